From an optimization exercise on the open Yosys and OpenROAD flow, aimed at small area; shortcuts taken in it are not production practice. At most, simulation tests tie the RTL to the original design; equivalence was not proved. Runs are listed by start time; runs that overlapped did not see each other's results, and the first one shown may already differ from the original design. Some runs may be left out. An edit can pass the tests and still lose a function that they never use. Only the layout flow was run in runs 7 and 11; the RTL was not checked for function there. Power and IR drop assume default switching activity.

File: design/flow/config.mk
export PLATFORM = sky130hd
export DESIGN_NAME = MIPS_ALU_top
export DESIGN_NICKNAME = MIPS_ALU_top
export VERILOG_FILES = /design/flow/design.v
export SDC_FILE = /design/flow/constraint.sdc
export NUM_CORES = 4
export LEC_CHECK = 0
export CAP_MARGIN = 20
export CORE_MARGIN = 2
export CORE_UTILIZATION = 40
export SLEW_MARGIN = 20
File: design/flow/constraint.sdc
create_clock -name core_clock -period 11.0 [get_ports {clk}]
set_input_delay 2.2000 -clock core_clock [delete_from_list [all_inputs] [get_ports {clk}]]
set_output_delay 2.2000 -clock core_clock [all_outputs]
set_load 0.01 [all_outputs]
File: design/flow/design.v
module ALU
#(
	parameter WORD_LENGTH =8
)
(
	input [WORD_LENGTH-1:0] dataA,
	input [WORD_LENGTH-1:0] dataB,
	input [3:0] control,
	input [4:0] shmt,
	output carry,
	output zero,
	output negative,
	output [WORD_LENGTH-1:0] dataC  
);
reg [WORD_LENGTH:0]result_reg; 				 
wire [WORD_LENGTH:0]mask= 1<< WORD_LENGTH;  
reg [WORD_LENGTH:0]compl_B;
reg negative_reg;
assign dataC = result_reg[31:0];
assign zero = (result_reg==0) ? 1'd1:1'd0;
assign carry =(result_reg & mask)?1'b1:1'b0; 
always@(*)begin 
	compl_B=(~dataB)+1; 	
	case(control)
		4'b0000:  
		begin
			result_reg	<=dataA * dataB;
			negative_reg <=0;
		end
		4'b0001:  
		begin						
			if(dataA > dataB)
			begin				
				result_reg 	<= dataA-dataB;								
				negative_reg <=0;
			end
			else if(dataA < dataB)
			begin								
				result_reg  <=(~(dataA+compl_B))+1'b1;
				negative_reg <=1;
			end	else if(dataA == dataB)begin
				result_reg 	<=0;								
				negative_reg <=0;				
			end else begin
				result_reg 	<=0;								
				negative_reg <=0;				
			end 
		end
		4'b0010:    
		begin
			result_reg 	<= dataA+dataB; 	
			negative_reg <=0;
		end	
		4'b0011:   
		begin
			result_reg	<=~dataA;
			negative_reg <=0;
		end
		4'b0100: 
		begin
			result_reg	<=(~dataA)+1'b1;
			negative_reg <=0;
		end 	
		4'b0101:  
		begin
			result_reg	<=(dataA & dataB);
			negative_reg <=0;
		end
		4'b0110:  
		begin
			result_reg	<=(dataA | dataB);
			negative_reg <=0;
		end
		4'b0111:  
		begin
			result_reg	<=(dataA ^ dataB);
			negative_reg <=0;
		end		
		4'b1000:  
		begin		
			result_reg	<=  dataB<< shmt;		
			negative_reg <=0;
		end
		4'b1001:  
		begin
			result_reg	<= dataB >> shmt;
			negative_reg <=0;
		end	
		4'b1010:	 
		begin
			result_reg	<=  dataB<< dataA;		
			negative_reg <=0;
		end 
		4'b1011:	 
		begin 
			result_reg	<=  dataB<< 16;		
			negative_reg <=0;
		end 
		4'b1100:	 
		begin
			if(dataA < dataB)
			begin
				result_reg	 <=	1'd1;
				negative_reg <=1'd1;
			end else begin
				result_reg	 <=	1'd0;
				negative_reg <=1'b0;
			end
		end
		default:
		begin 
			result_reg	 <=	1'd0;
			negative_reg <=0;		
		end
	endcase
end
assign negative = negative_reg;
endmodule
module MIPS_ALU_top (
    input             clk,
    input      [31:0] dataA,
    input      [31:0] dataB,
    input      [3:0]  control,
    input      [4:0]  shmt,
    output reg [31:0] dataC,
    output reg        carry,
    output reg        zero,
    output reg        negative
);
reg [31:0] dataA_q;
reg [31:0] dataB_q;
reg [3:0]  control_q;
reg [4:0]  shmt_q;
wire [31:0] dataC_w;
wire        carry_w;
wire        zero_w;
wire        negative_w;
always @(posedge clk) begin
    dataA_q   <= dataA;
    dataB_q   <= dataB;
    control_q <= control;
    shmt_q    <= shmt;
    dataC     <= dataC_w;
    carry     <= carry_w;
    zero      <= zero_w;
    negative  <= negative_w;
end
ALU #(
    .WORD_LENGTH(32)
) alu_unit (
    .dataA(dataA_q),
    .dataB(dataB_q),
    .control(control_q),
    .shmt(shmt_q),
    .carry(carry_w),
    .zero(zero_w),
    .negative(negative_w),
    .dataC(dataC_w)
);
endmodule
File: design/flow/run.sh
#!/bin/bash
# synth_recipe.tcl (not shown) runs the flow's synth.tcl, then flattens the netlist and writes it again
# the make line also repeats each setting of config.mk as NAME=value (left out here)
make -C /OpenROAD-flow-scripts/flow DESIGN_CONFIG=/design/flow/config.mk WORK_HOME=/design/flow/orfs CLKGATE_MAP_FILE= SYNTH_SCRIPT=/design/flow/synth_recipe.tcl finish
==> impl_metrics.json, run 1 <==
{
  "postCtsSetupRepairBufs": 0,
  "start_util_pct": 40.2,
  "cp-startpoint": "dataB_q[5]$_DFF_P_",
  "fp.dieH_um": 277,
  "criticalPathCategory": "flop to flop",
  "dp_hpwl_um": 113000,
  "finalCriticalPeriod_ns": 9.61,
  "cts_buffer_depth": 2,
  "ys_seq_area_share_pct": 7.25,
  "drive_above_1_share_pct": 6.96,
  "grt_use_met1_pct": 50.1,
  "drc_errors": 0,
  "cts_buffers": 9,
  "yosysMostFrequentCell": "inv_1",
  "ctsRootBufferMaster": "clkbuf_16",
  "grt_antenna_before_repair": 8,
  "grt_overflow_total": 0,
  "grt_pass1_wl_um": 213000,
  "holdBufCountCts": 0,
  "worst_path_dominant_cell_family": "adder cells",
  "cp.buffers_inverters": 3,
  "drv_slew": 0,
  "max_cap_viol_count": 0,
  "first_global_vias": 29700,
  "status": "finished clean",
  "worst_pin_slew_ns": 1.35,
  "hp-class": "flop to flop",
  "gp_congestion": 1.05,
  "wl_per_cell_um": 31.6,
  "syn_area_sq_um": 29800,
  "nFillCells": 7572,
  "yosys.area.top_type": "fa_1",
  "r2r_start": "dataB_q[5]$_DFF_P_",
  "gr-usage-all-layers_pct": 38.5,
  "clkSinkCount": 108,
  "synth_nets": 4417,
  "path_max_fanout": 19,
  "dieArea_sq_um": 76800,
  "ys_types": 99,
  "wl_um": 148000,
  "boundaryPins": 109,
  "hold_viol": 0,
  "slew_headroom_pct": 10.1,
  "fin_worst_skew_ns": 0.0229,
  "placed_cells": 4658,
  "die_w_um": 277,
  "areaGrowthSynthToFinish_pct": 9.22,
  "worst_setup_path_start_kind": "flop",
  "drtIter0Drc": 4225,
  "reg.largest.list": "dataA_q x32, dataB_q x32, dataC x32",
  "async_flop_share_pct": 0,
  "fin_cells": 4675,
  "synth-seq-cells": 108,
  "max_freq_mhz": 104,
  "vias": 29700,
  "synth_top_cells_by_count": "488 x inv_1, 463 x nor2_1, 440 x fa_1, 410 x nand2_1, 222 x ha_1",
  "min-delay-start": "control_q[3]$_DFF_P_",
  "critical_path_arrival_ns": 9.97,
  "syn_inst": 3681,
  "ant_nets": 0,
  "insertion_delay_ns": 0.43,
  "post-route-period-util_pct": 87.4,
  "grt_setup_unrepaired": "false",
  "drtPass1Iterations": 6,
  "crit_slowest_cell": "clkinv_1",
  "cts.clk_slew.worst_paths_ns": 0.10,
  "via_per_inst": 6.35,
  "rows": 100,
  "critPathMaxStageDelay_ns": 0.89,
  "grt_use_met3_pct": 12.1,
  "yosys-top-cells-area": "fa_1 30%, ha_1 9.3%, dfxtp_1 7.2%",
  "grt_max_degree": 43,
  "busiest_layer": "met2",
  "core_area_sq_um": 74200,
  "finalSetupViolCount": 0,
  "nets": 4436,
  "synth_edf_count": 0,
  "fin_setup_tns_ns": 0,
  "numPortBuffers": 108,
  "cts-resized-gates": 0,
  "yosysWarnings": 2,
  "grt_use_met2_pct": 56.0,
  "htreeDepth": 3,
  "cp_common_cell": "fa_1",
  "endpoint_kind": "flop",
  "crit_required_ns": 11.36,
  "synth_top_area_share_pct": 29.5,
  "syn_area_per_cell_sq_um": 8.11,
  "cts_tree": "done",
  "synthFlopType": "dfxtp_1"
}
[per-layer routing]
layer / routed length [um] / part of all wire, %
met1: 57900 / 39
met2: 61100 / 41
met3: 18200 / 12
met4: 10700 / 7.2
met5: 87 / 0.059
[final timing paths]
kind / cells past startpoint / slack [ns] / end
hold reg to reg: 3 / 0.94 / dataC[0]$_DFF_P_
setup reg to reg: 25 / 1.39 / zero$_DFF_P_
hold / removal: 3 / 0.94 / dataC[0]$_DFF_P_
setup / recovery: 25 / 1.39 / zero$_DFF_P_
[cells by family (layout without fill, tap and decap cells)]
group	count (synthesis)	count (layout)	share of synthesized area [%]
AO/OA/AOI/OAI	663	663	15.5
XOR/XNOR	171	171	5.07
adder cells (fa/ha/maj)	662	662	38.8
buffers and inverters	748	772	9.61
flip-flops	108	108	7.25
multiplexers	140	140	6.08
other	0	1	0
AND/OR/NAND/NOR	1189	1189	17.6
[final cells by class]
| cell class | instances | area [sq um] | area share [%] |
|---|---|---|---|
| multi-input combinational | 2825 | 24900 | 76.3 |
| sequential | 108 | 2160 | 6.64 |
| inverter | 517 | 1940 | 5.96 |
| clock buffer | 9 | 225 | 0.691 |
| tap | 969 | 1210 | 3.72 |
| timing repair buffer | 239 | 2080 | 6.37 |
| antenna | 1 | 2.50 | 0.00768 |
| clock inverter | 7 | 95.1 | 0.292 |
[worst register-to-register path: cells and delay by family (launching register included)]
| family | cells | cell delay (ns) |
|---|---|---|
| xor+xnor | 1 | 0.27 |
| simple gates | 7 | 2.02 |
| buf+inv | 3 | 0.99 |
| fa+ha+maj | 9 | 4.28 |
| flops | 1 | 0.34 |
| compound gates | 5 | 1.66 |
[layout by cell type, fill, tap and decap left out, types with 22 or more instances in the layout]
master           synthesis  final
a211oi_1                43     43
a21o_1                  27     27
a21oi_1                150    150
a31oi_1                 23     23
buf_4                    2    130
clkdlybuf4s50_1          0    108
dfxtp_1                108    106
fa_1                   440    440
ha_1                   222    222
inv_1                  488    487
mux2i_1                 88     86
mux4_2                  30     30
nand2_1                410    410
nand2b_1                26     26
nand3_1                 43     43
nor2_1                 463    462
nor3_1                  71     68
nor4_1                  33     32
o211ai_1                37     37
o21ai_0                106    106
o221ai_1                27     27
o22ai_1                 22     22
xnor2_1                139    139
xor2_1                  31     31
[metrics by stage]
step	hold WS, ns	util [%]	cell area, sq um	setup slack [ns]
after floorplan	0.758	-	29800	3.05
after global placement	0.898	43.5	32300	1.76
after detailed placement	0.900	43.5	32300	1.74
after CTS	0.910	43.9	32600	1.69
after global routing	0.918	43.9	32600	0.980
final	0.942	43.9	32600	1.39
Power of run 1 is not shown: default switching activity piles up to over one toggle a cycle in this logic, so the estimate is an artifact.
==> run 2, diff against run 1 <==
==> design/flow/design.v (replaced) <==
module ALU (
    input  [31:0] dataA,
    input  [31:0] dataB,
    input  [3:0]  control,
    input  [4:0]  shmt,
    output [32:0] R,
    output        negative
);
    wire op0 = (control == 4'd0);
    wire op1 = (control == 4'd1);
    wire op2 = (control == 4'd2);
    wire op3 = (control == 4'd3);
    wire op4 = (control == 4'd4);
    wire op5 = (control == 4'd5);
    wire op6 = (control == 4'd6);
    wire op7 = (control == 4'd7);
    wire op8 = (control == 4'd8);
    wire op9 = (control == 4'd9);
    wire op10 = (control == 4'd10);
    wire op11 = (control == 4'd11);
    wire op12 = (control == 4'd12);
    wire opL = op5 | op6 | op7;
    wire cg0 = dataB[0] & ~dataA[0];
    wire cp0 = dataB[0] | ~dataA[0];
    wire cg1 = dataB[1] & ~dataA[1];
    wire cp1 = dataB[1] | ~dataA[1];
    wire cg2 = dataB[2] & ~dataA[2];
    wire cp2 = dataB[2] | ~dataA[2];
    wire cg3 = dataB[3] & ~dataA[3];
    wire cp3 = dataB[3] | ~dataA[3];
    wire cg4 = dataB[4] & ~dataA[4];
    wire cp4 = dataB[4] | ~dataA[4];
    wire cg5 = dataB[5] & ~dataA[5];
    wire cp5 = dataB[5] | ~dataA[5];
    wire cg6 = dataB[6] & ~dataA[6];
    wire cp6 = dataB[6] | ~dataA[6];
    wire cg7 = dataB[7] & ~dataA[7];
    wire cp7 = dataB[7] | ~dataA[7];
    wire cg8 = dataB[8] & ~dataA[8];
    wire cp8 = dataB[8] | ~dataA[8];
    wire cg9 = dataB[9] & ~dataA[9];
    wire cp9 = dataB[9] | ~dataA[9];
    wire cg10 = dataB[10] & ~dataA[10];
    wire cp10 = dataB[10] | ~dataA[10];
    wire cg11 = dataB[11] & ~dataA[11];
    wire cp11 = dataB[11] | ~dataA[11];
    wire cg12 = dataB[12] & ~dataA[12];
    wire cp12 = dataB[12] | ~dataA[12];
    wire cg13 = dataB[13] & ~dataA[13];
    wire cp13 = dataB[13] | ~dataA[13];
    wire cg14 = dataB[14] & ~dataA[14];
    wire cp14 = dataB[14] | ~dataA[14];
    wire cg15 = dataB[15] & ~dataA[15];
    wire cp15 = dataB[15] | ~dataA[15];
    wire cg16 = dataB[16] & ~dataA[16];
    wire cp16 = dataB[16] | ~dataA[16];
    wire cg17 = dataB[17] & ~dataA[17];
    wire cp17 = dataB[17] | ~dataA[17];
    wire cg18 = dataB[18] & ~dataA[18];
    wire cp18 = dataB[18] | ~dataA[18];
    wire cg19 = dataB[19] & ~dataA[19];
    wire cp19 = dataB[19] | ~dataA[19];
    wire cg20 = dataB[20] & ~dataA[20];
    wire cp20 = dataB[20] | ~dataA[20];
    wire cg21 = dataB[21] & ~dataA[21];
    wire cp21 = dataB[21] | ~dataA[21];
    wire cg22 = dataB[22] & ~dataA[22];
    wire cp22 = dataB[22] | ~dataA[22];
    wire cg23 = dataB[23] & ~dataA[23];
    wire cp23 = dataB[23] | ~dataA[23];
    wire cg24 = dataB[24] & ~dataA[24];
    wire cp24 = dataB[24] | ~dataA[24];
    wire cg25 = dataB[25] & ~dataA[25];
    wire cp25 = dataB[25] | ~dataA[25];
    wire cg26 = dataB[26] & ~dataA[26];
    wire cp26 = dataB[26] | ~dataA[26];
    wire cg27 = dataB[27] & ~dataA[27];
    wire cp27 = dataB[27] | ~dataA[27];
    wire cg28 = dataB[28] & ~dataA[28];
    wire cp28 = dataB[28] | ~dataA[28];
    wire cg29 = dataB[29] & ~dataA[29];
    wire cp29 = dataB[29] | ~dataA[29];
    wire cg30 = dataB[30] & ~dataA[30];
    wire cp30 = dataB[30] | ~dataA[30];
    wire cg31 = dataB[31] & ~dataA[31];
    wire cp31 = dataB[31] | ~dataA[31];
    wire cG1 = cg1 | (cp1 & cg0);
    wire cP1 = cp1 & cp0;
    wire cG2 = cg3 | (cp3 & cg2);
    wire cP2 = cp3 & cp2;
    wire cG3 = cg5 | (cp5 & cg4);
    wire cP3 = cp5 & cp4;
    wire cG4 = cg7 | (cp7 & cg6);
    wire cP4 = cp7 & cp6;
    wire cG5 = cg9 | (cp9 & cg8);
    wire cP5 = cp9 & cp8;
    wire cG6 = cg11 | (cp11 & cg10);
    wire cP6 = cp11 & cp10;
    wire cG7 = cg13 | (cp13 & cg12);
    wire cP7 = cp13 & cp12;
    wire cG8 = cg15 | (cp15 & cg14);
    wire cP8 = cp15 & cp14;
    wire cG9 = cg17 | (cp17 & cg16);
    wire cP9 = cp17 & cp16;
    wire cG10 = cg19 | (cp19 & cg18);
    wire cP10 = cp19 & cp18;
    wire cG11 = cg21 | (cp21 & cg20);
    wire cP11 = cp21 & cp20;
    wire cG12 = cg23 | (cp23 & cg22);
    wire cP12 = cp23 & cp22;
    wire cG13 = cg25 | (cp25 & cg24);
    wire cP13 = cp25 & cp24;
    wire cG14 = cg27 | (cp27 & cg26);
    wire cP14 = cp27 & cp26;
    wire cG15 = cg29 | (cp29 & cg28);
    wire cP15 = cp29 & cp28;
    wire cG16 = cg31 | (cp31 & cg30);
    wire cP16 = cp31 & cp30;
    wire cG17 = cG2 | (cP2 & cG1);
    wire cP17 = cP2 & cP1;
    wire cG18 = cG4 | (cP4 & cG3);
    wire cP18 = cP4 & cP3;
    wire cG19 = cG6 | (cP6 & cG5);
    wire cP19 = cP6 & cP5;
    wire cG20 = cG8 | (cP8 & cG7);
    wire cP20 = cP8 & cP7;
    wire cG21 = cG10 | (cP10 & cG9);
    wire cP21 = cP10 & cP9;
    wire cG22 = cG12 | (cP12 & cG11);
    wire cP22 = cP12 & cP11;
    wire cG23 = cG14 | (cP14 & cG13);
    wire cP23 = cP14 & cP13;
    wire cG24 = cG16 | (cP16 & cG15);
    wire cP24 = cP16 & cP15;
    wire cG25 = cG18 | (cP18 & cG17);
    wire cP25 = cP18 & cP17;
    wire cG26 = cG20 | (cP20 & cG19);
    wire cP26 = cP20 & cP19;
    wire cG27 = cG22 | (cP22 & cG21);
    wire cP27 = cP22 & cP21;
    wire cG28 = cG24 | (cP24 & cG23);
    wire cP28 = cP24 & cP23;
    wire cG29 = cG26 | (cP26 & cG25);
    wire cP29 = cP26 & cP25;
    wire cG30 = cG28 | (cP28 & cG27);
    wire cP30 = cP28 & cP27;
    wire cG31 = cG30 | (cP30 & cG29);
    wire lt = cG31;
    wire [31:0] Brev;
    genvar gi;
    generate for (gi = 0; gi < 32; gi = gi + 1) begin : g_rev
        assign Brev[gi] = dataB[31-gi];
    end endgenerate
    wire [31:0] X = op9 ? Brev : dataB;
    wire a_hi_zero = ~|dataA[31:5];
    wire [4:0] amt = op10 ? dataA[4:0] : (op8 | op9) ? shmt : op11 ? 5'd16 : 5'd0;
    wire oh_en = op1 | op2 | opL | op8 | op9 | op11 | (op10 & a_hi_zero);
    wire [31:0] oh;
    generate for (gi = 0; gi < 32; gi = gi + 1) begin : g_oh
        assign oh[gi] = oh_en & (amt == gi);
    end endgenerate
    wire [31:0] Y = ({32{op0}} & dataA) | oh;
    wire zinv = op3 | op4 | (op1 & lt);
    wire zen = op1 | op2 | op3 | op4 | opL;
    wire [32:0] Z = {zinv, {32{zen}} & (dataA ^ {32{zinv}})};
    wire c0 = Y[1] | op4 | op1;   
    wire negfix = op1 & ~lt;   
    wire t32 = op10 & ~|dataA[31:6] & dataA[5] & ~|dataA[4:0] & dataB[0];
    wire one0 = Y[0] ^ 1'b0;
    wire two0 = (Y[1] & ~Y[0] & ~1'b0) | (~Y[1] & Y[0] & 1'b0);
    wire neg0 = (Y[1] & ~(Y[0] & 1'b0)) | negfix;
    wire pp0_0 = ((X[0] & one0)) ^ neg0;
    wire pp0_1 = ((X[1] & one0) | (X[0] & two0)) ^ neg0;
    wire pp0_2 = ((X[2] & one0) | (X[1] & two0)) ^ neg0;
    wire pp0_3 = ((X[3] & one0) | (X[2] & two0)) ^ neg0;
    wire pp0_4 = ((X[4] & one0) | (X[3] & two0)) ^ neg0;
    wire pp0_5 = ((X[5] & one0) | (X[4] & two0)) ^ neg0;
    wire pp0_6 = ((X[6] & one0) | (X[5] & two0)) ^ neg0;
    wire pp0_7 = ((X[7] & one0) | (X[6] & two0)) ^ neg0;
    wire pp0_8 = ((X[8] & one0) | (X[7] & two0)) ^ neg0;
    wire pp0_9 = ((X[9] & one0) | (X[8] & two0)) ^ neg0;
    wire pp0_10 = ((X[10] & one0) | (X[9] & two0)) ^ neg0;
    wire pp0_11 = ((X[11] & one0) | (X[10] & two0)) ^ neg0;
    wire pp0_12 = ((X[12] & one0) | (X[11] & two0)) ^ neg0;
    wire pp0_13 = ((X[13] & one0) | (X[12] & two0)) ^ neg0;
    wire pp0_14 = ((X[14] & one0) | (X[13] & two0)) ^ neg0;
    wire pp0_15 = ((X[15] & one0) | (X[14] & two0)) ^ neg0;
    wire pp0_16 = ((X[16] & one0) | (X[15] & two0)) ^ neg0;
    wire pp0_17 = ((X[17] & one0) | (X[16] & two0)) ^ neg0;
    wire pp0_18 = ((X[18] & one0) | (X[17] & two0)) ^ neg0;
    wire pp0_19 = ((X[19] & one0) | (X[18] & two0)) ^ neg0;
    wire pp0_20 = ((X[20] & one0) | (X[19] & two0)) ^ neg0;
    wire pp0_21 = ((X[21] & one0) | (X[20] & two0)) ^ neg0;
    wire pp0_22 = ((X[22] & one0) | (X[21] & two0)) ^ neg0;
    wire pp0_23 = ((X[23] & one0) | (X[22] & two0)) ^ neg0;
    wire pp0_24 = ((X[24] & one0) | (X[23] & two0)) ^ neg0;
    wire pp0_25 = ((X[25] & one0) | (X[24] & two0)) ^ neg0;
    wire pp0_26 = ((X[26] & one0) | (X[25] & two0)) ^ neg0;
    wire pp0_27 = ((X[27] & one0) | (X[26] & two0)) ^ neg0;
    wire pp0_28 = ((X[28] & one0) | (X[27] & two0)) ^ neg0;
    wire pp0_29 = ((X[29] & one0) | (X[28] & two0)) ^ neg0;
    wire pp0_30 = ((X[30] & one0) | (X[29] & two0)) ^ neg0;
    wire pp0_31 = ((X[31] & one0) | (X[30] & two0)) ^ neg0;
    wire pp0_32 = ((X[31] & two0)) ^ neg0;
    wire one1 = Y[2] ^ Y[1];
    wire two1 = (Y[3] & ~Y[2] & ~Y[1]) | (~Y[3] & Y[2] & Y[1]);
    wire neg1 = Y[3] & ~(Y[2] & Y[1]);
    wire pp1_0 = ((X[0] & one1)) ^ neg1;
    wire pp1_1 = ((X[1] & one1) | (X[0] & two1)) ^ neg1;
    wire pp1_2 = ((X[2] & one1) | (X[1] & two1)) ^ neg1;
    wire pp1_3 = ((X[3] & one1) | (X[2] & two1)) ^ neg1;
    wire pp1_4 = ((X[4] & one1) | (X[3] & two1)) ^ neg1;
    wire pp1_5 = ((X[5] & one1) | (X[4] & two1)) ^ neg1;
    wire pp1_6 = ((X[6] & one1) | (X[5] & two1)) ^ neg1;
    wire pp1_7 = ((X[7] & one1) | (X[6] & two1)) ^ neg1;
    wire pp1_8 = ((X[8] & one1) | (X[7] & two1)) ^ neg1;
    wire pp1_9 = ((X[9] & one1) | (X[8] & two1)) ^ neg1;
    wire pp1_10 = ((X[10] & one1) | (X[9] & two1)) ^ neg1;
    wire pp1_11 = ((X[11] & one1) | (X[10] & two1)) ^ neg1;
    wire pp1_12 = ((X[12] & one1) | (X[11] & two1)) ^ neg1;
    wire pp1_13 = ((X[13] & one1) | (X[12] & two1)) ^ neg1;
    wire pp1_14 = ((X[14] & one1) | (X[13] & two1)) ^ neg1;
    wire pp1_15 = ((X[15] & one1) | (X[14] & two1)) ^ neg1;
    wire pp1_16 = ((X[16] & one1) | (X[15] & two1)) ^ neg1;
    wire pp1_17 = ((X[17] & one1) | (X[16] & two1)) ^ neg1;
    wire pp1_18 = ((X[18] & one1) | (X[17] & two1)) ^ neg1;
    wire pp1_19 = ((X[19] & one1) | (X[18] & two1)) ^ neg1;
    wire pp1_20 = ((X[20] & one1) | (X[19] & two1)) ^ neg1;
    wire pp1_21 = ((X[21] & one1) | (X[20] & two1)) ^ neg1;
    wire pp1_22 = ((X[22] & one1) | (X[21] & two1)) ^ neg1;
    wire pp1_23 = ((X[23] & one1) | (X[22] & two1)) ^ neg1;
    wire pp1_24 = ((X[24] & one1) | (X[23] & two1)) ^ neg1;
    wire pp1_25 = ((X[25] & one1) | (X[24] & two1)) ^ neg1;
    wire pp1_26 = ((X[26] & one1) | (X[25] & two1)) ^ neg1;
    wire pp1_27 = ((X[27] & one1) | (X[26] & two1)) ^ neg1;
    wire pp1_28 = ((X[28] & one1) | (X[27] & two1)) ^ neg1;
    wire pp1_29 = ((X[29] & one1) | (X[28] & two1)) ^ neg1;
    wire pp1_30 = ((X[30] & one1) | (X[29] & two1)) ^ neg1;
    wire one2 = Y[4] ^ Y[3];
    wire two2 = (Y[5] & ~Y[4] & ~Y[3]) | (~Y[5] & Y[4] & Y[3]);
    wire neg2 = Y[5] & ~(Y[4] & Y[3]);
    wire pp2_0 = ((X[0] & one2)) ^ neg2;
    wire pp2_1 = ((X[1] & one2) | (X[0] & two2)) ^ neg2;
    wire pp2_2 = ((X[2] & one2) | (X[1] & two2)) ^ neg2;
    wire pp2_3 = ((X[3] & one2) | (X[2] & two2)) ^ neg2;
    wire pp2_4 = ((X[4] & one2) | (X[3] & two2)) ^ neg2;
    wire pp2_5 = ((X[5] & one2) | (X[4] & two2)) ^ neg2;
    wire pp2_6 = ((X[6] & one2) | (X[5] & two2)) ^ neg2;
    wire pp2_7 = ((X[7] & one2) | (X[6] & two2)) ^ neg2;
    wire pp2_8 = ((X[8] & one2) | (X[7] & two2)) ^ neg2;
    wire pp2_9 = ((X[9] & one2) | (X[8] & two2)) ^ neg2;
    wire pp2_10 = ((X[10] & one2) | (X[9] & two2)) ^ neg2;
    wire pp2_11 = ((X[11] & one2) | (X[10] & two2)) ^ neg2;
    wire pp2_12 = ((X[12] & one2) | (X[11] & two2)) ^ neg2;
    wire pp2_13 = ((X[13] & one2) | (X[12] & two2)) ^ neg2;
    wire pp2_14 = ((X[14] & one2) | (X[13] & two2)) ^ neg2;
    wire pp2_15 = ((X[15] & one2) | (X[14] & two2)) ^ neg2;
    wire pp2_16 = ((X[16] & one2) | (X[15] & two2)) ^ neg2;
    wire pp2_17 = ((X[17] & one2) | (X[16] & two2)) ^ neg2;
    wire pp2_18 = ((X[18] & one2) | (X[17] & two2)) ^ neg2;
    wire pp2_19 = ((X[19] & one2) | (X[18] & two2)) ^ neg2;
    wire pp2_20 = ((X[20] & one2) | (X[19] & two2)) ^ neg2;
    wire pp2_21 = ((X[21] & one2) | (X[20] & two2)) ^ neg2;
    wire pp2_22 = ((X[22] & one2) | (X[21] & two2)) ^ neg2;
    wire pp2_23 = ((X[23] & one2) | (X[22] & two2)) ^ neg2;
    wire pp2_24 = ((X[24] & one2) | (X[23] & two2)) ^ neg2;
    wire pp2_25 = ((X[25] & one2) | (X[24] & two2)) ^ neg2;
    wire pp2_26 = ((X[26] & one2) | (X[25] & two2)) ^ neg2;
    wire pp2_27 = ((X[27] & one2) | (X[26] & two2)) ^ neg2;
    wire pp2_28 = ((X[28] & one2) | (X[27] & two2)) ^ neg2;
    wire one3 = Y[6] ^ Y[5];
    wire two3 = (Y[7] & ~Y[6] & ~Y[5]) | (~Y[7] & Y[6] & Y[5]);
    wire neg3 = Y[7] & ~(Y[6] & Y[5]);
    wire pp3_0 = ((X[0] & one3)) ^ neg3;
    wire pp3_1 = ((X[1] & one3) | (X[0] & two3)) ^ neg3;
    wire pp3_2 = ((X[2] & one3) | (X[1] & two3)) ^ neg3;
    wire pp3_3 = ((X[3] & one3) | (X[2] & two3)) ^ neg3;
    wire pp3_4 = ((X[4] & one3) | (X[3] & two3)) ^ neg3;
    wire pp3_5 = ((X[5] & one3) | (X[4] & two3)) ^ neg3;
    wire pp3_6 = ((X[6] & one3) | (X[5] & two3)) ^ neg3;
    wire pp3_7 = ((X[7] & one3) | (X[6] & two3)) ^ neg3;
    wire pp3_8 = ((X[8] & one3) | (X[7] & two3)) ^ neg3;
    wire pp3_9 = ((X[9] & one3) | (X[8] & two3)) ^ neg3;
    wire pp3_10 = ((X[10] & one3) | (X[9] & two3)) ^ neg3;
    wire pp3_11 = ((X[11] & one3) | (X[10] & two3)) ^ neg3;
    wire pp3_12 = ((X[12] & one3) | (X[11] & two3)) ^ neg3;
    wire pp3_13 = ((X[13] & one3) | (X[12] & two3)) ^ neg3;
    wire pp3_14 = ((X[14] & one3) | (X[13] & two3)) ^ neg3;
    wire pp3_15 = ((X[15] & one3) | (X[14] & two3)) ^ neg3;
    wire pp3_16 = ((X[16] & one3) | (X[15] & two3)) ^ neg3;
    wire pp3_17 = ((X[17] & one3) | (X[16] & two3)) ^ neg3;
    wire pp3_18 = ((X[18] & one3) | (X[17] & two3)) ^ neg3;
    wire pp3_19 = ((X[19] & one3) | (X[18] & two3)) ^ neg3;
    wire pp3_20 = ((X[20] & one3) | (X[19] & two3)) ^ neg3;
    wire pp3_21 = ((X[21] & one3) | (X[20] & two3)) ^ neg3;
    wire pp3_22 = ((X[22] & one3) | (X[21] & two3)) ^ neg3;
    wire pp3_23 = ((X[23] & one3) | (X[22] & two3)) ^ neg3;
    wire pp3_24 = ((X[24] & one3) | (X[23] & two3)) ^ neg3;
    wire pp3_25 = ((X[25] & one3) | (X[24] & two3)) ^ neg3;
    wire pp3_26 = ((X[26] & one3) | (X[25] & two3)) ^ neg3;
    wire one4 = Y[8] ^ Y[7];
    wire two4 = (Y[9] & ~Y[8] & ~Y[7]) | (~Y[9] & Y[8] & Y[7]);
    wire neg4 = Y[9] & ~(Y[8] & Y[7]);
    wire pp4_0 = ((X[0] & one4)) ^ neg4;
    wire pp4_1 = ((X[1] & one4) | (X[0] & two4)) ^ neg4;
    wire pp4_2 = ((X[2] & one4) | (X[1] & two4)) ^ neg4;
    wire pp4_3 = ((X[3] & one4) | (X[2] & two4)) ^ neg4;
    wire pp4_4 = ((X[4] & one4) | (X[3] & two4)) ^ neg4;
    wire pp4_5 = ((X[5] & one4) | (X[4] & two4)) ^ neg4;
    wire pp4_6 = ((X[6] & one4) | (X[5] & two4)) ^ neg4;
    wire pp4_7 = ((X[7] & one4) | (X[6] & two4)) ^ neg4;
    wire pp4_8 = ((X[8] & one4) | (X[7] & two4)) ^ neg4;
    wire pp4_9 = ((X[9] & one4) | (X[8] & two4)) ^ neg4;
    wire pp4_10 = ((X[10] & one4) | (X[9] & two4)) ^ neg4;
    wire pp4_11 = ((X[11] & one4) | (X[10] & two4)) ^ neg4;
    wire pp4_12 = ((X[12] & one4) | (X[11] & two4)) ^ neg4;
    wire pp4_13 = ((X[13] & one4) | (X[12] & two4)) ^ neg4;
    wire pp4_14 = ((X[14] & one4) | (X[13] & two4)) ^ neg4;
    wire pp4_15 = ((X[15] & one4) | (X[14] & two4)) ^ neg4;
    wire pp4_16 = ((X[16] & one4) | (X[15] & two4)) ^ neg4;
    wire pp4_17 = ((X[17] & one4) | (X[16] & two4)) ^ neg4;
    wire pp4_18 = ((X[18] & one4) | (X[17] & two4)) ^ neg4;
    wire pp4_19 = ((X[19] & one4) | (X[18] & two4)) ^ neg4;
    wire pp4_20 = ((X[20] & one4) | (X[19] & two4)) ^ neg4;
    wire pp4_21 = ((X[21] & one4) | (X[20] & two4)) ^ neg4;
    wire pp4_22 = ((X[22] & one4) | (X[21] & two4)) ^ neg4;
    wire pp4_23 = ((X[23] & one4) | (X[22] & two4)) ^ neg4;
    wire pp4_24 = ((X[24] & one4) | (X[23] & two4)) ^ neg4;
    wire one5 = Y[10] ^ Y[9];
    wire two5 = (Y[11] & ~Y[10] & ~Y[9]) | (~Y[11] & Y[10] & Y[9]);
    wire neg5 = Y[11] & ~(Y[10] & Y[9]);
    wire pp5_0 = ((X[0] & one5)) ^ neg5;
    wire pp5_1 = ((X[1] & one5) | (X[0] & two5)) ^ neg5;
    wire pp5_2 = ((X[2] & one5) | (X[1] & two5)) ^ neg5;
    wire pp5_3 = ((X[3] & one5) | (X[2] & two5)) ^ neg5;
    wire pp5_4 = ((X[4] & one5) | (X[3] & two5)) ^ neg5;
    wire pp5_5 = ((X[5] & one5) | (X[4] & two5)) ^ neg5;
    wire pp5_6 = ((X[6] & one5) | (X[5] & two5)) ^ neg5;
    wire pp5_7 = ((X[7] & one5) | (X[6] & two5)) ^ neg5;
    wire pp5_8 = ((X[8] & one5) | (X[7] & two5)) ^ neg5;
    wire pp5_9 = ((X[9] & one5) | (X[8] & two5)) ^ neg5;
    wire pp5_10 = ((X[10] & one5) | (X[9] & two5)) ^ neg5;
    wire pp5_11 = ((X[11] & one5) | (X[10] & two5)) ^ neg5;
    wire pp5_12 = ((X[12] & one5) | (X[11] & two5)) ^ neg5;
    wire pp5_13 = ((X[13] & one5) | (X[12] & two5)) ^ neg5;
    wire pp5_14 = ((X[14] & one5) | (X[13] & two5)) ^ neg5;
    wire pp5_15 = ((X[15] & one5) | (X[14] & two5)) ^ neg5;
    wire pp5_16 = ((X[16] & one5) | (X[15] & two5)) ^ neg5;
    wire pp5_17 = ((X[17] & one5) | (X[16] & two5)) ^ neg5;
    wire pp5_18 = ((X[18] & one5) | (X[17] & two5)) ^ neg5;
    wire pp5_19 = ((X[19] & one5) | (X[18] & two5)) ^ neg5;
    wire pp5_20 = ((X[20] & one5) | (X[19] & two5)) ^ neg5;
    wire pp5_21 = ((X[21] & one5) | (X[20] & two5)) ^ neg5;
    wire pp5_22 = ((X[22] & one5) | (X[21] & two5)) ^ neg5;
    wire one6 = Y[12] ^ Y[11];
    wire two6 = (Y[13] & ~Y[12] & ~Y[11]) | (~Y[13] & Y[12] & Y[11]);
    wire neg6 = Y[13] & ~(Y[12] & Y[11]);
    wire pp6_0 = ((X[0] & one6)) ^ neg6;
    wire pp6_1 = ((X[1] & one6) | (X[0] & two6)) ^ neg6;
    wire pp6_2 = ((X[2] & one6) | (X[1] & two6)) ^ neg6;
    wire pp6_3 = ((X[3] & one6) | (X[2] & two6)) ^ neg6;
    wire pp6_4 = ((X[4] & one6) | (X[3] & two6)) ^ neg6;
    wire pp6_5 = ((X[5] & one6) | (X[4] & two6)) ^ neg6;
    wire pp6_6 = ((X[6] & one6) | (X[5] & two6)) ^ neg6;
    wire pp6_7 = ((X[7] & one6) | (X[6] & two6)) ^ neg6;
    wire pp6_8 = ((X[8] & one6) | (X[7] & two6)) ^ neg6;
    wire pp6_9 = ((X[9] & one6) | (X[8] & two6)) ^ neg6;
    wire pp6_10 = ((X[10] & one6) | (X[9] & two6)) ^ neg6;
    wire pp6_11 = ((X[11] & one6) | (X[10] & two6)) ^ neg6;
    wire pp6_12 = ((X[12] & one6) | (X[11] & two6)) ^ neg6;
    wire pp6_13 = ((X[13] & one6) | (X[12] & two6)) ^ neg6;
    wire pp6_14 = ((X[14] & one6) | (X[13] & two6)) ^ neg6;
    wire pp6_15 = ((X[15] & one6) | (X[14] & two6)) ^ neg6;
    wire pp6_16 = ((X[16] & one6) | (X[15] & two6)) ^ neg6;
    wire pp6_17 = ((X[17] & one6) | (X[16] & two6)) ^ neg6;
    wire pp6_18 = ((X[18] & one6) | (X[17] & two6)) ^ neg6;
    wire pp6_19 = ((X[19] & one6) | (X[18] & two6)) ^ neg6;
    wire pp6_20 = ((X[20] & one6) | (X[19] & two6)) ^ neg6;
    wire one7 = Y[14] ^ Y[13];
    wire two7 = (Y[15] & ~Y[14] & ~Y[13]) | (~Y[15] & Y[14] & Y[13]);
    wire neg7 = Y[15] & ~(Y[14] & Y[13]);
    wire pp7_0 = ((X[0] & one7)) ^ neg7;
    wire pp7_1 = ((X[1] & one7) | (X[0] & two7)) ^ neg7;
    wire pp7_2 = ((X[2] & one7) | (X[1] & two7)) ^ neg7;
    wire pp7_3 = ((X[3] & one7) | (X[2] & two7)) ^ neg7;
    wire pp7_4 = ((X[4] & one7) | (X[3] & two7)) ^ neg7;
    wire pp7_5 = ((X[5] & one7) | (X[4] & two7)) ^ neg7;
    wire pp7_6 = ((X[6] & one7) | (X[5] & two7)) ^ neg7;
    wire pp7_7 = ((X[7] & one7) | (X[6] & two7)) ^ neg7;
    wire pp7_8 = ((X[8] & one7) | (X[7] & two7)) ^ neg7;
    wire pp7_9 = ((X[9] & one7) | (X[8] & two7)) ^ neg7;
    wire pp7_10 = ((X[10] & one7) | (X[9] & two7)) ^ neg7;
    wire pp7_11 = ((X[11] & one7) | (X[10] & two7)) ^ neg7;
    wire pp7_12 = ((X[12] & one7) | (X[11] & two7)) ^ neg7;
    wire pp7_13 = ((X[13] & one7) | (X[12] & two7)) ^ neg7;
    wire pp7_14 = ((X[14] & one7) | (X[13] & two7)) ^ neg7;
    wire pp7_15 = ((X[15] & one7) | (X[14] & two7)) ^ neg7;
    wire pp7_16 = ((X[16] & one7) | (X[15] & two7)) ^ neg7;
    wire pp7_17 = ((X[17] & one7) | (X[16] & two7)) ^ neg7;
    wire pp7_18 = ((X[18] & one7) | (X[17] & two7)) ^ neg7;
    wire one8 = Y[16] ^ Y[15];
    wire two8 = (Y[17] & ~Y[16] & ~Y[15]) | (~Y[17] & Y[16] & Y[15]);
    wire neg8 = Y[17] & ~(Y[16] & Y[15]);
    wire pp8_0 = ((X[0] & one8)) ^ neg8;
    wire pp8_1 = ((X[1] & one8) | (X[0] & two8)) ^ neg8;
    wire pp8_2 = ((X[2] & one8) | (X[1] & two8)) ^ neg8;
    wire pp8_3 = ((X[3] & one8) | (X[2] & two8)) ^ neg8;
    wire pp8_4 = ((X[4] & one8) | (X[3] & two8)) ^ neg8;
    wire pp8_5 = ((X[5] & one8) | (X[4] & two8)) ^ neg8;
    wire pp8_6 = ((X[6] & one8) | (X[5] & two8)) ^ neg8;
    wire pp8_7 = ((X[7] & one8) | (X[6] & two8)) ^ neg8;
    wire pp8_8 = ((X[8] & one8) | (X[7] & two8)) ^ neg8;
    wire pp8_9 = ((X[9] & one8) | (X[8] & two8)) ^ neg8;
    wire pp8_10 = ((X[10] & one8) | (X[9] & two8)) ^ neg8;
    wire pp8_11 = ((X[11] & one8) | (X[10] & two8)) ^ neg8;
    wire pp8_12 = ((X[12] & one8) | (X[11] & two8)) ^ neg8;
    wire pp8_13 = ((X[13] & one8) | (X[12] & two8)) ^ neg8;
    wire pp8_14 = ((X[14] & one8) | (X[13] & two8)) ^ neg8;
    wire pp8_15 = ((X[15] & one8) | (X[14] & two8)) ^ neg8;
    wire pp8_16 = ((X[16] & one8) | (X[15] & two8)) ^ neg8;
    wire one9 = Y[18] ^ Y[17];
    wire two9 = (Y[19] & ~Y[18] & ~Y[17]) | (~Y[19] & Y[18] & Y[17]);
    wire neg9 = Y[19] & ~(Y[18] & Y[17]);
    wire pp9_0 = ((X[0] & one9)) ^ neg9;
    wire pp9_1 = ((X[1] & one9) | (X[0] & two9)) ^ neg9;
    wire pp9_2 = ((X[2] & one9) | (X[1] & two9)) ^ neg9;
    wire pp9_3 = ((X[3] & one9) | (X[2] & two9)) ^ neg9;
    wire pp9_4 = ((X[4] & one9) | (X[3] & two9)) ^ neg9;
    wire pp9_5 = ((X[5] & one9) | (X[4] & two9)) ^ neg9;
    wire pp9_6 = ((X[6] & one9) | (X[5] & two9)) ^ neg9;
    wire pp9_7 = ((X[7] & one9) | (X[6] & two9)) ^ neg9;
    wire pp9_8 = ((X[8] & one9) | (X[7] & two9)) ^ neg9;
    wire pp9_9 = ((X[9] & one9) | (X[8] & two9)) ^ neg9;
    wire pp9_10 = ((X[10] & one9) | (X[9] & two9)) ^ neg9;
    wire pp9_11 = ((X[11] & one9) | (X[10] & two9)) ^ neg9;
    wire pp9_12 = ((X[12] & one9) | (X[11] & two9)) ^ neg9;
    wire pp9_13 = ((X[13] & one9) | (X[12] & two9)) ^ neg9;
    wire pp9_14 = ((X[14] & one9) | (X[13] & two9)) ^ neg9;
    wire one10 = Y[20] ^ Y[19];
    wire two10 = (Y[21] & ~Y[20] & ~Y[19]) | (~Y[21] & Y[20] & Y[19]);
    wire neg10 = Y[21] & ~(Y[20] & Y[19]);
    wire pp10_0 = ((X[0] & one10)) ^ neg10;
    wire pp10_1 = ((X[1] & one10) | (X[0] & two10)) ^ neg10;
    wire pp10_2 = ((X[2] & one10) | (X[1] & two10)) ^ neg10;
    wire pp10_3 = ((X[3] & one10) | (X[2] & two10)) ^ neg10;
    wire pp10_4 = ((X[4] & one10) | (X[3] & two10)) ^ neg10;
    wire pp10_5 = ((X[5] & one10) | (X[4] & two10)) ^ neg10;
    wire pp10_6 = ((X[6] & one10) | (X[5] & two10)) ^ neg10;
    wire pp10_7 = ((X[7] & one10) | (X[6] & two10)) ^ neg10;
    wire pp10_8 = ((X[8] & one10) | (X[7] & two10)) ^ neg10;
    wire pp10_9 = ((X[9] & one10) | (X[8] & two10)) ^ neg10;
    wire pp10_10 = ((X[10] & one10) | (X[9] & two10)) ^ neg10;
    wire pp10_11 = ((X[11] & one10) | (X[10] & two10)) ^ neg10;
    wire pp10_12 = ((X[12] & one10) | (X[11] & two10)) ^ neg10;
    wire one11 = Y[22] ^ Y[21];
    wire two11 = (Y[23] & ~Y[22] & ~Y[21]) | (~Y[23] & Y[22] & Y[21]);
    wire neg11 = Y[23] & ~(Y[22] & Y[21]);
    wire pp11_0 = ((X[0] & one11)) ^ neg11;
    wire pp11_1 = ((X[1] & one11) | (X[0] & two11)) ^ neg11;
    wire pp11_2 = ((X[2] & one11) | (X[1] & two11)) ^ neg11;
    wire pp11_3 = ((X[3] & one11) | (X[2] & two11)) ^ neg11;
    wire pp11_4 = ((X[4] & one11) | (X[3] & two11)) ^ neg11;
    wire pp11_5 = ((X[5] & one11) | (X[4] & two11)) ^ neg11;
    wire pp11_6 = ((X[6] & one11) | (X[5] & two11)) ^ neg11;
    wire pp11_7 = ((X[7] & one11) | (X[6] & two11)) ^ neg11;
    wire pp11_8 = ((X[8] & one11) | (X[7] & two11)) ^ neg11;
    wire pp11_9 = ((X[9] & one11) | (X[8] & two11)) ^ neg11;
    wire pp11_10 = ((X[10] & one11) | (X[9] & two11)) ^ neg11;
    wire one12 = Y[24] ^ Y[23];
    wire two12 = (Y[25] & ~Y[24] & ~Y[23]) | (~Y[25] & Y[24] & Y[23]);
    wire neg12 = Y[25] & ~(Y[24] & Y[23]);
    wire pp12_0 = ((X[0] & one12)) ^ neg12;
    wire pp12_1 = ((X[1] & one12) | (X[0] & two12)) ^ neg12;
    wire pp12_2 = ((X[2] & one12) | (X[1] & two12)) ^ neg12;
    wire pp12_3 = ((X[3] & one12) | (X[2] & two12)) ^ neg12;
    wire pp12_4 = ((X[4] & one12) | (X[3] & two12)) ^ neg12;
    wire pp12_5 = ((X[5] & one12) | (X[4] & two12)) ^ neg12;
    wire pp12_6 = ((X[6] & one12) | (X[5] & two12)) ^ neg12;
    wire pp12_7 = ((X[7] & one12) | (X[6] & two12)) ^ neg12;
    wire pp12_8 = ((X[8] & one12) | (X[7] & two12)) ^ neg12;
    wire one13 = Y[26] ^ Y[25];
    wire two13 = (Y[27] & ~Y[26] & ~Y[25]) | (~Y[27] & Y[26] & Y[25]);
    wire neg13 = Y[27] & ~(Y[26] & Y[25]);
    wire pp13_0 = ((X[0] & one13)) ^ neg13;
    wire pp13_1 = ((X[1] & one13) | (X[0] & two13)) ^ neg13;
    wire pp13_2 = ((X[2] & one13) | (X[1] & two13)) ^ neg13;
    wire pp13_3 = ((X[3] & one13) | (X[2] & two13)) ^ neg13;
    wire pp13_4 = ((X[4] & one13) | (X[3] & two13)) ^ neg13;
    wire pp13_5 = ((X[5] & one13) | (X[4] & two13)) ^ neg13;
    wire pp13_6 = ((X[6] & one13) | (X[5] & two13)) ^ neg13;
    wire one14 = Y[28] ^ Y[27];
    wire two14 = (Y[29] & ~Y[28] & ~Y[27]) | (~Y[29] & Y[28] & Y[27]);
    wire neg14 = Y[29] & ~(Y[28] & Y[27]);
    wire pp14_0 = ((X[0] & one14)) ^ neg14;
    wire pp14_1 = ((X[1] & one14) | (X[0] & two14)) ^ neg14;
    wire pp14_2 = ((X[2] & one14) | (X[1] & two14)) ^ neg14;
    wire pp14_3 = ((X[3] & one14) | (X[2] & two14)) ^ neg14;
    wire pp14_4 = ((X[4] & one14) | (X[3] & two14)) ^ neg14;
    wire one15 = Y[30] ^ Y[29];
    wire two15 = (Y[31] & ~Y[30] & ~Y[29]) | (~Y[31] & Y[30] & Y[29]);
    wire neg15 = Y[31] & ~(Y[30] & Y[29]);
    wire pp15_0 = ((X[0] & one15)) ^ neg15;
    wire pp15_1 = ((X[1] & one15) | (X[0] & two15)) ^ neg15;
    wire pp15_2 = ((X[2] & one15) | (X[1] & two15)) ^ neg15;
    wire pp16_0 = X[0] & Y[31];
    wire s0;
    wire c1;
    assign s0 = Z[0] ^ pp0_0 ^ c0;
    assign c1 = (Z[0] & pp0_0) | (Z[0] & c0) | (pp0_0 & c0);
    wire s2;
    wire c3;
    assign s2 = Z[1] ^ pp0_1;
    assign c3 = Z[1] & pp0_1;
    wire s4;
    wire c5;
    assign s4 = Z[2] ^ pp0_2 ^ neg1;
    assign c5 = (Z[2] & pp0_2) | (Z[2] & neg1) | (pp0_2 & neg1);
    wire s6;
    wire c7;
    assign s6 = pp1_0 ^ c3;
    assign c7 = pp1_0 & c3;
    wire s8;
    wire c9;
    assign s8 = Z[3] ^ pp0_3 ^ pp1_1;
    assign c9 = (Z[3] & pp0_3) | (Z[3] & pp1_1) | (pp0_3 & pp1_1);
    wire s10;
    wire c11;
    assign s10 = c5 ^ s8;
    assign c11 = c5 & s8;
    wire s12;
    wire c13;
    assign s12 = Z[4] ^ pp0_4 ^ neg2;
    assign c13 = (Z[4] & pp0_4) | (Z[4] & neg2) | (pp0_4 & neg2);
    wire s14;
    wire c15;
    assign s14 = pp1_2 ^ pp2_0 ^ c9;
    assign c15 = (pp1_2 & pp2_0) | (pp1_2 & c9) | (pp2_0 & c9);
    wire s16;
    wire c17;
    assign s16 = s12 ^ c11;
    assign c17 = s12 & c11;
    wire s18;
    wire c19;
    assign s18 = Z[5] ^ pp0_5 ^ pp1_3;
    assign c19 = (Z[5] & pp0_5) | (Z[5] & pp1_3) | (pp0_5 & pp1_3);
    wire s20;
    wire c21;
    assign s20 = pp2_1 ^ c13 ^ s18;
    assign c21 = (pp2_1 & c13) | (pp2_1 & s18) | (c13 & s18);
    wire s22;
    wire c23;
    assign s22 = c15 ^ s20;
    assign c23 = c15 & s20;
    wire s24;
    wire c25;
    assign s24 = Z[6] ^ pp0_6 ^ neg3;
    assign c25 = (Z[6] & pp0_6) | (Z[6] & neg3) | (pp0_6 & neg3);
    wire s26;
    wire c27;
    assign s26 = pp1_4 ^ pp2_2 ^ pp3_0;
    assign c27 = (pp1_4 & pp2_2) | (pp1_4 & pp3_0) | (pp2_2 & pp3_0);
    wire s28;
    wire c29;
    assign s28 = s26 ^ c19 ^ s24;
    assign c29 = (s26 & c19) | (s26 & s24) | (c19 & s24);
    wire s30;
    wire c31;
    assign s30 = c21 ^ s28;
    assign c31 = c21 & s28;
    wire s32;
    wire c33;
    assign s32 = Z[7] ^ pp0_7 ^ pp1_5;
    assign c33 = (Z[7] & pp0_7) | (Z[7] & pp1_5) | (pp0_7 & pp1_5);
    wire s34;
    wire c35;
    assign s34 = pp2_3 ^ pp3_1 ^ c27;
    assign c35 = (pp2_3 & pp3_1) | (pp2_3 & c27) | (pp3_1 & c27);
    wire s36;
    wire c37;
    assign s36 = c25 ^ s32 ^ s34;
    assign c37 = (c25 & s32) | (c25 & s34) | (s32 & s34);
    wire s38;
    wire c39;
    assign s38 = c29 ^ c31;
    assign c39 = c29 & c31;
    wire s40;
    wire c41;
    assign s40 = Z[8] ^ pp0_8 ^ neg4;
    assign c41 = (Z[8] & pp0_8) | (Z[8] & neg4) | (pp0_8 & neg4);
    wire s42;
    wire c43;
    assign s42 = pp1_6 ^ pp2_4 ^ pp3_2;
    assign c43 = (pp1_6 & pp2_4) | (pp1_6 & pp3_2) | (pp2_4 & pp3_2);
    wire s44;
    wire c45;
    assign s44 = pp4_0 ^ s42 ^ c33;
    assign c45 = (pp4_0 & s42) | (pp4_0 & c33) | (s42 & c33);
    wire s46;
    wire c47;
    assign s46 = s40 ^ c35 ^ s44;
    assign c47 = (s40 & c35) | (s40 & s44) | (c35 & s44);
    wire s48;
    wire c49;
    assign s48 = c37 ^ s46;
    assign c49 = c37 & s46;
    wire s50;
    wire c51;
    assign s50 = Z[9] ^ pp0_9 ^ pp1_7;
    assign c51 = (Z[9] & pp0_9) | (Z[9] & pp1_7) | (pp0_9 & pp1_7);
    wire s52;
    wire c53;
    assign s52 = pp2_5 ^ pp3_3 ^ pp4_1;
    assign c53 = (pp2_5 & pp3_3) | (pp2_5 & pp4_1) | (pp3_3 & pp4_1);
    wire s54;
    wire c55;
    assign s54 = c43 ^ s52 ^ c41;
    assign c55 = (c43 & s52) | (c43 & c41) | (s52 & c41);
    wire s56;
    wire c57;
    assign s56 = s50 ^ c45 ^ s54;
    assign c57 = (s50 & c45) | (s50 & s54) | (c45 & s54);
    wire s58;
    wire c59;
    assign s58 = c47 ^ s56;
    assign c59 = c47 & s56;
    wire s60;
    wire c61;
    assign s60 = Z[10] ^ pp0_10 ^ neg5;
    assign c61 = (Z[10] & pp0_10) | (Z[10] & neg5) | (pp0_10 & neg5);
    wire s62;
    wire c63;
    assign s62 = pp1_8 ^ pp2_6 ^ pp3_4;
    assign c63 = (pp1_8 & pp2_6) | (pp1_8 & pp3_4) | (pp2_6 & pp3_4);
    wire s64;
    wire c65;
    assign s64 = pp4_2 ^ pp5_0 ^ c53;
    assign c65 = (pp4_2 & pp5_0) | (pp4_2 & c53) | (pp5_0 & c53);
    wire s66;
    wire c67;
    assign s66 = s62 ^ c51 ^ s60;
    assign c67 = (s62 & c51) | (s62 & s60) | (c51 & s60);
    wire s68;
    wire c69;
    assign s68 = s64 ^ c55 ^ s66;
    assign c69 = (s64 & c55) | (s64 & s66) | (c55 & s66);
    wire s70;
    wire c71;
    assign s70 = c57 ^ s68;
    assign c71 = c57 & s68;
    wire s72;
    wire c73;
    assign s72 = Z[11] ^ pp0_11 ^ pp1_9;
    assign c73 = (Z[11] & pp0_11) | (Z[11] & pp1_9) | (pp0_11 & pp1_9);
    wire s74;
    wire c75;
    assign s74 = pp2_7 ^ pp3_5 ^ pp4_3;
    assign c75 = (pp2_7 & pp3_5) | (pp2_7 & pp4_3) | (pp3_5 & pp4_3);
    wire s76;
    wire c77;
    assign s76 = pp5_1 ^ c63 ^ s74;
    assign c77 = (pp5_1 & c63) | (pp5_1 & s74) | (c63 & s74);
    wire s78;
    wire c79;
    assign s78 = c61 ^ s72 ^ c65;
    assign c79 = (c61 & s72) | (c61 & c65) | (s72 & c65);
    wire s80;
    wire c81;
    assign s80 = s76 ^ c67 ^ s78;
    assign c81 = (s76 & c67) | (s76 & s78) | (c67 & s78);
    wire s82;
    wire c83;
    assign s82 = c69 ^ c71;
    assign c83 = c69 & c71;
    wire s84;
    wire c85;
    assign s84 = Z[12] ^ pp0_12 ^ neg6;
    assign c85 = (Z[12] & pp0_12) | (Z[12] & neg6) | (pp0_12 & neg6);
    wire s86;
    wire c87;
    assign s86 = pp1_10 ^ pp2_8 ^ pp3_6;
    assign c87 = (pp1_10 & pp2_8) | (pp1_10 & pp3_6) | (pp2_8 & pp3_6);
    wire s88;
    wire c89;
    assign s88 = pp4_4 ^ pp5_2 ^ pp6_0;
    assign c89 = (pp4_4 & pp5_2) | (pp4_4 & pp6_0) | (pp5_2 & pp6_0);
    wire s90;
    wire c91;
    assign s90 = c75 ^ s86 ^ s88;
    assign c91 = (c75 & s86) | (c75 & s88) | (s86 & s88);
    wire s92;
    wire c93;
    assign s92 = c73 ^ s84 ^ c77;
    assign c93 = (c73 & s84) | (c73 & c77) | (s84 & c77);
    wire s94;
    wire c95;
    assign s94 = s90 ^ c79 ^ s92;
    assign c95 = (s90 & c79) | (s90 & s92) | (c79 & s92);
    wire s96;
    wire c97;
    assign s96 = c81 ^ s94;
    assign c97 = c81 & s94;
    wire s98;
    wire c99;
    assign s98 = Z[13] ^ pp0_13 ^ pp1_11;
    assign c99 = (Z[13] & pp0_13) | (Z[13] & pp1_11) | (pp0_13 & pp1_11);
    wire s100;
    wire c101;
    assign s100 = pp2_9 ^ pp3_7 ^ pp4_5;
    assign c101 = (pp2_9 & pp3_7) | (pp2_9 & pp4_5) | (pp3_7 & pp4_5);
    wire s102;
    wire c103;
    assign s102 = pp5_3 ^ pp6_1 ^ c87;
    assign c103 = (pp5_3 & pp6_1) | (pp5_3 & c87) | (pp6_1 & c87);
    wire s104;
    wire c105;
    assign s104 = c89 ^ s100 ^ c85;
    assign c105 = (c89 & s100) | (c89 & c85) | (s100 & c85);
    wire s106;
    wire c107;
    assign s106 = s98 ^ c91 ^ s102;
    assign c107 = (s98 & c91) | (s98 & s102) | (c91 & s102);
    wire s108;
    wire c109;
    assign s108 = s104 ^ c93 ^ s106;
    assign c109 = (s104 & c93) | (s104 & s106) | (c93 & s106);
    wire s110;
    wire c111;
    assign s110 = c95 ^ s108;
    assign c111 = c95 & s108;
    wire s112;
    wire c113;
    assign s112 = Z[14] ^ pp0_14 ^ neg7;
    assign c113 = (Z[14] & pp0_14) | (Z[14] & neg7) | (pp0_14 & neg7);
    wire s114;
    wire c115;
    assign s114 = pp1_12 ^ pp2_10 ^ pp3_8;
    assign c115 = (pp1_12 & pp2_10) | (pp1_12 & pp3_8) | (pp2_10 & pp3_8);
    wire s116;
    wire c117;
    assign s116 = pp4_6 ^ pp5_4 ^ pp6_2;
    assign c117 = (pp4_6 & pp5_4) | (pp4_6 & pp6_2) | (pp5_4 & pp6_2);
    wire s118;
    wire c119;
    assign s118 = pp7_0 ^ c101 ^ s114;
    assign c119 = (pp7_0 & c101) | (pp7_0 & s114) | (c101 & s114);
    wire s120;
    wire c121;
    assign s120 = s116 ^ c99 ^ s112;
    assign c121 = (s116 & c99) | (s116 & s112) | (c99 & s112);
    wire s122;
    wire c123;
    assign s122 = c103 ^ s118 ^ c105;
    assign c123 = (c103 & s118) | (c103 & c105) | (s118 & c105);
    wire s124;
    wire c125;
    assign s124 = s120 ^ c107 ^ s122;
    assign c125 = (s120 & c107) | (s120 & s122) | (c107 & s122);
    wire s126;
    wire c127;
    assign s126 = c109 ^ s124;
    assign c127 = c109 & s124;
    wire s128;
    wire c129;
    assign s128 = Z[15] ^ pp0_15 ^ pp1_13;
    assign c129 = (Z[15] & pp0_15) | (Z[15] & pp1_13) | (pp0_15 & pp1_13);
    wire s130;
    wire c131;
    assign s130 = pp2_11 ^ pp3_9 ^ pp4_7;
    assign c131 = (pp2_11 & pp3_9) | (pp2_11 & pp4_7) | (pp3_9 & pp4_7);
    wire s132;
    wire c133;
    assign s132 = pp5_5 ^ pp6_3 ^ pp7_1;
    assign c133 = (pp5_5 & pp6_3) | (pp5_5 & pp7_1) | (pp6_3 & pp7_1);
    wire s134;
    wire c135;
    assign s134 = c115 ^ c117 ^ s130;
    assign c135 = (c115 & c117) | (c115 & s130) | (c117 & s130);
    wire s136;
    wire c137;
    assign s136 = s132 ^ c113 ^ s128;
    assign c137 = (s132 & c113) | (s132 & s128) | (c113 & s128);
    wire s138;
    wire c139;
    assign s138 = c119 ^ s134 ^ c121;
    assign c139 = (c119 & s134) | (c119 & c121) | (s134 & c121);
    wire s140;
    wire c141;
    assign s140 = s136 ^ c123 ^ s138;
    assign c141 = (s136 & c123) | (s136 & s138) | (c123 & s138);
    wire s142;
    wire c143;
    assign s142 = c125 ^ s140;
    assign c143 = c125 & s140;
    wire s144;
    wire c145;
    assign s144 = Z[16] ^ pp0_16 ^ neg8;
    assign c145 = (Z[16] & pp0_16) | (Z[16] & neg8) | (pp0_16 & neg8);
    wire s146;
    wire c147;
    assign s146 = pp1_14 ^ pp2_12 ^ pp3_10;
    assign c147 = (pp1_14 & pp2_12) | (pp1_14 & pp3_10) | (pp2_12 & pp3_10);
    wire s148;
    wire c149;
    assign s148 = pp4_8 ^ pp5_6 ^ pp6_4;
    assign c149 = (pp4_8 & pp5_6) | (pp4_8 & pp6_4) | (pp5_6 & pp6_4);
    wire s150;
    wire c151;
    assign s150 = pp7_2 ^ pp8_0 ^ c131;
    assign c151 = (pp7_2 & pp8_0) | (pp7_2 & c131) | (pp8_0 & c131);
    wire s152;
    wire c153;
    assign s152 = c133 ^ s146 ^ s148;
    assign c153 = (c133 & s146) | (c133 & s148) | (s146 & s148);
    wire s154;
    wire c155;
    assign s154 = c129 ^ s144 ^ c135;
    assign c155 = (c129 & s144) | (c129 & c135) | (s144 & c135);
    wire s156;
    wire c157;
    assign s156 = s150 ^ s152 ^ c137;
    assign c157 = (s150 & s152) | (s150 & c137) | (s152 & c137);
    wire s158;
    wire c159;
    assign s158 = s154 ^ c139 ^ s156;
    assign c159 = (s154 & c139) | (s154 & s156) | (c139 & s156);
    wire s160;
    wire c161;
    assign s160 = c141 ^ s158;
    assign c161 = c141 & s158;
    wire s162;
    wire c163;
    assign s162 = Z[17] ^ pp0_17 ^ pp1_15;
    assign c163 = (Z[17] & pp0_17) | (Z[17] & pp1_15) | (pp0_17 & pp1_15);
    wire s164;
    wire c165;
    assign s164 = pp2_13 ^ pp3_11 ^ pp4_9;
    assign c165 = (pp2_13 & pp3_11) | (pp2_13 & pp4_9) | (pp3_11 & pp4_9);
    wire s166;
    wire c167;
    assign s166 = pp5_7 ^ pp6_5 ^ pp7_3;
    assign c167 = (pp5_7 & pp6_5) | (pp5_7 & pp7_3) | (pp6_5 & pp7_3);
    wire s168;
    wire c169;
    assign s168 = pp8_1 ^ c147 ^ c149;
    assign c169 = (pp8_1 & c147) | (pp8_1 & c149) | (c147 & c149);
    wire s170;
    wire c171;
    assign s170 = s164 ^ s166 ^ c145;
    assign c171 = (s164 & s166) | (s164 & c145) | (s166 & c145);
    wire s172;
    wire c173;
    assign s172 = s162 ^ c151 ^ c153;
    assign c173 = (s162 & c151) | (s162 & c153) | (c151 & c153);
    wire s174;
    wire c175;
    assign s174 = s168 ^ s170 ^ c155;
    assign c175 = (s168 & s170) | (s168 & c155) | (s170 & c155);
    wire s176;
    wire c177;
    assign s176 = s172 ^ c157 ^ s174;
    assign c177 = (s172 & c157) | (s172 & s174) | (c157 & s174);
    wire s178;
    wire c179;
    assign s178 = c159 ^ c161;
    assign c179 = c159 & c161;
    wire s180;
    wire c181;
    assign s180 = Z[18] ^ pp0_18 ^ neg9;
    assign c181 = (Z[18] & pp0_18) | (Z[18] & neg9) | (pp0_18 & neg9);
    wire s182;
    wire c183;
    assign s182 = pp1_16 ^ pp2_14 ^ pp3_12;
    assign c183 = (pp1_16 & pp2_14) | (pp1_16 & pp3_12) | (pp2_14 & pp3_12);
    wire s184;
    wire c185;
    assign s184 = pp4_10 ^ pp5_8 ^ pp6_6;
    assign c185 = (pp4_10 & pp5_8) | (pp4_10 & pp6_6) | (pp5_8 & pp6_6);
    wire s186;
    wire c187;
    assign s186 = pp7_4 ^ pp8_2 ^ pp9_0;
    assign c187 = (pp7_4 & pp8_2) | (pp7_4 & pp9_0) | (pp8_2 & pp9_0);
    wire s188;
    wire c189;
    assign s188 = c165 ^ c167 ^ s182;
    assign c189 = (c165 & c167) | (c165 & s182) | (c167 & s182);
    wire s190;
    wire c191;
    assign s190 = s184 ^ s186 ^ c163;
    assign c191 = (s184 & s186) | (s184 & c163) | (s186 & c163);
    wire s192;
    wire c193;
    assign s192 = s180 ^ c169 ^ s188;
    assign c193 = (s180 & c169) | (s180 & s188) | (c169 & s188);
    wire s194;
    wire c195;
    assign s194 = c171 ^ s190 ^ c173;
    assign c195 = (c171 & s190) | (c171 & c173) | (s190 & c173);
    wire s196;
    wire c197;
    assign s196 = s192 ^ c175 ^ s194;
    assign c197 = (s192 & c175) | (s192 & s194) | (c175 & s194);
    wire s198;
    wire c199;
    assign s198 = c177 ^ s196;
    assign c199 = c177 & s196;
    wire s200;
    wire c201;
    assign s200 = Z[19] ^ pp0_19 ^ pp1_17;
    assign c201 = (Z[19] & pp0_19) | (Z[19] & pp1_17) | (pp0_19 & pp1_17);
    wire s202;
    wire c203;
    assign s202 = pp2_15 ^ pp3_13 ^ pp4_11;
    assign c203 = (pp2_15 & pp3_13) | (pp2_15 & pp4_11) | (pp3_13 & pp4_11);
    wire s204;
    wire c205;
    assign s204 = pp5_9 ^ pp6_7 ^ pp7_5;
    assign c205 = (pp5_9 & pp6_7) | (pp5_9 & pp7_5) | (pp6_7 & pp7_5);
    wire s206;
    wire c207;
    assign s206 = pp8_3 ^ pp9_1 ^ c183;
    assign c207 = (pp8_3 & pp9_1) | (pp8_3 & c183) | (pp9_1 & c183);
    wire s208;
    wire c209;
    assign s208 = c185 ^ c187 ^ s202;
    assign c209 = (c185 & c187) | (c185 & s202) | (c187 & s202);
    wire s210;
    wire c211;
    assign s210 = s204 ^ c181 ^ s200;
    assign c211 = (s204 & c181) | (s204 & s200) | (c181 & s200);
    wire s212;
    wire c213;
    assign s212 = c189 ^ s206 ^ s208;
    assign c213 = (c189 & s206) | (c189 & s208) | (s206 & s208);
    wire s214;
    wire c215;
    assign s214 = c191 ^ s210 ^ c193;
    assign c215 = (c191 & s210) | (c191 & c193) | (s210 & c193);
    wire s216;
    wire c217;
    assign s216 = s212 ^ c195 ^ s214;
    assign c217 = (s212 & c195) | (s212 & s214) | (c195 & s214);
    wire s218;
    wire c219;
    assign s218 = c197 ^ s216;
    assign c219 = c197 & s216;
    wire s220;
    wire c221;
    assign s220 = Z[20] ^ pp0_20 ^ neg10;
    assign c221 = (Z[20] & pp0_20) | (Z[20] & neg10) | (pp0_20 & neg10);
    wire s222;
    wire c223;
    assign s222 = pp10_0 ^ pp1_18 ^ pp2_16;
    assign c223 = (pp10_0 & pp1_18) | (pp10_0 & pp2_16) | (pp1_18 & pp2_16);
    wire s224;
    wire c225;
    assign s224 = pp3_14 ^ pp4_12 ^ pp5_10;
    assign c225 = (pp3_14 & pp4_12) | (pp3_14 & pp5_10) | (pp4_12 & pp5_10);
    wire s226;
    wire c227;
    assign s226 = pp6_8 ^ pp7_6 ^ pp8_4;
    assign c227 = (pp6_8 & pp7_6) | (pp6_8 & pp8_4) | (pp7_6 & pp8_4);
    wire s228;
    wire c229;
    assign s228 = pp9_2 ^ c203 ^ c205;
    assign c229 = (pp9_2 & c203) | (pp9_2 & c205) | (c203 & c205);
    wire s230;
    wire c231;
    assign s230 = s222 ^ s224 ^ s226;
    assign c231 = (s222 & s224) | (s222 & s226) | (s224 & s226);
    wire s232;
    wire c233;
    assign s232 = c201 ^ s220 ^ c207;
    assign c233 = (c201 & s220) | (c201 & c207) | (s220 & c207);
    wire s234;
    wire c235;
    assign s234 = c209 ^ s228 ^ s230;
    assign c235 = (c209 & s228) | (c209 & s230) | (s228 & s230);
    wire s236;
    wire c237;
    assign s236 = c211 ^ s232 ^ c213;
    assign c237 = (c211 & s232) | (c211 & c213) | (s232 & c213);
    wire s238;
    wire c239;
    assign s238 = s234 ^ c215 ^ s236;
    assign c239 = (s234 & c215) | (s234 & s236) | (c215 & s236);
    wire s240;
    wire c241;
    assign s240 = c217 ^ s238;
    assign c241 = c217 & s238;
    wire s242;
    wire c243;
    assign s242 = Z[21] ^ pp0_21 ^ pp10_1;
    assign c243 = (Z[21] & pp0_21) | (Z[21] & pp10_1) | (pp0_21 & pp10_1);
    wire s244;
    wire c245;
    assign s244 = pp1_19 ^ pp2_17 ^ pp3_15;
    assign c245 = (pp1_19 & pp2_17) | (pp1_19 & pp3_15) | (pp2_17 & pp3_15);
    wire s246;
    wire c247;
    assign s246 = pp4_13 ^ pp5_11 ^ pp6_9;
    assign c247 = (pp4_13 & pp5_11) | (pp4_13 & pp6_9) | (pp5_11 & pp6_9);
    wire s248;
    wire c249;
    assign s248 = pp7_7 ^ pp8_5 ^ pp9_3;
    assign c249 = (pp7_7 & pp8_5) | (pp7_7 & pp9_3) | (pp8_5 & pp9_3);
    wire s250;
    wire c251;
    assign s250 = c223 ^ c225 ^ c227;
    assign c251 = (c223 & c225) | (c223 & c227) | (c225 & c227);
    wire s252;
    wire c253;
    assign s252 = s244 ^ s246 ^ s248;
    assign c253 = (s244 & s246) | (s244 & s248) | (s246 & s248);
    wire s254;
    wire c255;
    assign s254 = c221 ^ s242 ^ c229;
    assign c255 = (c221 & s242) | (c221 & c229) | (s242 & c229);
    wire s256;
    wire c257;
    assign s256 = c231 ^ s250 ^ s252;
    assign c257 = (c231 & s250) | (c231 & s252) | (s250 & s252);
    wire s258;
    wire c259;
    assign s258 = c233 ^ s254 ^ c235;
    assign c259 = (c233 & s254) | (c233 & c235) | (s254 & c235);
    wire s260;
    wire c261;
    assign s260 = s256 ^ c237 ^ s258;
    assign c261 = (s256 & c237) | (s256 & s258) | (c237 & s258);
    wire s262;
    wire c263;
    assign s262 = c239 ^ s260;
    assign c263 = c239 & s260;
    wire s264;
    wire c265;
    assign s264 = Z[22] ^ pp0_22 ^ neg11;
    assign c265 = (Z[22] & pp0_22) | (Z[22] & neg11) | (pp0_22 & neg11);
    wire s266;
    wire c267;
    assign s266 = pp10_2 ^ pp11_0 ^ pp1_20;
    assign c267 = (pp10_2 & pp11_0) | (pp10_2 & pp1_20) | (pp11_0 & pp1_20);
    wire s268;
    wire c269;
    assign s268 = pp2_18 ^ pp3_16 ^ pp4_14;
    assign c269 = (pp2_18 & pp3_16) | (pp2_18 & pp4_14) | (pp3_16 & pp4_14);
    wire s270;
    wire c271;
    assign s270 = pp5_12 ^ pp6_10 ^ pp7_8;
    assign c271 = (pp5_12 & pp6_10) | (pp5_12 & pp7_8) | (pp6_10 & pp7_8);
    wire s272;
    wire c273;
    assign s272 = pp8_6 ^ pp9_4 ^ c245;
    assign c273 = (pp8_6 & pp9_4) | (pp8_6 & c245) | (pp9_4 & c245);
    wire s274;
    wire c275;
    assign s274 = c247 ^ c249 ^ s266;
    assign c275 = (c247 & c249) | (c247 & s266) | (c249 & s266);
    wire s276;
    wire c277;
    assign s276 = s268 ^ s270 ^ c243;
    assign c277 = (s268 & s270) | (s268 & c243) | (s270 & c243);
    wire s278;
    wire c279;
    assign s278 = s264 ^ c251 ^ c253;
    assign c279 = (s264 & c251) | (s264 & c253) | (c251 & c253);
    wire s280;
    wire c281;
    assign s280 = s272 ^ s274 ^ s276;
    assign c281 = (s272 & s274) | (s272 & s276) | (s274 & s276);
    wire s282;
    wire c283;
    assign s282 = c255 ^ c257 ^ s278;
    assign c283 = (c255 & c257) | (c255 & s278) | (c257 & s278);
    wire s284;
    wire c285;
    assign s284 = s280 ^ c259 ^ s282;
    assign c285 = (s280 & c259) | (s280 & s282) | (c259 & s282);
    wire s286;
    wire c287;
    assign s286 = c261 ^ s284;
    assign c287 = c261 & s284;
    wire s288;
    wire c289;
    assign s288 = Z[23] ^ pp0_23 ^ pp10_3;
    assign c289 = (Z[23] & pp0_23) | (Z[23] & pp10_3) | (pp0_23 & pp10_3);
    wire s290;
    wire c291;
    assign s290 = pp11_1 ^ pp1_21 ^ pp2_19;
    assign c291 = (pp11_1 & pp1_21) | (pp11_1 & pp2_19) | (pp1_21 & pp2_19);
    wire s292;
    wire c293;
    assign s292 = pp3_17 ^ pp4_15 ^ pp5_13;
    assign c293 = (pp3_17 & pp4_15) | (pp3_17 & pp5_13) | (pp4_15 & pp5_13);
    wire s294;
    wire c295;
    assign s294 = pp6_11 ^ pp7_9 ^ pp8_7;
    assign c295 = (pp6_11 & pp7_9) | (pp6_11 & pp8_7) | (pp7_9 & pp8_7);
    wire s296;
    wire c297;
    assign s296 = pp9_5 ^ c267 ^ c269;
    assign c297 = (pp9_5 & c267) | (pp9_5 & c269) | (c267 & c269);
    wire s298;
    wire c299;
    assign s298 = c271 ^ s290 ^ s292;
    assign c299 = (c271 & s290) | (c271 & s292) | (s290 & s292);
    wire s300;
    wire c301;
    assign s300 = s294 ^ c265 ^ s288;
    assign c301 = (s294 & c265) | (s294 & s288) | (c265 & s288);
    wire s302;
    wire c303;
    assign s302 = c273 ^ c275 ^ s296;
    assign c303 = (c273 & c275) | (c273 & s296) | (c275 & s296);
    wire s304;
    wire c305;
    assign s304 = s298 ^ c277 ^ s300;
    assign c305 = (s298 & c277) | (s298 & s300) | (c277 & s300);
    wire s306;
    wire c307;
    assign s306 = c279 ^ s302 ^ c281;
    assign c307 = (c279 & s302) | (c279 & c281) | (s302 & c281);
    wire s308;
    wire c309;
    assign s308 = s304 ^ c283 ^ s306;
    assign c309 = (s304 & c283) | (s304 & s306) | (c283 & s306);
    wire s310;
    wire c311;
    assign s310 = c285 ^ s308;
    assign c311 = c285 & s308;
    wire s312;
    wire c313;
    assign s312 = Z[24] ^ pp0_24 ^ neg12;
    assign c313 = (Z[24] & pp0_24) | (Z[24] & neg12) | (pp0_24 & neg12);
    wire s314;
    wire c315;
    assign s314 = pp10_4 ^ pp11_2 ^ pp12_0;
    assign c315 = (pp10_4 & pp11_2) | (pp10_4 & pp12_0) | (pp11_2 & pp12_0);
    wire s316;
    wire c317;
    assign s316 = pp1_22 ^ pp2_20 ^ pp3_18;
    assign c317 = (pp1_22 & pp2_20) | (pp1_22 & pp3_18) | (pp2_20 & pp3_18);
    wire s318;
    wire c319;
    assign s318 = pp4_16 ^ pp5_14 ^ pp6_12;
    assign c319 = (pp4_16 & pp5_14) | (pp4_16 & pp6_12) | (pp5_14 & pp6_12);
    wire s320;
    wire c321;
    assign s320 = pp7_10 ^ pp8_8 ^ pp9_6;
    assign c321 = (pp7_10 & pp8_8) | (pp7_10 & pp9_6) | (pp8_8 & pp9_6);
    wire s322;
    wire c323;
    assign s322 = c291 ^ c293 ^ c295;
    assign c323 = (c291 & c293) | (c291 & c295) | (c293 & c295);
    wire s324;
    wire c325;
    assign s324 = s314 ^ s316 ^ s318;
    assign c325 = (s314 & s316) | (s314 & s318) | (s316 & s318);
    wire s326;
    wire c327;
    assign s326 = s320 ^ c289 ^ s312;
    assign c327 = (s320 & c289) | (s320 & s312) | (c289 & s312);
    wire s328;
    wire c329;
    assign s328 = c297 ^ c299 ^ s322;
    assign c329 = (c297 & c299) | (c297 & s322) | (c299 & s322);
    wire s330;
    wire c331;
    assign s330 = s324 ^ c301 ^ s326;
    assign c331 = (s324 & c301) | (s324 & s326) | (c301 & s326);
    wire s332;
    wire c333;
    assign s332 = c303 ^ s328 ^ c305;
    assign c333 = (c303 & s328) | (c303 & c305) | (s328 & c305);
    wire s334;
    wire c335;
    assign s334 = s330 ^ c307 ^ s332;
    assign c335 = (s330 & c307) | (s330 & s332) | (c307 & s332);
    wire s336;
    wire c337;
    assign s336 = c309 ^ s334;
    assign c337 = c309 & s334;
    wire s338;
    wire c339;
    assign s338 = Z[25] ^ pp0_25 ^ pp10_5;
    assign c339 = (Z[25] & pp0_25) | (Z[25] & pp10_5) | (pp0_25 & pp10_5);
    wire s340;
    wire c341;
    assign s340 = pp11_3 ^ pp12_1 ^ pp1_23;
    assign c341 = (pp11_3 & pp12_1) | (pp11_3 & pp1_23) | (pp12_1 & pp1_23);
    wire s342;
    wire c343;
    assign s342 = pp2_21 ^ pp3_19 ^ pp4_17;
    assign c343 = (pp2_21 & pp3_19) | (pp2_21 & pp4_17) | (pp3_19 & pp4_17);
    wire s344;
    wire c345;
    assign s344 = pp5_15 ^ pp6_13 ^ pp7_11;
    assign c345 = (pp5_15 & pp6_13) | (pp5_15 & pp7_11) | (pp6_13 & pp7_11);
    wire s346;
    wire c347;
    assign s346 = pp8_9 ^ pp9_7 ^ c315;
    assign c347 = (pp8_9 & pp9_7) | (pp8_9 & c315) | (pp9_7 & c315);
    wire s348;
    wire c349;
    assign s348 = c317 ^ c319 ^ c321;
    assign c349 = (c317 & c319) | (c317 & c321) | (c319 & c321);
    wire s350;
    wire c351;
    assign s350 = s340 ^ s342 ^ s344;
    assign c351 = (s340 & s342) | (s340 & s344) | (s342 & s344);
    wire s352;
    wire c353;
    assign s352 = c313 ^ s338 ^ c323;
    assign c353 = (c313 & s338) | (c313 & c323) | (s338 & c323);
    wire s354;
    wire c355;
    assign s354 = c325 ^ s346 ^ s348;
    assign c355 = (c325 & s346) | (c325 & s348) | (s346 & s348);
    wire s356;
    wire c357;
    assign s356 = s350 ^ c327 ^ c329;
    assign c357 = (s350 & c327) | (s350 & c329) | (c327 & c329);
    wire s358;
    wire c359;
    assign s358 = s352 ^ s354 ^ c331;
    assign c359 = (s352 & s354) | (s352 & c331) | (s354 & c331);
    wire s360;
    wire c361;
    assign s360 = s356 ^ c333 ^ s358;
    assign c361 = (s356 & c333) | (s356 & s358) | (c333 & s358);
    wire s362;
    wire c363;
    assign s362 = c335 ^ s360;
    assign c363 = c335 & s360;
    wire s364;
    wire c365;
    assign s364 = Z[26] ^ pp0_26 ^ neg13;
    assign c365 = (Z[26] & pp0_26) | (Z[26] & neg13) | (pp0_26 & neg13);
    wire s366;
    wire c367;
    assign s366 = pp10_6 ^ pp11_4 ^ pp12_2;
    assign c367 = (pp10_6 & pp11_4) | (pp10_6 & pp12_2) | (pp11_4 & pp12_2);
    wire s368;
    wire c369;
    assign s368 = pp13_0 ^ pp1_24 ^ pp2_22;
    assign c369 = (pp13_0 & pp1_24) | (pp13_0 & pp2_22) | (pp1_24 & pp2_22);
    wire s370;
    wire c371;
    assign s370 = pp3_20 ^ pp4_18 ^ pp5_16;
    assign c371 = (pp3_20 & pp4_18) | (pp3_20 & pp5_16) | (pp4_18 & pp5_16);
    wire s372;
    wire c373;
    assign s372 = pp6_14 ^ pp7_12 ^ pp8_10;
    assign c373 = (pp6_14 & pp7_12) | (pp6_14 & pp8_10) | (pp7_12 & pp8_10);
    wire s374;
    wire c375;
    assign s374 = pp9_8 ^ c341 ^ c343;
    assign c375 = (pp9_8 & c341) | (pp9_8 & c343) | (c341 & c343);
    wire s376;
    wire c377;
    assign s376 = c345 ^ s366 ^ s368;
    assign c377 = (c345 & s366) | (c345 & s368) | (s366 & s368);
    wire s378;
    wire c379;
    assign s378 = s370 ^ s372 ^ c339;
    assign c379 = (s370 & s372) | (s370 & c339) | (s372 & c339);
    wire s380;
    wire c381;
    assign s380 = s364 ^ c347 ^ c349;
    assign c381 = (s364 & c347) | (s364 & c349) | (c347 & c349);
    wire s382;
    wire c383;
    assign s382 = c351 ^ s374 ^ s376;
    assign c383 = (c351 & s374) | (c351 & s376) | (s374 & s376);
    wire s384;
    wire c385;
    assign s384 = s378 ^ c353 ^ c355;
    assign c385 = (s378 & c353) | (s378 & c355) | (c353 & c355);
    wire s386;
    wire c387;
    assign s386 = s380 ^ s382 ^ c357;
    assign c387 = (s380 & s382) | (s380 & c357) | (s382 & c357);
    wire s388;
    wire c389;
    assign s388 = s384 ^ c359 ^ s386;
    assign c389 = (s384 & c359) | (s384 & s386) | (c359 & s386);
    wire s390;
    wire c391;
    assign s390 = c361 ^ c363;
    assign c391 = c361 & c363;
    wire s392;
    wire c393;
    assign s392 = Z[27] ^ pp0_27 ^ pp10_7;
    assign c393 = (Z[27] & pp0_27) | (Z[27] & pp10_7) | (pp0_27 & pp10_7);
    wire s394;
    wire c395;
    assign s394 = pp11_5 ^ pp12_3 ^ pp13_1;
    assign c395 = (pp11_5 & pp12_3) | (pp11_5 & pp13_1) | (pp12_3 & pp13_1);
    wire s396;
    wire c397;
    assign s396 = pp1_25 ^ pp2_23 ^ pp3_21;
    assign c397 = (pp1_25 & pp2_23) | (pp1_25 & pp3_21) | (pp2_23 & pp3_21);
    wire s398;
    wire c399;
    assign s398 = pp4_19 ^ pp5_17 ^ pp6_15;
    assign c399 = (pp4_19 & pp5_17) | (pp4_19 & pp6_15) | (pp5_17 & pp6_15);
    wire s400;
    wire c401;
    assign s400 = pp7_13 ^ pp8_11 ^ pp9_9;
    assign c401 = (pp7_13 & pp8_11) | (pp7_13 & pp9_9) | (pp8_11 & pp9_9);
    wire s402;
    wire c403;
    assign s402 = c367 ^ c369 ^ c371;
    assign c403 = (c367 & c369) | (c367 & c371) | (c369 & c371);
    wire s404;
    wire c405;
    assign s404 = c373 ^ s394 ^ s396;
    assign c405 = (c373 & s394) | (c373 & s396) | (s394 & s396);
    wire s406;
    wire c407;
    assign s406 = s398 ^ s400 ^ c365;
    assign c407 = (s398 & s400) | (s398 & c365) | (s400 & c365);
    wire s408;
    wire c409;
    assign s408 = s392 ^ c375 ^ c377;
    assign c409 = (s392 & c375) | (s392 & c377) | (c375 & c377);
    wire s410;
    wire c411;
    assign s410 = s402 ^ s404 ^ c379;
    assign c411 = (s402 & s404) | (s402 & c379) | (s404 & c379);
    wire s412;
    wire c413;
    assign s412 = s406 ^ c381 ^ c383;
    assign c413 = (s406 & c381) | (s406 & c383) | (c381 & c383);
    wire s414;
    wire c415;
    assign s414 = s408 ^ s410 ^ c385;
    assign c415 = (s408 & s410) | (s408 & c385) | (s410 & c385);
    wire s416;
    wire c417;
    assign s416 = s412 ^ c387 ^ s414;
    assign c417 = (s412 & c387) | (s412 & s414) | (c387 & s414);
    wire s418;
    wire c419;
    assign s418 = c389 ^ s416;
    assign c419 = c389 & s416;
    wire s420;
    wire c421;
    assign s420 = Z[28] ^ pp0_28 ^ neg14;
    assign c421 = (Z[28] & pp0_28) | (Z[28] & neg14) | (pp0_28 & neg14);
    wire s422;
    wire c423;
    assign s422 = pp10_8 ^ pp11_6 ^ pp12_4;
    assign c423 = (pp10_8 & pp11_6) | (pp10_8 & pp12_4) | (pp11_6 & pp12_4);
    wire s424;
    wire c425;
    assign s424 = pp13_2 ^ pp14_0 ^ pp1_26;
    assign c425 = (pp13_2 & pp14_0) | (pp13_2 & pp1_26) | (pp14_0 & pp1_26);
    wire s426;
    wire c427;
    assign s426 = pp2_24 ^ pp3_22 ^ pp4_20;
    assign c427 = (pp2_24 & pp3_22) | (pp2_24 & pp4_20) | (pp3_22 & pp4_20);
    wire s428;
    wire c429;
    assign s428 = pp5_18 ^ pp6_16 ^ pp7_14;
    assign c429 = (pp5_18 & pp6_16) | (pp5_18 & pp7_14) | (pp6_16 & pp7_14);
    wire s430;
    wire c431;
    assign s430 = pp8_12 ^ pp9_10 ^ c395;
    assign c431 = (pp8_12 & pp9_10) | (pp8_12 & c395) | (pp9_10 & c395);
    wire s432;
    wire c433;
    assign s432 = c397 ^ c399 ^ c401;
    assign c433 = (c397 & c399) | (c397 & c401) | (c399 & c401);
    wire s434;
    wire c435;
    assign s434 = s422 ^ s424 ^ s426;
    assign c435 = (s422 & s424) | (s422 & s426) | (s424 & s426);
    wire s436;
    wire c437;
    assign s436 = s428 ^ c393 ^ s420;
    assign c437 = (s428 & c393) | (s428 & s420) | (c393 & s420);
    wire s438;
    wire c439;
    assign s438 = c403 ^ c405 ^ s430;
    assign c439 = (c403 & c405) | (c403 & s430) | (c405 & s430);
    wire s440;
    wire c441;
    assign s440 = s432 ^ s434 ^ c407;
    assign c441 = (s432 & s434) | (s432 & c407) | (s434 & c407);
    wire s442;
    wire c443;
    assign s442 = s436 ^ c409 ^ s438;
    assign c443 = (s436 & c409) | (s436 & s438) | (c409 & s438);
    wire s444;
    wire c445;
    assign s444 = c411 ^ s440 ^ c413;
    assign c445 = (c411 & s440) | (c411 & c413) | (s440 & c413);
    wire s446;
    wire c447;
    assign s446 = s442 ^ c415 ^ s444;
    assign c447 = (s442 & c415) | (s442 & s444) | (c415 & s444);
    wire s448;
    wire c449;
    assign s448 = c417 ^ s446;
    assign c449 = c417 & s446;
    wire s450;
    wire c451;
    assign s450 = Z[29] ^ pp0_29 ^ pp10_9;
    assign c451 = (Z[29] & pp0_29) | (Z[29] & pp10_9) | (pp0_29 & pp10_9);
    wire s452;
    wire c453;
    assign s452 = pp11_7 ^ pp12_5 ^ pp13_3;
    assign c453 = (pp11_7 & pp12_5) | (pp11_7 & pp13_3) | (pp12_5 & pp13_3);
    wire s454;
    wire c455;
    assign s454 = pp14_1 ^ pp1_27 ^ pp2_25;
    assign c455 = (pp14_1 & pp1_27) | (pp14_1 & pp2_25) | (pp1_27 & pp2_25);
    wire s456;
    wire c457;
    assign s456 = pp3_23 ^ pp4_21 ^ pp5_19;
    assign c457 = (pp3_23 & pp4_21) | (pp3_23 & pp5_19) | (pp4_21 & pp5_19);
    wire s458;
    wire c459;
    assign s458 = pp6_17 ^ pp7_15 ^ pp8_13;
    assign c459 = (pp6_17 & pp7_15) | (pp6_17 & pp8_13) | (pp7_15 & pp8_13);
    wire s460;
    wire c461;
    assign s460 = pp9_11 ^ c423 ^ c425;
    assign c461 = (pp9_11 & c423) | (pp9_11 & c425) | (c423 & c425);
    wire s462;
    wire c463;
    assign s462 = c427 ^ c429 ^ s452;
    assign c463 = (c427 & c429) | (c427 & s452) | (c429 & s452);
    wire s464;
    wire c465;
    assign s464 = s454 ^ s456 ^ s458;
    assign c465 = (s454 & s456) | (s454 & s458) | (s456 & s458);
    wire s466;
    wire c467;
    assign s466 = c421 ^ s450 ^ c431;
    assign c467 = (c421 & s450) | (c421 & c431) | (s450 & c431);
    wire s468;
    wire c469;
    assign s468 = c433 ^ c435 ^ s460;
    assign c469 = (c433 & c435) | (c433 & s460) | (c435 & s460);
    wire s470;
    wire c471;
    assign s470 = s462 ^ s464 ^ c437;
    assign c471 = (s462 & s464) | (s462 & c437) | (s464 & c437);
    wire s472;
    wire c473;
    assign s472 = c439 ^ s466 ^ s468;
    assign c473 = (c439 & s466) | (c439 & s468) | (s466 & s468);
    wire s474;
    wire c475;
    assign s474 = c441 ^ s470 ^ c443;
    assign c475 = (c441 & s470) | (c441 & c443) | (s470 & c443);
    wire s476;
    wire c477;
    assign s476 = s472 ^ c445 ^ s474;
    assign c477 = (s472 & c445) | (s472 & s474) | (c445 & s474);
    wire s478;
    wire c479;
    assign s478 = c447 ^ s476;
    assign c479 = c447 & s476;
    wire s480;
    wire c481;
    assign s480 = Z[30] ^ pp0_30 ^ neg15;
    assign c481 = (Z[30] & pp0_30) | (Z[30] & neg15) | (pp0_30 & neg15);
    wire s482;
    wire c483;
    assign s482 = pp10_10 ^ pp11_8 ^ pp12_6;
    assign c483 = (pp10_10 & pp11_8) | (pp10_10 & pp12_6) | (pp11_8 & pp12_6);
    wire s484;
    wire c485;
    assign s484 = pp13_4 ^ pp14_2 ^ pp15_0;
    assign c485 = (pp13_4 & pp14_2) | (pp13_4 & pp15_0) | (pp14_2 & pp15_0);
    wire s486;
    wire c487;
    assign s486 = pp1_28 ^ pp2_26 ^ pp3_24;
    assign c487 = (pp1_28 & pp2_26) | (pp1_28 & pp3_24) | (pp2_26 & pp3_24);
    wire s488;
    wire c489;
    assign s488 = pp4_22 ^ pp5_20 ^ pp6_18;
    assign c489 = (pp4_22 & pp5_20) | (pp4_22 & pp6_18) | (pp5_20 & pp6_18);
    wire s490;
    wire c491;
    assign s490 = pp7_16 ^ pp8_14 ^ pp9_12;
    assign c491 = (pp7_16 & pp8_14) | (pp7_16 & pp9_12) | (pp8_14 & pp9_12);
    wire s492;
    wire c493;
    assign s492 = c453 ^ c455 ^ c457;
    assign c493 = (c453 & c455) | (c453 & c457) | (c455 & c457);
    wire s494;
    wire c495;
    assign s494 = c459 ^ s482 ^ s484;
    assign c495 = (c459 & s482) | (c459 & s484) | (s482 & s484);
    wire s496;
    wire c497;
    assign s496 = s486 ^ s488 ^ s490;
    assign c497 = (s486 & s488) | (s486 & s490) | (s488 & s490);
    wire s498;
    wire c499;
    assign s498 = c451 ^ s480 ^ c461;
    assign c499 = (c451 & s480) | (c451 & c461) | (s480 & c461);
    wire s500;
    wire c501;
    assign s500 = c463 ^ c465 ^ s492;
    assign c501 = (c463 & c465) | (c463 & s492) | (c465 & s492);
    wire s502;
    wire c503;
    assign s502 = s494 ^ s496 ^ c467;
    assign c503 = (s494 & s496) | (s494 & c467) | (s496 & c467);
    wire s504;
    wire c505;
    assign s504 = c469 ^ s498 ^ s500;
    assign c505 = (c469 & s498) | (c469 & s500) | (s498 & s500);
    wire s506;
    wire c507;
    assign s506 = c471 ^ s502 ^ c473;
    assign c507 = (c471 & s502) | (c471 & c473) | (s502 & c473);
    wire s508;
    wire c509;
    assign s508 = s504 ^ c475 ^ s506;
    assign c509 = (s504 & c475) | (s504 & s506) | (c475 & s506);
    wire s510;
    wire c511;
    assign s510 = c477 ^ s508;
    assign c511 = c477 & s508;
    wire s512;
    wire c513;
    assign s512 = Z[31] ^ pp0_31 ^ pp10_11;
    assign c513 = (Z[31] & pp0_31) | (Z[31] & pp10_11) | (pp0_31 & pp10_11);
    wire s514;
    wire c515;
    assign s514 = pp11_9 ^ pp12_7 ^ pp13_5;
    assign c515 = (pp11_9 & pp12_7) | (pp11_9 & pp13_5) | (pp12_7 & pp13_5);
    wire s516;
    wire c517;
    assign s516 = pp14_3 ^ pp15_1 ^ pp1_29;
    assign c517 = (pp14_3 & pp15_1) | (pp14_3 & pp1_29) | (pp15_1 & pp1_29);
    wire s518;
    wire c519;
    assign s518 = pp2_27 ^ pp3_25 ^ pp4_23;
    assign c519 = (pp2_27 & pp3_25) | (pp2_27 & pp4_23) | (pp3_25 & pp4_23);
    wire s520;
    wire c521;
    assign s520 = pp5_21 ^ pp6_19 ^ pp7_17;
    assign c521 = (pp5_21 & pp6_19) | (pp5_21 & pp7_17) | (pp6_19 & pp7_17);
    wire s522;
    wire c523;
    assign s522 = pp8_15 ^ pp9_13 ^ c483;
    assign c523 = (pp8_15 & pp9_13) | (pp8_15 & c483) | (pp9_13 & c483);
    wire s524;
    wire c525;
    assign s524 = c485 ^ c487 ^ c489;
    assign c525 = (c485 & c487) | (c485 & c489) | (c487 & c489);
    wire s526;
    wire c527;
    assign s526 = c491 ^ s514 ^ s516;
    assign c527 = (c491 & s514) | (c491 & s516) | (s514 & s516);
    wire s528;
    wire c529;
    assign s528 = s518 ^ s520 ^ c481;
    assign c529 = (s518 & s520) | (s518 & c481) | (s520 & c481);
    wire s530;
    wire c531;
    assign s530 = s512 ^ c493 ^ c495;
    assign c531 = (s512 & c493) | (s512 & c495) | (c493 & c495);
    wire s532;
    wire c533;
    assign s532 = c497 ^ s522 ^ s524;
    assign c533 = (c497 & s522) | (c497 & s524) | (s522 & s524);
    wire s534;
    wire c535;
    assign s534 = s526 ^ s528 ^ c499;
    assign c535 = (s526 & s528) | (s526 & c499) | (s528 & c499);
    wire s536;
    wire c537;
    assign s536 = c501 ^ s530 ^ s532;
    assign c537 = (c501 & s530) | (c501 & s532) | (s530 & s532);
    wire s538;
    wire c539;
    assign s538 = c503 ^ s534 ^ c505;
    assign c539 = (c503 & s534) | (c503 & c505) | (s534 & c505);
    wire s540;
    wire c541;
    assign s540 = s536 ^ c507 ^ s538;
    assign c541 = (s536 & c507) | (s536 & s538) | (c507 & s538);
    wire s542;
    wire c543;
    assign s542 = c509 ^ s540;
    assign c543 = c509 & s540;
    wire x544;
    assign x544 = t32 ^ Z[32];
    wire x545;
    assign x545 = pp10_12 ^ pp11_10;
    wire x546;
    assign x546 = pp12_8 ^ pp13_6;
    wire x547;
    assign x547 = pp14_4 ^ pp15_2;
    wire x548;
    assign x548 = pp16_0 ^ pp1_30;
    wire x549;
    assign x549 = pp2_28 ^ pp3_26;
    wire x550;
    assign x550 = pp4_24 ^ pp5_22;
    wire x551;
    assign x551 = pp6_20 ^ pp7_18;
    wire x552;
    assign x552 = pp8_16 ^ pp9_14;
    wire x553;
    assign x553 = pp0_32 ^ x544;
    wire x554;
    assign x554 = x545 ^ x546;
    wire x555;
    assign x555 = x547 ^ x548;
    wire x556;
    assign x556 = x549 ^ x550;
    wire x557;
    assign x557 = x551 ^ x552;
    wire x558;
    assign x558 = c515 ^ c517;
    wire x559;
    assign x559 = c519 ^ c521;
    wire x560;
    assign x560 = x553 ^ x554;
    wire x561;
    assign x561 = x555 ^ x556;
    wire x562;
    assign x562 = x557 ^ c513;
    wire x563;
    assign x563 = x558 ^ x559;
    wire x564;
    assign x564 = x560 ^ x561;
    wire x565;
    assign x565 = x562 ^ c523;
    wire x566;
    assign x566 = c525 ^ c527;
    wire x567;
    assign x567 = x563 ^ x564;
    wire x568;
    assign x568 = c529 ^ x565;
    wire x569;
    assign x569 = x566 ^ x567;
    wire x570;
    assign x570 = c531 ^ c533;
    wire x571;
    assign x571 = x568 ^ x569;
    wire x572;
    assign x572 = x570 ^ x571;
    wire x573;
    assign x573 = c535 ^ c537;
    wire x574;
    assign x574 = x572 ^ x573;
    wire x575;
    assign x575 = c539 ^ x574;
    wire x576;
    assign x576 = x575 ^ c541;
    wire x577;
    assign x577 = x576 ^ c543;
    wire g0 = 1'b0;
    wire p0 = s0;
    wire g1 = s2 & c1;
    wire p1 = s2 ^ c1;
    wire g2 = s4 & s6;
    wire p2 = s4 ^ s6;
    wire g3 = c7 & s10;
    wire p3 = c7 ^ s10;
    wire g4 = s14 & s16;
    wire p4 = s14 ^ s16;
    wire g5 = c17 & s22;
    wire p5 = c17 ^ s22;
    wire g6 = c23 & s30;
    wire p6 = c23 ^ s30;
    wire g7 = s36 & s38;
    wire p7 = s36 ^ s38;
    wire g8 = c39 & s48;
    wire p8 = c39 ^ s48;
    wire g9 = c49 & s58;
    wire p9 = c49 ^ s58;
    wire g10 = c59 & s70;
    wire p10 = c59 ^ s70;
    wire g11 = s80 & s82;
    wire p11 = s80 ^ s82;
    wire g12 = c83 & s96;
    wire p12 = c83 ^ s96;
    wire g13 = c97 & s110;
    wire p13 = c97 ^ s110;
    wire g14 = c111 & s126;
    wire p14 = c111 ^ s126;
    wire g15 = c127 & s142;
    wire p15 = c127 ^ s142;
    wire g16 = c143 & s160;
    wire p16 = c143 ^ s160;
    wire g17 = s176 & s178;
    wire p17 = s176 ^ s178;
    wire g18 = c179 & s198;
    wire p18 = c179 ^ s198;
    wire g19 = c199 & s218;
    wire p19 = c199 ^ s218;
    wire g20 = c219 & s240;
    wire p20 = c219 ^ s240;
    wire g21 = c241 & s262;
    wire p21 = c241 ^ s262;
    wire g22 = c263 & s286;
    wire p22 = c263 ^ s286;
    wire g23 = c287 & s310;
    wire p23 = c287 ^ s310;
    wire g24 = c311 & s336;
    wire p24 = c311 ^ s336;
    wire g25 = c337 & s362;
    wire p25 = c337 ^ s362;
    wire g26 = s388 & s390;
    wire p26 = s388 ^ s390;
    wire g27 = c391 & s418;
    wire p27 = c391 ^ s418;
    wire g28 = c419 & s448;
    wire p28 = c419 ^ s448;
    wire g29 = c449 & s478;
    wire p29 = c449 ^ s478;
    wire g30 = c479 & s510;
    wire p30 = c479 ^ s510;
    wire g31 = c511 & s542;
    wire p31 = c511 ^ s542;
    wire [32:0] cy;
    assign cy[0] = 1'b0;
    wire G_u1_1 = g1 | (p1 & g0);
    wire P_u1_1 = p1 & p0;
    wire G_u3_1 = g3 | (p3 & g2);
    wire P_u3_1 = p3 & p2;
    wire G_u5_1 = g5 | (p5 & g4);
    wire P_u5_1 = p5 & p4;
    wire G_u7_1 = g7 | (p7 & g6);
    wire P_u7_1 = p7 & p6;
    wire G_u9_1 = g9 | (p9 & g8);
    wire P_u9_1 = p9 & p8;
    wire G_u11_1 = g11 | (p11 & g10);
    wire P_u11_1 = p11 & p10;
    wire G_u13_1 = g13 | (p13 & g12);
    wire P_u13_1 = p13 & p12;
    wire G_u15_1 = g15 | (p15 & g14);
    wire P_u15_1 = p15 & p14;
    wire G_u17_1 = g17 | (p17 & g16);
    wire P_u17_1 = p17 & p16;
    wire G_u19_1 = g19 | (p19 & g18);
    wire P_u19_1 = p19 & p18;
    wire G_u21_1 = g21 | (p21 & g20);
    wire P_u21_1 = p21 & p20;
    wire G_u23_1 = g23 | (p23 & g22);
    wire P_u23_1 = p23 & p22;
    wire G_u25_1 = g25 | (p25 & g24);
    wire P_u25_1 = p25 & p24;
    wire G_u27_1 = g27 | (p27 & g26);
    wire P_u27_1 = p27 & p26;
    wire G_u29_1 = g29 | (p29 & g28);
    wire P_u29_1 = p29 & p28;
    wire G_u31_1 = g31 | (p31 & g30);
    wire P_u31_1 = p31 & p30;
    wire G_u3_2 = G_u3_1 | (P_u3_1 & G_u1_1);
    wire P_u3_2 = P_u3_1 & P_u1_1;
    wire G_u7_2 = G_u7_1 | (P_u7_1 & G_u5_1);
    wire P_u7_2 = P_u7_1 & P_u5_1;
    wire G_u11_2 = G_u11_1 | (P_u11_1 & G_u9_1);
    wire P_u11_2 = P_u11_1 & P_u9_1;
    wire G_u15_2 = G_u15_1 | (P_u15_1 & G_u13_1);
    wire P_u15_2 = P_u15_1 & P_u13_1;
    wire G_u19_2 = G_u19_1 | (P_u19_1 & G_u17_1);
    wire P_u19_2 = P_u19_1 & P_u17_1;
    wire G_u23_2 = G_u23_1 | (P_u23_1 & G_u21_1);
    wire P_u23_2 = P_u23_1 & P_u21_1;
    wire G_u27_2 = G_u27_1 | (P_u27_1 & G_u25_1);
    wire P_u27_2 = P_u27_1 & P_u25_1;
    wire G_u31_2 = G_u31_1 | (P_u31_1 & G_u29_1);
    wire P_u31_2 = P_u31_1 & P_u29_1;
    wire G_u7_4 = G_u7_2 | (P_u7_2 & G_u3_2);
    wire P_u7_4 = P_u7_2 & P_u3_2;
    wire G_u15_4 = G_u15_2 | (P_u15_2 & G_u11_2);
    wire P_u15_4 = P_u15_2 & P_u11_2;
    wire G_u23_4 = G_u23_2 | (P_u23_2 & G_u19_2);
    wire P_u23_4 = P_u23_2 & P_u19_2;
    wire G_u31_4 = G_u31_2 | (P_u31_2 & G_u27_2);
    wire P_u31_4 = P_u31_2 & P_u27_2;
    wire G_u15_8 = G_u15_4 | (P_u15_4 & G_u7_4);
    wire P_u15_8 = P_u15_4 & P_u7_4;
    wire G_u31_8 = G_u31_4 | (P_u31_4 & G_u23_4);
    wire P_u31_8 = P_u31_4 & P_u23_4;
    wire G_u31_16 = G_u31_8 | (P_u31_8 & G_u15_8);
    wire P_u31_16 = P_u31_8 & P_u15_8;
    wire G_d23_8 = G_u23_4 | (P_u23_4 & G_u15_8);
    wire P_d23_8 = P_u23_4 & P_u15_8;
    wire G_d11_4 = G_u11_2 | (P_u11_2 & G_u7_4);
    wire P_d11_4 = P_u11_2 & P_u7_4;
    wire G_d19_4 = G_u19_2 | (P_u19_2 & G_u15_8);
    wire P_d19_4 = P_u19_2 & P_u15_8;
    wire G_d27_4 = G_u27_2 | (P_u27_2 & G_d23_8);
    wire P_d27_4 = P_u27_2 & P_d23_8;
    wire G_d5_2 = G_u5_1 | (P_u5_1 & G_u3_2);
    wire P_d5_2 = P_u5_1 & P_u3_2;
    wire G_d9_2 = G_u9_1 | (P_u9_1 & G_u7_4);
    wire P_d9_2 = P_u9_1 & P_u7_4;
    wire G_d13_2 = G_u13_1 | (P_u13_1 & G_d11_4);
    wire P_d13_2 = P_u13_1 & P_d11_4;
    wire G_d17_2 = G_u17_1 | (P_u17_1 & G_u15_8);
    wire P_d17_2 = P_u17_1 & P_u15_8;
    wire G_d21_2 = G_u21_1 | (P_u21_1 & G_d19_4);
    wire P_d21_2 = P_u21_1 & P_d19_4;
    wire G_d25_2 = G_u25_1 | (P_u25_1 & G_d23_8);
    wire P_d25_2 = P_u25_1 & P_d23_8;
    wire G_d29_2 = G_u29_1 | (P_u29_1 & G_d27_4);
    wire P_d29_2 = P_u29_1 & P_d27_4;
    wire G_d2_1 = g2 | (p2 & G_u1_1);
    wire P_d2_1 = p2 & P_u1_1;
    wire G_d4_1 = g4 | (p4 & G_u3_2);
    wire P_d4_1 = p4 & P_u3_2;
    wire G_d6_1 = g6 | (p6 & G_d5_2);
    wire P_d6_1 = p6 & P_d5_2;
    wire G_d8_1 = g8 | (p8 & G_u7_4);
    wire P_d8_1 = p8 & P_u7_4;
    wire G_d10_1 = g10 | (p10 & G_d9_2);
    wire P_d10_1 = p10 & P_d9_2;
    wire G_d12_1 = g12 | (p12 & G_d11_4);
    wire P_d12_1 = p12 & P_d11_4;
    wire G_d14_1 = g14 | (p14 & G_d13_2);
    wire P_d14_1 = p14 & P_d13_2;
    wire G_d16_1 = g16 | (p16 & G_u15_8);
    wire P_d16_1 = p16 & P_u15_8;
    wire G_d18_1 = g18 | (p18 & G_d17_2);
    wire P_d18_1 = p18 & P_d17_2;
    wire G_d20_1 = g20 | (p20 & G_d19_4);
    wire P_d20_1 = p20 & P_d19_4;
    wire G_d22_1 = g22 | (p22 & G_d21_2);
    wire P_d22_1 = p22 & P_d21_2;
    wire G_d24_1 = g24 | (p24 & G_d23_8);
    wire P_d24_1 = p24 & P_d23_8;
    wire G_d26_1 = g26 | (p26 & G_d25_2);
    wire P_d26_1 = p26 & P_d25_2;
    wire G_d28_1 = g28 | (p28 & G_d27_4);
    wire P_d28_1 = p28 & P_d27_4;
    wire G_d30_1 = g30 | (p30 & G_d29_2);
    wire P_d30_1 = p30 & P_d29_2;
    assign cy[1] = g0;
    assign cy[2] = G_u1_1;
    assign cy[3] = G_d2_1;
    assign cy[4] = G_u3_2;
    assign cy[5] = G_d4_1;
    assign cy[6] = G_d5_2;
    assign cy[7] = G_d6_1;
    assign cy[8] = G_u7_4;
    assign cy[9] = G_d8_1;
    assign cy[10] = G_d9_2;
    assign cy[11] = G_d10_1;
    assign cy[12] = G_d11_4;
    assign cy[13] = G_d12_1;
    assign cy[14] = G_d13_2;
    assign cy[15] = G_d14_1;
    assign cy[16] = G_u15_8;
    assign cy[17] = G_d16_1;
    assign cy[18] = G_d17_2;
    assign cy[19] = G_d18_1;
    assign cy[20] = G_d19_4;
    assign cy[21] = G_d20_1;
    assign cy[22] = G_d21_2;
    assign cy[23] = G_d22_1;
    assign cy[24] = G_d23_8;
    assign cy[25] = G_d24_1;
    assign cy[26] = G_d25_2;
    assign cy[27] = G_d26_1;
    assign cy[28] = G_d27_4;
    assign cy[29] = G_d28_1;
    assign cy[30] = G_d29_2;
    assign cy[31] = G_d30_1;
    assign cy[32] = G_u31_16;
    wire [32:0] P;
    assign P[0] = p0 ^ cy[0];
    assign P[1] = p1 ^ cy[1];
    assign P[2] = p2 ^ cy[2];
    assign P[3] = p3 ^ cy[3];
    assign P[4] = p4 ^ cy[4];
    assign P[5] = p5 ^ cy[5];
    assign P[6] = p6 ^ cy[6];
    assign P[7] = p7 ^ cy[7];
    assign P[8] = p8 ^ cy[8];
    assign P[9] = p9 ^ cy[9];
    assign P[10] = p10 ^ cy[10];
    assign P[11] = p11 ^ cy[11];
    assign P[12] = p12 ^ cy[12];
    assign P[13] = p13 ^ cy[13];
    assign P[14] = p14 ^ cy[14];
    assign P[15] = p15 ^ cy[15];
    assign P[16] = p16 ^ cy[16];
    assign P[17] = p17 ^ cy[17];
    assign P[18] = p18 ^ cy[18];
    assign P[19] = p19 ^ cy[19];
    assign P[20] = p20 ^ cy[20];
    assign P[21] = p21 ^ cy[21];
    assign P[22] = p22 ^ cy[22];
    assign P[23] = p23 ^ cy[23];
    assign P[24] = p24 ^ cy[24];
    assign P[25] = p25 ^ cy[25];
    assign P[26] = p26 ^ cy[26];
    assign P[27] = p27 ^ cy[27];
    assign P[28] = p28 ^ cy[28];
    assign P[29] = p29 ^ cy[29];
    assign P[30] = p30 ^ cy[30];
    assign P[31] = p31 ^ cy[31];
    assign P[32] = x577 ^ cy[32];
    wire kx = op6 | op7;
    wire ka = op5 | op6;
    wire kP = ~op9 & ~opL;
    wire [31:0] Lg;
    assign Lg[0] = (s0 & kx) | (c1 & ka);
    assign Lg[1] = (s2 & kx) | (c3 & ka);
    assign Lg[2] = (s4 & kx) | (c5 & ka);
    assign Lg[3] = (s8 & kx) | (c9 & ka);
    assign Lg[4] = (s12 & kx) | (c13 & ka);
    assign Lg[5] = (s18 & kx) | (c19 & ka);
    assign Lg[6] = (s24 & kx) | (c25 & ka);
    assign Lg[7] = (s32 & kx) | (c33 & ka);
    assign Lg[8] = (s40 & kx) | (c41 & ka);
    assign Lg[9] = (s50 & kx) | (c51 & ka);
    assign Lg[10] = (s60 & kx) | (c61 & ka);
    assign Lg[11] = (s72 & kx) | (c73 & ka);
    assign Lg[12] = (s84 & kx) | (c85 & ka);
    assign Lg[13] = (s98 & kx) | (c99 & ka);
    assign Lg[14] = (s112 & kx) | (c113 & ka);
    assign Lg[15] = (s128 & kx) | (c129 & ka);
    assign Lg[16] = (s144 & kx) | (c145 & ka);
    assign Lg[17] = (s162 & kx) | (c163 & ka);
    assign Lg[18] = (s180 & kx) | (c181 & ka);
    assign Lg[19] = (s200 & kx) | (c201 & ka);
    assign Lg[20] = (s220 & kx) | (c221 & ka);
    assign Lg[21] = (s242 & kx) | (c243 & ka);
    assign Lg[22] = (s264 & kx) | (c265 & ka);
    assign Lg[23] = (s288 & kx) | (c289 & ka);
    assign Lg[24] = (s312 & kx) | (c313 & ka);
    assign Lg[25] = (s338 & kx) | (c339 & ka);
    assign Lg[26] = (s364 & kx) | (c365 & ka);
    assign Lg[27] = (s392 & kx) | (c393 & ka);
    assign Lg[28] = (s420 & kx) | (c421 & ka);
    assign Lg[29] = (s450 & kx) | (c451 & ka);
    assign Lg[30] = (s480 & kx) | (c481 & ka);
    assign Lg[31] = (s512 & kx) | (c513 & ka);
    wire [31:0] Prev;
    generate for (gi = 0; gi < 32; gi = gi + 1) begin : g_prev
        assign Prev[gi] = P[31-gi];
    end endgenerate
    assign R = {P[32] & kP, ({32{kP}} & P[31:0]) | ({32{op9}} & Prev) | Lg | {31'd0, op12 & lt}};
    assign negative = lt & (op1 | op12);
endmodule
module MIPS_ALU_top (
    input             clk,
    input      [31:0] dataA,
    input      [31:0] dataB,
    input      [3:0]  control,
    input      [4:0]  shmt,
    output reg [31:0] dataC,
    output reg        carry,
    output reg        zero,
    output reg        negative
);
wire [32:0] r_w;
wire        negative_w;
reg  [32:0] r_q;
reg         negative_q;
ALU alu_unit (
    .dataA(dataA),
    .dataB(dataB),
    .control(control),
    .shmt(shmt),
    .R(r_w),
    .negative(negative_w)
);
always @(posedge clk) begin
    r_q        <= r_w;
    negative_q <= negative_w;
    dataC      <= r_q[31:0];
    carry      <= r_q[32];
    zero       <= (r_q == 33'd0);
    negative   <= negative_q;
end
endmodule
==> impl_metrics.json, run 2 <==
{
  "critical_path_arrival_ns": 11.02,
  "cts.clk_slew.worst_paths_ns": 0.06,
  "drtPass1Iterations": 7,
  "grt_setup_unrepaired": "false",
  "via_per_inst": 6.00,
  "grt_max_degree": 40,
  "nets": 2896,
  "finalCriticalPeriod_ns": 10.80,
  "wl_per_cell_um": 28.8,
  "async_flop_share_pct": 0,
  "nFillCells": 4489,
  "p_per_area_nw_per_um2": 182,
  "ctsRootBufferMaster": "clkbuf_16",
  "criticalPathCategory": "input pin to flop",
  "drive_above_1_share_pct": 13.8,
  "synth_top_area_share_pct": 27.8,
  "grt_overflow_total": 0,
  "endpoint_kind": "flop",
  "syn_inst": 2239,
  "synth_edf_count": 0,
  "fp.dieH_um": 219,
  "drv_slew": 0,
  "yosysMostFrequentCell": "inv_1",
  "drtIter0Drc": 2393,
  "areaGrowthSynthToFinish_pct": 21.3,
  "cp_common_cell": "fa_1",
  "boundaryPins": 109,
  "ys_seq_area_share_pct": 7.49,
  "path_max_fanout": 16,
  "gr-usage-all-layers_pct": 37.5,
  "core_area_sq_um": 45500,
  "post-route-period-util_pct": 98.2,
  "ir_worst_vdd_uv": 275,
  "ant_nets": 0,
  "worst_pin_slew_ns": 1.15,
  "fin_util_pct": 49.2,
  "synthFlopType": "dfxtp_1",
  "grt_pass1_wl_um": 128000,
  "die_w_um": 219,
  "holdBufCountCts": 0,
  "seq_area_sq_um": 1380,
  "crit_slowest_cell": "o21ai_1",
  "postCtsSetupRepairBufs": 0,
  "syn_area_sq_um": 18400,
  "hp-class": "flop to flop",
  "cts_buffers": 9,
  "synth_nets": 2646,
  "drc_errors": 0,
  "multi_input_area_sq_um": 15300,
  "yosysWarnings": 1,
  "dieArea_sq_um": 47800,
  "most-common-layout-cells": "316 x inv_1, 268 x xnor2_1, 264 x buf_4, 256 x fa_1, 228 x nand2_1",
  "gp_congestion": 1.06,
  "synth_top_cells_by_count": "316 x inv_1, 268 x xnor2_1, 256 x fa_1, 228 x nand2_1, 163 x o21ai_0",
  "rows": 78,
  "hold_viol": 0,
  "yosys-top-cells-area": "fa_1 28%, xnor2_1 13%, dfxtp_1 7.5%",
  "finalSetupViolCount": 0,
  "yosys.area.top_type": "fa_1",
  "largest_reg_flops": 33,
  "max_cap_viol_count": 0,
  "htreeDepth": 3,
  "grt_antenna_before_repair": 3,
  "synth-seq-cells": 69,
  "cts_tree": "done",
  "wl_um": 89100,
  "worst_setup_path_start_kind": "input pin",
  "numPortBuffers": 108,
  "vias": 18600,
  "clkSinkCount": 69,
  "max_freq_mhz": 92.6,
  "critPathMaxStageDelay_ns": 1.02,
  "start_util_pct": 40.5,
  "insertion_delay_ns": 0.35,
  "p_leak_nw": 9.55,
  "slew_headroom_pct": 22.8,
  "regMostFlops": "r_q",
  "cts_buffer_depth": 2,
  "fin_setup_tns_ns": 0,
  "syn_area_per_cell_sq_um": 8.24,
  "reg.largest.list": "r_q x33, dataC x32",
  "fin_worst_skew_ns": 0.0113,
  "ys_types": 80,
  "layout_commonest_cell": "inv_1",
  "cts-resized-gates": 0,
  "first_global_vias": 18700,
  "crit_required_ns": 11.22,
  "dp_hpwl_um": 72000,
  "status": "finished clean"
}
## run 2: cell types whose count changed after synthesis, moves of 129 or more
cell / before / now
ha_1: 222 / 77
nand2_1: 410 / 228
fa_1: 440 / 256
inv_1: 488 / 316
nor2_1: 463 / 85
xnor2_1: 139 / 268
## run 2: layout make-up
type / instances / share of cell area [%]
antenna: 1 / 0.0112
multi-input combinational: 1697 / 68.5
timing repair buffer: 387 / 15.0
tap: 600 / 3.36
sequential: 69 / 6.17
inverter: 325 / 5.47
clock buffer: 9 / 1.01
clock inverter: 7 / 0.470
## run 2: cell families after synthesis
logic type      share of synthesized area, %
compound gates                          20.2
xor+xnor                                16.3
fa+ha+maj                               33.5
buf+inv                                 9.90
flops                                   7.49
mux                                     1.76
simple gates                            10.9
## run 2: final timing paths
kind | start | end | slack, ns | cells after the start
worst max-delay path | control[3] | r_q[4]$_DFF_P_ | 0.20 | 29
worst min register to register | negative_q$_DFF_P_ | negative$_DFF_P_ | 0.33 | 0
worst min-delay path | negative_q$_DFF_P_ | negative$_DFF_P_ | 0.33 | 0
worst max register to register | r_q[29]$_DFF_P_ | zero$_DFF_P_ | 9.68 | 3
## run 2: power by group
part / switching, mW / total (mW) / internal [mW]
clock: 0.125 / 0.327 / 0.203
sequential: 0.0533 / 0.450 / 0.397
combinational: 1.89 / 3.29 / 1.40
## run 2: critical path, delay by kind of cell
kind	cells	cell delay [ns]
AO/OA/AOI/OAI	9	2.71
buffers and inverters	6	1.45
AND/OR/NAND/NOR	4	1.05
XOR/XNOR	2	0.72
adder cells (fa/ha/maj)	8	2.85
## run 2: per-stage QoR
| step | cell area [sq um] | instances | hold WS, ns | setup WS [ns] | power (mW) |
|---|---|---|---|---|---|
| final | 22400 | 3095 | 0.333 | 0.199 | 4.07 |
| after global routing | 22400 | 3094 | 0.342 | 0.00407 | 4.32 |
| after CTS | 22300 | 3094 | 0.338 | 0.151 | 4.05 |
| after detailed placement | 22000 | 3078 | 0.324 | -0.184 | 3.70 |
| after global placement | 22000 | 3078 | 0.311 | -0.159 | 3.67 |
| after floorplan | 18400 | 2239 | 0.310 | 0.528 | 2.20 |
## run 2: routing by layer
layer | wire [um] | global-route usage [%] | vias up
li1 | - | - | 7938
met1 | 34600 | 47.7 | 9137
met2 | 39800 | 59.7 | 1197
met3 | 8370 | 6.26 | 299
met4 | 6260 | 22.0 | 2
met5 | 63 | 0 | -
--- run 3: outline of the changes from run 2 ---
design/flow/design.v: 1982 -> 2512 lines; modules unchanged: 1
  ALU: edited, 1950 -> 2480 lines, shown in part
==> module ALU, changes in run 3, first 37 of 3115 lines <==
@@ -155,20 +155,111 @@
     wire a_hi_zero = ~|dataA[31:5];
     wire [4:0] amt = op10 ? dataA[4:0] : (op8 | op9) ? shmt : op11 ? 5'd16 : 5'd0;
     wire oh_en = op1 | op2 | opL | op8 | op9 | op11 | (op10 & a_hi_zero);
-    wire [31:0] oh;
-    generate for (gi = 0; gi < 32; gi = gi + 1) begin : g_oh
-        assign oh[gi] = oh_en & (amt == gi);
-    end endgenerate
-    wire [31:0] Y = ({32{op0}} & dataA) | oh;
     wire zinv = op3 | op4 | (op1 & lt);
     wire zen = op1 | op2 | op3 | op4 | opL;
     wire [32:0] Z = {zinv, {32{zen}} & (dataA ^ {32{zinv}})};
-    wire c0 = Y[1] | op4 | op1;   
-    wire negfix = op1 & ~lt;   
+    wire negfix = op1 & ~lt;
+    wire cin = 1'b0;
+    wire inv = 1'b0;
     wire t32 = op10 & ~|dataA[31:6] & dataA[5] & ~|dataA[4:0] & dataB[0];
-    wire one0 = Y[0] ^ 1'b0;
-    wire two0 = (Y[1] & ~Y[0] & ~1'b0) | (~Y[1] & Y[0] & 1'b0);
-    wire neg0 = (Y[1] & ~(Y[0] & 1'b0)) | negfix;
+    wire bo0 = dataA[0] ^ 1'b0;
+    wire bt0 = (dataA[1] & ~dataA[0] & ~1'b0) | (~dataA[1] & dataA[0] & 1'b0);
+    wire bn0 = dataA[1] & ~(dataA[0] & 1'b0);
+    wire one0 = (op0 & bo0) | (oh_en & (amt == 5'd0));
+    wire two0 = (op0 & bt0) | (oh_en & (amt == 5'd1));
+    wire neg0 = (op0 & bn0) | negfix;
+    wire bo1 = dataA[2] ^ dataA[1];
+    wire bt1 = (dataA[3] & ~dataA[2] & ~dataA[1]) | (~dataA[3] & dataA[2] & dataA[1]);
+    wire bn1 = dataA[3] & ~(dataA[2] & dataA[1]);
+    wire one1 = (op0 & bo1) | (oh_en & (amt == 5'd2));
+    wire two1 = (op0 & bt1) | (oh_en & (amt == 5'd3));
+    wire neg1 = (op0 & bn1);
+    wire bo2 = dataA[4] ^ dataA[3];
+    wire bt2 = (dataA[5] & ~dataA[4] & ~dataA[3]) | (~dataA[5] & dataA[4] & dataA[3]);
+    wire bn2 = dataA[5] & ~(dataA[4] & dataA[3]);
+    wire one2 = (op0 & bo2) | (oh_en & (amt == 5'd4));
--- a/design/flow/config.mk
+++ b/design/flow/config.mk
@@ -5,7 +5,10 @@
 export SDC_FILE = /design/flow/constraint.sdc
 export NUM_CORES = 4
 export LEC_CHECK = 0
+export ABC_AREA = 1
 export CAP_MARGIN = 20
 export CORE_MARGIN = 2
 export CORE_UTILIZATION = 40
+export GPL_TIMING_DRIVEN = 0
+export SETUP_SLACK_MARGIN = 0.2
 export SLEW_MARGIN = 20
==> impl_metrics.json, run 3 <==
{
  "grt_antenna_before_repair": 1,
  "async_flop_share_pct": 0,
  "most-common-layout-cells": "280 x o22ai_1, 279 x inv_1, 277 x nand2_1, 252 x xor2_1, 252 x fa_1",
  "synth-seq-cells": 69,
  "min-delay-start": "negative_q$_DFF_P_",
  "grt_setup_unrepaired": "false",
  "max_freq_mhz": 94.4,
  "p_per_area_nw_per_um2": 144,
  "path_max_fanout": 10,
  "grt_max_degree": 13,
  "hp-class": "flop to flop",
  "synth_nets": 2621,
  "yosys.area.top_type": "fa_1",
  "regMostFlops": "r_q",
  "post-route-period-util_pct": 96.3,
  "internal_power_mw": 1.42,
  "ys_types": 47,
  "first_global_vias": 17400,
  "cts_tree": "done",
  "dieArea_sq_um": 45300,
  "wl_per_cell_um": 28.9,
  "yosys-top-cells-area": "fa_1 29%, xor2_1 13%, o22ai_1 10%",
  "cp_common_cell": "fa_1",
  "cp-startpoint": "control[1]",
  "areaGrowthSynthToFinish_pct": 13.8,
  "drv_slew": 0,
  "ant_nets": 0,
  "clkSinkCount": 69,
  "p_leak_nw": 7.72,
  "pwr-share-clk_pct": 9.8,
  "htreeDepth": 3,
  "largest_reg_flops": 33,
  "cp.buffers_inverters": 7,
  "finalCriticalPeriod_ns": 10.60,
  "worst_setup_path_start_kind": "input pin",
  "finalSetupViolCount": 0,
  "ys_seq_area_share_pct": 7.92,
  "power_switching_mw": 1.43,
  "vias": 17700,
  "criticalPathCategory": "input pin to flop",
  "ctsRootBufferMaster": "clkbuf_16",
  "drive_above_1_share_pct": 7.10,
  "max_cap_viol_count": 0,
  "power_frac_comb_pct": 75.2,
  "worst_pin_slew_ns": 1.12,
  "wl_um": 84400,
  "grt_pass1_wl_um": 120000,
  "synth_top_area_share_pct": 29.0,
  "p_sw_share_pct": 50.1,
  "critPathMaxStageDelay_ns": 0.61,
  "dp_hpwl_um": 69500,
  "critical_path_arrival_ns": 10.79,
  "drtPass1Iterations": 8,
  "gr-usage-all-layers_pct": 37.5,
  "synth_top_cells_by_count": "291 x inv_1, 280 x o22ai_1, 277 x nand2_1, 253 x fa_1, 253 x xor2_1",
  "core_area_sq_um": 43100,
  "crit_slowest_cell": "clkdlybuf4s50_1",
  "p_seq_share_pct": 15.0,
  "die_w_um": 213,
  "yosysMostFrequentCell": "inv_1",
  "r2r_start": "r_q[1]$_DFF_P_",
  "numPortBuffers": 107,
  "via_per_inst": 6.06,
  "drc_errors": 0,
  "slew_headroom_pct": 25.2,
  "rows": 76,
  "ir_worst_vdd_uv": 149,
  "synthFlopType": "dfxtp_1",
  "start_util_pct": 40.5,
  "worst_path_dominant_cell_family": "adder cells",
  "crit_required_ns": 11.20,
  "grt_overflow_total": 0,
  "synth_edf_count": 0,
  "fin_setup_tns_ns": 0,
  "boundaryPins": 109,
  "fin_worst_skew_ns": 0.00349,
  "layout_commonest_cell": "o22ai_1",
  "syn_area_per_cell_sq_um": 7.92,
  "cts_buffer_depth": 2,
  "fin_cells": 2922,
  "syn_area_sq_um": 17400,
  "fin_util_pct": 46.1,
  "syn_inst": 2204,
  "drtIter0Drc": 2180,
  "endpoint_kind": "flop",
  "reg.largest.list": "r_q x33, dataC x32",
  "status": "finished clean",
  "hold_viol": 0,
  "n_antenna_cell": 0,
  "cts.clk_slew.worst_paths_ns": 0.05,
  "holdBufCountCts": 0,
  "placed_cells": 2896,
  "insertion_delay_ns": 0.32,
  "nets": 2749,
  "gp_congestion": 1.07,
  "fp.dieH_um": 213,
  "cts_buffers": 9,
  "yosysWarnings": 1
}
==> run 3: changes by cell type after synthesis, moves of 27 or more <==
cell / change
nor2_1: -36
o22ai_1: +236
nand2_1: +49
xor2_1: +190
a22oi_1: -113
nand3_1: +61
o21ai_0: -27
mux2i_1: -30
xnor2_1: -216
==> run 3: power groups by stage <==
stage,Sequential (mW),Combinational [mW],Clock [mW]
floorplan,0.461,1.24,0
global placement,0.435,2.03,0
detailed placement,0.436,2.06,0
CTS,0.431,2.08,0.284
global route,0.438,2.34,0.291
finish,0.429,2.15,0.279
==> run 3: per-layer routing <==
| metal | GRT usage [%] | vias to the layer above | routed length, um |
|---|---|---|---|
| li1 | - | 7621 | - |
| met1 | 49.9 | 8640 | 34000 |
| met5 | 0 | - | 13 |
| met4 | 17.7 | 2 | 4730 |
| met3 | 10.4 | 209 | 10400 |
| met2 | 56.1 | 1238 | 35300 |
==> run 3: logic make-up (layout without fill, tap and decap cells) <==
| kind of cell | after synthesis | after routing | synth area share (%) |
|---|---|---|---|
| compound gates | 571 | 571 | 19.4 |
| simple gates | 462 | 462 | 11.9 |
| buf+inv | 454 | 587 | 10.0 |
| fa+ha+maj | 343 | 343 | 35.5 |
| xor+xnor | 305 | 305 | 15.3 |
| flops | 69 | 69 | 7.92 |
==> run 3: final timing paths <==
kind                                    endpoint  slack (ns)  cells past startpoint
worst min-delay path            negative$_DFF_P_        0.32                      0
worst max register to register      zero$_DFF_P_        9.82                      3
worst min register to register  negative$_DFF_P_        0.32                      0
worst max-delay path             r_q[31]$_DFF_P_        0.40                     30
==> run 3: through the flow <==
step / worst slack (ns) / power, mW / instance area, sq um / hold WS, ns
floorplan: 1.98 / 1.70 / 17400 / 0.310
global placement: -0.906 / 2.46 / 19200 / 0.316
detailed placement: -0.901 / 2.49 / 19200 / 0.321
CTS: 0.203 / 2.79 / 19600 / 0.328
global route: 0.209 / 3.07 / 19800 / 0.329
finish: 0.405 / 2.85 / 19800 / 0.324
==> run 3: worst reg2reg max path: stages, from the launching register on <==
cell and delay, ns:
dfxtp_1 0.30, nor4_1 0.46, nand4_1 0.16, nor3_1 0.19
==> run 3: cell type report <==
class / count / area (sq um)
Tap cell: 585 / 732
Clock inverter: 5 / 58.8
Clock buffer: 11 / 243
Buffer: 125 / 559
Timing Repair Buffer: 117 / 1190
Inverter: 329 / 1280
Multi-Input combinational cell: 1681 / 14400
Fill cell: 4358 / 23200
Sequential cell: 69 / 1380
==> run 3: timing repair <==
action	4_1_cts	5_1_grt
resized for setup	35	108
endpoints found under the setup margin	20	20
buffers inserted	2	8
pin swaps	1	1
==> run 4, diff against run 3 <==
--- a/design/flow/config.mk
+++ b/design/flow/config.mk
@@ -9,6 +9,4 @@
 export CAP_MARGIN = 20
 export CORE_MARGIN = 2
 export CORE_UTILIZATION = 40
-export GPL_TIMING_DRIVEN = 0
-export SETUP_SLACK_MARGIN = 0.2
 export SLEW_MARGIN = 20
==> impl_metrics.json, run 4 <==
{
  "finalSetupViolCount": 0,
  "layout_commonest_cell": "inv_1",
  "power_frac_comb_pct": 75.4,
  "worst_pin_slew_ns": 1.17,
  "most-common-layout-cells": "291 x inv_1, 280 x o22ai_1, 274 x nand2_1, 253 x xor2_1, 253 x fa_1",
  "grt_pass1_wl_um": 112000,
  "endpoint_kind": "flop",
  "die_w_um": 213,
  "vias": 17300,
  "seq_area_sq_um": 1380,
  "worst_setup_path_start_kind": "input pin",
  "p_seq_share_pct": 15.0,
  "p_leak_nw": 7.88,
  "rows": 76,
  "path_max_fanout": 34,
  "yosysWarnings": 1,
  "multi_input_area_sq_um": 14300,
  "wl_um": 75100,
  "synthFlopType": "dfxtp_1",
  "synth_nets": 2621,
  "power_switching_mw": 1.46,
  "internal_power_mw": 1.45,
  "clkSinkCount": 69,
  "synth-xor-area-share_pct": 15.3,
  "drtIter0Drc": 1994,
  "synthAdderAreaFrac_pct": 35.5,
  "ctsRootBufferMaster": "clkbuf_16",
  "ant_nets": 0,
  "core_area_sq_um": 43100,
  "cts_buffer_depth": 2,
  "areaGrowthSynthToFinish_pct": 15.8,
  "ys_types": 47,
  "finalCriticalPeriod_ns": 10.61,
  "criticalPathCategory": "input pin to flop",
  "drtPass1Iterations": 6,
  "p_per_area_nw_per_um2": 144,
  "reg.largest.list": "r_q x33, dataC x32",
  "dieArea_sq_um": 45300,
  "grt_use_met2_pct": 52.1,
  "insertion_delay_ns": 0.32,
  "critical_path_arrival_ns": 10.86,
  "ys_seq_area_share_pct": 7.92,
  "synth_top_family_by_area": "adder cells",
  "ir_worst_vdd_uv": 181,
  "drv_slew": 0,
  "slew_headroom_pct": 22.1,
  "gp_congestion": 1.05,
  "busiest_layer": "met2",
  "syn_inst": 2204,
  "hp-class": "flop to flop",
  "synth_edf_count": 0,
  "crit_required_ns": 11.24,
  "gr-usage-all-layers_pct": 33.8,
  "htreeDepth": 3,
  "regMostFlops": "r_q",
  "grt_overflow_total": 0,
  "syn_area_sq_um": 17400,
  "fin_setup_tns_ns": 0,
  "max_freq_mhz": 94.2,
  "total_power_mw": 2.91,
  "crit_slowest_cell": "o21ai_0",
  "boundaryPins": 109,
  "grt_antenna_before_repair": 0,
  "fin_worst_skew_ns": 0.00359,
  "wl_per_cell_um": 25.6,
  "synth_top_cells_by_count": "291 x inv_1, 280 x o22ai_1, 277 x nand2_1, 253 x fa_1, 253 x xor2_1",
  "first_global_vias": 17300,
  "drc_errors": 0,
  "max_cap_viol_count": 0,
  "dp_hpwl_um": 62400,
  "grt_max_degree": 35,
  "yosysMostFrequentCell": "inv_1",
  "drive_above_1_share_pct": 9.36,
  "grt_setup_unrepaired": "false",
  "start_util_pct": 40.5,
  "cts_buffers": 9,
  "pwr-share-clk_pct": 9.6,
  "cp.buffers_inverters": 5,
  "grt_use_met1_pct": 45.1,
  "cts_tree": "done",
  "nets": 2763,
  "cp_cell_sequence": "clkdlybuf4s50_1, inv_2, nor2_2, nand2_2, o21ai_0, clkinv_1, buf_4, o22ai_1, xor2_1, fa_1, fa_1, fa_1, fa_1, fa_1, inv_1, fa_1, ha_1, ha_1, a21o_1, a221oi_1, o21ai_0, a31oi_1, fa_1, o21ai_0",
  "worst_path_dominant_cell_family": "adder cells",
  "p_sw_share_pct": 50.2,
  "synth_top_area_share_pct": 29.0,
  "synth-seq-cells": 69,
  "nFillCells": 4270,
  "synth_compound_area_share_pct": 19.4,
  "yosys.area.top_type": "fa_1",
  "async_flop_share_pct": 0,
  "status": "finished clean",
  "fp.dieH_um": 213,
  "synthMuxAreaShare_pct": 0,
  "largest_reg_flops": 33,
  "hold_viol": 0,
  "grt_use_met3_pct": 6.99,
  "synth-simple-area-share_pct": 11.9,
  "numPortBuffers": 108,
  "syn_area_per_cell_sq_um": 7.92,
  "yosys-top-cells-area": "fa_1 29%, xor2_1 13%, o22ai_1 10%",
  "post-route-period-util_pct": 96.5,
  "holdBufCountCts": 0,
  "cts.clk_slew.worst_paths_ns": 0.05,
  "via_per_inst": 5.88,
  "critPathMaxStageDelay_ns": 0.77,
  "cp_common_cell": "fa_1"
}
[run 4: path summary, 6_finish.rpt]
path	endpoint	depth (start not counted)	startpoint	slack (ns)
setup / recovery	r_q[30]$_DFF_P_	24	control[3]	0.39
hold / removal	negative$_DFF_P_	0	negative_q$_DFF_P_	0.32
setup reg to reg	zero$_DFF_P_	3	r_q[0]$_DFF_P_	9.79
hold reg to reg	negative$_DFF_P_	0	negative_q$_DFF_P_	0.32
[run 4: cells by family after synthesis]
kind of cell / Yosys count
AOI/OAI and AO/OA: 571
xor gates and xnor gates: 305
adders and majority gates: 343
buffers and inverters: 454
DFF: 69
and+or+nand+nor: 462
[run 4: through the flow]
step           cells  instance area (sq um)  hold slack, ns  utilization (%)  worst slack (ns)
6_report        2937                  20200           0.324             46.9             0.387
5_1_grt         2936                  20200           0.343             46.9            0.0936
4_1_cts         2936                  20200           0.324             46.9             0.376
3_5_place_dp    2920                  19900           0.312             46.2            0.0677
3_3_place_gp    2920                  19900           0.315             46.2             0.240
2_1_floorplan   2204                  17400           0.310                -              1.98
[run 4: repair_timing]
item                       CTS  global route
setup endpoints to repair    0             2
resized for setup            0             1
setup buffers                0             0
[run 4: power by group through the flow]
stage / Sequential (mW) / Combinational (mW) / Clock [mW]
after global routing: 0.448 / 2.40 / 0.292
final: 0.436 / 2.19 / 0.280
after detailed placement: 0.442 / 2.15 / 0
after global placement: 0.439 / 2.13 / 0
after CTS: 0.437 / 2.17 / 0.284
after floorplan: 0.461 / 1.24 / 0
[run 4: metal layers]
metal	routed length [um]	up-vias	part of all wire [%]
li1	-	7640	-
met1	30500	8402	41
met2	32600	1025	43
met3	7640	201	10
met4	4400	0	5.9
met5	0	-	0
[run 4: cell type report]
cell class                      count  share of cell area, %
Clock inverter                      4                  0.235
Multi-Input combinational cell   1681                   71.0
Antenna cell                        1                 0.0124
Tap cell                          585                   3.62
Timing Repair Buffer              256                   11.0
Clock buffer                       12                   1.22
Inverter                          329                   6.11
Sequential cell                    69                   6.84
==> run 5, diff against run 4 <==
--- a/design/flow/config.mk
+++ b/design/flow/config.mk
@@ -9,4 +9,7 @@
 export CAP_MARGIN = 20
 export CORE_MARGIN = 2
 export CORE_UTILIZATION = 40
+export CTS_BUF_LIST = sky130_fd_sc_hd__clkbuf_4 sky130_fd_sc_hd__clkbuf_8
+export GPL_TIMING_DRIVEN = 0
+export SETUP_SLACK_MARGIN = 0.2
 export SLEW_MARGIN = 20
==> impl_metrics.json, run 5 <==
{
  "max_cap_viol_count": 0,
  "cp_common_cell": "fa_1",
  "preCtsSetupSlack_ns": -0.901,
  "cts_tree": "done",
  "syn_inst": 2204,
  "n_antenna_cell": 0,
  "gp_congestion": 1.07,
  "grt_max_degree": 13,
  "multi_input_area_sq_um": 14400,
  "rows": 76,
  "core_area_sq_um": 43100,
  "synth_nets": 2621,
  "reg2regPathDepth": 3,
  "p_leak_nw": 7.62,
  "drv_slew": 0,
  "whs_ns": 0.329,
  "drive_above_1_share_pct": 6.85,
  "power_frac_comb_pct": 77.3,
  "hold_viol": 0,
  "start_util_pct": 40.5,
  "areaGrowthSynthToFinish_pct": 13.0,
  "regMostFlops": "r_q",
  "cts_buffer_depth": 2,
  "grt_overflow_total": 0,
  "crit_required_ns": 11.20,
  "yosysWarnings": 1,
  "status": "finished clean",
  "nets": 2748,
  "crit_slowest_cell": "fa_1",
  "reg.largest.list": "r_q x33, dataC x32",
  "r2r_end": "zero$_DFF_P_",
  "worst_pin_slew_ns": 1.14,
  "clkSinkCount": 69,
  "via_per_inst": 6.07,
  "p_seq_share_pct": 15.5,
  "synth_top_area_share_pct": 29.0,
  "die_w_um": 213,
  "seq_area_sq_um": 1380,
  "cp-endpoint": "r_q[31]$_DFF_P_",
  "synth_edf_count": 0,
  "synth-seq-cells": 69,
  "most-common-layout-cells": "280 x inv_1, 280 x o22ai_1, 277 x nand2_1, 252 x xor2_1, 252 x fa_1",
  "ys_seq_area_share_pct": 7.92,
  "critPathMaxStageDelay_ns": 0.59,
  "r2r_slack_ns": 9.74,
  "ys_types": 47,
  "largest_reg_flops": 33,
  "ant_nets": 0,
  "dp_hpwl_um": 69500,
  "gr-usage-all-layers_pct": 37.4,
  "grt_pass1_wl_um": 120000,
  "grt_antenna_before_repair": 1,
  "cp_num_cells": 30,
  "first_global_vias": 17500,
  "htreeDepth": 3,
  "r2r_start": "r_q[0]$_DFF_P_",
  "synth_top_cells_by_count": "291 x inv_1, 280 x o22ai_1, 277 x nand2_1, 253 x fa_1, 253 x xor2_1",
  "wl_per_cell_um": 28.9,
  "wl_um": 84400,
  "yosysMostFrequentCell": "inv_1",
  "dieArea_sq_um": 45300,
  "cts_buffers": 9,
  "finalCriticalPeriod_ns": 10.72,
  "grt_setup_unrepaired": "true",
  "critical_path_arrival_ns": 10.92,
  "finalSetupViolCount": 0,
  "endpoint_kind": "flop",
  "worst_setup_path_start_kind": "input pin",
  "insertion_delay_ns": 0.33,
  "cp.buffers_inverters": 8,
  "yosys.area.top_type": "fa_1",
  "drtPass1Iterations": 9,
  "drtIter0Drc": 2142,
  "power_switching_mw": 1.42,
  "fin_worst_skew_ns": 0.00376,
  "cts.clk_slew.worst_paths_ns": 0.07,
  "pwr-share-clk_pct": 7.2,
  "worst_path_dominant_cell_family": "adder cells",
  "path_max_fanout": 10,
  "criticalPathCategory": "input pin to flop",
  "setup_slack_ns": 0.283,
  "max_freq_mhz": 93.3,
  "drc_errors": 0,
  "async_flop_share_pct": 0,
  "yosys-top-cells-area": "fa_1 29%, xor2_1 13%, o22ai_1 10%",
  "ctsRootBufferMaster": "clkbuf_8",
  "synthFlopType": "dfxtp_1",
  "vias": 17700,
  "nFillCells": 4381,
  "post-route-period-util_pct": 97.4,
  "syn_area_sq_um": 17400,
  "hp-class": "flop to flop",
  "internal_power_mw": 1.36,
  "slew_headroom_pct": 24.1,
  "boundaryPins": 109,
  "numPortBuffers": 107,
  "p_per_area_nw_per_um2": 141,
  "p_sw_share_pct": 51.2,
  "syn_area_per_cell_sq_um": 7.92,
  "fp.dieH_um": 213,
  "ir_worst_vdd_uv": 115,
  "cp-startpoint": "control[1]"
}
==> run 5: cell count changes in the layout (fill, tap and decap cells not counted), moves of 14 or more <==
cell,change
buf_4,-135
clkbuf_1,+67
clkbuf_2,+26
clkdlybuf4s50_1,-17
dlymetal6s2s_1,+15
clkinv_1,-14
==> run 5: kinds of logic after synthesis <==
logic type,share of synthesized area (%)
flops,7.92
fa+ha+maj,35.5
xor+xnor,15.3
compound gates,19.4
buf+inv,10.0
simple gates,11.9
==> run 5: how the worst min path moves through the flow <==
stage	to	cells past startpoint	start	slack, ns
final	negative$_DFF_P_	0	negative_q$_DFF_P_	0.33
after global routing	negative$_DFF_P_	0	negative_q$_DFF_P_	0.33
after floorplan	negative$_DFF_P_	0	negative_q$_DFF_P_	0.31
after global placement	negative$_DFF_P_	0	negative_q$_DFF_P_	0.32
after CTS	negative$_DFF_P_	0	negative_q$_DFF_P_	0.33
after detailed placement	negative$_DFF_P_	0	negative_q$_DFF_P_	0.32
==> run 5: power groups by stage <==
stage | Combinational [mW] | Sequential, mW | Clock (mW)
5_1_grt | 2.34 | 0.438 | 0.213
3_5_place_dp | 2.06 | 0.436 | 0
4_1_cts | 2.08 | 0.431 | 0.205
3_3_place_gp | 2.03 | 0.435 | 0
2_1_floorplan | 1.24 | 0.461 | 0
6_report | 2.15 | 0.429 | 0.201
==> run 5: per-layer routing <==
layer  vias up  share of wire, %  routed length (um)  track usage [%]
met2      1178                42               35300             56.0
li1       7633                 -                   -                -
met4         2               5.8                4900             18.0
met1      8694                40               33700             49.6
met3       219                12               10400             10.6
met5         -             0.015                  13                0
==> run 5: layout make-up <==
type                    count  share of cell area [%]
plain buffers             125                    2.81
clock buffers              11                   0.736
clock inverters             5                   0.298
inverters                 329                    6.47
multi-input cells        1681                    73.0
flip-flops and latches     69                    7.00
well taps                 585                    3.71
repair buffers            116                    5.96
==> run 5: repair_timing <==
item,CTS,global route
endpoints found under the setup margin,20,20
gates resized for setup,33,93
buffers inserted,2,7
pin swaps,1,0
hold buffers,0,0
==> run 5: metrics by stage <==
step	std cells	setup TNS [ns]	power (mW)	instance area, sq um	util [%]
floorplan	2204	0	1.70	17400	-
detailed placement	2896	-11.39	2.49	19200	44.7
CTS	2914	0	2.71	19500	45.3
global route	2921	0	2.99	19700	45.8
finish	2921	0	2.78	19700	45.8
global placement	2896	-11.56	2.46	19200	44.7
==> run 6, diff against run 5 <==
==> design/flow/flow/run.sh (new file) <==
#!/bin/bash
set -uo pipefail
W=$(pwd)
{ cat <<'EOT'
# synth_recipe.tcl with ABC's -script argument pointed at flow/abc.script
proc abc {args} {
  set i [lsearch -exact $args -script]
  if {$i >= 0} { lset args [expr {$i + 1}] @ABC@ }
  yosys abc {*}$args
}
EOT
cat synth_recipe.tcl; } | sed "s#@ABC@#$W/flow/abc.script#" > synth_abc.tcl
bash standard.sh SYNTH_SCRIPT=$W/synth_abc.tcl synth > synth.log 2>&1 || exit 1
bash standard.sh > layout.log 2>&1
==> design/flow/flow/abc.script (new file) <==
strash
&get -n
&st
&dch
&nf -R 1000
&put
topo
stime -c
buffer -c
upsize -c
dnsize -c
==> design/flow/standard.sh (new file) <==
#!/bin/bash
# synth_recipe.tcl (not shown) runs the flow's synth.tcl, then flattens the netlist and writes it again
# the make line also repeats each setting of config.mk as NAME=value (left out here)
make -C /OpenROAD-flow-scripts/flow DESIGN_CONFIG=/design/flow/config.mk WORK_HOME=/design/flow/orfs CLKGATE_MAP_FILE= SYNTH_SCRIPT=/design/flow/synth_recipe.tcl "${@:-finish}"
removed: design/flow/run.sh
==> impl_metrics.json, run 6 <==
{
  "syn_area_sq_um": 16500,
  "preCtsSetupSlack_ns": -3.16,
  "ant_nets": 0,
  "yosys-top-cells-area": "fa_1 31%, xnor2_1 14%, o22ai_1 11%",
  "first_global_vias": 16900,
  "reg2regPathDepth": 3,
  "reg.largest.list": "r_q x33, dataC x32",
  "vias": 16700,
  "async_flop_share_pct": 0,
  "die_w_um": 207,
  "max_freq_mhz": 93.3,
  "worst_pin_slew_ns": 1.17,
  "synth_top_cells_by_count": "295 x o22ai_1, 269 x xnor2_1, 253 x fa_1, 175 x inv_1, 138 x clkbuf_1",
  "cts_buffer_depth": 2,
  "drc_errors": 0,
  "synthMuxAreaShare_pct": 0.243,
  "grt_max_degree": 14,
  "grt_setup_unrepaired": "false",
  "cts_buffers": 9,
  "synth_top_area_share_pct": 30.7,
  "insertion_delay_ns": 0.35,
  "cts_tree": "done",
  "worst_setup_path_start_kind": "input pin",
  "drive_above_1_share_pct": 15.5,
  "slew_headroom_pct": 21.5,
  "cp.buffers_inverters": 8,
  "r2r_slack_ns": 9.71,
  "worstHoldEndpoint": "negative$_DFF_P_",
  "synth-seq-cells": 69,
  "min_path_cells": 0,
  "p_sw_share_pct": 52.5,
  "post-route-period-util_pct": 97.4,
  "critPathMaxStageDelay_ns": 0.61,
  "ctsRootBufferMaster": "clkbuf_8",
  "synth_edf_count": 0,
  "finalCriticalPeriod_ns": 10.72,
  "rows": 74,
  "fp.dieH_um": 207,
  "ys_types": 49,
  "wl_um": 83400,
  "power_switching_mw": 1.72,
  "yosysMostFrequentCell": "o22ai_1",
  "clkSinkCount": 69,
  "setup_slack_ns": 0.282,
  "drtIter0Drc": 1944,
  "fin_util_pct": 49.0,
  "ir_worst_vdd_uv": 249,
  "synth_compound_area_share_pct": 20.8,
  "finalSetupViolCount": 0,
  "hp-class": "flop to flop",
  "synth_top_family_by_area": "adder cells",
  "yosys.area.top_type": "fa_1",
  "status": "finished clean",
  "synth-xor-area-share_pct": 18.3,
  "drtPass1Iterations": 6,
  "syn_area_per_cell_sq_um": 8.63,
  "yosysWarnings": 1,
  "crit_required_ns": 11.23,
  "p_leak_nw": 6.95,
  "crit_slowest_cell": "fa_1",
  "regMostFlops": "r_q",
  "gr-usage-all-layers_pct": 39.2,
  "worst_path_dominant_cell_family": "adder cells",
  "grt_overflow_total": 0,
  "dieArea_sq_um": 42800,
  "r2r_end": "zero$_DFF_P_",
  "p_seq_share_pct": 13.4,
  "synthAdderAreaFrac_pct": 37.7,
  "numPortBuffers": 103,
  "path_max_fanout": 10,
  "core_area_sq_um": 40700,
  "cts.clk_slew.worst_paths_ns": 0.07,
  "min-delay-start": "negative_q$_DFF_P_",
  "r2r_start": "r_q[17]$_DFF_P_",
  "grt_antenna_before_repair": 3,
  "power_frac_comb_pct": 80.4,
  "grt_pass1_wl_um": 118000,
  "total_power_mw": 3.27,
  "drv_slew": 0,
  "areaGrowthSynthToFinish_pct": 21.2,
  "via_per_inst": 6.43,
  "internal_power_mw": 1.56,
  "synth_nets": 2326,
  "synthFlopType": "dfxtp_1",
  "boundaryPins": 109,
  "largest_reg_flops": 33,
  "ys_seq_area_share_pct": 8.38,
  "layout_commonest_cell": "o22ai_1",
  "fin_worst_skew_ns": 0.00313,
  "nFillCells": 3982,
  "max_cap_viol_count": 0,
  "nets": 2482,
  "p_per_area_nw_per_um2": 164,
  "synth-simple-area-share_pct": 6.92,
  "start_util_pct": 40.4,
  "critical_path_arrival_ns": 10.95,
  "syn_inst": 1909,
  "htreeDepth": 3,
  "wl_per_cell_um": 32.0,
  "gp_congestion": 1.07,
  "hold_viol": 0,
  "dp_hpwl_um": 67000,
  "pwr-share-clk_pct": 6.2,
  "most-common-layout-cells": "284 x o22ai_1, 265 x xnor2_1, 235 x fa_1, 166 x inv_1, 86 x nand2_1",
  "endpoint_kind": "flop",
  "criticalPathCategory": "input pin to flop"
}
-- run 6: changes by cell type after synthesis, sizes merged, moves of 16 or more --
| cell | delta |
|---|---|
| nand2 | -195 |
| clkbuf | +45 |
| inv | -129 |
| xnor2 | +217 |
| xor2 | -178 |
| nor2 | +41 |
| clkinv | -23 |
| a22oi | +22 |
| o21ai | -79 |
| nand3 | -64 |
| o22ai | +16 |
-- run 6: area by class of cell --
cell class / instances / area (sq um) / area share, %
multi-input cells: 1506 / 14700 / 73.6
repair buffers: 145 / 1380 / 6.93
flip-flops and latches: 69 / 1380 / 6.92
plain buffers: 157 / 977 / 4.89
well taps: 532 / 666 / 3.33
inverters: 177 / 664 / 3.33
clock buffers: 9 / 124 / 0.620
clock inverters: 7 / 72.6 / 0.363
diodes: 1 / 2.50 / 0.0125
-- run 6: through the flow --
stage                     cells  area [sq um]  hold slack, ns  setup TNS (ns)
after floorplan            1909         16500           0.310               0
after global placement     2544         18200           0.315          -54.46
after detailed placement   2549         18300           0.318          -56.59
after CTS                  2586         19300           0.335               0
after global routing       2602         20000           0.338               0
final                      2603         20000           0.330               0
-- run 6: cell families (layout without fill, tap and decap cells) --
kind of cell               after synthesis  after routing
AOI/OAI and AO/OA                      554            554
adders and majority gates              345            345
xor gates and xnor gates               344            344
buffers and inverters                  334            495
and+or+nand+nor                        259            259
DFF                                     69             69
muxes                                    4              4
other                                    0              1
-- run 6: what timing repair did --
action / in CTS / in global routing
cloned: 1 / 0
pin swaps: 25 / 34
endpoints found under the setup margin: 33 / 11
hold buffers: 0 / 0
buffers inserted: 20 / 16
gates resized for setup: 248 / 187
-- run 6: power groups by stage --
stage / clock (mW) / combinational (mW) / sequential [mW]
floorplan: 0 / 1.24 / 0.462
global placement: 0 / 2.24 / 0.438
detailed placement: 0 / 2.26 / 0.442
CTS: 0.206 / 2.49 / 0.437
global route: 0.215 / 2.83 / 0.453
finish: 0.202 / 2.63 / 0.440
-- run 6: worst max-delay path by stage --
stage | startpoint | slack, ns | endpoint | cells past startpoint
after floorplan | control[1] | 0.88 | r_q[0]$_DFF_P_ | 33
after global placement | dataA[21] | -3.12 | r_q[0]$_DFF_P_ | 39
after detailed placement | control[3] | -3.16 | r_q[0]$_DFF_P_ | 35
after CTS | dataA[21] | 0.20 | r_q[0]$_DFF_P_ | 35
after global routing | dataA[16] | 0.17 | r_q[0]$_DFF_P_ | 41
final | dataA[19] | 0.28 | r_q[0]$_DFF_P_ | 36
-- run 6: worst reg2reg max path, cell delays in order, from the launching register on --
cell and delay, ns:
dfxtp_1 0.32, nor4_1 0.55, nand4_1 0.16, nor3_1 0.18
-- run 6: routing by layer --
metal  share of wire (%)  global-route usage [%]
met1                  38                    51.0
met2                  44                    60.6
met3                  11                    7.96
met4                 7.0                    22.0
met5               0.016                       0
==> run 7: too many edits to list; what changed since run 6 <==
design/flow/design.v: 2512 -> 2516 lines; modules unchanged: 0
  ALU: edited, 2480 -> 2480 lines, shown in part
  MIPS_ALU_top: edited, 32 -> 36 lines
==> module ALU, changes in run 7, first 67 of 2535 lines <==
@@ -551,1570 +551,1570 @@
     wire pp16_0 = X[0] & one16;
     wire s0;
     wire c1;
-    wire t2;
-    assign t2 = Z[0] ^ pp0_0;
-    assign s0 = t2 ^ c0;
-    assign c1 = (Z[0] & pp0_0) | (t2 & c0);
+    wire fx2;
+    assign fx2 = Z[0] ^ pp0_0;
+    assign s0 = fx2 ^ c0;
+    assign c1 = (Z[0] & pp0_0) | (fx2 & c0);
     wire s3;
     wire c4;
     assign s3 = Z[1] ^ pp0_1;
     assign c4 = Z[1] & pp0_1;
     wire s5;
     wire c6;
-    wire t7;
-    assign t7 = Z[2] ^ pp0_2;
-    assign s5 = t7 ^ pp1_0;
-    assign c6 = (Z[2] & pp0_2) | (t7 & pp1_0);
+    wire fx7;
+    assign fx7 = Z[2] ^ pp0_2;
+    assign s5 = fx7 ^ pp1_0;
+    assign c6 = (Z[2] & pp0_2) | (fx7 & pp1_0);
     wire s8;
     wire c9;
     assign s8 = neg1 ^ c4;
     assign c9 = neg1 & c4;
     wire s10;
     wire c11;
-    wire t12;
-    assign t12 = Z[3] ^ pp0_3;
-    assign s10 = t12 ^ pp1_1;
-    assign c11 = (Z[3] & pp0_3) | (t12 & pp1_1);
+    wire fx12;
+    assign fx12 = Z[3] ^ pp0_3;
+    assign s10 = fx12 ^ pp1_1;
+    assign c11 = (Z[3] & pp0_3) | (fx12 & pp1_1);
     wire s13;
     wire c14;
     assign s13 = c6 ^ s10;
     assign c14 = c6 & s10;
     wire s15;
     wire c16;
-    wire t17;
-    assign t17 = neg2 ^ pp1_2;
-    assign s15 = t17 ^ pp2_0;
-    assign c16 = (neg2 & pp1_2) | (t17 & pp2_0);
+    wire fx17;
+    assign fx17 = neg2 ^ pp1_2;
+    assign s15 = fx17 ^ pp2_0;
+    assign c16 = (neg2 & pp1_2) | (fx17 & pp2_0);
     wire s18;
     wire c19;
-    wire t20;
-    assign t20 = Z[4] ^ pp0_4;
-    assign s18 = t20 ^ s15;
-    assign c19 = (Z[4] & pp0_4) | (t20 & s15);
+    wire fx20;
+    assign fx20 = Z[4] ^ pp0_4;
+    assign s18 = fx20 ^ s15;
+    assign c19 = (Z[4] & pp0_4) | (fx20 & s15);
     wire s21;
     wire c22;
     assign s21 = c11 ^ s18;
==> module MIPS_ALU_top as of run 7 <==
module MIPS_ALU_top (
    input             clk,
    input      [31:0] dataA,
    input      [31:0] dataB,
    input      [3:0]  control,
    input      [4:0]  shmt,
    output reg [31:0] dataC,
    output reg        carry,
    output reg        zero,
    output reg        negative
);
reg [31:0] dataA_q;
reg [31:0] dataB_q;
reg [3:0]  control_q;
reg [4:0]  shmt_q;
wire [32:0] r_w;
wire        negative_w;
always @(posedge clk) begin
    dataA_q   <= dataA;
    dataB_q   <= dataB;
    control_q <= control;
    shmt_q    <= shmt;
    dataC     <= r_w[31:0];
    carry     <= r_w[32];
    zero      <= (r_w == 33'd0);
    negative  <= negative_w;
end
ALU alu_unit (
    .dataA(dataA_q),
    .dataB(dataB_q),
    .control(control_q),
    .shmt(shmt_q),
    .R(r_w),
    .negative(negative_w)
);
endmodule
==> design/flow/flow/abc.script (replaced) <==
strash
&get -n
&st
&dch
&nf -R 1000 -p
&st
&dch
&nf -R 1000 -p
&put
==> impl_metrics.json, run 7 <==
{
  "ant_nets": 0,
  "ir_worst_vdd_uv": 129,
  "p_per_area_nw_per_um2": 148,
  "ctsRootBufferMaster": "clkbuf_8",
  "max_cap_viol_count": 0,
  "via_per_inst": 6.69,
  "yosysMostFrequentCell": "o22ai_1",
  "grt_max_degree": 25,
  "insertion_delay_ns": 0.44,
  "finalCriticalPeriod_ns": 10.49,
  "synth_top_area_share_pct": 30.7,
  "hp-class": "flop to flop",
  "layout_commonest_cell": "o22ai_1",
  "synth_edf_count": 0,
  "syn_inst": 1711,
  "first_global_vias": 16800,
  "drive_above_1_share_pct": 10.2,
  "yosys-top-cells-area": "fa_1 31%, xnor2_1 15%, dfxtp_1 13%",
  "total_power_mw": 3.09,
  "synth_top_cells_by_count": "295 x o22ai_1, 283 x xnor2_1, 253 x fa_1, 167 x clkinv_1, 108 x dfxtp_1",
  "grt_pass1_wl_um": 106000,
  "cp_common_cell": "fa_1",
  "rows": 74,
  "htreeDepth": 3,
  "grt_setup_unrepaired": "false",
  "fp.dieH_um": 207,
  "critPathMaxStageDelay_ns": 0.75,
  "async_flop_share_pct": 0,
  "syn_area_sq_um": 16500,
  "preCtsSetupSlack_ns": -0.630,
  "drtPass1Iterations": 6,
  "endpoint_kind": "flop",
  "boundaryPins": 109,
  "wl_um": 70900,
  "holdBufCountCts": 0,
  "areaGrowthSynthToFinish_pct": 25.8,
  "syn_area_per_cell_sq_um": 9.65,
  "worst_pin_slew_ns": 1.23,
  "nets": 2348,
  "hold_viol": 0,
  "slew_headroom_pct": 17.8,
  "synthFlopType": "dfxtp_1",
  "dp_hpwl_um": 54600,
  "synth-seq-cells": 108,
  "reg.largest.list": "dataA_q x32, dataB_q x32, dataC x32",
  "worst_path_dominant_cell_family": "adder cells",
  "drtIter0Drc": 2206,
  "clkSinkCount": 108,
  "setup_slack_ns": 0.512,
  "cp.buffers_inverters": 4,
  "finalSetupViolCount": 0,
  "ys_seq_area_share_pct": 13.1,
  "critical_path_arrival_ns": 10.84,
  "path_max_fanout": 16,
  "nFillCells": 3685,
  "die_w_um": 207,
  "core_area_sq_um": 40800,
  "synth_nets": 2128,
  "crit_required_ns": 11.35,
  "n_antenna_cell": 0,
  "start_util_pct": 40.5,
  "p_leak_nw": 6.46,
  "dieArea_sq_um": 42900,
  "gr-usage-all-layers_pct": 32.6,
  "gp_congestion": 0.924,
  "wl_per_cell_um": 28.7,
  "grt_overflow_total": 0,
  "numPortBuffers": 108,
  "cts.clk_slew.worst_paths_ns": 0.12,
  "most-common-layout-cells": "295 x o22ai_1, 283 x xnor2_1, 253 x fa_1, 167 x clkinv_1, 108 x clkdlybuf4s50_1",
  "drc_errors": 0,
  "yosys.area.top_type": "fa_1",
  "cts_tree": "done",
  "cts_buffer_depth": 2,
  "status": "finished clean",
  "r2r_slack_ns": 0.51,
  "crit_slowest_cell": "nor2_2",
  "criticalPathCategory": "flop to flop",
  "worst_setup_path_start_kind": "flop",
  "fin_worst_skew_ns": 0.0253,
  "drv_slew": 0,
  "yosysWarnings": 1,
  "vias": 16500,
  "cts_buffers": 9,
  "max_freq_mhz": 95.3,
  "post-route-period-util_pct": 95.3,
  "grt_antenna_before_repair": 1,
  "ys_types": 46
}
run 7: changes by cell type after synthesis, sizes merged, moves of 25 or more:
cell    delta
mux2i     +28
clkinv   +167
nand2     -48
inv      -177
a32oi     +25
dfxtp     +39
clkbuf   -138
xor2      -25
run 7: cells by family (layout without fill, tap and decap cells):
family	count (synthesis)	after routing	share of synthesized area [%]
fa+ha+maj	343	343	37.5
compound gates	556	556	21.2
simple gates	171	171	4.82
buf+inv	167	392	3.79
mux	33	33	2.01
flops	108	108	13.1
xor+xnor	333	333	17.7
run 7: through the flow:
step	utilization [%]	cell area [sq um]	TNS, ns	hold WS [ns]	instances
floorplan	-	16500	0	0.549	1711
global placement	44.8	18300	-63.66	0.632	2351
detailed placement	49.7	20300	-0.630	0.674	2425
CTS	50.8	20700	0	0.690	2464
global route	50.9	20800	0	0.744	2468
finish	50.9	20800	0	0.710	2468
run 7: where the power goes:
group | internal [mW] | leakage (nW) | total, mW | switching, mW
combinational | 0.935 | 5.44 | 2.30 | 1.36
sequential | 0.481 | 0.910 | 0.532 | 0.0509
clock | 0.0923 | 0.105 | 0.257 | 0.165
run 7: worst paths after layout:
| kind | startpoint | to | cells past startpoint |
|---|---|---|---|
| max | dataA_q[19]$_DFF_P_ | zero$_DFF_P_ | 35 |
| min | control_q[3]$_DFF_P_ | negative$_DFF_P_ | 2 |
| max reg2reg | dataA_q[19]$_DFF_P_ | zero$_DFF_P_ | 35 |
| min reg2reg | control_q[3]$_DFF_P_ | negative$_DFF_P_ | 2 |
run 7: worst min-delay path: cells and delay by family, from the launching register on:
kind          cells  cell delay, ns
simple gates      2            0.24
flops             1            0.44
run 7: layout make-up:
cell class	count	area, sq um	area share, %
Clock buffer	9	124	0.596
Tap cell	532	666	3.20
Sequential cell	108	2170	10.4
Clock inverter	7	91.3	0.439
Timing Repair Buffer	209	2630	12.6
Inverter	167	627	3.02
Multi-Input combinational cell	1436	14500	69.7
run 7: timing repair:
item,in CTS,in global routing
buffers inserted,23,4
setup endpoints to repair,2,1
gates resized for setup,10,12
pin swaps,6,3
endpoints found under the hold margin,0,0
run 7: layer usage:
metal | vias to the layer above | share of wire [%] | track usage [%]
met3 | 328 | 13 | 8.71
li1 | 6667 | - | -
met2 | 1362 | 45 | 50.6
met5 | - | 0 | 0
met4 | 0 | 5.4 | 16.3
met1 | 8152 | 37 | 42.0
==> run 8, diff against run 7 <==
==> design/flow/design.v: back to that of run 3 <==
==> design/flow/run.sh (new file) <==
#!/bin/bash
# synth_recipe.tcl (not shown) runs the flow's synth.tcl, then flattens the netlist and writes it again
# the make line also repeats each setting of config.mk as NAME=value (left out here)
make -C /OpenROAD-flow-scripts/flow DESIGN_CONFIG=/design/flow/config.mk WORK_HOME=/design/flow/orfs CLKGATE_MAP_FILE= SYNTH_SCRIPT=/design/flow/synth_recipe.tcl finish
--- a/design/flow/config.mk
+++ b/design/flow/config.mk
@@ -8,7 +8,7 @@
 export ABC_AREA = 1
 export CAP_MARGIN = 20
 export CORE_MARGIN = 2
-export CORE_UTILIZATION = 40
+export CORE_UTILIZATION = 50
 export CTS_BUF_LIST = sky130_fd_sc_hd__clkbuf_4 sky130_fd_sc_hd__clkbuf_8
 export GPL_TIMING_DRIVEN = 0
 export SETUP_SLACK_MARGIN = 0.2
removed: design/flow/flow/run.sh
removed: design/flow/flow/abc.script
removed: design/flow/standard.sh
==> impl_metrics.json, run 8 <==
{
  "max_freq_mhz": 92.9,
  "hold_viol": 0,
  "ir_worst_vdd_uv": 165,
  "endpoint_kind": "flop",
  "finalCriticalPeriod_ns": 10.76,
  "htreeDepth": 3,
  "drv_slew": 0,
  "reg.largest.list": "r_q x33, dataC x32",
  "fin_setup_tns_ns": 0,
  "p_leak_nw": 7.57,
  "drt-met1-wl_um": 30900,
  "synth-seq-cells": 69,
  "met2_length_um": 34000,
  "wl_per_cell_um": 29.3,
  "drtPass1Iterations": 10,
  "slew_headroom_pct": 24.5,
  "synth_nets": 2621,
  "ys_types": 47,
  "clkSinkCount": 69,
  "status": "finished clean",
  "core_area_sq_um": 34500,
  "worst_setup_path_start_kind": "input pin",
  "gp_congestion": 1.08,
  "hp-class": "flop to flop",
  "yosysWarnings": 1,
  "drtIter0Drc": 2753,
  "grt_pass1_wl_um": 116000,
  "async_flop_share_pct": 0,
  "cts.clk_slew.worst_paths_ns": 0.06,
  "first_global_vias": 17500,
  "critical_path_arrival_ns": 10.99,
  "p_per_area_nw_per_um2": 141,
  "grt_max_degree": 12,
  "wl_um": 81500,
  "cp-endpoint": "r_q[2]$_DFF_P_",
  "reg2regPathDepth": 3,
  "layout_commonest_cell": "inv_1",
  "max_cap_viol_count": 0,
  "synth_top_area_share_pct": 29.0,
  "cts_buffer_depth": 2,
  "synthFlopType": "dfxtp_1",
  "ant_nets": 0,
  "post-route-period-util_pct": 97.8,
  "p_sw_share_pct": 51.3,
  "via_per_inst": 6.45,
  "boundaryPins": 109,
  "worst_pin_slew_ns": 1.13,
  "yosys.area.top_type": "fa_1",
  "preCtsSetupSlack_ns": -0.804,
  "cts_tree": "done",
  "grt_antenna_before_repair": 3,
  "critPathMaxStageDelay_ns": 0.68,
  "areaGrowthSynthToFinish_pct": 11.5,
  "finalSetupViolCount": 0,
  "min_path_cells": 0,
  "crit_slowest_cell": "clkbuf_1",
  "power_frac_comb_pct": 77.4,
  "largest_reg_flops": 33,
  "rows": 68,
  "grt_setup_unrepaired": "false",
  "start_util_pct": 50.6,
  "vias": 18000,
  "fp.dieH_um": 191,
  "criticalPathCategory": "input pin to flop",
  "grt_overflow_total": 0,
  "cp-startpoint": "control[1]",
  "most-common-layout-cells": "284 x inv_1, 280 x o22ai_1, 277 x nand2_1, 253 x xor2_1, 252 x fa_1",
  "syn_inst": 2204,
  "r2r_end": "zero$_DFF_P_",
  "synth_top_cells_by_count": "291 x inv_1, 280 x o22ai_1, 277 x nand2_1, 253 x fa_1, 253 x xor2_1",
  "internal_power_mw": 1.33,
  "pwr-share-clk_pct": 6.8,
  "crit_required_ns": 11.23,
  "ys_seq_area_share_pct": 7.92,
  "yosysMostFrequentCell": "inv_1",
  "nets": 2744,
  "syn_area_per_cell_sq_um": 7.92,
  "regMostFlops": "r_q",
  "drive_above_1_share_pct": 6.09,
  "insertion_delay_ns": 0.33,
  "power_switching_mw": 1.41,
  "cp_common_cell": "fa_1",
  "numPortBuffers": 107,
  "r2r_start": "r_q[1]$_DFF_P_",
  "r2r_slack_ns": 9.74,
  "wl_met3_um": 11400,
  "path_max_fanout": 10,
  "gr-usage-all-layers_pct": 44.7,
  "ctsRootBufferMaster": "clkbuf_8",
  "top_layer_used": "met5",
  "nFillCells": 3316,
  "synth_edf_count": 0,
  "die_w_um": 191,
  "fin_worst_skew_ns": 0.00355,
  "drc_errors": 0,
  "p_seq_share_pct": 15.8,
  "cts_buffers": 9,
  "setup_slack_ns": 0.241,
  "syn_area_sq_um": 17400,
  "dp_hpwl_um": 66900,
  "yosys-top-cells-area": "fa_1 29%, xor2_1 13%, o22ai_1 10%",
  "dieArea_sq_um": 36400
}
-- run 8: routing by layer --
layer | track usage (%) | vias to the layer above
li1 | - | 7612
met1 | 57.5 | 8687
met2 | 66.9 | 1396
met3 | 15.2 | 284
met4 | 22.0 | 6
met5 | 0 | -
-- run 8: worst max-delay path, delay by kind of cell --
kind                       cells  cell delay (ns)
xor gates and xnor gates       2             0.55
buffers and inverters          9             2.74
and+or+nand+nor                4             0.53
AOI/OAI and AO/OA              6             1.07
adders and majority gates      9             3.89
-- run 8: area by class of cell --
cell class                      instances  area (sq um)  area share (%)
Antenna cell                            1          2.50          0.0129
Buffer                                125           551            2.83
Clock buffer                           10           131           0.675
Clock inverter                          5          52.6           0.270
Inverter                              329          1270            6.54
Multi-Input combinational cell       1681         14400            73.8
Sequential cell                        69          1380            7.10
Tap cell                              455           569            2.93
Timing Repair Buffer                  112          1150            5.89
-- run 8: worst min path at each step --
| stage | from | to | slack [ns] |
|---|---|---|---|
| after CTS | negative_q$_DFF_P_ | negative$_DFF_P_ | 0.33 |
| after global routing | negative_q$_DFF_P_ | negative$_DFF_P_ | 0.34 |
| after floorplan | negative_q$_DFF_P_ | negative$_DFF_P_ | 0.31 |
| after detailed placement | negative_q$_DFF_P_ | negative$_DFF_P_ | 0.32 |
| final | negative_q$_DFF_P_ | negative$_DFF_P_ | 0.33 |
| after global placement | negative_q$_DFF_P_ | negative$_DFF_P_ | 0.31 |
-- run 8: metrics by stage --
stage | cell area (sq um) | hold WS, ns | utilization [%] | std cells | power (mW)
after floorplan | 17400 | 0.310 | - | 2204 | 1.70
after global placement | 19100 | 0.315 | 55.4 | 2766 | 2.42
after detailed placement | 19100 | 0.315 | 55.4 | 2766 | 2.45
after CTS | 19300 | 0.331 | 56.1 | 2783 | 2.66
after global routing | 19500 | 0.343 | 56.5 | 2786 | 2.93
final | 19500 | 0.328 | 56.5 | 2787 | 2.74
-- run 8: logic make-up (layout without fill, tap and decap cells) --
family	Yosys count	in the layout	share of synthesized area [%]
other cells	0	1	0
compound gates	571	571	19.4
buf+inv	454	581	10.0
xor+xnor	305	305	15.3
simple gates	462	462	11.9
fa+ha+maj	343	343	35.5
flops	69	69	7.92
-- run 8: timing repair --
item,CTS,global route
cloned,0,0
endpoints found under the setup margin,17,22
resized for setup,21,83
hold buffers,0,0
pin swaps,1,0
buffers inserted,2,3
-- run 8: power groups by stage --
stage	registers [mW]	clock network, mW	logic [mW]
floorplan	0.461	0	1.24
global placement	0.436	0	1.98
detailed placement	0.440	0	2.01
CTS	0.436	0.192	2.03
global route	0.445	0.200	2.29
finish	0.433	0.187	2.12
--- run 9: outline of the changes from run 8 ---
design/flow/design.v: 2512 -> 2510 lines; modules unchanged: 1
  ALU: edited, 2480 -> 2478 lines, shown in part
==> module ALU as of run 9, first 52 of 2478 lines <==
module ALU (
    input  [31:0] dataA,
    input  [31:0] dataB,
    input  [3:0]  control,
    input  [4:0]  shmt,
    output [32:0] R,
    output        negative
);
    wire op0 = (control == 4'd0);
    wire op1 = (control == 4'd1);
    wire op2 = (control == 4'd2);
    wire op3 = (control == 4'd3);
    wire op4 = (control == 4'd4);
    wire op5 = (control == 4'd5);
    wire op6 = (control == 4'd6);
    wire op7 = (control == 4'd7);
    wire op8 = (control == 4'd8);
    wire op9 = (control == 4'd9);
    wire op10 = (control == 4'd10);
    wire op11 = (control == 4'd11);
    wire op12 = (control == 4'd12);
    wire opL = op5 | op6 | op7;
    wire cg0 = dataB[0] & ~dataA[0];
    wire cp0 = dataB[0] | ~dataA[0];
    wire cg1 = dataB[1] & ~dataA[1];
    wire cp1 = dataB[1] | ~dataA[1];
    wire cg2 = dataB[2] & ~dataA[2];
    wire cp2 = dataB[2] | ~dataA[2];
    wire cg3 = dataB[3] & ~dataA[3];
    wire cp3 = dataB[3] | ~dataA[3];
    wire cg4 = dataB[4] & ~dataA[4];
    wire cp4 = dataB[4] | ~dataA[4];
    wire cg5 = dataB[5] & ~dataA[5];
    wire cp5 = dataB[5] | ~dataA[5];
    wire cg6 = dataB[6] & ~dataA[6];
    wire cp6 = dataB[6] | ~dataA[6];
    wire cg7 = dataB[7] & ~dataA[7];
    wire cp7 = dataB[7] | ~dataA[7];
    wire cg8 = dataB[8] & ~dataA[8];
    wire cp8 = dataB[8] | ~dataA[8];
    wire cg9 = dataB[9] & ~dataA[9];
    wire cp9 = dataB[9] | ~dataA[9];
    wire cg10 = dataB[10] & ~dataA[10];
    wire cp10 = dataB[10] | ~dataA[10];
    wire cg11 = dataB[11] & ~dataA[11];
    wire cp11 = dataB[11] | ~dataA[11];
    wire cg12 = dataB[12] & ~dataA[12];
    wire cp12 = dataB[12] | ~dataA[12];
    wire cg13 = dataB[13] & ~dataA[13];
    wire cp13 = dataB[13] | ~dataA[13];
    wire cg14 = dataB[14] & ~dataA[14];
    wire cp14 = dataB[14] | ~dataA[14];
--- a/design/flow/config.mk
+++ b/design/flow/config.mk
@@ -8,7 +8,7 @@
 export ABC_AREA = 1
 export CAP_MARGIN = 20
 export CORE_MARGIN = 2
-export CORE_UTILIZATION = 50
+export CORE_UTILIZATION = 40
 export CTS_BUF_LIST = sky130_fd_sc_hd__clkbuf_4 sky130_fd_sc_hd__clkbuf_8
 export GPL_TIMING_DRIVEN = 0
 export SETUP_SLACK_MARGIN = 0.2
==> impl_metrics.json, run 9 <==
{
  "fp.dieH_um": 209,
  "htreeDepth": 3,
  "synthFlopType": "dfxtp_1",
  "cts_buffers": 9,
  "critPathMaxStageDelay_ns": 1.00,
  "areaGrowthSynthToFinish_pct": 15.8,
  "criticalPathCategory": "input pin to flop",
  "synth_nets": 2669,
  "largest_reg_flops": 33,
  "gr-usage-all-layers_pct": 45.8,
  "first_global_vias": 19100,
  "p_seq_share_pct": 18.5,
  "placed_cells": 2908,
  "status": "finished clean",
  "async_flop_share_pct": 0,
  "dp_hpwl_um": 83600,
  "synth-seq-cells": 69,
  "post-route-period-util_pct": 98.2,
  "hold_viol": 0,
  "drv_slew": 0,
  "cts_tree": "done",
  "power_switching_mw": 1.14,
  "whs_ns": 0.327,
  "slew_headroom_pct": 13.6,
  "cts_buffer_depth": 2,
  "rows": 75,
  "cp_common_cell": "fa_1",
  "p_sw_share_pct": 51.6,
  "synth_top_cells_by_count": "333 x nand2_1, 286 x a21oi_1, 258 x fa_1, 256 x inv_1, 237 x o22ai_1",
  "numPortBuffers": 105,
  "most-common-layout-cells": "324 x nand2_1, 276 x a21oi_1, 254 x inv_1, 240 x fa_1, 237 x o22ai_1",
  "vias": 19900,
  "ir_worst_vdd_uv": 91.6,
  "syn_inst": 2262,
  "fin_cells": 2943,
  "r2r_slack_ns": 9.83,
  "drtPass1Iterations": 11,
  "grt_pass1_wl_um": 141000,
  "synth_edf_count": 0,
  "grt_antenna_before_repair": 4,
  "nets": 2806,
  "wl_um": 101000,
  "drtIter0Drc": 2961,
  "critical_path_arrival_ns": 11.02,
  "grt_setup_unrepaired": "true",
  "worst_setup_path_start_kind": "input pin",
  "yosysMostFrequentCell": "nand2_1",
  "ant_nets": 0,
  "max_cap_viol_count": 0,
  "start_util_pct": 40.4,
  "holdBufCountCts": 0,
  "ctsRootBufferMaster": "clkbuf_8",
  "via_per_inst": 6.75,
  "drive_above_1_share_pct": 8.83,
  "synth_top_area_share_pct": 30.6,
  "yosys-top-cells-area": "fa_1 31%, o22ai_1 8.8%, a21oi_1 8.5%",
  "yosys.area.top_type": "fa_1",
  "regMostFlops": "r_q",
  "wl_per_cell_um": 34.4,
  "dieArea_sq_um": 43800,
  "grt_max_degree": 11,
  "clkSinkCount": 69,
  "syn_area_per_cell_sq_um": 7.45,
  "worst_path_dominant_cell_family": "adder cells",
  "endpoint_kind": "flop",
  "crit_required_ns": 11.22,
  "pwr-share-clk_pct": 8.7,
  "drc_errors": 0,
  "power_frac_comb_pct": 72.8,
  "reg.largest.list": "r_q x33, dataC x32",
  "worst_pin_slew_ns": 1.29,
  "finalSetupViolCount": 0,
  "core_area_sq_um": 41800,
  "p_per_area_nw_per_um2": 113,
  "hp-class": "flop to flop",
  "boundaryPins": 109,
  "cp.buffers_inverters": 6,
  "layout_commonest_cell": "nand2_1",
  "yosysWarnings": 1,
  "p_leak_nw": 7.22,
  "cts.clk_slew.worst_paths_ns": 0.06,
  "max_freq_mhz": 92.6,
  "path_max_fanout": 10,
  "die_w_um": 209,
  "insertion_delay_ns": 0.33,
  "gp_congestion": 1.14,
  "grt_overflow_total": 0,
  "fin_worst_skew_ns": 0.00333,
  "internal_power_mw": 1.07,
  "syn_area_sq_um": 16900,
  "finalCriticalPeriod_ns": 10.80,
  "crit_slowest_cell": "nor3_1",
  "ys_types": 51,
  "fin_setup_tns_ns": 0,
  "ys_seq_area_share_pct": 8.19
}
[run 9: routing by layer]
metal	vias to the layer above	track usage (%)	part of all wire, %
li1	8126	-	-
met1	9654	56.0	36
met2	1663	67.0	41
met3	424	17.6	15
met4	4	30.4	8.4
met5	-	2.00	0.021
[run 9: cell type report]
class / instances / area, sq um
antenna: 2 / 5.00
buffer: 127 / 548
clock buffer: 12 / 153
clock inverter: 2 / 35.0
fill: 4217 / 22200
inverter: 295 / 1130
multi-input combinational: 1771 / 14400
sequential: 69 / 1380
tap: 539 / 674
timing repair buffer: 126 / 1220
[run 9: cell families (layout without fill, tap and decap cells)]
group | count (synthesis) | after routing | synth area share, %
AO/OA/AOI/OAI | 757 | 757 | 26.5
XOR/XNOR | 70 | 70 | 3.64
adder cells (fa/ha/maj) | 333 | 333 | 36.2
buffers and inverters | 422 | 562 | 9.71
flip-flops | 69 | 69 | 8.19
other | 0 | 2 | 0
AND/OR/NAND/NOR | 611 | 611 | 15.8
[run 9: power by group through the flow]
stage | registers [mW] | logic [mW] | clock network (mW)
after floorplan | 0.435 | 0.796 | 0
after global placement | 0.409 | 1.42 | 0
after detailed placement | 0.414 | 1.45 | 0
after CTS | 0.409 | 1.48 | 0.195
after global routing | 0.417 | 1.69 | 0.202
final | 0.407 | 1.60 | 0.193
[run 9: worst paths after layout]
path	startpoint	to	depth (start not counted)
worst min-delay path	negative_q$_DFF_P_	negative$_DFF_P_	0
worst max-delay path	control[2]	r_q[30]$_DFF_P_	27
worst min register to register	negative_q$_DFF_P_	negative$_DFF_P_	0
worst max register to register	r_q[29]$_DFF_P_	zero$_DFF_P_	3
[run 9: worst reg2reg max path, stage by stage, from the launching register on]
cell,delay [ns]
dfxtp_1,0.31
nor4_1,0.45
nand4_1,0.18
nor3_1,0.15
[run 9: repair_timing]
| item | in CTS | in global routing |
|---|---|---|
| pin swaps | 5 | 24 |
| gates resized for setup | 50 | 86 |
| buffers inserted | 3 | 16 |
| endpoints found under the setup margin | 21 | 26 |
| hold endpoints to repair | 0 | 0 |
[run 9: metrics by stage]
| step | utilization [%] | setup WS [ns] | total power, mW | instance area (sq um) |
|---|---|---|---|---|
| after floorplan | - | 1.15 | 1.23 | 16900 |
| after global placement | 44.5 | -1.47 | 1.83 | 18600 |
| after detailed placement | 44.6 | -1.57 | 1.86 | 18600 |
| after CTS | 45.7 | 0.231 | 2.08 | 19100 |
| after global routing | 46.7 | 0.140 | 2.31 | 19500 |
| final | 46.7 | 0.202 | 2.20 | 19500 |
==> run 10, diff against run 9 <==
--- a/design/flow/design.v
+++ b/design/flow/design.v
@@ -224,144 +224,190 @@
     wire tp30 = dataB[30] ^ dataB[29];
     wire tg31 = dataB[31] & dataB[30];
     wire tp31 = dataB[31] ^ dataB[30];
-    wire Gt_u1_1 = tg2 | (tp2 & tg1);
-    wire Pt_u1_1 = tp2 & tp1;
-    wire Gt_u3_1 = tg4 | (tp4 & tg3);
-    wire Pt_u3_1 = tp4 & tp3;
-    wire Gt_u5_1 = tg6 | (tp6 & tg5);
-    wire Pt_u5_1 = tp6 & tp5;
-    wire Gt_u7_1 = tg8 | (tp8 & tg7);
-    wire Pt_u7_1 = tp8 & tp7;
-    wire Gt_u9_1 = tg10 | (tp10 & tg9);
-    wire Pt_u9_1 = tp10 & tp9;
-    wire Gt_u11_1 = tg12 | (tp12 & tg11);
-    wire Pt_u11_1 = tp12 & tp11;
-    wire Gt_u13_1 = tg14 | (tp14 & tg13);
-    wire Pt_u13_1 = tp14 & tp13;
-    wire Gt_u15_1 = tg16 | (tp16 & tg15);
-    wire Pt_u15_1 = tp16 & tp15;
-    wire Gt_u17_1 = tg18 | (tp18 & tg17);
-    wire Pt_u17_1 = tp18 & tp17;
-    wire Gt_u19_1 = tg20 | (tp20 & tg19);
-    wire Pt_u19_1 = tp20 & tp19;
-    wire Gt_u21_1 = tg22 | (tp22 & tg21);
-    wire Pt_u21_1 = tp22 & tp21;
-    wire Gt_u23_1 = tg24 | (tp24 & tg23);
-    wire Pt_u23_1 = tp24 & tp23;
-    wire Gt_u25_1 = tg26 | (tp26 & tg25);
-    wire Pt_u25_1 = tp26 & tp25;
-    wire Gt_u27_1 = tg28 | (tp28 & tg27);
-    wire Pt_u27_1 = tp28 & tp27;
-    wire Gt_u29_1 = tg30 | (tp30 & tg29);
-    wire Pt_u29_1 = tp30 & tp29;
-    wire Gt_u3_2 = Gt_u3_1 | (Pt_u3_1 & Gt_u1_1);
-    wire Pt_u3_2 = Pt_u3_1 & Pt_u1_1;
-    wire Gt_u7_2 = Gt_u7_1 | (Pt_u7_1 & Gt_u5_1);
-    wire Pt_u7_2 = Pt_u7_1 & Pt_u5_1;
-    wire Gt_u11_2 = Gt_u11_1 | (Pt_u11_1 & Gt_u9_1);
-    wire Pt_u11_2 = Pt_u11_1 & Pt_u9_1;
-    wire Gt_u15_2 = Gt_u15_1 | (Pt_u15_1 & Gt_u13_1);
-    wire Pt_u15_2 = Pt_u15_1 & Pt_u13_1;
-    wire Gt_u19_2 = Gt_u19_1 | (Pt_u19_1 & Gt_u17_1);
-    wire Pt_u19_2 = Pt_u19_1 & Pt_u17_1;
-    wire Gt_u23_2 = Gt_u23_1 | (Pt_u23_1 & Gt_u21_1);
-    wire Pt_u23_2 = Pt_u23_1 & Pt_u21_1;
-    wire Gt_u27_2 = Gt_u27_1 | (Pt_u27_1 & Gt_u25_1);
-    wire Pt_u27_2 = Pt_u27_1 & Pt_u25_1;
-    wire Gt_u7_4 = Gt_u7_2 | (Pt_u7_2 & Gt_u3_2);
-    wire Pt_u7_4 = Pt_u7_2 & Pt_u3_2;
-    wire Gt_u15_4 = Gt_u15_2 | (Pt_u15_2 & Gt_u11_2);
-    wire Pt_u15_4 = Pt_u15_2 & Pt_u11_2;
-    wire Gt_u23_4 = Gt_u23_2 | (Pt_u23_2 & Gt_u19_2);
-    wire Pt_u23_4 = Pt_u23_2 & Pt_u19_2;
-    wire Gt_u15_8 = Gt_u15_4 | (Pt_u15_4 & Gt_u7_4);
-    wire Pt_u15_8 = Pt_u15_4 & Pt_u7_4;
-    wire Gt_d2 = tg3 | (tp3 & Gt_u1_1);
-    wire Pt_d2 = tp3 & Pt_u1_1;
-    wire Gt_d4 = tg5 | (tp5 & Gt_u3_2);
-    wire Pt_d4 = tp5 & Pt_u3_2;
-    wire Gt_d5 = Gt_u5_1 | (Pt_u5_1 & Gt_u3_2);
-    wire Pt_d5 = Pt_u5_1 & Pt_u3_2;
-    wire Gt_d6 = tg7 | (tp7 & Gt_d5);
-    wire Pt_d6 = tp7 & Pt_d5;
-    wire Gt_d8 = tg9 | (tp9 & Gt_u7_4);
-    wire Pt_d8 = tp9 & Pt_u7_4;
-    wire Gt_d9 = Gt_u9_1 | (Pt_u9_1 & Gt_u7_4);
-    wire Pt_d9 = Pt_u9_1 & Pt_u7_4;
-    wire Gt_d10 = tg11 | (tp11 & Gt_d9);
-    wire Pt_d10 = tp11 & Pt_d9;
-    wire Gt_d11 = Gt_u11_2 | (Pt_u11_2 & Gt_u7_4);
-    wire Pt_d11 = Pt_u11_2 & Pt_u7_4;
-    wire Gt_d12 = tg13 | (tp13 & Gt_d11);
-    wire Pt_d12 = tp13 & Pt_d11;
-    wire Gt_d13 = Gt_u13_1 | (Pt_u13_1 & Gt_d11);
-    wire Pt_d13 = Pt_u13_1 & Pt_d11;
-    wire Gt_d14 = tg15 | (tp15 & Gt_d13);
-    wire Pt_d14 = tp15 & Pt_d13;
-    wire Gt_d16 = tg17 | (tp17 & Gt_u15_8);
-    wire Pt_d16 = tp17 & Pt_u15_8;
-    wire Gt_d17 = Gt_u17_1 | (Pt_u17_1 & Gt_u15_8);
-    wire Pt_d17 = Pt_u17_1 & Pt_u15_8;
-    wire Gt_d18 = tg19 | (tp19 & Gt_d17);
-    wire Pt_d18 = tp19 & Pt_d17;
-    wire Gt_d19 = Gt_u19_2 | (Pt_u19_2 & Gt_u15_8);
-    wire Pt_d19 = Pt_u19_2 & Pt_u15_8;
-    wire Gt_d20 = tg21 | (tp21 & Gt_d19);
-    wire Pt_d20 = tp21 & Pt_d19;
-    wire Gt_d21 = Gt_u21_1 | (Pt_u21_1 & Gt_d19);
-    wire Pt_d21 = Pt_u21_1 & Pt_d19;
-    wire Gt_d22 = tg23 | (tp23 & Gt_d21);
-    wire Pt_d22 = tp23 & Pt_d21;
-    wire Gt_d23 = Gt_u23_4 | (Pt_u23_4 & Gt_u15_8);
-    wire Pt_d23 = Pt_u23_4 & Pt_u15_8;
-    wire Gt_d24 = tg25 | (tp25 & Gt_d23);
-    wire Pt_d24 = tp25 & Pt_d23;
-    wire Gt_d25 = Gt_u25_1 | (Pt_u25_1 & Gt_d23);
-    wire Pt_d25 = Pt_u25_1 & Pt_d23;
-    wire Gt_d26 = tg27 | (tp27 & Gt_d25);
-    wire Pt_d26 = tp27 & Pt_d25;
-    wire Gt_d27 = Gt_u27_2 | (Pt_u27_2 & Gt_d23);
-    wire Pt_d27 = Pt_u27_2 & Pt_d23;
-    wire Gt_d28 = tg29 | (tp29 & Gt_d27);
-    wire Pt_d28 = tp29 & Pt_d27;
-    wire Gt_d29 = Gt_u29_1 | (Pt_u29_1 & Gt_d27);
-    wire Pt_d29 = Pt_u29_1 & Pt_d27;
-    wire Gt_d30 = tg31 | (tp31 & Gt_d29);
-    wire Pt_d30 = tp31 & Pt_d29;
+    wire Gt_s1_1 = tg2 | (tp2 & tg1);
+    wire Pt_s1_1 = tp2 & tp1;
+    wire Gt_s3_1 = tg4 | (tp4 & tg3);
+    wire Pt_s3_1 = tp4 & tp3;
+    wire Gt_s5_1 = tg6 | (tp6 & tg5);
+    wire Pt_s5_1 = tp6 & tp5;
+    wire Gt_s7_1 = tg8 | (tp8 & tg7);
+    wire Pt_s7_1 = tp8 & tp7;
+    wire Gt_s9_1 = tg10 | (tp10 & tg9);
+    wire Pt_s9_1 = tp10 & tp9;
+    wire Gt_s11_1 = tg12 | (tp12 & tg11);
+    wire Pt_s11_1 = tp12 & tp11;
+    wire Gt_s13_1 = tg14 | (tp14 & tg13);
+    wire Pt_s13_1 = tp14 & tp13;
+    wire Gt_s15_1 = tg16 | (tp16 & tg15);
+    wire Pt_s15_1 = tp16 & tp15;
+    wire Gt_s17_1 = tg18 | (tp18 & tg17);
+    wire Pt_s17_1 = tp18 & tp17;
+    wire Gt_s19_1 = tg20 | (tp20 & tg19);
+    wire Pt_s19_1 = tp20 & tp19;
+    wire Gt_s21_1 = tg22 | (tp22 & tg21);
+    wire Pt_s21_1 = tp22 & tp21;
+    wire Gt_s23_1 = tg24 | (tp24 & tg23);
+    wire Pt_s23_1 = tp24 & tp23;
+    wire Gt_s25_1 = tg26 | (tp26 & tg25);
+    wire Pt_s25_1 = tp26 & tp25;
+    wire Gt_s27_1 = tg28 | (tp28 & tg27);
+    wire Pt_s27_1 = tp28 & tp27;
+    wire Gt_s29_1 = tg30 | (tp30 & tg29);
+    wire Pt_s29_1 = tp30 & tp29;
+    wire Gt_s2_2 = tg3 | (tp3 & Gt_s1_1);
+    wire Pt_s2_2 = tp3 & Pt_s1_1;
+    wire Gt_s3_2 = Gt_s3_1 | (Pt_s3_1 & Gt_s1_1);
+    wire Pt_s3_2 = Pt_s3_1 & Pt_s1_1;
+    wire Gt_s6_2 = tg7 | (tp7 & Gt_s5_1);
+    wire Pt_s6_2 = tp7 & Pt_s5_1;
+    wire Gt_s7_2 = Gt_s7_1 | (Pt_s7_1 & Gt_s5_1);
+    wire Pt_s7_2 = Pt_s7_1 & Pt_s5_1;
+    wire Gt_s10_2 = tg11 | (tp11 & Gt_s9_1);
+    wire Pt_s10_2 = tp11 & Pt_s9_1;
+    wire Gt_s11_2 = Gt_s11_1 | (Pt_s11_1 & Gt_s9_1);
+    wire Pt_s11_2 = Pt_s11_1 & Pt_s9_1;
+    wire Gt_s14_2 = tg15 | (tp15 & Gt_s13_1);
+    wire Pt_s14_2 = tp15 & Pt_s13_1;
+    wire Gt_s15_2 = Gt_s15_1 | (Pt_s15_1 & Gt_s13_1);
+    wire Pt_s15_2 = Pt_s15_1 & Pt_s13_1;
+    wire Gt_s18_2 = tg19 | (tp19 & Gt_s17_1);
+    wire Pt_s18_2 = tp19 & Pt_s17_1;
+    wire Gt_s19_2 = Gt_s19_1 | (Pt_s19_1 & Gt_s17_1);
+    wire Pt_s19_2 = Pt_s19_1 & Pt_s17_1;
+    wire Gt_s22_2 = tg23 | (tp23 & Gt_s21_1);
+    wire Pt_s22_2 = tp23 & Pt_s21_1;
+    wire Gt_s23_2 = Gt_s23_1 | (Pt_s23_1 & Gt_s21_1);
+    wire Pt_s23_2 = Pt_s23_1 & Pt_s21_1;
+    wire Gt_s26_2 = tg27 | (tp27 & Gt_s25_1);
+    wire Pt_s26_2 = tp27 & Pt_s25_1;
+    wire Gt_s27_2 = Gt_s27_1 | (Pt_s27_1 & Gt_s25_1);
+    wire Pt_s27_2 = Pt_s27_1 & Pt_s25_1;
+    wire Gt_s30_2 = tg31 | (tp31 & Gt_s29_1);
+    wire Pt_s30_2 = tp31 & Pt_s29_1;
+    wire Gt_s4_4 = tg5 | (tp5 & Gt_s3_2);
+    wire Pt_s4_4 = tp5 & Pt_s3_2;
+    wire Gt_s5_4 = Gt_s5_1 | (Pt_s5_1 & Gt_s3_2);
+    wire Pt_s5_4 = Pt_s5_1 & Pt_s3_2;
+    wire Gt_s6_4 = Gt_s6_2 | (Pt_s6_2 & Gt_s3_2);
+    wire Pt_s6_4 = Pt_s6_2 & Pt_s3_2;
+    wire Gt_s7_4 = Gt_s7_2 | (Pt_s7_2 & Gt_s3_2);
+    wire Pt_s7_4 = Pt_s7_2 & Pt_s3_2;
+    wire Gt_s12_4 = tg13 | (tp13 & Gt_s11_2);
+    wire Pt_s12_4 = tp13 & Pt_s11_2;
+    wire Gt_s13_4 = Gt_s13_1 | (Pt_s13_1 & Gt_s11_2);
+    wire Pt_s13_4 = Pt_s13_1 & Pt_s11_2;
+    wire Gt_s14_4 = Gt_s14_2 | (Pt_s14_2 & Gt_s11_2);
+    wire Pt_s14_4 = Pt_s14_2 & Pt_s11_2;
+    wire Gt_s15_4 = Gt_s15_2 | (Pt_s15_2 & Gt_s11_2);
+    wire Pt_s15_4 = Pt_s15_2 & Pt_s11_2;
+    wire Gt_s20_4 = tg21 | (tp21 & Gt_s19_2);
+    wire Pt_s20_4 = tp21 & Pt_s19_2;
+    wire Gt_s21_4 = Gt_s21_1 | (Pt_s21_1 & Gt_s19_2);
+    wire Pt_s21_4 = Pt_s21_1 & Pt_s19_2;
+    wire Gt_s22_4 = Gt_s22_2 | (Pt_s22_2 & Gt_s19_2);
+    wire Pt_s22_4 = Pt_s22_2 & Pt_s19_2;
+    wire Gt_s23_4 = Gt_s23_2 | (Pt_s23_2 & Gt_s19_2);
+    wire Pt_s23_4 = Pt_s23_2 & Pt_s19_2;
+    wire Gt_s28_4 = tg29 | (tp29 & Gt_s27_2);
+    wire Pt_s28_4 = tp29 & Pt_s27_2;
+    wire Gt_s29_4 = Gt_s29_1 | (Pt_s29_1 & Gt_s27_2);
+    wire Pt_s29_4 = Pt_s29_1 & Pt_s27_2;
+    wire Gt_s30_4 = Gt_s30_2 | (Pt_s30_2 & Gt_s27_2);
+    wire Pt_s30_4 = Pt_s30_2 & Pt_s27_2;
+    wire Gt_s8_8 = tg9 | (tp9 & Gt_s7_4);
+    wire Pt_s8_8 = tp9 & Pt_s7_4;
+    wire Gt_s9_8 = Gt_s9_1 | (Pt_s9_1 & Gt_s7_4);
+    wire Pt_s9_8 = Pt_s9_1 & Pt_s7_4;
+    wire Gt_s10_8 = Gt_s10_2 | (Pt_s10_2 & Gt_s7_4);
+    wire Pt_s10_8 = Pt_s10_2 & Pt_s7_4;
+    wire Gt_s11_8 = Gt_s11_2 | (Pt_s11_2 & Gt_s7_4);
+    wire Pt_s11_8 = Pt_s11_2 & Pt_s7_4;
+    wire Gt_s12_8 = Gt_s12_4 | (Pt_s12_4 & Gt_s7_4);
+    wire Pt_s12_8 = Pt_s12_4 & Pt_s7_4;
+    wire Gt_s13_8 = Gt_s13_4 | (Pt_s13_4 & Gt_s7_4);
+    wire Pt_s13_8 = Pt_s13_4 & Pt_s7_4;
+    wire Gt_s14_8 = Gt_s14_4 | (Pt_s14_4 & Gt_s7_4);
+    wire Pt_s14_8 = Pt_s14_4 & Pt_s7_4;
+    wire Gt_s15_8 = Gt_s15_4 | (Pt_s15_4 & Gt_s7_4);
+    wire Pt_s15_8 = Pt_s15_4 & Pt_s7_4;
+    wire Gt_s24_8 = tg25 | (tp25 & Gt_s23_4);
+    wire Pt_s24_8 = tp25 & Pt_s23_4;
+    wire Gt_s25_8 = Gt_s25_1 | (Pt_s25_1 & Gt_s23_4);
+    wire Pt_s25_8 = Pt_s25_1 & Pt_s23_4;
+    wire Gt_s26_8 = Gt_s26_2 | (Pt_s26_2 & Gt_s23_4);
+    wire Pt_s26_8 = Pt_s26_2 & Pt_s23_4;
+    wire Gt_s27_8 = Gt_s27_2 | (Pt_s27_2 & Gt_s23_4);
+    wire Pt_s27_8 = Pt_s27_2 & Pt_s23_4;
+    wire Gt_s28_8 = Gt_s28_4 | (Pt_s28_4 & Gt_s23_4);
+    wire Pt_s28_8 = Pt_s28_4 & Pt_s23_4;
+    wire Gt_s29_8 = Gt_s29_4 | (Pt_s29_4 & Gt_s23_4);
+    wire Pt_s29_8 = Pt_s29_4 & Pt_s23_4;
+    wire Gt_s30_8 = Gt_s30_4 | (Pt_s30_4 & Gt_s23_4);
+    wire Pt_s30_8 = Pt_s30_4 & Pt_s23_4;
+    wire Gt_s16_16 = tg17 | (tp17 & Gt_s15_8);
+    wire Pt_s16_16 = tp17 & Pt_s15_8;
+    wire Gt_s17_16 = Gt_s17_1 | (Pt_s17_1 & Gt_s15_8);
+    wire Pt_s17_16 = Pt_s17_1 & Pt_s15_8;
+    wire Gt_s18_16 = Gt_s18_2 | (Pt_s18_2 & Gt_s15_8);
+    wire Pt_s18_16 = Pt_s18_2 & Pt_s15_8;
+    wire Gt_s19_16 = Gt_s19_2 | (Pt_s19_2 & Gt_s15_8);
+    wire Pt_s19_16 = Pt_s19_2 & Pt_s15_8;
+    wire Gt_s20_16 = Gt_s20_4 | (Pt_s20_4 & Gt_s15_8);
+    wire Pt_s20_16 = Pt_s20_4 & Pt_s15_8;
+    wire Gt_s21_16 = Gt_s21_4 | (Pt_s21_4 & Gt_s15_8);
+    wire Pt_s21_16 = Pt_s21_4 & Pt_s15_8;
+    wire Gt_s22_16 = Gt_s22_4 | (Pt_s22_4 & Gt_s15_8);
+    wire Pt_s22_16 = Pt_s22_4 & Pt_s15_8;
+    wire Gt_s23_16 = Gt_s23_4 | (Pt_s23_4 & Gt_s15_8);
+    wire Pt_s23_16 = Pt_s23_4 & Pt_s15_8;
+    wire Gt_s24_16 = Gt_s24_8 | (Pt_s24_8 & Gt_s15_8);
+    wire Pt_s24_16 = Pt_s24_8 & Pt_s15_8;
+    wire Gt_s25_16 = Gt_s25_8 | (Pt_s25_8 & Gt_s15_8);
+    wire Pt_s25_16 = Pt_s25_8 & Pt_s15_8;
+    wire Gt_s26_16 = Gt_s26_8 | (Pt_s26_8 & Gt_s15_8);
+    wire Pt_s26_16 = Pt_s26_8 & Pt_s15_8;
+    wire Gt_s27_16 = Gt_s27_8 | (Pt_s27_8 & Gt_s15_8);
+    wire Pt_s27_16 = Pt_s27_8 & Pt_s15_8;
+    wire Gt_s28_16 = Gt_s28_8 | (Pt_s28_8 & Gt_s15_8);
+    wire Pt_s28_16 = Pt_s28_8 & Pt_s15_8;
+    wire Gt_s29_16 = Gt_s29_8 | (Pt_s29_8 & Gt_s15_8);
+    wire Pt_s29_16 = Pt_s29_8 & Pt_s15_8;
+    wire Gt_s30_16 = Gt_s30_8 | (Pt_s30_8 & Gt_s15_8);
+    wire Pt_s30_16 = Pt_s30_8 & Pt_s15_8;
     wire [32:0] T;
     assign T[0] = dataB[0];
     assign T[1] = tp1;
     assign T[2] = tp2 ^ tg1;
-    assign T[3] = tp3 ^ Gt_u1_1;
-    assign T[4] = tp4 ^ Gt_d2;
-    assign T[5] = tp5 ^ Gt_u3_2;
-    assign T[6] = tp6 ^ Gt_d4;
-    assign T[7] = tp7 ^ Gt_d5;
-    assign T[8] = tp8 ^ Gt_d6;
-    assign T[9] = tp9 ^ Gt_u7_4;
-    assign T[10] = tp10 ^ Gt_d8;
-    assign T[11] = tp11 ^ Gt_d9;
-    assign T[12] = tp12 ^ Gt_d10;
-    assign T[13] = tp13 ^ Gt_d11;
-    assign T[14] = tp14 ^ Gt_d12;
-    assign T[15] = tp15 ^ Gt_d13;
-    assign T[16] = tp16 ^ Gt_d14;
-    assign T[17] = tp17 ^ Gt_u15_8;
-    assign T[18] = tp18 ^ Gt_d16;
-    assign T[19] = tp19 ^ Gt_d17;
-    assign T[20] = tp20 ^ Gt_d18;
-    assign T[21] = tp21 ^ Gt_d19;
-    assign T[22] = tp22 ^ Gt_d20;
-    assign T[23] = tp23 ^ Gt_d21;
-    assign T[24] = tp24 ^ Gt_d22;
-    assign T[25] = tp25 ^ Gt_d23;
-    assign T[26] = tp26 ^ Gt_d24;
-    assign T[27] = tp27 ^ Gt_d25;
-    assign T[28] = tp28 ^ Gt_d26;
-    assign T[29] = tp29 ^ Gt_d27;
-    assign T[30] = tp30 ^ Gt_d28;
-    assign T[31] = tp31 ^ Gt_d29;
-    assign T[32] = dataB[31] ^ Gt_d30;
+    assign T[3] = tp3 ^ Gt_s1_1;
+    assign T[4] = tp4 ^ Gt_s2_2;
+    assign T[5] = tp5 ^ Gt_s3_2;
+    assign T[6] = tp6 ^ Gt_s4_4;
+    assign T[7] = tp7 ^ Gt_s5_4;
+    assign T[8] = tp8 ^ Gt_s6_4;
+    assign T[9] = tp9 ^ Gt_s7_4;
+    assign T[10] = tp10 ^ Gt_s8_8;
+    assign T[11] = tp11 ^ Gt_s9_8;
+    assign T[12] = tp12 ^ Gt_s10_8;
+    assign T[13] = tp13 ^ Gt_s11_8;
+    assign T[14] = tp14 ^ Gt_s12_8;
+    assign T[15] = tp15 ^ Gt_s13_8;
+    assign T[16] = tp16 ^ Gt_s14_8;
+    assign T[17] = tp17 ^ Gt_s15_8;
+    assign T[18] = tp18 ^ Gt_s16_16;
+    assign T[19] = tp19 ^ Gt_s17_16;
+    assign T[20] = tp20 ^ Gt_s18_16;
+    assign T[21] = tp21 ^ Gt_s19_16;
+    assign T[22] = tp22 ^ Gt_s20_16;
+    assign T[23] = tp23 ^ Gt_s21_16;
+    assign T[24] = tp24 ^ Gt_s22_16;
+    assign T[25] = tp25 ^ Gt_s23_16;
+    assign T[26] = tp26 ^ Gt_s24_16;
+    assign T[27] = tp27 ^ Gt_s25_16;
+    assign T[28] = tp28 ^ Gt_s26_16;
+    assign T[29] = tp29 ^ Gt_s27_16;
+    assign T[30] = tp30 ^ Gt_s28_16;
+    assign T[31] = tp31 ^ Gt_s29_16;
+    assign T[32] = dataB[31] ^ Gt_s30_16;
     wire one0 = (op0 & ~dataA[1] & dataA[0]) | (oh_en & (amt == 5'd0));
     wire two0 = (op0 & dataA[1] & ~dataA[0]) | (oh_en & (amt == 5'd1));
     wire thr0 = op0 & dataA[1] & dataA[0];
==> impl_metrics.json, run 10 <==
{
  "insertion_delay_ns": 0.33,
  "nFillCells": 4401,
  "yosys.area.top_type": "fa_1",
  "endpoint_kind": "flop",
  "crit_slowest_cell": "clkbuf_1",
  "rows": 76,
  "r2r_slack_ns": 9.64,
  "finalSetupViolCount": 0,
  "wl_um": 101000,
  "grt_setup_unrepaired": "false",
  "wl_per_cell_um": 32.2,
  "power_switching_mw": 1.09,
  "whs_ns": 0.330,
  "r2r_start": "r_q[1]$_DFF_P_",
  "finalCriticalPeriod_ns": 10.70,
  "vias": 20300,
  "core_area_sq_um": 42900,
  "first_global_vias": 19700,
  "syn_area_sq_um": 17300,
  "synthFlopType": "dfxtp_1",
  "regMostFlops": "r_q",
  "max_cap_viol_count": 0,
  "synth_top_cells_by_count": "427 x nand2_1, 300 x inv_1, 280 x a21oi_1, 247 x fa_1, 219 x o22ai_1",
  "htreeDepth": 3,
  "preCtsSetupSlack_ns": -0.618,
  "ys_types": 50,
  "most-common-layout-cells": "423 x nand2_1, 299 x inv_1, 277 x a21oi_1, 245 x fa_1, 219 x o22ai_1",
  "cts_buffers": 9,
  "boundaryPins": 109,
  "max_freq_mhz": 93.5,
  "pwr-share-clk_pct": 8.7,
  "slew_headroom_pct": 19.1,
  "synth_edf_count": 0,
  "dp_hpwl_um": 82500,
  "reg2regPathDepth": 3,
  "yosysWarnings": 1,
  "yosysMostFrequentCell": "nand2_1",
  "worst_path_dominant_cell_family": "adder cells",
  "drc_errors": 0,
  "hp-class": "flop to flop",
  "cts_buffer_depth": 2,
  "critPathMaxStageDelay_ns": 0.64,
  "worst_setup_path_start_kind": "input pin",
  "path_max_fanout": 10,
  "drv_slew": 0,
  "gp_congestion": 1.07,
  "drive_above_1_share_pct": 5.87,
  "crit_required_ns": 11.22,
  "nets": 2930,
  "met2_length_um": 41700,
  "worst_pin_slew_ns": 1.20,
  "worstHoldEndpoint": "negative$_DFF_P_",
  "syn_area_per_cell_sq_um": 7.17,
  "internal_power_mw": 1.01,
  "cp.buffers_inverters": 9,
  "cts.clk_slew.worst_paths_ns": 0.06,
  "fin_worst_skew_ns": 0.00452,
  "cts_tree": "done",
  "placed_cell_area_sq_um": 19100,
  "hold_viol": 0,
  "wl_met3_um": 13400,
  "syn_inst": 2413,
  "drt-met1-wl_um": 38300,
  "status": "finished clean",
  "grt_max_degree": 12,
  "ant_nets": 0,
  "post-route-period-util_pct": 97.3,
  "drtPass1Iterations": 8,
  "total_power_mw": 2.09,
  "p_seq_share_pct": 19.4,
  "min_path_cells": 0,
  "synth_nets": 2810,
  "layout_commonest_cell": "nand2_1",
  "die_w_um": 212,
  "top_layer_used": "met4",
  "drtIter0Drc": 3197,
  "clkSinkCount": 69,
  "holdBufCountCts": 0,
  "ys_seq_area_share_pct": 7.99,
  "criticalPathCategory": "input pin to flop",
  "async_flop_share_pct": 0,
  "cp_common_cell": "fa_1",
  "areaGrowthSynthToFinish_pct": 12.6,
  "setup_slack_ns": 0.300,
  "min-delay-start": "negative_q$_DFF_P_",
  "p_leak_nw": 7.44,
  "synth_top_area_share_pct": 28.6,
  "fp.dieH_um": 212,
  "power_frac_comb_pct": 71.9,
  "gr-usage-all-layers_pct": 44.6,
  "ctsRootBufferMaster": "clkbuf_8",
  "placed_cells": 3104,
  "p_sw_share_pct": 51.9,
  "final_cell_area_sq_um": 19500,
  "grt_antenna_before_repair": 1,
  "yosys-top-cells-area": "fa_1 29%, nand2_1 9.3%, a21oi_1 8.1%",
  "reg.largest.list": "r_q x33, dataC x32",
  "p_per_area_nw_per_um2": 107,
  "via_per_inst": 6.48,
  "fin_cells": 3126,
  "dieArea_sq_um": 44900,
  "ir_worst_vdd_uv": 104,
  "synth-seq-cells": 69,
  "r2r_end": "zero$_DFF_P_",
  "largest_reg_flops": 33,
  "start_util_pct": 40.3,
  "numPortBuffers": 106,
  "grt_overflow_total": 0,
  "critical_path_arrival_ns": 10.92,
  "multi_input_area_sq_um": 14300,
  "grt_pass1_wl_um": 140000,
  "seq_area_sq_um": 1380
}
==> run 10: how the worst max path moves through the flow <==
stage	startpoint	endpoint	slack, ns	depth (start not counted)
final	control[1]	r_q[30]$_DFF_P_	0.30	29
after global routing	control[1]	r_q[31]$_DFF_P_	0.20	31
after CTS	control[0]	r_q[31]$_DFF_P_	0.23	36
after detailed placement	dataA[28]	r_q[31]$_DFF_P_	-0.62	37
after global placement	dataB[2]	r_q[31]$_DFF_P_	-0.75	37
after floorplan	dataB[0]	r_q[30]$_DFF_P_	1.77	35
==> run 10: logic make-up (layout without fill, tap and decap cells) <==
family,count (synthesis),in the layout,synth area share (%)
compound gates,741,741,25.4
xor+xnor,70,70,3.54
fa+ha+maj,323,323,34.1
buf+inv,462,587,10.2
flops,69,69,7.99
other cells,0,3,0
simple gates,748,748,18.8
==> run 10: through the flow <==
step	setup TNS, ns	utilization (%)
after global routing	0	45.4
after CTS	0	45.0
after floorplan	0	-
after detailed placement	-6.43	44.6
after global placement	-9.11	44.5
final	0	45.4
==> run 10: power groups by stage <==
stage               registers, mW  logic, mW  clock network [mW]
floorplan                   0.435      0.812                   0
global placement            0.410       1.41                   0
detailed placement          0.414       1.44                   0
CTS                         0.408       1.44               0.186
global route                0.420       1.61               0.196
finish                      0.406       1.50               0.183
==> run 10: metal layers <==
metal  vias up  global-route usage (%)
met5         -                       0
met4         0                    26.4
met3       380                    14.8
met2      1579                    66.0
met1      9856                    56.5
li1       8447                       -
==> run 10: layout make-up <==
cell class	count	share of cell area (%)
well taps	585	3.76
plain buffers	130	2.91
multi-input cells	1882	73.2
clock buffers	13	0.854
diodes	3	0.0385
flip-flops and latches	69	7.09
repair buffers	109	5.58
inverters	332	6.46
clock inverters	3	0.103
==> run 10: timing repair <==
item / 4_1_cts / 5_1_grt
pin swaps: 0 / 0
buffers inserted: 0 / 2
endpoints found under the setup margin: 15 / 20
resized for setup: 12 / 69
cloned: 0 / 0
==> run 11, diff against run 10 <==
--- a/design/flow/design.v
+++ b/design/flow/design.v
@@ -224,190 +224,144 @@
     wire tp30 = dataB[30] ^ dataB[29];
     wire tg31 = dataB[31] & dataB[30];
     wire tp31 = dataB[31] ^ dataB[30];
-    wire Gt_s1_1 = tg2 | (tp2 & tg1);
-    wire Pt_s1_1 = tp2 & tp1;
-    wire Gt_s3_1 = tg4 | (tp4 & tg3);
-    wire Pt_s3_1 = tp4 & tp3;
-    wire Gt_s5_1 = tg6 | (tp6 & tg5);
-    wire Pt_s5_1 = tp6 & tp5;
-    wire Gt_s7_1 = tg8 | (tp8 & tg7);
-    wire Pt_s7_1 = tp8 & tp7;
-    wire Gt_s9_1 = tg10 | (tp10 & tg9);
-    wire Pt_s9_1 = tp10 & tp9;
-    wire Gt_s11_1 = tg12 | (tp12 & tg11);
-    wire Pt_s11_1 = tp12 & tp11;
-    wire Gt_s13_1 = tg14 | (tp14 & tg13);
-    wire Pt_s13_1 = tp14 & tp13;
-    wire Gt_s15_1 = tg16 | (tp16 & tg15);
-    wire Pt_s15_1 = tp16 & tp15;
-    wire Gt_s17_1 = tg18 | (tp18 & tg17);
-    wire Pt_s17_1 = tp18 & tp17;
-    wire Gt_s19_1 = tg20 | (tp20 & tg19);
-    wire Pt_s19_1 = tp20 & tp19;
-    wire Gt_s21_1 = tg22 | (tp22 & tg21);
-    wire Pt_s21_1 = tp22 & tp21;
-    wire Gt_s23_1 = tg24 | (tp24 & tg23);
-    wire Pt_s23_1 = tp24 & tp23;
-    wire Gt_s25_1 = tg26 | (tp26 & tg25);
-    wire Pt_s25_1 = tp26 & tp25;
-    wire Gt_s27_1 = tg28 | (tp28 & tg27);
-    wire Pt_s27_1 = tp28 & tp27;
-    wire Gt_s29_1 = tg30 | (tp30 & tg29);
-    wire Pt_s29_1 = tp30 & tp29;
-    wire Gt_s2_2 = tg3 | (tp3 & Gt_s1_1);
-    wire Pt_s2_2 = tp3 & Pt_s1_1;
-    wire Gt_s3_2 = Gt_s3_1 | (Pt_s3_1 & Gt_s1_1);
-    wire Pt_s3_2 = Pt_s3_1 & Pt_s1_1;
-    wire Gt_s6_2 = tg7 | (tp7 & Gt_s5_1);
-    wire Pt_s6_2 = tp7 & Pt_s5_1;
-    wire Gt_s7_2 = Gt_s7_1 | (Pt_s7_1 & Gt_s5_1);
-    wire Pt_s7_2 = Pt_s7_1 & Pt_s5_1;
-    wire Gt_s10_2 = tg11 | (tp11 & Gt_s9_1);
-    wire Pt_s10_2 = tp11 & Pt_s9_1;
-    wire Gt_s11_2 = Gt_s11_1 | (Pt_s11_1 & Gt_s9_1);
-    wire Pt_s11_2 = Pt_s11_1 & Pt_s9_1;
-    wire Gt_s14_2 = tg15 | (tp15 & Gt_s13_1);
-    wire Pt_s14_2 = tp15 & Pt_s13_1;
-    wire Gt_s15_2 = Gt_s15_1 | (Pt_s15_1 & Gt_s13_1);
-    wire Pt_s15_2 = Pt_s15_1 & Pt_s13_1;
-    wire Gt_s18_2 = tg19 | (tp19 & Gt_s17_1);
-    wire Pt_s18_2 = tp19 & Pt_s17_1;
-    wire Gt_s19_2 = Gt_s19_1 | (Pt_s19_1 & Gt_s17_1);
-    wire Pt_s19_2 = Pt_s19_1 & Pt_s17_1;
-    wire Gt_s22_2 = tg23 | (tp23 & Gt_s21_1);
-    wire Pt_s22_2 = tp23 & Pt_s21_1;
-    wire Gt_s23_2 = Gt_s23_1 | (Pt_s23_1 & Gt_s21_1);
-    wire Pt_s23_2 = Pt_s23_1 & Pt_s21_1;
-    wire Gt_s26_2 = tg27 | (tp27 & Gt_s25_1);
-    wire Pt_s26_2 = tp27 & Pt_s25_1;
-    wire Gt_s27_2 = Gt_s27_1 | (Pt_s27_1 & Gt_s25_1);
-    wire Pt_s27_2 = Pt_s27_1 & Pt_s25_1;
-    wire Gt_s30_2 = tg31 | (tp31 & Gt_s29_1);
-    wire Pt_s30_2 = tp31 & Pt_s29_1;
-    wire Gt_s4_4 = tg5 | (tp5 & Gt_s3_2);
-    wire Pt_s4_4 = tp5 & Pt_s3_2;
-    wire Gt_s5_4 = Gt_s5_1 | (Pt_s5_1 & Gt_s3_2);
-    wire Pt_s5_4 = Pt_s5_1 & Pt_s3_2;
-    wire Gt_s6_4 = Gt_s6_2 | (Pt_s6_2 & Gt_s3_2);
-    wire Pt_s6_4 = Pt_s6_2 & Pt_s3_2;
-    wire Gt_s7_4 = Gt_s7_2 | (Pt_s7_2 & Gt_s3_2);
-    wire Pt_s7_4 = Pt_s7_2 & Pt_s3_2;
-    wire Gt_s12_4 = tg13 | (tp13 & Gt_s11_2);
-    wire Pt_s12_4 = tp13 & Pt_s11_2;
-    wire Gt_s13_4 = Gt_s13_1 | (Pt_s13_1 & Gt_s11_2);
-    wire Pt_s13_4 = Pt_s13_1 & Pt_s11_2;
-    wire Gt_s14_4 = Gt_s14_2 | (Pt_s14_2 & Gt_s11_2);
-    wire Pt_s14_4 = Pt_s14_2 & Pt_s11_2;
-    wire Gt_s15_4 = Gt_s15_2 | (Pt_s15_2 & Gt_s11_2);
-    wire Pt_s15_4 = Pt_s15_2 & Pt_s11_2;
-    wire Gt_s20_4 = tg21 | (tp21 & Gt_s19_2);
-    wire Pt_s20_4 = tp21 & Pt_s19_2;
-    wire Gt_s21_4 = Gt_s21_1 | (Pt_s21_1 & Gt_s19_2);
-    wire Pt_s21_4 = Pt_s21_1 & Pt_s19_2;
-    wire Gt_s22_4 = Gt_s22_2 | (Pt_s22_2 & Gt_s19_2);
-    wire Pt_s22_4 = Pt_s22_2 & Pt_s19_2;
-    wire Gt_s23_4 = Gt_s23_2 | (Pt_s23_2 & Gt_s19_2);
-    wire Pt_s23_4 = Pt_s23_2 & Pt_s19_2;
-    wire Gt_s28_4 = tg29 | (tp29 & Gt_s27_2);
-    wire Pt_s28_4 = tp29 & Pt_s27_2;
-    wire Gt_s29_4 = Gt_s29_1 | (Pt_s29_1 & Gt_s27_2);
-    wire Pt_s29_4 = Pt_s29_1 & Pt_s27_2;
-    wire Gt_s30_4 = Gt_s30_2 | (Pt_s30_2 & Gt_s27_2);
-    wire Pt_s30_4 = Pt_s30_2 & Pt_s27_2;
-    wire Gt_s8_8 = tg9 | (tp9 & Gt_s7_4);
-    wire Pt_s8_8 = tp9 & Pt_s7_4;
-    wire Gt_s9_8 = Gt_s9_1 | (Pt_s9_1 & Gt_s7_4);
-    wire Pt_s9_8 = Pt_s9_1 & Pt_s7_4;
-    wire Gt_s10_8 = Gt_s10_2 | (Pt_s10_2 & Gt_s7_4);
-    wire Pt_s10_8 = Pt_s10_2 & Pt_s7_4;
-    wire Gt_s11_8 = Gt_s11_2 | (Pt_s11_2 & Gt_s7_4);
-    wire Pt_s11_8 = Pt_s11_2 & Pt_s7_4;
-    wire Gt_s12_8 = Gt_s12_4 | (Pt_s12_4 & Gt_s7_4);
-    wire Pt_s12_8 = Pt_s12_4 & Pt_s7_4;
-    wire Gt_s13_8 = Gt_s13_4 | (Pt_s13_4 & Gt_s7_4);
-    wire Pt_s13_8 = Pt_s13_4 & Pt_s7_4;
-    wire Gt_s14_8 = Gt_s14_4 | (Pt_s14_4 & Gt_s7_4);
-    wire Pt_s14_8 = Pt_s14_4 & Pt_s7_4;
-    wire Gt_s15_8 = Gt_s15_4 | (Pt_s15_4 & Gt_s7_4);
-    wire Pt_s15_8 = Pt_s15_4 & Pt_s7_4;
-    wire Gt_s24_8 = tg25 | (tp25 & Gt_s23_4);
-    wire Pt_s24_8 = tp25 & Pt_s23_4;
-    wire Gt_s25_8 = Gt_s25_1 | (Pt_s25_1 & Gt_s23_4);
-    wire Pt_s25_8 = Pt_s25_1 & Pt_s23_4;
-    wire Gt_s26_8 = Gt_s26_2 | (Pt_s26_2 & Gt_s23_4);
-    wire Pt_s26_8 = Pt_s26_2 & Pt_s23_4;
-    wire Gt_s27_8 = Gt_s27_2 | (Pt_s27_2 & Gt_s23_4);
-    wire Pt_s27_8 = Pt_s27_2 & Pt_s23_4;
-    wire Gt_s28_8 = Gt_s28_4 | (Pt_s28_4 & Gt_s23_4);
-    wire Pt_s28_8 = Pt_s28_4 & Pt_s23_4;
-    wire Gt_s29_8 = Gt_s29_4 | (Pt_s29_4 & Gt_s23_4);
-    wire Pt_s29_8 = Pt_s29_4 & Pt_s23_4;
-    wire Gt_s30_8 = Gt_s30_4 | (Pt_s30_4 & Gt_s23_4);
-    wire Pt_s30_8 = Pt_s30_4 & Pt_s23_4;
-    wire Gt_s16_16 = tg17 | (tp17 & Gt_s15_8);
-    wire Pt_s16_16 = tp17 & Pt_s15_8;
-    wire Gt_s17_16 = Gt_s17_1 | (Pt_s17_1 & Gt_s15_8);
-    wire Pt_s17_16 = Pt_s17_1 & Pt_s15_8;
-    wire Gt_s18_16 = Gt_s18_2 | (Pt_s18_2 & Gt_s15_8);
-    wire Pt_s18_16 = Pt_s18_2 & Pt_s15_8;
-    wire Gt_s19_16 = Gt_s19_2 | (Pt_s19_2 & Gt_s15_8);
-    wire Pt_s19_16 = Pt_s19_2 & Pt_s15_8;
-    wire Gt_s20_16 = Gt_s20_4 | (Pt_s20_4 & Gt_s15_8);
-    wire Pt_s20_16 = Pt_s20_4 & Pt_s15_8;
-    wire Gt_s21_16 = Gt_s21_4 | (Pt_s21_4 & Gt_s15_8);
-    wire Pt_s21_16 = Pt_s21_4 & Pt_s15_8;
-    wire Gt_s22_16 = Gt_s22_4 | (Pt_s22_4 & Gt_s15_8);
-    wire Pt_s22_16 = Pt_s22_4 & Pt_s15_8;
-    wire Gt_s23_16 = Gt_s23_4 | (Pt_s23_4 & Gt_s15_8);
-    wire Pt_s23_16 = Pt_s23_4 & Pt_s15_8;
-    wire Gt_s24_16 = Gt_s24_8 | (Pt_s24_8 & Gt_s15_8);
-    wire Pt_s24_16 = Pt_s24_8 & Pt_s15_8;
-    wire Gt_s25_16 = Gt_s25_8 | (Pt_s25_8 & Gt_s15_8);
-    wire Pt_s25_16 = Pt_s25_8 & Pt_s15_8;
-    wire Gt_s26_16 = Gt_s26_8 | (Pt_s26_8 & Gt_s15_8);
-    wire Pt_s26_16 = Pt_s26_8 & Pt_s15_8;
-    wire Gt_s27_16 = Gt_s27_8 | (Pt_s27_8 & Gt_s15_8);
-    wire Pt_s27_16 = Pt_s27_8 & Pt_s15_8;
-    wire Gt_s28_16 = Gt_s28_8 | (Pt_s28_8 & Gt_s15_8);
-    wire Pt_s28_16 = Pt_s28_8 & Pt_s15_8;
-    wire Gt_s29_16 = Gt_s29_8 | (Pt_s29_8 & Gt_s15_8);
-    wire Pt_s29_16 = Pt_s29_8 & Pt_s15_8;
-    wire Gt_s30_16 = Gt_s30_8 | (Pt_s30_8 & Gt_s15_8);
-    wire Pt_s30_16 = Pt_s30_8 & Pt_s15_8;
+    wire Gt_u1_1 = tg2 | (tp2 & tg1);
+    wire Pt_u1_1 = tp2 & tp1;
+    wire Gt_u3_1 = tg4 | (tp4 & tg3);
+    wire Pt_u3_1 = tp4 & tp3;
+    wire Gt_u5_1 = tg6 | (tp6 & tg5);
+    wire Pt_u5_1 = tp6 & tp5;
+    wire Gt_u7_1 = tg8 | (tp8 & tg7);
+    wire Pt_u7_1 = tp8 & tp7;
+    wire Gt_u9_1 = tg10 | (tp10 & tg9);
+    wire Pt_u9_1 = tp10 & tp9;
+    wire Gt_u11_1 = tg12 | (tp12 & tg11);
+    wire Pt_u11_1 = tp12 & tp11;
+    wire Gt_u13_1 = tg14 | (tp14 & tg13);
+    wire Pt_u13_1 = tp14 & tp13;
+    wire Gt_u15_1 = tg16 | (tp16 & tg15);
+    wire Pt_u15_1 = tp16 & tp15;
+    wire Gt_u17_1 = tg18 | (tp18 & tg17);
+    wire Pt_u17_1 = tp18 & tp17;
+    wire Gt_u19_1 = tg20 | (tp20 & tg19);
+    wire Pt_u19_1 = tp20 & tp19;
+    wire Gt_u21_1 = tg22 | (tp22 & tg21);
+    wire Pt_u21_1 = tp22 & tp21;
+    wire Gt_u23_1 = tg24 | (tp24 & tg23);
+    wire Pt_u23_1 = tp24 & tp23;
+    wire Gt_u25_1 = tg26 | (tp26 & tg25);
+    wire Pt_u25_1 = tp26 & tp25;
+    wire Gt_u27_1 = tg28 | (tp28 & tg27);
+    wire Pt_u27_1 = tp28 & tp27;
+    wire Gt_u29_1 = tg30 | (tp30 & tg29);
+    wire Pt_u29_1 = tp30 & tp29;
+    wire Gt_u3_2 = Gt_u3_1 | (Pt_u3_1 & Gt_u1_1);
+    wire Pt_u3_2 = Pt_u3_1 & Pt_u1_1;
+    wire Gt_u7_2 = Gt_u7_1 | (Pt_u7_1 & Gt_u5_1);
+    wire Pt_u7_2 = Pt_u7_1 & Pt_u5_1;
+    wire Gt_u11_2 = Gt_u11_1 | (Pt_u11_1 & Gt_u9_1);
+    wire Pt_u11_2 = Pt_u11_1 & Pt_u9_1;
+    wire Gt_u15_2 = Gt_u15_1 | (Pt_u15_1 & Gt_u13_1);
+    wire Pt_u15_2 = Pt_u15_1 & Pt_u13_1;
+    wire Gt_u19_2 = Gt_u19_1 | (Pt_u19_1 & Gt_u17_1);
+    wire Pt_u19_2 = Pt_u19_1 & Pt_u17_1;
+    wire Gt_u23_2 = Gt_u23_1 | (Pt_u23_1 & Gt_u21_1);
+    wire Pt_u23_2 = Pt_u23_1 & Pt_u21_1;
+    wire Gt_u27_2 = Gt_u27_1 | (Pt_u27_1 & Gt_u25_1);
+    wire Pt_u27_2 = Pt_u27_1 & Pt_u25_1;
+    wire Gt_u7_4 = Gt_u7_2 | (Pt_u7_2 & Gt_u3_2);
+    wire Pt_u7_4 = Pt_u7_2 & Pt_u3_2;
+    wire Gt_u15_4 = Gt_u15_2 | (Pt_u15_2 & Gt_u11_2);
+    wire Pt_u15_4 = Pt_u15_2 & Pt_u11_2;
+    wire Gt_u23_4 = Gt_u23_2 | (Pt_u23_2 & Gt_u19_2);
+    wire Pt_u23_4 = Pt_u23_2 & Pt_u19_2;
+    wire Gt_u15_8 = Gt_u15_4 | (Pt_u15_4 & Gt_u7_4);
+    wire Pt_u15_8 = Pt_u15_4 & Pt_u7_4;
+    wire Gt_d2 = tg3 | (tp3 & Gt_u1_1);
+    wire Pt_d2 = tp3 & Pt_u1_1;
+    wire Gt_d4 = tg5 | (tp5 & Gt_u3_2);
+    wire Pt_d4 = tp5 & Pt_u3_2;
+    wire Gt_d5 = Gt_u5_1 | (Pt_u5_1 & Gt_u3_2);
+    wire Pt_d5 = Pt_u5_1 & Pt_u3_2;
+    wire Gt_d6 = tg7 | (tp7 & Gt_d5);
+    wire Pt_d6 = tp7 & Pt_d5;
+    wire Gt_d8 = tg9 | (tp9 & Gt_u7_4);
+    wire Pt_d8 = tp9 & Pt_u7_4;
+    wire Gt_d9 = Gt_u9_1 | (Pt_u9_1 & Gt_u7_4);
+    wire Pt_d9 = Pt_u9_1 & Pt_u7_4;
+    wire Gt_d10 = tg11 | (tp11 & Gt_d9);
+    wire Pt_d10 = tp11 & Pt_d9;
+    wire Gt_d11 = Gt_u11_2 | (Pt_u11_2 & Gt_u7_4);
+    wire Pt_d11 = Pt_u11_2 & Pt_u7_4;
+    wire Gt_d12 = tg13 | (tp13 & Gt_d11);
+    wire Pt_d12 = tp13 & Pt_d11;
+    wire Gt_d13 = Gt_u13_1 | (Pt_u13_1 & Gt_d11);
+    wire Pt_d13 = Pt_u13_1 & Pt_d11;
+    wire Gt_d14 = tg15 | (tp15 & Gt_d13);
+    wire Pt_d14 = tp15 & Pt_d13;
+    wire Gt_d16 = tg17 | (tp17 & Gt_u15_8);
+    wire Pt_d16 = tp17 & Pt_u15_8;
+    wire Gt_d17 = Gt_u17_1 | (Pt_u17_1 & Gt_u15_8);
+    wire Pt_d17 = Pt_u17_1 & Pt_u15_8;
+    wire Gt_d18 = tg19 | (tp19 & Gt_d17);
+    wire Pt_d18 = tp19 & Pt_d17;
+    wire Gt_d19 = Gt_u19_2 | (Pt_u19_2 & Gt_u15_8);
+    wire Pt_d19 = Pt_u19_2 & Pt_u15_8;
+    wire Gt_d20 = tg21 | (tp21 & Gt_d19);
+    wire Pt_d20 = tp21 & Pt_d19;
+    wire Gt_d21 = Gt_u21_1 | (Pt_u21_1 & Gt_d19);
+    wire Pt_d21 = Pt_u21_1 & Pt_d19;
+    wire Gt_d22 = tg23 | (tp23 & Gt_d21);
+    wire Pt_d22 = tp23 & Pt_d21;
+    wire Gt_d23 = Gt_u23_4 | (Pt_u23_4 & Gt_u15_8);
+    wire Pt_d23 = Pt_u23_4 & Pt_u15_8;
+    wire Gt_d24 = tg25 | (tp25 & Gt_d23);
+    wire Pt_d24 = tp25 & Pt_d23;
+    wire Gt_d25 = Gt_u25_1 | (Pt_u25_1 & Gt_d23);
+    wire Pt_d25 = Pt_u25_1 & Pt_d23;
+    wire Gt_d26 = tg27 | (tp27 & Gt_d25);
+    wire Pt_d26 = tp27 & Pt_d25;
+    wire Gt_d27 = Gt_u27_2 | (Pt_u27_2 & Gt_d23);
+    wire Pt_d27 = Pt_u27_2 & Pt_d23;
+    wire Gt_d28 = tg29 | (tp29 & Gt_d27);
+    wire Pt_d28 = tp29 & Pt_d27;
+    wire Gt_d29 = Gt_u29_1 | (Pt_u29_1 & Gt_d27);
+    wire Pt_d29 = Pt_u29_1 & Pt_d27;
+    wire Gt_d30 = tg31 | (tp31 & Gt_d29);
+    wire Pt_d30 = tp31 & Pt_d29;
     wire [32:0] T;
     assign T[0] = dataB[0];
     assign T[1] = tp1;
     assign T[2] = tp2 ^ tg1;
-    assign T[3] = tp3 ^ Gt_s1_1;
-    assign T[4] = tp4 ^ Gt_s2_2;
-    assign T[5] = tp5 ^ Gt_s3_2;
-    assign T[6] = tp6 ^ Gt_s4_4;
-    assign T[7] = tp7 ^ Gt_s5_4;
-    assign T[8] = tp8 ^ Gt_s6_4;
-    assign T[9] = tp9 ^ Gt_s7_4;
-    assign T[10] = tp10 ^ Gt_s8_8;
-    assign T[11] = tp11 ^ Gt_s9_8;
-    assign T[12] = tp12 ^ Gt_s10_8;
-    assign T[13] = tp13 ^ Gt_s11_8;
-    assign T[14] = tp14 ^ Gt_s12_8;
-    assign T[15] = tp15 ^ Gt_s13_8;
-    assign T[16] = tp16 ^ Gt_s14_8;
-    assign T[17] = tp17 ^ Gt_s15_8;
-    assign T[18] = tp18 ^ Gt_s16_16;
-    assign T[19] = tp19 ^ Gt_s17_16;
-    assign T[20] = tp20 ^ Gt_s18_16;
-    assign T[21] = tp21 ^ Gt_s19_16;
-    assign T[22] = tp22 ^ Gt_s20_16;
-    assign T[23] = tp23 ^ Gt_s21_16;
-    assign T[24] = tp24 ^ Gt_s22_16;
-    assign T[25] = tp25 ^ Gt_s23_16;
-    assign T[26] = tp26 ^ Gt_s24_16;
-    assign T[27] = tp27 ^ Gt_s25_16;
-    assign T[28] = tp28 ^ Gt_s26_16;
-    assign T[29] = tp29 ^ Gt_s27_16;
-    assign T[30] = tp30 ^ Gt_s28_16;
-    assign T[31] = tp31 ^ Gt_s29_16;
-    assign T[32] = dataB[31] ^ Gt_s30_16;
+    assign T[3] = tp3 ^ Gt_u1_1;
+    assign T[4] = tp4 ^ Gt_d2;
+    assign T[5] = tp5 ^ Gt_u3_2;
+    assign T[6] = tp6 ^ Gt_d4;
+    assign T[7] = tp7 ^ Gt_d5;
+    assign T[8] = tp8 ^ Gt_d6;
+    assign T[9] = tp9 ^ Gt_u7_4;
+    assign T[10] = tp10 ^ Gt_d8;
+    assign T[11] = tp11 ^ Gt_d9;
+    assign T[12] = tp12 ^ Gt_d10;
+    assign T[13] = tp13 ^ Gt_d11;
+    assign T[14] = tp14 ^ Gt_d12;
+    assign T[15] = tp15 ^ Gt_d13;
+    assign T[16] = tp16 ^ Gt_d14;
+    assign T[17] = tp17 ^ Gt_u15_8;
+    assign T[18] = tp18 ^ Gt_d16;
+    assign T[19] = tp19 ^ Gt_d17;
+    assign T[20] = tp20 ^ Gt_d18;
+    assign T[21] = tp21 ^ Gt_d19;
+    assign T[22] = tp22 ^ Gt_d20;
+    assign T[23] = tp23 ^ Gt_d21;
+    assign T[24] = tp24 ^ Gt_d22;
+    assign T[25] = tp25 ^ Gt_d23;
+    assign T[26] = tp26 ^ Gt_d24;
+    assign T[27] = tp27 ^ Gt_d25;
+    assign T[28] = tp28 ^ Gt_d26;
+    assign T[29] = tp29 ^ Gt_d27;
+    assign T[30] = tp30 ^ Gt_d28;
+    assign T[31] = tp31 ^ Gt_d29;
+    assign T[32] = dataB[31] ^ Gt_d30;
     wire one0 = (op0 & ~dataA[1] & dataA[0]) | (oh_en & (amt == 5'd0));
     wire two0 = (op0 & dataA[1] & ~dataA[0]) | (oh_en & (amt == 5'd1));
     wire thr0 = op0 & dataA[1] & dataA[0];
@@ -2533,24 +2487,28 @@
     output reg        zero,
     output reg        negative
 );
+reg [31:0] dataA_q;
+reg [31:0] dataB_q;
+reg [3:0]  control_q;
+reg [4:0]  shmt_q;
 wire [32:0] r_w;
 wire        negative_w;
-reg  [32:0] r_q;
-reg         negative_q;
+always @(posedge clk) begin
+    dataA_q   <= dataA;
+    dataB_q   <= dataB;
+    control_q <= control;
+    shmt_q    <= shmt;
+    dataC     <= r_w[31:0];
+    carry     <= r_w[32];
+    zero      <= (r_w == 33'd0);
+    negative  <= negative_w;
+end
 ALU alu_unit (
-    .dataA(dataA),
-    .dataB(dataB),
-    .control(control),
-    .shmt(shmt),
+    .dataA(dataA_q),
+    .dataB(dataB_q),
+    .control(control_q),
+    .shmt(shmt_q),
     .R(r_w),
     .negative(negative_w)
 );
-always @(posedge clk) begin
-    r_q        <= r_w;
-    negative_q <= negative_w;
-    dataC      <= r_q[31:0];
-    carry      <= r_q[32];
-    zero       <= (r_q == 33'd0);
-    negative   <= negative_q;
-end
 endmodule
--- a/design/flow/config.mk
+++ b/design/flow/config.mk
@@ -9,7 +9,6 @@
 export CAP_MARGIN = 20
 export CORE_MARGIN = 2
 export CORE_UTILIZATION = 40
-export CTS_BUF_LIST = sky130_fd_sc_hd__clkbuf_4 sky130_fd_sc_hd__clkbuf_8
 export GPL_TIMING_DRIVEN = 0
 export SETUP_SLACK_MARGIN = 0.2
 export SLEW_MARGIN = 20
==> impl_metrics.json, run 11 <==
{
  "cts.clk_slew.worst_paths_ns": 0.08,
  "hp-class": "flop to flop",
  "ant_nets": 0,
  "fp.dieH_um": 214,
  "finalCriticalPeriod_ns": 10.36,
  "status": "finished clean",
  "cp_num_cells": 41,
  "first_global_vias": 18700,
  "worst_pin_slew_ns": 1.20,
  "wl_per_cell_um": 32.5,
  "via_per_inst": 6.47,
  "start_util_pct": 40.7,
  "drc_errors": 0,
  "criticalPathCategory": "flop to flop",
  "total_power_mw": 2.24,
  "r2r_slack_ns": 0.64,
  "gp_congestion": 1.08,
  "layout_commonest_cell": "nand2_1",
  "drtIter0Drc": 3030,
  "htreeDepth": 3,
  "p_leak_nw": 7.24,
  "ys_seq_area_share_pct": 12.3,
  "ir_worst_vdd_uv": 108,
  "holdBufCountCts": 0,
  "r2r_end": "zero$_DFF_P_",
  "drive_above_1_share_pct": 3.26,
  "fin_worst_skew_ns": 0.00954,
  "postCtsSetupRepairBufs": 0,
  "worst_setup_path_start_kind": "flop",
  "synthFlopType": "dfxtp_1",
  "drtPass1Iterations": 6,
  "r2r_start": "dataB_q[4]$_DFF_P_",
  "wl_um": 98000,
  "cts_buffer_depth": 2,
  "critical_path_arrival_ns": 10.71,
  "gr-usage-all-layers_pct": 43.4,
  "vias": 19500,
  "reg2regPathDepth": 41,
  "finalSetupViolCount": 0,
  "yosys-top-cells-area": "fa_1 29%, dfxtp_1 12%, o22ai_1 8.7%",
  "yosysWarnings": 1,
  "cp.buffers_inverters": 2,
  "critPathMaxStageDelay_ns": 0.61,
  "worst_path_dominant_cell_family": "adder cells",
  "cp-startpoint": "dataB_q[4]$_DFF_P_",
  "grt_pass1_wl_um": 137000,
  "grt_max_degree": 20,
  "yosysMostFrequentCell": "nand2_1",
  "reg.largest.list": "dataA_q x32, dataB_q x32, dataC x32",
  "synth_edf_count": 0,
  "synth_top_area_share_pct": 29.4,
  "synth_nets": 2710,
  "yosys.area.top_type": "fa_1",
  "boundaryPins": 109,
  "syn_inst": 2303,
  "drv_slew": 0,
  "areaGrowthSynthToFinish_pct": 12.4,
  "core_area_sq_um": 43200,
  "grt_setup_unrepaired": "false",
  "numPortBuffers": 108,
  "slew_headroom_pct": 18.9,
  "min-delay-start": "control_q[2]$_DFF_P_",
  "cts_tree": "done",
  "nets": 2829,
  "cp-endpoint": "zero$_DFF_P_",
  "die_w_um": 214,
  "syn_area_per_cell_sq_um": 7.63,
  "synth-seq-cells": 108,
  "most-common-layout-cells": "323 x nand2_1, 291 x a21oi_1, 264 x inv_1, 258 x fa_1, 244 x o22ai_1",
  "max_cap_viol_count": 0,
  "async_flop_share_pct": 0,
  "p_per_area_nw_per_um2": 114,
  "ys_types": 46,
  "crit_slowest_cell": "fa_1",
  "ctsRootBufferMaster": "clkbuf_16",
  "grt_antenna_before_repair": 2,
  "placed_cells": 2996,
  "endpoint_kind": "flop",
  "rows": 76,
  "grt_overflow_total": 0,
  "cts_buffers": 9,
  "crit_required_ns": 11.35,
  "clkSinkCount": 108,
  "dp_hpwl_um": 82000,
  "dieArea_sq_um": 45600,
  "syn_area_sq_um": 17600,
  "hold_viol": 0,
  "insertion_delay_ns": 0.41,
  "fin_cells": 3013,
  "path_max_fanout": 7,
  "post-route-period-util_pct": 94.2,
  "synth_top_cells_by_count": "323 x nand2_1, 294 x a21oi_1, 264 x inv_1, 258 x fa_1, 244 x o22ai_1",
  "max_freq_mhz": 96.5
}
## run 11: changes by cell type after synthesis, sizes merged, moves of 16 or more
cell    delta
a221oi    -27
xor2      +16
nand2    -117
inv       -32
nor2      -54
nand4     +19
o22ai     +25
dfxtp     +39
## run 11: where the power goes
group	switching, mW	internal [mW]
registers	0.0441	0.465
clock network	0.169	0.158
logic	0.882	0.526
total	1.10	1.15
## run 11: worst min-delay path: cells and delay by family (launching register included)
kind	cells	cell delay [ns]
flip-flops	1	0.37
AND/OR/NAND/NOR	3	0.21
buffers and inverters	1	0.10
## run 11: how the worst min path moves through the flow
| stage | end | cells past startpoint |
|---|---|---|
| 3_3_place_gp | negative$_DFF_P_ | 4 |
| 4_1_cts | negative$_DFF_P_ | 4 |
| 2_1_floorplan | negative$_DFF_P_ | 4 |
| 3_5_place_dp | negative$_DFF_P_ | 4 |
| 5_1_grt | negative$_DFF_P_ | 4 |
| 6_report | negative$_DFF_P_ | 4 |
## run 11: cells by family after synthesis
logic type	after synthesis	synth area share [%]
flops	108	12.3
buf+inv	442	9.61
compound gates	762	25.2
xor+xnor	73	3.64
fa+ha+maj	333	34.7
simple gates	585	14.5
## run 11: final cells by class
cell class	instances	area, sq um
Fill cell	4496	23400
Multi-Input combinational cell	1753	13800
Sequential cell	108	2160
Inverter	298	1120
Timing Repair Buffer	108	1080
Tap cell	585	732
Buffer	144	571
Clock buffer	10	229
Clock inverter	6	60.1
Antenna cell	1	2.50
## run 11: metal layers
layer	global-route usage, %	vias up	part of all wire (%)
met2	62.7	1507	41
met4	22.2	4	6.2
met5	0.216	-	0.027
met1	56.0	9483	39
li1	-	8189	-
met3	17.0	307	14
## run 11: metrics by stage
stage	worst slack, ns	hold WS, ns	utilization [%]	TNS, ns	area [sq um]
after global routing	0.209	0.761	45.7	0	19700
after floorplan	2.02	0.630	-	0	17600
after CTS	0.248	0.715	45.6	0	19700
after global placement	-0.0810	0.694	44.9	-0.0810	19400
after detailed placement	-0.220	0.703	44.9	-0.220	19400
final	0.642	0.718	45.7	0	19800
## run 11: what timing repair did
action                     in CTS  in global routing
setup endpoints to repair       1                  1
gates cloned                    0                  0
gates resized for setup         6                 14
==> run 12, diff against run 11 <==
--- a/design/flow/design.v
+++ b/design/flow/design.v
@@ -224,144 +224,190 @@
     wire tp30 = dataB[30] ^ dataB[29];
     wire tg31 = dataB[31] & dataB[30];
     wire tp31 = dataB[31] ^ dataB[30];
-    wire Gt_u1_1 = tg2 | (tp2 & tg1);
-    wire Pt_u1_1 = tp2 & tp1;
-    wire Gt_u3_1 = tg4 | (tp4 & tg3);
-    wire Pt_u3_1 = tp4 & tp3;
-    wire Gt_u5_1 = tg6 | (tp6 & tg5);
-    wire Pt_u5_1 = tp6 & tp5;
-    wire Gt_u7_1 = tg8 | (tp8 & tg7);
-    wire Pt_u7_1 = tp8 & tp7;
-    wire Gt_u9_1 = tg10 | (tp10 & tg9);
-    wire Pt_u9_1 = tp10 & tp9;
-    wire Gt_u11_1 = tg12 | (tp12 & tg11);
-    wire Pt_u11_1 = tp12 & tp11;
-    wire Gt_u13_1 = tg14 | (tp14 & tg13);
-    wire Pt_u13_1 = tp14 & tp13;
-    wire Gt_u15_1 = tg16 | (tp16 & tg15);
-    wire Pt_u15_1 = tp16 & tp15;
-    wire Gt_u17_1 = tg18 | (tp18 & tg17);
-    wire Pt_u17_1 = tp18 & tp17;
-    wire Gt_u19_1 = tg20 | (tp20 & tg19);
-    wire Pt_u19_1 = tp20 & tp19;
-    wire Gt_u21_1 = tg22 | (tp22 & tg21);
-    wire Pt_u21_1 = tp22 & tp21;
-    wire Gt_u23_1 = tg24 | (tp24 & tg23);
-    wire Pt_u23_1 = tp24 & tp23;
-    wire Gt_u25_1 = tg26 | (tp26 & tg25);
-    wire Pt_u25_1 = tp26 & tp25;
-    wire Gt_u27_1 = tg28 | (tp28 & tg27);
-    wire Pt_u27_1 = tp28 & tp27;
-    wire Gt_u29_1 = tg30 | (tp30 & tg29);
-    wire Pt_u29_1 = tp30 & tp29;
-    wire Gt_u3_2 = Gt_u3_1 | (Pt_u3_1 & Gt_u1_1);
-    wire Pt_u3_2 = Pt_u3_1 & Pt_u1_1;
-    wire Gt_u7_2 = Gt_u7_1 | (Pt_u7_1 & Gt_u5_1);
-    wire Pt_u7_2 = Pt_u7_1 & Pt_u5_1;
-    wire Gt_u11_2 = Gt_u11_1 | (Pt_u11_1 & Gt_u9_1);
-    wire Pt_u11_2 = Pt_u11_1 & Pt_u9_1;
-    wire Gt_u15_2 = Gt_u15_1 | (Pt_u15_1 & Gt_u13_1);
-    wire Pt_u15_2 = Pt_u15_1 & Pt_u13_1;
-    wire Gt_u19_2 = Gt_u19_1 | (Pt_u19_1 & Gt_u17_1);
-    wire Pt_u19_2 = Pt_u19_1 & Pt_u17_1;
-    wire Gt_u23_2 = Gt_u23_1 | (Pt_u23_1 & Gt_u21_1);
-    wire Pt_u23_2 = Pt_u23_1 & Pt_u21_1;
-    wire Gt_u27_2 = Gt_u27_1 | (Pt_u27_1 & Gt_u25_1);
-    wire Pt_u27_2 = Pt_u27_1 & Pt_u25_1;
-    wire Gt_u7_4 = Gt_u7_2 | (Pt_u7_2 & Gt_u3_2);
-    wire Pt_u7_4 = Pt_u7_2 & Pt_u3_2;
-    wire Gt_u15_4 = Gt_u15_2 | (Pt_u15_2 & Gt_u11_2);
-    wire Pt_u15_4 = Pt_u15_2 & Pt_u11_2;
-    wire Gt_u23_4 = Gt_u23_2 | (Pt_u23_2 & Gt_u19_2);
-    wire Pt_u23_4 = Pt_u23_2 & Pt_u19_2;
-    wire Gt_u15_8 = Gt_u15_4 | (Pt_u15_4 & Gt_u7_4);
-    wire Pt_u15_8 = Pt_u15_4 & Pt_u7_4;
-    wire Gt_d2 = tg3 | (tp3 & Gt_u1_1);
-    wire Pt_d2 = tp3 & Pt_u1_1;
-    wire Gt_d4 = tg5 | (tp5 & Gt_u3_2);
-    wire Pt_d4 = tp5 & Pt_u3_2;
-    wire Gt_d5 = Gt_u5_1 | (Pt_u5_1 & Gt_u3_2);
-    wire Pt_d5 = Pt_u5_1 & Pt_u3_2;
-    wire Gt_d6 = tg7 | (tp7 & Gt_d5);
-    wire Pt_d6 = tp7 & Pt_d5;
-    wire Gt_d8 = tg9 | (tp9 & Gt_u7_4);
-    wire Pt_d8 = tp9 & Pt_u7_4;
-    wire Gt_d9 = Gt_u9_1 | (Pt_u9_1 & Gt_u7_4);
-    wire Pt_d9 = Pt_u9_1 & Pt_u7_4;
-    wire Gt_d10 = tg11 | (tp11 & Gt_d9);
-    wire Pt_d10 = tp11 & Pt_d9;
-    wire Gt_d11 = Gt_u11_2 | (Pt_u11_2 & Gt_u7_4);
-    wire Pt_d11 = Pt_u11_2 & Pt_u7_4;
-    wire Gt_d12 = tg13 | (tp13 & Gt_d11);
-    wire Pt_d12 = tp13 & Pt_d11;
-    wire Gt_d13 = Gt_u13_1 | (Pt_u13_1 & Gt_d11);
-    wire Pt_d13 = Pt_u13_1 & Pt_d11;
-    wire Gt_d14 = tg15 | (tp15 & Gt_d13);
-    wire Pt_d14 = tp15 & Pt_d13;
-    wire Gt_d16 = tg17 | (tp17 & Gt_u15_8);
-    wire Pt_d16 = tp17 & Pt_u15_8;
-    wire Gt_d17 = Gt_u17_1 | (Pt_u17_1 & Gt_u15_8);
-    wire Pt_d17 = Pt_u17_1 & Pt_u15_8;
-    wire Gt_d18 = tg19 | (tp19 & Gt_d17);
-    wire Pt_d18 = tp19 & Pt_d17;
-    wire Gt_d19 = Gt_u19_2 | (Pt_u19_2 & Gt_u15_8);
-    wire Pt_d19 = Pt_u19_2 & Pt_u15_8;
-    wire Gt_d20 = tg21 | (tp21 & Gt_d19);
-    wire Pt_d20 = tp21 & Pt_d19;
-    wire Gt_d21 = Gt_u21_1 | (Pt_u21_1 & Gt_d19);
-    wire Pt_d21 = Pt_u21_1 & Pt_d19;
-    wire Gt_d22 = tg23 | (tp23 & Gt_d21);
-    wire Pt_d22 = tp23 & Pt_d21;
-    wire Gt_d23 = Gt_u23_4 | (Pt_u23_4 & Gt_u15_8);
-    wire Pt_d23 = Pt_u23_4 & Pt_u15_8;
-    wire Gt_d24 = tg25 | (tp25 & Gt_d23);
-    wire Pt_d24 = tp25 & Pt_d23;
-    wire Gt_d25 = Gt_u25_1 | (Pt_u25_1 & Gt_d23);
-    wire Pt_d25 = Pt_u25_1 & Pt_d23;
-    wire Gt_d26 = tg27 | (tp27 & Gt_d25);
-    wire Pt_d26 = tp27 & Pt_d25;
-    wire Gt_d27 = Gt_u27_2 | (Pt_u27_2 & Gt_d23);
-    wire Pt_d27 = Pt_u27_2 & Pt_d23;
-    wire Gt_d28 = tg29 | (tp29 & Gt_d27);
-    wire Pt_d28 = tp29 & Pt_d27;
-    wire Gt_d29 = Gt_u29_1 | (Pt_u29_1 & Gt_d27);
-    wire Pt_d29 = Pt_u29_1 & Pt_d27;
-    wire Gt_d30 = tg31 | (tp31 & Gt_d29);
-    wire Pt_d30 = tp31 & Pt_d29;
+    wire Gt_s1_1 = tg2 | (tp2 & tg1);
+    wire Pt_s1_1 = tp2 & tp1;
+    wire Gt_s3_1 = tg4 | (tp4 & tg3);
+    wire Pt_s3_1 = tp4 & tp3;
+    wire Gt_s5_1 = tg6 | (tp6 & tg5);
+    wire Pt_s5_1 = tp6 & tp5;
+    wire Gt_s7_1 = tg8 | (tp8 & tg7);
+    wire Pt_s7_1 = tp8 & tp7;
+    wire Gt_s9_1 = tg10 | (tp10 & tg9);
+    wire Pt_s9_1 = tp10 & tp9;
+    wire Gt_s11_1 = tg12 | (tp12 & tg11);
+    wire Pt_s11_1 = tp12 & tp11;
+    wire Gt_s13_1 = tg14 | (tp14 & tg13);
+    wire Pt_s13_1 = tp14 & tp13;
+    wire Gt_s15_1 = tg16 | (tp16 & tg15);
+    wire Pt_s15_1 = tp16 & tp15;
+    wire Gt_s17_1 = tg18 | (tp18 & tg17);
+    wire Pt_s17_1 = tp18 & tp17;
+    wire Gt_s19_1 = tg20 | (tp20 & tg19);
+    wire Pt_s19_1 = tp20 & tp19;
+    wire Gt_s21_1 = tg22 | (tp22 & tg21);
+    wire Pt_s21_1 = tp22 & tp21;
+    wire Gt_s23_1 = tg24 | (tp24 & tg23);
+    wire Pt_s23_1 = tp24 & tp23;
+    wire Gt_s25_1 = tg26 | (tp26 & tg25);
+    wire Pt_s25_1 = tp26 & tp25;
+    wire Gt_s27_1 = tg28 | (tp28 & tg27);
+    wire Pt_s27_1 = tp28 & tp27;
+    wire Gt_s29_1 = tg30 | (tp30 & tg29);
+    wire Pt_s29_1 = tp30 & tp29;
+    wire Gt_s2_2 = tg3 | (tp3 & Gt_s1_1);
+    wire Pt_s2_2 = tp3 & Pt_s1_1;
+    wire Gt_s3_2 = Gt_s3_1 | (Pt_s3_1 & Gt_s1_1);
+    wire Pt_s3_2 = Pt_s3_1 & Pt_s1_1;
+    wire Gt_s6_2 = tg7 | (tp7 & Gt_s5_1);
+    wire Pt_s6_2 = tp7 & Pt_s5_1;
+    wire Gt_s7_2 = Gt_s7_1 | (Pt_s7_1 & Gt_s5_1);
+    wire Pt_s7_2 = Pt_s7_1 & Pt_s5_1;
+    wire Gt_s10_2 = tg11 | (tp11 & Gt_s9_1);
+    wire Pt_s10_2 = tp11 & Pt_s9_1;
+    wire Gt_s11_2 = Gt_s11_1 | (Pt_s11_1 & Gt_s9_1);
+    wire Pt_s11_2 = Pt_s11_1 & Pt_s9_1;
+    wire Gt_s14_2 = tg15 | (tp15 & Gt_s13_1);
+    wire Pt_s14_2 = tp15 & Pt_s13_1;
+    wire Gt_s15_2 = Gt_s15_1 | (Pt_s15_1 & Gt_s13_1);
+    wire Pt_s15_2 = Pt_s15_1 & Pt_s13_1;
+    wire Gt_s18_2 = tg19 | (tp19 & Gt_s17_1);
+    wire Pt_s18_2 = tp19 & Pt_s17_1;
+    wire Gt_s19_2 = Gt_s19_1 | (Pt_s19_1 & Gt_s17_1);
+    wire Pt_s19_2 = Pt_s19_1 & Pt_s17_1;
+    wire Gt_s22_2 = tg23 | (tp23 & Gt_s21_1);
+    wire Pt_s22_2 = tp23 & Pt_s21_1;
+    wire Gt_s23_2 = Gt_s23_1 | (Pt_s23_1 & Gt_s21_1);
+    wire Pt_s23_2 = Pt_s23_1 & Pt_s21_1;
+    wire Gt_s26_2 = tg27 | (tp27 & Gt_s25_1);
+    wire Pt_s26_2 = tp27 & Pt_s25_1;
+    wire Gt_s27_2 = Gt_s27_1 | (Pt_s27_1 & Gt_s25_1);
+    wire Pt_s27_2 = Pt_s27_1 & Pt_s25_1;
+    wire Gt_s30_2 = tg31 | (tp31 & Gt_s29_1);
+    wire Pt_s30_2 = tp31 & Pt_s29_1;
+    wire Gt_s4_4 = tg5 | (tp5 & Gt_s3_2);
+    wire Pt_s4_4 = tp5 & Pt_s3_2;
+    wire Gt_s5_4 = Gt_s5_1 | (Pt_s5_1 & Gt_s3_2);
+    wire Pt_s5_4 = Pt_s5_1 & Pt_s3_2;
+    wire Gt_s6_4 = Gt_s6_2 | (Pt_s6_2 & Gt_s3_2);
+    wire Pt_s6_4 = Pt_s6_2 & Pt_s3_2;
+    wire Gt_s7_4 = Gt_s7_2 | (Pt_s7_2 & Gt_s3_2);
+    wire Pt_s7_4 = Pt_s7_2 & Pt_s3_2;
+    wire Gt_s12_4 = tg13 | (tp13 & Gt_s11_2);
+    wire Pt_s12_4 = tp13 & Pt_s11_2;
+    wire Gt_s13_4 = Gt_s13_1 | (Pt_s13_1 & Gt_s11_2);
+    wire Pt_s13_4 = Pt_s13_1 & Pt_s11_2;
+    wire Gt_s14_4 = Gt_s14_2 | (Pt_s14_2 & Gt_s11_2);
+    wire Pt_s14_4 = Pt_s14_2 & Pt_s11_2;
+    wire Gt_s15_4 = Gt_s15_2 | (Pt_s15_2 & Gt_s11_2);
+    wire Pt_s15_4 = Pt_s15_2 & Pt_s11_2;
+    wire Gt_s20_4 = tg21 | (tp21 & Gt_s19_2);
+    wire Pt_s20_4 = tp21 & Pt_s19_2;
+    wire Gt_s21_4 = Gt_s21_1 | (Pt_s21_1 & Gt_s19_2);
+    wire Pt_s21_4 = Pt_s21_1 & Pt_s19_2;
+    wire Gt_s22_4 = Gt_s22_2 | (Pt_s22_2 & Gt_s19_2);
+    wire Pt_s22_4 = Pt_s22_2 & Pt_s19_2;
+    wire Gt_s23_4 = Gt_s23_2 | (Pt_s23_2 & Gt_s19_2);
+    wire Pt_s23_4 = Pt_s23_2 & Pt_s19_2;
+    wire Gt_s28_4 = tg29 | (tp29 & Gt_s27_2);
+    wire Pt_s28_4 = tp29 & Pt_s27_2;
+    wire Gt_s29_4 = Gt_s29_1 | (Pt_s29_1 & Gt_s27_2);
+    wire Pt_s29_4 = Pt_s29_1 & Pt_s27_2;
+    wire Gt_s30_4 = Gt_s30_2 | (Pt_s30_2 & Gt_s27_2);
+    wire Pt_s30_4 = Pt_s30_2 & Pt_s27_2;
+    wire Gt_s8_8 = tg9 | (tp9 & Gt_s7_4);
+    wire Pt_s8_8 = tp9 & Pt_s7_4;
+    wire Gt_s9_8 = Gt_s9_1 | (Pt_s9_1 & Gt_s7_4);
+    wire Pt_s9_8 = Pt_s9_1 & Pt_s7_4;
+    wire Gt_s10_8 = Gt_s10_2 | (Pt_s10_2 & Gt_s7_4);
+    wire Pt_s10_8 = Pt_s10_2 & Pt_s7_4;
+    wire Gt_s11_8 = Gt_s11_2 | (Pt_s11_2 & Gt_s7_4);
+    wire Pt_s11_8 = Pt_s11_2 & Pt_s7_4;
+    wire Gt_s12_8 = Gt_s12_4 | (Pt_s12_4 & Gt_s7_4);
+    wire Pt_s12_8 = Pt_s12_4 & Pt_s7_4;
+    wire Gt_s13_8 = Gt_s13_4 | (Pt_s13_4 & Gt_s7_4);
+    wire Pt_s13_8 = Pt_s13_4 & Pt_s7_4;
+    wire Gt_s14_8 = Gt_s14_4 | (Pt_s14_4 & Gt_s7_4);
+    wire Pt_s14_8 = Pt_s14_4 & Pt_s7_4;
+    wire Gt_s15_8 = Gt_s15_4 | (Pt_s15_4 & Gt_s7_4);
+    wire Pt_s15_8 = Pt_s15_4 & Pt_s7_4;
+    wire Gt_s24_8 = tg25 | (tp25 & Gt_s23_4);
+    wire Pt_s24_8 = tp25 & Pt_s23_4;
+    wire Gt_s25_8 = Gt_s25_1 | (Pt_s25_1 & Gt_s23_4);
+    wire Pt_s25_8 = Pt_s25_1 & Pt_s23_4;
+    wire Gt_s26_8 = Gt_s26_2 | (Pt_s26_2 & Gt_s23_4);
+    wire Pt_s26_8 = Pt_s26_2 & Pt_s23_4;
+    wire Gt_s27_8 = Gt_s27_2 | (Pt_s27_2 & Gt_s23_4);
+    wire Pt_s27_8 = Pt_s27_2 & Pt_s23_4;
+    wire Gt_s28_8 = Gt_s28_4 | (Pt_s28_4 & Gt_s23_4);
+    wire Pt_s28_8 = Pt_s28_4 & Pt_s23_4;
+    wire Gt_s29_8 = Gt_s29_4 | (Pt_s29_4 & Gt_s23_4);
+    wire Pt_s29_8 = Pt_s29_4 & Pt_s23_4;
+    wire Gt_s30_8 = Gt_s30_4 | (Pt_s30_4 & Gt_s23_4);
+    wire Pt_s30_8 = Pt_s30_4 & Pt_s23_4;
+    wire Gt_s16_16 = tg17 | (tp17 & Gt_s15_8);
+    wire Pt_s16_16 = tp17 & Pt_s15_8;
+    wire Gt_s17_16 = Gt_s17_1 | (Pt_s17_1 & Gt_s15_8);
+    wire Pt_s17_16 = Pt_s17_1 & Pt_s15_8;
+    wire Gt_s18_16 = Gt_s18_2 | (Pt_s18_2 & Gt_s15_8);
+    wire Pt_s18_16 = Pt_s18_2 & Pt_s15_8;
+    wire Gt_s19_16 = Gt_s19_2 | (Pt_s19_2 & Gt_s15_8);
+    wire Pt_s19_16 = Pt_s19_2 & Pt_s15_8;
+    wire Gt_s20_16 = Gt_s20_4 | (Pt_s20_4 & Gt_s15_8);
+    wire Pt_s20_16 = Pt_s20_4 & Pt_s15_8;
+    wire Gt_s21_16 = Gt_s21_4 | (Pt_s21_4 & Gt_s15_8);
+    wire Pt_s21_16 = Pt_s21_4 & Pt_s15_8;
+    wire Gt_s22_16 = Gt_s22_4 | (Pt_s22_4 & Gt_s15_8);
+    wire Pt_s22_16 = Pt_s22_4 & Pt_s15_8;
+    wire Gt_s23_16 = Gt_s23_4 | (Pt_s23_4 & Gt_s15_8);
+    wire Pt_s23_16 = Pt_s23_4 & Pt_s15_8;
+    wire Gt_s24_16 = Gt_s24_8 | (Pt_s24_8 & Gt_s15_8);
+    wire Pt_s24_16 = Pt_s24_8 & Pt_s15_8;
+    wire Gt_s25_16 = Gt_s25_8 | (Pt_s25_8 & Gt_s15_8);
+    wire Pt_s25_16 = Pt_s25_8 & Pt_s15_8;
+    wire Gt_s26_16 = Gt_s26_8 | (Pt_s26_8 & Gt_s15_8);
+    wire Pt_s26_16 = Pt_s26_8 & Pt_s15_8;
+    wire Gt_s27_16 = Gt_s27_8 | (Pt_s27_8 & Gt_s15_8);
+    wire Pt_s27_16 = Pt_s27_8 & Pt_s15_8;
+    wire Gt_s28_16 = Gt_s28_8 | (Pt_s28_8 & Gt_s15_8);
+    wire Pt_s28_16 = Pt_s28_8 & Pt_s15_8;
+    wire Gt_s29_16 = Gt_s29_8 | (Pt_s29_8 & Gt_s15_8);
+    wire Pt_s29_16 = Pt_s29_8 & Pt_s15_8;
+    wire Gt_s30_16 = Gt_s30_8 | (Pt_s30_8 & Gt_s15_8);
+    wire Pt_s30_16 = Pt_s30_8 & Pt_s15_8;
     wire [32:0] T;
     assign T[0] = dataB[0];
     assign T[1] = tp1;
     assign T[2] = tp2 ^ tg1;
-    assign T[3] = tp3 ^ Gt_u1_1;
-    assign T[4] = tp4 ^ Gt_d2;
-    assign T[5] = tp5 ^ Gt_u3_2;
-    assign T[6] = tp6 ^ Gt_d4;
-    assign T[7] = tp7 ^ Gt_d5;
-    assign T[8] = tp8 ^ Gt_d6;
-    assign T[9] = tp9 ^ Gt_u7_4;
-    assign T[10] = tp10 ^ Gt_d8;
-    assign T[11] = tp11 ^ Gt_d9;
-    assign T[12] = tp12 ^ Gt_d10;
-    assign T[13] = tp13 ^ Gt_d11;
-    assign T[14] = tp14 ^ Gt_d12;
-    assign T[15] = tp15 ^ Gt_d13;
-    assign T[16] = tp16 ^ Gt_d14;
-    assign T[17] = tp17 ^ Gt_u15_8;
-    assign T[18] = tp18 ^ Gt_d16;
-    assign T[19] = tp19 ^ Gt_d17;
-    assign T[20] = tp20 ^ Gt_d18;
-    assign T[21] = tp21 ^ Gt_d19;
-    assign T[22] = tp22 ^ Gt_d20;
-    assign T[23] = tp23 ^ Gt_d21;
-    assign T[24] = tp24 ^ Gt_d22;
-    assign T[25] = tp25 ^ Gt_d23;
-    assign T[26] = tp26 ^ Gt_d24;
-    assign T[27] = tp27 ^ Gt_d25;
-    assign T[28] = tp28 ^ Gt_d26;
-    assign T[29] = tp29 ^ Gt_d27;
-    assign T[30] = tp30 ^ Gt_d28;
-    assign T[31] = tp31 ^ Gt_d29;
-    assign T[32] = dataB[31] ^ Gt_d30;
+    assign T[3] = tp3 ^ Gt_s1_1;
+    assign T[4] = tp4 ^ Gt_s2_2;
+    assign T[5] = tp5 ^ Gt_s3_2;
+    assign T[6] = tp6 ^ Gt_s4_4;
+    assign T[7] = tp7 ^ Gt_s5_4;
+    assign T[8] = tp8 ^ Gt_s6_4;
+    assign T[9] = tp9 ^ Gt_s7_4;
+    assign T[10] = tp10 ^ Gt_s8_8;
+    assign T[11] = tp11 ^ Gt_s9_8;
+    assign T[12] = tp12 ^ Gt_s10_8;
+    assign T[13] = tp13 ^ Gt_s11_8;
+    assign T[14] = tp14 ^ Gt_s12_8;
+    assign T[15] = tp15 ^ Gt_s13_8;
+    assign T[16] = tp16 ^ Gt_s14_8;
+    assign T[17] = tp17 ^ Gt_s15_8;
+    assign T[18] = tp18 ^ Gt_s16_16;
+    assign T[19] = tp19 ^ Gt_s17_16;
+    assign T[20] = tp20 ^ Gt_s18_16;
+    assign T[21] = tp21 ^ Gt_s19_16;
+    assign T[22] = tp22 ^ Gt_s20_16;
+    assign T[23] = tp23 ^ Gt_s21_16;
+    assign T[24] = tp24 ^ Gt_s22_16;
+    assign T[25] = tp25 ^ Gt_s23_16;
+    assign T[26] = tp26 ^ Gt_s24_16;
+    assign T[27] = tp27 ^ Gt_s25_16;
+    assign T[28] = tp28 ^ Gt_s26_16;
+    assign T[29] = tp29 ^ Gt_s27_16;
+    assign T[30] = tp30 ^ Gt_s28_16;
+    assign T[31] = tp31 ^ Gt_s29_16;
+    assign T[32] = dataB[31] ^ Gt_s30_16;
     wire one0 = (op0 & ~dataA[1] & dataA[0]) | (oh_en & (amt == 5'd0));
     wire two0 = (op0 & dataA[1] & ~dataA[0]) | (oh_en & (amt == 5'd1));
     wire thr0 = op0 & dataA[1] & dataA[0];
@@ -2252,152 +2298,198 @@
     wire [32:0] cy;
     assign cy[0] = cin;
     wire g0c = g0 | (p0 & cin);
-    wire G_u1_1 = g1 | (p1 & g0c);
-    wire P_u1_1 = p1 & p0;
-    wire G_u3_1 = g3 | (p3 & g2);
-    wire P_u3_1 = p3 & p2;
-    wire G_u5_1 = g5 | (p5 & g4);
-    wire P_u5_1 = p5 & p4;
-    wire G_u7_1 = g7 | (p7 & g6);
-    wire P_u7_1 = p7 & p6;
-    wire G_u9_1 = g9 | (p9 & g8);
-    wire P_u9_1 = p9 & p8;
-    wire G_u11_1 = g11 | (p11 & g10);
-    wire P_u11_1 = p11 & p10;
-    wire G_u13_1 = g13 | (p13 & g12);
-    wire P_u13_1 = p13 & p12;
-    wire G_u15_1 = g15 | (p15 & g14);
-    wire P_u15_1 = p15 & p14;
-    wire G_u17_1 = g17 | (p17 & g16);
-    wire P_u17_1 = p17 & p16;
-    wire G_u19_1 = g19 | (p19 & g18);
-    wire P_u19_1 = p19 & p18;
-    wire G_u21_1 = g21 | (p21 & g20);
-    wire P_u21_1 = p21 & p20;
-    wire G_u23_1 = g23 | (p23 & g22);
-    wire P_u23_1 = p23 & p22;
-    wire G_u25_1 = g25 | (p25 & g24);
-    wire P_u25_1 = p25 & p24;
-    wire G_u27_1 = g27 | (p27 & g26);
-    wire P_u27_1 = p27 & p26;
-    wire G_u29_1 = g29 | (p29 & g28);
-    wire P_u29_1 = p29 & p28;
-    wire G_u31_1 = g31 | (p31 & g30);
-    wire P_u31_1 = p31 & p30;
-    wire G_u3_2 = G_u3_1 | (P_u3_1 & G_u1_1);
-    wire P_u3_2 = P_u3_1 & P_u1_1;
-    wire G_u7_2 = G_u7_1 | (P_u7_1 & G_u5_1);
-    wire P_u7_2 = P_u7_1 & P_u5_1;
-    wire G_u11_2 = G_u11_1 | (P_u11_1 & G_u9_1);
-    wire P_u11_2 = P_u11_1 & P_u9_1;
-    wire G_u15_2 = G_u15_1 | (P_u15_1 & G_u13_1);
-    wire P_u15_2 = P_u15_1 & P_u13_1;
-    wire G_u19_2 = G_u19_1 | (P_u19_1 & G_u17_1);
-    wire P_u19_2 = P_u19_1 & P_u17_1;
-    wire G_u23_2 = G_u23_1 | (P_u23_1 & G_u21_1);
-    wire P_u23_2 = P_u23_1 & P_u21_1;
-    wire G_u27_2 = G_u27_1 | (P_u27_1 & G_u25_1);
-    wire P_u27_2 = P_u27_1 & P_u25_1;
-    wire G_u31_2 = G_u31_1 | (P_u31_1 & G_u29_1);
-    wire P_u31_2 = P_u31_1 & P_u29_1;
-    wire G_u7_4 = G_u7_2 | (P_u7_2 & G_u3_2);
-    wire P_u7_4 = P_u7_2 & P_u3_2;
-    wire G_u15_4 = G_u15_2 | (P_u15_2 & G_u11_2);
-    wire P_u15_4 = P_u15_2 & P_u11_2;
-    wire G_u23_4 = G_u23_2 | (P_u23_2 & G_u19_2);
-    wire P_u23_4 = P_u23_2 & P_u19_2;
-    wire G_u31_4 = G_u31_2 | (P_u31_2 & G_u27_2);
-    wire P_u31_4 = P_u31_2 & P_u27_2;
-    wire G_u15_8 = G_u15_4 | (P_u15_4 & G_u7_4);
-    wire P_u15_8 = P_u15_4 & P_u7_4;
-    wire G_u31_8 = G_u31_4 | (P_u31_4 & G_u23_4);
-    wire P_u31_8 = P_u31_4 & P_u23_4;
-    wire G_u31_16 = G_u31_8 | (P_u31_8 & G_u15_8);
-    wire P_u31_16 = P_u31_8 & P_u15_8;
-    wire G_d23_8 = G_u23_4 | (P_u23_4 & G_u15_8);
-    wire P_d23_8 = P_u23_4 & P_u15_8;
-    wire G_d11_4 = G_u11_2 | (P_u11_2 & G_u7_4);
-    wire P_d11_4 = P_u11_2 & P_u7_4;
-    wire G_d19_4 = G_u19_2 | (P_u19_2 & G_u15_8);
-    wire P_d19_4 = P_u19_2 & P_u15_8;
-    wire G_d27_4 = G_u27_2 | (P_u27_2 & G_d23_8);
-    wire P_d27_4 = P_u27_2 & P_d23_8;
-    wire G_d5_2 = G_u5_1 | (P_u5_1 & G_u3_2);
-    wire P_d5_2 = P_u5_1 & P_u3_2;
-    wire G_d9_2 = G_u9_1 | (P_u9_1 & G_u7_4);
-    wire P_d9_2 = P_u9_1 & P_u7_4;
-    wire G_d13_2 = G_u13_1 | (P_u13_1 & G_d11_4);
-    wire P_d13_2 = P_u13_1 & P_d11_4;
-    wire G_d17_2 = G_u17_1 | (P_u17_1 & G_u15_8);
-    wire P_d17_2 = P_u17_1 & P_u15_8;
-    wire G_d21_2 = G_u21_1 | (P_u21_1 & G_d19_4);
-    wire P_d21_2 = P_u21_1 & P_d19_4;
-    wire G_d25_2 = G_u25_1 | (P_u25_1 & G_d23_8);
-    wire P_d25_2 = P_u25_1 & P_d23_8;
-    wire G_d29_2 = G_u29_1 | (P_u29_1 & G_d27_4);
-    wire P_d29_2 = P_u29_1 & P_d27_4;
-    wire G_d2_1 = g2 | (p2 & G_u1_1);
-    wire P_d2_1 = p2 & P_u1_1;
-    wire G_d4_1 = g4 | (p4 & G_u3_2);
-    wire P_d4_1 = p4 & P_u3_2;
-    wire G_d6_1 = g6 | (p6 & G_d5_2);
-    wire P_d6_1 = p6 & P_d5_2;
-    wire G_d8_1 = g8 | (p8 & G_u7_4);
-    wire P_d8_1 = p8 & P_u7_4;
-    wire G_d10_1 = g10 | (p10 & G_d9_2);
-    wire P_d10_1 = p10 & P_d9_2;
-    wire G_d12_1 = g12 | (p12 & G_d11_4);
-    wire P_d12_1 = p12 & P_d11_4;
-    wire G_d14_1 = g14 | (p14 & G_d13_2);
-    wire P_d14_1 = p14 & P_d13_2;
-    wire G_d16_1 = g16 | (p16 & G_u15_8);
-    wire P_d16_1 = p16 & P_u15_8;
-    wire G_d18_1 = g18 | (p18 & G_d17_2);
-    wire P_d18_1 = p18 & P_d17_2;
-    wire G_d20_1 = g20 | (p20 & G_d19_4);
-    wire P_d20_1 = p20 & P_d19_4;
-    wire G_d22_1 = g22 | (p22 & G_d21_2);
-    wire P_d22_1 = p22 & P_d21_2;
-    wire G_d24_1 = g24 | (p24 & G_d23_8);
-    wire P_d24_1 = p24 & P_d23_8;
-    wire G_d26_1 = g26 | (p26 & G_d25_2);
-    wire P_d26_1 = p26 & P_d25_2;
-    wire G_d28_1 = g28 | (p28 & G_d27_4);
-    wire P_d28_1 = p28 & P_d27_4;
-    wire G_d30_1 = g30 | (p30 & G_d29_2);
-    wire P_d30_1 = p30 & P_d29_2;
+    wire G_1_1 = g1 | (p1 & g0c);
+    wire P_1_1 = p1 & p0;
+    wire G_3_1 = g3 | (p3 & g2);
+    wire P_3_1 = p3 & p2;
+    wire G_5_1 = g5 | (p5 & g4);
+    wire P_5_1 = p5 & p4;
+    wire G_7_1 = g7 | (p7 & g6);
+    wire P_7_1 = p7 & p6;
+    wire G_9_1 = g9 | (p9 & g8);
+    wire P_9_1 = p9 & p8;
+    wire G_11_1 = g11 | (p11 & g10);
+    wire P_11_1 = p11 & p10;
+    wire G_13_1 = g13 | (p13 & g12);
+    wire P_13_1 = p13 & p12;
+    wire G_15_1 = g15 | (p15 & g14);
+    wire P_15_1 = p15 & p14;
+    wire G_17_1 = g17 | (p17 & g16);
+    wire P_17_1 = p17 & p16;
+    wire G_19_1 = g19 | (p19 & g18);
+    wire P_19_1 = p19 & p18;
+    wire G_21_1 = g21 | (p21 & g20);
+    wire P_21_1 = p21 & p20;
+    wire G_23_1 = g23 | (p23 & g22);
+    wire P_23_1 = p23 & p22;
+    wire G_25_1 = g25 | (p25 & g24);
+    wire P_25_1 = p25 & p24;
+    wire G_27_1 = g27 | (p27 & g26);
+    wire P_27_1 = p27 & p26;
+    wire G_29_1 = g29 | (p29 & g28);
+    wire P_29_1 = p29 & p28;
+    wire G_31_1 = g31 | (p31 & g30);
+    wire P_31_1 = p31 & p30;
+    wire G_2_2 = g2 | (p2 & G_1_1);
+    wire P_2_2 = p2 & P_1_1;
+    wire G_3_2 = G_3_1 | (P_3_1 & G_1_1);
+    wire P_3_2 = P_3_1 & P_1_1;
+    wire G_6_2 = g6 | (p6 & G_5_1);
+    wire P_6_2 = p6 & P_5_1;
+    wire G_7_2 = G_7_1 | (P_7_1 & G_5_1);
+    wire P_7_2 = P_7_1 & P_5_1;
+    wire G_10_2 = g10 | (p10 & G_9_1);
+    wire P_10_2 = p10 & P_9_1;
+    wire G_11_2 = G_11_1 | (P_11_1 & G_9_1);
+    wire P_11_2 = P_11_1 & P_9_1;
+    wire G_14_2 = g14 | (p14 & G_13_1);
+    wire P_14_2 = p14 & P_13_1;
+    wire G_15_2 = G_15_1 | (P_15_1 & G_13_1);
+    wire P_15_2 = P_15_1 & P_13_1;
+    wire G_18_2 = g18 | (p18 & G_17_1);
+    wire P_18_2 = p18 & P_17_1;
+    wire G_19_2 = G_19_1 | (P_19_1 & G_17_1);
+    wire P_19_2 = P_19_1 & P_17_1;
+    wire G_22_2 = g22 | (p22 & G_21_1);
+    wire P_22_2 = p22 & P_21_1;
+    wire G_23_2 = G_23_1 | (P_23_1 & G_21_1);
+    wire P_23_2 = P_23_1 & P_21_1;
+    wire G_26_2 = g26 | (p26 & G_25_1);
+    wire P_26_2 = p26 & P_25_1;
+    wire G_27_2 = G_27_1 | (P_27_1 & G_25_1);
+    wire P_27_2 = P_27_1 & P_25_1;
+    wire G_30_2 = g30 | (p30 & G_29_1);
+    wire P_30_2 = p30 & P_29_1;
+    wire G_31_2 = G_31_1 | (P_31_1 & G_29_1);
+    wire P_31_2 = P_31_1 & P_29_1;
+    wire G_4_4 = g4 | (p4 & G_3_2);
+    wire P_4_4 = p4 & P_3_2;
+    wire G_5_4 = G_5_1 | (P_5_1 & G_3_2);
+    wire P_5_4 = P_5_1 & P_3_2;
+    wire G_6_4 = G_6_2 | (P_6_2 & G_3_2);
+    wire P_6_4 = P_6_2 & P_3_2;
+    wire G_7_4 = G_7_2 | (P_7_2 & G_3_2);
+    wire P_7_4 = P_7_2 & P_3_2;
+    wire G_12_4 = g12 | (p12 & G_11_2);
+    wire P_12_4 = p12 & P_11_2;
+    wire G_13_4 = G_13_1 | (P_13_1 & G_11_2);
+    wire P_13_4 = P_13_1 & P_11_2;
+    wire G_14_4 = G_14_2 | (P_14_2 & G_11_2);
+    wire P_14_4 = P_14_2 & P_11_2;
+    wire G_15_4 = G_15_2 | (P_15_2 & G_11_2);
+    wire P_15_4 = P_15_2 & P_11_2;
+    wire G_20_4 = g20 | (p20 & G_19_2);
+    wire P_20_4 = p20 & P_19_2;
+    wire G_21_4 = G_21_1 | (P_21_1 & G_19_2);
+    wire P_21_4 = P_21_1 & P_19_2;
+    wire G_22_4 = G_22_2 | (P_22_2 & G_19_2);
+    wire P_22_4 = P_22_2 & P_19_2;
+    wire G_23_4 = G_23_2 | (P_23_2 & G_19_2);
+    wire P_23_4 = P_23_2 & P_19_2;
+    wire G_28_4 = g28 | (p28 & G_27_2);
+    wire P_28_4 = p28 & P_27_2;
+    wire G_29_4 = G_29_1 | (P_29_1 & G_27_2);
+    wire P_29_4 = P_29_1 & P_27_2;
+    wire G_30_4 = G_30_2 | (P_30_2 & G_27_2);
+    wire P_30_4 = P_30_2 & P_27_2;
+    wire G_31_4 = G_31_2 | (P_31_2 & G_27_2);
+    wire P_31_4 = P_31_2 & P_27_2;
+    wire G_8_8 = g8 | (p8 & G_7_4);
+    wire P_8_8 = p8 & P_7_4;
+    wire G_9_8 = G_9_1 | (P_9_1 & G_7_4);
+    wire P_9_8 = P_9_1 & P_7_4;
+    wire G_10_8 = G_10_2 | (P_10_2 & G_7_4);
+    wire P_10_8 = P_10_2 & P_7_4;
+    wire G_11_8 = G_11_2 | (P_11_2 & G_7_4);
+    wire P_11_8 = P_11_2 & P_7_4;
+    wire G_12_8 = G_12_4 | (P_12_4 & G_7_4);
+    wire P_12_8 = P_12_4 & P_7_4;
+    wire G_13_8 = G_13_4 | (P_13_4 & G_7_4);
+    wire P_13_8 = P_13_4 & P_7_4;
+    wire G_14_8 = G_14_4 | (P_14_4 & G_7_4);
+    wire P_14_8 = P_14_4 & P_7_4;
+    wire G_15_8 = G_15_4 | (P_15_4 & G_7_4);
+    wire P_15_8 = P_15_4 & P_7_4;
+    wire G_24_8 = g24 | (p24 & G_23_4);
+    wire P_24_8 = p24 & P_23_4;
+    wire G_25_8 = G_25_1 | (P_25_1 & G_23_4);
+    wire P_25_8 = P_25_1 & P_23_4;
+    wire G_26_8 = G_26_2 | (P_26_2 & G_23_4);
+    wire P_26_8 = P_26_2 & P_23_4;
+    wire G_27_8 = G_27_2 | (P_27_2 & G_23_4);
+    wire P_27_8 = P_27_2 & P_23_4;
+    wire G_28_8 = G_28_4 | (P_28_4 & G_23_4);
+    wire P_28_8 = P_28_4 & P_23_4;
+    wire G_29_8 = G_29_4 | (P_29_4 & G_23_4);
+    wire P_29_8 = P_29_4 & P_23_4;
+    wire G_30_8 = G_30_4 | (P_30_4 & G_23_4);
+    wire P_30_8 = P_30_4 & P_23_4;
+    wire G_31_8 = G_31_4 | (P_31_4 & G_23_4);
+    wire P_31_8 = P_31_4 & P_23_4;
+    wire G_16_16 = g16 | (p16 & G_15_8);
+    wire P_16_16 = p16 & P_15_8;
+    wire G_17_16 = G_17_1 | (P_17_1 & G_15_8);
+    wire P_17_16 = P_17_1 & P_15_8;
+    wire G_18_16 = G_18_2 | (P_18_2 & G_15_8);
+    wire P_18_16 = P_18_2 & P_15_8;
+    wire G_19_16 = G_19_2 | (P_19_2 & G_15_8);
+    wire P_19_16 = P_19_2 & P_15_8;
+    wire G_20_16 = G_20_4 | (P_20_4 & G_15_8);
+    wire P_20_16 = P_20_4 & P_15_8;
+    wire G_21_16 = G_21_4 | (P_21_4 & G_15_8);
+    wire P_21_16 = P_21_4 & P_15_8;
+    wire G_22_16 = G_22_4 | (P_22_4 & G_15_8);
+    wire P_22_16 = P_22_4 & P_15_8;
+    wire G_23_16 = G_23_4 | (P_23_4 & G_15_8);
+    wire P_23_16 = P_23_4 & P_15_8;
+    wire G_24_16 = G_24_8 | (P_24_8 & G_15_8);
+    wire P_24_16 = P_24_8 & P_15_8;
+    wire G_25_16 = G_25_8 | (P_25_8 & G_15_8);
+    wire P_25_16 = P_25_8 & P_15_8;
+    wire G_26_16 = G_26_8 | (P_26_8 & G_15_8);
+    wire P_26_16 = P_26_8 & P_15_8;
+    wire G_27_16 = G_27_8 | (P_27_8 & G_15_8);
+    wire P_27_16 = P_27_8 & P_15_8;
+    wire G_28_16 = G_28_8 | (P_28_8 & G_15_8);
+    wire P_28_16 = P_28_8 & P_15_8;
+    wire G_29_16 = G_29_8 | (P_29_8 & G_15_8);
+    wire P_29_16 = P_29_8 & P_15_8;
+    wire G_30_16 = G_30_8 | (P_30_8 & G_15_8);
+    wire P_30_16 = P_30_8 & P_15_8;
+    wire G_31_16 = G_31_8 | (P_31_8 & G_15_8);
+    wire P_31_16 = P_31_8 & P_15_8;
     assign cy[1] = g0c;
-    assign cy[2] = G_u1_1;
-    assign cy[3] = G_d2_1;
-    assign cy[4] = G_u3_2;
-    assign cy[5] = G_d4_1;
-    assign cy[6] = G_d5_2;
-    assign cy[7] = G_d6_1;
-    assign cy[8] = G_u7_4;
-    assign cy[9] = G_d8_1;
-    assign cy[10] = G_d9_2;
-    assign cy[11] = G_d10_1;
-    assign cy[12] = G_d11_4;
-    assign cy[13] = G_d12_1;
-    assign cy[14] = G_d13_2;
-    assign cy[15] = G_d14_1;
-    assign cy[16] = G_u15_8;
-    assign cy[17] = G_d16_1;
-    assign cy[18] = G_d17_2;
-    assign cy[19] = G_d18_1;
-    assign cy[20] = G_d19_4;
-    assign cy[21] = G_d20_1;
-    assign cy[22] = G_d21_2;
-    assign cy[23] = G_d22_1;
-    assign cy[24] = G_d23_8;
-    assign cy[25] = G_d24_1;
-    assign cy[26] = G_d25_2;
-    assign cy[27] = G_d26_1;
-    assign cy[28] = G_d27_4;
-    assign cy[29] = G_d28_1;
-    assign cy[30] = G_d29_2;
-    assign cy[31] = G_d30_1;
-    assign cy[32] = G_u31_16;
+    assign cy[2] = G_1_1;
+    assign cy[3] = G_2_2;
+    assign cy[4] = G_3_2;
+    assign cy[5] = G_4_4;
+    assign cy[6] = G_5_4;
+    assign cy[7] = G_6_4;
+    assign cy[8] = G_7_4;
+    assign cy[9] = G_8_8;
+    assign cy[10] = G_9_8;
+    assign cy[11] = G_10_8;
+    assign cy[12] = G_11_8;
+    assign cy[13] = G_12_8;
+    assign cy[14] = G_13_8;
+    assign cy[15] = G_14_8;
+    assign cy[16] = G_15_8;
+    assign cy[17] = G_16_16;
+    assign cy[18] = G_17_16;
+    assign cy[19] = G_18_16;
+    assign cy[20] = G_19_16;
+    assign cy[21] = G_20_16;
+    assign cy[22] = G_21_16;
+    assign cy[23] = G_22_16;
+    assign cy[24] = G_23_16;
+    assign cy[25] = G_24_16;
+    assign cy[26] = G_25_16;
+    assign cy[27] = G_26_16;
+    assign cy[28] = G_27_16;
+    assign cy[29] = G_28_16;
+    assign cy[30] = G_29_16;
+    assign cy[31] = G_30_16;
+    assign cy[32] = G_31_16;
     wire [32:0] P;
     assign P[0] = p0 ^ cy[0];
     assign P[1] = p1 ^ cy[1];
@@ -2487,28 +2579,24 @@
     output reg        zero,
     output reg        negative
 );
-reg [31:0] dataA_q;
-reg [31:0] dataB_q;
-reg [3:0]  control_q;
-reg [4:0]  shmt_q;
 wire [32:0] r_w;
 wire        negative_w;
-always @(posedge clk) begin
-    dataA_q   <= dataA;
-    dataB_q   <= dataB;
-    control_q <= control;
-    shmt_q    <= shmt;
-    dataC     <= r_w[31:0];
-    carry     <= r_w[32];
-    zero      <= (r_w == 33'd0);
-    negative  <= negative_w;
-end
+reg  [32:0] r_q;
+reg         negative_q;
 ALU alu_unit (
-    .dataA(dataA_q),
-    .dataB(dataB_q),
-    .control(control_q),
-    .shmt(shmt_q),
+    .dataA(dataA),
+    .dataB(dataB),
+    .control(control),
+    .shmt(shmt),
     .R(r_w),
     .negative(negative_w)
 );
+always @(posedge clk) begin
+    r_q        <= r_w;
+    negative_q <= negative_w;
+    dataC      <= r_q[31:0];
+    carry      <= r_q[32];
+    zero       <= (r_q == 33'd0);
+    negative   <= negative_q;
+end
 endmodule
--- a/design/flow/config.mk
+++ b/design/flow/config.mk
@@ -9,6 +9,7 @@
 export CAP_MARGIN = 20
 export CORE_MARGIN = 2
 export CORE_UTILIZATION = 40
+export CTS_BUF_LIST = sky130_fd_sc_hd__clkbuf_4 sky130_fd_sc_hd__clkbuf_8
 export GPL_TIMING_DRIVEN = 0
 export SETUP_SLACK_MARGIN = 0.2
 export SLEW_MARGIN = 20
==> impl_metrics.json, run 12 <==
{
  "pwr-share-clk_pct": 10.4,
  "p_leak_nw": 7.61,
  "holdBufCountCts": 0,
  "synth-seq-cells": 69,
  "core_area_sq_um": 42800,
  "gp_congestion": 1.11,
  "r2r_start": "r_q[13]$_DFF_P_",
  "whs_ns": 0.337,
  "wl_per_cell_um": 33.3,
  "fin_worst_skew_ns": 0.00955,
  "drtIter0Drc": 3197,
  "reg.largest.list": "r_q x33, dataC x32",
  "preCtsSetupSlack_ns": -1.17,
  "grt_setup_unrepaired": "false",
  "async_flop_share_pct": 0,
  "finalSetupViolCount": 0,
  "max_freq_mhz": 93.2,
  "finalCriticalPeriod_ns": 10.73,
  "yosysMostFrequentCell": "nand2_1",
  "worst_setup_path_start_kind": "input pin",
  "yosysWarnings": 1,
  "min_path_cells": 0,
  "min-delay-start": "negative_q$_DFF_P_",
  "syn_area_per_cell_sq_um": 7.11,
  "internal_power_mw": 1.07,
  "htreeDepth": 3,
  "fp.dieH_um": 212,
  "nets": 2933,
  "die_w_um": 212,
  "ys_types": 55,
  "hold_viol": 0,
  "nFillCells": 4442,
  "layout_commonest_cell": "nand2_1",
  "drive_above_1_share_pct": 5.41,
  "synth_top_cells_by_count": "431 x nand2_1, 314 x inv_1, 277 x a21oi_1, 236 x fa_1, 198 x o22ai_1",
  "worst_path_dominant_cell_family": "adder cells",
  "crit_slowest_cell": "clkdlybuf4s50_1",
  "drv_slew": 0,
  "synth_edf_count": 0,
  "drc_errors": 0,
  "ctsRootBufferMaster": "clkbuf_8",
  "criticalPathCategory": "input pin to flop",
  "yosys-top-cells-area": "fa_1 27%, nand2_1 9.4%, a21oi_1 8.0%",
  "first_global_vias": 19600,
  "syn_inst": 2427,
  "status": "finished clean",
  "ys_seq_area_share_pct": 8.01,
  "grt_pass1_wl_um": 143000,
  "hp-class": "flop to flop",
  "critPathMaxStageDelay_ns": 0.61,
  "drtPass1Iterations": 6,
  "areaGrowthSynthToFinish_pct": 13.0,
  "path_max_fanout": 10,
  "rows": 76,
  "p_sw_share_pct": 54.4,
  "grt_max_degree": 15,
  "insertion_delay_ns": 0.36,
  "grt_overflow_total": 0,
  "cts_buffers": 9,
  "crit_required_ns": 11.19,
  "via_per_inst": 6.58,
  "r2r_end": "zero$_DFF_P_",
  "post-route-period-util_pct": 97.6,
  "regMostFlops": "r_q",
  "slew_headroom_pct": 18.8,
  "wl_um": 103000,
  "power_frac_comb_pct": 71.9,
  "dp_hpwl_um": 84200,
  "numPortBuffers": 107,
  "boundaryPins": 109,
  "synth_top_area_share_pct": 27.4,
  "clkSinkCount": 69,
  "reg2regPathDepth": 3,
  "max_cap_viol_count": 0,
  "start_util_pct": 40.3,
  "most-common-layout-cells": "427 x nand2_1, 311 x inv_1, 275 x a21oi_1, 236 x fa_1, 198 x o22ai_1",
  "ant_nets": 0,
  "fin_setup_tns_ns": 0,
  "cts_buffer_depth": 2,
  "cp.buffers_inverters": 11,
  "power_switching_mw": 1.28,
  "worstHoldEndpoint": "negative$_DFF_P_",
  "yosys.area.top_type": "fa_1",
  "vias": 20400,
  "r2r_slack_ns": 9.65,
  "gr-usage-all-layers_pct": 45.8,
  "ir_worst_vdd_uv": 116,
  "largest_reg_flops": 33,
  "synth_nets": 2813,
  "dieArea_sq_um": 44800,
  "grt_antenna_before_repair": 8,
  "synthFlopType": "dfxtp_1",
  "p_seq_share_pct": 17.7,
  "cts.clk_slew.worst_paths_ns": 0.09,
  "worst_pin_slew_ns": 1.22,
  "endpoint_kind": "flop",
  "setup_slack_ns": 0.266,
  "critical_path_arrival_ns": 10.92,
  "syn_area_sq_um": 17200,
  "p_per_area_nw_per_um2": 120,
  "cts_tree": "done"
}
## run 12: cell types whose count changed in the layout (fill, tap and decap cells not counted), moves of 11 or more
cell,delta
clkbuf_1,-29
nand2_2,+11
a221oi_1,+36
a21oi_1,-16
dfxtp_1,-39
nor2_1,+65
inv_1,+47
nand2_1,+104
fa_1,-22
nand4_1,-15
o22ai_1,-46
## run 12: area by class of cell
cell class	count	area (sq um)	share of cell area (%)
multi-input cells	1887	14200	73.0
flip-flops and latches	69	1380	7.09
inverters	349	1320	6.79
repair buffers	109	1100	5.67
well taps	546	683	3.51
plain buffers	122	538	2.76
clock buffers	9	124	0.636
clock inverters	7	105	0.540
diodes	4	10.0	0.0514
## run 12: kinds of logic after synthesis
family	count (synthesis)	synth area share (%)
compound gates	726	25.1
xor+xnor	80	4.11
fa+ha+maj	312	32.9
buf+inv	471	10.6
flops	69	8.01
simple gates	769	19.3
## run 12: power groups by stage
stage                     logic, mW  registers [mW]  clock network, mW
after floorplan               0.871           0.443                  0
after global placement         1.55           0.419                  0
after detailed placement       1.57           0.422                  0
after CTS                      1.59           0.417              0.246
after global routing           1.77           0.426              0.255
final                          1.69           0.416              0.243
## run 12: worst max path at each step
stage,start,end,slack (ns),cells past startpoint
after floorplan,dataB[0],r_q[0]$_DFF_P_,1.87,33
after global placement,dataA[31],r_q[2]$_DFF_P_,-1.26,32
after detailed placement,dataA[31],r_q[2]$_DFF_P_,-1.17,32
after CTS,dataA[31],r_q[2]$_DFF_P_,0.19,33
after global routing,dataB[0],r_q[0]$_DFF_P_,0.24,36
final,dataA[29],r_q[0]$_DFF_P_,0.27,34
## run 12: worst reg2reg max path: cells and delay by family (launching register included)
family,cells,cell delay (ns)
and+or+nand+nor,3,0.94
DFF,1,0.32
## run 12: what timing repair did
action	4_1_cts	5_1_grt
resized for setup	21	48
setup endpoints to repair	28	14
endpoints found under the hold margin	0	0
setup buffers	0	1
pin swaps	1	3
## run 12: layer usage
metal  global-route usage [%]  share of wire, %  up-vias
met3                     17.0                15      343
met5                        0             0.041        -
met2                     67.3                41     1773
met4                     24.6               6.7        6
li1                         -                 -     8494
met1                     58.2                37     9806
## run 12: stage by stage
step	total power [mW]	utilization [%]	cell area [sq um]	instances
final	2.35	45.5	19500	3102
after global routing	2.45	45.5	19500	3098
after CTS	2.25	45.2	19300	3097
after detailed placement	1.99	44.4	19000	3081
after global placement	1.97	44.4	19000	3080
after floorplan	1.31	-	17200	2427
==> run 13, diff against run 12 <==
==> design/flow/design.v: back to that of run 10 <==
==> design/flow/flow/run.sh (new file) <==
#!/bin/bash
set -uo pipefail
W=$(pwd)
{ cat <<'EOT'
# synth_recipe.tcl with ABC's -script argument pointed at flow/abc.script
proc abc {args} {
  set i [lsearch -exact $args -script]
  if {$i >= 0} { lset args [expr {$i + 1}] @ABC@ }
  yosys abc {*}$args
}
EOT
cat synth_recipe.tcl; } | sed "s#@ABC@#$W/flow/abc.script#" > synth_abc.tcl
bash standard.sh SYNTH_SCRIPT=$W/synth_abc.tcl synth > synth.log 2>&1 || exit 1
bash standard.sh > layout.log 2>&1
==> design/flow/flow/abc.script (new file) <==
strash
dch
map -a -B 0.9
topo
stime -c
buffer -c
upsize -c
dnsize -c
==> design/flow/standard.sh (new file) <==
#!/bin/bash
# synth_recipe.tcl (not shown) runs the flow's synth.tcl, then flattens the netlist and writes it again
# the make line also repeats each setting of config.mk as NAME=value (left out here)
make -C /OpenROAD-flow-scripts/flow DESIGN_CONFIG=/design/flow/config.mk WORK_HOME=/design/flow/orfs CLKGATE_MAP_FILE= SYNTH_SCRIPT=/design/flow/synth_recipe.tcl "${@:-finish}"
removed: design/flow/run.sh
==> impl_metrics.json, run 13 <==
{
  "finalCriticalPeriod_ns": 10.76,
  "drv_slew": 0,
  "p_seq_share_pct": 20.8,
  "clkSinkCount": 69,
  "p_leak_nw": 7.04,
  "drive_above_1_share_pct": 9.36,
  "power_frac_comb_pct": 70.8,
  "gp_congestion": 1.10,
  "criticalPathCategory": "input pin to flop",
  "critPathMaxStageDelay_ns": 0.75,
  "htreeDepth": 3,
  "internal_power_mw": 1.00,
  "endpoint_kind": "flop",
  "critical_path_arrival_ns": 10.97,
  "grt_max_degree": 13,
  "grt_antenna_before_repair": 2,
  "areaGrowthSynthToFinish_pct": 16.1,
  "drc_errors": 0,
  "crit_required_ns": 11.22,
  "cts_tree": "done",
  "ys_types": 58,
  "power_switching_mw": 1.07,
  "r2r_slack_ns": 9.58,
  "drtIter0Drc": 3097,
  "finalSetupViolCount": 0,
  "worst_setup_path_start_kind": "input pin",
  "wl_um": 97100,
  "rows": 74,
  "max_freq_mhz": 93.0,
  "dp_hpwl_um": 79300,
  "reg.largest.list": "r_q x33, dataC x32",
  "ant_nets": 0,
  "p_per_area_nw_per_um2": 109,
  "cp_common_cell": "fa_1",
  "n_antenna_cell": 0,
  "crit_slowest_cell": "clkdlybuf4s50_1",
  "yosys-top-cells-area": "fa_1 30%, dfxtp_1 8.4%, a21oi_1 7.6%",
  "yosys.area.top_type": "fa_1",
  "r2r_start": "r_q[29]$_DFF_P_",
  "gr-usage-all-layers_pct": 45.6,
  "cts_buffers": 9,
  "first_global_vias": 17900,
  "start_util_pct": 40.3,
  "vias": 18800,
  "ir_worst_vdd_uv": 64.6,
  "p_sw_share_pct": 51.6,
  "fp.dieH_um": 206,
  "async_flop_share_pct": 0,
  "syn_area_per_cell_sq_um": 7.73,
  "path_max_fanout": 10,
  "nFillCells": 4136,
  "cp-endpoint": "r_q[30]$_DFF_P_",
  "synthFlopType": "dfxtp_1",
  "ctsRootBufferMaster": "clkbuf_8",
  "syn_area_sq_um": 16400,
  "synth_top_area_share_pct": 30.2,
  "synth_top_cells_by_count": "258 x inv_1, 248 x a21oi_1, 247 x fa_1, 214 x nand2_1, 175 x o22ai_1",
  "r2r_end": "zero$_DFF_P_",
  "yosysMostFrequentCell": "inv_1",
  "wl_per_cell_um": 34.8,
  "nets": 2647,
  "cts.clk_slew.worst_paths_ns": 0.07,
  "most-common-layout-cells": "251 x inv_1, 245 x fa_1, 240 x a21oi_1, 203 x nand2_1, 174 x o22ai_1",
  "worst_pin_slew_ns": 1.19,
  "largest_reg_flops": 33,
  "via_per_inst": 6.73,
  "min_path_cells": 0,
  "post-route-period-util_pct": 97.8,
  "reg2regPathDepth": 3,
  "ys_seq_area_share_pct": 8.45,
  "synth_edf_count": 0,
  "yosysWarnings": 1,
  "syn_inst": 2115,
  "grt_overflow_total": 0,
  "grt_setup_unrepaired": "true",
  "synth-seq-cells": 69,
  "max_cap_viol_count": 0,
  "synth_nets": 2512,
  "slew_headroom_pct": 19.6,
  "regMostFlops": "r_q",
  "holdBufCountCts": 0,
  "grt_pass1_wl_um": 135000,
  "insertion_delay_ns": 0.33,
  "total_power_mw": 2.07,
  "core_area_sq_um": 40600,
  "drtPass1Iterations": 7,
  "hp-class": "flop to flop",
  "numPortBuffers": 104,
  "fin_worst_skew_ns": 0.00707,
  "pwr-share-clk_pct": 8.4,
  "cts_buffer_depth": 2,
  "status": "finished clean",
  "dieArea_sq_um": 42500,
  "layout_commonest_cell": "inv_1",
  "die_w_um": 206,
  "boundaryPins": 109,
  "whs_ns": 0.333,
  "cp-startpoint": "dataA[4]",
  "hold_viol": 0
}
==> run 13: critical path: cells and delay by family <==
kind | cells | cell delay, ns
adders and majority gates | 8 | 3.62
buffers and inverters | 8 | 2.09
and+or+nand+nor | 7 | 0.63
AOI/OAI and AO/OA | 8 | 2.42
==> run 13: repair_timing <==
action | CTS | global route
endpoints found under the setup margin | 29 | 17
buffers inserted | 4 | 14
pin swaps | 3 | 19
gates resized for setup | 96 | 105
==> run 13: cell type report <==
class                           count  area [sq um]  share of cell area, %
Clock inverter                      6          38.8                  0.204
Clock buffer                       10           131                  0.692
Tap cell                          532           666                   3.51
Inverter                          299          1150                   6.08
Sequential cell                    69          1380                   7.27
Buffer                            123           576                   3.03
Multi-Input combinational cell   1624         13800                   72.6
Timing Repair Buffer              124          1250                   6.57
==> run 13: cell families (layout without fill, tap and decap cells) <==
kind of cell,Yosys count,count (layout),synth area share [%]
AND/OR/NAND/NOR,457,457,11.6
buffers and inverters,422,562,9.75
XOR/XNOR,99,99,5.35
AO/OA/AOI/OAI,745,745,28.8
flip-flops,69,69,8.45
adder cells (fa/ha/maj),323,323,36.0
==> run 13: power groups by stage <==
stage | sequential, mW | clock, mW | combinational, mW
detailed placement | 0.438 | 0 | 1.37
floorplan | 0.436 | 0 | 0.793
global route | 0.439 | 0.188 | 1.58
CTS | 0.432 | 0.179 | 1.39
finish | 0.430 | 0.175 | 1.47
global placement | 0.437 | 0 | 1.35
==> run 13: worst min path at each step <==
stage	start	slack, ns	end
5_1_grt	r_q[6]$_DFF_P_	0.34	dataC[6]$_DFF_P_
3_5_place_dp	negative_q$_DFF_P_	0.32	negative$_DFF_P_
4_1_cts	negative_q$_DFF_P_	0.33	negative$_DFF_P_
2_1_floorplan	negative_q$_DFF_P_	0.31	negative$_DFF_P_
6_report	negative_q$_DFF_P_	0.33	negative$_DFF_P_
3_3_place_gp	negative_q$_DFF_P_	0.31	negative$_DFF_P_
==> run 13: stage by stage <==
step | utilization (%) | setup WS (ns) | area, sq um | setup TNS (ns) | instances
5_1_grt | 46.8 | 0.190 | 19000 | 0 | 2787
3_3_place_gp | 44.5 | -1.62 | 18100 | -25.44 | 2751
6_report | 46.8 | 0.243 | 19000 | 0 | 2787
4_1_cts | 45.8 | 0.201 | 18600 | 0 | 2773
3_5_place_dp | 44.7 | -1.67 | 18100 | -26.54 | 2753
2_1_floorplan | - | 1.31 | 16400 | 0 | 2115
==> run 13: layer usage <==
layer | up-vias | share of wire [%] | GRT usage, %
li1 | 7683 | - | -
met1 | 9127 | 37 | 57.9
met2 | 1598 | 42 | 68.9
met3 | 354 | 14 | 15.8
met4 | 6 | 6.1 | 22.0
met5 | - | 0.13 | 1.79
==> run 14, diff against run 13 <==
==> design/flow/flow/abc.script (replaced) <==
strash
&get -n
&st
&dch
&nf -R 1000
&put
topo
stime -c
buffer -c
upsize -c
dnsize -c
--- a/design/flow/config.mk
+++ b/design/flow/config.mk
@@ -7,6 +7,8 @@
 export LEC_CHECK = 0
 export ABC_AREA = 1
 export CAP_MARGIN = 20
+export CELL_PAD_IN_SITES_DETAIL_PLACEMENT = 1
+export CELL_PAD_IN_SITES_GLOBAL_PLACEMENT = 1
 export CORE_MARGIN = 2
 export CORE_UTILIZATION = 40
 export CTS_BUF_LIST = sky130_fd_sc_hd__clkbuf_4 sky130_fd_sc_hd__clkbuf_8
==> impl_metrics.json, run 14 <==
{
  "final_cell_area_sq_um": 18600,
  "r2r_start": "r_q[1]$_DFF_P_",
  "grt_overflow_total": 0,
  "worst_pin_slew_ns": 1.33,
  "vias": 17800,
  "placed_cell_area_sq_um": 17200,
  "finalCriticalPeriod_ns": 10.63,
  "grt_max_degree": 15,
  "synth_edf_count": 0,
  "cts_tree": "done",
  "yosysMostFrequentCell": "a222oi_1",
  "fp.dieH_um": 201,
  "yosys-top-cells-area": "fa_1 32%, a222oi_1 17%, dfxtp_1 8.9%",
  "drive_above_1_share_pct": 13.8,
  "cp_common_cell": "fa_1",
  "setup_slack_ns": 0.372,
  "worst_setup_path_start_kind": "input pin",
  "syn_area_per_cell_sq_um": 9.14,
  "whs_ns": 0.334,
  "synthFlopType": "dfxtp_1",
  "syn_area_sq_um": 15600,
  "core_area_sq_um": 38600,
  "p_per_area_nw_per_um2": 123,
  "criticalPathCategory": "input pin to flop",
  "insertion_delay_ns": 0.37,
  "max_freq_mhz": 94.1,
  "grt_pass1_wl_um": 128000,
  "crit_required_ns": 11.24,
  "grt_setup_unrepaired": "false",
  "ctsRootBufferMaster": "clkbuf_8",
  "grt_antenna_before_repair": 2,
  "cts_buffer_depth": 2,
  "cts_buffers": 9,
  "worst_path_dominant_cell_family": "adder cells",
  "total_power_mw": 2.28,
  "preCtsSetupSlack_ns": -1.99,
  "gp_congestion": 1.10,
  "async_flop_share_pct": 0,
  "nets": 2248,
  "htreeDepth": 3,
  "cp-startpoint": "dataA[26]",
  "wl_per_cell_um": 38.2,
  "synth-seq-cells": 69,
  "hp-class": "flop to flop",
  "synth_top_area_share_pct": 31.8,
  "drv_slew": 0,
  "dp_hpwl_um": 73100,
  "ant_nets": 0,
  "ys_types": 65,
  "hold_viol": 0,
  "fin_setup_tns_ns": 0,
  "cp.buffers_inverters": 5,
  "clkSinkCount": 69,
  "yosysWarnings": 1,
  "fin_worst_skew_ns": 0.00987,
  "slew_headroom_pct": 10.6,
  "p_leak_nw": 6.28,
  "regMostFlops": "r_q",
  "largest_reg_flops": 33,
  "synth_nets": 2099,
  "rows": 72,
  "reg.largest.list": "r_q x33, dataC x32",
  "layout_commonest_cell": "a222oi_1",
  "drtIter0Drc": 4348,
  "ys_seq_area_share_pct": 8.88,
  "boundaryPins": 109,
  "drc_errors": 0,
  "ir_worst_vdd_uv": 73.9,
  "numPortBuffers": 97,
  "synth_top_cells_by_count": "270 x a222oi_1, 247 x fa_1, 154 x clkbuf_1, 139 x inv_1, 106 x a21oi_1",
  "max_cap_viol_count": 0,
  "die_w_um": 201,
  "endpoint_kind": "flop",
  "most-common-layout-cells": "270 x a222oi_1, 237 x fa_1, 137 x inv_1, 101 x nand2_1, 93 x a21oi_1",
  "gr-usage-all-layers_pct": 43.6,
  "start_util_pct": 40.3,
  "wl_um": 90700,
  "via_per_inst": 7.49,
  "dieArea_sq_um": 40500,
  "drtPass1Iterations": 22,
  "finalSetupViolCount": 0,
  "post-route-period-util_pct": 96.6,
  "min-delay-start": "negative_q$_DFF_P_",
  "yosys.area.top_type": "fa_1",
  "critical_path_arrival_ns": 10.87,
  "syn_inst": 1702,
  "status": "finished clean",
  "areaGrowthSynthToFinish_pct": 19.3,
  "first_global_vias": 17400,
  "cts.clk_slew.worst_paths_ns": 0.07,
  "critPathMaxStageDelay_ns": 0.81,
  "path_max_fanout": 10,
  "crit_slowest_cell": "o22ai_1"
}
-- run 14: changes by cell type after synthesis, sizes merged, moves of 58 or more --
| cell | delta |
|---|---|
| a222oi | +270 |
| a21oi | -143 |
| inv | -134 |
| nand2 | -111 |
| o22ai | -141 |
| nor2 | -71 |
| a221oi | -58 |
-- run 14: layer usage --
metal	wire length (um)	GRT usage (%)	share of wire, %
met1	34500	57.0	38
met2	37500	65.1	41
met3	12800	13.6	14
met4	5950	22.1	6.6
met5	0	0.714	0
-- run 14: logic make-up (layout without fill, tap and decap cells) --
group / count (synthesis) / in the layout / synth area share (%)
adders and majority gates: 323 / 323 / 37.9
DFF: 69 / 69 / 8.88
and+or+nand+nor: 299 / 299 / 8.94
other: 0 / 3 / 0
xor gates and xnor gates: 104 / 104 / 5.99
AOI/OAI and AO/OA: 589 / 589 / 30.5
buffers and inverters: 318 / 472 / 7.77
-- run 14: worst paths after layout --
kind                      endpoint  slack (ns)  depth (start not counted)
hold / removal    negative$_DFF_P_        0.33                          0
hold reg to reg   negative$_DFF_P_        0.33                          0
setup reg to reg      zero$_DFF_P_        9.59                          3
setup / recovery    r_q[0]$_DFF_P_        0.37                         29
-- run 14: what timing repair did --
item                                    4_1_cts  5_1_grt
setup buffers                                10       30
pin swaps                                    19       40
gates resized for setup                     175      129
endpoints found under the setup margin       28       20
cloned                                        1        0
hold buffers                                  0        0
-- run 14: final cells by class --
| cell class | count | area (sq um) |
|---|---|---|
| Multi-Input combinational cell | 1315 | 13600 |
| Fill cell | 4490 | 20000 |
| Clock buffer | 9 | 124 |
| Inverter | 141 | 529 |
| Timing Repair Buffer | 138 | 1310 |
| Tap cell | 518 | 648 |
| Clock inverter | 7 | 81.3 |
| Antenna cell | 3 | 7.51 |
| Sequential cell | 69 | 1380 |
| Buffer | 177 | 893 |
-- run 14: worst register-to-register path, cell delays in order (launching register included) --
cell and delay [ns]:
dfxtp_1 0.32, nor4_1 0.69, nand4_1 0.18, nor3_1 0.16
-- run 14: power by group --
group / switching (mW) / internal [mW] / leakage [nW]
Combinational: 1.01 / 0.637 / 5.60
Sequential: 0.0431 / 0.374 / 0.580
Clock: 0.108 / 0.107 / 0.100
Total: 1.16 / 1.12 / 6.28
-- run 14: per-stage QoR --
step	utilization, %	instances
after global placement	44.5	2317
after detailed placement	44.6	2317
final	48.1	2377
after floorplan	-	1702
after CTS	46.8	2344
after global routing	48.1	2374
==> run 15, diff against run 14 <==
--- a/design/flow/config.mk
+++ b/design/flow/config.mk
@@ -7,10 +7,8 @@
 export LEC_CHECK = 0
 export ABC_AREA = 1
 export CAP_MARGIN = 20
-export CELL_PAD_IN_SITES_DETAIL_PLACEMENT = 1
-export CELL_PAD_IN_SITES_GLOBAL_PLACEMENT = 1
 export CORE_MARGIN = 2
-export CORE_UTILIZATION = 40
+export CORE_UTILIZATION = 33
 export CTS_BUF_LIST = sky130_fd_sc_hd__clkbuf_4 sky130_fd_sc_hd__clkbuf_8
 export GPL_TIMING_DRIVEN = 0
 export SETUP_SLACK_MARGIN = 0.2
==> impl_metrics.json, run 15 <==
{
  "finalCriticalPeriod_ns": 10.54,
  "yosysMostFrequentCell": "a222oi_1",
  "fp.dieH_um": 221,
  "syn_inst": 1702,
  "numPortBuffers": 97,
  "power_frac_comb_pct": 72.1,
  "first_global_vias": 17100,
  "post-route-period-util_pct": 95.8,
  "start_util_pct": 33.4,
  "clkSinkCount": 69,
  "ys_seq_area_share_pct": 8.88,
  "preCtsSetupSlack_ns": -1.76,
  "ir_worst_vdd_uv": 178,
  "p_sw_share_pct": 49.0,
  "cts.clk_slew.worst_paths_ns": 0.07,
  "synth_top_cells_by_count": "270 x a222oi_1, 247 x fa_1, 154 x clkbuf_1, 139 x inv_1, 106 x a21oi_1",
  "status": "finished clean",
  "dp_hpwl_um": 75200,
  "largest_reg_flops": 33,
  "critPathMaxStageDelay_ns": 0.63,
  "grt_setup_unrepaired": "false",
  "wl_um": 93300,
  "max_cap_viol_count": 0,
  "max_freq_mhz": 94.9,
  "p_seq_share_pct": 18.5,
  "layout_commonest_cell": "a222oi_1",
  "yosysWarnings": 1,
  "power_switching_mw": 1.11,
  "boundaryPins": 109,
  "reg.largest.list": "r_q x33, dataC x32",
  "grt_antenna_before_repair": 2,
  "drv_slew": 0,
  "wl_per_cell_um": 37.9,
  "min_path_cells": 0,
  "yosys.area.top_type": "fa_1",
  "nets": 2246,
  "htreeDepth": 3,
  "critical_path_arrival_ns": 10.76,
  "syn_area_sq_um": 15600,
  "gr-usage-all-layers_pct": 36.9,
  "worst_pin_slew_ns": 1.22,
  "cts_tree": "done",
  "fin_util_pct": 40.2,
  "fin_setup_tns_ns": 0,
  "ys_types": 65,
  "core_area_sq_um": 46600,
  "most-common-layout-cells": "270 x a222oi_1, 228 x fa_1, 137 x inv_1, 96 x nand2_1, 94 x a21oi_1",
  "crit_slowest_cell": "clkdlybuf4s50_1",
  "grt_max_degree": 13,
  "hp-class": "flop to flop",
  "criticalPathCategory": "input pin to flop",
  "grt_overflow_total": 0,
  "die_w_um": 221,
  "ant_nets": 0,
  "hold_viol": 0,
  "synth_edf_count": 0,
  "p_leak_nw": 6.27,
  "areaGrowthSynthToFinish_pct": 20.2,
  "drtPass1Iterations": 13,
  "ctsRootBufferMaster": "clkbuf_8",
  "synth_top_area_share_pct": 31.8,
  "synth-seq-cells": 69,
  "slew_headroom_pct": 18.6,
  "setup_slack_ns": 0.459,
  "yosys-top-cells-area": "fa_1 32%, a222oi_1 17%, dfxtp_1 8.9%",
  "pwr-share-clk_pct": 9.4,
  "finalSetupViolCount": 0,
  "drive_above_1_share_pct": 14.0,
  "grt_pass1_wl_um": 130000,
  "cts_buffer_depth": 2,
  "vias": 17500,
  "dieArea_sq_um": 48900,
  "fin_worst_skew_ns": 0.00589,
  "drc_errors": 0,
  "syn_area_per_cell_sq_um": 9.14,
  "reg2regPathDepth": 3,
  "drtIter0Drc": 3787,
  "synth_nets": 2099,
  "gp_congestion": 1.03,
  "async_flop_share_pct": 0,
  "regMostFlops": "r_q",
  "via_per_inst": 7.11,
  "path_max_fanout": 10,
  "internal_power_mw": 1.15,
  "worst_setup_path_start_kind": "input pin",
  "p_per_area_nw_per_um2": 121,
  "rows": 79,
  "crit_required_ns": 11.22,
  "endpoint_kind": "flop",
  "holdBufCountCts": 0,
  "cp_common_cell": "fa_1",
  "cts_buffers": 9,
  "insertion_delay_ns": 0.33,
  "synthFlopType": "dfxtp_1"
}
[run 15: cell count changes in the layout (fill, tap and decap cells not counted), moves of 5 or more]
cell      before  now
fa_2          10   19
clkbuf_1      82   92
clkbuf_2      58   47
buf_4         41   36
nand2_2        3    8
fa_1         237  228
nand2_1      101   96
[run 15: critical path, delay by kind of cell]
kind	cells	cell delay [ns]
adders and majority gates	9	3.93
and+or+nand+nor	8	1.29
xor gates and xnor gates	1	0.21
AOI/OAI and AO/OA	7	1.71
buffers and inverters	4	1.40
[run 15: metrics by stage]
step	hold WS, ns	power (mW)	instances	cell area, sq um
after CTS	0.338	2.16	2440	18200
final	0.334	2.26	2461	18700
after global placement	0.321	1.88	2406	17300
after detailed placement	0.315	1.90	2408	17400
after global routing	0.353	2.40	2460	18700
after floorplan	0.310	1.32	1702	15600
[run 15: power groups by stage]
stage,clock [mW],sequential [mW],combinational (mW)
2_1_floorplan,0,0.445,0.872
3_3_place_gp,0,0.419,1.46
3_5_place_dp,0,0.425,1.48
4_1_cts,0.217,0.420,1.52
5_1_grt,0.226,0.432,1.75
6_report,0.213,0.418,1.63
[run 15: cells by family after synthesis]
group,share of synthesized area (%)
xor+xnor,5.99
simple gates,8.94
buf+inv,7.77
fa+ha+maj,37.9
flops,8.88
compound gates,30.5
[run 15: path summary, 6_finish.rpt]
path                       from               end  slack, ns
max                   dataA[25]    r_q[0]$_DFF_P_       0.46
min          negative_q$_DFF_P_  negative$_DFF_P_       0.33
max reg2reg      r_q[1]$_DFF_P_      zero$_DFF_P_       9.78
min reg2reg  negative_q$_DFF_P_  negative$_DFF_P_       0.33
[run 15: layer usage]
metal  GRT usage, %  vias to the layer above  share of wire [%]
li1               -                     6892                  -
met1           48.1                     8843                 39
met2           55.9                     1464                 42
met3           11.5                      289                 14
met4           16.3                        2                5.6
met5          0.880                        -              0.067
[run 15: layout make-up]
cell class                      count  area [sq um]
Fill cell                        4659         27900
Multi-Input combinational cell   1315         13600
Sequential cell                    69          1380
Timing Repair Buffer              136          1320
Buffer                            177           860
Tap cell                          607           759
Inverter                          141           529
Clock buffer                        9           124
Clock inverter                      6          87.6
Antenna cell                        1          2.50
[run 15: timing repair]
item | CTS | global route
gates resized for setup | 142 | 148
hold endpoints to repair | 0 | 0
pin swaps | 15 | 57
gates cloned | 0 | 0
setup endpoints to repair | 25 | 19
setup buffers | 17 | 20
==> run 16, diff against run 15 <==
==> design/flow/design.v: back to that of run 12 <==
==> impl_metrics.json, run 16 <==
{
  "nets": 2261,
  "p_leak_nw": 6.02,
  "fin_worst_skew_ns": 0.00666,
  "slew_headroom_pct": 21.6,
  "synthMuxAreaShare_pct": 0,
  "synth-xor-area-share_pct": 6.36,
  "synth_top_area_share_pct": 30.7,
  "grt_setup_unrepaired": "false",
  "synth_edf_count": 0,
  "crit_required_ns": 11.21,
  "async_flop_share_pct": 0,
  "ant_nets": 0,
  "drtIter0Drc": 4610,
  "boundaryPins": 109,
  "yosysMostFrequentCell": "a222oi_1",
  "post-route-period-util_pct": 98.0,
  "cts.clk_slew.worst_paths_ns": 0.07,
  "whs_ns": 0.328,
  "hp-class": "flop to flop",
  "max_freq_mhz": 92.8,
  "gr-usage-all-layers_pct": 38.7,
  "synth_top_cells_by_count": "247 x a222oi_1, 236 x fa_1, 156 x clkbuf_1, 130 x inv_1, 117 x nand2_1",
  "largest_reg_flops": 33,
  "ctsRootBufferMaster": "clkbuf_8",
  "cts_buffer_depth": 2,
  "worst_setup_path_start_kind": "input pin",
  "layout_commonest_cell": "a222oi_1",
  "numPortBuffers": 90,
  "grt_antenna_before_repair": 4,
  "synth_compound_area_share_pct": 31.0,
  "reg.largest.list": "r_q x33, dataC x32",
  "synth-simple-area-share_pct": 9.14,
  "ir_worst_vdd_uv": 156,
  "clkSinkCount": 69,
  "syn_area_sq_um": 15400,
  "nFillCells": 4747,
  "holdBufCountCts": 0,
  "yosys.area.top_type": "fa_1",
  "fp.dieH_um": 220,
  "final_cell_area_sq_um": 18400,
  "syn_area_per_cell_sq_um": 8.90,
  "vias": 17600,
  "die_w_um": 220,
  "finalCriticalPeriod_ns": 10.78,
  "path_max_fanout": 10,
  "syn_inst": 1731,
  "synthAdderAreaFrac_pct": 36.8,
  "drv_slew": 0,
  "synth-seq-cells": 69,
  "total_power_mw": 2.27,
  "yosysWarnings": 1,
  "core_area_sq_um": 46400,
  "synth_top_family_by_area": "adder cells",
  "grt_pass1_wl_um": 131000,
  "gp_congestion": 1.07,
  "wl_um": 94200,
  "grt_max_degree": 12,
  "drc_errors": 0,
  "synthFlopType": "dfxtp_1",
  "hold_viol": 0,
  "rows": 79,
  "areaGrowthSynthToFinish_pct": 19.7,
  "criticalPathCategory": "input pin to flop",
  "ys_types": 66,
  "placed_cell_area_sq_um": 17200,
  "critical_path_arrival_ns": 10.99,
  "htreeDepth": 3,
  "ys_seq_area_share_pct": 8.96,
  "regMostFlops": "r_q",
  "dp_hpwl_um": 74800,
  "max_cap_viol_count": 0,
  "drive_above_1_share_pct": 12.1,
  "grt_overflow_total": 0,
  "synth_nets": 2117,
  "cts_tree": "done",
  "dieArea_sq_um": 48500,
  "start_util_pct": 33.2,
  "first_global_vias": 17000,
  "via_per_inst": 7.08,
  "drtPass1Iterations": 13,
  "status": "finished clean",
  "endpoint_kind": "flop",
  "p_per_area_nw_per_um2": 123,
  "worst_pin_slew_ns": 1.18,
  "most-common-layout-cells": "247 x a222oi_1, 228 x fa_1, 127 x inv_1, 115 x nand2_1, 107 x clkbuf_1",
  "finalSetupViolCount": 0,
  "cts_buffers": 9,
  "wl_per_cell_um": 37.8,
  "insertion_delay_ns": 0.33,
  "yosys-top-cells-area": "fa_1 31%, a222oi_1 16%, dfxtp_1 9.0%"
}
run 16: layout make-up:
class                      count  area (sq um)  share of cell area (%)
multi-input combinational   1351         13500                    73.1
sequential                    69          1380                    7.49
timing repair buffer         133          1280                    6.95
buffer                       175           802                    4.35
tap                          607           759                    4.12
inverter                     136           514                    2.79
clock buffer                  12           146                   0.794
clock inverter                 4          72.6                   0.393
antenna                        2          5.00                  0.0271
run 16: final timing paths:
check	start	slack [ns]	to	cells after the start
max	dataA[21]	0.22	r_q[0]$_DFF_P_	26
min	negative_q$_DFF_P_	0.33	negative$_DFF_P_	0
max reg2reg	r_q[17]$_DFF_P_	9.80	zero$_DFF_P_	3
min reg2reg	negative_q$_DFF_P_	0.33	negative$_DFF_P_	0
run 16: repair_timing:
| action | in CTS | in global routing |
|---|---|---|
| cloned | 0 | 0 |
| buffers inserted | 20 | 17 |
| gates resized for setup | 119 | 107 |
| endpoints found under the setup margin | 33 | 19 |
| pin swaps | 18 | 34 |
run 16: routing by layer:
metal	track usage, %	routed length, um
met4	20.4	6980
met1	49.4	34900
met5	1.52	115
met2	56.1	37900
met3	14.7	14200
run 16: stage by stage:
stage	setup slack, ns	setup TNS, ns	utilization (%)	instances
detailed placement	-1.62	-33.82	37.2	2433
finish	0.225	0	39.8	2489
CTS	0.208	0	38.9	2469
floorplan	1.00	0	-	1731
global placement	-1.52	-30.79	36.8	2428
global route	0.108	0	39.8	2488
run 16: worst max-delay path, cell delays in order:
cell	delay, ns
clkdlybuf4s50_1	0.75
nor4_1	0.57
nand4_1	0.24
nand3_1	0.17
nand2_2	0.22
o22ai_4	0.55
clkbuf_1	0.60
a222oi_1	0.26
fa_1	0.50
fa_1	0.41
fa_1	0.42
fa_1	0.48
fa_1	0.48
fa_1	0.40
fa_1	0.49
inv_1	0.04
ha_1	0.34
a21o_1	0.21
a21o_1	0.19
a21o_1	0.22
nand2b_1	0.19
a31o_2	0.28
nor2_4	0.14
xor2_2	0.19
nor2_1	0.05
or3_1	0.37
run 16: cell families after synthesis:
group                      after synthesis
AOI/OAI and AO/OA                      614
and+or+nand+nor                        313
adders and majority gates              312
buffers and inverters                  311
xor gates and xnor gates               112
DFF                                     69
run 16: where the power goes:
group	total (mW)	switching (mW)	internal, mW	leakage (nW)
registers	0.415	0.0413	0.374	0.580
clock network	0.217	0.0818	0.135	0.111
logic	1.64	1.01	0.637	5.33
total	2.27	1.13	1.15	6.02

==> what the ideal ports hide <==
How much do the figures lean on ideal ports? The routed layouts below were timed once more, with nothing changed but the port constraints.
Step 1 assumes that a clkbuf_16 drives the clock port and a buf_2 every other input.
Step 2, shift: input delay + t, output delay - t, t = (earliest + latest rising clock arrival at the registers) / 2. This alone moves slack from input paths to output paths.
Three values: ideal ports, drivers, drivers and shift; two values: the first two.
| run | t (ns) | setup WS [ns] | slew at the worst register clock pin (ns) |
|---|---|---|---|
| run 1 | 0.482 | 1.387 / 1.387 / 1.387 | 0.11 / 0.11 |
| run 2 | 0.380 | 0.199 / 0.215 / -0.165 | 0.07 / 0.07 |
| run 3 | 0.349 | 0.405 / 0.410 / 0.061 | 0.05 / 0.05 |
| run 4 | 0.357 | 0.387 / 0.395 / 0.038 | 0.05 / 0.05 |
| run 5 | 0.356 | 0.283 / 0.286 / -0.070 | 0.07 / 0.07 |
| run 6 | 0.373 | 0.282 / 0.293 / -0.081 | 0.07 / 0.07 |
| run 7 | 0.471 | 0.512 / 0.512 / 0.512 | 0.12 / 0.12 |
| run 8 | 0.352 | 0.241 / 0.237 / -0.116 | 0.07 / 0.07 |
| run 9 | 0.364 | 0.202 / 0.209 / -0.155 | 0.06 / 0.06 |
| run 10 | 0.359 | 0.300 / 0.304 / -0.056 | 0.07 / 0.07 |
| run 11 | 0.457 | 0.642 / 0.642 / 0.642 | 0.08 / 0.08 |
| run 12 | 0.389 | 0.266 / 0.264 / -0.125 | 0.09 / 0.09 |
| run 13 | 0.352 | 0.243 / 0.244 / -0.109 | 0.08 / 0.08 |
| run 14 | 0.403 | 0.372 / 0.390 / -0.014 | 0.09 / 0.09 |
| run 15 | 0.359 | 0.459 / 0.461 / 0.102 | 0.07 / 0.07 |
| run 16 | 0.350 | 0.225 / 0.226 / -0.124 | 0.07 / 0.07 |
Met with ideal ports but missed after step 2: setup timing in 10 of these runs. The setup slack of run 12, which loses most, moves by -0.002 ns with the drivers and by -0.391 ns with both steps.
